This design comes from an exercise in tuning for small area and a short achievable clock period on the open sky130 flow, not from production work.
At most, simulation tests tie the RTL to the original design; equivalence was not proved.
Runs are listed by start time; runs that overlapped did not see each other's results, and the first one shown may already differ from the original design.
Not every run is shown, and edits may drop behaviour that the tests do not exercise.
Function not checked in runs 2 to 7, 25, 37 and 38: the RTL went through the layout flow alone.

==> flow/design.v <==
`timescale 1ns / 1ps
module AHB_Mul(  
    input HCLK,
    input HRESETn,
    input [31:0]M_AHB_0_haddr,
    input [2:0]M_AHB_0_hburst,
    input M_AHB_0_hmastlock,
    input [3:0]M_AHB_0_hprot,
    output reg [31:0]M_AHB_0_hrdata,
    output M_AHB_0_hready,
    output M_AHB_0_hresp,
    input [2:0]M_AHB_0_hsize,
    input [1:0]M_AHB_0_htrans,
    input [31:0]M_AHB_0_hwdata,
    input M_AHB_0_hwrite,
    output[3:0] led 
    );
    assign M_AHB_0_hready = 1'b1;
    assign M_AHB_0_hresp = 1'b0;
    reg [31:0] mem_A;    
    reg [31:0] mem_B;    
    reg [31:0] mem_C;    
    reg [31:0] mem_D;    
    reg [31:0] mem_E;    
    reg [31:0] mem_F;    
    reg [31:0] mem_G;    
    reg [31:0] mem_H;    
    reg[31:0] mem_I;   
    reg [1:0]   w_ctrl;  
    reg [1:0]   r_ctrl;  
    reg [3:0]   w_addr;  
    reg [3:0]   r_addr;  
    assign led[3:0] = mem_A[3:0];  
    always@(posedge HCLK)
    begin 
        if(!HRESETn)
        begin
            w_ctrl <= 2'b00;
            w_addr <= 4'h0;
        end
        else if(M_AHB_0_hwrite == 1'b1) 
        begin
        case(M_AHB_0_htrans)
            2'b00 :  
            begin
                w_ctrl <= 2'b00;
            end
            2'b01 :  
            begin
                w_ctrl <= 2'b01;
            end
            2'b10 :  
            begin
                w_ctrl <= 2'b10;
                w_addr <= M_AHB_0_haddr[5:2];
            end
            2'b11 :  
            begin
                w_ctrl <= 2'b11;
                w_addr <= M_AHB_0_haddr[5:2];
            end
        endcase
        end
        else
        begin
            w_ctrl <= 2'b00;  
        end
   end
    always@(posedge HCLK)  
    begin
    if(!HRESETn)
    begin
        mem_A <= 32'h0;
        mem_B <= 32'h0;
        mem_C <= 32'h0;
        mem_D <= 32'h0;
        mem_E <= 32'h0;
        mem_F <= 32'h0;
        mem_G <= 32'h0;
        mem_H <= 32'h0;
    end
    else
    case(w_ctrl)
        2'b00:  
        begin        
        end
        2'b01:  
        begin
        end
        2'b10:  
        begin
        case(w_addr)
            4'h0 : mem_A <= M_AHB_0_hwdata;
            4'h1 : mem_B <= M_AHB_0_hwdata;
            4'h2 : mem_C <= M_AHB_0_hwdata;
            4'h3 : mem_D <= M_AHB_0_hwdata;
            4'h4 : mem_E <= M_AHB_0_hwdata;
            4'h5 : mem_F <= M_AHB_0_hwdata;
            4'h6 : mem_G <= M_AHB_0_hwdata;
            4'h7 : mem_H <= M_AHB_0_hwdata;
        endcase
        end
        2'b11:  
        begin
        case(w_addr)
            4'h0 : mem_A <= M_AHB_0_hwdata;
            4'h1 : mem_B <= M_AHB_0_hwdata;
            4'h2 : mem_C <= M_AHB_0_hwdata;
            4'h3 : mem_D <= M_AHB_0_hwdata;
            4'h4 : mem_E <= M_AHB_0_hwdata;
            4'h5 : mem_F <= M_AHB_0_hwdata;
            4'h6 : mem_G <= M_AHB_0_hwdata;
            4'h7 : mem_H <= M_AHB_0_hwdata;
        endcase
        end
    endcase
    end
    always@(posedge HCLK) begin
        if (!HRESETn) begin
            r_ctrl <= 2'b00;
            r_addr <= 4'h0;
        end
        else if (M_AHB_0_hwrite == 1'b0) begin  
            case(M_AHB_0_htrans)
                2'b00 : r_ctrl <= 2'b00; 
                2'b01 : r_ctrl <= 2'b01; 
                2'b10 : 
                    begin
                        r_ctrl <= 2'b10; 
                        r_addr <= M_AHB_0_haddr[5:2];
                    end
                2'b11 :
                    begin
                        r_ctrl <= 2'b11; 
                        r_addr <= M_AHB_0_haddr[5:2];
                    end
            endcase
        end
        else begin
            r_ctrl <= 2'b00;  
        end
    end
    always@(*) begin
        case(r_addr)
            4'h0 : M_AHB_0_hrdata = mem_A;
            4'h1 : M_AHB_0_hrdata = mem_B;
            4'h2 : M_AHB_0_hrdata = mem_C;
            4'h3 : M_AHB_0_hrdata = mem_D;
            4'h4 : M_AHB_0_hrdata = mem_E;
            4'h5 : M_AHB_0_hrdata = mem_F;
            4'h6 : M_AHB_0_hrdata = mem_G;
            4'h7 : M_AHB_0_hrdata = mem_H;
            4'h8 : M_AHB_0_hrdata = mem_I;
            default : M_AHB_0_hrdata = 32'h0;
        endcase
    end
    always@(posedge HCLK) begin
        if (!HRESETn) begin
            mem_I <= 32'h1;
        end
        else
        case(w_ctrl) 
        2'b00 : begin end  
        2'b01 : begin end  
        2'b10 , 2'b11 : begin  
            case(w_addr)
                4'h0 : mem_I <= mem_I * M_AHB_0_hwdata;
                4'h1 : mem_I <= mem_I * M_AHB_0_hwdata;
                4'h2 : mem_I <= mem_I * M_AHB_0_hwdata;
                4'h3 : mem_I <= mem_I * M_AHB_0_hwdata;
                4'h4 : mem_I <= mem_I * M_AHB_0_hwdata;
                4'h5 : mem_I <= mem_I * M_AHB_0_hwdata;
                4'h6 : mem_I <= mem_I * M_AHB_0_hwdata;
                4'h7 : mem_I <= mem_I * M_AHB_0_hwdata;
                4'h8 : mem_I <= M_AHB_0_hwdata;
            endcase
        end
        endcase
    end
endmodule
==> flow/run.sh <==
#!/bin/bash
# synth_recipe.tcl (not shown) runs the flow's synth.tcl, then flattens the netlist and writes it again
# the make line also repeats each setting of config.mk as NAME=value (left out here)
make -C /OpenROAD-flow-scripts/flow DESIGN_CONFIG=/design/flow/config.mk WORK_HOME=/design/flow/orfs CLKGATE_MAP_FILE= SYNTH_SCRIPT=/design/flow/synth_recipe.tcl finish
==> flow/config.mk <==
export PLATFORM = sky130hd
export DESIGN_NAME = AHB_Mul
export DESIGN_NICKNAME = AHB_Mul
export VERILOG_FILES = /design/flow/design.v
export SDC_FILE = /design/flow/constraint.sdc
export NUM_CORES = 4
export LEC_CHECK = 0
export CAP_MARGIN = 20
export CORE_MARGIN = 2
export CORE_UTILIZATION = 40
export PLACE_DENSITY = 0.6
export SLEW_MARGIN = 20
==> flow/constraint.sdc <==
create_clock -name core_clock -period 10.0 [get_ports {HCLK}]
set_input_delay 2.0000 -clock core_clock [delete_from_list [all_inputs] [get_ports {HCLK}]]
set_output_delay 2.0000 -clock core_clock [all_outputs]
set_load 0.01 [all_outputs]
==> results of run 1 <==
[path summary, 6_finish.rpt]
check / start / to / slack (ns) / cells past startpoint
setup / recovery: M_AHB_0_hwdata[6] / mem_I[31]$_SDFFE_PN0P_ / 0.79 / 24
hold / removal: mem_A[14]$_SDFFE_PN0P_ / mem_A[14]$_SDFFE_PN0P_ / 0.45 / 2
setup reg to reg: mem_I[10]$_SDFFE_PN0P_ / mem_I[31]$_SDFFE_PN0P_ / 2.15 / 24
hold reg to reg: mem_A[14]$_SDFFE_PN0P_ / mem_A[14]$_SDFFE_PN0P_ / 0.45 / 2
[layout by cell type (no fill, tap or decap), drive strengths merged, types with 21 or more instances in the layout]
cell type and n:
nor2 41, a221oi 36, a21oi 293, fa 408
o21ai 34, inv 383, ha 123, and3 21
nand2 810, dfxtp 297, buf 110, mux2i 22
xnor2 61, a22oi 64, nand3 32, and2 315
clkbuf 45, clkdlybuf4s50 73
[cell families after synthesis]
family	share of synthesized area, %
and+or+nand+nor	20.5
xor gates and xnor gates	2.56
buffers and inverters	8.84
muxes	0.782
other	0.0267
adders and majority gates	34.5
DFF	21.1
AOI/OAI and AO/OA	11.7
[critical path: cells and delay by family]
family                     cells  cell delay, ns
adders and majority gates      9            4.31
AOI/OAI and AO/OA              5            1.10
buffers and inverters          5            1.34
and+or+nand+nor                5            0.86
[final cells by class]
| class | instances | area, um^2 | share of cell area [%] |
|---|---|---|---|
| diodes | 1 | 2.50 | 0.00808 |
| repair buffers | 183 | 1610 | 5.21 |
| well taps | 940 | 1180 | 3.80 |
| flip-flops and latches | 297 | 5950 | 19.2 |
| clock buffers | 45 | 868 | 2.80 |
| inverters | 381 | 1440 | 4.64 |
| multi-input cells | 2440 | 19800 | 63.9 |
| clock inverters | 10 | 135 | 0.436 |
[state kept, by name, indices dropped and copies added (netlist names)]
register  cells
mem_D        32
mem_I        32
w_ctrl        1
r_addr        4
mem_G        32
mem_B        32
mem_A        32
w_addr        4
mem_E        32
mem_F        32
mem_H        32
mem_C        32
[per-stage QoR]
stage | utilization (%) | hold slack (ns)
after floorplan | - | 0.434
after global placement | 42.9 | 0.441
after detailed placement | 42.9 | 0.444
after CTS | 44.3 | 0.454
after global routing | 44.3 | 0.465
final | 44.3 | 0.453
[routing by layer]
metal | vias up | global-route usage, %
li1 | 10500 | -
met1 | 11600 | 35.5
met2 | 793 | 40.4
met3 | 136 | 2.73
met4 | 0 | 6.35
met5 | - | 0
==> out/qor.txt, run 1 <==
WL/cell - 21.0 um
post-synth net total - 4000
clock buffer count from CTS - 31
1st-pass router iterations - 5
max-cap violations - 0
most frequent cell after synthesis - nand2_1
vias in the first global route - 23600
Die Span X - 269 um
PostCTS Resize Cnt - 0
Avg Cell Area, Syn - 8.31 um^2
H-tree depth - 1
GP Congestion - 0.859
Async S/R FF share, synth - 0%
Yosys reg bits - 297
worst-skew pair later-pin latency - 0.59 ns
period utilisation layout - 92.1%
worst hold path type - flip-flop to flip-flop
vias per inst - 5.37
Routed Antenna Nets - 0
Worst path slowest cell - clkdlybuf4s50_1
area of the die - 0.0725 mm^2
Final Max Tran Viols - 0
post-layout min period - 9.21 ns
area grow syn2layout - 10.0%
Die Y - 269 um
fin area - 0.0310 mm^2
WS Path Type - primary input to flip-flop
Global Route Usage Sum - 24.9%
wire length on met3 - 5.81 mm
Area after DPL - 0.0300 mm^2
Final #Nets - 3945
Placed Cells - 4241
Slew Limit Headroom - 29.5%
Yosys top cell area share - 29.0%
filler cell count - 7016
vias post-DR - 23100
slowest stage delay, CP - 0.74 ns
postcts setup bufs - 0
Final Hold Vio Count - 0
Critical Path RT - 10.43 ns
post-DP HPWL - 63.3 mm
met2 WL post-DR - 41.4 mm
post-synth top area cell - fa_1
Fmax - 0.109 GHz
total global routing overflow - 0
# hold bufs at CTS - 0
Finish-stage setup viols - 0
final WL - 90.1 mm
pre-CTS setup slack - 0.242 ns
worst-margin pin slew - 1.06 ns
pin count of the biggest net entering global routing - 142
main flop type after synthesis - dfxtp_1
max layer used - met4
Mapped Area - 0.0282 mm^2
Syn Inst Count - 3389
Port Buf Inserts - 75
Post-synth top cells - 810 x nand2_1, 408 x fa_1, 381 x inv_1, 315 x and2_1, 297 x dfxtp_1
Final WS setup - 0.793 ns
CTS clock-pin slew for the worst setup and hold paths - 0.06 ns
Worst Setup Start Kind - primary input
Post-synth EDFFs - 0
row count - 97
CTS root buffer - clkbuf_16
CTS tree - yes
Cell variety after synth - 57
RSZ-0062 raised after global routing - no
initial antenna violation count - 5
I/O pin cnt - 118
share of cells above drive strength 1 - 5.39%
CP Cell Sequence - clkdlybuf4s50_1, buf_12, and2_1, fa_1, fa_1, fa_1, inv_1, fa_1, inv_1, fa_1, fa_1, fa_1, fa_1, ha_1, nand2_1, nor2_1, a211oi_1, o21ai_0, o311ai_0, buf_4, a21oi_1, or4_1, nand3_1, a311oi_1
CP Capture Type - flip-flop
sequential fraction of the synthesis area - 21.1%
Worst Skew - 0.0209 ns
Worst Path Arrival - 9.64 ns
DRC Markers - 0
final std cells w/o fill - 4297
Synth Warn # - 1
first-pass GRT wire length - 141 mm
CTS Buffer Depth - 3
1st-iter DRT viols - 1938
total negative slack - 0 ns
cell mode on critical path - fa_1
Clock Sinks - 297
Max Fanout on Critical Path - 12
Initial Utilization - 40.3%
Area contributors post-synth - fa_1 29%, dfxtp_1 21%, nand2_1 11%
Core ar. - 0.0699 mm^2
WL met1 - 40.5 mm
status - no timing/DRC/antenna violations
Power of run 1 is not shown: the default activity estimate is doubtful for this run.
==> inputs of run 2 (changes only) <==
==> flow/design.v (replaced) <==
`timescale 1ns / 1ps
module AHB_Mul(
    input HCLK,
    input HRESETn,
    input [31:0]M_AHB_0_haddr,
    input [2:0]M_AHB_0_hburst,
    input M_AHB_0_hmastlock,
    input [3:0]M_AHB_0_hprot,
    output reg [31:0]M_AHB_0_hrdata,
    output M_AHB_0_hready,
    output M_AHB_0_hresp,
    input [2:0]M_AHB_0_hsize,
    input [1:0]M_AHB_0_htrans,
    input [31:0]M_AHB_0_hwdata,
    input M_AHB_0_hwrite,
    output[3:0] led
    );
    assign M_AHB_0_hready = 1'b1;
    assign M_AHB_0_hresp = 1'b0;
    reg [31:0] mem_A, mem_B, mem_C, mem_D, mem_E, mem_F, mem_G, mem_H;
    reg [31:0] p_s, p_c;      
    reg        w_act;         
    reg [3:0]  addr_q;        
    assign led[3:0] = mem_A[3:0];
    always @(posedge HCLK) begin
        w_act  <= HRESETn & M_AHB_0_htrans[1] & M_AHB_0_hwrite;
        addr_q <= M_AHB_0_haddr[5:2];
    end
    wire [31:0] wd = M_AHB_0_hwdata;
    wire mul_we = w_act & ~addr_q[3];
    wire p_we   = w_act & (addr_q == 4'h8);
    wire [31:0] wdr = wd & {32{HRESETn}};
    wire [7:0] ld;
    genvar i;
    generate for (i = 0; i < 8; i = i + 1) begin : g_ld
        assign ld[i] = ~HRESETn | (w_act & (addr_q == i));
    end endgenerate
    always @(posedge HCLK) begin
        if (ld[0]) mem_A <= wdr;
        if (ld[1]) mem_B <= wdr;
        if (ld[2]) mem_C <= wdr;
        if (ld[3]) mem_D <= wdr;
        if (ld[4]) mem_E <= wdr;
        if (ld[5]) mem_F <= wdr;
        if (ld[6]) mem_G <= wdr;
        if (ld[7]) mem_H <= wdr;
    end
    wire [31:0] p = p_s + p_c;
    wire [31:0] ms, mc;
    AHB_Mul_booth u_mul (.p(p), .d(wd), .ms(ms), .mc(mc));
    always @(posedge HCLK) begin
        if (!HRESETn) begin
            p_s <= 32'h1;
            p_c <= 32'h0;
        end else if (p_we) begin
            p_s <= wd;
            p_c <= 32'h0;
        end else if (mul_we) begin
            p_s <= ms;
            p_c <= mc;
        end
    end
    always @(*) begin
        case (addr_q)
            4'h0 : M_AHB_0_hrdata = mem_A;
            4'h1 : M_AHB_0_hrdata = mem_B;
            4'h2 : M_AHB_0_hrdata = mem_C;
            4'h3 : M_AHB_0_hrdata = mem_D;
            4'h4 : M_AHB_0_hrdata = mem_E;
            4'h5 : M_AHB_0_hrdata = mem_F;
            4'h6 : M_AHB_0_hrdata = mem_G;
            4'h7 : M_AHB_0_hrdata = mem_H;
            4'h8 : M_AHB_0_hrdata = p;
            default : M_AHB_0_hrdata = 32'h0;
        endcase
    end
endmodule
module AHB_Mul_booth(
    input  [31:0] p,
    input  [31:0] d,
    output [31:0] ms,
    output [31:0] mc
    );
    wire [32:0] pe = {p, 1'b0};
    wire [15:0] b_one, b_two, b_neg;
    genvar g;
    generate for (g = 0; g < 16; g = g + 1) begin : enc
        assign b_one[g] = pe[2*g+1] ^ pe[2*g];
        assign b_two[g] = (pe[2*g+2] & ~pe[2*g+1] & ~pe[2*g]) | (~pe[2*g+2] & pe[2*g+1] & pe[2*g]);
        assign b_neg[g] = pe[2*g+2];
    end endgenerate
    wire pp0_0 = (b_one[0] & d[0]) ^ b_neg[0];
    wire pp0_1 = ((b_one[0] & d[1]) | (b_two[0] & d[0])) ^ b_neg[0];
    wire pp0_2 = ((b_one[0] & d[2]) | (b_two[0] & d[1])) ^ b_neg[0];
    wire pp0_3 = ((b_one[0] & d[3]) | (b_two[0] & d[2])) ^ b_neg[0];
    wire pp0_4 = ((b_one[0] & d[4]) | (b_two[0] & d[3])) ^ b_neg[0];
    wire pp0_5 = ((b_one[0] & d[5]) | (b_two[0] & d[4])) ^ b_neg[0];
    wire pp0_6 = ((b_one[0] & d[6]) | (b_two[0] & d[5])) ^ b_neg[0];
    wire pp0_7 = ((b_one[0] & d[7]) | (b_two[0] & d[6])) ^ b_neg[0];
    wire pp0_8 = ((b_one[0] & d[8]) | (b_two[0] & d[7])) ^ b_neg[0];
    wire pp0_9 = ((b_one[0] & d[9]) | (b_two[0] & d[8])) ^ b_neg[0];
    wire pp0_10 = ((b_one[0] & d[10]) | (b_two[0] & d[9])) ^ b_neg[0];
    wire pp0_11 = ((b_one[0] & d[11]) | (b_two[0] & d[10])) ^ b_neg[0];
    wire pp0_12 = ((b_one[0] & d[12]) | (b_two[0] & d[11])) ^ b_neg[0];
    wire pp0_13 = ((b_one[0] & d[13]) | (b_two[0] & d[12])) ^ b_neg[0];
    wire pp0_14 = ((b_one[0] & d[14]) | (b_two[0] & d[13])) ^ b_neg[0];
    wire pp0_15 = ((b_one[0] & d[15]) | (b_two[0] & d[14])) ^ b_neg[0];
    wire pp0_16 = ((b_one[0] & d[16]) | (b_two[0] & d[15])) ^ b_neg[0];
    wire pp0_17 = ((b_one[0] & d[17]) | (b_two[0] & d[16])) ^ b_neg[0];
    wire pp0_18 = ((b_one[0] & d[18]) | (b_two[0] & d[17])) ^ b_neg[0];
    wire pp0_19 = ((b_one[0] & d[19]) | (b_two[0] & d[18])) ^ b_neg[0];
    wire pp0_20 = ((b_one[0] & d[20]) | (b_two[0] & d[19])) ^ b_neg[0];
    wire pp0_21 = ((b_one[0] & d[21]) | (b_two[0] & d[20])) ^ b_neg[0];
    wire pp0_22 = ((b_one[0] & d[22]) | (b_two[0] & d[21])) ^ b_neg[0];
    wire pp0_23 = ((b_one[0] & d[23]) | (b_two[0] & d[22])) ^ b_neg[0];
    wire pp0_24 = ((b_one[0] & d[24]) | (b_two[0] & d[23])) ^ b_neg[0];
    wire pp0_25 = ((b_one[0] & d[25]) | (b_two[0] & d[24])) ^ b_neg[0];
    wire pp0_26 = ((b_one[0] & d[26]) | (b_two[0] & d[25])) ^ b_neg[0];
    wire pp0_27 = ((b_one[0] & d[27]) | (b_two[0] & d[26])) ^ b_neg[0];
    wire pp0_28 = ((b_one[0] & d[28]) | (b_two[0] & d[27])) ^ b_neg[0];
    wire pp0_29 = ((b_one[0] & d[29]) | (b_two[0] & d[28])) ^ b_neg[0];
    wire pp0_30 = ((b_one[0] & d[30]) | (b_two[0] & d[29])) ^ b_neg[0];
    wire pp0_31 = ((b_one[0] & d[31]) | (b_two[0] & d[30])) ^ b_neg[0];
    wire pp1_0 = (b_one[1] & d[0]) ^ b_neg[1];
    wire pp1_1 = ((b_one[1] & d[1]) | (b_two[1] & d[0])) ^ b_neg[1];
    wire pp1_2 = ((b_one[1] & d[2]) | (b_two[1] & d[1])) ^ b_neg[1];
    wire pp1_3 = ((b_one[1] & d[3]) | (b_two[1] & d[2])) ^ b_neg[1];
    wire pp1_4 = ((b_one[1] & d[4]) | (b_two[1] & d[3])) ^ b_neg[1];
    wire pp1_5 = ((b_one[1] & d[5]) | (b_two[1] & d[4])) ^ b_neg[1];
    wire pp1_6 = ((b_one[1] & d[6]) | (b_two[1] & d[5])) ^ b_neg[1];
    wire pp1_7 = ((b_one[1] & d[7]) | (b_two[1] & d[6])) ^ b_neg[1];
    wire pp1_8 = ((b_one[1] & d[8]) | (b_two[1] & d[7])) ^ b_neg[1];
    wire pp1_9 = ((b_one[1] & d[9]) | (b_two[1] & d[8])) ^ b_neg[1];
    wire pp1_10 = ((b_one[1] & d[10]) | (b_two[1] & d[9])) ^ b_neg[1];
    wire pp1_11 = ((b_one[1] & d[11]) | (b_two[1] & d[10])) ^ b_neg[1];
    wire pp1_12 = ((b_one[1] & d[12]) | (b_two[1] & d[11])) ^ b_neg[1];
    wire pp1_13 = ((b_one[1] & d[13]) | (b_two[1] & d[12])) ^ b_neg[1];
    wire pp1_14 = ((b_one[1] & d[14]) | (b_two[1] & d[13])) ^ b_neg[1];
    wire pp1_15 = ((b_one[1] & d[15]) | (b_two[1] & d[14])) ^ b_neg[1];
    wire pp1_16 = ((b_one[1] & d[16]) | (b_two[1] & d[15])) ^ b_neg[1];
    wire pp1_17 = ((b_one[1] & d[17]) | (b_two[1] & d[16])) ^ b_neg[1];
    wire pp1_18 = ((b_one[1] & d[18]) | (b_two[1] & d[17])) ^ b_neg[1];
    wire pp1_19 = ((b_one[1] & d[19]) | (b_two[1] & d[18])) ^ b_neg[1];
    wire pp1_20 = ((b_one[1] & d[20]) | (b_two[1] & d[19])) ^ b_neg[1];
    wire pp1_21 = ((b_one[1] & d[21]) | (b_two[1] & d[20])) ^ b_neg[1];
    wire pp1_22 = ((b_one[1] & d[22]) | (b_two[1] & d[21])) ^ b_neg[1];
    wire pp1_23 = ((b_one[1] & d[23]) | (b_two[1] & d[22])) ^ b_neg[1];
    wire pp1_24 = ((b_one[1] & d[24]) | (b_two[1] & d[23])) ^ b_neg[1];
    wire pp1_25 = ((b_one[1] & d[25]) | (b_two[1] & d[24])) ^ b_neg[1];
    wire pp1_26 = ((b_one[1] & d[26]) | (b_two[1] & d[25])) ^ b_neg[1];
    wire pp1_27 = ((b_one[1] & d[27]) | (b_two[1] & d[26])) ^ b_neg[1];
    wire pp1_28 = ((b_one[1] & d[28]) | (b_two[1] & d[27])) ^ b_neg[1];
    wire pp1_29 = ((b_one[1] & d[29]) | (b_two[1] & d[28])) ^ b_neg[1];
    wire pp2_0 = (b_one[2] & d[0]) ^ b_neg[2];
    wire pp2_1 = ((b_one[2] & d[1]) | (b_two[2] & d[0])) ^ b_neg[2];
    wire pp2_2 = ((b_one[2] & d[2]) | (b_two[2] & d[1])) ^ b_neg[2];
    wire pp2_3 = ((b_one[2] & d[3]) | (b_two[2] & d[2])) ^ b_neg[2];
    wire pp2_4 = ((b_one[2] & d[4]) | (b_two[2] & d[3])) ^ b_neg[2];
    wire pp2_5 = ((b_one[2] & d[5]) | (b_two[2] & d[4])) ^ b_neg[2];
    wire pp2_6 = ((b_one[2] & d[6]) | (b_two[2] & d[5])) ^ b_neg[2];
    wire pp2_7 = ((b_one[2] & d[7]) | (b_two[2] & d[6])) ^ b_neg[2];
    wire pp2_8 = ((b_one[2] & d[8]) | (b_two[2] & d[7])) ^ b_neg[2];
    wire pp2_9 = ((b_one[2] & d[9]) | (b_two[2] & d[8])) ^ b_neg[2];
    wire pp2_10 = ((b_one[2] & d[10]) | (b_two[2] & d[9])) ^ b_neg[2];
    wire pp2_11 = ((b_one[2] & d[11]) | (b_two[2] & d[10])) ^ b_neg[2];
    wire pp2_12 = ((b_one[2] & d[12]) | (b_two[2] & d[11])) ^ b_neg[2];
    wire pp2_13 = ((b_one[2] & d[13]) | (b_two[2] & d[12])) ^ b_neg[2];
    wire pp2_14 = ((b_one[2] & d[14]) | (b_two[2] & d[13])) ^ b_neg[2];
    wire pp2_15 = ((b_one[2] & d[15]) | (b_two[2] & d[14])) ^ b_neg[2];
    wire pp2_16 = ((b_one[2] & d[16]) | (b_two[2] & d[15])) ^ b_neg[2];
    wire pp2_17 = ((b_one[2] & d[17]) | (b_two[2] & d[16])) ^ b_neg[2];
    wire pp2_18 = ((b_one[2] & d[18]) | (b_two[2] & d[17])) ^ b_neg[2];
    wire pp2_19 = ((b_one[2] & d[19]) | (b_two[2] & d[18])) ^ b_neg[2];
    wire pp2_20 = ((b_one[2] & d[20]) | (b_two[2] & d[19])) ^ b_neg[2];
    wire pp2_21 = ((b_one[2] & d[21]) | (b_two[2] & d[20])) ^ b_neg[2];
    wire pp2_22 = ((b_one[2] & d[22]) | (b_two[2] & d[21])) ^ b_neg[2];
    wire pp2_23 = ((b_one[2] & d[23]) | (b_two[2] & d[22])) ^ b_neg[2];
    wire pp2_24 = ((b_one[2] & d[24]) | (b_two[2] & d[23])) ^ b_neg[2];
    wire pp2_25 = ((b_one[2] & d[25]) | (b_two[2] & d[24])) ^ b_neg[2];
    wire pp2_26 = ((b_one[2] & d[26]) | (b_two[2] & d[25])) ^ b_neg[2];
    wire pp2_27 = ((b_one[2] & d[27]) | (b_two[2] & d[26])) ^ b_neg[2];
    wire pp3_0 = (b_one[3] & d[0]) ^ b_neg[3];
    wire pp3_1 = ((b_one[3] & d[1]) | (b_two[3] & d[0])) ^ b_neg[3];
    wire pp3_2 = ((b_one[3] & d[2]) | (b_two[3] & d[1])) ^ b_neg[3];
    wire pp3_3 = ((b_one[3] & d[3]) | (b_two[3] & d[2])) ^ b_neg[3];
    wire pp3_4 = ((b_one[3] & d[4]) | (b_two[3] & d[3])) ^ b_neg[3];
    wire pp3_5 = ((b_one[3] & d[5]) | (b_two[3] & d[4])) ^ b_neg[3];
    wire pp3_6 = ((b_one[3] & d[6]) | (b_two[3] & d[5])) ^ b_neg[3];
    wire pp3_7 = ((b_one[3] & d[7]) | (b_two[3] & d[6])) ^ b_neg[3];
    wire pp3_8 = ((b_one[3] & d[8]) | (b_two[3] & d[7])) ^ b_neg[3];
    wire pp3_9 = ((b_one[3] & d[9]) | (b_two[3] & d[8])) ^ b_neg[3];
    wire pp3_10 = ((b_one[3] & d[10]) | (b_two[3] & d[9])) ^ b_neg[3];
    wire pp3_11 = ((b_one[3] & d[11]) | (b_two[3] & d[10])) ^ b_neg[3];
    wire pp3_12 = ((b_one[3] & d[12]) | (b_two[3] & d[11])) ^ b_neg[3];
    wire pp3_13 = ((b_one[3] & d[13]) | (b_two[3] & d[12])) ^ b_neg[3];
    wire pp3_14 = ((b_one[3] & d[14]) | (b_two[3] & d[13])) ^ b_neg[3];
    wire pp3_15 = ((b_one[3] & d[15]) | (b_two[3] & d[14])) ^ b_neg[3];
    wire pp3_16 = ((b_one[3] & d[16]) | (b_two[3] & d[15])) ^ b_neg[3];
    wire pp3_17 = ((b_one[3] & d[17]) | (b_two[3] & d[16])) ^ b_neg[3];
    wire pp3_18 = ((b_one[3] & d[18]) | (b_two[3] & d[17])) ^ b_neg[3];
    wire pp3_19 = ((b_one[3] & d[19]) | (b_two[3] & d[18])) ^ b_neg[3];
    wire pp3_20 = ((b_one[3] & d[20]) | (b_two[3] & d[19])) ^ b_neg[3];
    wire pp3_21 = ((b_one[3] & d[21]) | (b_two[3] & d[20])) ^ b_neg[3];
    wire pp3_22 = ((b_one[3] & d[22]) | (b_two[3] & d[21])) ^ b_neg[3];
    wire pp3_23 = ((b_one[3] & d[23]) | (b_two[3] & d[22])) ^ b_neg[3];
    wire pp3_24 = ((b_one[3] & d[24]) | (b_two[3] & d[23])) ^ b_neg[3];
    wire pp3_25 = ((b_one[3] & d[25]) | (b_two[3] & d[24])) ^ b_neg[3];
    wire pp4_0 = (b_one[4] & d[0]) ^ b_neg[4];
    wire pp4_1 = ((b_one[4] & d[1]) | (b_two[4] & d[0])) ^ b_neg[4];
    wire pp4_2 = ((b_one[4] & d[2]) | (b_two[4] & d[1])) ^ b_neg[4];
    wire pp4_3 = ((b_one[4] & d[3]) | (b_two[4] & d[2])) ^ b_neg[4];
    wire pp4_4 = ((b_one[4] & d[4]) | (b_two[4] & d[3])) ^ b_neg[4];
    wire pp4_5 = ((b_one[4] & d[5]) | (b_two[4] & d[4])) ^ b_neg[4];
    wire pp4_6 = ((b_one[4] & d[6]) | (b_two[4] & d[5])) ^ b_neg[4];
    wire pp4_7 = ((b_one[4] & d[7]) | (b_two[4] & d[6])) ^ b_neg[4];
    wire pp4_8 = ((b_one[4] & d[8]) | (b_two[4] & d[7])) ^ b_neg[4];
    wire pp4_9 = ((b_one[4] & d[9]) | (b_two[4] & d[8])) ^ b_neg[4];
    wire pp4_10 = ((b_one[4] & d[10]) | (b_two[4] & d[9])) ^ b_neg[4];
    wire pp4_11 = ((b_one[4] & d[11]) | (b_two[4] & d[10])) ^ b_neg[4];
    wire pp4_12 = ((b_one[4] & d[12]) | (b_two[4] & d[11])) ^ b_neg[4];
    wire pp4_13 = ((b_one[4] & d[13]) | (b_two[4] & d[12])) ^ b_neg[4];
    wire pp4_14 = ((b_one[4] & d[14]) | (b_two[4] & d[13])) ^ b_neg[4];
    wire pp4_15 = ((b_one[4] & d[15]) | (b_two[4] & d[14])) ^ b_neg[4];
    wire pp4_16 = ((b_one[4] & d[16]) | (b_two[4] & d[15])) ^ b_neg[4];
    wire pp4_17 = ((b_one[4] & d[17]) | (b_two[4] & d[16])) ^ b_neg[4];
    wire pp4_18 = ((b_one[4] & d[18]) | (b_two[4] & d[17])) ^ b_neg[4];
    wire pp4_19 = ((b_one[4] & d[19]) | (b_two[4] & d[18])) ^ b_neg[4];
    wire pp4_20 = ((b_one[4] & d[20]) | (b_two[4] & d[19])) ^ b_neg[4];
    wire pp4_21 = ((b_one[4] & d[21]) | (b_two[4] & d[20])) ^ b_neg[4];
    wire pp4_22 = ((b_one[4] & d[22]) | (b_two[4] & d[21])) ^ b_neg[4];
    wire pp4_23 = ((b_one[4] & d[23]) | (b_two[4] & d[22])) ^ b_neg[4];
    wire pp5_0 = (b_one[5] & d[0]) ^ b_neg[5];
    wire pp5_1 = ((b_one[5] & d[1]) | (b_two[5] & d[0])) ^ b_neg[5];
    wire pp5_2 = ((b_one[5] & d[2]) | (b_two[5] & d[1])) ^ b_neg[5];
    wire pp5_3 = ((b_one[5] & d[3]) | (b_two[5] & d[2])) ^ b_neg[5];
    wire pp5_4 = ((b_one[5] & d[4]) | (b_two[5] & d[3])) ^ b_neg[5];
    wire pp5_5 = ((b_one[5] & d[5]) | (b_two[5] & d[4])) ^ b_neg[5];
    wire pp5_6 = ((b_one[5] & d[6]) | (b_two[5] & d[5])) ^ b_neg[5];
    wire pp5_7 = ((b_one[5] & d[7]) | (b_two[5] & d[6])) ^ b_neg[5];
    wire pp5_8 = ((b_one[5] & d[8]) | (b_two[5] & d[7])) ^ b_neg[5];
    wire pp5_9 = ((b_one[5] & d[9]) | (b_two[5] & d[8])) ^ b_neg[5];
    wire pp5_10 = ((b_one[5] & d[10]) | (b_two[5] & d[9])) ^ b_neg[5];
    wire pp5_11 = ((b_one[5] & d[11]) | (b_two[5] & d[10])) ^ b_neg[5];
    wire pp5_12 = ((b_one[5] & d[12]) | (b_two[5] & d[11])) ^ b_neg[5];
    wire pp5_13 = ((b_one[5] & d[13]) | (b_two[5] & d[12])) ^ b_neg[5];
    wire pp5_14 = ((b_one[5] & d[14]) | (b_two[5] & d[13])) ^ b_neg[5];
    wire pp5_15 = ((b_one[5] & d[15]) | (b_two[5] & d[14])) ^ b_neg[5];
    wire pp5_16 = ((b_one[5] & d[16]) | (b_two[5] & d[15])) ^ b_neg[5];
    wire pp5_17 = ((b_one[5] & d[17]) | (b_two[5] & d[16])) ^ b_neg[5];
    wire pp5_18 = ((b_one[5] & d[18]) | (b_two[5] & d[17])) ^ b_neg[5];
    wire pp5_19 = ((b_one[5] & d[19]) | (b_two[5] & d[18])) ^ b_neg[5];
    wire pp5_20 = ((b_one[5] & d[20]) | (b_two[5] & d[19])) ^ b_neg[5];
    wire pp5_21 = ((b_one[5] & d[21]) | (b_two[5] & d[20])) ^ b_neg[5];
    wire pp6_0 = (b_one[6] & d[0]) ^ b_neg[6];
    wire pp6_1 = ((b_one[6] & d[1]) | (b_two[6] & d[0])) ^ b_neg[6];
    wire pp6_2 = ((b_one[6] & d[2]) | (b_two[6] & d[1])) ^ b_neg[6];
    wire pp6_3 = ((b_one[6] & d[3]) | (b_two[6] & d[2])) ^ b_neg[6];
    wire pp6_4 = ((b_one[6] & d[4]) | (b_two[6] & d[3])) ^ b_neg[6];
    wire pp6_5 = ((b_one[6] & d[5]) | (b_two[6] & d[4])) ^ b_neg[6];
    wire pp6_6 = ((b_one[6] & d[6]) | (b_two[6] & d[5])) ^ b_neg[6];
    wire pp6_7 = ((b_one[6] & d[7]) | (b_two[6] & d[6])) ^ b_neg[6];
    wire pp6_8 = ((b_one[6] & d[8]) | (b_two[6] & d[7])) ^ b_neg[6];
    wire pp6_9 = ((b_one[6] & d[9]) | (b_two[6] & d[8])) ^ b_neg[6];
    wire pp6_10 = ((b_one[6] & d[10]) | (b_two[6] & d[9])) ^ b_neg[6];
    wire pp6_11 = ((b_one[6] & d[11]) | (b_two[6] & d[10])) ^ b_neg[6];
    wire pp6_12 = ((b_one[6] & d[12]) | (b_two[6] & d[11])) ^ b_neg[6];
    wire pp6_13 = ((b_one[6] & d[13]) | (b_two[6] & d[12])) ^ b_neg[6];
    wire pp6_14 = ((b_one[6] & d[14]) | (b_two[6] & d[13])) ^ b_neg[6];
    wire pp6_15 = ((b_one[6] & d[15]) | (b_two[6] & d[14])) ^ b_neg[6];
    wire pp6_16 = ((b_one[6] & d[16]) | (b_two[6] & d[15])) ^ b_neg[6];
    wire pp6_17 = ((b_one[6] & d[17]) | (b_two[6] & d[16])) ^ b_neg[6];
    wire pp6_18 = ((b_one[6] & d[18]) | (b_two[6] & d[17])) ^ b_neg[6];
    wire pp6_19 = ((b_one[6] & d[19]) | (b_two[6] & d[18])) ^ b_neg[6];
    wire pp7_0 = (b_one[7] & d[0]) ^ b_neg[7];
    wire pp7_1 = ((b_one[7] & d[1]) | (b_two[7] & d[0])) ^ b_neg[7];
    wire pp7_2 = ((b_one[7] & d[2]) | (b_two[7] & d[1])) ^ b_neg[7];
    wire pp7_3 = ((b_one[7] & d[3]) | (b_two[7] & d[2])) ^ b_neg[7];
    wire pp7_4 = ((b_one[7] & d[4]) | (b_two[7] & d[3])) ^ b_neg[7];
    wire pp7_5 = ((b_one[7] & d[5]) | (b_two[7] & d[4])) ^ b_neg[7];
    wire pp7_6 = ((b_one[7] & d[6]) | (b_two[7] & d[5])) ^ b_neg[7];
    wire pp7_7 = ((b_one[7] & d[7]) | (b_two[7] & d[6])) ^ b_neg[7];
    wire pp7_8 = ((b_one[7] & d[8]) | (b_two[7] & d[7])) ^ b_neg[7];
    wire pp7_9 = ((b_one[7] & d[9]) | (b_two[7] & d[8])) ^ b_neg[7];
    wire pp7_10 = ((b_one[7] & d[10]) | (b_two[7] & d[9])) ^ b_neg[7];
    wire pp7_11 = ((b_one[7] & d[11]) | (b_two[7] & d[10])) ^ b_neg[7];
    wire pp7_12 = ((b_one[7] & d[12]) | (b_two[7] & d[11])) ^ b_neg[7];
    wire pp7_13 = ((b_one[7] & d[13]) | (b_two[7] & d[12])) ^ b_neg[7];
    wire pp7_14 = ((b_one[7] & d[14]) | (b_two[7] & d[13])) ^ b_neg[7];
    wire pp7_15 = ((b_one[7] & d[15]) | (b_two[7] & d[14])) ^ b_neg[7];
    wire pp7_16 = ((b_one[7] & d[16]) | (b_two[7] & d[15])) ^ b_neg[7];
    wire pp7_17 = ((b_one[7] & d[17]) | (b_two[7] & d[16])) ^ b_neg[7];
    wire pp8_0 = (b_one[8] & d[0]) ^ b_neg[8];
    wire pp8_1 = ((b_one[8] & d[1]) | (b_two[8] & d[0])) ^ b_neg[8];
    wire pp8_2 = ((b_one[8] & d[2]) | (b_two[8] & d[1])) ^ b_neg[8];
    wire pp8_3 = ((b_one[8] & d[3]) | (b_two[8] & d[2])) ^ b_neg[8];
    wire pp8_4 = ((b_one[8] & d[4]) | (b_two[8] & d[3])) ^ b_neg[8];
    wire pp8_5 = ((b_one[8] & d[5]) | (b_two[8] & d[4])) ^ b_neg[8];
    wire pp8_6 = ((b_one[8] & d[6]) | (b_two[8] & d[5])) ^ b_neg[8];
    wire pp8_7 = ((b_one[8] & d[7]) | (b_two[8] & d[6])) ^ b_neg[8];
    wire pp8_8 = ((b_one[8] & d[8]) | (b_two[8] & d[7])) ^ b_neg[8];
    wire pp8_9 = ((b_one[8] & d[9]) | (b_two[8] & d[8])) ^ b_neg[8];
    wire pp8_10 = ((b_one[8] & d[10]) | (b_two[8] & d[9])) ^ b_neg[8];
    wire pp8_11 = ((b_one[8] & d[11]) | (b_two[8] & d[10])) ^ b_neg[8];
    wire pp8_12 = ((b_one[8] & d[12]) | (b_two[8] & d[11])) ^ b_neg[8];
    wire pp8_13 = ((b_one[8] & d[13]) | (b_two[8] & d[12])) ^ b_neg[8];
    wire pp8_14 = ((b_one[8] & d[14]) | (b_two[8] & d[13])) ^ b_neg[8];
    wire pp8_15 = ((b_one[8] & d[15]) | (b_two[8] & d[14])) ^ b_neg[8];
    wire pp9_0 = (b_one[9] & d[0]) ^ b_neg[9];
    wire pp9_1 = ((b_one[9] & d[1]) | (b_two[9] & d[0])) ^ b_neg[9];
    wire pp9_2 = ((b_one[9] & d[2]) | (b_two[9] & d[1])) ^ b_neg[9];
    wire pp9_3 = ((b_one[9] & d[3]) | (b_two[9] & d[2])) ^ b_neg[9];
    wire pp9_4 = ((b_one[9] & d[4]) | (b_two[9] & d[3])) ^ b_neg[9];
    wire pp9_5 = ((b_one[9] & d[5]) | (b_two[9] & d[4])) ^ b_neg[9];
    wire pp9_6 = ((b_one[9] & d[6]) | (b_two[9] & d[5])) ^ b_neg[9];
    wire pp9_7 = ((b_one[9] & d[7]) | (b_two[9] & d[6])) ^ b_neg[9];
    wire pp9_8 = ((b_one[9] & d[8]) | (b_two[9] & d[7])) ^ b_neg[9];
    wire pp9_9 = ((b_one[9] & d[9]) | (b_two[9] & d[8])) ^ b_neg[9];
    wire pp9_10 = ((b_one[9] & d[10]) | (b_two[9] & d[9])) ^ b_neg[9];
    wire pp9_11 = ((b_one[9] & d[11]) | (b_two[9] & d[10])) ^ b_neg[9];
    wire pp9_12 = ((b_one[9] & d[12]) | (b_two[9] & d[11])) ^ b_neg[9];
    wire pp9_13 = ((b_one[9] & d[13]) | (b_two[9] & d[12])) ^ b_neg[9];
    wire pp10_0 = (b_one[10] & d[0]) ^ b_neg[10];
    wire pp10_1 = ((b_one[10] & d[1]) | (b_two[10] & d[0])) ^ b_neg[10];
    wire pp10_2 = ((b_one[10] & d[2]) | (b_two[10] & d[1])) ^ b_neg[10];
    wire pp10_3 = ((b_one[10] & d[3]) | (b_two[10] & d[2])) ^ b_neg[10];
    wire pp10_4 = ((b_one[10] & d[4]) | (b_two[10] & d[3])) ^ b_neg[10];
    wire pp10_5 = ((b_one[10] & d[5]) | (b_two[10] & d[4])) ^ b_neg[10];
    wire pp10_6 = ((b_one[10] & d[6]) | (b_two[10] & d[5])) ^ b_neg[10];
    wire pp10_7 = ((b_one[10] & d[7]) | (b_two[10] & d[6])) ^ b_neg[10];
    wire pp10_8 = ((b_one[10] & d[8]) | (b_two[10] & d[7])) ^ b_neg[10];
    wire pp10_9 = ((b_one[10] & d[9]) | (b_two[10] & d[8])) ^ b_neg[10];
    wire pp10_10 = ((b_one[10] & d[10]) | (b_two[10] & d[9])) ^ b_neg[10];
    wire pp10_11 = ((b_one[10] & d[11]) | (b_two[10] & d[10])) ^ b_neg[10];
    wire pp11_0 = (b_one[11] & d[0]) ^ b_neg[11];
    wire pp11_1 = ((b_one[11] & d[1]) | (b_two[11] & d[0])) ^ b_neg[11];
    wire pp11_2 = ((b_one[11] & d[2]) | (b_two[11] & d[1])) ^ b_neg[11];
    wire pp11_3 = ((b_one[11] & d[3]) | (b_two[11] & d[2])) ^ b_neg[11];
    wire pp11_4 = ((b_one[11] & d[4]) | (b_two[11] & d[3])) ^ b_neg[11];
    wire pp11_5 = ((b_one[11] & d[5]) | (b_two[11] & d[4])) ^ b_neg[11];
    wire pp11_6 = ((b_one[11] & d[6]) | (b_two[11] & d[5])) ^ b_neg[11];
    wire pp11_7 = ((b_one[11] & d[7]) | (b_two[11] & d[6])) ^ b_neg[11];
    wire pp11_8 = ((b_one[11] & d[8]) | (b_two[11] & d[7])) ^ b_neg[11];
    wire pp11_9 = ((b_one[11] & d[9]) | (b_two[11] & d[8])) ^ b_neg[11];
    wire pp12_0 = (b_one[12] & d[0]) ^ b_neg[12];
    wire pp12_1 = ((b_one[12] & d[1]) | (b_two[12] & d[0])) ^ b_neg[12];
    wire pp12_2 = ((b_one[12] & d[2]) | (b_two[12] & d[1])) ^ b_neg[12];
    wire pp12_3 = ((b_one[12] & d[3]) | (b_two[12] & d[2])) ^ b_neg[12];
    wire pp12_4 = ((b_one[12] & d[4]) | (b_two[12] & d[3])) ^ b_neg[12];
    wire pp12_5 = ((b_one[12] & d[5]) | (b_two[12] & d[4])) ^ b_neg[12];
    wire pp12_6 = ((b_one[12] & d[6]) | (b_two[12] & d[5])) ^ b_neg[12];
    wire pp12_7 = ((b_one[12] & d[7]) | (b_two[12] & d[6])) ^ b_neg[12];
    wire pp13_0 = (b_one[13] & d[0]) ^ b_neg[13];
    wire pp13_1 = ((b_one[13] & d[1]) | (b_two[13] & d[0])) ^ b_neg[13];
    wire pp13_2 = ((b_one[13] & d[2]) | (b_two[13] & d[1])) ^ b_neg[13];
    wire pp13_3 = ((b_one[13] & d[3]) | (b_two[13] & d[2])) ^ b_neg[13];
    wire pp13_4 = ((b_one[13] & d[4]) | (b_two[13] & d[3])) ^ b_neg[13];
    wire pp13_5 = ((b_one[13] & d[5]) | (b_two[13] & d[4])) ^ b_neg[13];
    wire pp14_0 = (b_one[14] & d[0]) ^ b_neg[14];
    wire pp14_1 = ((b_one[14] & d[1]) | (b_two[14] & d[0])) ^ b_neg[14];
    wire pp14_2 = ((b_one[14] & d[2]) | (b_two[14] & d[1])) ^ b_neg[14];
    wire pp14_3 = ((b_one[14] & d[3]) | (b_two[14] & d[2])) ^ b_neg[14];
    wire pp15_0 = (b_one[15] & d[0]) ^ b_neg[15];
    wire pp15_1 = ((b_one[15] & d[1]) | (b_two[15] & d[0])) ^ b_neg[15];
    wire hs0 = b_neg[1] ^ pp0_2;
    wire hc0 = b_neg[1] & pp0_2;
    wire hs1 = pp0_3 ^ pp1_1;
    wire hc1 = pp0_3 & pp1_1;
    wire fs0 = b_neg[2] ^ pp0_4 ^ pp1_2;
    wire fc0 = (b_neg[2] & pp0_4) | (b_neg[2] & pp1_2) | (pp0_4 & pp1_2);
    wire hs2 = pp2_0 ^ hc1;
    wire hc2 = pp2_0 & hc1;
    wire fs1 = pp0_5 ^ pp1_3 ^ pp2_1;
    wire fc1 = (pp0_5 & pp1_3) | (pp0_5 & pp2_1) | (pp1_3 & pp2_1);
    wire hs3 = fc0 ^ hc2;
    wire hc3 = fc0 & hc2;
    wire fs2 = b_neg[3] ^ pp0_6 ^ pp1_4;
    wire fc2 = (b_neg[3] & pp0_6) | (b_neg[3] & pp1_4) | (pp0_6 & pp1_4);
    wire fs3 = pp2_2 ^ pp3_0 ^ fc1;
    wire fc3 = (pp2_2 & pp3_0) | (pp2_2 & fc1) | (pp3_0 & fc1);
    wire hs4 = fs2 ^ hc3;
    wire hc4 = fs2 & hc3;
    wire fs4 = pp0_7 ^ pp1_5 ^ pp2_3;
    wire fc4 = (pp0_7 & pp1_5) | (pp0_7 & pp2_3) | (pp1_5 & pp2_3);
    wire fs5 = pp3_1 ^ fc2 ^ fs4;
    wire fc5 = (pp3_1 & fc2) | (pp3_1 & fs4) | (fc2 & fs4);
    wire hs5 = fc3 ^ hc4;
    wire hc5 = fc3 & hc4;
    wire fs6 = b_neg[4] ^ pp0_8 ^ pp1_6;
    wire fc6 = (b_neg[4] & pp0_8) | (b_neg[4] & pp1_6) | (pp0_8 & pp1_6);
    wire fs7 = pp2_4 ^ pp3_2 ^ pp4_0;
    wire fc7 = (pp2_4 & pp3_2) | (pp2_4 & pp4_0) | (pp3_2 & pp4_0);
    wire fs8 = fc4 ^ fs6 ^ fs7;
    wire fc8 = (fc4 & fs6) | (fc4 & fs7) | (fs6 & fs7);
    wire hs6 = fc5 ^ fs8;
    wire hc6 = fc5 & fs8;
    wire fs9 = pp0_9 ^ pp1_7 ^ pp2_5;
    wire fc9 = (pp0_9 & pp1_7) | (pp0_9 & pp2_5) | (pp1_7 & pp2_5);
    wire fs10 = pp3_3 ^ pp4_1 ^ fc6;
    wire fc10 = (pp3_3 & pp4_1) | (pp3_3 & fc6) | (pp4_1 & fc6);
    wire fs11 = fc7 ^ fs9 ^ fc8;
    wire fc11 = (fc7 & fs9) | (fc7 & fc8) | (fs9 & fc8);
    wire hs7 = fs10 ^ hc6;
    wire hc7 = fs10 & hc6;
    wire fs12 = b_neg[5] ^ pp0_10 ^ pp1_8;
    wire fc12 = (b_neg[5] & pp0_10) | (b_neg[5] & pp1_8) | (pp0_10 & pp1_8);
    wire fs13 = pp2_6 ^ pp3_4 ^ pp4_2;
    wire fc13 = (pp2_6 & pp3_4) | (pp2_6 & pp4_2) | (pp3_4 & pp4_2);
    wire fs14 = pp5_0 ^ fc9 ^ fs12;
    wire fc14 = (pp5_0 & fc9) | (pp5_0 & fs12) | (fc9 & fs12);
    wire fs15 = fs13 ^ fc10 ^ fs14;
    wire fc15 = (fs13 & fc10) | (fs13 & fs14) | (fc10 & fs14);
    wire hs8 = fc11 ^ hc7;
    wire hc8 = fc11 & hc7;
    wire fs16 = pp0_11 ^ pp1_9 ^ pp2_7;
    wire fc16 = (pp0_11 & pp1_9) | (pp0_11 & pp2_7) | (pp1_9 & pp2_7);
    wire fs17 = pp3_5 ^ pp4_3 ^ pp5_1;
    wire fc17 = (pp3_5 & pp4_3) | (pp3_5 & pp5_1) | (pp4_3 & pp5_1);
    wire fs18 = fc12 ^ fc13 ^ fs16;
    wire fc18 = (fc12 & fc13) | (fc12 & fs16) | (fc13 & fs16);
    wire fs19 = fs17 ^ fc14 ^ fs18;
    wire fc19 = (fs17 & fc14) | (fs17 & fs18) | (fc14 & fs18);
    wire hs9 = fc15 ^ fs19;
    wire hc9 = fc15 & fs19;
    wire fs20 = b_neg[6] ^ pp0_12 ^ pp1_10;
    wire fc20 = (b_neg[6] & pp0_12) | (b_neg[6] & pp1_10) | (pp0_12 & pp1_10);
    wire fs21 = pp2_8 ^ pp3_6 ^ pp4_4;
    wire fc21 = (pp2_8 & pp3_6) | (pp2_8 & pp4_4) | (pp3_6 & pp4_4);
    wire fs22 = pp5_2 ^ pp6_0 ^ fc16;
    wire fc22 = (pp5_2 & pp6_0) | (pp5_2 & fc16) | (pp6_0 & fc16);
    wire fs23 = fc17 ^ fs20 ^ fs21;
    wire fc23 = (fc17 & fs20) | (fc17 & fs21) | (fs20 & fs21);
    wire fs24 = fc18 ^ fs22 ^ fs23;
    wire fc24 = (fc18 & fs22) | (fc18 & fs23) | (fs22 & fs23);
    wire hs10 = fc19 ^ fs24;
    wire hc10 = fc19 & fs24;
    wire fs25 = pp0_13 ^ pp1_11 ^ pp2_9;
    wire fc25 = (pp0_13 & pp1_11) | (pp0_13 & pp2_9) | (pp1_11 & pp2_9);
    wire fs26 = pp3_7 ^ pp4_5 ^ pp5_3;
    wire fc26 = (pp3_7 & pp4_5) | (pp3_7 & pp5_3) | (pp4_5 & pp5_3);
    wire fs27 = pp6_1 ^ fc20 ^ fc21;
    wire fc27 = (pp6_1 & fc20) | (pp6_1 & fc21) | (fc20 & fc21);
    wire fs28 = fs25 ^ fs26 ^ fc22;
    wire fc28 = (fs25 & fs26) | (fs25 & fc22) | (fs26 & fc22);
    wire fs29 = fc23 ^ fs27 ^ fs28;
    wire fc29 = (fc23 & fs27) | (fc23 & fs28) | (fs27 & fs28);
    wire hs11 = fc24 ^ hc10;
    wire hc11 = fc24 & hc10;
    wire fs30 = b_neg[7] ^ pp0_14 ^ pp1_12;
    wire fc30 = (b_neg[7] & pp0_14) | (b_neg[7] & pp1_12) | (pp0_14 & pp1_12);
    wire fs31 = pp2_10 ^ pp3_8 ^ pp4_6;
    wire fc31 = (pp2_10 & pp3_8) | (pp2_10 & pp4_6) | (pp3_8 & pp4_6);
    wire fs32 = pp5_4 ^ pp6_2 ^ pp7_0;
    wire fc32 = (pp5_4 & pp6_2) | (pp5_4 & pp7_0) | (pp6_2 & pp7_0);
    wire fs33 = fc25 ^ fc26 ^ fs30;
    wire fc33 = (fc25 & fc26) | (fc25 & fs30) | (fc26 & fs30);
    wire fs34 = fs31 ^ fs32 ^ fc27;
    wire fc34 = (fs31 & fs32) | (fs31 & fc27) | (fs32 & fc27);
    wire fs35 = fs33 ^ fc28 ^ fs34;
    wire fc35 = (fs33 & fc28) | (fs33 & fs34) | (fc28 & fs34);
    wire hs12 = fc29 ^ fs35;
    wire hc12 = fc29 & fs35;
    wire fs36 = pp0_15 ^ pp1_13 ^ pp2_11;
    wire fc36 = (pp0_15 & pp1_13) | (pp0_15 & pp2_11) | (pp1_13 & pp2_11);
    wire fs37 = pp3_9 ^ pp4_7 ^ pp5_5;
    wire fc37 = (pp3_9 & pp4_7) | (pp3_9 & pp5_5) | (pp4_7 & pp5_5);
    wire fs38 = pp6_3 ^ pp7_1 ^ fc30;
    wire fc38 = (pp6_3 & pp7_1) | (pp6_3 & fc30) | (pp7_1 & fc30);
    wire fs39 = fc31 ^ fc32 ^ fs36;
    wire fc39 = (fc31 & fc32) | (fc31 & fs36) | (fc32 & fs36);
    wire fs40 = fs37 ^ fc33 ^ fs38;
    wire fc40 = (fs37 & fc33) | (fs37 & fs38) | (fc33 & fs38);
    wire fs41 = fs39 ^ fc34 ^ fs40;
    wire fc41 = (fs39 & fc34) | (fs39 & fs40) | (fc34 & fs40);
    wire hs13 = fc35 ^ fs41;
    wire hc13 = fc35 & fs41;
    wire fs42 = b_neg[8] ^ pp0_16 ^ pp1_14;
    wire fc42 = (b_neg[8] & pp0_16) | (b_neg[8] & pp1_14) | (pp0_16 & pp1_14);
    wire fs43 = pp2_12 ^ pp3_10 ^ pp4_8;
    wire fc43 = (pp2_12 & pp3_10) | (pp2_12 & pp4_8) | (pp3_10 & pp4_8);
    wire fs44 = pp5_6 ^ pp6_4 ^ pp7_2;
    wire fc44 = (pp5_6 & pp6_4) | (pp5_6 & pp7_2) | (pp6_4 & pp7_2);
    wire fs45 = pp8_0 ^ fc36 ^ fc37;
    wire fc45 = (pp8_0 & fc36) | (pp8_0 & fc37) | (fc36 & fc37);
    wire fs46 = fs42 ^ fs43 ^ fs44;
    wire fc46 = (fs42 & fs43) | (fs42 & fs44) | (fs43 & fs44);
    wire fs47 = fc38 ^ fc39 ^ fs45;
    wire fc47 = (fc38 & fc39) | (fc38 & fs45) | (fc39 & fs45);
    wire fs48 = fs46 ^ fc40 ^ fs47;
    wire fc48 = (fs46 & fc40) | (fs46 & fs47) | (fc40 & fs47);
    wire hs14 = fc41 ^ fs48;
    wire hc14 = fc41 & fs48;
    wire fs49 = pp0_17 ^ pp1_15 ^ pp2_13;
    wire fc49 = (pp0_17 & pp1_15) | (pp0_17 & pp2_13) | (pp1_15 & pp2_13);
    wire fs50 = pp3_11 ^ pp4_9 ^ pp5_7;
    wire fc50 = (pp3_11 & pp4_9) | (pp3_11 & pp5_7) | (pp4_9 & pp5_7);
    wire fs51 = pp6_5 ^ pp7_3 ^ pp8_1;
    wire fc51 = (pp6_5 & pp7_3) | (pp6_5 & pp8_1) | (pp7_3 & pp8_1);
    wire fs52 = fc42 ^ fc43 ^ fc44;
    wire fc52 = (fc42 & fc43) | (fc42 & fc44) | (fc43 & fc44);
    wire fs53 = fs49 ^ fs50 ^ fs51;
    wire fc53 = (fs49 & fs50) | (fs49 & fs51) | (fs50 & fs51);
    wire fs54 = fc45 ^ fc46 ^ fs52;
    wire fc54 = (fc45 & fc46) | (fc45 & fs52) | (fc46 & fs52);
    wire fs55 = fs53 ^ fc47 ^ fs54;
    wire fc55 = (fs53 & fc47) | (fs53 & fs54) | (fc47 & fs54);
    wire hs15 = fc48 ^ fs55;
    wire hc15 = fc48 & fs55;
    wire fs56 = b_neg[9] ^ pp0_18 ^ pp1_16;
    wire fc56 = (b_neg[9] & pp0_18) | (b_neg[9] & pp1_16) | (pp0_18 & pp1_16);
    wire fs57 = pp2_14 ^ pp3_12 ^ pp4_10;
    wire fc57 = (pp2_14 & pp3_12) | (pp2_14 & pp4_10) | (pp3_12 & pp4_10);
    wire fs58 = pp5_8 ^ pp6_6 ^ pp7_4;
    wire fc58 = (pp5_8 & pp6_6) | (pp5_8 & pp7_4) | (pp6_6 & pp7_4);
    wire fs59 = pp8_2 ^ pp9_0 ^ fc49;
    wire fc59 = (pp8_2 & pp9_0) | (pp8_2 & fc49) | (pp9_0 & fc49);
    wire fs60 = fc50 ^ fc51 ^ fs56;
    wire fc60 = (fc50 & fc51) | (fc50 & fs56) | (fc51 & fs56);
    wire fs61 = fs57 ^ fs58 ^ fc52;
    wire fc61 = (fs57 & fs58) | (fs57 & fc52) | (fs58 & fc52);
    wire fs62 = fc53 ^ fs59 ^ fs60;
    wire fc62 = (fc53 & fs59) | (fc53 & fs60) | (fs59 & fs60);
    wire fs63 = fc54 ^ fs61 ^ fs62;
    wire fc63 = (fc54 & fs61) | (fc54 & fs62) | (fs61 & fs62);
    wire hs16 = fc55 ^ fs63;
    wire hc16 = fc55 & fs63;
    wire fs64 = pp0_19 ^ pp1_17 ^ pp2_15;
    wire fc64 = (pp0_19 & pp1_17) | (pp0_19 & pp2_15) | (pp1_17 & pp2_15);
    wire fs65 = pp3_13 ^ pp4_11 ^ pp5_9;
    wire fc65 = (pp3_13 & pp4_11) | (pp3_13 & pp5_9) | (pp4_11 & pp5_9);
    wire fs66 = pp6_7 ^ pp7_5 ^ pp8_3;
    wire fc66 = (pp6_7 & pp7_5) | (pp6_7 & pp8_3) | (pp7_5 & pp8_3);
    wire fs67 = pp9_1 ^ fc56 ^ fc57;
    wire fc67 = (pp9_1 & fc56) | (pp9_1 & fc57) | (fc56 & fc57);
    wire fs68 = fc58 ^ fs64 ^ fs65;
    wire fc68 = (fc58 & fs64) | (fc58 & fs65) | (fs64 & fs65);
    wire fs69 = fs66 ^ fc59 ^ fc60;
    wire fc69 = (fs66 & fc59) | (fs66 & fc60) | (fc59 & fc60);
    wire fs70 = fs67 ^ fs68 ^ fc61;
    wire fc70 = (fs67 & fs68) | (fs67 & fc61) | (fs68 & fc61);
    wire fs71 = fc62 ^ fs69 ^ fs70;
    wire fc71 = (fc62 & fs69) | (fc62 & fs70) | (fs69 & fs70);
    wire hs17 = fc63 ^ fs71;
    wire hc17 = fc63 & fs71;
    wire fs72 = b_neg[10] ^ pp0_20 ^ pp10_0;
    wire fc72 = (b_neg[10] & pp0_20) | (b_neg[10] & pp10_0) | (pp0_20 & pp10_0);
    wire fs73 = pp1_18 ^ pp2_16 ^ pp3_14;
    wire fc73 = (pp1_18 & pp2_16) | (pp1_18 & pp3_14) | (pp2_16 & pp3_14);
    wire fs74 = pp4_12 ^ pp5_10 ^ pp6_8;
    wire fc74 = (pp4_12 & pp5_10) | (pp4_12 & pp6_8) | (pp5_10 & pp6_8);
    wire fs75 = pp7_6 ^ pp8_4 ^ pp9_2;
    wire fc75 = (pp7_6 & pp8_4) | (pp7_6 & pp9_2) | (pp8_4 & pp9_2);
    wire fs76 = fc64 ^ fc65 ^ fc66;
    wire fc76 = (fc64 & fc65) | (fc64 & fc66) | (fc65 & fc66);
    wire fs77 = fs72 ^ fs73 ^ fs74;
    wire fc77 = (fs72 & fs73) | (fs72 & fs74) | (fs73 & fs74);
    wire fs78 = fs75 ^ fc67 ^ fc68;
    wire fc78 = (fs75 & fc67) | (fs75 & fc68) | (fc67 & fc68);
    wire fs79 = fs76 ^ fs77 ^ fc69;
    wire fc79 = (fs76 & fs77) | (fs76 & fc69) | (fs77 & fc69);
    wire fs80 = fs78 ^ fc70 ^ fs79;
    wire fc80 = (fs78 & fc70) | (fs78 & fs79) | (fc70 & fs79);
    wire hs18 = fc71 ^ fs80;
    wire hc18 = fc71 & fs80;
    wire fs81 = pp0_21 ^ pp10_1 ^ pp1_19;
    wire fc81 = (pp0_21 & pp10_1) | (pp0_21 & pp1_19) | (pp10_1 & pp1_19);
    wire fs82 = pp2_17 ^ pp3_15 ^ pp4_13;
    wire fc82 = (pp2_17 & pp3_15) | (pp2_17 & pp4_13) | (pp3_15 & pp4_13);
    wire fs83 = pp5_11 ^ pp6_9 ^ pp7_7;
    wire fc83 = (pp5_11 & pp6_9) | (pp5_11 & pp7_7) | (pp6_9 & pp7_7);
    wire fs84 = pp8_5 ^ pp9_3 ^ fc72;
    wire fc84 = (pp8_5 & pp9_3) | (pp8_5 & fc72) | (pp9_3 & fc72);
    wire fs85 = fc73 ^ fc74 ^ fc75;
    wire fc85 = (fc73 & fc74) | (fc73 & fc75) | (fc74 & fc75);
    wire fs86 = fs81 ^ fs82 ^ fs83;
    wire fc86 = (fs81 & fs82) | (fs81 & fs83) | (fs82 & fs83);
    wire fs87 = fc76 ^ fc77 ^ fs84;
    wire fc87 = (fc76 & fc77) | (fc76 & fs84) | (fc77 & fs84);
    wire fs88 = fs85 ^ fs86 ^ fc78;
    wire fc88 = (fs85 & fs86) | (fs85 & fc78) | (fs86 & fc78);
    wire fs89 = fs87 ^ fc79 ^ fs88;
    wire fc89 = (fs87 & fc79) | (fs87 & fs88) | (fc79 & fs88);
    wire hs19 = fc80 ^ fs89;
    wire hc19 = fc80 & fs89;
    wire fs90 = b_neg[11] ^ pp0_22 ^ pp10_2;
    wire fc90 = (b_neg[11] & pp0_22) | (b_neg[11] & pp10_2) | (pp0_22 & pp10_2);
    wire fs91 = pp11_0 ^ pp1_20 ^ pp2_18;
    wire fc91 = (pp11_0 & pp1_20) | (pp11_0 & pp2_18) | (pp1_20 & pp2_18);
    wire fs92 = pp3_16 ^ pp4_14 ^ pp5_12;
    wire fc92 = (pp3_16 & pp4_14) | (pp3_16 & pp5_12) | (pp4_14 & pp5_12);
    wire fs93 = pp6_10 ^ pp7_8 ^ pp8_6;
    wire fc93 = (pp6_10 & pp7_8) | (pp6_10 & pp8_6) | (pp7_8 & pp8_6);
    wire fs94 = pp9_4 ^ fc81 ^ fc82;
    wire fc94 = (pp9_4 & fc81) | (pp9_4 & fc82) | (fc81 & fc82);
    wire fs95 = fc83 ^ fs90 ^ fs91;
    wire fc95 = (fc83 & fs90) | (fc83 & fs91) | (fs90 & fs91);
    wire fs96 = fs92 ^ fs93 ^ fc84;
    wire fc96 = (fs92 & fs93) | (fs92 & fc84) | (fs93 & fc84);
    wire fs97 = fc85 ^ fc86 ^ fs94;
    wire fc97 = (fc85 & fc86) | (fc85 & fs94) | (fc86 & fs94);
    wire fs98 = fs95 ^ fc87 ^ fs96;
    wire fc98 = (fs95 & fc87) | (fs95 & fs96) | (fc87 & fs96);
    wire fs99 = fs97 ^ fc88 ^ fs98;
    wire fc99 = (fs97 & fc88) | (fs97 & fs98) | (fc88 & fs98);
    wire hs20 = fc89 ^ fs99;
    wire hc20 = fc89 & fs99;
    wire fs100 = pp0_23 ^ pp10_3 ^ pp11_1;
    wire fc100 = (pp0_23 & pp10_3) | (pp0_23 & pp11_1) | (pp10_3 & pp11_1);
    wire fs101 = pp1_21 ^ pp2_19 ^ pp3_17;
    wire fc101 = (pp1_21 & pp2_19) | (pp1_21 & pp3_17) | (pp2_19 & pp3_17);
    wire fs102 = pp4_15 ^ pp5_13 ^ pp6_11;
    wire fc102 = (pp4_15 & pp5_13) | (pp4_15 & pp6_11) | (pp5_13 & pp6_11);
    wire fs103 = pp7_9 ^ pp8_7 ^ pp9_5;
    wire fc103 = (pp7_9 & pp8_7) | (pp7_9 & pp9_5) | (pp8_7 & pp9_5);
    wire fs104 = fc90 ^ fc91 ^ fc92;
    wire fc104 = (fc90 & fc91) | (fc90 & fc92) | (fc91 & fc92);
    wire fs105 = fc93 ^ fs100 ^ fs101;
    wire fc105 = (fc93 & fs100) | (fc93 & fs101) | (fs100 & fs101);
    wire fs106 = fs102 ^ fs103 ^ fc94;
    wire fc106 = (fs102 & fs103) | (fs102 & fc94) | (fs103 & fc94);
    wire fs107 = fc95 ^ fs104 ^ fs105;
    wire fc107 = (fc95 & fs104) | (fc95 & fs105) | (fs104 & fs105);
    wire fs108 = fc96 ^ fc97 ^ fs106;
    wire fc108 = (fc96 & fc97) | (fc96 & fs106) | (fc97 & fs106);
    wire fs109 = fs107 ^ fc98 ^ fs108;
    wire fc109 = (fs107 & fc98) | (fs107 & fs108) | (fc98 & fs108);
    wire hs21 = fc99 ^ fs109;
    wire hc21 = fc99 & fs109;
    wire fs110 = b_neg[12] ^ pp0_24 ^ pp10_4;
    wire fc110 = (b_neg[12] & pp0_24) | (b_neg[12] & pp10_4) | (pp0_24 & pp10_4);
    wire fs111 = pp11_2 ^ pp12_0 ^ pp1_22;
    wire fc111 = (pp11_2 & pp12_0) | (pp11_2 & pp1_22) | (pp12_0 & pp1_22);
    wire fs112 = pp2_20 ^ pp3_18 ^ pp4_16;
    wire fc112 = (pp2_20 & pp3_18) | (pp2_20 & pp4_16) | (pp3_18 & pp4_16);
    wire fs113 = pp5_14 ^ pp6_12 ^ pp7_10;
    wire fc113 = (pp5_14 & pp6_12) | (pp5_14 & pp7_10) | (pp6_12 & pp7_10);
    wire fs114 = pp8_8 ^ pp9_6 ^ fc100;
    wire fc114 = (pp8_8 & pp9_6) | (pp8_8 & fc100) | (pp9_6 & fc100);
    wire fs115 = fc101 ^ fc102 ^ fc103;
    wire fc115 = (fc101 & fc102) | (fc101 & fc103) | (fc102 & fc103);
    wire fs116 = fs110 ^ fs111 ^ fs112;
    wire fc116 = (fs110 & fs111) | (fs110 & fs112) | (fs111 & fs112);
    wire fs117 = fs113 ^ fc104 ^ fc105;
    wire fc117 = (fs113 & fc104) | (fs113 & fc105) | (fc104 & fc105);
    wire fs118 = fs114 ^ fs115 ^ fs116;
    wire fc118 = (fs114 & fs115) | (fs114 & fs116) | (fs115 & fs116);
    wire fs119 = fc106 ^ fc107 ^ fs117;
    wire fc119 = (fc106 & fc107) | (fc106 & fs117) | (fc107 & fs117);
    wire fs120 = fs118 ^ fc108 ^ fs119;
    wire fc120 = (fs118 & fc108) | (fs118 & fs119) | (fc108 & fs119);
    wire hs22 = fc109 ^ fs120;
    wire hc22 = fc109 & fs120;
    wire fs121 = pp0_25 ^ pp10_5 ^ pp11_3;
    wire fc121 = (pp0_25 & pp10_5) | (pp0_25 & pp11_3) | (pp10_5 & pp11_3);
    wire fs122 = pp12_1 ^ pp1_23 ^ pp2_21;
    wire fc122 = (pp12_1 & pp1_23) | (pp12_1 & pp2_21) | (pp1_23 & pp2_21);
    wire fs123 = pp3_19 ^ pp4_17 ^ pp5_15;
    wire fc123 = (pp3_19 & pp4_17) | (pp3_19 & pp5_15) | (pp4_17 & pp5_15);
    wire fs124 = pp6_13 ^ pp7_11 ^ pp8_9;
    wire fc124 = (pp6_13 & pp7_11) | (pp6_13 & pp8_9) | (pp7_11 & pp8_9);
    wire fs125 = pp9_7 ^ fc110 ^ fc111;
    wire fc125 = (pp9_7 & fc110) | (pp9_7 & fc111) | (fc110 & fc111);
    wire fs126 = fc112 ^ fc113 ^ fs121;
    wire fc126 = (fc112 & fc113) | (fc112 & fs121) | (fc113 & fs121);
    wire fs127 = fs122 ^ fs123 ^ fs124;
    wire fc127 = (fs122 & fs123) | (fs122 & fs124) | (fs123 & fs124);
    wire fs128 = fc114 ^ fc115 ^ fc116;
    wire fc128 = (fc114 & fc115) | (fc114 & fc116) | (fc115 & fc116);
    wire fs129 = fs125 ^ fs126 ^ fs127;
    wire fc129 = (fs125 & fs126) | (fs125 & fs127) | (fs126 & fs127);
    wire fs130 = fc117 ^ fc118 ^ fs128;
    wire fc130 = (fc117 & fc118) | (fc117 & fs128) | (fc118 & fs128);
    wire fs131 = fs129 ^ fc119 ^ fs130;
    wire fc131 = (fs129 & fc119) | (fs129 & fs130) | (fc119 & fs130);
    wire hs23 = fc120 ^ fs131;
    wire hc23 = fc120 & fs131;
    wire fs132 = b_neg[13] ^ pp0_26 ^ pp10_6;
    wire fc132 = (b_neg[13] & pp0_26) | (b_neg[13] & pp10_6) | (pp0_26 & pp10_6);
    wire fs133 = pp11_4 ^ pp12_2 ^ pp13_0;
    wire fc133 = (pp11_4 & pp12_2) | (pp11_4 & pp13_0) | (pp12_2 & pp13_0);
    wire fs134 = pp1_24 ^ pp2_22 ^ pp3_20;
    wire fc134 = (pp1_24 & pp2_22) | (pp1_24 & pp3_20) | (pp2_22 & pp3_20);
    wire fs135 = pp4_18 ^ pp5_16 ^ pp6_14;
    wire fc135 = (pp4_18 & pp5_16) | (pp4_18 & pp6_14) | (pp5_16 & pp6_14);
    wire fs136 = pp7_12 ^ pp8_10 ^ pp9_8;
    wire fc136 = (pp7_12 & pp8_10) | (pp7_12 & pp9_8) | (pp8_10 & pp9_8);
    wire fs137 = fc121 ^ fc122 ^ fc123;
    wire fc137 = (fc121 & fc122) | (fc121 & fc123) | (fc122 & fc123);
    wire fs138 = fc124 ^ fs132 ^ fs133;
    wire fc138 = (fc124 & fs132) | (fc124 & fs133) | (fs132 & fs133);
    wire fs139 = fs134 ^ fs135 ^ fs136;
    wire fc139 = (fs134 & fs135) | (fs134 & fs136) | (fs135 & fs136);
    wire fs140 = fc125 ^ fc126 ^ fc127;
    wire fc140 = (fc125 & fc126) | (fc125 & fc127) | (fc126 & fc127);
    wire fs141 = fs137 ^ fs138 ^ fs139;
    wire fc141 = (fs137 & fs138) | (fs137 & fs139) | (fs138 & fs139);
    wire fs142 = fc128 ^ fc129 ^ fs140;
    wire fc142 = (fc128 & fc129) | (fc128 & fs140) | (fc129 & fs140);
    wire fs143 = fs141 ^ fc130 ^ fs142;
    wire fc143 = (fs141 & fc130) | (fs141 & fs142) | (fc130 & fs142);
    wire hs24 = fc131 ^ fs143;
    wire hc24 = fc131 & fs143;
    wire fs144 = pp0_27 ^ pp10_7 ^ pp11_5;
    wire fc144 = (pp0_27 & pp10_7) | (pp0_27 & pp11_5) | (pp10_7 & pp11_5);
    wire fs145 = pp12_3 ^ pp13_1 ^ pp1_25;
    wire fc145 = (pp12_3 & pp13_1) | (pp12_3 & pp1_25) | (pp13_1 & pp1_25);
    wire fs146 = pp2_23 ^ pp3_21 ^ pp4_19;
    wire fc146 = (pp2_23 & pp3_21) | (pp2_23 & pp4_19) | (pp3_21 & pp4_19);
    wire fs147 = pp5_17 ^ pp6_15 ^ pp7_13;
    wire fc147 = (pp5_17 & pp6_15) | (pp5_17 & pp7_13) | (pp6_15 & pp7_13);
    wire fs148 = pp8_11 ^ pp9_9 ^ fc132;
    wire fc148 = (pp8_11 & pp9_9) | (pp8_11 & fc132) | (pp9_9 & fc132);
    wire fs149 = fc133 ^ fc134 ^ fc135;
    wire fc149 = (fc133 & fc134) | (fc133 & fc135) | (fc134 & fc135);
    wire fs150 = fc136 ^ fs144 ^ fs145;
    wire fc150 = (fc136 & fs144) | (fc136 & fs145) | (fs144 & fs145);
    wire fs151 = fs146 ^ fs147 ^ fc137;
    wire fc151 = (fs146 & fs147) | (fs146 & fc137) | (fs147 & fc137);
    wire fs152 = fc138 ^ fc139 ^ fs148;
    wire fc152 = (fc138 & fc139) | (fc138 & fs148) | (fc139 & fs148);
    wire fs153 = fs149 ^ fs150 ^ fc140;
    wire fc153 = (fs149 & fs150) | (fs149 & fc140) | (fs150 & fc140);
    wire fs154 = fs151 ^ fc141 ^ fs152;
    wire fc154 = (fs151 & fc141) | (fs151 & fs152) | (fc141 & fs152);
    wire fs155 = fc142 ^ fs153 ^ fs154;
    wire fc155 = (fc142 & fs153) | (fc142 & fs154) | (fs153 & fs154);
    wire hs25 = fc143 ^ fs155;
    wire hc25 = fc143 & fs155;
    wire fs156 = b_neg[14] ^ pp0_28 ^ pp10_8;
    wire fc156 = (b_neg[14] & pp0_28) | (b_neg[14] & pp10_8) | (pp0_28 & pp10_8);
    wire fs157 = pp11_6 ^ pp12_4 ^ pp13_2;
    wire fc157 = (pp11_6 & pp12_4) | (pp11_6 & pp13_2) | (pp12_4 & pp13_2);
    wire fs158 = pp14_0 ^ pp1_26 ^ pp2_24;
    wire fc158 = (pp14_0 & pp1_26) | (pp14_0 & pp2_24) | (pp1_26 & pp2_24);
    wire fs159 = pp3_22 ^ pp4_20 ^ pp5_18;
    wire fc159 = (pp3_22 & pp4_20) | (pp3_22 & pp5_18) | (pp4_20 & pp5_18);
    wire fs160 = pp6_16 ^ pp7_14 ^ pp8_12;
    wire fc160 = (pp6_16 & pp7_14) | (pp6_16 & pp8_12) | (pp7_14 & pp8_12);
    wire fs161 = pp9_10 ^ fc144 ^ fc145;
    wire fc161 = (pp9_10 & fc144) | (pp9_10 & fc145) | (fc144 & fc145);
    wire fs162 = fc146 ^ fc147 ^ fs156;
    wire fc162 = (fc146 & fc147) | (fc146 & fs156) | (fc147 & fs156);
    wire fs163 = fs157 ^ fs158 ^ fs159;
    wire fc163 = (fs157 & fs158) | (fs157 & fs159) | (fs158 & fs159);
    wire fs164 = fs160 ^ fc148 ^ fc149;
    wire fc164 = (fs160 & fc148) | (fs160 & fc149) | (fc148 & fc149);
    wire fs165 = fc150 ^ fs161 ^ fs162;
    wire fc165 = (fc150 & fs161) | (fc150 & fs162) | (fs161 & fs162);
    wire fs166 = fs163 ^ fc151 ^ fc152;
    wire fc166 = (fs163 & fc151) | (fs163 & fc152) | (fc151 & fc152);
    wire fs167 = fs164 ^ fs165 ^ fc153;
    wire fc167 = (fs164 & fs165) | (fs164 & fc153) | (fs165 & fc153);
    wire fs168 = fc154 ^ fs166 ^ fs167;
    wire fc168 = (fc154 & fs166) | (fc154 & fs167) | (fs166 & fs167);
    wire hs26 = fc155 ^ hc25;
    wire hc26 = fc155 & hc25;
    wire fs169 = pp0_29 ^ pp10_9 ^ pp11_7;
    wire fc169 = (pp0_29 & pp10_9) | (pp0_29 & pp11_7) | (pp10_9 & pp11_7);
    wire fs170 = pp12_5 ^ pp13_3 ^ pp14_1;
    wire fc170 = (pp12_5 & pp13_3) | (pp12_5 & pp14_1) | (pp13_3 & pp14_1);
    wire fs171 = pp1_27 ^ pp2_25 ^ pp3_23;
    wire fc171 = (pp1_27 & pp2_25) | (pp1_27 & pp3_23) | (pp2_25 & pp3_23);
    wire fs172 = pp4_21 ^ pp5_19 ^ pp6_17;
    wire fc172 = (pp4_21 & pp5_19) | (pp4_21 & pp6_17) | (pp5_19 & pp6_17);
    wire fs173 = pp7_15 ^ pp8_13 ^ pp9_11;
    wire fc173 = (pp7_15 & pp8_13) | (pp7_15 & pp9_11) | (pp8_13 & pp9_11);
    wire fs174 = fc156 ^ fc157 ^ fc158;
    wire fc174 = (fc156 & fc157) | (fc156 & fc158) | (fc157 & fc158);
    wire fs175 = fc159 ^ fc160 ^ fs169;
    wire fc175 = (fc159 & fc160) | (fc159 & fs169) | (fc160 & fs169);
    wire fs176 = fs170 ^ fs171 ^ fs172;
    wire fc176 = (fs170 & fs171) | (fs170 & fs172) | (fs171 & fs172);
    wire fs177 = fs173 ^ fc161 ^ fc162;
    wire fc177 = (fs173 & fc161) | (fs173 & fc162) | (fc161 & fc162);
    wire fs178 = fc163 ^ fs174 ^ fs175;
    wire fc178 = (fc163 & fs174) | (fc163 & fs175) | (fs174 & fs175);
    wire fs179 = fs176 ^ fc164 ^ fc165;
    wire fc179 = (fs176 & fc164) | (fs176 & fc165) | (fc164 & fc165);
    wire fs180 = fs177 ^ fs178 ^ fc166;
    wire fc180 = (fs177 & fs178) | (fs177 & fc166) | (fs178 & fc166);
    wire fs181 = fs179 ^ fc167 ^ fs180;
    wire fc181 = (fs179 & fc167) | (fs179 & fs180) | (fc167 & fs180);
    wire hs27 = fc168 ^ fs181;
    wire hc27 = fc168 & fs181;
    wire fs182 = b_neg[15] ^ pp0_30 ^ pp10_10;
    wire fc182 = (b_neg[15] & pp0_30) | (b_neg[15] & pp10_10) | (pp0_30 & pp10_10);
    wire fs183 = pp11_8 ^ pp12_6 ^ pp13_4;
    wire fc183 = (pp11_8 & pp12_6) | (pp11_8 & pp13_4) | (pp12_6 & pp13_4);
    wire fs184 = pp14_2 ^ pp15_0 ^ pp1_28;
    wire fc184 = (pp14_2 & pp15_0) | (pp14_2 & pp1_28) | (pp15_0 & pp1_28);
    wire fs185 = pp2_26 ^ pp3_24 ^ pp4_22;
    wire fc185 = (pp2_26 & pp3_24) | (pp2_26 & pp4_22) | (pp3_24 & pp4_22);
    wire fs186 = pp5_20 ^ pp6_18 ^ pp7_16;
    wire fc186 = (pp5_20 & pp6_18) | (pp5_20 & pp7_16) | (pp6_18 & pp7_16);
    wire fs187 = pp8_14 ^ pp9_12 ^ fc169;
    wire fc187 = (pp8_14 & pp9_12) | (pp8_14 & fc169) | (pp9_12 & fc169);
    wire fs188 = fc170 ^ fc171 ^ fc172;
    wire fc188 = (fc170 & fc171) | (fc170 & fc172) | (fc171 & fc172);
    wire fs189 = fc173 ^ fs182 ^ fs183;
    wire fc189 = (fc173 & fs182) | (fc173 & fs183) | (fs182 & fs183);
    wire fs190 = fs184 ^ fs185 ^ fs186;
    wire fc190 = (fs184 & fs185) | (fs184 & fs186) | (fs185 & fs186);
    wire fs191 = fc174 ^ fc175 ^ fc176;
    wire fc191 = (fc174 & fc175) | (fc174 & fc176) | (fc175 & fc176);
    wire fs192 = fs187 ^ fs188 ^ fs189;
    wire fc192 = (fs187 & fs188) | (fs187 & fs189) | (fs188 & fs189);
    wire fs193 = fs190 ^ fc177 ^ fc178;
    wire fc193 = (fs190 & fc177) | (fs190 & fc178) | (fc177 & fc178);
    wire fs194 = fs191 ^ fs192 ^ fc179;
    wire fc194 = (fs191 & fs192) | (fs191 & fc179) | (fs192 & fc179);
    wire fs195 = fs193 ^ fc180 ^ fs194;
    wire fc195 = (fs193 & fc180) | (fs193 & fs194) | (fc180 & fs194);
    wire hs28 = fc181 ^ fs195;
    wire hc28 = fc181 & fs195;
    wire fs196 = pp0_31 ^ pp10_11 ^ pp11_9;
    wire fs197 = pp12_7 ^ pp13_5 ^ pp14_3;
    wire fs198 = pp15_1 ^ pp1_29 ^ pp2_27;
    wire fs199 = pp3_25 ^ pp4_23 ^ pp5_21;
    wire fs200 = pp6_19 ^ pp7_17 ^ pp8_15;
    wire fs201 = pp9_13 ^ fc182 ^ fc183;
    wire fs202 = fc184 ^ fc185 ^ fc186;
    wire fs203 = fs196 ^ fs197 ^ fs198;
    wire fs204 = fs199 ^ fs200 ^ fc187;
    wire fs205 = fc188 ^ fc189 ^ fc190;
    wire fs206 = fs201 ^ fs202 ^ fs203;
    wire fs207 = fc191 ^ fs204 ^ fc192;
    wire fs208 = fs205 ^ fs206 ^ fc193;
    wire fs209 = fs207 ^ fc194 ^ fs208;
    wire hs29 = fc195 ^ fs209;
    assign ms = {hc28, hc27, hc26, fs168, hc24, hc23, hc22, hc21, hc20, hc19, hc18, hc17, hc16, hc15, hc14, hc13, hc12, hc11, fs29, hc9, hc8, fs15, fs11, hc5, fs5, fs3, fs1, fs0, hc0, pp1_0, pp0_1, b_neg[0]};
    assign mc = {hs29, hs28, hs27, hs26, hs25, hs24, hs23, hs22, hs21, hs20, hs19, hs18, hs17, hs16, hs15, hs14, hs13, hs12, hs11, hs10, hs9, hs8, hs7, hs6, hs5, hs4, hs3, hs2, hs1, hs0, 1'b0, pp0_0};
endmodule
--- a/flow/config.mk
+++ b/flow/config.mk
@@ -5,6 +5,7 @@
 export SDC_FILE = /design/flow/constraint.sdc
 export NUM_CORES = 4
 export LEC_CHECK = 0
+export ABC_AREA = 1
 export CAP_MARGIN = 20
 export CORE_MARGIN = 2
 export CORE_UTILIZATION = 40
==> run 2 against run 1 <==
Still clean; utilization increased by 1.0 points; synthesized cell count decreased by 17%; fmax increased by 22%; register-to-register slack improved by 0.31 ns; global-route usage increased by 4.4 points; via count decreased by 5.0%; flip-flop and latch count increased by 27; worst hold slack improved by 0.011 ns; clock-buffer cell count increased by 9; wire length increased by 5.6%.
==> out/qor.txt, run 2 <==
status - no timing/DRC/antenna violations
worst hold path type - flip-flop to flip-flop
vias per inst - 5.95
Die Y - 255 um
final WL - 95.2 mm
CP Capture Type - flip-flop
Synth Warn # - 1
GP Congestion - 1.00
R2R cell count - 36
Fmax - 0.133 GHz
WS Path Type - flip-flop to flip-flop
Final Max Tran Viols - 0
Initial Utilization - 40.6%
post-DP HPWL - 65.3 mm
hold path depth - 2
post-layout min period - 7.54 ns
max-cap violations - 0
slowest stage delay, CP - 0.64 ns
Yosys reg bits - 324
postcts setup bufs - 0
Global Route Usage Sum - 29.3%
first-pass GRT wire length - 140 mm
PostCTS Resize Cnt - 0
Post-synth EDFFs - 256
Final Hold Vio Count - 0
I/O pin cnt - 118
CTS clock-pin slew for the worst setup and hold paths - 0.06 ns
WL/cell - 25.9 um
r2r endpoint - p_c[31]$_SDFFE_PP0P_
period utilisation layout - 75.4%
Port Buf Inserts - 75
Async S/R FF share, synth - 0%
Mapped Area - 0.0252 mm^2
Finish-stage setup viols - 0
most frequent cells in the layout - 614 x nand2_1, 371 x inv_1, 261 x xor2_1
Area after DPL - 0.0269 mm^2
worst-skew pair later-pin latency - 0.56 ns
Critical Path RT - 10.47 ns
Core ar. - 0.0619 mm^2
# hold bufs at CTS - 0
total global routing overflow - 0
worst-margin pin slew - 1.20 ns
H-tree depth - 2
hold path endpoint - p_c[29]$_SDFFE_PP0P_
worst r2r src - p_s[9]$_SDFFE_PN0P_
met3 usage - 5.71%
most frequent cell after synthesis - nand2_1
Die Span X - 255 um
fin area - 0.0281 mm^2
Cell variety after synth - 48
CTS Buffer Depth - 3
Worst Path Arrival - 8.02 ns
CTS tree - yes
Final #Nets - 3146
filler cell count - 5954
Yosys top cell area share - 30.5%
row count - 91
area grow syn2layout - 11.6%
Worst path slowest cell - nand2_1
vias post-DR - 21900
RSZ-0062 raised after global routing - no
Clock Sinks - 324
met1 Track Usage GR - 38.4%
Area contributors post-synth - edfxtp_1 31%, fa_1 15%, nand2_1 9.2%
cell mode on critical path - nand2_1
initial antenna violation count - 4
pin count of the biggest net entering global routing - 54
Worst R2R Setup Slack - 2.46 ns
sequential fraction of the synthesis area - 35.9%
1st-iter DRT viols - 2569
clock buffer count from CTS - 36
total negative slack - 0 ns
post-synth net total - 3131
Syn Inst Count - 2797
CTS root buffer - clkbuf_16
Routed Antenna Nets - 0
share of cells above drive strength 1 - 5.74%
DRC Markers - 0
CP startpoint - p_s[9]$_SDFFE_PN0P_
main flop type after synthesis - edfxtp_1
Worst Skew - 0.0149 ns
hold_sp - p_c[29]$_SDFFE_PP0P_
met2 usage - 46.8%
vias in the first global route - 21800
most common cell after layout, fill and taps aside - nand2_1
post-synth top area cell - edfxtp_1
Post-synth top cells - 616 x nand2_1, 373 x inv_1, 261 x xor2_1, 256 x edfxtp_1, 240 x o22ai_1
1st-pass router iterations - 6
Max Fanout on Critical Path - 18
Avg Cell Area, Syn - 9.00 um^2
Slew Limit Headroom - 19.5%
area of the die - 0.0650 mm^2
GR peak layer - met2
Worst Setup Start Kind - flip-flop
[run 2: cell count changes after synthesis, moves of 50 or more]
cell and delta:
a21oi_1 -200, clkbuf_1 -114, ha_1 -63, xnor2_1 -50
edfxtp_1 +256, xor2_1 +243, a22oi_1 -64, nand3_1 +98
dfxtp_1 -229, nand2_1 -194, o22ai_1 +224, and2_1 -312
fa_1 -214
[run 2: cells by family after synthesis]
kind of cell	Yosys count	share of synthesized area [%]
AOI/OAI and AO/OA	515	13.1
other	2	0.0298
adders and majority gates	254	18.4
DFF	324	35.9
buffers and inverters	545	8.30
xor gates and xnor gates	276	9.84
and+or+nand+nor	881	14.4
[run 2: how the worst max path moves through the flow]
stage	cells past startpoint	end	slack, ns
after CTS	36	p_c[31]$_SDFFE_PP0P_	2.69
after global routing	43	p_c[31]$_SDFFE_PP0P_	2.09
final	36	p_c[31]$_SDFFE_PP0P_	2.46
after global placement	28	p_c[31]$_SDFFE_PP0P_	2.17
after detailed placement	27	p_c[31]$_SDFFE_PP0P_	2.44
after floorplan	29	p_c[31]$_SDFFE_PP0P_	3.83
[run 2: worst max-delay path: cells and delay by family, from the launching register on]
kind,cells,cell delay [ns]
buf+inv,4,0.23
flops,1,0.32
simple gates,24,3.84
compound gates,1,0.41
fa+ha+maj,6,2.47
xor+xnor,1,0.14
[run 2: through the flow]
step / setup WS, ns / hold slack [ns] / utilization, % / cells
6_report: 2.46 / 0.465 / 45.4 / 3679
5_1_grt: 2.09 / 0.484 / 45.4 / 3678
4_1_cts: 2.69 / 0.468 / 45.4 / 3677
3_5_place_dp: 2.44 / 0.461 / 43.5 / 3611
3_3_place_gp: 2.17 / 0.454 / 43.4 / 3610
2_1_floorplan: 3.83 / 0.445 / - / 2797
[run 2: routing by layer]
layer  routed length, um  vias to the layer above
met4                5130                        6
met5                  36                        -
li1                    -                     9393
met1               37200                    10800
met2               43300                     1376
met3                9590                      326
[run 2: cell type report]
type	instances	area [um^2]	share of cell area [%]
Tap cell	837	1050	3.73
Clock buffer	54	1020	3.64
Inverter	390	1470	5.23
Clock inverter	12	154	0.548
Sequential cell	324	9050	32.2
Multi-Input combinational cell	1928	14200	50.4
Timing Repair Buffer	132	1190	4.25
Antenna cell	2	5.00	0.0178
Power of run 2 is not shown: the default activity estimate is doubtful for this run.
==> run 3: too many edits to list; what changed since run 2 <==
flow/design.v: 831 -> 845 lines; modules unchanged: 1
  AHB_Mul_booth: edited, 754 -> 768 lines, shown in part
==> module AHB_Mul_booth as of run 3, first 33 of 768 lines <==
module AHB_Mul_booth(
    input  [31:0] p,
    input  [31:0] d,
    output [31:0] ms,
    output [31:0] mc
    );
    wire [32:0] pe = {p, 1'b0};
    wire [15:0] b_one, b_two, b_neg;
    genvar g;
    generate for (g = 0; g < 16; g = g + 1) begin : enc
        assign b_one[g] = pe[2*g+1] ^ pe[2*g];
        assign b_two[g] = (pe[2*g+2] & ~pe[2*g+1] & ~pe[2*g]) | (~pe[2*g+2] & pe[2*g+1] & pe[2*g]);
        assign b_neg[g] = pe[2*g+2];
    end endgenerate
    wire pp0_0 = (b_one[0] & d[0]) ^ b_neg[0];
    wire pp0_1 = ((b_one[0] & d[1]) | (b_two[0] & d[0])) ^ b_neg[0];
    wire pp0_2 = ((b_one[0] & d[2]) | (b_two[0] & d[1])) ^ b_neg[0];
    wire pp0_3 = ((b_one[0] & d[3]) | (b_two[0] & d[2])) ^ b_neg[0];
    wire pp0_4 = ((b_one[0] & d[4]) | (b_two[0] & d[3])) ^ b_neg[0];
    wire pp0_5 = ((b_one[0] & d[5]) | (b_two[0] & d[4])) ^ b_neg[0];
    wire pp0_6 = ((b_one[0] & d[6]) | (b_two[0] & d[5])) ^ b_neg[0];
    wire pp0_7 = ((b_one[0] & d[7]) | (b_two[0] & d[6])) ^ b_neg[0];
    wire pp0_8 = ((b_one[0] & d[8]) | (b_two[0] & d[7])) ^ b_neg[0];
    wire pp0_9 = ((b_one[0] & d[9]) | (b_two[0] & d[8])) ^ b_neg[0];
    wire pp0_10 = ((b_one[0] & d[10]) | (b_two[0] & d[9])) ^ b_neg[0];
    wire pp0_11 = ((b_one[0] & d[11]) | (b_two[0] & d[10])) ^ b_neg[0];
    wire pp0_12 = ((b_one[0] & d[12]) | (b_two[0] & d[11])) ^ b_neg[0];
    wire pp0_13 = ((b_one[0] & d[13]) | (b_two[0] & d[12])) ^ b_neg[0];
    wire pp0_14 = ((b_one[0] & d[14]) | (b_two[0] & d[13])) ^ b_neg[0];
    wire pp0_15 = ((b_one[0] & d[15]) | (b_two[0] & d[14])) ^ b_neg[0];
    wire pp0_16 = ((b_one[0] & d[16]) | (b_two[0] & d[15])) ^ b_neg[0];
    wire pp0_17 = ((b_one[0] & d[17]) | (b_two[0] & d[16])) ^ b_neg[0];
    wire pp0_18 = ((b_one[0] & d[18]) | (b_two[0] & d[17])) ^ b_neg[0];
==> run 3 against run 2 <==
Still clean; critical path depth decreased by 22; sequential share of layout area decreased by 0.70 points; worst setup slack improved by 0.48 ns; register-to-register slack improved by 0.63 ns; synthesized area increased by 2.7%; utilization decreased by 0.65 points; non-clock buffer count decreased by 5; die area increased by 2.6%.
==> out/qor.txt, run 3 <==
final WL - 95.2 mm
1st-pass router iterations - 6
WS Path Type - primary input to flip-flop
most common cell after layout, fill and taps aside - nand2_1
GP Congestion - 0.979
Post-synth EDFFs - 256
worst-skew pair later-pin latency - 0.56 ns
Die Span X - 258 um
worst hold path type - flip-flop to flip-flop
Final Max Tran Viols - 0
cell mode on critical path - fa_1
r2r endpoint - p_c[31]$_SDFFE_PP0P_
initial antenna violation count - 1
Port Buf Inserts - 75
final core utilization - 44.7%
total negative slack - 0 ns
1st-iter DRT viols - 2614
Post-synth top cells - 693 x nand2_1, 407 x inv_1, 261 x xor2_1, 256 x edfxtp_1, 241 x o22ai_1
Worst R2R Setup Slack - 3.09 ns
most frequent cell after synthesis - nand2_1
Finish-stage setup viols - 0
hold slack - 0.471 ns
CTS clock-pin slew for the worst setup and hold paths - 0.07 ns
clock buffer count from CTS - 35
Critical Path RT - 10.41 ns
Fmax - 0.142 GHz
Clock Sinks - 324
sequential fraction of the synthesis area - 35.0%
worst r2r src - p_c[8]$_SDFFE_PP0P_
postcts setup bufs - 0
Routed Antenna Nets - 0
hold path endpoint - p_s[7]$_SDFFE_PN0P_
post-layout min period - 7.06 ns
Syn Inst Count - 2928
H-tree depth - 2
Initial Utilization - 40.2%
Worst Skew - 0.0313 ns
area grow syn2layout - 11.1%
CP Cell Sequence - clkdlybuf4s50_1, clkinv_1, o22ai_1, xor2_1, fa_1, fa_1, fa_1, fa_1, fa_1, fa_1, xor2_1, xor2_1, xnor2_1, a211oi_1
post-synth net total - 3263
CTS root buffer - clkbuf_16
row count - 93
pin count of the biggest net entering global routing - 61
WL/cell - 25.0 um
total global routing overflow - 0
Yosys reg bits - 324
hold path depth - 2
CP Capture Type - flip-flop
Worst path slowest cell - clkinv_1
Final WS setup - 2.94 ns
post-DP HPWL - 64.7 mm
DRC Markers - 0
Synth Warn # - 1
slowest stage delay, CP - 0.91 ns
Worst Path Arrival - 7.47 ns
most frequent cells in the layout - 690 x nand2_1, 407 x inv_1, 261 x xor2_1
Global Route Usage Sum - 28.2%
Max Fanout on Critical Path - 26
PostCTS Resize Cnt - 0
hold_sp - p_s[7]$_SDFFE_PN0P_
GR peak layer - met2
vias post-DR - 22300
worst-margin pin slew - 1.24 ns
vias in the first global route - 22200
filler cell count - 6234
Final Hold Vio Count - 0
vias per inst - 5.84
Cell variety after synth - 44
main flop type after synthesis - edfxtp_1
Core ar. - 0.0642 mm^2
Area contributors post-synth - edfxtp_1 30%, fa_1 15%, nand2_1 10%
area of the die - 0.0667 mm^2
Final #Nets - 3265
Yosys top cell area share - 29.7%
CTS tree - yes
Async S/R FF share, synth - 0%
Die Y - 258 um
I/O pin cnt - 118
period utilisation layout - 70.6%
# hold bufs at CTS - 0
met1 Track Usage GR - 37.7%
Mapped Area - 0.0259 mm^2
pre-CTS setup slack - 2.48 ns
post-synth top area cell - edfxtp_1
met2 usage - 42.9%
CTS Buffer Depth - 3
Slew Limit Headroom - 17.4%
met3 usage - 6.00%
Worst Setup Start Kind - primary input
R2R cell count - 25
Avg Cell Area, Syn - 8.83 um^2
first-pass GRT wire length - 140 mm
RSZ-0062 raised after global routing - no
status - no timing/DRC/antenna violations
share of cells above drive strength 1 - 7.03%
max-cap violations - 0
==> run 3: changes by cell type after synthesis, moves of 7 or more <==
| cell | delta |
|---|---|
| inv_1 | +34 |
| a21oi_1 | -9 |
| nand2_1 | +77 |
| nand2_4 | +8 |
| nand2_2 | +28 |
| nor2_1 | -7 |
| inv_2 | +9 |
| nand3_2 | +10 |
| o21ai_0 | -25 |
| buf_1 | +10 |
| clkbuf_1 | -10 |
==> run 3: area by class of cell <==
cell class	count	area (um^2)	share of cell area (%)
Antenna cell	1	2.50	0.00871
Clock buffer	41	908	3.16
Clock inverter	23	308	1.07
Inverter	432	1620	5.65
Multi-Input combinational cell	2010	14600	50.8
Sequential cell	324	9050	31.5
Tap cell	855	1070	3.73
Timing Repair Buffer	127	1170	4.08
==> run 3: per-stage QoR <==
stage	std cells	area (um^2)
6_report	3813	28700
5_1_grt	3813	28700
4_1_cts	3810	28700
3_5_place_dp	3746	27500
3_3_place_gp	3745	27400
2_1_floorplan	2928	25900
==> run 3: worst max-delay path: cells and delay by family <==
family / cells / cell delay (ns)
buffers and inverters: 2 / 1.52
XOR/XNOR: 4 / 0.69
adder cells (fa/ha/maj): 6 / 2.66
AO/OA/AOI/OAI: 2 / 0.59
==> run 3: metal layers <==
layer | up-vias | wire length [um]
met3 | 322 | 9210
li1 | 9701 | -
met1 | 11000 | 38500
met5 | - | 0
met2 | 1269 | 41900
met4 | 0 | 5580
==> run 3: how the worst max path moves through the flow <==
stage	startpoint	to	slack, ns	cells after the start
global placement	M_AHB_0_hwdata[6]	p_c[31]$_SDFFE_PP0P_	2.52	14
CTS	M_AHB_0_hwdata[6]	p_c[31]$_SDFFE_PP0P_	3.06	14
floorplan	M_AHB_0_hwdata[3]	p_c[31]$_SDFFE_PP0P_	3.92	18
detailed placement	M_AHB_0_hwdata[6]	p_c[31]$_SDFFE_PP0P_	2.48	14
finish	M_AHB_0_hwdata[6]	p_c[31]$_SDFFE_PP0P_	2.94	14
global route	p_c[8]$_SDFFE_PP0P_	p_c[31]$_SDFFE_PP0P_	2.79	26
==> run 3: kinds of logic after synthesis <==
logic type / count (synthesis) / synth area share [%]
AND/OR/NAND/NOR: 992 / 16.4
buffers and inverters: 594 / 8.93
AO/OA/AOI/OAI: 486 / 12.3
flip-flops: 324 / 35.0
XOR/XNOR: 275 / 9.35
adder cells (fa/ha/maj): 255 / 18.0
other: 2 / 0.0291
Power of run 3 is not shown: the default activity estimate is doubtful for this run.
==> inputs of run 4 (changes only) <==
--- a/flow/design.v
+++ b/flow/design.v
@@ -45,17 +45,15 @@
         if (ld[6]) mem_G <= wdr;
         if (ld[7]) mem_H <= wdr;
     end
-    wire [31:0] p = p_s + p_c;
+    reg p_one;
+    wire p_en = w_act & (~addr_q[3] | p_we);
+    always @(posedge HCLK)
+        p_one <= ~HRESETn | (p_one & ~p_en);
+    wire [31:0] p = (p_one | p_we) ? 32'h1 : p_s + p_c;
     wire [31:0] ms, mc;
     AHB_Mul_booth u_mul (.p(p), .d(wd), .ms(ms), .mc(mc));
     always @(posedge HCLK) begin
-        if (!HRESETn) begin
-            p_s <= 32'h1;
-            p_c <= 32'h0;
-        end else if (p_we) begin
-            p_s <= wd;
-            p_c <= 32'h0;
-        end else if (mul_we) begin
+        if (p_en) begin
             p_s <= ms;
             p_c <= mc;
         end
--- a/flow/config.mk
+++ b/flow/config.mk
@@ -10,4 +10,5 @@
 export CORE_MARGIN = 2
 export CORE_UTILIZATION = 40
 export PLACE_DENSITY = 0.6
+export SETUP_SLACK_MARGIN = 3
 export SLEW_MARGIN = 20
==> run 4 against run 3 <==
Flip-flop and latch count rose by 1; utilization up 0.18 points; clock skew increased by 0.019 ns; design area fell by 1.9%; die area decreased by 2.2%; worst setup slack better by 0.26 ns; non-clock buffer count fell by 7; critical endpoint is now p_c[31]$_DFFE_PP_; still clean on timing, DRC and antenna.
==> out/qor.txt, run 4 <==
area of the die - 0.0652 mm^2
worst hold path type - flip-flop to flip-flop
first-pass GRT wire length - 126 mm
1st-pass router iterations - 6
Final #Nets - 2982
CTS Buffer Depth - 3
worst-margin pin slew - 1.07 ns
CTS root buffer - clkbuf_16
Global Route Usage Sum - 25.7%
most common cell after layout, fill and taps aside - nand2_1
Finish-stage setup viols - 0
Final Hold Vio Count - 0
Port Buf Inserts - 75
Worst Setup Start Kind - primary input
row count - 92
CP startpoint - M_AHB_0_hwdata[7]
Final Max Tran Viols - 0
I/O pin cnt - 118
Worst Skew - 0.0499 ns
max-cap violations - 0
vias post-DR - 19900
RSZ-0062 raised after global routing - no
Async S/R FF share, synth - 0%
post-synth net total - 2959
WS Path Type - primary input to flip-flop
hold_sp - p_one$_DFF_P_
Syn Inst Count - 2624
Critical Path RT - 10.34 ns
Mapped Area - 0.0253 mm^2
Clock Sinks - 325
post-DP HPWL - 59.0 mm
pin count of the biggest net entering global routing - 65
Multi-input gate area - 0.0134 mm^2
total global routing overflow - 0
vias per inst - 5.65
Cell variety after synth - 57
CTS clock-pin slew for the worst setup and hold paths - 0.06 ns
Routed Antenna Nets - 0
Die Span X - 255 um
worst-skew pair later-pin latency - 0.59 ns
total negative slack - 0 ns
DRC Markers - 0
ANT cells - 0
initial antenna violation count - 0
WL/cell - 24.1 um
status - no timing/DRC/antenna violations
clock buffer count from CTS - 36
Storage cell area - 0.00970 mm^2
Post-synth top cells - 527 x nand2_1, 419 x inv_1, 319 x edfxtp_1, 268 x xor2_1, 240 x o22ai_1
Core ar. - 0.0627 mm^2
Worst Path Arrival - 7.14 ns
Yosys reg bits - 325
Max Fanout on Critical Path - 12
final WL - 84.7 mm
1st-iter DRT viols - 2575
Synth Warn # - 1
Area contributors post-synth - edfxtp_1 38%, fa_1 15%, xor2_1 9.3%
filler cell count - 5917
Avg Cell Area, Syn - 9.63 um^2
area grow syn2layout - 11.5%
Initial Utilization - 40.3%
most frequent cells in the layout - 520 x nand2_1, 412 x inv_1, 319 x edfxtp_1
GP Congestion - 0.956
Die Y - 255 um
vias in the first global route - 20100
post-layout min period - 6.80 ns
most frequent cell after synthesis - nand2_1
CTS tree - yes
Yosys top cell area share - 37.9%
main flop type after synthesis - edfxtp_1
Slew Limit Headroom - 28.3%
post-synth top area cell - edfxtp_1
worst r2r src - addr_q[2]$_DFF_P_
H-tree depth - 2
CP Capture Type - flip-flop
Post-synth EDFFs - 319
period utilisation layout - 68.0%
sequential fraction of the synthesis area - 38.4%
Fmax - 0.147 GHz
share of cells above drive strength 1 - 7.29%
run 4: cell count changes after synthesis, moves of 12 or more:
cell      change
o211ai_1     -30
clkbuf_1     -28
a21oi_1      -63
edfxtp_1     +63
nand2_2      -28
nand2_1     -166
dfxtp_1      -62
nand3_1      -34
inv_1        +12
buf_1        -12
run 4: metal layers:
| layer | GRT usage (%) | wire length (um) | up-vias |
|---|---|---|---|
| li1 | - | - | 8759 |
| met1 | 34.5 | 33700 | 9701 |
| met2 | 39.7 | 37400 | 1174 |
| met3 | 5.00 | 8880 | 265 |
| met4 | 12.7 | 4630 | 0 |
| met5 | 0 | 0 | - |
run 4: layout make-up:
| type | instances | area share [%] |
|---|---|---|
| clock buffer | 39 | 3.24 |
| clock inverter | 26 | 1.08 |
| inverter | 443 | 6.07 |
| multi-input combinational | 1719 | 47.5 |
| sequential | 325 | 34.4 |
| tap | 846 | 3.76 |
| timing repair buffer | 120 | 3.86 |
| timing repair inverter | 2 | 0.0355 |
run 4: cells by family after synthesis:
group	after synthesis	share of synthesized area [%]
fa+ha+maj	255	18.4
buf+inv	580	9.19
simple gates	784	13.7
xor+xnor	283	9.81
other cells	2	0.0297
flops	325	38.4
compound gates	395	10.4
run 4: repair_timing:
| item | 4_1_cts | 5_1_grt |
|---|---|---|
| gates resized for setup | 7 | 24 |
| gates cloned | 0 | 2 |
| pin swaps | 0 | 2 |
| endpoints found under the setup margin | 1 | 1 |
| endpoints found under the hold margin | 0 | 0 |
| setup buffers | 0 | 8 |
| hold buffers | 0 | 0 |
run 4: final timing paths:
path / endpoint / slack (ns) / depth (start not counted)
hold / removal: p_one$_DFF_P_ / 0.55 / 2
setup reg to reg: p_c[31]$_DFFE_PP_ / 3.34 / 23
hold reg to reg: p_one$_DFF_P_ / 0.55 / 2
setup / recovery: p_c[31]$_DFFE_PP_ / 3.20 / 16
run 4: worst max-delay path, cell delays in order:
cell	delay, ns
clkdlybuf4s50_1	0.79
clkinvlp_4	0.49
o22ai_1	0.31
xor2_1	0.20
fa_1	0.43
inv_1	0.09
fa_1	0.43
fa_1	0.49
inv_1	0.05
fa_1	0.39
fa_1	0.42
fa_1	0.42
xor2_1	0.18
xor2_1	0.25
xnor2_1	0.15
inv_1	0.05
run 4: stage by stage:
step                util, %  std cells  worst slack [ns]  area [um^2]  hold slack, ns
global route           44.9       3520              3.01        28200           0.572
finish                 44.9       3520              3.20        28200           0.548
detailed placement     42.7       3445              2.38        26800           0.540
CTS                    44.6       3510              3.05        28000           0.548
floorplan                 -       2624              3.87        25300           0.508
global placement       42.7       3445              2.35        26800           0.520
Power of run 4 is not shown: the default activity estimate is doubtful for this run.
==> inputs of run 5 (changes only) <==
--- a/flow/design.v
+++ b/flow/design.v
@@ -51,7 +51,7 @@
         p_one <= ~HRESETn | (p_one & ~p_en);
     wire [31:0] p = (p_one | p_we) ? 32'h1 : p_s + p_c;
     wire [31:0] ms, mc;
-    AHB_Mul_booth u_mul (.p(p), .d(wd), .ms(ms), .mc(mc));
+    AHB_Mul_booth u_mul (.p(wd), .d(p), .ms(ms), .mc(mc));
     always @(posedge HCLK) begin
         if (p_en) begin
             p_s <= ms;
==> run 5 against run 4 <==
Non-clock buffer count grew 12; global-route usage is 1.1 points higher; design area shrank 0.48%; worst hold slack improved by 0.013 ns; critical path depth is 2 higher; wire length up 1.5%; synthesized area down 0.37%; highest routed layer is now met5.
==> out/qor.txt, run 5 <==
Final Max Tran Viols - 0
1st-pass router iterations - 6
WS Path Type - primary input to flip-flop
max-cap violations - 0
CP Capture Type - flip-flop
filler cell count - 5927
Syn Inst Count - 2639
DRC Markers - 0
Initial Utilization - 40.6%
CTS tree - yes
ANT cells - 0
r2r endpoint - p_c[31]$_DFFE_PP_
vias per inst - 5.63
Synth Warn # - 1
Cell variety after synth - 54
initial antenna violation count - 2
H-tree depth - 2
worst-skew pair later-pin latency - 0.58 ns
Area contributors post-synth - edfxtp_1 38%, fa_1 16%, xor2_1 9.2%
Critical Path RT - 10.32 ns
final WL - 85.9 mm
Yosys reg bits - 325
most frequent cell after synthesis - nand2_1
RSZ-0062 raised after global routing - no
Worst Setup Start Kind - primary input
Worst Skew - 0.0188 ns
hold path depth - 2
Core ar. - 0.0619 mm^2
worst-margin pin slew - 1.03 ns
GP Congestion - 1.01
CTS clock-pin slew for the worst setup and hold paths - 0.06 ns
worst hold path type - flip-flop to flip-flop
post-DP HPWL - 61.4 mm
Die Y - 255 um
total global routing overflow - 0
post-synth top area cell - edfxtp_1
Yosys top cell area share - 38.1%
Clock Sinks - 325
Avg Cell Area, Syn - 9.54 um^2
Max Fanout on Critical Path - 18
hold_sp - p_one$_DFF_P_
hold path endpoint - p_one$_DFF_P_
period utilisation layout - 67.4%
vias in the first global route - 19700
sequential fraction of the synthesis area - 38.5%
most frequent cells in the layout - 519 x nand2_1, 413 x inv_1, 319 x edfxtp_1
area of the die - 0.0649 mm^2
Async S/R FF share, synth - 0%
I/O pin cnt - 118
main flop type after synthesis - edfxtp_1
Final #Nets - 2998
Worst Path Arrival - 7.06 ns
area grow syn2layout - 11.3%
share of cells above drive strength 1 - 6.43%
Die Span X - 255 um
Final Hold Vio Count - 0
post-layout min period - 6.74 ns
CTS root buffer - clkbuf_16
Finish-stage setup viols - 0
first-pass GRT wire length - 127 mm
vias post-DR - 19900
clock buffer count from CTS - 37
final std cells w/o fill - 3527
Mapped Area - 0.0252 mm^2
total negative slack - 0 ns
# hold bufs at CTS - 0
Post-synth EDFFs - 319
post-synth net total - 2974
status - no timing/DRC/antenna violations
CTS Buffer Depth - 3
most common cell after layout, fill and taps aside - nand2_1
Placed Cells - 3460
pin count of the biggest net entering global routing - 65
final core utilization - 45.2%
R2R cell count - 20
1st-iter DRT viols - 2184
row count - 91
Global Route Usage Sum - 26.7%
worst r2r src - p_s[26]$_DFFE_PP_
Fmax - 0.148 GHz
Port Buf Inserts - 75
Routed Antenna Nets - 0
Post-synth top cells - 520 x nand2_1, 414 x inv_1, 319 x edfxtp_1, 263 x xor2_1, 236 x o22ai_1
Worst R2R Setup Slack - 3.35 ns
Slew Limit Headroom - 31.0%
WL/cell - 24.4 um
==> run 5: logic make-up (layout without fill, tap and decap cells) <==
group | count (synthesis) | in the layout | share of synthesized area, %
AND/OR/NAND/NOR | 797 | 797 | 13.6
buffers and inverters | 584 | 635 | 9.19
AO/OA/AOI/OAI | 400 | 400 | 10.5
flip-flops | 325 | 325 | 38.5
XOR/XNOR | 275 | 275 | 9.60
adder cells (fa/ha/maj) | 255 | 255 | 18.5
other | 2 | 2 | 0.0298
multiplexers | 1 | 1 | 0.0447
==> run 5: through the flow <==
stage,instance area [um^2],setup WS [ns],hold WS [ns]
3_3_place_gp,26800,2.21,0.519
4_1_cts,28000,3.03,0.557
3_5_place_dp,26800,2.18,0.549
6_report,28000,3.26,0.561
2_1_floorplan,25200,3.40,0.508
5_1_grt,28000,3.05,0.574
==> run 5: routing by layer <==
layer  share of wire, %  vias up  global-route usage [%]
met5              0.014        -                       0
met4                4.9        2                    12.6
met3                8.6      210                    4.29
met2                 46     1022                    43.5
met1                 40     9769                    35.0
li1                   -     8847                       -
==> run 5: critical path, cell delays in order <==
cell	delay, ns
clkdlybuf4s50_1	0.47
buf_6	0.26
nand2_1	0.12
o21ai_1	0.24
clkinv_2	0.22
o22ai_1	0.23
xor2_1	0.20
fa_1	0.44
inv_1	0.10
fa_1	0.44
fa_1	0.54
inv_1	0.07
fa_1	0.38
fa_1	0.40
fa_1	0.44
xor2_1	0.19
xor2_1	0.16
xor2_1	0.14
==> run 5: area by class of cell <==
cell class                 instances  area (um^2)  area share (%)
timing repair buffer             132         1180            4.21
multi-input combinational       1730        13200            47.2
tap                              837         1050            3.74
inverter                         437         1650            5.88
clock inverter                    24          267           0.951
sequential                       325         9700            34.6
clock buffer                      42          945            3.37
==> run 5: how the worst max path moves through the flow <==
stage                             from           endpoint  slack, ns  depth (start not counted)
finish              M_AHB_0_hwdata[19]  p_c[31]$_DFFE_PP_       3.26                         18
global route        M_AHB_0_hwdata[19]  p_c[31]$_DFFE_PP_       3.05                         18
CTS                  M_AHB_0_hwdata[5]  p_c[31]$_DFFE_PP_       3.03                         15
detailed placement   M_AHB_0_hwdata[3]  p_c[31]$_DFFE_PP_       2.18                         16
global placement     M_AHB_0_hwdata[3]  p_c[31]$_DFFE_PP_       2.21                         16
floorplan            M_AHB_0_hwdata[1]  p_c[31]$_DFFE_PP_       3.40                         19
==> run 5: repair_timing <==
| item | in CTS | in global routing |
|---|---|---|
| setup endpoints to repair | 1 | 1 |
| setup buffers | 0 | 1 |
| gates resized for setup | 4 | 12 |
| cloned | 0 | 0 |
Power of run 5 is not shown: the default activity estimate is doubtful for this run.
==> inputs of run 6 (changes only) <==
--- a/flow/design.v
+++ b/flow/design.v
@@ -51,7 +51,7 @@
         p_one <= ~HRESETn | (p_one & ~p_en);
     wire [31:0] p = (p_one | p_we) ? 32'h1 : p_s + p_c;
     wire [31:0] ms, mc;
-    AHB_Mul_booth u_mul (.p(wd), .d(p), .ms(ms), .mc(mc));
+    AHB_Mul_booth u_mul (.p(p), .d(wd), .ms(ms), .mc(mc));
     always @(posedge HCLK) begin
         if (p_en) begin
             p_s <= ms;
--- a/flow/config.mk
+++ b/flow/config.mk
@@ -10,5 +10,5 @@
 export CORE_MARGIN = 2
 export CORE_UTILIZATION = 40
 export PLACE_DENSITY = 0.6
-export SETUP_SLACK_MARGIN = 3
+export SETUP_SLACK_MARGIN = 5
 export SLEW_MARGIN = 20
==> run 6 against run 5 <==
Still clean; utilization rose by 7.3 points; first-iteration DRC count rose by 29%; worst hold slack improved by 0.060 ns; die area rose by 0.36%; wire length rose by 8.9%.
==> out/qor.txt, run 6 <==
Final Max Tran Viols - 0
Die Span X - 255 um
Worst Path Arrival - 6.32 ns
RSZ-0062 raised after global routing - yes
Global Route Usage Sum - 28.1%
H-tree depth - 2
slowest stage delay, CP - 0.52 ns
Worst Skew - 0.0328 ns
r2r endpoint - p_c[31]$_DFFE_PP_
most frequent cells in the layout - 400 x nand2_1, 361 x inv_1, 319 x edfxtp_1
Routed Antenna Nets - 0
Finish-stage setup viols - 0
WL met1 - 35.4 mm
clock buffer count from CTS - 37
vias in the first global route - 21800
area of the die - 0.0652 mm^2
DRC Markers - 0
hold_sp - p_one$_DFF_P_
Initial Utilization - 40.3%
worst hold path type - flip-flop to flip-flop
Core ar. - 0.0627 mm^2
Syn Inst Count - 2624
post-layout min period - 5.96 ns
most common cell after layout, fill and taps aside - nand2_1
initial antenna violation count - 0
R2R cell count - 29
Final Hold Vio Count - 0
post-synth top area cell - edfxtp_1
Avg Cell Area, Syn - 9.63 um^2
WS Path Type - flip-flop to flip-flop
share of cells above drive strength 1 - 30.2%
sequential fraction of the synthesis area - 38.4%
Slew Limit Headroom - 31.6%
first-pass GRT wire length - 138 mm
most frequent cell after synthesis - nand2_1
Post-synth EDFFs - 319
Yosys top cell area share - 37.9%
I/O pin cnt - 118
hold path endpoint - p_one$_DFF_P_
Port Buf Inserts - 75
CP startpoint - p_s[7]$_DFFE_PP_
post-synth net total - 2959
CTS root buffer - clkbuf_16
Yosys reg bits - 325
Critical Path RT - 10.35 ns
Synth Area in XOR/XNOR - 9.81%
CP Capture Type - flip-flop
worst-margin pin slew - 1.03 ns
CTS tree - yes
main flop type after synthesis - edfxtp_1
Die Y - 255 um
vias per inst - 5.81
GP Congestion - 0.932
1st-pass router iterations - 6
period utilisation layout - 59.6%
WL/cell - 25.0 um
Synth Warn # - 1
vias post-DR - 21700
mux cell area share after synthesis - 0%
worst-skew pair later-pin latency - 0.59 ns
Cell variety after synth - 57
Clock Sinks - 325
pin count of the biggest net entering global routing - 65
Mapped Area - 0.0253 mm^2
1st-iter DRT viols - 2826
Worst R2R Setup Slack - 4.04 ns
max-cap violations - 0
Worst Setup Start Kind - flip-flop
Post-synth top cells - 527 x nand2_1, 419 x inv_1, 319 x edfxtp_1, 268 x xor2_1, 240 x o22ai_1
met2 WL post-DR - 41.4 mm
Worst path slowest cell - fa_1
Fmax - 0.168 GHz
status - no timing/DRC/antenna violations
row count - 92
Final #Nets - 3196
area grow syn2layout - 30.6%
Synth Area in Compound Gates - 10.4%
largest family of logic cells by synthesized area - adder cells
Max Fanout on Critical Path - 5
wire length on met3 - 11.1 mm
total global routing overflow - 0
final WL - 93.5 mm
ANT cells - 0
total negative slack - 0 ns
Async S/R FF share, synth - 0%
Area contributors post-synth - edfxtp_1 38%, fa_1 15%, xor2_1 9.3%
CTS clock-pin slew for the worst setup and hold paths - 0.08 ns
cell mode on critical path - nand2_4
post-DP HPWL - 59.0 mm
Simple-Gate Fraction of Synth Area - 13.7%
CTS Buffer Depth - 3
max layer used - met4
Adder-Cell Fraction of Synth Area - 18.4%
hold path depth - 2
worst r2r src - p_s[7]$_DFFE_PP_
[run 6: final cells by class]
type / count / area [um^2]
fillers: 5389 / 29700
multi-input cells: 1720 / 15800
flip-flops and latches: 325 / 9700
repair buffers: 325 / 3230
inverters: 443 / 1960
well taps: 846 / 1060
clock buffers: 42 / 955
clock inverters: 26 / 260
repair inverters: 9 / 58.8
[run 6: worst max-delay path, delay by kind of cell (launching register included)]
family / cells / cell delay, ns
adder cells (fa/ha/maj): 7 / 2.60
AND/OR/NAND/NOR: 9 / 0.88
XOR/XNOR: 4 / 0.80
AO/OA/AOI/OAI: 3 / 0.60
flip-flops: 1 / 0.43
buffers and inverters: 6 / 0.43
[run 6: timing repair]
item | CTS | global route
resized for setup | 770 | 131
hold buffers | 0 | 0
pin swaps | 146 | 76
buffers inserted | 178 | 29
cloned | 15 | 0
endpoints found under the setup margin | 81 | 62
[run 6: worst max-delay path by stage]
stage	end	slack, ns	cells after the start
final	p_c[31]$_DFFE_PP_	4.04	29
after global placement	p_c[31]$_DFFE_PP_	2.62	17
after CTS	p_c[31]$_DFFE_PP_	4.11	14
after global routing	p_c[31]$_DFFE_PP_	3.79	29
after floorplan	p_c[31]$_DFFE_PP_	4.21	17
after detailed placement	p_c[31]$_DFFE_PP_	2.64	17
[run 6: metal layers]
layer / up-vias / global-route usage, %
li1: 9206 / -
met1: 10700 / 36.8
met2: 1414 / 43.5
met3: 379 / 6.86
met4: 0 / 14.2
met5: - / 0
[run 6: per-stage QoR]
step                instance area [um^2]  setup WS, ns  hold slack (ns)  utilization [%]  std cells
floorplan                          25700          4.21            0.508                -       2624
global placement                   27000          2.62            0.519             43.0       3445
detailed placement                 27000          2.64            0.539             43.1       3446
CTS                                32300          4.11            0.615             51.4       3707
global route                       33000          3.79            0.675             52.6       3736
finish                             33000          4.04            0.621             52.6       3736
[run 6: logic make-up (layout without fill, tap and decap cells)]
| group | Yosys count | in the layout |
|---|---|---|
| AO/OA/AOI/OAI | 395 | 395 |
| XOR/XNOR | 283 | 283 |
| adder cells (fa/ha/maj) | 255 | 255 |
| buffers and inverters | 580 | 845 |
| flip-flops | 325 | 325 |
| other | 2 | 2 |
| AND/OR/NAND/NOR | 784 | 785 |
Power of run 6 is not shown: the default activity estimate is doubtful for this run.
==> inputs of run 7 (changes only) <==
--- a/flow/design.v
+++ b/flow/design.v
@@ -51,7 +51,7 @@
         p_one <= ~HRESETn | (p_one & ~p_en);
     wire [31:0] p = (p_one | p_we) ? 32'h1 : p_s + p_c;
     wire [31:0] ms, mc;
-    AHB_Mul_booth u_mul (.p(p), .d(wd), .ms(ms), .mc(mc));
+    AHB_Mul_booth u_mul (.p(wd), .d(p), .ms(ms), .mc(mc));
     always @(posedge HCLK) begin
         if (p_en) begin
             p_s <= ms;
==> flow/flow/run.sh (new file) <==
#!/bin/bash
# Own layout flow: the standard synthesis and layout, with two changes:
#  - after synthesis, fixfa.py removes the inverters that Yosys's full-adder
#    extraction leaves between adder cells (each adder may be swapped for its
#    complemented form, fa(~a,~b,~c) = ~fa(a,b,c));
#  - the port buffers are buf_4 cells instead of the slow delay buffers that
#    buffer_ports picks by default.
# Each tool's full output goes to a log file of its own in this folder.
set -euo pipefail
R=orfs/results/sky130hd/AHB_Mul/base
bash standard.sh synth > synth.log 2>&1
cp $R/1_2_yosys.v yosys_orig.v
python3 flow/fixfa.py yosys_orig.v $R/1_2_yosys.v > fixfa.log 2>&1
rm -f $R/1_synth.odb $R/1_synth.sdc
bash standard.sh BUFFER_PORTS_ARGS="-buffer_cell sky130_fd_sc_hd__buf_4" finish > finish.log 2>&1
==> flow/flow/fixfa.py (new file) <==
#!/usr/bin/env python3
"""Remove the inverters that Yosys's extract_fa leaves around full adders.

A full adder with all three inputs inverted gives both outputs inverted:
fa(~a, ~b, ~c) = (~sum, ~cout).  So each fa cell may be swapped for its
complemented form (inputs and outputs inverted) without changing what it
computes.  This script picks, for every fa cell, the form that needs the
fewest inverters on the nets around the adders, rewires the netlist, and
drops the inverters left without loads.

usage: fixfa.py IN.v OUT.v
"""
import re
import sys
from collections import defaultdict

INV = re.compile(r"sky130_fd_sc_hd__(inv|clkinv)_\d+$")
FA = re.compile(r"sky130_fd_sc_hd__fa_\d+$")
OUTPINS = {"X", "Y", "Q", "Q_N", "SUM", "COUT", "HI", "LO"}

src = open(sys.argv[1]).read()
mod_start = src.index("module ")
body_end = src.rindex("endmodule")

cell_re = re.compile(r"\n(\s*)(sky130_fd_sc_hd__\w+)\s+(\S+)\s*\((.*?)\);", re.S)
pin_re = re.compile(r"\.(\w+)\(\s*((?:\\\S+\s)|[^()\s]+)\s*\)")

cells = []
for m in cell_re.finditer(src):
    pins = [(p, n.strip()) for p, n in pin_re.findall(m.group(4))]
    cells.append({"span": m.span(), "type": m.group(2), "name": m.group(3),
                  "pins": dict(pins), "order": [p for p, _ in pins], "indent": m.group(1)})

driver = {}
loads = defaultdict(list)
for i, c in enumerate(cells):
    for p, n in c["pins"].items():
        if p in OUTPINS:
            driver[n] = (i, p)
        else:
            loads[n].append((i, p))

others = "\n".join(l for l in src[mod_start:body_end].split("\n")
                   if l.strip().startswith(("assign", "input", "output", "inout")))
others += src[mod_start:src.index(");", mod_start)]
other_tokens = set(re.findall(r"\\\S+|[A-Za-z_][A-Za-z0-9_$]*(?:\[\d+\])?", others))
for t in list(other_tokens):
    other_tokens.add(re.sub(r"\[\d+\]$", "", t))


def is_inv(i):
    return INV.match(cells[i]["type"]) is not None


def resolve(n):
    p = 0
    while n in driver and is_inv(driver[n][0]):
        n = cells[driver[n][0]]["pins"]["A"]
        p ^= 1
    return n, p


fas = [i for i, c in enumerate(cells) if FA.match(c["type"])]
fa_out = {}  # net -> fa index
for i in fas:
    for p in ("SUM", "COUT"):
        if p in cells[i]["pins"]:
            fa_out[cells[i]["pins"][p]] = i

# load pins to rewire: every fa input, and every non-inverter load of a net
# that resolves to an fa output
uses = []  # (cell, pin, base, parity)
for i in fas:
    for p in ("A", "B", "CIN"):
        b, par = resolve(cells[i]["pins"][p])
        uses.append((i, p, b, par))
for i, c in enumerate(cells):
    if is_inv(i) or FA.match(c["type"]):
        continue
    for p, n in c["pins"].items():
        if p in OUTPINS:
            continue
        b, par = resolve(n)
        if b in fa_out:
            uses.append((i, p, b, par))
# nets that resolve to an fa output and are used outside instances: keep as is
for n in list(driver):
    if n in other_tokens:
        b, par = resolve(n)
        if b in fa_out:
            sys.exit(f"fixfa: net {n} used outside cells resolves to an adder output; not handled")

x = {i: 0 for i in fas}
SWAP = {"sky130_fd_sc_hd__xor2_1": "sky130_fd_sc_hd__xnor2_1",
        "sky130_fd_sc_hd__xnor2_1": "sky130_fd_sc_hd__xor2_1"}
all_loads = defaultdict(int)
for i, c in enumerate(cells):
    for p, n in c["pins"].items():
        if p not in OUTPINS:
            all_loads[n] += 1
# a swappable driver whose every load is rewired here may be complemented
use_count = defaultdict(int)
for (i, p, b, par) in uses:
    use_count[b] += 1
swappable = set()
for b, k in use_count.items():
    if b in driver and cells[driver[b][0]]["type"] in SWAP and b not in other_tokens:
        # all loads of b, and of inverters of b, must be among the uses
        ok = True
        stack = [b]
        while stack:
            n = stack.pop()
            for (i, p) in loads[n]:
                if is_inv(i):
                    stack.append(cells[i]["pins"]["Y"])
                    if cells[i]["pins"]["Y"] in other_tokens:
                        ok = False
        if ok:
            swappable.add(b)


def needs():
    pol = defaultdict(set)
    for (i, p, b, par) in uses:
        q = par ^ (x[i] if FA.match(cells[i]["type"]) and p in ("A", "B", "CIN") else 0)
        q ^= x[fa_out[b]] if b in fa_out else 0
        pol[b].add(q)
    return pol


def cost():
    n = 0
    for b, qs in needs().items():
        if 1 in qs and not (b in swappable and qs == {1}):
            n += 1
    return n


best = cost()
print(f"fixfa: {len(fas)} adders, {best} inverted nets before", file=sys.stderr)
improved = True
rounds = 0
while improved and rounds < 50:
    improved = False
    rounds += 1
    for i in fas:
        x[i] ^= 1
        c = cost()
        if c < best:
            best = c
            improved = True
        else:
            x[i] ^= 1
print(f"fixfa: {sum(x.values())} adders complemented, {best} inverted nets after", file=sys.stderr)

# physical nets: a complemented adder drives new nets holding the complement
phys = {}
newnets = []
for i in fas:
    if x[i]:
        for p in ("SUM", "COUT"):
            if p in cells[i]["pins"]:
                n = cells[i]["pins"][p]
                r = "fixfa_n" + str(len(newnets))
                newnets.append(r)
                phys[n] = r
                cells[i]["pins"][p] = r
inv_of = {}
newcells = []


def literal(b, q):
    """net carrying value(b) xor q"""
    pb = phys.get(b, b)
    if b in fa_out and x[fa_out[b]]:
        q ^= 1
    if not q:
        return pb
    if pb not in inv_of:
        o = "fixfa_i" + str(len(newnets))
        newnets.append(o)
        inv_of[pb] = o
        newcells.append(f"  sky130_fd_sc_hd__inv_1 fixfa_inv{len(newcells)} (\n    .A({pb}),\n    .Y({o})\n  );")
    return inv_of[pb]


swapped = set()
for b, qs in needs().items():
    if b in swappable and qs == {1}:
        d = driver[b][0]
        cells[d]["type"] = SWAP[cells[d]["type"]]
        o, n = ("X", "Y") if "X" in cells[d]["pins"] else ("Y", "X")
        cells[d]["pins"][n] = cells[d]["pins"].pop(o)
        cells[d]["order"] = [n if q == o else q for q in cells[d]["order"]]
        swapped.add(b)
print(f"fixfa: swapped {len(swapped)} xor/xnor drivers", file=sys.stderr)
for (i, p, b, par) in uses:
    q = par ^ (x[i] if FA.match(cells[i]["type"]) and p in ("A", "B", "CIN") else 0)
    cells[i]["pins"][p] = literal(b, q ^ (1 if b in swapped else 0))

# drop inverters without loads, repeatedly; a complemented adder's old output
# net that still has loads is driven from an inverter of the new net
dead = set()
restore = {}
while True:
    cnt = defaultdict(int)
    for i, c in enumerate(cells):
        if i in dead:
            continue
        for p, n in c["pins"].items():
            if p not in OUTPINS:
                cnt[n] += 1
    for t in newcells:
        cnt[re.search(r"\.A\(([^()]*)\)", t).group(1).strip()] += 1
    more = [i for i, c in enumerate(cells) if i not in dead and is_inv(i)
            and cnt[c["pins"]["Y"]] == 0 and c["pins"]["Y"] not in other_tokens]
    if not more:
        break
    dead.update(more)
for n, r in phys.items():
    if cnt.get(n, 0) or n in other_tokens:
        newcells.append(f"  sky130_fd_sc_hd__inv_1 fixfa_inv{len(newcells)} (\n    .A({r}),\n    .Y({n})\n  );")
print(f"fixfa: removed {len(dead)} inverters, added {len(newcells)}", file=sys.stderr)


def fmt(n):
    return n + " " if n.startswith("\\") else n


out = []
pos = 0
for i, c in enumerate(cells):
    s, e = c["span"]
    out.append(src[pos:s])
    if i not in dead:
        pins = ",\n".join(f"    .{p}({fmt(c['pins'][p])})" for p in c["order"])
        out.append(f"\n{c['indent']}{c['type']} {c['name']} (\n{pins}\n  );")
    pos = e
rest = src[pos:]
k = rest.rindex("endmodule")
decl = "".join(f"  wire {n};\n" for n in newnets)
out.append(rest[:k] + "\n".join(newcells) + "\n" + rest[k:])
text = "".join(out)
h = text.index(");", text.index("module ")) + 2
text = text[:h] + "\n" + decl + text[h:]
open(sys.argv[2], "w").write(text)
==> flow/standard.sh (new file) <==
#!/bin/bash
# synth_recipe.tcl (not shown) runs the flow's synth.tcl, then flattens the netlist and writes it again
# the make line also repeats each setting of config.mk as NAME=value (left out here)
make -C /OpenROAD-flow-scripts/flow DESIGN_CONFIG=/design/flow/config.mk WORK_HOME=/design/flow/orfs CLKGATE_MAP_FILE= SYNTH_SCRIPT=/design/flow/synth_recipe.tcl "${@:-finish}"
--- a/flow/config.mk
+++ b/flow/config.mk
@@ -10,5 +10,5 @@
 export CORE_MARGIN = 2
 export CORE_UTILIZATION = 40
 export PLACE_DENSITY = 0.6
-export SETUP_SLACK_MARGIN = 5
+export SETUP_SLACK_MARGIN = 3
 export SLEW_MARGIN = 20
removed: flow/run.sh
==> run 7 against run 6 <==
Clock skew down 0.012 ns; global-route usage down 2.0 points; design area down 18%; die area down 2.3%; sequential share of layout area up 6.4 points; critical path depth down 15.
==> out/qor.txt, run 7 <==
status - no timing/DRC/antenna violations
Mapped Area - 0.0247 mm^2
row count - 91
worst-margin pin slew - 1.07 ns
Slew Limit Headroom - 28.9%
WS Path Type - primary input to flip-flop
Critical path buffers and inverters - 2
area of the die - 0.0637 mm^2
area grow syn2layout - 9.65%
post-synth net total - 2841
final WL - 83.2 mm
# hold bufs at CTS - 0
DRC Markers - 0
Clock Sinks - 325
Routed Antenna Nets - 0
pre-CTS setup slack - 2.27 ns
Worst Path Arrival - 7.13 ns
Crit path max-delay family - adder cells
final std cells w/o fill - 3321
most frequent cells in the layout - 518 x nand2_1, 319 x edfxtp_1, 279 x inv_1
GP Congestion - 0.927
Avg Cell Area, Syn - 9.84 um^2
initial antenna violation count - 2
cell mode on critical path - fa_1
max-cap violations - 0
hold path endpoint - p_one$_DFF_P_
ANT cells - 0
Final Hold Vio Count - 0
worst r2r src - p_c[11]$_DFFE_PP_
Synth Warn # - 1
R2R cell count - 20
hold path depth - 2
Worst Setup Start Kind - primary input
Worst R2R Setup Slack - 3.37 ns
Final #Nets - 2841
r2r endpoint - p_c[31]$_DFFE_PP_
Worst path slowest cell - o21ai_0
total negative slack - 0 ns
Global Route Usage Sum - 26.1%
slowest stage delay, CP - 0.71 ns
CP Cell Sequence - buf_4, nand2_1, o21ai_0, inv_1, o22ai_1, xor2_1, fa_1, fa_1, fa_1, fa_1, fa_1, xor2_1, xor2_1, xor2_1
Core ar. - 0.0614 mm^2
vias in the first global route - 19100
Syn Inst Count - 2506
Placed Cells - 3258
vias post-DR - 19200
CTS tree - yes
filler cell count - 5833
I/O pin cnt - 118
Die Span X - 252 um
vias per inst - 5.79
Final WS setup - 3.26 ns
CP Capture Type - flip-flop
Fmax - 0.148 GHz
Port Buf Inserts - 75
hold slack - 0.536 ns
Initial Utilization - 40.2%
H-tree depth - 2
worst hold path type - flip-flop to flip-flop
1st-pass router iterations - 6
RSZ-0062 raised after global routing - no
share of cells above drive strength 1 - 8.65%
total global routing overflow - 0
post-DP HPWL - 58.2 mm
first-pass GRT wire length - 123 mm
post-layout min period - 6.74 ns
CTS root buffer - clkbuf_16
hold_sp - p_one$_DFF_P_
Die Y - 252 um
most common cell after layout, fill and taps aside - nand2_1
Final Max Tran Viols - 0
Critical Path RT - 10.39 ns
Finish-stage setup viols - 0
CTS Buffer Depth - 3
clock buffer count from CTS - 35
Worst Skew - 0.0210 ns
period utilisation layout - 67.4%
1st-iter DRT viols - 2157
pin count of the biggest net entering global routing - 65
Max Fanout on Critical Path - 18
WL/cell - 25.1 um
CTS clock-pin slew for the worst setup and hold paths - 0.06 ns
worst-skew pair later-pin latency - 0.58 ns
==> run 7: area by class of cell <==
type,count,area (um^2),share of cell area (%)
clock buffer,49,988,3.65
clock inverter,13,148,0.546
inverter,304,1150,4.26
tap,790,988,3.65
multi-input combinational,1730,13200,49.0
sequential,325,9700,35.9
timing repair buffer,110,830,3.07
==> run 7: per-stage QoR <==
stage / cell area [um^2] / util, %
floorplan: 24700 / -
global placement: 25900 / 42.2
detailed placement: 25900 / 42.2
CTS: 27000 / 44.1
global route: 27100 / 44.1
finish: 27100 / 44.1
==> run 7: worst max-delay path by stage <==
stage	from	cells after the start	slack, ns	to
global route	M_AHB_0_hwdata[11]	15	3.04	p_c[31]$_DFFE_PP_
global placement	M_AHB_0_hwdata[1]	17	2.38	p_c[31]$_DFFE_PP_
floorplan	M_AHB_0_hwdata[1]	17	3.43	p_c[31]$_DFFE_PP_
detailed placement	M_AHB_0_hwdata[1]	17	2.27	p_c[31]$_DFFE_PP_
finish	M_AHB_0_hwdata[17]	14	3.26	p_c[31]$_DFFE_PP_
CTS	M_AHB_0_hwdata[1]	17	3.26	p_c[31]$_DFFE_PP_
==> run 7: worst min-delay path, stage by stage, from the launching register on <==
cell     delay [ns]
dfxtp_1        0.30
inv_1          0.10
o21ai_0        0.09
==> run 7: per-layer routing <==
metal  routed length [um]  vias to the layer above  GRT usage, %
met5                   33                        -             0
met4                 3340                        4          10.3
met3                 7590                      220          4.60
met2                38400                     1006          41.7
met1                33800                     9483          35.4
li1                     -                     8526             -
==> run 7: repair_timing <==
action | CTS | global route
hold endpoints to repair | 0 | 0
buffers inserted | 1 | 0
resized for setup | 1 | 3
endpoints found under the setup margin | 1 | 1
Power of run 7 is not shown: the default activity estimate is doubtful for this run.
==> inputs of run 8 (changes only) <==
--- a/flow/design.v
+++ b/flow/design.v
@@ -19,6 +19,7 @@
     assign M_AHB_0_hresp = 1'b0;
     reg [31:0] mem_A, mem_B, mem_C, mem_D, mem_E, mem_F, mem_G, mem_H;
     reg [31:0] p_s, p_c;      
+    reg [2:0] p_t;        
     reg        w_act;         
     reg [3:0]  addr_q;        
     assign led[3:0] = mem_A[3:0];
@@ -49,13 +50,15 @@
     wire p_en = w_act & (~addr_q[3] | p_we);
     always @(posedge HCLK)
         p_one <= ~HRESETn | (p_one & ~p_en);
-    wire [31:0] p = (p_one | p_we) ? 32'h1 : p_s + p_c;
+    wire [31:0] p = (p_one | p_we) ? 32'h1 : p_s + p_c + {^p_t, 31'h0};
     wire [31:0] ms, mc;
-    AHB_Mul_booth u_mul (.p(wd), .d(p), .ms(ms), .mc(mc));
+    wire [2:0] mt;
+    AHB_Mul_booth u_mul (.p(wd), .d(p), .ms(ms), .mc(mc), .mt(mt));
     always @(posedge HCLK) begin
         if (p_en) begin
             p_s <= ms;
             p_c <= mc;
+            p_t <= mt;
         end
     end
     always @(*) begin
@@ -77,7 +80,8 @@
     input  [31:0] p,
     input  [31:0] d,
     output [31:0] ms,
-    output [31:0] mc
+    output [31:0] mc,
+    output [2:0] mt
     );
     wire [32:0] pe = {p, 1'b0};
     wire [15:0] b_one, b_two, b_neg;
@@ -817,27 +821,25 @@
     wire tx5 = pp4_23 ^ pp5_21;
     wire tx6 = pp6_19 ^ pp7_17;
     wire tx7 = pp8_15 ^ pp9_13;
-    wire tx8 = tx0 ^ tx1;
-    wire tx9 = tx2 ^ tx3;
-    wire tx10 = tx4 ^ tx5;
-    wire tx11 = tx6 ^ tx7;
-    wire tx12 = tx10 ^ tx11;
-    wire tx13 = tx8 ^ tx9;
-    wire tx14 = tx12 ^ tx13;
-    wire ty0 = hc6 ^ fc45;
-    wire ty1 = fc46 ^ fc6;
-    wire ty2 = fc7 ^ fc8;
-    wire ty3 = ty0 ^ ty1;
-    wire ty4 = ty2 ^ fc47;
-    wire ty5 = ty3 ^ fc48;
-    wire ty6 = fc97 ^ ty4;
-    wire ty7 = fc98 ^ ty5;
-    wire ty8 = ty6 ^ ty7;
-    wire ty9 = fc142 ^ fc99;
-    wire ty10 = ty8 ^ ty9;
-    wire ty11 = ty10 ^ fc143;
-    wire ty12 = ty11 ^ fc168;
-    wire ty13 = ty12 ^ fc195;
-    assign ms = {tx14, fc194, fc193, fc192, fc191, fc190, fc189, fc188, fc187, fc186, fc185, fc184, fc183, fc182, fc181, fc180, fc179, fc178, fc177, fc176, fc175, fc174, fc173, fc172, fc171, fc170, fc169, hc28, hc27, hs27, pp0_1, b_neg[0]};
-    assign mc = {ty13, fs195, fs194, fs193, fs192, fs191, fs190, fs189, fs188, fs187, fs186, fs185, fs184, fs183, fs182, fs181, fs180, fs179, fs178, fs177, fs176, fs175, fs174, fs173, fs172, fs171, fs170, fs169, hs28, pp1_0, 1'b0, pp0_0};
+    wire tx8 = hc6 ^ tx0;
+    wire tx9 = tx1 ^ tx2;
+    wire tx10 = tx3 ^ tx4;
+    wire tx11 = tx5 ^ tx6;
+    wire tx12 = tx7 ^ fc45;
+    wire tx13 = fc46 ^ fc6;
+    wire tx14 = fc7 ^ fc8;
+    wire tx15 = tx10 ^ tx11;
+    wire tx16 = tx8 ^ tx9;
+    wire tx17 = tx12 ^ tx13;
+    wire tx18 = tx14 ^ tx15;
+    wire tx19 = tx16 ^ fc47;
+    wire tx20 = tx17 ^ fc48;
+    wire tx21 = fc97 ^ tx18;
+    wire tx22 = tx19 ^ fc98;
+    wire tx23 = tx20 ^ tx21;
+    wire tx24 = tx22 ^ tx23;
+    wire tx25 = fc142 ^ tx24;
+    assign ms = {tx25, fc194, fc193, fc192, fc191, fc190, fc189, fc188, fc187, fc186, fc185, fc184, fc183, fc182, fc181, fc180, fc179, fc178, fc177, fc176, fc175, fc174, fc173, fc172, fc171, fc170, fc169, hc28, hc27, hs27, pp0_1, b_neg[0]};
+    assign mc = {fc195, fs195, fs194, fs193, fs192, fs191, fs190, fs189, fs188, fs187, fs186, fs185, fs184, fs183, fs182, fs181, fs180, fs179, fs178, fs177, fs176, fs175, fs174, fs173, fs172, fs171, fs170, fs169, hs28, pp1_0, 1'b0, pp0_0};
+    assign mt = {fc168, fc143, fc99};
 endmodule
==> run 8 against run 7 <==
Still clean; critical path depth down 2; final cell count up 1.0%; die area up 0.68%; clock skew up 0.0066 ns; critical endpoint is now p_c[30]$_DFFE_PP_; largest cell class unchanged.
==> out/qor.txt, run 8 <==
Final #Nets - 2851
post-synth net total - 2855
DRC Markers - 0
max-cap violations - 0
vias per inst - 5.80
total global routing overflow - 0
hold path endpoint - p_one$_DFF_P_
Die Y - 253 um
vias post-DR - 19500
Synth Warn # - 1
Max Fanout on Critical Path - 28
hold path depth - 2
CTS clock-pin slew for the worst setup and hold paths - 0.06 ns
post-DP HPWL - 59.5 mm
area of the die - 0.0641 mm^2
I/O pin cnt - 118
vias in the first global route - 19600
Final Hold Vio Count - 0
Die Span X - 253 um
pin count of the biggest net entering global routing - 68
1st-pass router iterations - 6
WL met1 - 34.3 mm
final WL - 84.9 mm
max layer used - met4
Worst R2R Setup Slack - 3.72 ns
r2r endpoint - p_c[30]$_DFFE_PP_
period utilisation layout - 67.8%
CTS Buffer Depth - 3
WL/cell - 25.3 um
total negative slack - 0 ns
row count - 91
Port Buf Inserts - 75
Worst Skew - 0.0277 ns
postcts setup bufs - 0
worst-skew pair later-pin latency - 0.58 ns
first-pass GRT wire length - 126 mm
share of cells above drive strength 1 - 7.87%
H-tree depth - 2
filler cell count - 5889
most frequent cells in the layout - 491 x nand2_1, 322 x edfxtp_1, 260 x inv_1
Core ar. - 0.0616 mm^2
Mapped Area - 0.0248 mm^2
area grow syn2layout - 10.3%
Global Route Usage Sum - 26.7%
met2 WL post-DR - 38.1 mm
Finish-stage setup viols - 0
clock buffer count from CTS - 38
CP Capture Type - flip-flop
final core utilization - 44.5%
worst hold path type - flip-flop to flip-flop
wire length on met3 - 8.47 mm
CTS tree - yes
Avg Cell Area, Syn - 9.97 um^2
GP Congestion - 0.949
R2R cell count - 16
Fmax - 0.148 GHz
Worst Setup Start Kind - primary input
Critical Path RT - 10.29 ns
CTS root buffer - clkbuf_16
status - no timing/DRC/antenna violations
worst r2r src - p_s[6]$_DFFE_PP_
Final Max Tran Viols - 0
Syn Inst Count - 2491
hold slack - 0.544 ns
worst-margin pin slew - 1.11 ns
Slew Limit Headroom - 25.6%
post-layout min period - 6.78 ns
hold_sp - p_one$_DFF_P_
WS Path Type - primary input to flip-flop
Initial Utilization - 40.3%
initial antenna violation count - 1
Worst Path Arrival - 7.07 ns
1st-iter DRT viols - 2122
RSZ-0062 raised after global routing - no
most common cell after layout, fill and taps aside - nand2_1
Routed Antenna Nets - 0
Clock Sinks - 328
-- run 8: worst max-delay path: stages --
cell	delay, ns
buf_4	0.44
inv_1	0.55
nor2_1	0.27
clkinv_2	0.46
o21ai_0	0.38
xnor2_1	0.13
fa_1	0.58
fa_1	0.46
fa_1	0.46
fa_1	0.41
fa_1	0.51
fa_1	0.41
-- run 8: worst max-delay path by stage --
stage,from,to,cells after the start
after global routing,M_AHB_0_hwdata[1],p_c[29]$_DFFE_PP_,12
after global placement,M_AHB_0_hwdata[1],p_c[30]$_DFFE_PP_,12
after CTS,M_AHB_0_hwdata[1],p_c[30]$_DFFE_PP_,12
final,M_AHB_0_hwdata[1],p_c[30]$_DFFE_PP_,12
after floorplan,M_AHB_0_hwdata[1],p_c[29]$_DFFE_PP_,13
after detailed placement,M_AHB_0_hwdata[1],p_c[30]$_DFFE_PP_,12
-- run 8: through the flow --
stage	area, um^2	worst slack, ns	instances
global route	27400	3.09	3354
CTS	27400	3.28	3353
finish	27400	3.22	3355
floorplan	24800	3.80	2491
detailed placement	26100	2.24	3284
global placement	26100	2.29	3284
-- run 8: repair_timing --
action                                  in CTS  in global routing
hold buffers                                 0                  0
endpoints found under the setup margin       5                  0
resized for setup                            1                  0
-- run 8: per-layer routing --
| layer | vias up | GRT usage [%] |
|---|---|---|
| li1 | 8530 | - |
| met1 | 9624 | 35.8 |
| met2 | 1087 | 41.8 |
| met3 | 228 | 5.56 |
| met4 | 0 | 12.2 |
| met5 | - | 0 |
-- run 8: cell type report --
type | count | area, um^2 | share of cell area [%]
tap | 837 | 1050 | 3.82
antenna | 2 | 5.00 | 0.0183
clock inverter | 23 | 267 | 0.972
multi-input combinational | 1731 | 13400 | 49.0
inverter | 283 | 1070 | 3.89
sequential | 328 | 9790 | 35.7
clock buffer | 46 | 1000 | 3.65
timing repair buffer | 105 | 788 | 2.88
Power of run 8 is not shown: the default activity estimate is doubtful for this run.
==> inputs of run 9 (changes only) <==
--- a/flow/config.mk
+++ b/flow/config.mk
@@ -10,5 +10,5 @@
 export CORE_MARGIN = 2
 export CORE_UTILIZATION = 40
 export PLACE_DENSITY = 0.6
-export SETUP_SLACK_MARGIN = 3
+export SETUP_SLACK_MARGIN = 4
 export SLEW_MARGIN = 20
==> run 9 against run 8 <==
Largest cell class unchanged; clock-buffer cell count decreased by 3; first-iteration DRC count up 0.33%; critical path type unchanged; fmax grew 14%; synthesized cell count unchanged; still clean on timing, DRC and antenna; global-route usage rose by 0.052 points; worst setup slack better by 0.84 ns; utilization increased by 0.86 points; final cell count rose by 0.63%; design area is 1.9% higher; via count is 0.85% higher.
==> out/qor.txt, run 9 <==
Worst Setup Start Kind - primary input
Crit path max-delay family - adder cells
1st-pass router iterations - 5
area of the die - 0.0641 mm^2
cell mode on critical path - fa_1
Finish-stage setup viols - 0
Multi-input gate area - 0.0137 mm^2
GP Congestion - 0.957
Core ar. - 0.0616 mm^2
share of cells above drive strength 1 - 11.3%
Storage cell area - 0.00979 mm^2
WS Path Type - primary input to flip-flop
first-pass GRT wire length - 126 mm
Final #Nets - 2875
filler cell count - 5827
Global Route Usage Sum - 26.8%
Port Buf Inserts - 75
Worst Skew - 0.0226 ns
Worst Path Arrival - 6.24 ns
vias per inst - 5.82
Slew Limit Headroom - 25.1%
worst hold path type - flip-flop to flip-flop
Die Y - 253 um
DRC Markers - 0
I/O pin cnt - 118
fin area - 0.0279 mm^2
vias in the first global route - 19700
1st-iter DRT viols - 2129
vias post-DR - 19600
post-synth net total - 2855
Synth Warn # - 1
total global routing overflow - 0
pre-CTS setup slack - 2.71 ns
CTS Buffer Depth - 3
CP Capture Type - flip-flop
post-layout min period - 5.93 ns
# hold bufs at CTS - 0
WL/cell - 25.4 um
area grow syn2layout - 12.5%
Syn Inst Count - 2491
period utilisation layout - 59.3%
Clock Sinks - 328
CP Cell Sequence - buf_4, nor2_1, nor2_4, clkinv_2, o22ai_1, xnor2_1, fa_1, fa_1, fa_1, fa_1, fa_1, fa_1
Critical Path RT - 10.31 ns
Final Hold Vio Count - 0
CTS root buffer - clkbuf_16
CTS clock-pin slew for the worst setup and hold paths - 0.06 ns
slowest stage delay, CP - 0.55 ns
final core utilization - 45.4%
Routed Antenna Nets - 0
Fmax - 0.169 GHz
final WL - 85.8 mm
clock buffer count from CTS - 37
initial antenna violation count - 0
ANT cells - 0
H-tree depth - 2
status - no timing/DRC/antenna violations
most frequent cells in the layout - 488 x nand2_1, 322 x edfxtp_1, 252 x inv_1
Final Max Tran Viols - 0
worst-margin pin slew - 1.12 ns
Initial Utilization - 40.3%
pin count of the biggest net entering global routing - 68
max-cap violations - 0
Worst path slowest cell - fa_1
Area after DPL - 0.0261 mm^2
CTS tree - yes
RSZ-0062 raised after global routing - yes
Mapped Area - 0.0248 mm^2
Final WS setup - 4.07 ns
Critical path buffers and inverters - 2
Max Fanout on Critical Path - 17
worst-skew pair later-pin latency - 0.57 ns
total negative slack - 0 ns
Die Span X - 253 um
post-DP HPWL - 59.6 mm
most common cell after layout, fill and taps aside - nand2_1
row count - 91
Avg Cell Area, Syn - 9.97 um^2
## run 9: metal layers
layer	vias to the layer above	GRT usage [%]	share of wire, %
met5	-	0	0
li1	8605	-	-
met4	0	10.9	4.5
met3	222	5.40	9.4
met2	1073	42.8	46
met1	9735	35.6	40
## run 9: timing repair
action                     in CTS  in global routing
pin swaps                       0                  0
buffers inserted                8                 12
gates cloned                    5                  0
setup endpoints to repair      36                 35
gates resized for setup        27                 63
## run 9: path summary, 6_finish.rpt
kind / start / to / slack, ns / cells past startpoint
setup / recovery: M_AHB_0_hwdata[19] / p_c[30]$_DFFE_PP_ / 4.07 / 12
hold / removal: p_one$_DFF_P_ / p_one$_DFF_P_ / 0.53 / 2
setup reg to reg: p_s[23]$_DFFE_PP_ / p_c[30]$_DFFE_PP_ / 4.07 / 22
hold reg to reg: p_one$_DFF_P_ / p_one$_DFF_P_ / 0.53 / 2
## run 9: per-stage QoR
| stage | cells | hold slack (ns) |
|---|---|---|
| floorplan | 2491 | 0.508 |
| global placement | 3284 | 0.523 |
| detailed placement | 3284 | 0.525 |
| CTS | 3364 | 0.535 |
| global route | 3376 | 0.558 |
| finish | 3376 | 0.533 |
## run 9: final cells by class
type | instances | share of cell area, %
clock inverter | 24 | 1.12
sequential | 328 | 35.0
clock buffer | 43 | 3.47
timing repair buffer | 125 | 3.40
inverter | 283 | 4.04
timing repair inverter | 5 | 0.116
tap | 837 | 3.75
multi-input combinational | 1731 | 49.1
## run 9: worst min-delay path: stages, from the launching register on
cell	delay [ns]
dfxtp_1	0.30
inv_1	0.09
o21ai_0	0.09
Power of run 9 is not shown: the default activity estimate is doubtful for this run.
==> inputs of run 10 (changes only) <==
--- a/flow/config.mk
+++ b/flow/config.mk
@@ -10,5 +10,5 @@
 export CORE_MARGIN = 2
 export CORE_UTILIZATION = 40
 export PLACE_DENSITY = 0.6
-export SETUP_SLACK_MARGIN = 4
+export SETUP_SLACK_MARGIN = 4.5
 export SLEW_MARGIN = 20
==> run 10 against run 9 <==
First-iteration DRC count up 7.7%; via count up 4.2%; design area up 9.8%; critical path type unchanged; critical endpoint is now p_c[29]$_DFFE_PP_.
==> out/qor.txt, run 10 <==
worst r2r src - p_s[26]$_DFFE_PP_
Worst Setup Start Kind - primary input
Worst Skew - 0.0266 ns
worst-margin pin slew - 1.09 ns
Final #Nets - 2990
1st-pass router iterations - 8
GP Congestion - 0.973
CTS root buffer - clkbuf_16
first-pass GRT wire length - 130 mm
most common cell after layout, fill and taps aside - nand2_1
ANT cells - 0
Critical Path RT - 10.32 ns
worst hold path type - flip-flop to flip-flop
post-synth net total - 2855
R2R cell count - 20
WS Path Type - primary input to flip-flop
area of the die - 0.0641 mm^2
Global Route Usage Sum - 27.6%
hold path depth - 2
status - no timing/DRC/antenna violations
worst-skew pair later-pin latency - 0.59 ns
Max Fanout on Critical Path - 19
1st-iter DRT viols - 2292
vias per inst - 5.87
CTS tree - yes
share of cells above drive strength 1 - 23.5%
max-cap violations - 0
Final WS setup - 4.52 ns
Synth Warn # - 1
Die Y - 253 um
DRC Markers - 0
Final Hold Vio Count - 0
area grow syn2layout - 23.5%
total global routing overflow - 0
Routed Antenna Nets - 0
CTS clock-pin slew for the worst setup and hold paths - 0.07 ns
post-layout min period - 5.48 ns
Final Max Tran Viols - 0
r2r endpoint - p_c[30]$_DFFE_PP_
pre-CTS setup slack - 3.30 ns
most frequent cells in the layout - 439 x nand2_1, 322 x edfxtp_1, 237 x inv_1
# hold bufs at CTS - 0
Core ar. - 0.0616 mm^2
Worst Path Arrival - 5.81 ns
initial antenna violation count - 3
Initial Utilization - 40.3%
Worst path slowest cell - fa_1
hold path endpoint - p_one$_DFF_P_
slowest stage delay, CP - 0.55 ns
Syn Inst Count - 2491
pin count of the biggest net entering global routing - 68
final WL - 90.7 mm
vias in the first global route - 20100
post-DP HPWL - 59.9 mm
clock buffer count from CTS - 38
vias post-DR - 20500
CP Capture Type - flip-flop
Clock Sinks - 328
I/O pin cnt - 118
CTS Buffer Depth - 3
fin area - 0.0307 mm^2
row count - 91
Slew Limit Headroom - 27.0%
CP Cell Sequence - buf_4, clkinvlp_4, buf_6, o22ai_4, xnor2_2, fa_2, fa_1, fa_2, fa_2, fa_1, fa_2
RSZ-0062 raised after global routing - yes
WL/cell - 26.0 um
period utilisation layout - 54.8%
cell mode on critical path - fa_2
Finish-stage setup viols - 0
H-tree depth - 2
hold_sp - p_one$_DFF_P_
Mapped Area - 0.0248 mm^2
total negative slack - 0 ns
Avg Cell Area, Syn - 9.97 um^2
Die Span X - 253 um
Port Buf Inserts - 75
Worst R2R Setup Slack - 4.55 ns
Area after DPL - 0.0263 mm^2
Fmax - 0.182 GHz
[run 10: cell types whose count changed in the layout (fill, tap and decap cells not counted), sizes merged]
| cell | before | now |
|---|---|---|
| clkinvlp | 19 | 16 |
| nand3 | 107 | 109 |
| bufinv | 6 | 4 |
| buf | 125 | 229 |
| clkinv | 26 | 29 |
| clkbuf | 43 | 53 |
| inv | 261 | 258 |
[run 10: repair_timing]
item | in CTS | in global routing
pin swaps | 13 | 89
cloned | 8 | 6
resized for setup | 202 | 234
endpoints found under the setup margin | 65 | 53
endpoints found under the hold margin | 0 | 0
setup buffers | 35 | 92
[run 10: how the worst max path moves through the flow]
stage / startpoint / end / depth (start not counted)
floorplan: M_AHB_0_hwdata[1] / p_c[29]$_DFFE_PP_ / 13
global placement: M_AHB_0_hwdata[5] / p_c[27]$_DFFE_PP_ / 12
detailed placement: M_AHB_0_hwdata[5] / p_c[25]$_DFFE_PP_ / 13
CTS: p_s[26]$_DFFE_PP_ / p_c[29]$_DFFE_PP_ / 18
global route: p_s[19]$_DFFE_PP_ / p_c[29]$_DFFE_PP_ / 19
finish: M_AHB_0_hwdata[0] / p_c[29]$_DFFE_PP_ / 11
[run 10: per-layer routing]
metal	routed length, um	GRT usage (%)
met4	4450	10.8
met2	42000	44.7
met5	13	0
met3	9190	5.92
met1	35100	36.3
[run 10: area by class of cell]
class | count | area, um^2
inverters | 283 | 1190
fillers | 5502 | 30900
clock buffers | 50 | 1020
well taps | 837 | 1050
flip-flops and latches | 328 | 9790
clock inverters | 14 | 183
repair inverters | 10 | 66.3
repair buffers | 232 | 2040
multi-input cells | 1733 | 15400
[run 10: worst max-delay path, delay by kind of cell]
kind,cells,cell delay [ns]
compound gates,1,0.14
xor+xnor,1,0.14
fa+ha+maj,6,2.78
buf+inv,3,0.73
[run 10: through the flow]
step	cells	hold WS [ns]	utilization [%]
final	3487	0.541	49.8
after CTS	3389	0.539	46.7
after detailed placement	3282	0.530	42.6
after global placement	3282	0.522	42.6
after floorplan	2491	0.508	-
after global routing	3487	0.614	49.8
Power of run 10 is not shown: the default activity estimate is doubtful for this run.
--- run 11: outline of the changes from run 10 ---
flow/design.v: 845 -> 841 lines; modules unchanged: 0
  AHB_Mul: edited, 77 -> 80 lines
  AHB_Mul_booth: edited, 767 -> 760 lines, not shown
==> module AHB_Mul, changes in run 11 <==
@@ -19,6 +19,7 @@
     reg [31:0] mem_A, mem_B, mem_C, mem_D, mem_E, mem_F, mem_G, mem_H;
     reg [31:0] p_s, p_c;      
     reg [2:0] p_t;        
+    reg [6:0] p_3;        
     reg        w_act;         
     reg [3:0]  addr_q;        
     assign led[3:0] = mem_A[3:0];
@@ -49,15 +50,17 @@
     wire p_en = w_act & (~addr_q[3] | p_we);
     always @(posedge HCLK)
         p_one <= ~HRESETn | (p_one & ~p_en);
-    wire [31:0] p = (p_one | p_we) ? 32'h1 : p_s + p_c + {^p_t, 31'h0};
+    wire [31:0] p = (p_one | p_we) ? 32'h1 : p_s + p_c + {^p_t, p_3, 24'h0};
     wire [31:0] ms, mc;
     wire [2:0] mt;
-    AHB_Mul_booth u_mul (.p(wd), .d(p), .ms(ms), .mc(mc), .mt(mt));
+    wire [6:0] m3;
+    AHB_Mul_booth u_mul (.p(wd), .d(p), .ms(ms), .mc(mc), .mt(mt), .m3(m3));
     always @(posedge HCLK) begin
         if (p_en) begin
             p_s <= ms;
             p_c <= mc;
             p_t <= mt;
+            p_3 <= m3;
         end
     end
     always @(*) begin
--- a/flow/config.mk
+++ b/flow/config.mk
@@ -10,5 +10,5 @@
 export CORE_MARGIN = 2
 export CORE_UTILIZATION = 40
 export PLACE_DENSITY = 0.6
-export SETUP_SLACK_MARGIN = 4.5
+export SETUP_SLACK_MARGIN = 4
 export SLEW_MARGIN = 20
==> run 11 against run 10 <==
Design area shrank 8.3%; utilization shrank 5.0 points; clock skew grew 0.012 ns; worst hold slack gained 0.0017 ns; worst setup slack lost 0.47 ns; register-to-register slack lost 0.29 ns; flip-flop and latch count grew 7; non-clock buffer count shrank 107.
==> out/qor.txt, run 11 <==
Initial Utilization - 40.3%
post-layout min period - 5.96 ns
fin area - 0.0281 mm^2
CTS tree - yes
ANT cells - 0
CP Cell Sequence - buf_4, nor2_1, nor2_1, inv_2, buf_4, o22ai_1, xor2_1, fa_1, fa_1, fa_1, fa_1, fa_1, inv_1
area of the die - 0.0652 mm^2
Synth Warn # - 1
final std cells w/o fill - 3451
Fmax - 0.168 GHz
WL/cell - 25.2 um
total negative slack - 0 ns
Worst Setup Start Kind - primary input
Global Route Usage Sum - 26.0%
clock buffer count from CTS - 39
most common cell after layout, fill and taps aside - nand2_1
Slew Limit Headroom - 27.5%
# hold bufs at CTS - 0
total global routing overflow - 0
worst hold path type - flip-flop to flip-flop
Avg Cell Area, Syn - 9.89 um^2
vias per inst - 5.76
post-synth net total - 2915
RSZ-0062 raised after global routing - yes
slowest stage delay, CP - 0.62 ns
Mapped Area - 0.0253 mm^2
Critical path buffers and inverters - 4
post-DP HPWL - 60.5 mm
area grow syn2layout - 11.4%
Area after DPL - 0.0267 mm^2
DRC Markers - 0
Port Buf Inserts - 75
CTS clock-pin slew for the worst setup and hold paths - 0.06 ns
period utilisation layout - 59.6%
worst-skew pair later-pin latency - 0.60 ns
Routed Antenna Nets - 0
status - no timing/DRC/antenna violations
initial antenna violation count - 2
worst-margin pin slew - 1.08 ns
I/O pin cnt - 118
WS Path Type - primary input to flip-flop
most frequent cells in the layout - 510 x nand2_1, 329 x edfxtp_1, 292 x inv_1
vias in the first global route - 19700
Die Y - 255 um
Worst path slowest cell - fa_1
Worst Path Arrival - 6.30 ns
Syn Inst Count - 2555
Die Span X - 255 um
H-tree depth - 2
Clock Sinks - 335
Core ar. - 0.0627 mm^2
Final #Nets - 2935
Finish-stage setup viols - 0
Max Fanout on Critical Path - 22
Final Hold Vio Count - 0
CTS Buffer Depth - 3
1st-pass router iterations - 5
Final Max Tran Viols - 0
Placed Cells - 3376
final WL - 87.0 mm
Critical Path RT - 10.34 ns
CTS root buffer - clkbuf_16
CP Capture Type - flip-flop
max-cap violations - 0
1st-iter DRT viols - 2094
Crit path max-delay family - adder cells
Worst Skew - 0.0390 ns
vias post-DR - 19900
GP Congestion - 0.977
share of cells above drive strength 1 - 9.94%
cell mode on critical path - fa_1
row count - 92
pin count of the biggest net entering global routing - 48
first-pass GRT wire length - 127 mm
-- run 11: changes by cell type in the layout (fill, tap and decap cells not counted), sizes merged, moves of 7 or more --
cell      previous run  this run
buf                229       125
clkinvlp            16         6
edfxtp             322       329
inv                258       311
nand2              494       516
nand3              109       119
nand3b              17         4
xnor2               84        71
xor2               188       206
-- run 11: worst paths after layout --
check                                        from                 to  slack, ns  depth (start not counted)
worst max-delay path            M_AHB_0_hwdata[5]  p_c[23]$_DFFE_PP_       4.04                         13
worst min-delay path                p_one$_DFF_P_      p_one$_DFF_P_       0.54                          2
worst max register to register   p_s[8]$_DFFE_PP_  p_c[21]$_DFFE_PP_       4.26                         20
worst min register to register      p_one$_DFF_P_      p_one$_DFF_P_       0.54                          2
-- run 11: layout make-up --
type	count	area (um^2)
clock inverters	24	255
flip-flops and latches	335	10000
fillers	5954	34600
multi-input cells	1752	13600
repair buffers	125	950
well taps	846	1060
clock buffers	47	1030
inverters	322	1220
-- run 11: what timing repair did --
| action | CTS | global route |
|---|---|---|
| setup buffers | 1 | 3 |
| pin swaps | 0 | 4 |
| endpoints found under the setup margin | 30 | 32 |
| resized for setup | 11 | 34 |
-- run 11: layer usage --
metal	wire, um	vias up	global-route usage [%]
li1	-	8731	-
met1	34300	9786	34.2
met2	39900	1118	41.8
met3	8510	233	5.26
met4	4190	0	11.3
met5	0	-	0
-- run 11: stage by stage --
| step | hold slack, ns | setup slack [ns] | utilization [%] |
|---|---|---|---|
| after floorplan | 0.508 | 4.15 | - |
| after global placement | 0.524 | 3.20 | 42.5 |
| after detailed placement | 0.527 | 3.16 | 42.5 |
| after CTS | 0.540 | 3.89 | 44.6 |
| after global routing | 0.565 | 3.93 | 44.8 |
| final | 0.542 | 4.04 | 44.8 |
-- run 11: worst reg2reg max path, stage by stage (launching register included) --
cell and delay, ns:
edfxtp_1 0.38, ha_1 0.31, ha_1 0.38, nand2_1 0.13
nor2_1 0.23, nand3_1 0.16, nand2_1 0.20, nand2_1 0.07
nand2_1 0.12, nor2_1 0.11, nor2_1 0.22, nand2_4 0.16
buf_4 0.22, o22ai_1 0.23, xor2_1 0.21, fa_1 0.47
fa_1 0.50, inv_1 0.06, fa_1 0.38, fa_1 0.51
fa_1 0.42
Power of run 11 is not shown: the default activity estimate is doubtful for this run.
==> inputs of run 12 (changes only) <==
==> flow/design.v: back to that of run 8 <==
--- a/flow/config.mk
+++ b/flow/config.mk
@@ -9,6 +9,7 @@
 export CAP_MARGIN = 20
 export CORE_MARGIN = 2
 export CORE_UTILIZATION = 40
+export CTS_BUF_LIST = sky130_fd_sc_hd__clkbuf_4 sky130_fd_sc_hd__clkbuf_8
 export PLACE_DENSITY = 0.6
 export SETUP_SLACK_MARGIN = 4
 export SLEW_MARGIN = 20
==> run 12 against run 11 <==
Sequential share of layout area fell by 0.34 points; design area fell by 1.2%; register-to-register slack got worse by 0.16 ns; synthesized area fell by 1.7%; synthesized cell count fell by 2.5%; global-route usage rose by 0.73 points; utilization rose by 0.30 points; critical path type unchanged; flip-flop and latch count fell by 7; non-clock buffer count fell by 1; worst setup slack got worse by 0.069 ns; clock skew rose by 0.016 ns; final cell count fell by 1.2%; still clean; highest routed layer unchanged.
==> out/qor.txt, run 12 <==
slowest stage delay, CP - 0.56 ns
r2r endpoint - p_c[30]$_DFFE_PP_
area grow syn2layout - 11.9%
vias post-DR - 19800
Multi-input gate area - 0.0137 mm^2
area of the die - 0.0641 mm^2
vias in the first global route - 19800
Storage cell area - 0.00979 mm^2
worst r2r src - p_s[24]$_DFFE_PP_
most frequent cells in the layout - 487 x nand2_1, 322 x edfxtp_1, 252 x inv_1
Synth Warn # - 1
Core ar. - 0.0616 mm^2
CTS tree - yes
post-layout min period - 6.03 ns
Avg Cell Area, Syn - 9.97 um^2
max-cap violations - 0
status - no timing/DRC/antenna violations
1st-iter DRT viols - 2067
Slew Limit Headroom - 23.4%
hold slack - 0.533 ns
row count - 91
CTS Buffer Depth - 3
GP Congestion - 0.957
CP startpoint - M_AHB_0_hwdata[19]
Fmax - 0.166 GHz
CTS root buffer - clkbuf_8
period utilisation layout - 60.3%
total negative slack - 0 ns
Final Max Tran Viols - 0
Die Y - 253 um
vias per inst - 5.80
Worst R2R Setup Slack - 4.10 ns
Port Buf Inserts - 75
CTS clock-pin slew for the worst setup and hold paths - 0.06 ns
Worst Path Arrival - 6.44 ns
most common cell after layout, fill and taps aside - nand2_1
Finish-stage setup viols - 0
Mapped Area - 0.0248 mm^2
total global routing overflow - 0
Max Fanout on Critical Path - 17
Worst setup endpoint - p_c[30]$_DFFE_PP_
DRC Markers - 0
Global Route Usage Sum - 26.8%
post-synth net total - 2855
Initial Utilization - 40.3%
R2R cell count - 15
Die Span X - 253 um
Final Hold Vio Count - 0
filler cell count - 5870
initial antenna violation count - 1
worst hold path type - flip-flop to flip-flop
worst-margin pin slew - 1.15 ns
final WL - 86.2 mm
first-pass GRT wire length - 126 mm
Worst path slowest cell - fa_1
WL/cell - 25.3 um
cell mode on critical path - fa_1
Critical Path RT - 10.41 ns
pin count of the biggest net entering global routing - 68
RSZ-0062 raised after global routing - yes
share of cells above drive strength 1 - 12.6%
# hold bufs at CTS - 0
I/O pin cnt - 118
1st-pass router iterations - 8
clock buffer count from CTS - 56
worst-skew pair later-pin latency - 0.69 ns
Syn Inst Count - 2491
Clock Sinks - 328
post-DP HPWL - 59.6 mm
Worst Setup Start Kind - primary input
Routed Antenna Nets - 0
CP Capture Type - flip-flop
H-tree depth - 2
Final #Nets - 2893
WS Path Type - primary input to flip-flop
CP Cell Sequence - buf_4, nor2_1, nor2_2, clkinv_2, o22ai_1, xnor2_1, fa_1, fa_1, fa_1, fa_1, fa_1, fa_1
Worst Skew - 0.0549 ns
run 12: layout make-up:
class | instances | share of cell area (%)
Tap cell | 837 | 3.77
Multi-Input combinational cell | 1731 | 49.3
Inverter | 283 | 4.02
Timing Repair Buffer | 124 | 3.37
Timing Repair inverter | 5 | 0.0990
Clock buffer | 86 | 3.69
Antenna cell | 1 | 0.00900
Clock inverter | 14 | 0.495
Sequential cell | 328 | 35.2
run 12: worst min path at each step:
stage | startpoint | endpoint | slack, ns | cells after the start
after floorplan | p_one$_DFF_P_ | p_one$_DFF_P_ | 0.51 | 2
after global placement | p_one$_DFF_P_ | p_one$_DFF_P_ | 0.52 | 2
after detailed placement | p_one$_DFF_P_ | p_one$_DFF_P_ | 0.53 | 2
after CTS | p_one$_DFF_P_ | p_one$_DFF_P_ | 0.53 | 2
after global routing | p_one$_DFF_P_ | p_one$_DFF_P_ | 0.56 | 2
final | p_one$_DFF_P_ | p_one$_DFF_P_ | 0.53 | 2
run 12: what timing repair did:
item,in CTS,in global routing
setup buffers,2,17
setup endpoints to repair,35,49
cloned,2,3
resized for setup,22,67
pin swaps,0,1
run 12: critical path: cells and delay by family:
| family | cells | cell delay [ns] |
|---|---|---|
| simple gates | 2 | 0.55 |
| xor+xnor | 1 | 0.20 |
| buf+inv | 2 | 0.63 |
| compound gates | 1 | 0.23 |
| fa+ha+maj | 6 | 2.80 |
run 12: metal layers:
metal / part of all wire, % / track usage, % / routed length (um)
met2: 46 / 43.1 / 39900
met3: 9.2 / 5.68 / 7910
met1: 41 / 35.4 / 34900
met4: 4.1 / 10.3 / 3490
met5: 0 / 0 / 0
run 12: stage by stage:
step	cells	area, um^2	utilization, %	setup slack, ns
after floorplan	2491	24800	-	4.00
after global placement	3284	26100	42.4	2.77
after detailed placement	3284	26100	42.4	2.71
after CTS	3388	27400	44.5	3.92
after global routing	3409	27800	45.1	3.94
final	3409	27800	45.1	3.97
Power of run 12 is not shown: the default activity estimate is doubtful for this run.
==> inputs of run 13 (changes only) <==
==> flow/design.v: back to that of run 11 <==
--- a/flow/config.mk
+++ b/flow/config.mk
@@ -8,8 +8,7 @@
 export ABC_AREA = 1
 export CAP_MARGIN = 20
 export CORE_MARGIN = 2
-export CORE_UTILIZATION = 40
-export CTS_BUF_LIST = sky130_fd_sc_hd__clkbuf_4 sky130_fd_sc_hd__clkbuf_8
-export PLACE_DENSITY = 0.6
+export CORE_UTILIZATION = 55
+export PLACE_DENSITY = 0.7
 export SETUP_SLACK_MARGIN = 4
 export SLEW_MARGIN = 20
==> run 13 against run 12 <==
Still clean; non-clock buffer count shrank 6; register-to-register slack gained 0.20 ns; design area is essentially flat; die area shrank 26%; synthesized area grew 1.7%; utilization grew 16 points; wire length shrank 3.9%; final cell count shrank 6.2%; clock skew shrank 0.030 ns; critical path depth grew 1; critical path type unchanged; critical endpoint is now p_c[23]$_DFFE_PP_.
==> out/qor.txt, run 13 <==
post-synth net total - 2915
Die Y - 218 um
I/O pin cnt - 118
vias post-DR - 20100
most common cell after layout, fill and taps aside - nand2_1
CTS root buffer - clkbuf_16
initial antenna violation count - 0
1st-iter DRT viols - 2742
total global routing overflow - 0
Critical Path RT - 10.32 ns
RSZ-0062 raised after global routing - yes
Final Hold Vio Count - 0
total negative slack - 0 ns
Core ar. - 0.0454 mm^2
post-DP HPWL - 57.1 mm
final WL - 82.9 mm
share of cells above drive strength 1 - 9.62%
vias in the first global route - 19900
status - no timing/DRC/antenna violations
Worst Path Arrival - 6.31 ns
cell mode on critical path - fa_1
Finish-stage setup viols - 0
Routed Antenna Nets - 0
Mapped Area - 0.0253 mm^2
WL/cell - 25.9 um
Initial Utilization - 55.7%
Worst R2R Setup Slack - 4.30 ns
vias per inst - 6.30
post-layout min period - 5.99 ns
met1 Track Usage GR - 43.9%
area grow syn2layout - 10.2%
Avg Cell Area, Syn - 9.89 um^2
Final Max Tran Viols - 0
Final #Nets - 2928
Slew Limit Headroom - 27.7%
period utilisation layout - 59.9%
worst-margin pin slew - 1.08 ns
Clock Sinks - 335
max-cap violations - 0
Fmax - 0.167 GHz
pin count of the biggest net entering global routing - 73
row count - 78
CTS Buffer Depth - 3
clock buffer count from CTS - 38
CTS tree - yes
CTS clock-pin slew for the worst setup and hold paths - 0.06 ns
Syn Inst Count - 2555
Port Buf Inserts - 75
1st-pass router iterations - 7
Max Fanout on Critical Path - 22
worst-skew pair later-pin latency - 0.59 ns
CP Capture Type - flip-flop
CP Cell Sequence - buf_4, nor2_1, nor2_1, inv_1, buf_4, o22ai_1, xor2_1, fa_1, fa_1, fa_1, fa_1, fa_1, inv_1
Global Route Usage Sum - 35.0%
Worst path slowest cell - fa_1
ANT cells - 0
worst hold path type - flip-flop to flip-flop
Worst Skew - 0.0249 ns
met2 usage - 55.2%
first-pass GRT wire length - 122 mm
met3 usage - 8.85%
GP Congestion - 0.976
GR peak layer - met2
H-tree depth - 2
Die Span X - 218 um
DRC Markers - 0
slowest stage delay, CP - 0.50 ns
Synth Warn # - 1
most frequent cells in the layout - 509 x nand2_1, 329 x edfxtp_1, 292 x inv_1
Worst Setup Start Kind - primary input
area of the die - 0.0477 mm^2
WS Path Type - primary input to flip-flop
[run 13: critical path: cells and delay by family]
family                     cells  cell delay [ns]
AOI/OAI and AO/OA              1             0.22
xor gates and xnor gates       1             0.23
and+or+nand+nor                2             0.54
adders and majority gates      5             2.31
buffers and inverters          4             0.98
[run 13: timing repair]
item | in CTS | in global routing
pin swaps | 0 | 2
gates resized for setup | 10 | 28
hold buffers | 0 | 0
endpoints found under the hold margin | 0 | 0
setup buffers | 1 | 6
gates cloned | 0 | 1
endpoints found under the setup margin | 13 | 29
[run 13: worst paths after layout]
check,from,end,depth (start not counted)
setup reg to reg,p_s[6]$_DFFE_PP_,p_c[23]$_DFFE_PP_,17
hold reg to reg,p_one$_DFF_P_,p_one$_DFF_P_,2
hold / removal,p_one$_DFF_P_,p_one$_DFF_P_,2
setup / recovery,M_AHB_0_hwdata[5],p_c[23]$_DFFE_PP_,13
[run 13: metal layers]
| layer | share of wire, % | up-vias | wire [um] |
|---|---|---|---|
| li1 | - | 8719 | - |
| met4 | 6.9 | 0 | 5680 |
| met3 | 11 | 326 | 8840 |
| met1 | 37 | 9751 | 30400 |
| met2 | 46 | 1353 | 37900 |
| met5 | 0 | - | 0 |
[run 13: area by class of cell]
cell class / count / area [um^2]
fillers: 3746 / 17600
multi-input cells: 1752 / 13600
flip-flops and latches: 335 / 10000
repair inverters: 1 / 7.51
well taps: 600 / 751
clock inverters: 27 / 359
clock buffers: 43 / 970
repair buffers: 118 / 893
inverters: 322 / 1230
[run 13: through the flow]
stage	setup slack [ns]	cell area [um^2]	std cells	hold slack, ns	utilization [%]
after floorplan	4.15	25300	2555	0.508	-
after global placement	3.37	26300	3120	0.517	57.9
after detailed placement	3.28	26300	3120	0.533	57.9
after CTS	3.95	27700	3191	0.543	60.9
after global routing	3.88	27800	3198	0.567	61.3
final	4.01	27800	3198	0.551	61.3
Power of run 13 is not shown: the default activity estimate is doubtful for this run.
==> inputs of run 14 (changes only) <==
--- a/flow/config.mk
+++ b/flow/config.mk
@@ -8,7 +8,7 @@
 export ABC_AREA = 1
 export CAP_MARGIN = 20
 export CORE_MARGIN = 2
-export CORE_UTILIZATION = 55
-export PLACE_DENSITY = 0.7
-export SETUP_SLACK_MARGIN = 4
+export CORE_UTILIZATION = 40
+export PLACE_DENSITY = 0.6
+export SETUP_SLACK_MARGIN = 4.75
 export SLEW_MARGIN = 20
==> run 14 against run 13 <==
Sequential share of layout area down 4.4 points; die area grew 37%; non-clock buffer count rose by 128; worst hold slack worse by 0.019 ns; design area grew 14%; still clean on timing, DRC and antenna.
==> out/qor.txt, run 14 <==
status - no timing/DRC/antenna violations
CTS Buffer Depth - 3
Slew Limit Headroom - 27.9%
post-layout min period - 5.40 ns
1st-pass router iterations - 8
slowest stage delay, CP - 0.62 ns
max-cap violations - 0
total global routing overflow - 0
worst hold path type - flip-flop to flip-flop
Worst Skew - 0.0185 ns
hold_sp - p_one$_DFF_P_
Finish-stage setup viols - 0
area grow syn2layout - 25.7%
Worst path slowest cell - fa_2
vias per inst - 5.83
CP Capture Type - primary output
worst-margin pin slew - 1.08 ns
CTS clock-pin slew for the worst setup and hold paths - 0.05 ns
Mapped Area - 0.0253 mm^2
WL/cell - 26.0 um
Port Buf Inserts - 75
H-tree depth - 2
Die Y - 255 um
Final Hold Vio Count - 0
Worst Setup Start Kind - flip-flop
Routed Antenna Nets - 0
Final Max Tran Viols - 0
worst-skew pair later-pin latency - 0.59 ns
Area after DPL - 0.0269 mm^2
WS Path Type - flip-flop to primary output
Syn Inst Count - 2555
ANT cells - 0
Critical Path RT - 8.00 ns
Core ar. - 0.0627 mm^2
share of cells above drive strength 1 - 26.7%
post-synth net total - 2915
Synth Warn # - 1
area of the die - 0.0652 mm^2
Clock Sinks - 335
GP Congestion - 0.989
Avg Cell Area, Syn - 9.89 um^2
clock buffer count from CTS - 38
fin area - 0.0318 mm^2
vias post-DR - 20800
CTS tree - yes
RSZ-0062 raised after global routing - yes
Crit path max-delay family - adder cells
initial antenna violation count - 1
Fmax - 0.185 GHz
vias in the first global route - 21200
period utilisation layout - 54.0%
CP startpoint - p_s[24]$_DFFE_PP_
Worst Path Arrival - 3.40 ns
DRC Markers - 0
CP Cell Sequence - fa_2, ha_4, buf_6, nand2_8, inv_6, nand2_4, inv_2, a21oi_2, nand4_1, nand3_4, o21ai_2, a221oi_2, nand3_2, buf_6
most common cell after layout, fill and taps aside - nand2_1
I/O pin cnt - 118
first-pass GRT wire length - 135 mm
1st-iter DRT viols - 2403
worst r2r src - p_s[24]$_DFFE_PP_
row count - 92
most frequent cells in the layout - 408 x nand2_1, 329 x edfxtp_1, 270 x inv_1
total negative slack - 0 ns
Global Route Usage Sum - 27.9%
CTS root buffer - clkbuf_16
pin count of the biggest net entering global routing - 75
Max Fanout on Critical Path - 5
Critical path buffers and inverters - 4
final WL - 93.0 mm
cell mode on critical path - buf_6
Initial Utilization - 40.3%
Die Span X - 255 um
Final #Nets - 3059
post-DP HPWL - 59.9 mm
==> run 14: changes by cell type in the layout (fill, tap and decap cells not counted), moves of 28 or more <==
cell and change:
buf_4 +72, buf_6 +28, ha_1 -48, ha_4 +48, nand2_1 -101, nand2_2 +68, nand2_4 +30, nand3_1 -30
nor2_1 -40
==> run 14: cell type report <==
| class | instances | area, um^2 |
|---|---|---|
| clock buffers | 47 | 985 |
| clock inverters | 22 | 250 |
| fillers | 5559 | 31000 |
| inverters | 322 | 1300 |
| multi-input cells | 1753 | 15800 |
| flip-flops and latches | 335 | 10000 |
| well taps | 846 | 1060 |
| repair buffers | 246 | 2370 |
| repair inverters | 3 | 17.5 |
==> run 14: worst min-delay path, stage by stage, from the launching register on <==
cell and delay [ns]:
dfxtp_1 0.29, inv_1 0.09, o21ai_0 0.09
==> run 14: what timing repair did <==
item | in CTS | in global routing
resized for setup | 349 | 187
buffers inserted | 93 | 31
hold buffers | 0 | 0
pin swaps | 109 | 109
endpoints found under the setup margin | 78 | 58
cloned | 9 | 1
==> run 14: metal layers <==
| layer | vias to the layer above | GRT usage (%) | share of wire (%) |
|---|---|---|---|
| met1 | 10300 | 35.8 | 38 |
| li1 | 8997 | - | - |
| met4 | 2 | 13.4 | 6.0 |
| met3 | 291 | 6.61 | 11 |
| met2 | 1257 | 44.4 | 45 |
| met5 | - | 0 | 0.0086 |
==> run 14: final timing paths <==
path              cells past startpoint            endpoint  slack [ns]
setup / recovery                     14  M_AHB_0_hrdata[26]        4.60
hold / removal                        2       p_one$_DFF_P_        0.53
setup reg to reg                     38   p_s[31]$_DFFE_PP_        4.63
hold reg to reg                       2       p_one$_DFF_P_        0.53
==> run 14: metrics by stage <==
step | instances | utilization [%] | hold slack (ns) | setup slack [ns]
3_3_place_gp | 3371 | 42.8 | 0.520 | 3.28
2_1_floorplan | 2555 | - | 0.508 | 4.52
6_report | 3574 | 50.6 | 0.532 | 4.60
5_1_grt | 3574 | 50.6 | 0.596 | 4.42
4_1_cts | 3542 | 48.9 | 0.534 | 4.67
3_5_place_dp | 3371 | 42.8 | 0.525 | 3.24
Power of run 14 is not shown: the default activity estimate is doubtful for this run.
==> inputs of run 15 (changes only) <==
--- a/flow/config.mk
+++ b/flow/config.mk
@@ -10,5 +10,5 @@
 export CORE_MARGIN = 2
 export CORE_UTILIZATION = 40
 export PLACE_DENSITY = 0.6
-export SETUP_SLACK_MARGIN = 4.75
+export SETUP_SLACK_MARGIN = 5
 export SLEW_MARGIN = 20
==> run 15 against run 14 <==
Clock-buffer cell count up 2; register-to-register slack better by 0.09 ns; global-route usage up 0.44 points; sequential share of layout area down 2.2 points; critical endpoint is now M_AHB_0_hrdata[30]; fmax up 0.76%; synthesized area unchanged; final cell count up 2.8%.
==> out/qor.txt, run 15 <==
vias in the first global route - 21400
area of the die - 0.0652 mm^2
Max Fanout on Critical Path - 4
Worst Path Arrival - 3.36 ns
DRC Markers - 0
Critical Path RT - 8.00 ns
Core ar. - 0.0627 mm^2
CTS tree - yes
hold_sp - p_one$_DFF_P_
Routed Antenna Nets - 0
vias per inst - 5.90
Final #Nets - 3157
share of cells above drive strength 1 - 38.3%
I/O pin cnt - 118
clock buffer count from CTS - 39
area grow syn2layout - 35.2%
CTS Buffer Depth - 3
Final Max Tran Viols - 0
initial antenna violation count - 2
final WL - 96.2 mm
CP Cell Sequence - fa_1, ha_4, nand2_4, inv_4, nand2_4, nor3_4, and2_4, nand2_4, nand2_2, nand2_2, nand2_2, nor2_4, a221oi_2, nand3_1, buf_4
WS Path Type - flip-flop to primary output
status - no timing/DRC/antenna violations
worst-skew pair later-pin latency - 0.59 ns
post-DP HPWL - 61.5 mm
WL/cell - 26.2 um
Finish-stage setup viols - 0
most common cell after layout, fill and taps aside - nand2_1
CTS root buffer - clkbuf_16
Die Y - 255 um
worst-margin pin slew - 1.09 ns
Fmax - 0.187 GHz
Syn Inst Count - 2555
Port Buf Inserts - 75
pin count of the biggest net entering global routing - 75
period utilisation layout - 53.6%
Global Route Usage Sum - 28.3%
1st-iter DRT viols - 2546
worst r2r src - p_s[5]$_DFFE_PP_
GP Congestion - 0.976
Die Span X - 255 um
Worst Skew - 0.0302 ns
Worst Setup Start Kind - flip-flop
CP startpoint - p_s[25]$_DFFE_PP_
Initial Utilization - 40.3%
max-cap violations - 0
Avg Cell Area, Syn - 9.89 um^2
Worst path slowest cell - fa_1
RSZ-0062 raised after global routing - yes
CTS clock-pin slew for the worst setup and hold paths - 0.06 ns
vias post-DR - 21700
Slew Limit Headroom - 27.3%
Clock Sinks - 335
CP Capture Type - primary output
slowest stage delay, CP - 0.54 ns
1st-pass router iterations - 7
worst hold path type - flip-flop to flip-flop
first-pass GRT wire length - 138 mm
post-layout min period - 5.36 ns
# hold bufs at CTS - 0
row count - 92
total global routing overflow - 0
most frequent cells in the layout - 351 x nand2_1, 329 x edfxtp_1, 245 x buf_4
Mapped Area - 0.0253 mm^2
H-tree depth - 2
total negative slack - 0 ns
post-synth net total - 2915
Synth Warn # - 1
Final Hold Vio Count - 0
-- run 15: final timing paths --
check / slack, ns / end / cells past startpoint
worst max-delay path: 4.64 / M_AHB_0_hrdata[30] / 15
worst min-delay path: 0.63 / p_one$_DFF_P_ / 2
worst max register to register: 4.72 / p_c[23]$_DFFE_PP_ / 21
worst min register to register: 0.63 / p_one$_DFF_P_ / 2
-- run 15: metrics by stage --
| stage | hold slack [ns] | utilization, % | std cells | area [um^2] | worst slack [ns] |
|---|---|---|---|---|---|
| after detailed placement | 0.553 | 43.1 | 3369 | 27000 | 3.42 |
| after floorplan | 0.508 | - | 2555 | 25900 | 4.52 |
| after global routing | 0.645 | 54.4 | 3674 | 34200 | 4.51 |
| after global placement | 0.529 | 43.0 | 3368 | 27000 | 3.46 |
| after CTS | 0.630 | 50.4 | 3576 | 31600 | 4.61 |
| final | 0.628 | 54.4 | 3675 | 34200 | 4.64 |
-- run 15: worst max-delay path: cells and delay by family (launching register included) --
kind                       cells  cell delay (ns)
and+or+nand+nor               10             0.98
adders and majority gates      2             0.93
DFF                            1             0.39
buffers and inverters          2             0.23
AOI/OAI and AO/OA              1             0.23
-- run 15: metal layers --
metal / wire [um] / global-route usage (%) / up-vias
met1: 36000 / 36.8 / 10700
met4: 5790 / 12.8 / 2
met5: 16 / 0 / -
met2: 44600 / 46.1 / 1348
met3: 9830 / 5.19 / 376
li1: - / - / 9203
-- run 15: repair_timing --
item | 4_1_cts | 5_1_grt
setup endpoints to repair | 85 | 72
resized for setup | 470 | 423
cloned | 9 | 0
pin swaps | 134 | 243
setup buffers | 126 | 98
-- run 15: cell type report --
| class | count | area, um^2 |
|---|---|---|
| fill | 5265 | 28600 |
| tap | 846 | 1060 |
| clock inverter | 23 | 191 |
| sequential | 335 | 10000 |
| timing repair inverter | 4 | 27.5 |
| inverter | 322 | 1340 |
| timing repair buffer | 343 | 3370 |
| antenna | 1 | 2.50 |
| multi-input combinational | 1752 | 17100 |
| clock buffer | 49 | 1050 |
Power of run 15 is not shown: the default activity estimate is doubtful for this run.
==> inputs of run 16 (changes only) <==
--- a/flow/config.mk
+++ b/flow/config.mk
@@ -10,5 +10,6 @@
 export CORE_MARGIN = 2
 export CORE_UTILIZATION = 40
 export PLACE_DENSITY = 0.6
-export SETUP_SLACK_MARGIN = 5
+export SETUP_SLACK_MARGIN = 4.5
 export SLEW_MARGIN = 20
+export TNS_END_PERCENT = 20
==> run 16 against run 15 <==
Non-clock buffer count fell by 187; clock-buffer cell count is 5 lower; die area unchanged; critical path type is now primary input to flip-flop; largest cell class unchanged; final cell count decreased by 5.3%; synthesized cell count stayed put; flip-flop and latch count is the same; synthesized area unchanged; first-iteration DRC count is 6.7% lower; still clean.
==> out/qor.txt, run 16 <==
status - no timing/DRC/antenna violations
Final #Nets - 2965
Worst Skew - 0.0232 ns
Synth Warn # - 1
Routed Antenna Nets - 0
clock buffer count from CTS - 38
# hold bufs at CTS - 0
initial antenna violation count - 6
total global routing overflow - 0
period utilisation layout - 55.2%
H-tree depth - 2
Max Fanout on Critical Path - 28
worst-skew pair later-pin latency - 0.60 ns
Syn Inst Count - 2555
WS Path Type - primary input to flip-flop
Critical path buffers and inverters - 4
post-layout min period - 5.52 ns
vias post-DR - 20200
Fmax - 0.181 GHz
Die Span X - 255 um
Final Hold Vio Count - 0
1st-pass router iterations - 5
Crit path max-delay family - adder cells
CTS root buffer - clkbuf_16
hold path depth - 2
1st-iter DRT viols - 2376
Worst path slowest cell - fa_1
Worst Path Arrival - 5.84 ns
pre-CTS setup slack - 3.56 ns
WL/cell - 25.7 um
r2r endpoint - p_c[29]$_DFFE_PP_
CP Capture Type - flip-flop
hold_sp - p_one$_DFF_P_
first-pass GRT wire length - 130 mm
vias in the first global route - 20400
CP startpoint - M_AHB_0_hwdata[1]
row count - 92
final std cells w/o fill - 3480
Mapped Area - 0.0253 mm^2
fin area - 0.0296 mm^2
area grow syn2layout - 17.1%
DRC Markers - 0
Core ar. - 0.0627 mm^2
cell mode on critical path - fa_1
CTS tree - yes
most common cell after layout, fill and taps aside - nand2_1
max-cap violations - 0
final WL - 89.3 mm
RSZ-0062 raised after global routing - yes
Slew Limit Headroom - 26.5%
worst hold path type - flip-flop to flip-flop
CTS clock-pin slew for the worst setup and hold paths - 0.05 ns
pin count of the biggest net entering global routing - 75
Clock Sinks - 335
GP Congestion - 0.992
CP Cell Sequence - buf_8, nand2_1, inv_1, nor2_2, inv_2, buf_4, o22ai_1, xor2_1, fa_1, fa_1, fa_1, fa_1, fa_1
Finish-stage setup viols - 0
worst r2r src - p_c[26]$_DFFE_PP_
Worst Setup Start Kind - primary input
worst-margin pin slew - 1.10 ns
Worst R2R Setup Slack - 4.63 ns
Port Buf Inserts - 75
vias per inst - 5.81
area of the die - 0.0652 mm^2
I/O pin cnt - 118
post-synth net total - 2915
Critical Path RT - 10.32 ns
total negative slack - 0 ns
Final Max Tran Viols - 0
CTS Buffer Depth - 3
hold path endpoint - p_one$_DFF_P_
most frequent cells in the layout - 478 x nand2_1, 329 x edfxtp_1, 285 x inv_1
Avg Cell Area, Syn - 9.89 um^2
post-DP HPWL - 59.4 mm
Global Route Usage Sum - 26.9%
Final WS setup - 4.48 ns
Initial Utilization - 40.3%
R2R cell count - 16
Placed Cells - 3377
share of cells above drive strength 1 - 16.7%
Die Y - 255 um
Area after DPL - 0.0268 mm^2
slowest stage delay, CP - 0.52 ns
## run 16: layout make-up
class                      count  area, um^2
clock buffer                  44         973
tap                          846        1060
timing repair buffer         156        1360
inverter                     322        1280
fill                        5876       33200
antenna                        1        2.50
multi-input combinational   1752       14600
clock inverter                24         287
sequential                   335       10000
## run 16: worst max-delay path by stage
stage	to	slack, ns	cells past startpoint
6_report	p_c[19]$_DFFE_PP_	4.48	13
4_1_cts	M_AHB_0_hrdata[9]	4.39	13
3_5_place_dp	p_c[22]$_DFFE_PP_	3.56	12
3_3_place_gp	p_c[23]$_DFFE_PP_	3.65	12
2_1_floorplan	p_c[23]$_DFFE_PP_	4.49	15
5_1_grt	M_AHB_0_hrdata[29]	4.42	14
## run 16: layer usage
metal	global-route usage, %	share of wire, %	vias up
li1	-	-	8802
met5	0	0.026	-
met1	35.2	39	9993
met4	10.9	4.8	4
met2	42.9	46	1139
met3	6.32	10	281
## run 16: worst register-to-register path, stage by stage, from the launching register on
cell      delay (ns)
edfxtp_1        0.43
fa_1            0.55
ha_4            0.35
nand2_4         0.10
nor4_4          0.33
nand3_2         0.17
buf_4           0.17
nand3_2         0.11
nand3_4         0.14
buf_6           0.20
o22ai_1         0.13
xnor2_1         0.19
fa_2            0.48
fa_1            0.53
fa_1            0.44
fa_2            0.36
fa_1            0.45
## run 16: what timing repair did
item	4_1_cts	5_1_grt
gates cloned	1	1
pin swaps	19	35
setup buffers	14	17
gates resized for setup	103	156
endpoints found under the setup margin	51	49
## run 16: metrics by stage
stage               util (%)  hold WS, ns
finish                  47.1        0.536
detailed placement      42.7        0.527
global placement        42.7        0.521
global route            47.1        0.557
CTS                     45.7        0.539
floorplan                  -        0.508
Power of run 16 is not shown: the default activity estimate is doubtful for this run.
==> inputs of run 17 (changes only) <==
--- a/flow/config.mk
+++ b/flow/config.mk
@@ -12,4 +12,4 @@
 export PLACE_DENSITY = 0.6
 export SETUP_SLACK_MARGIN = 4.5
 export SLEW_MARGIN = 20
-export TNS_END_PERCENT = 20
+export TNS_END_PERCENT = 0
==> run 17 against run 16 <==
First-iteration DRC count fell by 4.1%; worst setup slack got worse by 0.0018 ns; die area stayed put; clock skew rose by 0.0041 ns; clock-buffer cell count decreased by 1; synthesized cell count did not move; sequential share of layout area is 0.10 points higher; highest routed layer unchanged.
==> out/qor.txt, run 17 <==
Max Fanout on Critical Path - 12
first-pass GRT wire length - 130 mm
hold_sp - p_one$_DFF_P_
area grow syn2layout - 16.7%
GP Congestion - 0.972
Final Max Tran Viols - 0
Critical path buffers and inverters - 3
Die Y - 255 um
Worst R2R Setup Slack - 4.60 ns
total negative slack - 0 ns
post-synth net total - 2915
post-layout min period - 5.52 ns
Slew Limit Headroom - 22.6%
Port Buf Inserts - 75
slowest stage delay, CP - 0.54 ns
CTS Buffer Depth - 3
period utilisation layout - 55.2%
Syn Inst Count - 2555
Critical Path RT - 10.34 ns
Finish-stage setup viols - 0
CP Cell Sequence - buf_4, nor2_1, nand2_1, o21ai_1, clkinv_2, o22ai_1, xnor2_2, fa_1, fa_1, fa_2, fa_1, fa_1, inv_1
H-tree depth - 2
1st-pass router iterations - 13
Initial Utilization - 40.3%
CP Capture Type - flip-flop
max-cap violations - 0
CTS root buffer - clkbuf_16
Routed Antenna Nets - 0
pin count of the biggest net entering global routing - 73
Final Hold Vio Count - 0
R2R cell count - 19
post-DP HPWL - 59.5 mm
Crit path max-delay family - adder cells
Clock Sinks - 335
Die Span X - 255 um
worst hold path type - flip-flop to flip-flop
Mapped Area - 0.0253 mm^2
Final #Nets - 2969
share of cells above drive strength 1 - 16.2%
1st-iter DRT viols - 2278
final WL - 90.0 mm
clock buffer count from CTS - 38
Worst Path Arrival - 5.86 ns
most frequent cells in the layout - 487 x nand2_1, 329 x edfxtp_1, 290 x inv_1
worst-skew pair later-pin latency - 0.59 ns
ANT cells - 0
worst r2r src - p_s[25]$_DFFE_PP_
most common cell after layout, fill and taps aside - nand2_1
row count - 92
cell mode on critical path - fa_1
Worst Skew - 0.0273 ns
Fmax - 0.181 GHz
I/O pin cnt - 118
vias in the first global route - 20200
hold path depth - 2
Synth Warn # - 1
hold path endpoint - p_one$_DFF_P_
Core ar. - 0.0627 mm^2
initial antenna violation count - 3
CTS tree - yes
CTS clock-pin slew for the worst setup and hold paths - 0.06 ns
total global routing overflow - 0
Global Route Usage Sum - 26.8%
worst-margin pin slew - 1.16 ns
DRC Markers - 0
Avg Cell Area, Syn - 9.89 um^2
Worst Setup Start Kind - primary input
WL/cell - 25.8 um
filler cell count - 5765
vias per inst - 5.88
area of the die - 0.0652 mm^2
status - no timing/DRC/antenna violations
r2r endpoint - p_c[30]$_DFFE_PP_
RSZ-0062 raised after global routing - yes
vias post-DR - 20500
Worst path slowest cell - fa_1
WS Path Type - primary input to flip-flop
-- run 17: timing repair --
item,CTS,global route
pin swaps,15,39
gates cloned,1,2
hold buffers,0,0
setup endpoints to repair,69,54
resized for setup,81,154
buffers inserted,13,29
-- run 17: through the flow --
step / hold slack [ns] / cell area, um^2 / std cells / utilization [%] / worst slack, ns
2_1_floorplan: 0.508 / 25400 / 2555 / - / 4.48
3_3_place_gp: 0.518 / 26700 / 3370 / 42.6 / 3.02
3_5_place_dp: 0.533 / 26700 / 3370 / 42.6 / 2.98
4_1_cts: 0.543 / 28500 / 3452 / 45.4 / 4.40
5_1_grt: 0.583 / 29500 / 3483 / 47.0 / 4.34
6_report: 0.537 / 29500 / 3483 / 47.0 / 4.48
-- run 17: how the worst max path moves through the flow --
| stage | startpoint | end | slack (ns) | cells past startpoint |
|---|---|---|---|---|
| final | M_AHB_0_hwdata[19] | p_c[23]$_DFFE_PP_ | 4.48 | 13 |
| after floorplan | M_AHB_0_hwdata[3] | p_c[21]$_DFFE_PP_ | 4.48 | 14 |
| after detailed placement | M_AHB_0_hwdata[1] | p_c[20]$_DFFE_PP_ | 2.98 | 13 |
| after global placement | M_AHB_0_hwdata[1] | p_c[20]$_DFFE_PP_ | 3.02 | 13 |
| after global routing | M_AHB_0_hwdata[13] | p_c[23]$_DFFE_PP_ | 4.34 | 13 |
| after CTS | p_s[14]$_DFFE_PP_ | M_AHB_0_hrdata[15] | 4.40 | 14 |
-- run 17: layout make-up --
type                    instances  area, um^2  share of cell area (%)
inverters                     322        1270                    4.32
repair buffers                159        1330                    4.49
flip-flops and latches        335       10000                    33.9
clock buffers                  43         970                    3.29
well taps                     846        1060                    3.59
multi-input cells            1753       14600                    49.4
clock inverters                25         297                    1.01
-- run 17: layer usage --
layer | GRT usage (%) | vias up | part of all wire [%]
li1 | - | 8790 | -
met1 | 34.7 | 10100 | 39
met2 | 43.4 | 1289 | 46
met3 | 5.24 | 280 | 10
met4 | 12.5 | 4 | 5.4
met5 | 0 | - | 0.019
-- run 17: worst min-delay path, delay by kind of cell (launching register included) --
| family | cells | cell delay (ns) |
|---|---|---|
| AOI/OAI and AO/OA | 1 | 0.09 |
| DFF | 1 | 0.30 |
| buffers and inverters | 1 | 0.10 |
Power of run 17 is not shown: the default activity estimate is doubtful for this run.
==> inputs of run 18 (changes only) <==
--- a/flow/config.mk
+++ b/flow/config.mk
@@ -12,4 +12,3 @@
 export PLACE_DENSITY = 0.6
 export SETUP_SLACK_MARGIN = 4.5
 export SLEW_MARGIN = 20
-export TNS_END_PERCENT = 0
==> run 18 against run 17 <==
Register-to-register slack improved by 0.02 ns; wire length decreased by 0.58%; critical path depth unchanged; utilization increased by 0.44 points; die area unchanged; flip-flop and latch count unchanged; sequential share of layout area decreased by 0.32 points; clock skew decreased by 0.0044 ns; highest routed layer unchanged; critical endpoint is now p_c[22]$_DFFE_PP_.
==> out/qor.txt, run 18 <==
# hold bufs at CTS - 0
1st-pass router iterations - 5
vias post-DR - 20400
post-layout min period - 5.48 ns
R2R cell count - 16
vias in the first global route - 20300
Worst setup endpoint - p_c[22]$_DFFE_PP_
Final Hold Vio Count - 0
share of cells above drive strength 1 - 17.5%
post-DP HPWL - 59.4 mm
Worst Setup Start Kind - primary input
worst-skew pair later-pin latency - 0.59 ns
final WL - 89.5 mm
Synth Warn # - 1
Avg Cell Area, Syn - 9.89 um^2
Critical Path RT - 10.32 ns
max-cap violations - 0
Final Max Tran Viols - 0
Finish-stage setup viols - 0
clock buffer count from CTS - 38
pre-CTS setup slack - 3.56 ns
CP startpoint - M_AHB_0_hwdata[19]
hold slack - 0.535 ns
Global Route Usage Sum - 26.9%
Final WS setup - 4.52 ns
Core ar. - 0.0627 mm^2
period utilisation layout - 54.8%
worst r2r src - p_c[26]$_DFFE_PP_
Die Span X - 255 um
worst hold path type - flip-flop to flip-flop
RSZ-0062 raised after global routing - yes
Final #Nets - 2970
first-pass GRT wire length - 131 mm
row count - 92
Routed Antenna Nets - 0
Max Fanout on Critical Path - 12
area grow syn2layout - 17.8%
WL/cell - 25.7 um
status - no timing/DRC/antenna violations
Worst Path Arrival - 5.80 ns
post-synth net total - 2915
CTS clock-pin slew for the worst setup and hold paths - 0.06 ns
most frequent cells in the layout - 474 x nand2_1, 329 x edfxtp_1, 285 x inv_1
pin count of the biggest net entering global routing - 75
Mapped Area - 0.0253 mm^2
vias per inst - 5.84
I/O pin cnt - 118
1st-iter DRT viols - 2356
WS Path Type - primary input to flip-flop
area of the die - 0.0652 mm^2
CP Capture Type - flip-flop
Initial Utilization - 40.3%
Port Buf Inserts - 75
Clock Sinks - 335
Syn Inst Count - 2555
Slew Limit Headroom - 26.5%
CTS Buffer Depth - 3
DRC Markers - 0
total negative slack - 0 ns
GP Congestion - 0.992
initial antenna violation count - 4
CTS root buffer - clkbuf_16
total global routing overflow - 0
ANT cells - 0
Fmax - 0.182 GHz
r2r endpoint - p_c[29]$_DFFE_PP_
Die Y - 255 um
Worst R2R Setup Slack - 4.62 ns
CTS tree - yes
worst-margin pin slew - 1.10 ns
H-tree depth - 2
most common cell after layout, fill and taps aside - nand2_1
Worst Skew - 0.0230 ns
[run 18: per-layer routing]
metal / GRT usage (%) / up-vias / part of all wire, %
met1: 35.3 / 10000 / 39
met4: 11.3 / 2 / 4.9
met2: 42.8 / 1232 / 45
met3: 6.13 / 294 / 11
li1: - / 8808 / -
met5: 0 / - / 0.015
[run 18: final cells by class]
type	instances	area, um^2
clock inverter	24	287
tap	846	1060
timing repair buffer	161	1430
sequential	335	10000
fill	5856	33000
multi-input combinational	1752	14700
inverter	322	1290
clock buffer	44	973
[run 18: stage by stage]
| stage | area (um^2) | instances | util, % |
|---|---|---|---|
| 2_1_floorplan | 25500 | 2555 | - |
| 3_5_place_dp | 26800 | 3377 | 42.7 |
| 3_3_place_gp | 26800 | 3377 | 42.7 |
| 4_1_cts | 28800 | 3461 | 45.8 |
| 6_report | 29800 | 3484 | 47.4 |
| 5_1_grt | 29800 | 3484 | 47.4 |
[run 18: worst min path at each step]
| stage | from | slack (ns) | cells after the start | to |
|---|---|---|---|---|
| 4_1_cts | p_one$_DFF_P_ | 0.54 | 2 | p_one$_DFF_P_ |
| 6_report | p_one$_DFF_P_ | 0.53 | 2 | p_one$_DFF_P_ |
| 2_1_floorplan | p_one$_DFF_P_ | 0.51 | 2 | p_one$_DFF_P_ |
| 3_3_place_gp | p_one$_DFF_P_ | 0.52 | 2 | p_one$_DFF_P_ |
| 3_5_place_dp | p_one$_DFF_P_ | 0.53 | 2 | p_one$_DFF_P_ |
| 5_1_grt | p_one$_DFF_P_ | 0.56 | 2 | p_one$_DFF_P_ |
[run 18: repair_timing]
item,4_1_cts,5_1_grt
cloned,1,1
pin swaps,20,54
hold endpoints to repair,0,0
setup buffers,15,21
setup endpoints to repair,51,48
resized for setup,121,169
[run 18: worst max-delay path: stages]
cell	delay, ns
buf_4	0.22
nor2_1	0.24
nand2_1	0.08
o21ai_1	0.17
bufinv_8	0.26
o22ai_1	0.16
xnor2_1	0.25
fa_2	0.55
fa_2	0.48
fa_1	0.39
fa_1	0.49
inv_1	0.05
fa_1	0.43
Power of run 18 is not shown: the default activity estimate is doubtful for this run.
==> inputs of run 19 (changes only) <==
--- a/flow/config.mk
+++ b/flow/config.mk
@@ -5,7 +5,6 @@
 export SDC_FILE = /design/flow/constraint.sdc
 export NUM_CORES = 4
 export LEC_CHECK = 0
-export ABC_AREA = 1
 export CAP_MARGIN = 20
 export CORE_MARGIN = 2
 export CORE_UTILIZATION = 40
==> run 19 against run 18 <==
Fmax down 24%; highest routed layer unchanged; synthesized area up 11%; synthesized cell count up 17%; still clean; final cell count up 14%; critical path type is now flip-flop to flip-flop; non-clock buffer count up 155; critical path depth up 18; worst setup slack worse by 1.7 ns; critical endpoint is now p_s[31]$_DFFE_PP_.
==> out/qor.txt, run 19 <==
post-DP HPWL - 68.8 mm
pre-CTS setup slack - 2.00 ns
final std cells w/o fill - 3979
share of cells above drive strength 1 - 22.9%
CTS root buffer - clkbuf_16
total global routing overflow - 0
Die Span X - 269 um
Synth Warn # - 1
most common cell after layout, fill and taps aside - edfxtp_1
Routed Antenna Nets - 0
Worst Path Arrival - 7.55 ns
GP Congestion - 0.928
area grow syn2layout - 21.7%
CTS Buffer Depth - 3
Initial Utilization - 40.3%
RSZ-0062 raised after global routing - yes
cell mode on critical path - xnor2_1
Clock Sinks - 335
initial antenna violation count - 13
CTS clock-pin slew for the worst setup and hold paths - 0.06 ns
vias per inst - 6.77
Worst Skew - 0.0216 ns
Slew Limit Headroom - 27.1%
Final Max Tran Viols - 0
Die Y - 269 um
row count - 97
WS Path Type - flip-flop to flip-flop
Avg Cell Area, Syn - 9.43 um^2
filler cell count - 6287
CTS tree - yes
Port Buf Inserts - 75
status - no timing/DRC/antenna violations
Final #Nets - 3365
vias post-DR - 26900
Global Route Usage Sum - 30.4%
final WL - 116 mm
Fmax - 0.139 GHz
I/O pin cnt - 118
Finish-stage setup viols - 0
period utilisation layout - 72.1%
Area after DPL - 0.0293 mm^2
Critical path buffers and inverters - 3
vias in the first global route - 25600
Mapped Area - 0.0282 mm^2
post-synth net total - 3348
max-cap violations - 0
fin area - 0.0343 mm^2
WL/cell - 29.1 um
clock buffer count from CTS - 39
DRC Markers - 0
Placed Cells - 3727
Final Hold Vio Count - 0
Syn Inst Count - 2988
area of the die - 0.0726 mm^2
Crit path max-delay family - XOR/XNOR gates
Critical Path RT - 10.34 ns
Final WS setup - 2.79 ns
worst-margin pin slew - 1.09 ns
slowest stage delay, CP - 0.41 ns
most frequent cells in the layout - 329 x edfxtp_1, 253 x a21oi_1, 232 x nor2_1
post-layout min period - 7.21 ns
Max Fanout on Critical Path - 2
Worst path slowest cell - edfxtp_1
1st-iter DRT viols - 4587
Core ar. - 0.0699 mm^2
first-pass GRT wire length - 166 mm
pin count of the biggest net entering global routing - 75
# hold bufs at CTS - 0
worst-skew pair later-pin latency - 0.58 ns
CP Capture Type - flip-flop
total negative slack - 0 ns
1st-pass router iterations - 9
H-tree depth - 2
worst hold path type - flip-flop to flip-flop
Worst Setup Start Kind - flip-flop
[run 19: cell types whose count changed in the layout (fill, tap and decap cells not counted), moves of 36 or more]
cell and delta:
nand2_1 -264, xor2_1 -174, and2_1 +47, inv_1 -181
a21oi_1 +242, buf_6 +46, nor2_1 +165, o22ai_1 -36
fa_1 -42, buf_4 +85, fa_2 +42, a22oi_1 +152
o21ai_0 +130
[run 19: worst paths after layout]
check,from,end,slack (ns),cells after the start
setup / recovery,p_s[3]$_DFFE_PP_,p_s[31]$_DFFE_PP_,2.79,31
hold / removal,p_one$_DFF_P_,p_one$_DFF_P_,0.53,2
hold reg to reg,p_one$_DFF_P_,p_one$_DFF_P_,0.53,2
setup reg to reg,p_s[3]$_DFFE_PP_,p_s[31]$_DFFE_PP_,2.79,31
[run 19: worst reg2reg max path, delay by kind of cell (launching register included)]
kind                     cells  cell delay [ns]
XOR/XNOR                    14             2.64
adder cells (fa/ha/maj)      6             1.93
flip-flops                   1             0.41
AO/OA/AOI/OAI                5             1.19
buffers and inverters        3             0.42
AND/OR/NAND/NOR              3             0.39
[run 19: cell type report]
class                   instances  area [um^2]  share of cell area [%]
multi-input cells            2195        18200                    53.1
flip-flops and latches        335        10000                    29.2
repair buffers                316         3160                    9.21
well taps                     940         1180                    3.43
clock buffers                  49         1050                    3.07
inverters                     118          454                    1.33
clock inverters                21          213                   0.621
diodes                          5         12.5                  0.0365
[run 19: per-stage QoR]
stage	util, %	hold slack, ns
2_1_floorplan	-	0.473
6_report	49.0	0.530
4_1_cts	47.0	0.532
3_3_place_gp	41.9	0.505
5_1_grt	49.0	0.610
3_5_place_dp	41.9	0.520
[run 19: what timing repair did]
action / in CTS / in global routing
buffers inserted: 84 / 74
pin swaps: 94 / 111
gates resized for setup: 279 / 189
setup endpoints to repair: 79 / 77
cloned: 16 / 3
endpoints found under the hold margin: 0 / 0
[run 19: routing by layer]
metal | vias up | GRT usage, % | part of all wire, %
li1 | 11100 | - | -
met4 | 12 | 17.9 | 7.0
met5 | - | 0 | 0.071
met3 | 569 | 10.1 | 14
met2 | 2164 | 45.2 | 43
met1 | 13100 | 38.7 | 36
Power of run 19 is not shown: the default activity estimate is doubtful for this run.
==> inputs of run 20 (changes only) <==
--- a/flow/flow/fixfa.py
+++ b/flow/flow/fixfa.py
@@ -151,6 +151,26 @@
             improved = True
         else:
             x[i] ^= 1
+# then simulated annealing from the greedy result (fixed seed: reproducible)
+import math
+import random
+rng = random.Random(1)
+cur = best
+bestx = dict(x)
+steps = 6000
+for s_ in range(steps):
+    temp = 2.0 * (1 - s_ / steps) + 0.05
+    i = rng.choice(fas)
+    x[i] ^= 1
+    c = cost()
+    if c <= cur or rng.random() < math.exp((cur - c) / temp):
+        cur = c
+        if c < best:
+            best = c
+            bestx = dict(x)
+    else:
+        x[i] ^= 1
+x = bestx
 print(f"fixfa: {sum(x.values())} adders complemented, {best} inverted nets after", file=sys.stderr)
 
 # physical nets: a complemented adder drives new nets holding the complement
--- a/flow/config.mk
+++ b/flow/config.mk
@@ -5,6 +5,7 @@
 export SDC_FILE = /design/flow/constraint.sdc
 export NUM_CORES = 4
 export LEC_CHECK = 0
+export ABC_AREA = 1
 export CAP_MARGIN = 20
 export CORE_MARGIN = 2
 export CORE_UTILIZATION = 40
==> run 20 against run 19 <==
Still clean; synthesized area decreased by 11%; wire length down 24%; first-iteration DRC count fell by 51%; sequential share of layout area increased by 4.9 points; clock-buffer cell count increased by 3; non-clock buffer count shrank 151; largest cell class unchanged.
==> out/qor.txt, run 20 <==
period utilisation layout - 55.0%
Critical path buffers and inverters - 1
Mapped Area - 0.0251 mm^2
Worst Path Arrival - 3.50 ns
row count - 91
area of the die - 0.0647 mm^2
Syn Inst Count - 2503
GP Congestion - 0.980
Fmax - 0.182 GHz
total negative slack - 0 ns
I/O pin cnt - 118
vias in the first global route - 19900
H-tree depth - 2
Synth Warn # - 1
ANT cells - 0
Final Max Tran Viols - 0
Crit path max-delay family - simple AND/OR/NAND/NOR gates
Worst Skew - 0.0350 ns
max-cap violations - 0
Clock Sinks - 335
1st-iter DRT viols - 2232
post-synth net total - 2863
CTS root buffer - clkbuf_16
CTS tree - yes
worst-margin pin slew - 1.12 ns
Slew Limit Headroom - 25.2%
cell mode on critical path - nand2_1
post-layout min period - 5.50 ns
area grow syn2layout - 17.1%
1st-pass router iterations - 7
Die Y - 254 um
CTS clock-pin slew for the worst setup and hold paths - 0.06 ns
Placed Cells - 3308
clock buffer count from CTS - 37
Worst Setup Start Kind - flip-flop
Finish-stage setup viols - 0
CTS Buffer Depth - 3
DRC Markers - 0
CP Capture Type - primary output
WL/cell - 25.7 um
Final Hold Vio Count - 0
filler cell count - 5723
most common cell after layout, fill and taps aside - nand2_1
worst hold path type - flip-flop to flip-flop
Global Route Usage Sum - 26.7%
Die Span X - 254 um
first-pass GRT wire length - 126 mm
worst-skew pair later-pin latency - 0.58 ns
status - no timing/DRC/antenna violations
Initial Utilization - 40.6%
most frequent cells in the layout - 477 x nand2_1, 329 x edfxtp_1, 232 x inv_1
slowest stage delay, CP - 0.41 ns
Port Buf Inserts - 75
Critical Path RT - 8.00 ns
vias per inst - 5.86
Final #Nets - 2925
final std cells w/o fill - 3431
pin count of the biggest net entering global routing - 75
vias post-DR - 20100
CP Cell Sequence - ha_1, ha_4, nand2_2, nor2_2, nand3_1, nand2_2, nand2_1, nand2_1, nand2_1, nand3_4, nor2_1, a211oi_1, nand3_1, buf_4
Core ar. - 0.0618 mm^2
Avg Cell Area, Syn - 10.0 um^2
final WL - 88.3 mm
post-DP HPWL - 59.3 mm
WS Path Type - flip-flop to primary output
# hold bufs at CTS - 0
RSZ-0062 raised after global routing - yes
total global routing overflow - 0
Max Fanout on Critical Path - 5
Worst path slowest cell - edfxtp_1
Routed Antenna Nets - 0
initial antenna violation count - 2
share of cells above drive strength 1 - 17.2%
[run 20: cell count changes in the layout (fill, tap and decap cells not counted), sizes merged, moves of 75 or more]
cell   previous run  this run
inv             117       252
xnor2            48       123
xor2             38       154
nor2            246       105
nand2           233       516
a22oi           155         0
buf             304       164
a21oi           281        21
o21ai           192        52
[run 20: timing repair]
| action | 4_1_cts | 5_1_grt |
|---|---|---|
| cloned | 2 | 3 |
| buffers inserted | 14 | 36 |
| pin swaps | 17 | 42 |
| setup endpoints to repair | 57 | 51 |
| resized for setup | 95 | 174 |
[run 20: final cells by class]
| cell class | instances | area (um^2) | share of cell area (%) |
|---|---|---|---|
| Inverter | 270 | 1110 | 3.77 |
| Multi-Input combinational cell | 1754 | 14600 | 49.7 |
| Clock buffer | 52 | 1030 | 3.52 |
| Sequential cell | 335 | 10000 | 34.1 |
| Clock inverter | 16 | 159 | 0.541 |
| Timing Repair Buffer | 165 | 1400 | 4.76 |
| Timing Repair inverter | 2 | 15.0 | 0.0511 |
| Tap cell | 837 | 1050 | 3.57 |
[run 20: worst paths after layout]
path	start	end	slack, ns	depth (start not counted)
worst max-delay path	p_c[8]$_DFFE_PP_	M_AHB_0_hrdata[17]	4.50	14
worst min-delay path	p_one$_DFF_P_	p_one$_DFF_P_	0.54	2
worst max register to register	p_s[26]$_DFFE_PP_	p_c[30]$_DFFE_PP_	4.55	16
worst min register to register	p_one$_DFF_P_	p_one$_DFF_P_	0.54	2
[run 20: worst register-to-register path, stage by stage, from the launching register on]
cell,delay (ns)
edfxtp_1,0.45
fa_1,0.52
ha_4,0.35
nand2_4,0.10
nor4_4,0.30
nand3_2,0.16
buf_4,0.17
nand3_2,0.12
nand3_4,0.14
buf_4,0.22
o21ai_0,0.19
xnor2_1,0.13
fa_1,0.58
fa_1,0.43
fa_1,0.49
fa_1,0.39
fa_1,0.43
[run 20: metal layers]
layer | global-route usage [%] | routed length, um | vias up
met5 | 0 | 26 | -
met2 | 42.7 | 40000 | 1234
met4 | 11.3 | 4430 | 4
met1 | 34.9 | 34300 | 9838
met3 | 6.12 | 9570 | 319
li1 | - | - | 8715
[run 20: stage by stage]
stage | hold slack, ns | worst slack (ns) | cell area (um^2) | utilization, %
after detailed placement | 0.526 | 3.42 | 26400 | 42.8
after floorplan | 0.508 | 4.49 | 25200 | -
after global routing | 0.556 | 4.28 | 29400 | 47.5
final | 0.538 | 4.50 | 29400 | 47.5
after CTS | 0.539 | 4.32 | 28200 | 45.6
after global placement | 0.520 | 3.50 | 26400 | 42.8
Power of run 20 is not shown: the default activity estimate is doubtful for this run.
==> inputs of run 21 (changes only) <==
--- a/flow/flow/run.sh
+++ b/flow/flow/run.sh
@@ -12,4 +12,4 @@
 cp $R/1_2_yosys.v yosys_orig.v
 python3 flow/fixfa.py yosys_orig.v $R/1_2_yosys.v > fixfa.log 2>&1
 rm -f $R/1_synth.odb $R/1_synth.sdc
-bash standard.sh BUFFER_PORTS_ARGS="-buffer_cell sky130_fd_sc_hd__buf_4" finish > finish.log 2>&1
+bash standard.sh BUFFER_PORTS_ARGS="-buffer_cell sky130_fd_sc_hd__buf_4" RECOVER_POWER=50 finish > finish.log 2>&1
==> run 21 against run 20 <==
Now fails the layout checks on max-capacitance violations, max-slew violations; die area unchanged; non-clock buffer count stayed put; via count increased by 0.11%; sequential share of layout area rose by 0.087 points; worst setup slack got worse by 1.5 ns; critical path type is now primary input to flip-flop; highest routed layer unchanged.
==> out/qor.txt, run 21 <==
vias in the first global route - 19900
CTS tree - yes
first-pass GRT wire length - 126 mm
RSZ-0062 raised after global routing - yes
1st-iter DRT viols - 2316
r2r endpoint - p_c[30]$_DFFE_PP_
Mapped Area - 0.0251 mm^2
Critical Path RT - 10.31 ns
worst r2r src - p_s[26]$_DFFE_PP_
worst-margin pin slew - 4.34 ns
CP Capture Type - flip-flop
slowest stage delay, CP - 1.65 ns
Global Route Usage Sum - 26.7%
worst hold path type - flip-flop to flip-flop
status - failed layout checks
WL/cell - 25.7 um
Synth Warn # - 1
worst-skew pair later-pin latency - 0.59 ns
Worst path slowest cell - clkbuf_1
CTS root buffer - clkbuf_16
DRC Markers - 0
Routed Antenna Nets - 0
Die Span X - 254 um
share of cells above drive strength 1 - 16.8%
Die Y - 254 um
final WL - 88.3 mm
CTS clock-pin slew for the worst setup and hold paths - 0.06 ns
WS Path Type - primary input to flip-flop
H-tree depth - 2
# hold bufs at CTS - 0
Finish-stage setup viols - 0
Worst R2R Setup Slack - 4.49 ns
clock buffer count from CTS - 37
GP Congestion - 0.980
Core ar. - 0.0618 mm^2
ANT cells - 0
Avg Cell Area, Syn - 10.0 um^2
row count - 91
total global routing overflow - 0
Worst Skew - 0.0368 ns
Max Fanout on Critical Path - 28
max-cap violations - 7
Initial Utilization - 40.6%
area of the die - 0.0647 mm^2
I/O pin cnt - 118
total negative slack - 0 ns
most frequent cells in the layout - 477 x nand2_1, 329 x edfxtp_1, 232 x inv_1
initial antenna violation count - 2
filler cell count - 5736
Fmax - 0.144 GHz
Syn Inst Count - 2503
R2R cell count - 16
Final Hold Vio Count - 0
vias per inst - 5.87
pin count of the biggest net entering global routing - 75
area grow syn2layout - 16.8%
vias post-DR - 20100
Worst setup endpoint - p_c[21]$_DFFE_PP_
post-DP HPWL - 59.3 mm
final std cells w/o fill - 3431
most common cell after layout, fill and taps aside - nand2_1
CP startpoint - M_AHB_0_hwdata[1]
hold slack - 0.538 ns
Worst Setup Start Kind - primary input
post-synth net total - 2863
Clock Sinks - 335
post-layout min period - 6.96 ns
Worst Path Arrival - 7.27 ns
Placed Cells - 3308
Slew Limit Headroom - -190%
period utilisation layout - 69.6%
CP Cell Sequence - clkbuf_1, nand2_1, inv_1, nor2_1, inv_4, o22ai_1, xnor2_1, fa_1, fa_1, fa_1, fa_1, fa_1
Port Buf Inserts - 75
Final #Nets - 2925
cell mode on critical path - fa_1
1st-pass router iterations - 6
CTS Buffer Depth - 3
Final Max Tran Viols - 199
Fail Reasons - max-capacitance violations, max-slew violations
[run 21: critical path: cells and delay by family]
kind | cells | cell delay [ns]
buf+inv | 3 | 2.11
compound gates | 1 | 0.18
simple gates | 2 | 0.37
xor+xnor | 1 | 0.18
fa+ha+maj | 5 | 2.38
[run 21: final cells by class]
cell class | instances | area (um^2) | area share, %
inverter | 270 | 1110 | 3.78
clock buffer | 52 | 1030 | 3.53
tap | 837 | 1050 | 3.58
sequential | 335 | 10000 | 34.2
timing repair buffer | 165 | 1370 | 4.67
timing repair inverter | 2 | 15.0 | 0.0513
multi-input combinational | 1754 | 14600 | 49.7
clock inverter | 16 | 159 | 0.543
[run 21: routing by layer]
metal / vias to the layer above / track usage (%) / share of wire [%]
met2: 1176 / 42.7 / 45
li1: 8721 / - / -
met5: - / 0 / 0.034
met1: 9904 / 34.9 / 40
met3: 327 / 6.12 / 10
met4: 4 / 11.3 / 5.2
[run 21: through the flow]
stage / worst slack [ns] / area [um^2] / util [%]
2_1_floorplan: 4.49 / 25200 / -
3_3_place_gp: 3.50 / 26400 / 42.8
3_5_place_dp: 3.42 / 26400 / 42.8
4_1_cts: 4.32 / 28200 / 45.6
5_1_grt: 2.88 / 29300 / 47.4
6_report: 3.04 / 29300 / 47.4
[run 21: how the worst min path moves through the flow]
stage	start	endpoint	slack, ns	depth (start not counted)
floorplan	p_one$_DFF_P_	p_one$_DFF_P_	0.51	2
detailed placement	p_one$_DFF_P_	p_one$_DFF_P_	0.53	2
global route	p_one$_DFF_P_	p_one$_DFF_P_	0.56	2
CTS	p_one$_DFF_P_	p_one$_DFF_P_	0.54	2
finish	p_one$_DFF_P_	p_one$_DFF_P_	0.54	2
global placement	p_one$_DFF_P_	p_one$_DFF_P_	0.52	2
[run 21: timing repair]
| item | CTS | global route |
|---|---|---|
| endpoints found under the setup margin | 57 | 51 |
| gates resized for setup | 95 | 174 |
| setup buffers | 14 | 36 |
| gates cloned | 2 | 3 |
| pin swaps | 17 | 42 |
Power of run 21 is not shown: the default activity estimate is doubtful for this run.
==> inputs of run 22 (changes only) <==
--- a/flow/design.v
+++ b/flow/design.v
@@ -64,20 +64,21 @@
             p_3 <= m3;
         end
     end
+    reg [31:0] rd_ah;
     always @(*) begin
-        case (addr_q)
-            4'h0 : M_AHB_0_hrdata = mem_A;
-            4'h1 : M_AHB_0_hrdata = mem_B;
-            4'h2 : M_AHB_0_hrdata = mem_C;
-            4'h3 : M_AHB_0_hrdata = mem_D;
-            4'h4 : M_AHB_0_hrdata = mem_E;
-            4'h5 : M_AHB_0_hrdata = mem_F;
-            4'h6 : M_AHB_0_hrdata = mem_G;
-            4'h7 : M_AHB_0_hrdata = mem_H;
-            4'h8 : M_AHB_0_hrdata = p;
-            default : M_AHB_0_hrdata = 32'h0;
+        case (addr_q[2:0])
+            3'h0 : rd_ah = mem_A;
+            3'h1 : rd_ah = mem_B;
+            3'h2 : rd_ah = mem_C;
+            3'h3 : rd_ah = mem_D;
+            3'h4 : rd_ah = mem_E;
+            3'h5 : rd_ah = mem_F;
+            3'h6 : rd_ah = mem_G;
+            default : rd_ah = mem_H;
         endcase
     end
+    always @(*)
+        M_AHB_0_hrdata = addr_q[3] ? (addr_q[2:0] == 3'h0 ? p : 32'h0) : rd_ah;
 endmodule
 module AHB_Mul_booth(
     input  [31:0] p,
--- a/flow/flow/run.sh
+++ b/flow/flow/run.sh
@@ -12,4 +12,4 @@
 cp $R/1_2_yosys.v yosys_orig.v
 python3 flow/fixfa.py yosys_orig.v $R/1_2_yosys.v > fixfa.log 2>&1
 rm -f $R/1_synth.odb $R/1_synth.sdc
-bash standard.sh BUFFER_PORTS_ARGS="-buffer_cell sky130_fd_sc_hd__buf_4" RECOVER_POWER=50 finish > finish.log 2>&1
+bash standard.sh BUFFER_PORTS_ARGS="-buffer_cell sky130_fd_sc_hd__buf_4" finish > finish.log 2>&1
==> run 22 against run 21 <==
The run now finishes clean; clock skew is 0.0074 ns lower; fmax grew 28%; worst setup slack improved by 1.5 ns; synthesized cell count down 0.52%; via count increased by 0.62%; clock-buffer cell count down 9; global-route usage rose by 1.3 points; sequential share of layout area up 0.68 points; synthesized area grew 0.33%; wire length increased by 4.1%; critical path type unchanged.
==> out/qor.txt, run 22 <==
status - no timing/DRC/antenna violations
total global routing overflow - 0
1st-iter DRT viols - 2442
Slew Limit Headroom - 29.4%
Die Y - 255 um
met1 Track Usage GR - 37.4%
Final Max Tran Viols - 0
Global Route Usage Sum - 28.0%
worst-skew pair later-pin latency - 0.59 ns
Critical Path RT - 10.32 ns
met3 usage - 5.46%
CTS root buffer - clkbuf_16
Max Fanout on Critical Path - 12
pin count of the biggest net entering global routing - 75
clock buffer count from CTS - 39
Final #Nets - 2890
# hold bufs at CTS - 0
Finish-stage setup viols - 0
Core ar. - 0.0619 mm^2
Syn Inst Count - 2490
Fmax - 0.183 GHz
H-tree depth - 2
vias in the first global route - 20300
worst r2r src - p_s[6]$_DFFE_PP_
WL/cell - 27.1 um
GP Congestion - 0.988
Routed Antenna Nets - 0
Final WS setup - 4.55 ns
row count - 91
post-synth net total - 2850
post-DP HPWL - 61.2 mm
max-cap violations - 0
Worst Setup Start Kind - primary input
most common cell after layout, fill and taps aside - nand2_1
pre-CTS setup slack - 3.41 ns
post-layout min period - 5.45 ns
hold path depth - 2
CTS Buffer Depth - 3
CP Capture Type - flip-flop
CTS tree - yes
Synth Warn # - 1
Die Span X - 255 um
Final Hold Vio Count - 0
CP startpoint - M_AHB_0_hwdata[19]
I/O pin cnt - 118
final WL - 91.9 mm
RSZ-0062 raised after global routing - yes
vias per inst - 5.96
Worst Path Arrival - 5.77 ns
Avg Cell Area, Syn - 10.1 um^2
Mapped Area - 0.0252 mm^2
WS Path Type - primary input to flip-flop
met2 usage - 44.8%
first-pass GRT wire length - 132 mm
vias post-DR - 20300
R2R cell count - 16
worst hold path type - flip-flop to flip-flop
area of the die - 0.0649 mm^2
worst-margin pin slew - 1.06 ns
Worst Skew - 0.0294 ns
Port Buf Inserts - 75
share of cells above drive strength 1 - 14.6%
Initial Utilization - 40.6%
1st-pass router iterations - 6
CTS clock-pin slew for the worst setup and hold paths - 0.06 ns
filler cell count - 5836
area grow syn2layout - 14.1%
GR peak layer - met2
most frequent cells in the layout - 468 x nand2_1, 329 x edfxtp_1, 249 x o22ai_1
hold_sp - p_one$_DFF_P_
total negative slack - 0 ns
Clock Sinks - 335
initial antenna violation count - 1
period utilisation layout - 54.5%
DRC Markers - 0
## run 22: what timing repair did
| action | CTS | global route |
|---|---|---|
| endpoints found under the setup margin | 54 | 51 |
| gates resized for setup | 49 | 98 |
| cloned | 0 | 4 |
| pin swaps | 0 | 12 |
| buffers inserted | 0 | 33 |
## run 22: per-layer routing
layer	share of wire (%)	routed length, um	vias up
met5	0	0	-
met4	4.5	4090	0
met3	11	10000	259
met2	45	41700	1316
met1	39	36100	10000
li1	-	-	8676
## run 22: per-stage QoR
stage / hold WS [ns] / instances / cell area (um^2) / utilization (%)
after floorplan: 0.469 / 2490 / 25200 / -
after global placement: 0.488 / 3289 / 26500 / 42.8
after detailed placement: 0.492 / 3289 / 26500 / 42.8
after CTS: 0.505 / 3360 / 27900 / 45.1
after global routing: 0.553 / 3397 / 28700 / 46.3
final: 0.501 / 3398 / 28700 / 46.4
## run 22: path summary, 6_finish.rpt
path | slack, ns | to
worst max-delay path | 4.55 | p_c[23]$_DFFE_PP_
worst min-delay path | 0.50 | p_one$_DFF_P_
worst max register to register | 4.58 | p_c[23]$_DFFE_PP_
worst min register to register | 0.50 | p_one$_DFF_P_
## run 22: layout make-up
cell class	instances	area, um^2	share of cell area, %
antenna	1	2.50	0.00872
sequential	335	10000	34.8
timing repair buffer	149	1210	4.22
clock buffer	43	1000	3.49
inverter	258	1030	3.57
clock inverter	28	274	0.954
tap	837	1050	3.65
multi-input combinational	1747	14100	49.3
## run 22: critical path, cell delays in order
cell      delay, ns
buf_4          0.25
nor2_1         0.13
nor2_4         0.24
clkinv_2       0.21
o22ai_1        0.31
xor2_2         0.27
fa_1           0.49
fa_1           0.47
fa_1           0.45
fa_1           0.50
fa_1           0.42
Power of run 22 is not shown: the default activity estimate is doubtful for this run.
==> inputs of run 23 (changes only) <==
--- a/flow/config.mk
+++ b/flow/config.mk
@@ -10,5 +10,5 @@
 export CORE_MARGIN = 2
 export CORE_UTILIZATION = 40
 export PLACE_DENSITY = 0.6
-export SETUP_SLACK_MARGIN = 4.5
+export SETUP_SLACK_MARGIN = 4.7
 export SLEW_MARGIN = 20
==> run 23 against run 22 <==
Still clean on timing, DRC and antenna; highest routed layer unchanged; first-iteration DRC count down 5.8%; synthesized area stayed put; flip-flop and latch count unchanged; largest cell class unchanged.
==> out/qor.txt, run 23 <==
final WL - 93.4 mm
most frequent cells in the layout - 449 x nand2_1, 329 x edfxtp_1, 229 x o22ai_1
Storage cell area - 0.0100 mm^2
Crit path max-delay family - adder cells
Die Y - 255 um
Die Span X - 255 um
Global Route Usage Sum - 27.8%
Clock Sinks - 335
Max Fanout on Critical Path - 20
period utilisation layout - 53.0%
row count - 91
WL/cell - 27.1 um
Multi-input gate area - 0.0148 mm^2
cell mode on critical path - fa_1
Worst R2R Setup Slack - 4.77 ns
total negative slack - 0 ns
Slew Limit Headroom - 34.6%
# hold bufs at CTS - 0
Syn Inst Count - 2490
CTS clock-pin slew for the worst setup and hold paths - 0.06 ns
Worst Skew - 0.0224 ns
pin count of the biggest net entering global routing - 75
CTS root buffer - clkbuf_16
Finish-stage setup viols - 0
slowest stage delay, CP - 0.53 ns
CTS Buffer Depth - 3
Final Max Tran Viols - 0
H-tree depth - 2
DRC Markers - 0
vias per inst - 5.98
Final Hold Vio Count - 0
1st-pass router iterations - 8
Routed Antenna Nets - 0
WS Path Type - primary input to flip-flop
clock buffer count from CTS - 39
Avg Cell Area, Syn - 10.1 um^2
Mapped Area - 0.0252 mm^2
vias post-DR - 20600
total global routing overflow - 0
Initial Utilization - 40.6%
Critical path buffers and inverters - 3
initial antenna violation count - 1
I/O pin cnt - 118
post-DP HPWL - 60.2 mm
Final #Nets - 2939
first-pass GRT wire length - 131 mm
worst-margin pin slew - 0.979 ns
Area after DPL - 0.0266 mm^2
CP Capture Type - flip-flop
CP Cell Sequence - buf_4, o21ai_1, inv_1, buf_4, o22ai_2, xnor2_1, fa_1, fa_1, fa_2, fa_1, fa_1
share of cells above drive strength 1 - 20.5%
Critical Path RT - 10.31 ns
GP Congestion - 0.968
most common cell after layout, fill and taps aside - nand2_1
max-cap violations - 0
Worst path slowest cell - fa_1
Port Buf Inserts - 75
Worst Setup Start Kind - primary input
area of the die - 0.0649 mm^2
Core ar. - 0.0619 mm^2
worst hold path type - flip-flop to flip-flop
hold slack - 0.502 ns
area grow syn2layout - 19.0%
status - no timing/DRC/antenna violations
1st-iter DRT viols - 2301
post-synth net total - 2850
final std cells w/o fill - 3445
RSZ-0062 raised after global routing - yes
Fmax - 0.189 GHz
post-layout min period - 5.30 ns
Worst Path Arrival - 5.61 ns
Synth Warn # - 1
fin area - 0.0299 mm^2
worst-skew pair later-pin latency - 0.58 ns
CTS tree - yes
filler cell count - 5755
vias in the first global route - 20300
Placed Cells - 3284
[run 23: final timing paths]
kind,startpoint,end,cells past startpoint
worst max-delay path,M_AHB_0_hwdata[11],p_c[23]$_DFFE_PP_,11
worst min-delay path,p_one$_DFF_P_,p_one$_DFF_P_,2
worst max register to register,p_3[1]$_DFFE_PP_,p_c[27]$_DFFE_PP_,16
worst min register to register,p_one$_DFF_P_,p_one$_DFF_P_,2
[run 23: stage by stage]
stage / worst slack, ns / utilization [%]
floorplan: 4.57 / -
global placement: 3.58 / 43.0
detailed placement: 3.50 / 43.0
CTS: 4.59 / 46.1
global route: 4.64 / 48.3
finish: 4.70 / 48.3
[run 23: timing repair]
item / 4_1_cts / 5_1_grt
cloned: 3 / 8
buffers inserted: 22 / 57
endpoints found under the hold margin: 0 / 0
setup endpoints to repair: 67 / 60
pin swaps: 9 / 35
resized for setup: 112 / 160
[run 23: layout make-up]
type | count | area share, %
antenna | 1 | 0.00836
timing repair inverter | 2 | 0.0334
clock buffer | 49 | 3.49
timing repair buffer | 192 | 5.69
sequential | 335 | 33.4
tap | 837 | 3.50
multi-input combinational | 1751 | 49.6
clock inverter | 20 | 0.740
inverter | 258 | 3.50
[run 23: layer usage]
layer / up-vias / global-route usage, % / routed length, um
li1: 8790 / - / -
met1: 10200 / 36.1 / 35800
met2: 1310 / 44.7 / 42300
met3: 326 / 6.34 / 10400
met4: 0 / 11.7 / 4910
met5: - / 0 / 0
[run 23: tightest hold or removal path: cells and delay by family, from the launching register on]
| kind | cells | cell delay (ns) |
|---|---|---|
| flip-flops | 1 | 0.29 |
| buffers and inverters | 1 | 0.07 |
| AO/OA/AOI/OAI | 1 | 0.08 |
Power of run 23 is not shown: the default activity estimate is doubtful for this run.
==> inputs of run 24 (changes only) <==
--- a/flow/config.mk
+++ b/flow/config.mk
@@ -9,6 +9,8 @@
 export CAP_MARGIN = 20
 export CORE_MARGIN = 2
 export CORE_UTILIZATION = 40
+export CTS_CLUSTER_DIAMETER = 100
+export CTS_CLUSTER_SIZE = 30
 export PLACE_DENSITY = 0.6
-export SETUP_SLACK_MARGIN = 4.7
+export SETUP_SLACK_MARGIN = 4.5
 export SLEW_MARGIN = 20
==> run 24 against run 23 <==
Fmax shrank 3.4%; final cell count shrank 2.6%; global-route usage shrank 0.057 points; worst hold slack gained 0.0038 ns; first-iteration DRC count shrank 0.61%; highest routed layer unchanged.
==> out/qor.txt, run 24 <==
share of cells above drive strength 1 - 13.0%
Syn Inst Count - 2490
period utilisation layout - 54.8%
most common cell after layout, fill and taps aside - nand2_1
area of the die - 0.0649 mm^2
WL/cell - 26.9 um
GP Congestion - 0.988
final WL - 90.2 mm
WS Path Type - flip-flop to primary output
Die Y - 255 um
Worst path slowest cell - nand3_4
CTS Buffer Depth - 3
worst-margin pin slew - 1.06 ns
1st-iter DRT viols - 2287
Port Buf Inserts - 75
worst r2r src - p_c[7]$_DFFE_PP_
Worst Setup Start Kind - flip-flop
Critical Path RT - 8.00 ns
critical path depth - 12
CTS tree - yes
CP Cell Sequence - ha_1, ha_1, nand2_1, nor2_1, nand2_1, nand2_2, nand2_2, nand2_2, or2_4, nand3_4, o22ai_2, buf_4
Die Span X - 255 um
max-cap violations - 0
vias in the first global route - 20100
total negative slack - 0 ns
post-DP HPWL - 61.2 mm
H-tree depth - 1
Worst Skew - 0.0298 ns
Finish-stage setup viols - 0
worst hold path type - flip-flop to flip-flop
Area after DPL - 0.0265 mm^2
CTS clock-pin slew for the worst setup and hold paths - 0.10 ns
fin area - 0.0280 mm^2
Fmax - 0.182 GHz
Synth Warn # - 1
Slew Limit Headroom - 29.5%
vias post-DR - 20000
Final Max Tran Viols - 0
Global Route Usage Sum - 27.7%
DRC Markers - 0
clock buffer count from CTS - 19
Final #Nets - 2864
vias per inst - 5.95
slowest stage delay, CP - 0.43 ns
final core utilization - 45.1%
pin count of the biggest net entering global routing - 75
post-synth net total - 2850
cell mode on critical path - nand2_2
Placed Cells - 3289
Worst Path Arrival - 3.48 ns
most frequent cells in the layout - 462 x nand2_1, 329 x edfxtp_1, 255 x o22ai_1
RSZ-0062 raised after global routing - yes
R2R cell count - 18
Final Hold Vio Count - 0
total global routing overflow - 0
area grow syn2layout - 11.1%
Max Fanout on Critical Path - 22
CTS root buffer - clkbuf_16
Routed Antenna Nets - 0
r2r endpoint - p_c[27]$_DFFE_PP_
I/O pin cnt - 118
Initial Utilization - 40.6%
1st-pass router iterations - 6
row count - 91
Critical path buffers and inverters - 1
Clock Sinks - 335
status - no timing/DRC/antenna violations
worst-skew pair later-pin latency - 0.58 ns
ANT cells - 0
Mapped Area - 0.0252 mm^2
Avg Cell Area, Syn - 10.1 um^2
CP startpoint - p_s[4]$_DFFE_PP_
Worst R2R Setup Slack - 4.66 ns
final std cells w/o fill - 3354
Crit path max-delay family - simple AND/OR/NAND/NOR gates
Core ar. - 0.0619 mm^2
initial antenna violation count - 1
first-pass GRT wire length - 131 mm
CP Capture Type - primary output
post-layout min period - 5.48 ns
Worst setup endpoint - M_AHB_0_hrdata[10]
[run 24: area by class of cell]
type | count | area (um^2)
fillers | 5919 | 34000
inverters | 258 | 1030
flip-flops and latches | 335 | 10000
clock inverters | 9 | 149
well taps | 837 | 1050
repair buffers | 146 | 1190
multi-input cells | 1744 | 14000
clock buffers | 25 | 498
[run 24: how the worst min path moves through the flow]
stage / start / slack, ns / to / depth (start not counted)
after floorplan: p_one$_DFF_P_ / 0.47 / p_one$_DFF_P_ / 2
after global placement: p_one$_DFF_P_ / 0.49 / p_one$_DFF_P_ / 2
after detailed placement: p_one$_DFF_P_ / 0.49 / p_one$_DFF_P_ / 2
after CTS: p_one$_DFF_P_ / 0.51 / p_one$_DFF_P_ / 2
after global routing: p_one$_DFF_P_ / 0.56 / p_one$_DFF_P_ / 2
final: p_one$_DFF_P_ / 0.51 / p_one$_DFF_P_ / 2
[run 24: what timing repair did]
| item | in CTS | in global routing |
|---|---|---|
| setup endpoints to repair | 54 | 49 |
| hold buffers | 0 | 0 |
| gates resized for setup | 49 | 94 |
| buffers inserted | 1 | 29 |
| pin swaps | 1 | 9 |
| cloned | 0 | 1 |
[run 24: tightest hold or removal path: cells and delay by family, from the launching register on]
family	cells	cell delay, ns
AO/OA/AOI/OAI	1	0.08
flip-flops	1	0.31
buffers and inverters	1	0.07
[run 24: per-layer routing]
metal | global-route usage [%] | wire (um) | vias to the layer above
li1 | - | - | 8597
met1 | 37.3 | 35400 | 9896
met2 | 44.8 | 41400 | 1215
met3 | 4.91 | 9380 | 243
met4 | 10.3 | 4010 | 0
met5 | 0 | 0 | -
[run 24: metrics by stage]
step / worst slack [ns] / hold slack [ns]
6_report: 4.52 / 0.506
5_1_grt: 4.44 / 0.559
4_1_cts: 4.32 / 0.510
3_5_place_dp: 3.41 / 0.492
3_3_place_gp: 3.51 / 0.488
2_1_floorplan: 4.50 / 0.469
Power of run 24 is not shown: the default activity estimate is doubtful for this run.
==> run 25: too many edits to list; what changed since run 24 <==
flow/design.v: 842 -> 838 lines; modules unchanged: 0
  AHB_Mul: edited, 81 -> 81 lines
  AHB_Mul_booth: edited, 760 -> 756 lines, not shown
==> module AHB_Mul, changes in run 25 <==
@@ -19,7 +19,7 @@
     reg [31:0] mem_A, mem_B, mem_C, mem_D, mem_E, mem_F, mem_G, mem_H;
     reg [31:0] p_s, p_c;      
     reg [2:0] p_t;        
-    reg [6:0] p_3;        
+    reg [8:0] p_3;        
     reg        w_act;         
     reg [3:0]  addr_q;        
     assign led[3:0] = mem_A[3:0];
@@ -50,10 +50,10 @@
     wire p_en = w_act & (~addr_q[3] | p_we);
     always @(posedge HCLK)
         p_one <= ~HRESETn | (p_one & ~p_en);
-    wire [31:0] p = (p_one | p_we) ? 32'h1 : p_s + p_c + {^p_t, p_3, 24'h0};
+    wire [31:0] p = (p_one | p_we) ? 32'h1 : p_s + p_c + {^p_t, p_3, 22'h0};
     wire [31:0] ms, mc;
     wire [2:0] mt;
-    wire [6:0] m3;
+    wire [8:0] m3;
     AHB_Mul_booth u_mul (.p(wd), .d(p), .ms(ms), .mc(mc), .mt(mt), .m3(m3));
     always @(posedge HCLK) begin
         if (p_en) begin
--- a/flow/config.mk
+++ b/flow/config.mk
@@ -9,8 +9,6 @@
 export CAP_MARGIN = 20
 export CORE_MARGIN = 2
 export CORE_UTILIZATION = 40
-export CTS_CLUSTER_DIAMETER = 100
-export CTS_CLUSTER_SIZE = 30
 export PLACE_DENSITY = 0.6
 export SETUP_SLACK_MARGIN = 4.5
 export SLEW_MARGIN = 20
==> run 25 against run 24 <==
Still clean; synthesized cell count shrank 1.9%; clock-buffer cell count up 23; final cell count about the same; register-to-register slack worse by 0.06 ns; critical path type is now primary input to flip-flop; critical endpoint is now p_c[20]$_DFFE_PP_.
==> out/qor.txt, run 25 <==
ANT cells - 0
post-DP HPWL - 59.7 mm
period utilisation layout - 54.7%
Port Buf Inserts - 75
Worst Setup Start Kind - primary input
Finish-stage setup viols - 0
Final #Nets - 2847
final WL - 88.7 mm
I/O pin cnt - 118
initial antenna violation count - 0
Mapped Area - 0.0250 mm^2
Initial Utilization - 40.5%
post-layout min period - 5.47 ns
Die Span X - 254 um
# hold bufs at CTS - 0
Worst Path Arrival - 5.80 ns
1st-pass router iterations - 6
Worst path slowest cell - fa_1
most frequent cells in the layout - 446 x nand2_1, 331 x edfxtp_1, 249 x o22ai_1
max-cap violations - 0
RSZ-0062 raised after global routing - yes
CP Capture Type - flip-flop
slowest stage delay, CP - 0.51 ns
vias per inst - 5.89
clock buffer count from CTS - 39
Synth Warn # - 1
Critical Path RT - 10.33 ns
worst-skew pair later-pin latency - 0.59 ns
Avg Cell Area, Syn - 10.2 um^2
Worst Skew - 0.0261 ns
most common cell after layout, fill and taps aside - nand2_1
H-tree depth - 2
CTS Buffer Depth - 3
CTS clock-pin slew for the worst setup and hold paths - 0.07 ns
pin count of the biggest net entering global routing - 77
total negative slack - 0 ns
status - no timing/DRC/antenna violations
Global Route Usage Sum - 27.7%
Syn Inst Count - 2443
first-pass GRT wire length - 130 mm
Final Hold Vio Count - 0
worst hold path type - flip-flop to flip-flop
share of cells above drive strength 1 - 14.8%
CP Cell Sequence - buf_16, inv_1, buf_4, nor2_2, clkinvlp_4, buf_12, o22ai_2, xor2_1, fa_1, fa_1, fa_1, fa_1, fa_1
area grow syn2layout - 14.8%
CTS tree - yes
DRC Markers - 0
Storage cell area - 0.0101 mm^2
row count - 91
Core ar. - 0.0617 mm^2
CTS root buffer - clkbuf_16
Clock Sinks - 337
post-synth net total - 2801
Die Y - 254 um
Multi-input gate area - 0.0140 mm^2
total global routing overflow - 0
WS Path Type - primary input to flip-flop
filler cell count - 5850
vias post-DR - 19800
GP Congestion - 0.950
Fmax - 0.183 GHz
worst-margin pin slew - 1.06 ns
Slew Limit Headroom - 29.3%
area of the die - 0.0645 mm^2
Max Fanout on Critical Path - 28
Routed Antenna Nets - 0
cell mode on critical path - fa_1
vias in the first global route - 20100
1st-iter DRT viols - 2086
Final Max Tran Viols - 0
WL/cell - 26.5 um
-- run 25: cell type report --
cell class	count	area share, %
Tap cell	837	3.65
Clock inverter	22	0.999
Timing Repair Buffer	155	4.34
Sequential cell	337	35.1
Timing Repair inverter	3	0.0785
Clock buffer	48	3.63
Multi-Input combinational cell	1715	48.9
Inverter	238	3.30
-- run 25: final timing paths --
| check | startpoint | endpoint | slack (ns) | cells past startpoint |
|---|---|---|---|---|
| worst max register to register | p_s[25]$_DFFE_PP_ | p_c[29]$_DFFE_PP_ | 4.60 | 14 |
| worst min-delay path | p_one$_DFF_P_ | p_one$_DFF_P_ | 0.54 | 2 |
| worst max-delay path | M_AHB_0_hwdata[1] | p_c[20]$_DFFE_PP_ | 4.53 | 13 |
| worst min register to register | p_one$_DFF_P_ | p_one$_DFF_P_ | 0.54 | 2 |
-- run 25: layer usage --
metal  GRT usage [%]  part of all wire [%]  vias to the layer above
li1                -                     -                     8578
met1            35.7                    39                     9715
met2            44.7                    46                     1149
met3            6.22                    10                      316
met4            12.1                   5.1                        0
met5               0                     0                        -
-- run 25: critical path, delay by kind of cell --
| kind | cells | cell delay, ns |
|---|---|---|
| compound gates | 1 | 0.16 |
| xor+xnor | 1 | 0.20 |
| fa+ha+maj | 5 | 2.29 |
| buf+inv | 5 | 0.90 |
| simple gates | 1 | 0.19 |
-- run 25: stage by stage --
stage                     utilization [%]  std cells  hold WS, ns  cell area (um^2)  worst slack (ns)
after CTS                            45.5       3340        0.540             28100              4.32
after global placement               42.8       3248        0.519             26400              3.38
after detailed placement             42.8       3248        0.532             26400              3.41
after global routing                 46.5       3355        0.573             28700              4.45
final                                46.5       3355        0.541             28700              4.53
after floorplan                         -       2443        0.508             25100              4.50
-- run 25: timing repair --
| item | CTS | global route |
|---|---|---|
| pin swaps | 0 | 4 |
| endpoints found under the setup margin | 57 | 56 |
| gates resized for setup | 43 | 98 |
| setup buffers | 19 | 14 |
| cloned | 3 | 0 |
Power of run 25 is not shown: the default activity estimate is doubtful for this run.
## Run 26: large edit since run 25, in outline
flow/design.v: 838 -> 841 lines; modules unchanged: 0
  AHB_Mul: edited, 81 -> 80 lines, not shown
  AHB_Mul_booth: edited, 756 -> 760 lines, not shown
--- a/flow/config.mk
+++ b/flow/config.mk
@@ -9,6 +9,8 @@
 export CAP_MARGIN = 20
 export CORE_MARGIN = 2
 export CORE_UTILIZATION = 40
+export CTS_CLUSTER_DIAMETER = 100
+export CTS_CLUSTER_SIZE = 30
 export PLACE_DENSITY = 0.6
-export SETUP_SLACK_MARGIN = 4.5
+export SETUP_SLACK_MARGIN = 4.7
 export SLEW_MARGIN = 20
==> run 26 against run 25 <==
Clock-buffer cell count shrank 20; register-to-register slack gained 0.17 ns; sequential share of layout area shrank 2.5 points; non-clock buffer count increased by 67; first-iteration DRC count up 7.9%; global-route usage is 0.53 points higher; flip-flop and latch count fell by 2; highest routed layer is now met5; synthesized cell count grew 2.0%; fmax increased by 1.7%; die area decreased by 2.5%; critical endpoint is now p_c[20]$_DFF_P_.
==> out/qor.txt, run 26 <==
final core utilization - 47.2%
CTS tree - yes
hold_sp - p_one$_DFF_P_
1st-pass router iterations - 7
Port Buf Inserts - 75
Avg Cell Area, Syn - 9.77 um^2
area grow syn2layout - 16.9%
max-cap violations - 0
Worst Setup Start Kind - primary input
1st-iter DRT viols - 2250
DRC Markers - 0
Initial Utilization - 40.4%
Final #Nets - 2947
area of the die - 0.0628 mm^2
row count - 90
cell mode on critical path - fa_1
final std cells w/o fill - 3383
first-pass GRT wire length - 131 mm
RSZ-0062 raised after global routing - yes
Max Fanout on Critical Path - 28
Final Hold Vio Count - 0
Die Span X - 251 um
Synth Warn # - 1
met1 Track Usage GR - 36.6%
CTS root buffer - clkbuf_16
Global Route Usage Sum - 28.2%
Syn Inst Count - 2491
pin count of the biggest net entering global routing - 44
hold path depth - 2
share of cells above drive strength 1 - 17.2%
fin area - 0.0284 mm^2
Final Max Tran Viols - 0
worst-skew pair later-pin latency - 0.60 ns
WS Path Type - primary input to flip-flop
period utilisation layout - 53.8%
initial antenna violation count - 1
ANT cells - 0
clock buffer count from CTS - 20
Routed Antenna Nets - 0
post-DP HPWL - 59.1 mm
most frequent cells in the layout - 419 x nand2_1, 256 x edfxtp_1, 237 x o22ai_1
Critical Path RT - 10.41 ns
worst r2r src - addr_q[3]$_DFF_P_
Fmax - 0.186 GHz
WL/cell - 26.5 um
# hold bufs at CTS - 0
vias in the first global route - 20500
met2 usage - 45.3%
total global routing overflow - 0
Worst path slowest cell - fa_1
Critical path buffers and inverters - 1
Clock Sinks - 335
Worst Path Arrival - 5.79 ns
H-tree depth - 1
Crit path max-delay family - adder cells
worst hold path type - flip-flop to flip-flop
final WL - 89.6 mm
Slew Limit Headroom - 39.4%
Mapped Area - 0.0243 mm^2
total negative slack - 0 ns
I/O pin cnt - 118
CP Capture Type - flip-flop
GP Congestion - 0.951
Worst R2R Setup Slack - 4.77 ns
Finish-stage setup viols - 0
Core ar. - 0.0602 mm^2
Die Y - 251 um
worst-margin pin slew - 0.908 ns
r2r endpoint - p_c[23]$_DFF_P_
GR peak layer - met2
vias post-DR - 20400
Placed Cells - 3249
filler cell count - 5570
status - no timing/DRC/antenna violations
CTS Buffer Depth - 3
CTS clock-pin slew for the worst setup and hold paths - 0.08 ns
vias per inst - 6.02
R2R cell count - 14
post-synth net total - 2851
met3 usage - 6.05%
slowest stage delay, CP - 0.55 ns
Worst Skew - 0.0712 ns
hold path endpoint - p_one$_DFF_P_
most common cell after layout, fill and taps aside - nand2_1
Area after DPL - 0.0259 mm^2
CP Cell Sequence - buf_4, nor2_1, nor2_1, nand2_8, o22ai_2, xnor2_1, fa_1, fa_1, fa_2, fa_1, fa_1
post-layout min period - 5.38 ns
## run 26: cell types whose count changed in the layout (fill, tap and decap cells not counted), sizes merged, moves of 15 or more
cell	delta
dfxtp	+73
buf	+65
xnor2	+15
nand3	+22
clkbuf	-18
xor2	-16
edfxtp	-75
## run 26: worst min-delay path, stage by stage (launching register included)
cell	delay, ns
dfxtp_1	0.30
inv_1	0.09
o21ai_0	0.10
## run 26: stage by stage
step	setup slack, ns	hold slack (ns)
after global routing	4.58	0.603
final	4.62	0.549
after global placement	2.64	0.471
after floorplan	4.53	0.447
after detailed placement	2.71	0.479
after CTS	4.52	0.509
## run 26: worst max-delay path by stage
stage	depth (start not counted)	from	slack [ns]	end
5_1_grt	11	M_AHB_0_hwdata[3]	4.58	p_c[20]$_DFF_P_
3_3_place_gp	13	M_AHB_0_hwdata[9]	2.64	p_c[23]$_DFF_P_
4_1_cts	12	p_s[10]$_DFF_P_	4.52	M_AHB_0_hrdata[16]
2_1_floorplan	13	M_AHB_0_hwdata[5]	4.53	p_c[20]$_DFF_P_
6_report	11	M_AHB_0_hwdata[3]	4.62	p_c[20]$_DFF_P_
3_5_place_dp	13	M_AHB_0_hwdata[9]	2.71	p_c[23]$_DFF_P_
## run 26: layout make-up
type	count	area, um^2	share of cell area (%)
Timing Repair Buffer	222	1890	6.65
Sequential cell	335	9270	32.6
Inverter	247	1020	3.58
Clock buffer	28	531	1.87
Tap cell	782	978	3.44
Clock inverter	8	146	0.515
Multi-Input combinational cell	1759	14600	51.3
Timing Repair inverter	2	13.8	0.0484
## run 26: what timing repair did
item / 4_1_cts / 5_1_grt
endpoints found under the setup margin: 92 / 58
gates cloned: 2 / 1
buffers inserted: 36 / 59
pin swaps: 10 / 26
gates resized for setup: 118 / 119
## run 26: metal layers
metal	routed length, um	part of all wire (%)
met1	34500	39
met4	4500	5.0
met5	13	0.015
met3	9470	11
met2	41100	46
Power of run 26 is not shown: the default activity estimate is doubtful for this run.
==> inputs of run 27 (changes only) <==
--- a/flow/config.mk
+++ b/flow/config.mk
@@ -8,9 +8,9 @@
 export ABC_AREA = 1
 export CAP_MARGIN = 20
 export CORE_MARGIN = 2
-export CORE_UTILIZATION = 40
+export CORE_UTILIZATION = 50
 export CTS_CLUSTER_DIAMETER = 100
 export CTS_CLUSTER_SIZE = 30
-export PLACE_DENSITY = 0.6
-export SETUP_SLACK_MARGIN = 4.7
+export PLACE_DENSITY = 0.7
+export SETUP_SLACK_MARGIN = 4.5
 export SLEW_MARGIN = 20
==> run 27 against run 26 <==
Highest routed layer unchanged; final cell count down 6.4%; register-to-register slack got worse by 0.09 ns; worst setup slack got worse by 0.14 ns; largest cell class unchanged; synthesized area unchanged; sequential share of layout area rose by 1.5 points; global-route usage grew 6.4 points; utilization increased by 9.6 points.
==> out/qor.txt, run 27 <==
worst hold path type - flip-flop to flip-flop
CTS root buffer - clkbuf_16
vias per inst - 6.55
WL/cell - 27.9 um
Initial Utilization - 50.9%
Worst Skew - 0.0313 ns
RSZ-0062 raised after global routing - no
Global Route Usage Sum - 34.6%
Die Y - 225 um
status - no timing/DRC/antenna violations
1st-iter DRT viols - 2974
WS Path Type - primary input to flip-flop
I/O pin cnt - 118
Fmax - 0.181 GHz
Die Span X - 225 um
CP Capture Type - flip-flop
most common cell after layout, fill and taps aside - nand2_1
Critical Path RT - 10.42 ns
post-synth net total - 2851
period utilisation layout - 55.2%
clock buffer count from CTS - 19
R2R cell count - 20
Max Fanout on Critical Path - 13
worst-margin pin slew - 0.959 ns
row count - 80
cell mode on critical path - fa_1
first-pass GRT wire length - 128 mm
max-cap violations - 0
hold_sp - p_one$_DFF_P_
area grow syn2layout - 11.8%
CTS Buffer Depth - 3
H-tree depth - 1
area of the die - 0.0505 mm^2
Slew Limit Headroom - 36.0%
Worst Path Arrival - 5.94 ns
Mapped Area - 0.0243 mm^2
hold path depth - 2
vias post-DR - 20700
Final #Nets - 2899
total negative slack - 0 ns
post-DP HPWL - 58.6 mm
DRC Markers - 0
GP Congestion - 0.987
CP Cell Sequence - buf_4, inv_1, nor2_4, clkinv_4, buf_4, o21ai_4, inv_4, buf_6, o22ai_1, xnor2_1, fa_1, fa_1, fa_2, fa_1, fa_1
CTS clock-pin slew for the worst setup and hold paths - 0.12 ns
total global routing overflow - 0
Clock Sinks - 335
worst r2r src - p_s[7]$_DFF_P_
pin count of the biggest net entering global routing - 43
most frequent cells in the layout - 422 x nand2_1, 256 x edfxtp_1, 251 x o22ai_1
final WL - 88.3 mm
CP startpoint - M_AHB_0_hwdata[9]
Syn Inst Count - 2491
worst-skew pair later-pin latency - 0.57 ns
Avg Cell Area, Syn - 9.77 um^2
pre-CTS setup slack - 2.67 ns
initial antenna violation count - 4
Worst Setup Start Kind - primary input
Final WS setup - 4.48 ns
vias in the first global route - 20600
post-layout min period - 5.52 ns
Critical path buffers and inverters - 6
share of cells above drive strength 1 - 13.1%
Final Hold Vio Count - 0
Synth Warn # - 1
Port Buf Inserts - 75
Crit path max-delay family - adder cells
Routed Antenna Nets - 0
Finish-stage setup viols - 0
critical path depth - 15
CTS tree - yes
1st-pass router iterations - 8
slowest stage delay, CP - 0.52 ns
Worst path slowest cell - fa_1
Core ar. - 0.0478 mm^2
# hold bufs at CTS - 0
Final Max Tran Viols - 0
run 27: area by class of cell:
cell class                      count  area (um^2)
Fill cell                        4090        20600
Multi-Input combinational cell   1761        14200
Sequential cell                   335         9270
Timing Repair Buffer              173         1390
Inverter                          247         1020
Tap cell                          615          769
Clock buffer                       28          519
Clock inverter                      5         50.0
Timing Repair inverter              2         15.0
Antenna cell                        1         2.50
run 27: stage by stage:
stage	cells	util, %	area (um^2)	hold slack (ns)
after floorplan	2491	-	24400	0.447
after global placement	3081	53.4	25600	0.463
after detailed placement	3081	53.4	25600	0.471
after CTS	3133	55.5	26500	0.491
after global routing	3166	56.9	27200	0.555
final	3167	56.9	27200	0.516
run 27: worst paths after layout:
path | slack [ns] | to
max | 4.48 | p_c[23]$_DFF_P_
max reg2reg | 4.68 | p_c[23]$_DFF_P_
min | 0.52 | p_one$_DFF_P_
min reg2reg | 0.52 | p_one$_DFF_P_
run 27: repair_timing:
| item | 4_1_cts | 5_1_grt |
|---|---|---|
| cloned | 1 | 3 |
| pin swaps | 4 | 11 |
| resized for setup | 72 | 91 |
| setup buffers | 18 | 30 |
| setup endpoints to repair | 88 | 60 |
| endpoints found under the hold margin | 0 | 0 |
run 27: tightest hold or removal path, delay by kind of cell, from the launching register on:
kind | cells | cell delay, ns
AO/OA/AOI/OAI | 1 | 0.08
flip-flops | 1 | 0.32
buffers and inverters | 1 | 0.07
run 27: routing by layer:
metal | vias up | global-route usage (%) | part of all wire [%]
met5 | - | 0 | 0.040
met4 | 6 | 16.6 | 5.7
met1 | 9985 | 45.3 | 37
met3 | 385 | 11.5 | 14
met2 | 1664 | 52.0 | 43
li1 | 8692 | - | -
Power of run 27 is not shown: the default activity estimate is doubtful for this run.
==> inputs of run 28 (changes only) <==
--- a/flow/config.mk
+++ b/flow/config.mk
@@ -8,9 +8,9 @@
 export ABC_AREA = 1
 export CAP_MARGIN = 20
 export CORE_MARGIN = 2
-export CORE_UTILIZATION = 50
+export CORE_UTILIZATION = 40
 export CTS_CLUSTER_DIAMETER = 100
 export CTS_CLUSTER_SIZE = 30
-export PLACE_DENSITY = 0.7
+export PLACE_DENSITY = 0.6
 export SETUP_SLACK_MARGIN = 4.5
 export SLEW_MARGIN = 20
==> run 28 against run 27 <==
Synthesized area unchanged; first-iteration DRC count down 20%; die area up 25%; critical path type is now flip-flop to primary output; final cell count up 5.1%; worst hold slack worse by 0.0031 ns; flip-flop and latch count unchanged; non-clock buffer count down 4; worst setup slack worse by 0.022 ns; critical path depth down 3; sequential share of layout area down 0.22 points; utilization down 11 points; register-to-register slack worse by 0.06 ns.
==> out/qor.txt, run 28 <==
status - no timing/DRC/antenna violations
most frequent cells in the layout - 430 x nand2_1, 258 x o22ai_1, 256 x edfxtp_1
WS Path Type - flip-flop to primary output
CP Cell Sequence - ha_1, ha_1, nand2_1, inv_1, a21oi_1, nand2_1, nand2_1, nand2_1, nand2_1, nand3_2, o22ai_2, buf_4
CTS Buffer Depth - 3
final core utilization - 45.4%
total global routing overflow - 0
period utilisation layout - 55.4%
1st-pass router iterations - 6
area grow syn2layout - 12.5%
CP Capture Type - primary output
Finish-stage setup viols - 0
Worst Skew - 0.0472 ns
worst-margin pin slew - 1.12 ns
Worst path slowest cell - o22ai_2
Die Y - 251 um
Core ar. - 0.0602 mm^2
Initial Utilization - 40.4%
final WL - 89.3 mm
Mapped Area - 0.0243 mm^2
Critical Path RT - 8.00 ns
Worst Setup Start Kind - flip-flop
pin count of the biggest net entering global routing - 43
Critical path buffers and inverters - 2
H-tree depth - 1
ANT cells - 0
first-pass GRT wire length - 131 mm
post-layout min period - 5.54 ns
vias post-DR - 20200
Syn Inst Count - 2491
CTS clock-pin slew for the worst setup and hold paths - 0.07 ns
post-DP HPWL - 60.0 mm
row count - 90
most common cell after layout, fill and taps aside - nand2_1
WL/cell - 26.8 um
Global Route Usage Sum - 28.2%
vias per inst - 6.06
Clock Sinks - 335
Routed Antenna Nets - 0
Slew Limit Headroom - 25.1%
1st-iter DRT viols - 2381
Final #Nets - 2893
slowest stage delay, CP - 0.48 ns
share of cells above drive strength 1 - 12.4%
Worst Path Arrival - 3.54 ns
GP Congestion - 0.929
clock buffer count from CTS - 20
cell mode on critical path - nand2_1
CTS tree - yes
initial antenna violation count - 1
CTS root buffer - clkbuf_16
Fmax - 0.181 GHz
Final Hold Vio Count - 0
Synth Warn # - 1
worst-skew pair later-pin latency - 0.58 ns
area of the die - 0.0628 mm^2
vias in the first global route - 20200
total negative slack - 0 ns
Final Max Tran Viols - 0
max-cap violations - 0
worst hold path type - flip-flop to flip-flop
post-synth net total - 2851
Port Buf Inserts - 75
I/O pin cnt - 118
Crit path max-delay family - simple AND/OR/NAND/NOR gates
DRC Markers - 0
Die Span X - 251 um
Max Fanout on Critical Path - 15
Avg Cell Area, Syn - 9.77 um^2
RSZ-0062 raised after global routing - yes
## run 28: tightest hold or removal path, delay by kind of cell (launching register included)
family / cells / cell delay [ns]
compound gates: 1 / 0.09
buf+inv: 1 / 0.07
flops: 1 / 0.30
## run 28: path summary, 6_finish.rpt
kind	startpoint	slack, ns	end	cells past startpoint
worst max register to register	addr_q[1]$_DFF_P_	4.62	p_c[23]$_DFF_P_	15
worst min-delay path	p_one$_DFF_P_	0.51	p_one$_DFF_P_	2
worst min register to register	p_one$_DFF_P_	0.51	p_one$_DFF_P_	2
worst max-delay path	p_s[8]$_DFF_P_	4.46	M_AHB_0_hrdata[17]	12
## run 28: metrics by stage
stage          cells  hold slack, ns  cell area (um^2)  setup WS, ns
2_1_floorplan   2491           0.447             24400          4.47
3_3_place_gp    3256           0.465             25800          2.81
3_5_place_dp    3256           0.489             25800          2.77
4_1_cts         3306           0.518             27000          4.42
5_1_grt         3328           0.565             27400          4.37
6_report        3328           0.513             27400          4.46
## run 28: layout make-up
class,count,area [um^2]
clock buffers,27,527
clock inverters,8,123
fillers,5668,32900
inverters,247,1010
multi-input cells,1759,14000
flip-flops and latches,335,9270
well taps,782,978
repair buffers,169,1430
repair inverters,1,5.00
## run 28: timing repair
item / CTS / global route
hold buffers: 0 / 0
setup endpoints to repair: 84 / 55
endpoints found under the hold margin: 0 / 0
gates cloned: 1 / 1
pin swaps: 3 / 8
setup buffers: 14 / 21
resized for setup: 86 / 53
## run 28: routing by layer
metal  up-vias  part of all wire [%]  global-route usage (%)
met5         -                 0.016                       0
met4         2                   4.8                    11.9
met3       274                    11                    6.53
met2      1316                    45                    44.3
met1      9914                    39                    37.5
li1       8660                     -                       -
Power of run 28 is not shown: the default activity estimate is doubtful for this run.
==> inputs of run 29 (changes only) <==
==> flow/flow/run.sh (replaced) <==
#!/bin/bash
# Own layout flow: the standard synthesis and layout, with two changes:
#  - after synthesis, fixfa.py removes the inverters that Yosys's full-adder
#    extraction leaves between adder cells (each adder may be swapped for its
#    complemented form, fa(~a,~b,~c) = ~fa(a,b,c));
#  - the port buffers are buf_2 cells instead of the slow delay buffers that
#    buffer_ports picks by default.
# Each tool's full output goes to a log file of its own in this folder.
set -euo pipefail
R=orfs/results/sky130hd/AHB_Mul/base
bash standard.sh synth > synth.log 2>&1
cp $R/1_2_yosys.v yosys_orig.v
python3 flow/fixfa.py yosys_orig.v $R/1_2_yosys.v > fixfa.log 2>&1
rm -f $R/1_synth.odb $R/1_synth.sdc
bash standard.sh BUFFER_PORTS_ARGS="-buffer_cell sky130_fd_sc_hd__buf_2" finish > finish.log 2>&1
==> run 29 against run 28 <==
Highest routed layer unchanged; register-to-register slack better by 0.02 ns; worst hold slack worse by 0.0028 ns; global-route usage is 0.70 points lower; still clean on timing, DRC and antenna.
==> out/qor.txt, run 29 <==
1st-pass router iterations - 6
vias in the first global route - 20100
CTS clock-pin slew for the worst setup and hold paths - 0.11 ns
Routed Antenna Nets - 0
worst hold path type - flip-flop to flip-flop
max-cap violations - 0
hold path depth - 2
Clock Sinks - 335
Synth Warn # - 1
CTS tree - yes
Avg Cell Area, Syn - 9.77 um^2
Fmax - 0.182 GHz
status - no timing/DRC/antenna violations
CTS Buffer Depth - 3
Port Buf Inserts - 75
Die Y - 251 um
Worst Setup Start Kind - flip-flop
CP Capture Type - primary output
first-pass GRT wire length - 128 mm
Initial Utilization - 40.4%
CP Cell Sequence - inv_2, nand4_1, nand2_2, clkinv_1, clkbuf_8, nand2_1, nor2_2, inv_6, o22ai_1, buf_2
most common cell after layout, fill and taps aside - nand2_1
Final Hold Vio Count - 0
area of the die - 0.0628 mm^2
row count - 90
post-synth net total - 2851
Critical Path RT - 8.00 ns
Worst path slowest cell - dfxtp_2
total global routing overflow - 0
Worst Skew - 0.0394 ns
I/O pin cnt - 118
slowest stage delay, CP - 0.50 ns
final WL - 87.8 mm
RSZ-0062 raised after global routing - yes
H-tree depth - 1
Mapped Area - 0.0243 mm^2
Slew Limit Headroom - 38.7%
WL/cell - 26.4 um
pin count of the biggest net entering global routing - 43
share of cells above drive strength 1 - 12.7%
Syn Inst Count - 2491
Global Route Usage Sum - 27.5%
1st-iter DRT viols - 2371
Core ar. - 0.0602 mm^2
post-DP HPWL - 59.2 mm
period utilisation layout - 54.9%
area grow syn2layout - 11.9%
Worst Path Arrival - 3.49 ns
Max Fanout on Critical Path - 38
worst-skew pair later-pin latency - 0.59 ns
most frequent cells in the layout - 425 x nand2_1, 260 x o22ai_1, 256 x edfxtp_1
vias per inst - 6.06
total negative slack - 0 ns
Final Max Tran Viols - 0
worst-margin pin slew - 0.917 ns
initial antenna violation count - 4
Finish-stage setup viols - 0
CTS root buffer - clkbuf_16
Final #Nets - 2894
R2R cell count - 17
Die Span X - 251 um
DRC Markers - 0
GP Congestion - 0.959
WS Path Type - flip-flop to primary output
ANT cells - 0
clock buffer count from CTS - 21
vias post-DR - 20200
post-layout min period - 5.49 ns
run 29: worst paths after layout:
path | endpoint | startpoint | slack [ns]
worst max register to register | p_c[23]$_DFF_P_ | addr_q[2]$_DFF_P_ | 4.64
worst min-delay path | p_one$_DFF_P_ | p_one$_DFF_P_ | 0.51
worst max-delay path | M_AHB_0_hrdata[7] | addr_q[2]$_DFF_P_ | 4.51
worst min register to register | p_one$_DFF_P_ | p_one$_DFF_P_ | 0.51
run 29: layer usage:
metal / GRT usage (%) / wire length, um / share of wire (%) / vias up
li1: - / - / - / 8681
met1: 36.6 / 34700 / 39 / 9900
met2: 43.6 / 39000 / 44 / 1279
met3: 6.17 / 9890 / 11 / 320
met4: 11.0 / 4180 / 4.8 / 8
met5: 0 / 57 / 0.065 / -
run 29: timing repair:
action                                  in CTS  in global routing
endpoints found under the setup margin      78                 45
buffers inserted                            15                 18
gates cloned                                 1                  2
resized for setup                           72                 74
pin swaps                                    5                  6
hold buffers                                 0                  0
run 29: stage by stage:
| stage | area, um^2 | utilization (%) | setup slack (ns) | std cells | hold WS, ns |
|---|---|---|---|---|---|
| CTS | 26700 | 44.4 | 4.38 | 3311 | 0.521 |
| floorplan | 24400 | - | 4.47 | 2491 | 0.447 |
| finish | 27200 | 45.2 | 4.51 | 3331 | 0.511 |
| detailed placement | 25700 | 42.6 | 2.67 | 3257 | 0.485 |
| global route | 27200 | 45.2 | 4.40 | 3331 | 0.557 |
| global placement | 25700 | 42.6 | 2.72 | 3257 | 0.474 |
run 29: worst max-delay path, delay by kind of cell (launching register included):
kind | cells | cell delay, ns
AOI/OAI and AO/OA | 1 | 0.35
buffers and inverters | 5 | 1.16
DFF | 1 | 0.50
and+or+nand+nor | 4 | 0.83
run 29: final cells by class:
| cell class | count | area, um^2 |
|---|---|---|
| Fill cell | 5667 | 33000 |
| Multi-Input combinational cell | 1759 | 14100 |
| Sequential cell | 335 | 9270 |
| Timing Repair Buffer | 168 | 1190 |
| Inverter | 247 | 1010 |
| Tap cell | 782 | 978 |
| Clock buffer | 29 | 566 |
| Clock inverter | 9 | 135 |
| Timing Repair inverter | 2 | 10.0 |
Power of run 29 is not shown: the default activity estimate is doubtful for this run.
==> inputs of run 30 (changes only) <==
--- a/flow/config.mk
+++ b/flow/config.mk
@@ -8,9 +8,9 @@
 export ABC_AREA = 1
 export CAP_MARGIN = 20
 export CORE_MARGIN = 2
-export CORE_UTILIZATION = 40
+export CORE_UTILIZATION = 50
 export CTS_CLUSTER_DIAMETER = 100
 export CTS_CLUSTER_SIZE = 30
-export PLACE_DENSITY = 0.6
+export PLACE_DENSITY = 0.7
 export SETUP_SLACK_MARGIN = 4.5
 export SLEW_MARGIN = 20
==> run 30 against run 29 <==
Global-route usage rose by 7.2 points; non-clock buffer count fell by 4; flip-flop and latch count did not move; wire length rose by 0.66%; sequential share of layout area rose by 0.38 points; worst hold slack improved by 0.010 ns; synthesized cell count did not move; largest cell class unchanged.
==> out/qor.txt, run 30 <==
status - no timing/DRC/antenna violations
worst-skew pair later-pin latency - 0.57 ns
worst-margin pin slew - 0.905 ns
Core ar. - 0.0478 mm^2
CTS clock-pin slew for the worst setup and hold paths - 0.08 ns
Final #Nets - 2890
Synth Warn # - 1
vias in the first global route - 20400
Die Span X - 225 um
H-tree depth - 1
area grow syn2layout - 10.6%
total global routing overflow - 0
Finish-stage setup viols - 0
post-synth net total - 2851
Worst Skew - 0.0445 ns
1st-pass router iterations - 8
Final Max Tran Viols - 0
final WL - 88.4 mm
share of cells above drive strength 1 - 12.7%
Global Route Usage Sum - 34.7%
vias per inst - 6.59
post-layout min period - 5.51 ns
GP Congestion - 0.973
Clock Sinks - 335
1st-iter DRT viols - 2941
Critical Path RT - 8.00 ns
Port Buf Inserts - 75
Worst Path Arrival - 3.51 ns
DRC Markers - 0
post-DP HPWL - 58.0 mm
Worst Setup Start Kind - flip-flop
Max Fanout on Critical Path - 14
Mapped Area - 0.0243 mm^2
Fmax - 0.181 GHz
clock buffer count from CTS - 18
max-cap violations - 0
period utilisation layout - 55.1%
CTS root buffer - clkbuf_16
initial antenna violation count - 5
Final Hold Vio Count - 0
Die Y - 225 um
CTS Buffer Depth - 3
worst hold path type - flip-flop to flip-flop
RSZ-0062 raised after global routing - yes
Routed Antenna Nets - 0
hold slack - 0.521 ns
Initial Utilization - 50.9%
vias post-DR - 20800
row count - 80
most common cell after layout, fill and taps aside - nand2_1
CP Capture Type - primary output
Slew Limit Headroom - 39.6%
WS Path Type - flip-flop to primary output
Avg Cell Area, Syn - 9.77 um^2
filler cell count - 4108
CTS tree - yes
Syn Inst Count - 2491
area of the die - 0.0505 mm^2
pin count of the biggest net entering global routing - 42
Worst R2R Setup Slack - 4.54 ns
I/O pin cnt - 118
WL/cell - 28.0 um
total negative slack - 0 ns
most frequent cells in the layout - 423 x nand2_1, 256 x edfxtp_1, 255 x o22ai_1
first-pass GRT wire length - 128 mm
[run 30: critical path: stages, from the launching register on]
cell and delay, ns:
dfxtp_1 0.31, ha_1 0.29, ha_1 0.38, nand2_1 0.19, inv_1 0.08, a21oi_1 0.28, nand3_2 0.19, nand2_1 0.11
nand3_2 0.29, buf_4 0.36, o22ai_1 0.27, buf_2 0.19
[run 30: cell type report]
type                            instances  area [um^2]  area share [%]
Timing Repair inverter                  2         15.0          0.0558
Clock buffer                           25          477            1.77
Sequential cell                       335         9270            34.4
Clock inverter                          7         82.6           0.307
Antenna cell                            3         7.51          0.0279
Timing Repair Buffer                  164         1100            4.07
Inverter                              247         1040            3.87
Tap cell                              615          769            2.86
Multi-Input combinational cell       1762        14200            52.6
[run 30: worst paths after layout]
| check | start | to | depth (start not counted) |
|---|---|---|---|
| max | p_s[9]$_DFF_P_ | M_AHB_0_hrdata[10] | 11 |
| min | p_one$_DFF_P_ | p_one$_DFF_P_ | 2 |
| max reg2reg | p_s[13]$_DFF_P_ | p_c[29]$_DFF_P_ | 15 |
| min reg2reg | p_one$_DFF_P_ | p_one$_DFF_P_ | 2 |
[run 30: layer usage]
layer  track usage [%]  share of wire (%)  wire (um)  up-vias
met2              50.3                 42      36900     1736
met3              12.3                 16      13900      363
met4              16.2                5.6       4960        6
li1                  -                  -          -     8679
met5             0.880              0.091         80        -
met1              46.5                 37      32500    10000
[run 30: what timing repair did]
| item | CTS | global route |
|---|---|---|
| pin swaps | 4 | 5 |
| setup buffers | 20 | 19 |
| endpoints found under the setup margin | 80 | 62 |
| hold buffers | 0 | 0 |
| resized for setup | 73 | 91 |
| gates cloned | 1 | 4 |
[run 30: through the flow]
stage | cell area (um^2) | instances | utilization (%) | setup WS, ns
floorplan | 24400 | 2491 | - | 4.47
finish | 26900 | 3160 | 56.3 | 4.49
global route | 26900 | 3158 | 56.3 | 4.44
global placement | 25400 | 3081 | 53.1 | 2.77
detailed placement | 25400 | 3081 | 53.1 | 2.71
CTS | 26300 | 3134 | 55.1 | 4.35
Power of run 30 is not shown: the default activity estimate is doubtful for this run.
==> inputs of run 31 (changes only) <==
--- a/flow/design.v
+++ b/flow/design.v
@@ -29,7 +29,6 @@
         addr_q <= M_AHB_0_haddr[5:2];
     end
     wire [31:0] wd = M_AHB_0_hwdata;
-    wire mul_we = w_act & ~addr_q[3];
     wire p_we   = w_act & (addr_q == 4'h8);
     wire [31:0] wdr = wd & {32{HRESETn}};
     wire [7:0] ld;
@@ -51,7 +50,12 @@
     wire p_en = w_act & (~addr_q[3] | p_we);
     always @(posedge HCLK)
         p_one <= ~HRESETn | (p_one & ~p_en);
-    wire [31:0] p = (p_one | p_we) ? 32'h1 : p_s + p_c + {^p_t, p_3, 24'h0};
+    wire [31:24] t3 = {^p_t, p_3};
+    wire [31:24] x3 = p_s[31:24] ^ p_c[31:24] ^ t3;
+    wire [31:24] y3 = (p_s[31:24] & p_c[31:24]) | (p_s[31:24] & t3) | (p_c[31:24] & t3);
+    wire [31:0] pa = {x3, p_s[24-1:0]};
+    wire [31:0] pb = {y3[30:24], 1'b0, p_c[24-1:0]};
+    wire [31:0] p = (p_one | p_we) ? 32'h1 : pa + pb;
     wire [31:0] dm = p_en ? wd : 32'h1;
     wire [31:0] ms, mc;
     wire [2:0] mt;
--- a/flow/config.mk
+++ b/flow/config.mk
@@ -8,9 +8,9 @@
 export ABC_AREA = 1
 export CAP_MARGIN = 20
 export CORE_MARGIN = 2
-export CORE_UTILIZATION = 50
+export CORE_UTILIZATION = 40
 export CTS_CLUSTER_DIAMETER = 100
 export CTS_CLUSTER_SIZE = 30
-export PLACE_DENSITY = 0.7
+export PLACE_DENSITY = 0.6
 export SETUP_SLACK_MARGIN = 4.5
 export SLEW_MARGIN = 20
==> run 31 against run 30 <==
Flip-flop and latch count did not move; clock-buffer cell count fell by 1; first-iteration DRC count fell by 25%; worst hold slack improved by 0.030 ns; highest routed layer unchanged; fmax fell by 1.3%; still clean on timing, DRC and antenna; synthesized cell count fell by 1.4%; clock skew fell by 0.0091 ns; die area rose by 23%; design area fell by 1.0%; synthesized area fell by 1.5%; register-to-register slack improved by 0.11 ns; critical endpoint is now M_AHB_0_hrdata[30]; final cell count rose by 3.4%.
==> out/qor.txt, run 31 <==
status - no timing/DRC/antenna violations
CTS clock-pin slew for the worst setup and hold paths - 0.11 ns
Finish-stage setup viols - 0
area grow syn2layout - 11.1%
Final Hold Vio Count - 0
DRC Markers - 0
final core utilization - 45.1%
Worst Setup Start Kind - flip-flop
post-synth net total - 2794
GP Congestion - 0.967
first-pass GRT wire length - 124 mm
final WL - 84.6 mm
Critical Path RT - 8.00 ns
H-tree depth - 1
vias in the first global route - 19300
vias per inst - 5.91
Worst Path Arrival - 3.58 ns
1st-iter DRT viols - 2200
Port Buf Inserts - 75
CP Capture Type - primary output
1st-pass router iterations - 6
worst hold path type - flip-flop to flip-flop
Routed Antenna Nets - 0
Die Y - 249 um
most common cell after layout, fill and taps aside - nand2_1
WL/cell - 25.9 um
total global routing overflow - 0
Global Route Usage Sum - 26.7%
Synth Warn # - 1
filler cell count - 5568
R2R cell count - 16
hold path depth - 2
Max Fanout on Critical Path - 6
Avg Cell Area, Syn - 9.76 um^2
Storage cell area - 0.00927 mm^2
RSZ-0062 raised after global routing - yes
total negative slack - 0 ns
Worst Skew - 0.0355 ns
vias post-DR - 19300
clock buffer count from CTS - 19
CTS Buffer Depth - 3
Syn Inst Count - 2457
Final Max Tran Viols - 0
post-layout min period - 5.58 ns
period utilisation layout - 55.8%
CTS tree - yes
Die Span X - 249 um
CTS root buffer - clkbuf_16
Mapped Area - 0.0240 mm^2
Fmax - 0.179 GHz
Slew Limit Headroom - 33.6%
initial antenna violation count - 6
pin count of the biggest net entering global routing - 43
WS Path Type - flip-flop to primary output
Final #Nets - 2816
# hold bufs at CTS - 0
post-DP HPWL - 59.2 mm
max-cap violations - 0
share of cells above drive strength 1 - 11.9%
Clock Sinks - 335
I/O pin cnt - 118
row count - 89
worst-skew pair later-pin latency - 0.58 ns
Core ar. - 0.0591 mm^2
most frequent cells in the layout - 454 x nand2_1, 256 x o22ai_1, 256 x edfxtp_1
Multi-input gate area - 0.0137 mm^2
worst-margin pin slew - 0.996 ns
area of the die - 0.0619 mm^2
Initial Utilization - 40.6%
-- run 31: repair_timing --
| item | CTS | global route |
|---|---|---|
| resized for setup | 79 | 56 |
| setup endpoints to repair | 91 | 42 |
| cloned | 0 | 1 |
| setup buffers | 11 | 10 |
| pin swaps | 6 | 2 |
-- run 31: per-stage QoR --
step / cell area (um^2) / hold slack, ns / setup WS (ns) / std cells
floorplan: 24000 / 0.501 / 4.45 / 2457
global placement: 25200 / 0.520 / 2.90 / 3209
detailed placement: 25200 / 0.534 / 2.98 / 3209
CTS: 26300 / 0.554 / 4.42 / 3254
global route: 26600 / 0.616 / 4.34 / 3266
finish: 26600 / 0.550 / 4.42 / 3267
-- run 31: final timing paths --
check             slack (ns)         startpoint                 end
setup / recovery        4.42    p_s[27]$_DFF_P_  M_AHB_0_hrdata[30]
hold / removal          0.55      p_one$_DFF_P_       p_one$_DFF_P_
setup reg to reg        4.65  addr_q[1]$_DFF_P_     p_c[31]$_DFF_P_
hold reg to reg         0.55      p_one$_DFF_P_       p_one$_DFF_P_
-- run 31: cell type report --
cell class | instances | area share, %
diodes | 2 | 0.0188
clock buffers | 24 | 1.89
clock inverters | 10 | 0.836
inverters | 234 | 3.65
multi-input cells | 1741 | 51.3
flip-flops and latches | 335 | 34.8
well taps | 773 | 3.63
repair buffers | 148 | 3.86
-- run 31: critical path: stages, from the launching register on --
cell	delay, ns
dfxtp_1	0.33
fa_1	0.47
ha_1	0.40
a21oi_1	0.26
o21bai_1	0.10
a21oi_1	0.21
o21ai_0	0.12
nor2_1	0.21
nand2_1	0.07
nand2_1	0.08
nand3_1	0.25
o22ai_2	0.30
buf_2	0.19
-- run 31: routing by layer --
layer  routed length (um)  part of all wire, %  vias to the layer above  GRT usage (%)
met1                32800                   39                     9520           34.7
met5                   20                0.024                        -              0
met3                 8490                   10                      184           5.52
met4                 3270                  3.9                        4           10.4
met2                40000                   47                     1116           43.8
li1                     -                    -                     8470              -
Power of run 31 is not shown: the default activity estimate is doubtful for this run.
==> inputs of run 32 (changes only) <==
==> flow/flow/run.sh (replaced) <==
#!/bin/bash
# Own layout flow: the standard synthesis and layout, with two changes:
#  - after synthesis, fixfa.py removes the inverters that Yosys's full-adder
#    extraction leaves between adder cells (each adder may be swapped for its
#    complemented form, fa(~a,~b,~c) = ~fa(a,b,c));
#  - the port buffers are buf_1 cells instead of the slow delay buffers that
#    buffer_ports picks by default.
# Each tool's full output goes to a log file of its own in this folder.
set -euo pipefail
R=orfs/results/sky130hd/AHB_Mul/base
bash standard.sh synth > synth.log 2>&1
cp $R/1_2_yosys.v yosys_orig.v
python3 flow/fixfa.py yosys_orig.v $R/1_2_yosys.v > fixfa.log 2>&1
rm -f $R/1_synth.odb $R/1_synth.sdc
bash standard.sh BUFFER_PORTS_ARGS="-buffer_cell sky130_fd_sc_hd__buf_1" finish > finish.log 2>&1
==> run 32 against run 31 <==
Die area unchanged; flip-flop and latch count stayed put; via count is 1.2% higher; worst hold slack improved by 0.0024 ns; first-iteration DRC count increased by 0.55%; critical endpoint is now M_AHB_0_hrdata[6]; highest routed layer unchanged.
==> out/qor.txt, run 32 <==
Final Hold Vio Count - 0
H-tree depth - 1
CTS Buffer Depth - 3
Placed Cells - 3211
WL/cell - 26.0 um
CTS clock-pin slew for the worst setup and hold paths - 0.11 ns
max-cap violations - 0
Max Fanout on Critical Path - 17
Worst Skew - 0.0284 ns
I/O pin cnt - 118
initial antenna violation count - 2
Final WS setup - 4.53 ns
Syn Inst Count - 2457
most common cell after layout, fill and taps aside - nand2_1
area of the die - 0.0619 mm^2
total negative slack - 0 ns
Critical Path RT - 8.00 ns
share of cells above drive strength 1 - 10.3%
status - no timing/DRC/antenna violations
final WL - 85.7 mm
Global Route Usage Sum - 27.0%
Die Span X - 249 um
DRC Markers - 0
first-pass GRT wire length - 125 mm
worst hold path type - flip-flop to flip-flop
RSZ-0062 raised after global routing - yes
Final #Nets - 2842
Mapped Area - 0.0240 mm^2
worst-skew pair later-pin latency - 0.58 ns
Clock Sinks - 335
post-synth net total - 2794
CP startpoint - addr_q[2]$_DFF_P_
1st-pass router iterations - 5
Initial Utilization - 40.6%
Die Y - 249 um
Finish-stage setup viols - 0
Final Max Tran Viols - 0
1st-iter DRT viols - 2212
Core ar. - 0.0591 mm^2
CTS root buffer - clkbuf_16
# hold bufs at CTS - 0
Port Buf Inserts - 75
hold_sp - p_one$_DFF_P_
fin area - 0.0267 mm^2
clock buffer count from CTS - 19
final std cells w/o fill - 3292
Slew Limit Headroom - 38.0%
Avg Cell Area, Syn - 9.76 um^2
most frequent cells in the layout - 453 x nand2_1, 256 x edfxtp_1, 255 x o22ai_1
Routed Antenna Nets - 0
vias post-DR - 19500
worst-margin pin slew - 0.928 ns
post-DP HPWL - 58.6 mm
pre-CTS setup slack - 2.66 ns
Worst Path Arrival - 3.47 ns
period utilisation layout - 54.7%
row count - 89
WS Path Type - flip-flop to primary output
post-layout min period - 5.47 ns
Synth Warn # - 1
filler cell count - 5582
vias in the first global route - 19500
GP Congestion - 0.967
Worst Setup Start Kind - flip-flop
Area after DPL - 0.0251 mm^2
CTS tree - yes
Fmax - 0.183 GHz
worst r2r src - addr_q[2]$_DFF_P_
vias per inst - 5.93
area grow syn2layout - 11.5%
total global routing overflow - 0
pin count of the biggest net entering global routing - 43
CP Capture Type - primary output
## run 32: layer usage
| layer | vias to the layer above | share of wire (%) | track usage, % |
|---|---|---|---|
| li1 | 8519 | - | - |
| met1 | 9600 | 39 | 35.1 |
| met2 | 1165 | 46 | 44.4 |
| met3 | 236 | 10 | 5.35 |
| met4 | 2 | 4.5 | 10.2 |
| met5 | - | 0.015 | 0 |
## run 32: area by class of cell
cell class | instances | area, um^2 | share of cell area (%)
timing repair inverter | 4 | 32.5 | 0.122
tap | 773 | 967 | 3.62
sequential | 335 | 9270 | 34.7
multi-input combinational | 1741 | 13700 | 51.2
inverter | 234 | 960 | 3.59
clock buffer | 25 | 498 | 1.86
clock inverter | 9 | 178 | 0.665
timing repair buffer | 170 | 1120 | 4.20
antenna | 1 | 2.50 | 0.00936
## run 32: path summary, 6_finish.rpt
kind,end,slack [ns],cells after the start
worst max-delay path,M_AHB_0_hrdata[6],4.53,10
worst min-delay path,p_one$_DFF_P_,0.55,2
worst max register to register,p_c[22]$_DFF_P_,4.65,19
worst min register to register,p_one$_DFF_P_,0.55,2
## run 32: repair_timing
item                                    4_1_cts  5_1_grt
setup buffers                                23       18
gates cloned                                  2        3
endpoints found under the setup margin       86       51
pin swaps                                     9       10
gates resized for setup                      91       63
## run 32: critical path, cell delays in order, from the launching register on
cell and delay, ns:
dfxtp_4 0.48, inv_4 0.10, nand2_2 0.20, inv_2 0.13
nand2_8 0.21, o21ai_4 0.13, buf_12 0.16, nor3_2 0.48
inv_4 0.25, o21ai_0 0.51, buf_1 0.22
## run 32: through the flow
| stage | utilization [%] | hold slack (ns) |
|---|---|---|
| floorplan | - | 0.501 |
| global placement | 42.5 | 0.518 |
| detailed placement | 42.5 | 0.533 |
| CTS | 44.5 | 0.553 |
| global route | 45.2 | 0.612 |
| finish | 45.2 | 0.553 |
Power of run 32 is not shown: the default activity estimate is doubtful for this run.
==> inputs of run 33 (changes only) <==
--- a/flow/config.mk
+++ b/flow/config.mk
@@ -12,5 +12,5 @@
 export CTS_CLUSTER_DIAMETER = 100
 export CTS_CLUSTER_SIZE = 30
 export PLACE_DENSITY = 0.6
-export SETUP_SLACK_MARGIN = 4.5
+export SETUP_SLACK_MARGIN = 4.6
 export SLEW_MARGIN = 20
==> run 33 against run 32 <==
Final cell count is 1.2% higher; via count is 2.4% higher; synthesized area is the same; fmax up 1.5%; utilization is 1.3 points higher; design area up 2.9%; synthesized cell count did not move; worst setup slack gained 0.083 ns; flip-flop and latch count unchanged; critical endpoint is now M_AHB_0_hrdata[28].
==> out/qor.txt, run 33 <==
pre-CTS setup slack - 2.75 ns
post-layout min period - 5.38 ns
Die Span X - 249 um
1st-pass router iterations - 6
most frequent cells in the layout - 448 x nand2_1, 256 x edfxtp_1, 246 x o22ai_1
Critical Path RT - 8.00 ns
Slew Limit Headroom - 40.6%
filler cell count - 5533
period utilisation layout - 53.8%
vias post-DR - 20000
WS Path Type - flip-flop to primary output
max-cap violations - 0
worst hold path type - flip-flop to flip-flop
area of the die - 0.0619 mm^2
row count - 89
Mapped Area - 0.0240 mm^2
Max Fanout on Critical Path - 6
most common cell after layout, fill and taps aside - nand2_1
total negative slack - 0 ns
total global routing overflow - 0
Final Max Tran Viols - 0
post-synth net total - 2794
# hold bufs at CTS - 0
worst-margin pin slew - 0.890 ns
Worst Setup Start Kind - flip-flop
share of cells above drive strength 1 - 13.6%
I/O pin cnt - 118
Global Route Usage Sum - 27.4%
vias in the first global route - 19600
Die Y - 249 um
1st-iter DRT viols - 2454
DRC Markers - 0
GP Congestion - 0.947
pin count of the biggest net entering global routing - 43
Routed Antenna Nets - 0
CTS clock-pin slew for the worst setup and hold paths - 0.11 ns
CTS tree - yes
clock buffer count from CTS - 19
worst-skew pair later-pin latency - 0.58 ns
vias per inst - 6.00
Finish-stage setup viols - 0
WL/cell - 26.1 um
first-pass GRT wire length - 127 mm
Multi-input gate area - 0.0140 mm^2
CTS Buffer Depth - 3
post-DP HPWL - 59.0 mm
Syn Inst Count - 2457
status - no timing/DRC/antenna violations
Clock Sinks - 335
RSZ-0062 raised after global routing - yes
Final WS setup - 4.62 ns
Synth Warn # - 1
Final Hold Vio Count - 0
Storage cell area - 0.00927 mm^2
Worst Skew - 0.0432 ns
CTS root buffer - clkbuf_16
H-tree depth - 1
Fmax - 0.186 GHz
fin area - 0.0275 mm^2
Port Buf Inserts - 75
Worst Path Arrival - 3.38 ns
Avg Cell Area, Syn - 9.76 um^2
Final #Nets - 2883
Core ar. - 0.0591 mm^2
CP Capture Type - primary output
area grow syn2layout - 14.7%
initial antenna violation count - 2
Initial Utilization - 40.6%
final WL - 87.1 mm
Area after DPL - 0.0252 mm^2
[run 33: cell count changes in the layout (fill, tap and decap cells not counted), moves of 5 or more]
cell | previous run | this run
buf_12 | 7 | 12
nand3_4 | 2 | 13
fa_1 | 195 | 185
buf_4 | 82 | 110
nand2_4 | 6 | 11
o22ai_1 | 255 | 246
fa_2 | 1 | 11
o22ai_2 | 6 | 12
buf_1 | 66 | 61
nand2_1 | 453 | 448
nand3_2 | 15 | 7
[run 33: worst paths after layout]
| path | start | to | slack [ns] | depth (start not counted) |
|---|---|---|---|---|
| worst min register to register | p_one$_DFF_P_ | p_one$_DFF_P_ | 0.55 | 2 |
| worst max register to register | addr_q[1]$_DFF_P_ | p_c[31]$_DFF_P_ | 4.71 | 16 |
| worst min-delay path | p_one$_DFF_P_ | p_one$_DFF_P_ | 0.55 | 2 |
| worst max-delay path | p_s[26]$_DFF_P_ | M_AHB_0_hrdata[28] | 4.62 | 9 |
[run 33: area by class of cell]
type | count | share of cell area [%]
clock inverter | 8 | 0.382
timing repair inverter | 6 | 0.182
inverter | 234 | 3.83
antenna | 1 | 0.00910
clock buffer | 26 | 1.86
multi-input combinational | 1742 | 51.0
tap | 773 | 3.52
timing repair buffer | 208 | 5.50
sequential | 335 | 33.7
[run 33: timing repair]
item	4_1_cts	5_1_grt
resized for setup	139	103
endpoints found under the setup margin	86	50
buffers inserted	34	48
pin swaps	7	36
gates cloned	5	3
[run 33: stage by stage]
stage | util, % | instances | hold slack [ns]
after CTS | 45.1 | 3281 | 0.548
final | 46.5 | 3333 | 0.545
after global routing | 46.5 | 3333 | 0.584
after global placement | 42.6 | 3208 | 0.517
after detailed placement | 42.6 | 3208 | 0.530
after floorplan | - | 2457 | 0.501
[run 33: critical path, cell delays in order, from the launching register on]
cell and delay, ns:
dfxtp_1 0.32, fa_1 0.49, ha_2 0.41, nand2_1 0.17, nor4_2 0.35, nand3_1 0.17, nand3_1 0.18, nand3_2 0.27
o22ai_2 0.28, buf_1 0.19
[run 33: per-layer routing]
layer	wire (um)	global-route usage (%)
met5	13	0
met2	40100	44.1
met3	8480	4.38
met1	33600	36.0
met4	4920	13.6
Power of run 33 is not shown: the default activity estimate is doubtful for this run.
==> inputs of run 34 (changes only) <==
--- a/flow/config.mk
+++ b/flow/config.mk
@@ -11,6 +11,7 @@
 export CORE_UTILIZATION = 40
 export CTS_CLUSTER_DIAMETER = 100
 export CTS_CLUSTER_SIZE = 30
+export GPL_ROUTABILITY_DRIVEN = 0
 export PLACE_DENSITY = 0.6
-export SETUP_SLACK_MARGIN = 4.6
+export SETUP_SLACK_MARGIN = 4.5
 export SLEW_MARGIN = 20
==> run 34 against run 33 <==
Still clean; synthesized cell count did not move; via count fell by 0.21%; register-to-register slack got worse by 0.12 ns; non-clock buffer count fell by 17; synthesized area did not move; sequential share of layout area rose by 1.0 points; global-route usage fell by 0.72 points; utilization fell by 1.3 points; clock skew rose by 0.0090 ns; fmax fell by 2.9%; worst setup slack got worse by 0.16 ns; wire length fell by 3.3%; largest cell class unchanged; highest routed layer unchanged.
==> out/qor.txt, run 34 <==
Avg Cell Area, Syn - 9.76 um^2
CTS root buffer - clkbuf_16
Worst Setup Start Kind - flip-flop
Critical Path RT - 8.00 ns
Final Max Tran Viols - 0
Syn Inst Count - 2457
DRC Markers - 0
worst hold path type - flip-flop to flip-flop
Core ar. - 0.0591 mm^2
CP Capture Type - primary output
area of the die - 0.0619 mm^2
final std cells w/o fill - 3306
Max Fanout on Critical Path - 6
Port Buf Inserts - 75
first-pass GRT wire length - 125 mm
worst-skew pair later-pin latency - 0.58 ns
row count - 89
vias in the first global route - 19800
ANT cells - 0
CTS clock-pin slew for the worst setup and hold paths - 0.11 ns
Multi-input gate area - 0.0136 mm^2
Routed Antenna Nets - 0
CTS Buffer Depth - 3
Fmax - 0.180 GHz
post-synth net total - 2794
I/O pin cnt - 118
CTS tree - yes
final WL - 84.2 mm
Die Span X - 249 um
1st-pass router iterations - 6
1st-iter DRT viols - 2500
vias per inst - 6.03
most common cell after layout, fill and taps aside - nand2_1
pre-CTS setup slack - 2.64 ns
WL/cell - 25.5 um
area grow syn2layout - 11.4%
Slew Limit Headroom - 20.7%
Worst Skew - 0.0523 ns
worst-margin pin slew - 1.19 ns
post-DP HPWL - 56.4 mm
Initial Utilization - 40.6%
WS Path Type - flip-flop to primary output
Storage cell area - 0.00927 mm^2
Global Route Usage Sum - 26.7%
Die Y - 249 um
H-tree depth - 1
Synth Warn # - 1
Finish-stage setup viols - 0
Placed Cells - 3209
Clock Sinks - 335
vias post-DR - 20000
clock buffer count from CTS - 18
Final Hold Vio Count - 0
hold slack - 0.538 ns
share of cells above drive strength 1 - 10.5%
cell mode on critical path - nand3_1
Final #Nets - 2858
post-layout min period - 5.55 ns
period utilisation layout - 55.5%
status - no timing/DRC/antenna violations
max-cap violations - 0
most frequent cells in the layout - 455 x nand2_1, 256 x edfxtp_1, 252 x o22ai_1
Final WS setup - 4.45 ns
RSZ-0062 raised after global routing - yes
Mapped Area - 0.0240 mm^2
Worst Path Arrival - 3.55 ns
pin count of the biggest net entering global routing - 43
# hold bufs at CTS - 0
total global routing overflow - 0
initial antenna violation count - 2
total negative slack - 0 ns
Worst path slowest cell - fa_1
slowest stage delay, CP - 0.48 ns
CP Cell Sequence - fa_1, ha_1, nand2_1, nor4_1, nand3_1, nand3_1, nand3_1, o22ai_1, buf_1
filler cell count - 5482
run 34: changes by cell type in the layout (fill, tap and decap cells not counted), sizes merged:
cell | before | now
clkinvlp | 8 | 4
clkinv | 8 | 12
bufinv | 2 | 1
nand2 | 468 | 467
nor2 | 106 | 105
diode | 1 | 0
buf | 200 | 181
inv | 230 | 226
run 34: area by class of cell:
class | instances | share of cell area, %
repair inverters | 1 | 0.0281
inverters | 234 | 3.62
clock buffers | 24 | 1.77
multi-input cells | 1740 | 51.1
flip-flops and latches | 335 | 34.7
well taps | 773 | 3.62
clock inverters | 8 | 0.314
repair buffers | 191 | 4.86
run 34: stage by stage:
stage | area (um^2) | util (%)
after CTS | 26200 | 44.2
final | 26700 | 45.2
after global placement | 25100 | 42.5
after floorplan | 24000 | -
after global routing | 26700 | 45.2
after detailed placement | 25100 | 42.5
run 34: layer usage:
metal / vias to the layer above / routed length (um) / global-route usage, %
met3: 269 / 9580 / 5.04
met1: 9766 / 32600 / 35.7
met4: 2 / 4280 / 11.4
li1: 8570 / - / -
met2: 1343 / 37800 / 42.4
met5: - / 13 / 0
run 34: worst paths after layout:
| path | startpoint | to | slack [ns] | cells after the start |
|---|---|---|---|---|
| min reg2reg | p_one$_DFF_P_ | p_one$_DFF_P_ | 0.54 | 2 |
| max | p_s[27]$_DFF_P_ | M_AHB_0_hrdata[28] | 4.45 | 9 |
| max reg2reg | p_s[27]$_DFF_P_ | p_s[30]$_DFF_P_ | 4.59 | 14 |
| min | p_one$_DFF_P_ | p_one$_DFF_P_ | 0.54 | 2 |
run 34: worst max-delay path: cells and delay by family, from the launching register on:
family,cells,cell delay (ns)
AND/OR/NAND/NOR,5,1.23
adder cells (fa/ha/maj),2,0.89
flip-flops,1,0.33
buffers and inverters,1,0.21
AO/OA/AOI/OAI,1,0.35
run 34: what timing repair did:
item / 4_1_cts / 5_1_grt
gates cloned: 1 / 1
pin swaps: 10 / 19
resized for setup: 79 / 73
setup endpoints to repair: 88 / 52
setup buffers: 29 / 34
Power of run 34 is not shown: the default activity estimate is doubtful for this run.
==> inputs of run 35 (changes only) <==
--- a/flow/config.mk
+++ b/flow/config.mk
@@ -9,9 +9,8 @@
 export CAP_MARGIN = 20
 export CORE_MARGIN = 2
 export CORE_UTILIZATION = 40
-export CTS_CLUSTER_DIAMETER = 100
-export CTS_CLUSTER_SIZE = 30
-export GPL_ROUTABILITY_DRIVEN = 0
+export CTS_CLUSTER_DIAMETER = 80
+export CTS_CLUSTER_SIZE = 25
 export PLACE_DENSITY = 0.6
 export SETUP_SLACK_MARGIN = 4.5
 export SLEW_MARGIN = 20
==> run 35 against run 34 <==
Clock-buffer cell count grew 8; final cell count is 0.12% lower; flip-flop and latch count did not move; critical path depth up 2; clock skew up 0.0056 ns; worst setup slack lost 0.063 ns; non-clock buffer count decreased by 21; worst hold slack better by 0.010 ns; synthesized area is the same; still clean; global-route usage up 0.41 points; synthesized cell count unchanged; highest routed layer is now met4; register-to-register slack is essentially flat.
==> out/qor.txt, run 35 <==
Final Max Tran Viols - 0
Worst Skew - 0.0579 ns
pre-CTS setup slack - 2.66 ns
final std cells w/o fill - 3302
first-pass GRT wire length - 126 mm
Worst Setup Start Kind - flip-flop
# hold bufs at CTS - 0
vias in the first global route - 19600
most frequent cells in the layout - 454 x nand2_1, 256 x o22ai_1, 256 x edfxtp_1
Mapped Area - 0.0240 mm^2
post-synth net total - 2794
WL/cell - 26.0 um
I/O pin cnt - 118
final WL - 85.7 mm
Clock Sinks - 335
Fmax - 0.178 GHz
worst-margin pin slew - 0.908 ns
R2R cell count - 19
pin count of the biggest net entering global routing - 43
CTS tree - yes
Final Hold Vio Count - 0
RSZ-0062 raised after global routing - yes
area grow syn2layout - 11.5%
Worst path slowest cell - fa_1
worst-skew pair later-pin latency - 0.61 ns
CP Capture Type - primary output
CTS Buffer Depth - 3
max-cap violations - 0
clock buffer count from CTS - 23
CP startpoint - p_s[26]$_DFF_P_
critical path depth - 11
vias post-DR - 19600
Global Route Usage Sum - 27.1%
Die Span X - 249 um
CTS clock-pin slew for the worst setup and hold paths - 0.10 ns
most common cell after layout, fill and taps aside - nand2_1
Critical path buffers and inverters - 1
row count - 89
period utilisation layout - 56.1%
Worst R2R Setup Slack - 4.58 ns
Initial Utilization - 40.6%
WS Path Type - flip-flop to primary output
Die Y - 249 um
CP Cell Sequence - fa_1, ha_1, a21oi_1, o21ai_0, nand2_1, o311ai_0, nor2_1, a21o_1, nand3_1, o21ai_0, buf_1
post-layout min period - 5.61 ns
1st-pass router iterations - 8
Slew Limit Headroom - 39.4%
Placed Cells - 3211
Finish-stage setup viols - 0
Port Buf Inserts - 75
share of cells above drive strength 1 - 9.98%
Critical Path RT - 8.00 ns
Final WS setup - 4.39 ns
slowest stage delay, CP - 0.47 ns
Core ar. - 0.0591 mm^2
CTS root buffer - clkbuf_16
r2r endpoint - p_c[22]$_DFF_P_
Avg Cell Area, Syn - 9.76 um^2
Worst setup endpoint - M_AHB_0_hrdata[31]
Worst Path Arrival - 3.61 ns
Crit path max-delay family - compound AO/OA/AOI/OAI gates
initial antenna violation count - 2
area of the die - 0.0619 mm^2
fin area - 0.0267 mm^2
Max Fanout on Critical Path - 6
worst hold path type - flip-flop to flip-flop
Synth Warn # - 1
Area after DPL - 0.0251 mm^2
vias per inst - 5.95
DRC Markers - 0
total negative slack - 0 ns
status - no timing/DRC/antenna violations
cell mode on critical path - o21ai_0
Final #Nets - 2846
Routed Antenna Nets - 0
total global routing overflow - 0
post-DP HPWL - 58.6 mm
worst r2r src - addr_q[2]$_DFF_P_
filler cell count - 5578
H-tree depth - 1
Syn Inst Count - 2457
1st-iter DRT viols - 2226
GP Congestion - 0.967
[run 35: cell type report]
type                       count  area [um^2]  area share, %
sequential                   335         9270           34.7
timing repair buffer         170         1110           4.16
antenna                        3         7.51         0.0281
multi-input combinational   1741        13600           51.0
tap                          773          967           3.62
inverter                     234          952           3.56
timing repair inverter         4         30.0          0.112
clock buffer                  32          609           2.28
clock inverter                10          138          0.515
[run 35: metal layers]
layer  routed length [um]  track usage (%)  share of wire, %  up-vias
met2                39300             44.3                46     1221
met1                33400             35.1                39     9624
li1                     -                -                 -     8541
met4                 4240             11.4               5.0        0
met5                    0                0                 0        -
met3                 8750             5.36                10      253
[run 35: repair_timing]
action	in CTS	in global routing
pin swaps	10	4
resized for setup	93	43
endpoints found under the setup margin	86	41
setup buffers	25	16
cloned	3	2
[run 35: worst reg2reg max path: cells and delay by family (launching register included)]
kind / cells / cell delay (ns)
DFF: 1 / 0.47
xor gates and xnor gates: 1 / 0.25
adders and majority gates: 5 / 2.31
AOI/OAI and AO/OA: 2 / 0.24
buffers and inverters: 7 / 1.25
and+or+nand+nor: 4 / 0.72
[run 35: worst min-delay path by stage]
stage | from | endpoint | slack, ns | depth (start not counted)
CTS | p_one$_DFF_P_ | p_one$_DFF_P_ | 0.55 | 2
floorplan | p_one$_DFF_P_ | p_one$_DFF_P_ | 0.50 | 2
finish | p_one$_DFF_P_ | p_one$_DFF_P_ | 0.55 | 2
detailed placement | p_one$_DFF_P_ | p_one$_DFF_P_ | 0.53 | 2
global placement | p_one$_DFF_P_ | p_one$_DFF_P_ | 0.52 | 2
global route | p_one$_DFF_P_ | p_one$_DFF_P_ | 0.61 | 2
[run 35: per-stage QoR]
step / hold WS [ns] / utilization, %
final: 0.548 / 45.2
after global routing: 0.610 / 45.2
after CTS: 0.551 / 44.6
after detailed placement: 0.533 / 42.5
after global placement: 0.518 / 42.5
after floorplan: 0.501 / -
Power of run 35 is not shown: the default activity estimate is doubtful for this run.
==> inputs of run 36 (changes only) <==
==> flow/config.mk (replaced) <==
export PLATFORM = sky130hd
export DESIGN_NAME = AHB_Mul
export DESIGN_NICKNAME = AHB_Mul
export VERILOG_FILES = /design/flow/design.v
export SDC_FILE = /design/flow/constraint.sdc
export NUM_CORES = 4
export LEC_CHECK = 0
export ABC_AREA = 1
export CAP_MARGIN = 5
export CORE_MARGIN = 2
export CORE_UTILIZATION = 40
export CTS_CLUSTER_DIAMETER = 100
export CTS_CLUSTER_SIZE = 30
export PLACE_DENSITY = 0.6
export SETUP_SLACK_MARGIN = 4.5
export SLEW_MARGIN = 5
==> run 36 against run 35 <==
Worst setup slack better by 0.066 ns; final cell count is 0.12% lower; worst hold slack better by 0.0020 ns; via count is 0.70% lower; critical path type unchanged; largest cell class unchanged; die area stayed put; utilization is 0.057 points higher; critical path depth stayed put; clock skew is 0.030 ns lower; synthesized area stayed put; flip-flop and latch count stayed put.
==> out/qor.txt, run 36 <==
Critical Path RT - 8.00 ns
Max Fanout on Critical Path - 6
Port Buf Inserts - 75
Mapped Area - 0.0240 mm^2
1st-iter DRT viols - 2285
initial antenna violation count - 2
WL/cell - 26.0 um
pre-CTS setup slack - 2.66 ns
Final #Nets - 2848
Fmax - 0.180 GHz
Finish-stage setup viols - 0
period utilisation layout - 55.4%
Slew Limit Headroom - 37.9%
worst hold path type - flip-flop to flip-flop
Final Hold Vio Count - 0
share of cells above drive strength 1 - 10.4%
Global Route Usage Sum - 27.0%
CTS tree - yes
max-cap violations - 0
Final WS setup - 4.46 ns
post-layout min period - 5.54 ns
total negative slack - 0 ns
most common cell after layout, fill and taps aside - nand2_1
Avg Cell Area, Syn - 9.76 um^2
Worst Path Arrival - 3.54 ns
Core ar. - 0.0591 mm^2
DRC Markers - 0
Synth Warn # - 1
clock buffer count from CTS - 19
status - no timing/DRC/antenna violations
Die Span X - 249 um
post-DP HPWL - 58.6 mm
H-tree depth - 1
Syn Inst Count - 2457
first-pass GRT wire length - 125 mm
area grow syn2layout - 11.6%
CP Capture Type - primary output
RSZ-0062 raised after global routing - yes
Area after DPL - 0.0251 mm^2
# hold bufs at CTS - 0
worst-skew pair later-pin latency - 0.58 ns
Worst Skew - 0.0283 ns
vias post-DR - 19500
post-synth net total - 2794
row count - 89
fin area - 0.0268 mm^2
vias per inst - 5.91
CTS root buffer - clkbuf_16
total global routing overflow - 0
Final Max Tran Viols - 0
GP Congestion - 0.967
CTS Buffer Depth - 3
final core utilization - 45.3%
Die Y - 249 um
pin count of the biggest net entering global routing - 43
1st-pass router iterations - 6
Worst Setup Start Kind - flip-flop
I/O pin cnt - 118
worst-margin pin slew - 0.930 ns
WS Path Type - flip-flop to primary output
Initial Utilization - 40.6%
CTS clock-pin slew for the worst setup and hold paths - 0.11 ns
area of the die - 0.0619 mm^2
Clock Sinks - 335
vias in the first global route - 19600
final WL - 85.8 mm
most frequent cells in the layout - 453 x nand2_1, 256 x edfxtp_1, 255 x o22ai_1
Routed Antenna Nets - 0
## run 36: critical path, stage by stage, from the launching register on
cell and delay [ns]:
dfxtp_1 0.33, fa_1 0.47, ha_1 0.39, a21oi_1 0.22, o21ai_0 0.14, nand2_1 0.08
o311ai_0 0.12, nor2_1 0.24, a21o_1 0.17, nand3_1 0.28, o21ai_1 0.32, buf_1 0.22
## run 36: stage by stage
step	instances	hold WS (ns)
final	3298	0.550
after floorplan	2457	0.501
after CTS	3274	0.553
after global routing	3298	0.612
after detailed placement	3211	0.533
after global placement	3211	0.518
## run 36: cell type report
| class | instances | area, um^2 |
|---|---|---|
| antenna | 1 | 2.50 |
| clock buffer | 25 | 498 |
| clock inverter | 9 | 178 |
| fill | 5582 | 32400 |
| inverter | 234 | 958 |
| multi-input combinational | 1741 | 13700 |
| sequential | 335 | 9270 |
| tap | 773 | 967 |
| timing repair buffer | 175 | 1170 |
| timing repair inverter | 5 | 40.0 |
## run 36: routing by layer
metal  global-route usage [%]  share of wire, %  wire (um)
met5                        0             0.015         13
met4                     10.9               4.9       4200
met3                     5.25               9.6       8250
met2                     44.4                46      39500
met1                     35.0                39      33900
## run 36: path summary, 6_finish.rpt
path	start	end	slack (ns)	cells after the start
worst max-delay path	p_s[26]$_DFF_P_	M_AHB_0_hrdata[31]	4.46	11
worst min-delay path	p_one$_DFF_P_	p_one$_DFF_P_	0.55	2
worst max register to register	addr_q[2]$_DFF_P_	p_c[22]$_DFF_P_	4.65	19
worst min register to register	p_one$_DFF_P_	p_one$_DFF_P_	0.55	2
## run 36: repair_timing
action / CTS / global route
cloned: 3 / 3
buffers inserted: 26 / 20
setup endpoints to repair: 86 / 49
pin swaps: 9 / 9
endpoints found under the hold margin: 0 / 0
resized for setup: 94 / 62
Power of run 36 is not shown: the default activity estimate is doubtful for this run.
==> inputs of run 37 (changes only) <==
==> flow/design.v (replaced) <==
`timescale 1ns / 1ps
module AHB_Mul(
    input HCLK,
    input HRESETn,
    input [31:0]M_AHB_0_haddr,
    input [2:0]M_AHB_0_hburst,
    input M_AHB_0_hmastlock,
    input [3:0]M_AHB_0_hprot,
    output reg [31:0]M_AHB_0_hrdata,
    output M_AHB_0_hready,
    output M_AHB_0_hresp,
    input [2:0]M_AHB_0_hsize,
    input [1:0]M_AHB_0_htrans,
    input [31:0]M_AHB_0_hwdata,
    input M_AHB_0_hwrite,
    output[3:0] led
    );
    assign M_AHB_0_hready = 1'b1;
    assign M_AHB_0_hresp = 1'b0;
    reg [31:0] mem_A, mem_B, mem_C, mem_D, mem_E, mem_F, mem_G, mem_H;
    reg [31:0] p_s, p_c;      
    reg [2:0] p_t;        
    reg [14:0] p_3;        
    reg [6:0] p_4;        
    reg        w_act;         
    reg [3:0]  addr_q;        
    assign led[3:0] = mem_A[3:0];
    always @(posedge HCLK) begin
        w_act  <= HRESETn & M_AHB_0_htrans[1] & M_AHB_0_hwrite;
        addr_q <= M_AHB_0_haddr[5:2];
    end
    wire [31:0] wd = M_AHB_0_hwdata;
    wire p_we   = w_act & (addr_q == 4'h8);
    wire [31:0] wdr = wd & {32{HRESETn}};
    wire [7:0] ld;
    genvar i;
    generate for (i = 0; i < 8; i = i + 1) begin : g_ld
        assign ld[i] = ~HRESETn | (w_act & (addr_q == i));
    end endgenerate
    always @(posedge HCLK) begin
        if (ld[0]) mem_A <= wdr;
        if (ld[1]) mem_B <= wdr;
        if (ld[2]) mem_C <= wdr;
        if (ld[3]) mem_D <= wdr;
        if (ld[4]) mem_E <= wdr;
        if (ld[5]) mem_F <= wdr;
        if (ld[6]) mem_G <= wdr;
        if (ld[7]) mem_H <= wdr;
    end
    reg p_one;
    wire p_en = w_act & (~addr_q[3] | p_we);
    always @(posedge HCLK)
        p_one <= ~HRESETn | (p_one & ~p_en);
    wire [31:16] t3 = {^p_t, p_3};
    wire [31:16] x1 = p_s[31:16] ^ p_c[31:16] ^ t3;
    wire [31:16] y1 = (p_s[31:16] & p_c[31:16]) | (p_s[31:16] & t3) | (p_c[31:16] & t3);
    wire [31:24] t4 = {1'b0, p_4};
    wire [31:24] y1s = y1[30:24-1];
    wire [31:24] x2 = x1[31:24] ^ y1s ^ t4;
    wire [31:24] y2 = (x1[31:24] & y1s) | (x1[31:24] & t4) | (y1s & t4);
    wire [31:0] pa = {x2, x1[24-1:16], p_s[16-1:0]};
    wire [31:0] pb = {y2[30:24], 1'b0, y1[24-2:16], 1'b0, p_c[16-1:0]};
    wire [31:0] p = (p_one | p_we) ? 32'h1 : pa + pb;
    wire [31:0] dm = p_en ? wd : 32'h1;
    wire [31:0] ms, mc;
    wire [2:0] mt;
    wire [14:0] m3;
    wire [6:0] m4;
    AHB_Mul_booth u_mul (.p(dm), .d(p), .ms(ms), .mc(mc), .mt(mt), .m3(m3), .m4(m4));
    always @(posedge HCLK) begin
        p_s <= ms;
        p_c <= mc;
        p_t <= mt;
        p_3 <= m3;
        p_4 <= m4;
    end
    reg [31:0] rd_ah;
    always @(*) begin
        case (addr_q[2:0])
            3'h0 : rd_ah = mem_A;
            3'h1 : rd_ah = mem_B;
            3'h2 : rd_ah = mem_C;
            3'h3 : rd_ah = mem_D;
            3'h4 : rd_ah = mem_E;
            3'h5 : rd_ah = mem_F;
            3'h6 : rd_ah = mem_G;
            default : rd_ah = mem_H;
        endcase
    end
    always @(*)
        M_AHB_0_hrdata = addr_q[3] ? (addr_q[2:0] == 3'h0 ? p : 32'h0) : rd_ah;
endmodule
module AHB_Mul_booth(
    input  [31:0] p,
    input  [31:0] d,
    output [31:0] ms,
    output [31:0] mc,
    output [2:0] mt,
    output [14:0] m3,
    output [6:0] m4
    );
    wire [32:0] pe = {p, 1'b0};
    wire [15:0] b_one, b_two, b_neg;
    genvar g;
    generate for (g = 0; g < 16; g = g + 1) begin : enc
        assign b_one[g] = pe[2*g+1] ^ pe[2*g];
        assign b_two[g] = (pe[2*g+2] & ~pe[2*g+1] & ~pe[2*g]) | (~pe[2*g+2] & pe[2*g+1] & pe[2*g]);
        assign b_neg[g] = pe[2*g+2];
    end endgenerate
    wire pp0_0 = (b_one[0] & d[0]) ^ b_neg[0];
    wire pp0_1 = ((b_one[0] & d[1]) | (b_two[0] & d[0])) ^ b_neg[0];
    wire pp0_2 = ((b_one[0] & d[2]) | (b_two[0] & d[1])) ^ b_neg[0];
    wire pp0_3 = ((b_one[0] & d[3]) | (b_two[0] & d[2])) ^ b_neg[0];
    wire pp0_4 = ((b_one[0] & d[4]) | (b_two[0] & d[3])) ^ b_neg[0];
    wire pp0_5 = ((b_one[0] & d[5]) | (b_two[0] & d[4])) ^ b_neg[0];
    wire pp0_6 = ((b_one[0] & d[6]) | (b_two[0] & d[5])) ^ b_neg[0];
    wire pp0_7 = ((b_one[0] & d[7]) | (b_two[0] & d[6])) ^ b_neg[0];
    wire pp0_8 = ((b_one[0] & d[8]) | (b_two[0] & d[7])) ^ b_neg[0];
    wire pp0_9 = ((b_one[0] & d[9]) | (b_two[0] & d[8])) ^ b_neg[0];
    wire pp0_10 = ((b_one[0] & d[10]) | (b_two[0] & d[9])) ^ b_neg[0];
    wire pp0_11 = ((b_one[0] & d[11]) | (b_two[0] & d[10])) ^ b_neg[0];
    wire pp0_12 = ((b_one[0] & d[12]) | (b_two[0] & d[11])) ^ b_neg[0];
    wire pp0_13 = ((b_one[0] & d[13]) | (b_two[0] & d[12])) ^ b_neg[0];
    wire pp0_14 = ((b_one[0] & d[14]) | (b_two[0] & d[13])) ^ b_neg[0];
    wire pp0_15 = ((b_one[0] & d[15]) | (b_two[0] & d[14])) ^ b_neg[0];
    wire pp0_16 = ((b_one[0] & d[16]) | (b_two[0] & d[15])) ^ b_neg[0];
    wire pp0_17 = ((b_one[0] & d[17]) | (b_two[0] & d[16])) ^ b_neg[0];
    wire pp0_18 = ((b_one[0] & d[18]) | (b_two[0] & d[17])) ^ b_neg[0];
    wire pp0_19 = ((b_one[0] & d[19]) | (b_two[0] & d[18])) ^ b_neg[0];
    wire pp0_20 = ((b_one[0] & d[20]) | (b_two[0] & d[19])) ^ b_neg[0];
    wire pp0_21 = ((b_one[0] & d[21]) | (b_two[0] & d[20])) ^ b_neg[0];
    wire pp0_22 = ((b_one[0] & d[22]) | (b_two[0] & d[21])) ^ b_neg[0];
    wire pp0_23 = ((b_one[0] & d[23]) | (b_two[0] & d[22])) ^ b_neg[0];
    wire pp0_24 = ((b_one[0] & d[24]) | (b_two[0] & d[23])) ^ b_neg[0];
    wire pp0_25 = ((b_one[0] & d[25]) | (b_two[0] & d[24])) ^ b_neg[0];
    wire pp0_26 = ((b_one[0] & d[26]) | (b_two[0] & d[25])) ^ b_neg[0];
    wire pp0_27 = ((b_one[0] & d[27]) | (b_two[0] & d[26])) ^ b_neg[0];
    wire pp0_28 = ((b_one[0] & d[28]) | (b_two[0] & d[27])) ^ b_neg[0];
    wire pp0_29 = ((b_one[0] & d[29]) | (b_two[0] & d[28])) ^ b_neg[0];
    wire pp0_30 = ((b_one[0] & d[30]) | (b_two[0] & d[29])) ^ b_neg[0];
    wire pp0_31 = ((b_one[0] & d[31]) | (b_two[0] & d[30])) ^ b_neg[0];
    wire pp1_0 = (b_one[1] & d[0]) ^ b_neg[1];
    wire pp1_1 = ((b_one[1] & d[1]) | (b_two[1] & d[0])) ^ b_neg[1];
    wire pp1_2 = ((b_one[1] & d[2]) | (b_two[1] & d[1])) ^ b_neg[1];
    wire pp1_3 = ((b_one[1] & d[3]) | (b_two[1] & d[2])) ^ b_neg[1];
    wire pp1_4 = ((b_one[1] & d[4]) | (b_two[1] & d[3])) ^ b_neg[1];
    wire pp1_5 = ((b_one[1] & d[5]) | (b_two[1] & d[4])) ^ b_neg[1];
    wire pp1_6 = ((b_one[1] & d[6]) | (b_two[1] & d[5])) ^ b_neg[1];
    wire pp1_7 = ((b_one[1] & d[7]) | (b_two[1] & d[6])) ^ b_neg[1];
    wire pp1_8 = ((b_one[1] & d[8]) | (b_two[1] & d[7])) ^ b_neg[1];
    wire pp1_9 = ((b_one[1] & d[9]) | (b_two[1] & d[8])) ^ b_neg[1];
    wire pp1_10 = ((b_one[1] & d[10]) | (b_two[1] & d[9])) ^ b_neg[1];
    wire pp1_11 = ((b_one[1] & d[11]) | (b_two[1] & d[10])) ^ b_neg[1];
    wire pp1_12 = ((b_one[1] & d[12]) | (b_two[1] & d[11])) ^ b_neg[1];
    wire pp1_13 = ((b_one[1] & d[13]) | (b_two[1] & d[12])) ^ b_neg[1];
    wire pp1_14 = ((b_one[1] & d[14]) | (b_two[1] & d[13])) ^ b_neg[1];
    wire pp1_15 = ((b_one[1] & d[15]) | (b_two[1] & d[14])) ^ b_neg[1];
    wire pp1_16 = ((b_one[1] & d[16]) | (b_two[1] & d[15])) ^ b_neg[1];
    wire pp1_17 = ((b_one[1] & d[17]) | (b_two[1] & d[16])) ^ b_neg[1];
    wire pp1_18 = ((b_one[1] & d[18]) | (b_two[1] & d[17])) ^ b_neg[1];
    wire pp1_19 = ((b_one[1] & d[19]) | (b_two[1] & d[18])) ^ b_neg[1];
    wire pp1_20 = ((b_one[1] & d[20]) | (b_two[1] & d[19])) ^ b_neg[1];
    wire pp1_21 = ((b_one[1] & d[21]) | (b_two[1] & d[20])) ^ b_neg[1];
    wire pp1_22 = ((b_one[1] & d[22]) | (b_two[1] & d[21])) ^ b_neg[1];
    wire pp1_23 = ((b_one[1] & d[23]) | (b_two[1] & d[22])) ^ b_neg[1];
    wire pp1_24 = ((b_one[1] & d[24]) | (b_two[1] & d[23])) ^ b_neg[1];
    wire pp1_25 = ((b_one[1] & d[25]) | (b_two[1] & d[24])) ^ b_neg[1];
    wire pp1_26 = ((b_one[1] & d[26]) | (b_two[1] & d[25])) ^ b_neg[1];
    wire pp1_27 = ((b_one[1] & d[27]) | (b_two[1] & d[26])) ^ b_neg[1];
    wire pp1_28 = ((b_one[1] & d[28]) | (b_two[1] & d[27])) ^ b_neg[1];
    wire pp1_29 = ((b_one[1] & d[29]) | (b_two[1] & d[28])) ^ b_neg[1];
    wire pp2_0 = (b_one[2] & d[0]) ^ b_neg[2];
    wire pp2_1 = ((b_one[2] & d[1]) | (b_two[2] & d[0])) ^ b_neg[2];
    wire pp2_2 = ((b_one[2] & d[2]) | (b_two[2] & d[1])) ^ b_neg[2];
    wire pp2_3 = ((b_one[2] & d[3]) | (b_two[2] & d[2])) ^ b_neg[2];
    wire pp2_4 = ((b_one[2] & d[4]) | (b_two[2] & d[3])) ^ b_neg[2];
    wire pp2_5 = ((b_one[2] & d[5]) | (b_two[2] & d[4])) ^ b_neg[2];
    wire pp2_6 = ((b_one[2] & d[6]) | (b_two[2] & d[5])) ^ b_neg[2];
    wire pp2_7 = ((b_one[2] & d[7]) | (b_two[2] & d[6])) ^ b_neg[2];
    wire pp2_8 = ((b_one[2] & d[8]) | (b_two[2] & d[7])) ^ b_neg[2];
    wire pp2_9 = ((b_one[2] & d[9]) | (b_two[2] & d[8])) ^ b_neg[2];
    wire pp2_10 = ((b_one[2] & d[10]) | (b_two[2] & d[9])) ^ b_neg[2];
    wire pp2_11 = ((b_one[2] & d[11]) | (b_two[2] & d[10])) ^ b_neg[2];
    wire pp2_12 = ((b_one[2] & d[12]) | (b_two[2] & d[11])) ^ b_neg[2];
    wire pp2_13 = ((b_one[2] & d[13]) | (b_two[2] & d[12])) ^ b_neg[2];
    wire pp2_14 = ((b_one[2] & d[14]) | (b_two[2] & d[13])) ^ b_neg[2];
    wire pp2_15 = ((b_one[2] & d[15]) | (b_two[2] & d[14])) ^ b_neg[2];
    wire pp2_16 = ((b_one[2] & d[16]) | (b_two[2] & d[15])) ^ b_neg[2];
    wire pp2_17 = ((b_one[2] & d[17]) | (b_two[2] & d[16])) ^ b_neg[2];
    wire pp2_18 = ((b_one[2] & d[18]) | (b_two[2] & d[17])) ^ b_neg[2];
    wire pp2_19 = ((b_one[2] & d[19]) | (b_two[2] & d[18])) ^ b_neg[2];
    wire pp2_20 = ((b_one[2] & d[20]) | (b_two[2] & d[19])) ^ b_neg[2];
    wire pp2_21 = ((b_one[2] & d[21]) | (b_two[2] & d[20])) ^ b_neg[2];
    wire pp2_22 = ((b_one[2] & d[22]) | (b_two[2] & d[21])) ^ b_neg[2];
    wire pp2_23 = ((b_one[2] & d[23]) | (b_two[2] & d[22])) ^ b_neg[2];
    wire pp2_24 = ((b_one[2] & d[24]) | (b_two[2] & d[23])) ^ b_neg[2];
    wire pp2_25 = ((b_one[2] & d[25]) | (b_two[2] & d[24])) ^ b_neg[2];
    wire pp2_26 = ((b_one[2] & d[26]) | (b_two[2] & d[25])) ^ b_neg[2];
    wire pp2_27 = ((b_one[2] & d[27]) | (b_two[2] & d[26])) ^ b_neg[2];
    wire pp3_0 = (b_one[3] & d[0]) ^ b_neg[3];
    wire pp3_1 = ((b_one[3] & d[1]) | (b_two[3] & d[0])) ^ b_neg[3];
    wire pp3_2 = ((b_one[3] & d[2]) | (b_two[3] & d[1])) ^ b_neg[3];
    wire pp3_3 = ((b_one[3] & d[3]) | (b_two[3] & d[2])) ^ b_neg[3];
    wire pp3_4 = ((b_one[3] & d[4]) | (b_two[3] & d[3])) ^ b_neg[3];
    wire pp3_5 = ((b_one[3] & d[5]) | (b_two[3] & d[4])) ^ b_neg[3];
    wire pp3_6 = ((b_one[3] & d[6]) | (b_two[3] & d[5])) ^ b_neg[3];
    wire pp3_7 = ((b_one[3] & d[7]) | (b_two[3] & d[6])) ^ b_neg[3];
    wire pp3_8 = ((b_one[3] & d[8]) | (b_two[3] & d[7])) ^ b_neg[3];
    wire pp3_9 = ((b_one[3] & d[9]) | (b_two[3] & d[8])) ^ b_neg[3];
    wire pp3_10 = ((b_one[3] & d[10]) | (b_two[3] & d[9])) ^ b_neg[3];
    wire pp3_11 = ((b_one[3] & d[11]) | (b_two[3] & d[10])) ^ b_neg[3];
    wire pp3_12 = ((b_one[3] & d[12]) | (b_two[3] & d[11])) ^ b_neg[3];
    wire pp3_13 = ((b_one[3] & d[13]) | (b_two[3] & d[12])) ^ b_neg[3];
    wire pp3_14 = ((b_one[3] & d[14]) | (b_two[3] & d[13])) ^ b_neg[3];
    wire pp3_15 = ((b_one[3] & d[15]) | (b_two[3] & d[14])) ^ b_neg[3];
    wire pp3_16 = ((b_one[3] & d[16]) | (b_two[3] & d[15])) ^ b_neg[3];
    wire pp3_17 = ((b_one[3] & d[17]) | (b_two[3] & d[16])) ^ b_neg[3];
    wire pp3_18 = ((b_one[3] & d[18]) | (b_two[3] & d[17])) ^ b_neg[3];
    wire pp3_19 = ((b_one[3] & d[19]) | (b_two[3] & d[18])) ^ b_neg[3];
    wire pp3_20 = ((b_one[3] & d[20]) | (b_two[3] & d[19])) ^ b_neg[3];
    wire pp3_21 = ((b_one[3] & d[21]) | (b_two[3] & d[20])) ^ b_neg[3];
    wire pp3_22 = ((b_one[3] & d[22]) | (b_two[3] & d[21])) ^ b_neg[3];
    wire pp3_23 = ((b_one[3] & d[23]) | (b_two[3] & d[22])) ^ b_neg[3];
    wire pp3_24 = ((b_one[3] & d[24]) | (b_two[3] & d[23])) ^ b_neg[3];
    wire pp3_25 = ((b_one[3] & d[25]) | (b_two[3] & d[24])) ^ b_neg[3];
    wire pp4_0 = (b_one[4] & d[0]) ^ b_neg[4];
    wire pp4_1 = ((b_one[4] & d[1]) | (b_two[4] & d[0])) ^ b_neg[4];
    wire pp4_2 = ((b_one[4] & d[2]) | (b_two[4] & d[1])) ^ b_neg[4];
    wire pp4_3 = ((b_one[4] & d[3]) | (b_two[4] & d[2])) ^ b_neg[4];
    wire pp4_4 = ((b_one[4] & d[4]) | (b_two[4] & d[3])) ^ b_neg[4];
    wire pp4_5 = ((b_one[4] & d[5]) | (b_two[4] & d[4])) ^ b_neg[4];
    wire pp4_6 = ((b_one[4] & d[6]) | (b_two[4] & d[5])) ^ b_neg[4];
    wire pp4_7 = ((b_one[4] & d[7]) | (b_two[4] & d[6])) ^ b_neg[4];
    wire pp4_8 = ((b_one[4] & d[8]) | (b_two[4] & d[7])) ^ b_neg[4];
    wire pp4_9 = ((b_one[4] & d[9]) | (b_two[4] & d[8])) ^ b_neg[4];
    wire pp4_10 = ((b_one[4] & d[10]) | (b_two[4] & d[9])) ^ b_neg[4];
    wire pp4_11 = ((b_one[4] & d[11]) | (b_two[4] & d[10])) ^ b_neg[4];
    wire pp4_12 = ((b_one[4] & d[12]) | (b_two[4] & d[11])) ^ b_neg[4];
    wire pp4_13 = ((b_one[4] & d[13]) | (b_two[4] & d[12])) ^ b_neg[4];
    wire pp4_14 = ((b_one[4] & d[14]) | (b_two[4] & d[13])) ^ b_neg[4];
    wire pp4_15 = ((b_one[4] & d[15]) | (b_two[4] & d[14])) ^ b_neg[4];
    wire pp4_16 = ((b_one[4] & d[16]) | (b_two[4] & d[15])) ^ b_neg[4];
    wire pp4_17 = ((b_one[4] & d[17]) | (b_two[4] & d[16])) ^ b_neg[4];
    wire pp4_18 = ((b_one[4] & d[18]) | (b_two[4] & d[17])) ^ b_neg[4];
    wire pp4_19 = ((b_one[4] & d[19]) | (b_two[4] & d[18])) ^ b_neg[4];
    wire pp4_20 = ((b_one[4] & d[20]) | (b_two[4] & d[19])) ^ b_neg[4];
    wire pp4_21 = ((b_one[4] & d[21]) | (b_two[4] & d[20])) ^ b_neg[4];
    wire pp4_22 = ((b_one[4] & d[22]) | (b_two[4] & d[21])) ^ b_neg[4];
    wire pp4_23 = ((b_one[4] & d[23]) | (b_two[4] & d[22])) ^ b_neg[4];
    wire pp5_0 = (b_one[5] & d[0]) ^ b_neg[5];
    wire pp5_1 = ((b_one[5] & d[1]) | (b_two[5] & d[0])) ^ b_neg[5];
    wire pp5_2 = ((b_one[5] & d[2]) | (b_two[5] & d[1])) ^ b_neg[5];
    wire pp5_3 = ((b_one[5] & d[3]) | (b_two[5] & d[2])) ^ b_neg[5];
    wire pp5_4 = ((b_one[5] & d[4]) | (b_two[5] & d[3])) ^ b_neg[5];
    wire pp5_5 = ((b_one[5] & d[5]) | (b_two[5] & d[4])) ^ b_neg[5];
    wire pp5_6 = ((b_one[5] & d[6]) | (b_two[5] & d[5])) ^ b_neg[5];
    wire pp5_7 = ((b_one[5] & d[7]) | (b_two[5] & d[6])) ^ b_neg[5];
    wire pp5_8 = ((b_one[5] & d[8]) | (b_two[5] & d[7])) ^ b_neg[5];
    wire pp5_9 = ((b_one[5] & d[9]) | (b_two[5] & d[8])) ^ b_neg[5];
    wire pp5_10 = ((b_one[5] & d[10]) | (b_two[5] & d[9])) ^ b_neg[5];
    wire pp5_11 = ((b_one[5] & d[11]) | (b_two[5] & d[10])) ^ b_neg[5];
    wire pp5_12 = ((b_one[5] & d[12]) | (b_two[5] & d[11])) ^ b_neg[5];
    wire pp5_13 = ((b_one[5] & d[13]) | (b_two[5] & d[12])) ^ b_neg[5];
    wire pp5_14 = ((b_one[5] & d[14]) | (b_two[5] & d[13])) ^ b_neg[5];
    wire pp5_15 = ((b_one[5] & d[15]) | (b_two[5] & d[14])) ^ b_neg[5];
    wire pp5_16 = ((b_one[5] & d[16]) | (b_two[5] & d[15])) ^ b_neg[5];
    wire pp5_17 = ((b_one[5] & d[17]) | (b_two[5] & d[16])) ^ b_neg[5];
    wire pp5_18 = ((b_one[5] & d[18]) | (b_two[5] & d[17])) ^ b_neg[5];
    wire pp5_19 = ((b_one[5] & d[19]) | (b_two[5] & d[18])) ^ b_neg[5];
    wire pp5_20 = ((b_one[5] & d[20]) | (b_two[5] & d[19])) ^ b_neg[5];
    wire pp5_21 = ((b_one[5] & d[21]) | (b_two[5] & d[20])) ^ b_neg[5];
    wire pp6_0 = (b_one[6] & d[0]) ^ b_neg[6];
    wire pp6_1 = ((b_one[6] & d[1]) | (b_two[6] & d[0])) ^ b_neg[6];
    wire pp6_2 = ((b_one[6] & d[2]) | (b_two[6] & d[1])) ^ b_neg[6];
    wire pp6_3 = ((b_one[6] & d[3]) | (b_two[6] & d[2])) ^ b_neg[6];
    wire pp6_4 = ((b_one[6] & d[4]) | (b_two[6] & d[3])) ^ b_neg[6];
    wire pp6_5 = ((b_one[6] & d[5]) | (b_two[6] & d[4])) ^ b_neg[6];
    wire pp6_6 = ((b_one[6] & d[6]) | (b_two[6] & d[5])) ^ b_neg[6];
    wire pp6_7 = ((b_one[6] & d[7]) | (b_two[6] & d[6])) ^ b_neg[6];
    wire pp6_8 = ((b_one[6] & d[8]) | (b_two[6] & d[7])) ^ b_neg[6];
    wire pp6_9 = ((b_one[6] & d[9]) | (b_two[6] & d[8])) ^ b_neg[6];
    wire pp6_10 = ((b_one[6] & d[10]) | (b_two[6] & d[9])) ^ b_neg[6];
    wire pp6_11 = ((b_one[6] & d[11]) | (b_two[6] & d[10])) ^ b_neg[6];
    wire pp6_12 = ((b_one[6] & d[12]) | (b_two[6] & d[11])) ^ b_neg[6];
    wire pp6_13 = ((b_one[6] & d[13]) | (b_two[6] & d[12])) ^ b_neg[6];
    wire pp6_14 = ((b_one[6] & d[14]) | (b_two[6] & d[13])) ^ b_neg[6];
    wire pp6_15 = ((b_one[6] & d[15]) | (b_two[6] & d[14])) ^ b_neg[6];
    wire pp6_16 = ((b_one[6] & d[16]) | (b_two[6] & d[15])) ^ b_neg[6];
    wire pp6_17 = ((b_one[6] & d[17]) | (b_two[6] & d[16])) ^ b_neg[6];
    wire pp6_18 = ((b_one[6] & d[18]) | (b_two[6] & d[17])) ^ b_neg[6];
    wire pp6_19 = ((b_one[6] & d[19]) | (b_two[6] & d[18])) ^ b_neg[6];
    wire pp7_0 = (b_one[7] & d[0]) ^ b_neg[7];
    wire pp7_1 = ((b_one[7] & d[1]) | (b_two[7] & d[0])) ^ b_neg[7];
    wire pp7_2 = ((b_one[7] & d[2]) | (b_two[7] & d[1])) ^ b_neg[7];
    wire pp7_3 = ((b_one[7] & d[3]) | (b_two[7] & d[2])) ^ b_neg[7];
    wire pp7_4 = ((b_one[7] & d[4]) | (b_two[7] & d[3])) ^ b_neg[7];
    wire pp7_5 = ((b_one[7] & d[5]) | (b_two[7] & d[4])) ^ b_neg[7];
    wire pp7_6 = ((b_one[7] & d[6]) | (b_two[7] & d[5])) ^ b_neg[7];
    wire pp7_7 = ((b_one[7] & d[7]) | (b_two[7] & d[6])) ^ b_neg[7];
    wire pp7_8 = ((b_one[7] & d[8]) | (b_two[7] & d[7])) ^ b_neg[7];
    wire pp7_9 = ((b_one[7] & d[9]) | (b_two[7] & d[8])) ^ b_neg[7];
    wire pp7_10 = ((b_one[7] & d[10]) | (b_two[7] & d[9])) ^ b_neg[7];
    wire pp7_11 = ((b_one[7] & d[11]) | (b_two[7] & d[10])) ^ b_neg[7];
    wire pp7_12 = ((b_one[7] & d[12]) | (b_two[7] & d[11])) ^ b_neg[7];
    wire pp7_13 = ((b_one[7] & d[13]) | (b_two[7] & d[12])) ^ b_neg[7];
    wire pp7_14 = ((b_one[7] & d[14]) | (b_two[7] & d[13])) ^ b_neg[7];
    wire pp7_15 = ((b_one[7] & d[15]) | (b_two[7] & d[14])) ^ b_neg[7];
    wire pp7_16 = ((b_one[7] & d[16]) | (b_two[7] & d[15])) ^ b_neg[7];
    wire pp7_17 = ((b_one[7] & d[17]) | (b_two[7] & d[16])) ^ b_neg[7];
    wire pp8_0 = (b_one[8] & d[0]) ^ b_neg[8];
    wire pp8_1 = ((b_one[8] & d[1]) | (b_two[8] & d[0])) ^ b_neg[8];
    wire pp8_2 = ((b_one[8] & d[2]) | (b_two[8] & d[1])) ^ b_neg[8];
    wire pp8_3 = ((b_one[8] & d[3]) | (b_two[8] & d[2])) ^ b_neg[8];
    wire pp8_4 = ((b_one[8] & d[4]) | (b_two[8] & d[3])) ^ b_neg[8];
    wire pp8_5 = ((b_one[8] & d[5]) | (b_two[8] & d[4])) ^ b_neg[8];
    wire pp8_6 = ((b_one[8] & d[6]) | (b_two[8] & d[5])) ^ b_neg[8];
    wire pp8_7 = ((b_one[8] & d[7]) | (b_two[8] & d[6])) ^ b_neg[8];
    wire pp8_8 = ((b_one[8] & d[8]) | (b_two[8] & d[7])) ^ b_neg[8];
    wire pp8_9 = ((b_one[8] & d[9]) | (b_two[8] & d[8])) ^ b_neg[8];
    wire pp8_10 = ((b_one[8] & d[10]) | (b_two[8] & d[9])) ^ b_neg[8];
    wire pp8_11 = ((b_one[8] & d[11]) | (b_two[8] & d[10])) ^ b_neg[8];
    wire pp8_12 = ((b_one[8] & d[12]) | (b_two[8] & d[11])) ^ b_neg[8];
    wire pp8_13 = ((b_one[8] & d[13]) | (b_two[8] & d[12])) ^ b_neg[8];
    wire pp8_14 = ((b_one[8] & d[14]) | (b_two[8] & d[13])) ^ b_neg[8];
    wire pp8_15 = ((b_one[8] & d[15]) | (b_two[8] & d[14])) ^ b_neg[8];
    wire pp9_0 = (b_one[9] & d[0]) ^ b_neg[9];
    wire pp9_1 = ((b_one[9] & d[1]) | (b_two[9] & d[0])) ^ b_neg[9];
    wire pp9_2 = ((b_one[9] & d[2]) | (b_two[9] & d[1])) ^ b_neg[9];
    wire pp9_3 = ((b_one[9] & d[3]) | (b_two[9] & d[2])) ^ b_neg[9];
    wire pp9_4 = ((b_one[9] & d[4]) | (b_two[9] & d[3])) ^ b_neg[9];
    wire pp9_5 = ((b_one[9] & d[5]) | (b_two[9] & d[4])) ^ b_neg[9];
    wire pp9_6 = ((b_one[9] & d[6]) | (b_two[9] & d[5])) ^ b_neg[9];
    wire pp9_7 = ((b_one[9] & d[7]) | (b_two[9] & d[6])) ^ b_neg[9];
    wire pp9_8 = ((b_one[9] & d[8]) | (b_two[9] & d[7])) ^ b_neg[9];
    wire pp9_9 = ((b_one[9] & d[9]) | (b_two[9] & d[8])) ^ b_neg[9];
    wire pp9_10 = ((b_one[9] & d[10]) | (b_two[9] & d[9])) ^ b_neg[9];
    wire pp9_11 = ((b_one[9] & d[11]) | (b_two[9] & d[10])) ^ b_neg[9];
    wire pp9_12 = ((b_one[9] & d[12]) | (b_two[9] & d[11])) ^ b_neg[9];
    wire pp9_13 = ((b_one[9] & d[13]) | (b_two[9] & d[12])) ^ b_neg[9];
    wire pp10_0 = (b_one[10] & d[0]) ^ b_neg[10];
    wire pp10_1 = ((b_one[10] & d[1]) | (b_two[10] & d[0])) ^ b_neg[10];
    wire pp10_2 = ((b_one[10] & d[2]) | (b_two[10] & d[1])) ^ b_neg[10];
    wire pp10_3 = ((b_one[10] & d[3]) | (b_two[10] & d[2])) ^ b_neg[10];
    wire pp10_4 = ((b_one[10] & d[4]) | (b_two[10] & d[3])) ^ b_neg[10];
    wire pp10_5 = ((b_one[10] & d[5]) | (b_two[10] & d[4])) ^ b_neg[10];
    wire pp10_6 = ((b_one[10] & d[6]) | (b_two[10] & d[5])) ^ b_neg[10];
    wire pp10_7 = ((b_one[10] & d[7]) | (b_two[10] & d[6])) ^ b_neg[10];
    wire pp10_8 = ((b_one[10] & d[8]) | (b_two[10] & d[7])) ^ b_neg[10];
    wire pp10_9 = ((b_one[10] & d[9]) | (b_two[10] & d[8])) ^ b_neg[10];
    wire pp10_10 = ((b_one[10] & d[10]) | (b_two[10] & d[9])) ^ b_neg[10];
    wire pp10_11 = ((b_one[10] & d[11]) | (b_two[10] & d[10])) ^ b_neg[10];
    wire pp11_0 = (b_one[11] & d[0]) ^ b_neg[11];
    wire pp11_1 = ((b_one[11] & d[1]) | (b_two[11] & d[0])) ^ b_neg[11];
    wire pp11_2 = ((b_one[11] & d[2]) | (b_two[11] & d[1])) ^ b_neg[11];
    wire pp11_3 = ((b_one[11] & d[3]) | (b_two[11] & d[2])) ^ b_neg[11];
    wire pp11_4 = ((b_one[11] & d[4]) | (b_two[11] & d[3])) ^ b_neg[11];
    wire pp11_5 = ((b_one[11] & d[5]) | (b_two[11] & d[4])) ^ b_neg[11];
    wire pp11_6 = ((b_one[11] & d[6]) | (b_two[11] & d[5])) ^ b_neg[11];
    wire pp11_7 = ((b_one[11] & d[7]) | (b_two[11] & d[6])) ^ b_neg[11];
    wire pp11_8 = ((b_one[11] & d[8]) | (b_two[11] & d[7])) ^ b_neg[11];
    wire pp11_9 = ((b_one[11] & d[9]) | (b_two[11] & d[8])) ^ b_neg[11];
    wire pp12_0 = (b_one[12] & d[0]) ^ b_neg[12];
    wire pp12_1 = ((b_one[12] & d[1]) | (b_two[12] & d[0])) ^ b_neg[12];
    wire pp12_2 = ((b_one[12] & d[2]) | (b_two[12] & d[1])) ^ b_neg[12];
    wire pp12_3 = ((b_one[12] & d[3]) | (b_two[12] & d[2])) ^ b_neg[12];
    wire pp12_4 = ((b_one[12] & d[4]) | (b_two[12] & d[3])) ^ b_neg[12];
    wire pp12_5 = ((b_one[12] & d[5]) | (b_two[12] & d[4])) ^ b_neg[12];
    wire pp12_6 = ((b_one[12] & d[6]) | (b_two[12] & d[5])) ^ b_neg[12];
    wire pp12_7 = ((b_one[12] & d[7]) | (b_two[12] & d[6])) ^ b_neg[12];
    wire pp13_0 = (b_one[13] & d[0]) ^ b_neg[13];
    wire pp13_1 = ((b_one[13] & d[1]) | (b_two[13] & d[0])) ^ b_neg[13];
    wire pp13_2 = ((b_one[13] & d[2]) | (b_two[13] & d[1])) ^ b_neg[13];
    wire pp13_3 = ((b_one[13] & d[3]) | (b_two[13] & d[2])) ^ b_neg[13];
    wire pp13_4 = ((b_one[13] & d[4]) | (b_two[13] & d[3])) ^ b_neg[13];
    wire pp13_5 = ((b_one[13] & d[5]) | (b_two[13] & d[4])) ^ b_neg[13];
    wire pp14_0 = (b_one[14] & d[0]) ^ b_neg[14];
    wire pp14_1 = ((b_one[14] & d[1]) | (b_two[14] & d[0])) ^ b_neg[14];
    wire pp14_2 = ((b_one[14] & d[2]) | (b_two[14] & d[1])) ^ b_neg[14];
    wire pp14_3 = ((b_one[14] & d[3]) | (b_two[14] & d[2])) ^ b_neg[14];
    wire pp15_0 = (b_one[15] & d[0]) ^ b_neg[15];
    wire pp15_1 = ((b_one[15] & d[1]) | (b_two[15] & d[0])) ^ b_neg[15];
    wire hs0 = b_neg[5] ^ pp0_10;
    wire hc0 = b_neg[5] & pp0_10;
    wire hs1 = pp0_11 ^ pp1_9;
    wire hc1 = pp0_11 & pp1_9;
    wire fs0 = b_neg[6] ^ pp0_12 ^ pp1_10;
    wire fc0 = (b_neg[6] & pp0_12) | (b_neg[6] & pp1_10) | (pp0_12 & pp1_10);
    wire hs2 = pp2_8 ^ pp3_6;
    wire hc2 = pp2_8 & pp3_6;
    wire fs1 = pp0_13 ^ pp1_11 ^ pp2_9;
    wire fc1 = (pp0_13 & pp1_11) | (pp0_13 & pp2_9) | (pp1_11 & pp2_9);
    wire hs3 = pp3_7 ^ pp4_5;
    wire hc3 = pp3_7 & pp4_5;
    wire fs2 = b_neg[7] ^ pp0_14 ^ pp1_12;
    wire fc2 = (b_neg[7] & pp0_14) | (b_neg[7] & pp1_12) | (pp0_14 & pp1_12);
    wire fs3 = pp2_10 ^ pp3_8 ^ pp4_6;
    wire fc3 = (pp2_10 & pp3_8) | (pp2_10 & pp4_6) | (pp3_8 & pp4_6);
    wire hs4 = pp5_4 ^ pp6_2;
    wire hc4 = pp5_4 & pp6_2;
    wire fs4 = pp0_15 ^ pp1_13 ^ pp2_11;
    wire fc4 = (pp0_15 & pp1_13) | (pp0_15 & pp2_11) | (pp1_13 & pp2_11);
    wire fs5 = pp3_9 ^ pp4_7 ^ pp5_5;
    wire fc5 = (pp3_9 & pp4_7) | (pp3_9 & pp5_5) | (pp4_7 & pp5_5);
    wire hs5 = pp6_3 ^ pp7_1;
    wire hc5 = pp6_3 & pp7_1;
    wire fs6 = b_neg[8] ^ pp0_16 ^ pp1_14;
    wire fc6 = (b_neg[8] & pp0_16) | (b_neg[8] & pp1_14) | (pp0_16 & pp1_14);
    wire fs7 = pp2_12 ^ pp3_10 ^ pp4_8;
    wire fc7 = (pp2_12 & pp3_10) | (pp2_12 & pp4_8) | (pp3_10 & pp4_8);
    wire fs8 = pp0_17 ^ pp1_15 ^ pp2_13;
    wire fc8 = (pp0_17 & pp1_15) | (pp0_17 & pp2_13) | (pp1_15 & pp2_13);
    wire fs9 = b_neg[9] ^ pp0_18 ^ pp1_16;
    wire fc9 = (b_neg[9] & pp0_18) | (b_neg[9] & pp1_16) | (pp0_18 & pp1_16);
    wire hs6 = pp2_14 ^ pp3_12;
    wire hc6 = pp2_14 & pp3_12;
    wire fs10 = pp0_19 ^ pp1_17 ^ pp2_15;
    wire fc10 = (pp0_19 & pp1_17) | (pp0_19 & pp2_15) | (pp1_17 & pp2_15);
    wire hs7 = pp3_13 ^ pp4_11;
    wire hc7 = pp3_13 & pp4_11;
    wire fs11 = b_neg[10] ^ pp0_20 ^ pp10_0;
    wire fc11 = (b_neg[10] & pp0_20) | (b_neg[10] & pp10_0) | (pp0_20 & pp10_0);
    wire fs12 = pp1_18 ^ pp2_16 ^ pp3_14;
    wire fc12 = (pp1_18 & pp2_16) | (pp1_18 & pp3_14) | (pp2_16 & pp3_14);
    wire hs8 = pp4_12 ^ pp5_10;
    wire hc8 = pp4_12 & pp5_10;
    wire fs13 = pp0_21 ^ pp10_1 ^ pp1_19;
    wire fc13 = (pp0_21 & pp10_1) | (pp0_21 & pp1_19) | (pp10_1 & pp1_19);
    wire fs14 = pp2_17 ^ pp3_15 ^ pp4_13;
    wire fc14 = (pp2_17 & pp3_15) | (pp2_17 & pp4_13) | (pp3_15 & pp4_13);
    wire hs9 = pp5_11 ^ pp6_9;
    wire hc9 = pp5_11 & pp6_9;
    wire fs15 = b_neg[11] ^ pp0_22 ^ pp10_2;
    wire fc15 = (b_neg[11] & pp0_22) | (b_neg[11] & pp10_2) | (pp0_22 & pp10_2);
    wire fs16 = pp11_0 ^ pp1_20 ^ pp2_18;
    wire fc16 = (pp11_0 & pp1_20) | (pp11_0 & pp2_18) | (pp1_20 & pp2_18);
    wire fs17 = pp3_16 ^ pp4_14 ^ pp5_12;
    wire fc17 = (pp3_16 & pp4_14) | (pp3_16 & pp5_12) | (pp4_14 & pp5_12);
    wire hs10 = pp6_10 ^ pp7_8;
    wire hc10 = pp6_10 & pp7_8;
    wire fs18 = pp0_23 ^ pp10_3 ^ pp11_1;
    wire fc18 = (pp0_23 & pp10_3) | (pp0_23 & pp11_1) | (pp10_3 & pp11_1);
    wire fs19 = pp1_21 ^ pp2_19 ^ pp3_17;
    wire fc19 = (pp1_21 & pp2_19) | (pp1_21 & pp3_17) | (pp2_19 & pp3_17);
    wire fs20 = pp4_15 ^ pp5_13 ^ pp6_11;
    wire fc20 = (pp4_15 & pp5_13) | (pp4_15 & pp6_11) | (pp5_13 & pp6_11);
    wire hs11 = pp7_9 ^ pp8_7;
    wire hc11 = pp7_9 & pp8_7;
    wire fs21 = b_neg[12] ^ pp0_24 ^ pp10_4;
    wire fc21 = (b_neg[12] & pp0_24) | (b_neg[12] & pp10_4) | (pp0_24 & pp10_4);
    wire fs22 = pp11_2 ^ pp12_0 ^ pp1_22;
    wire fc22 = (pp11_2 & pp12_0) | (pp11_2 & pp1_22) | (pp12_0 & pp1_22);
    wire hs12 = pp2_20 ^ pp3_18;
    wire hc12 = pp2_20 & pp3_18;
    wire fs23 = pp0_25 ^ pp10_5 ^ pp11_3;
    wire fc23 = (pp0_25 & pp10_5) | (pp0_25 & pp11_3) | (pp10_5 & pp11_3);
    wire hs13 = pp12_1 ^ pp1_23;
    wire hc13 = pp12_1 & pp1_23;
    wire fs24 = b_neg[13] ^ pp0_26 ^ pp10_6;
    wire fc24 = (b_neg[13] & pp0_26) | (b_neg[13] & pp10_6) | (pp0_26 & pp10_6);
    wire fs25 = pp11_4 ^ pp12_2 ^ pp13_0;
    wire fc25 = (pp11_4 & pp12_2) | (pp11_4 & pp13_0) | (pp12_2 & pp13_0);
    wire fs26 = pp0_27 ^ pp10_7 ^ pp11_5;
    wire fc26 = (pp0_27 & pp10_7) | (pp0_27 & pp11_5) | (pp10_7 & pp11_5);
    wire hs14 = pp12_3 ^ pp13_1;
    wire hc14 = pp12_3 & pp13_1;
    wire fs27 = b_neg[14] ^ pp0_28 ^ pp10_8;
    wire fc27 = (b_neg[14] & pp0_28) | (b_neg[14] & pp10_8) | (pp0_28 & pp10_8);
    wire fs28 = pp11_6 ^ pp12_4 ^ pp13_2;
    wire fc28 = (pp11_6 & pp12_4) | (pp11_6 & pp13_2) | (pp12_4 & pp13_2);
    wire hs15 = pp14_0 ^ pp1_26;
    wire hc15 = pp14_0 & pp1_26;
    wire fs29 = pp0_29 ^ pp10_9 ^ pp11_7;
    wire fc29 = (pp0_29 & pp10_9) | (pp0_29 & pp11_7) | (pp10_9 & pp11_7);
    wire fs30 = pp12_5 ^ pp13_3 ^ pp14_1;
    wire fc30 = (pp12_5 & pp13_3) | (pp12_5 & pp14_1) | (pp13_3 & pp14_1);
    wire hs16 = pp1_27 ^ pp2_25;
    wire hc16 = pp1_27 & pp2_25;
    wire fs31 = b_neg[15] ^ pp0_30 ^ pp10_10;
    wire fc31 = (b_neg[15] & pp0_30) | (b_neg[15] & pp10_10) | (pp0_30 & pp10_10);
    wire fs32 = pp11_8 ^ pp12_6 ^ pp13_4;
    wire fc32 = (pp11_8 & pp12_6) | (pp11_8 & pp13_4) | (pp12_6 & pp13_4);
    wire fs33 = pp14_2 ^ pp15_0 ^ pp1_28;
    wire fc33 = (pp14_2 & pp15_0) | (pp14_2 & pp1_28) | (pp15_0 & pp1_28);
    wire hs17 = pp2_26 ^ pp3_24;
    wire hc17 = pp2_26 & pp3_24;
    wire hs18 = b_neg[3] ^ pp0_6;
    wire hc18 = b_neg[3] & pp0_6;
    wire hs19 = pp0_7 ^ pp1_5;
    wire hc19 = pp0_7 & pp1_5;
    wire fs34 = b_neg[4] ^ pp0_8 ^ pp1_6;
    wire fc34 = (b_neg[4] & pp0_8) | (b_neg[4] & pp1_6) | (pp0_8 & pp1_6);
    wire hs20 = pp2_4 ^ pp3_2;
    wire hc20 = pp2_4 & pp3_2;
    wire fs35 = pp0_9 ^ pp1_7 ^ pp2_5;
    wire fc35 = (pp0_9 & pp1_7) | (pp0_9 & pp2_5) | (pp1_7 & pp2_5);
    wire hs21 = pp3_3 ^ pp4_1;
    wire hc21 = pp3_3 & pp4_1;
    wire fs36 = pp1_8 ^ pp2_6 ^ pp3_4;
    wire fc36 = (pp1_8 & pp2_6) | (pp1_8 & pp3_4) | (pp2_6 & pp3_4);
    wire fs37 = pp4_2 ^ pp5_0 ^ hs0;
    wire fc37 = (pp4_2 & pp5_0) | (pp4_2 & hs0) | (pp5_0 & hs0);
    wire fs38 = pp2_7 ^ pp3_5 ^ pp4_3;
    wire fc38 = (pp2_7 & pp3_5) | (pp2_7 & pp4_3) | (pp3_5 & pp4_3);
    wire fs39 = pp5_1 ^ hc0 ^ hs1;
    wire fc39 = (pp5_1 & hc0) | (pp5_1 & hs1) | (hc0 & hs1);
    wire fs40 = pp4_4 ^ pp5_2 ^ pp6_0;
    wire fc40 = (pp4_4 & pp5_2) | (pp4_4 & pp6_0) | (pp5_2 & pp6_0);
    wire fs41 = hc1 ^ hs2 ^ fs0;
    wire fc41 = (hc1 & hs2) | (hc1 & fs0) | (hs2 & fs0);
    wire fs42 = pp5_3 ^ pp6_1 ^ hc2;
    wire fc42 = (pp5_3 & pp6_1) | (pp5_3 & hc2) | (pp6_1 & hc2);
    wire fs43 = hs3 ^ fc0 ^ fs1;
    wire fc43 = (hs3 & fc0) | (hs3 & fs1) | (fc0 & fs1);
    wire fs44 = pp7_0 ^ hc3 ^ hs4;
    wire fc44 = (pp7_0 & hc3) | (pp7_0 & hs4) | (hc3 & hs4);
    wire fs45 = fc1 ^ fs2 ^ fs3;
    wire fc45 = (fc1 & fs2) | (fc1 & fs3) | (fs2 & fs3);
    wire fs46 = hc4 ^ hs5 ^ fc2;
    wire fc46 = (hc4 & hs5) | (hc4 & fc2) | (hs5 & fc2);
    wire fs47 = fc3 ^ fs4 ^ fs5;
    wire fc47 = (fc3 & fs4) | (fc3 & fs5) | (fs4 & fs5);
    wire fs48 = pp5_6 ^ pp6_4 ^ pp7_2;
    wire fc48 = (pp5_6 & pp6_4) | (pp5_6 & pp7_2) | (pp6_4 & pp7_2);
    wire fs49 = pp8_0 ^ hc5 ^ fc4;
    wire fc49 = (pp8_0 & hc5) | (pp8_0 & fc4) | (hc5 & fc4);
    wire hs22 = fc5 ^ fs6;
    wire hc22 = fc5 & fs6;
    wire fs50 = pp3_11 ^ pp4_9 ^ pp5_7;
    wire fc50 = (pp3_11 & pp4_9) | (pp3_11 & pp5_7) | (pp4_9 & pp5_7);
    wire fs51 = pp6_5 ^ pp7_3 ^ pp8_1;
    wire fc51 = (pp6_5 & pp7_3) | (pp6_5 & pp8_1) | (pp7_3 & pp8_1);
    wire fs52 = fc6 ^ fc7 ^ fs8;
    wire fc52 = (fc6 & fc7) | (fc6 & fs8) | (fc7 & fs8);
    wire fs53 = pp4_10 ^ pp5_8 ^ pp6_6;
    wire fc53 = (pp4_10 & pp5_8) | (pp4_10 & pp6_6) | (pp5_8 & pp6_6);
    wire fs54 = pp7_4 ^ pp8_2 ^ pp9_0;
    wire fc54 = (pp7_4 & pp8_2) | (pp7_4 & pp9_0) | (pp8_2 & pp9_0);
    wire fs55 = hs6 ^ fc8 ^ fs9;
    wire fc55 = (hs6 & fc8) | (hs6 & fs9) | (fc8 & fs9);
    wire fs56 = pp5_9 ^ pp6_7 ^ pp7_5;
    wire fc56 = (pp5_9 & pp6_7) | (pp5_9 & pp7_5) | (pp6_7 & pp7_5);
    wire fs57 = pp8_3 ^ pp9_1 ^ hc6;
    wire fc57 = (pp8_3 & pp9_1) | (pp8_3 & hc6) | (pp9_1 & hc6);
    wire fs58 = hs7 ^ fc9 ^ fs10;
    wire fc58 = (hs7 & fc9) | (hs7 & fs10) | (fc9 & fs10);
    wire fs59 = pp6_8 ^ pp7_6 ^ pp8_4;
    wire fc59 = (pp6_8 & pp7_6) | (pp6_8 & pp8_4) | (pp7_6 & pp8_4);
    wire fs60 = pp9_2 ^ hc7 ^ hs8;
    wire fc60 = (pp9_2 & hc7) | (pp9_2 & hs8) | (hc7 & hs8);
    wire fs61 = fc10 ^ fs11 ^ fs12;
    wire fc61 = (fc10 & fs11) | (fc10 & fs12) | (fs11 & fs12);
    wire fs62 = pp7_7 ^ pp8_5 ^ pp9_3;
    wire fc62 = (pp7_7 & pp8_5) | (pp7_7 & pp9_3) | (pp8_5 & pp9_3);
    wire fs63 = hc8 ^ hs9 ^ fc11;
    wire fc63 = (hc8 & hs9) | (hc8 & fc11) | (hs9 & fc11);
    wire fs64 = fc12 ^ fs13 ^ fs14;
    wire fc64 = (fc12 & fs13) | (fc12 & fs14) | (fs13 & fs14);
    wire fs65 = pp8_6 ^ pp9_4 ^ hc9;
    wire fc65 = (pp8_6 & pp9_4) | (pp8_6 & hc9) | (pp9_4 & hc9);
    wire fs66 = hs10 ^ fc13 ^ fc14;
    wire fc66 = (hs10 & fc13) | (hs10 & fc14) | (fc13 & fc14);
    wire fs67 = fs15 ^ fs16 ^ fs17;
    wire fc67 = (fs15 & fs16) | (fs15 & fs17) | (fs16 & fs17);
    wire fs68 = pp9_5 ^ hc10 ^ hs11;
    wire fc68 = (pp9_5 & hc10) | (pp9_5 & hs11) | (hc10 & hs11);
    wire fs69 = fc15 ^ fc16 ^ fc17;
    wire fc69 = (fc15 & fc16) | (fc15 & fc17) | (fc16 & fc17);
    wire fs70 = fs18 ^ fs19 ^ fs20;
    wire fc70 = (fs18 & fs19) | (fs18 & fs20) | (fs19 & fs20);
    wire fs71 = pp4_16 ^ pp5_14 ^ pp6_12;
    wire fc71 = (pp4_16 & pp5_14) | (pp4_16 & pp6_12) | (pp5_14 & pp6_12);
    wire fs72 = pp7_10 ^ pp8_8 ^ pp9_6;
    wire fc72 = (pp7_10 & pp8_8) | (pp7_10 & pp9_6) | (pp8_8 & pp9_6);
    wire fs73 = hc11 ^ hs12 ^ fc18;
    wire fc73 = (hc11 & hs12) | (hc11 & fc18) | (hs12 & fc18);
    wire hs23 = fc19 ^ fc20;
    wire hc23 = fc19 & fc20;
    wire fs74 = pp2_21 ^ pp3_19 ^ pp4_17;
    wire fc74 = (pp2_21 & pp3_19) | (pp2_21 & pp4_17) | (pp3_19 & pp4_17);
    wire fs75 = pp5_15 ^ pp6_13 ^ pp7_11;
    wire fc75 = (pp5_15 & pp6_13) | (pp5_15 & pp7_11) | (pp6_13 & pp7_11);
    wire fs76 = pp8_9 ^ pp9_7 ^ hc12;
    wire fc76 = (pp8_9 & pp9_7) | (pp8_9 & hc12) | (pp9_7 & hc12);
    wire fs77 = hs13 ^ fc21 ^ fc22;
    wire fc77 = (hs13 & fc21) | (hs13 & fc22) | (fc21 & fc22);
    wire fs78 = pp1_24 ^ pp2_22 ^ pp3_20;
    wire fc78 = (pp1_24 & pp2_22) | (pp1_24 & pp3_20) | (pp2_22 & pp3_20);
    wire fs79 = pp4_18 ^ pp5_16 ^ pp6_14;
    wire fc79 = (pp4_18 & pp5_16) | (pp4_18 & pp6_14) | (pp5_16 & pp6_14);
    wire fs80 = pp7_12 ^ pp8_10 ^ pp9_8;
    wire fc80 = (pp7_12 & pp8_10) | (pp7_12 & pp9_8) | (pp8_10 & pp9_8);
    wire fs81 = hc13 ^ fc23 ^ fs24;
    wire fc81 = (hc13 & fc23) | (hc13 & fs24) | (fc23 & fs24);
    wire fs82 = pp1_25 ^ pp2_23 ^ pp3_21;
    wire fc82 = (pp1_25 & pp2_23) | (pp1_25 & pp3_21) | (pp2_23 & pp3_21);
    wire fs83 = pp4_19 ^ pp5_17 ^ pp6_15;
    wire fc83 = (pp4_19 & pp5_17) | (pp4_19 & pp6_15) | (pp5_17 & pp6_15);
    wire fs84 = pp7_13 ^ pp8_11 ^ pp9_9;
    wire fc84 = (pp7_13 & pp8_11) | (pp7_13 & pp9_9) | (pp8_11 & pp9_9);
    wire fs85 = hs14 ^ fc24 ^ fc25;
    wire fc85 = (hs14 & fc24) | (hs14 & fc25) | (fc24 & fc25);
    wire fs86 = pp2_24 ^ pp3_22 ^ pp4_20;
    wire fc86 = (pp2_24 & pp3_22) | (pp2_24 & pp4_20) | (pp3_22 & pp4_20);
    wire fs87 = pp5_18 ^ pp6_16 ^ pp7_14;
    wire fc87 = (pp5_18 & pp6_16) | (pp5_18 & pp7_14) | (pp6_16 & pp7_14);
    wire fs88 = pp8_12 ^ pp9_10 ^ hc14;
    wire fc88 = (pp8_12 & pp9_10) | (pp8_12 & hc14) | (pp9_10 & hc14);
    wire fs89 = hs15 ^ fc26 ^ fs27;
    wire fc89 = (hs15 & fc26) | (hs15 & fs27) | (fc26 & fs27);
    wire fs90 = pp3_23 ^ pp4_21 ^ pp5_19;
    wire fc90 = (pp3_23 & pp4_21) | (pp3_23 & pp5_19) | (pp4_21 & pp5_19);
    wire fs91 = pp6_17 ^ pp7_15 ^ pp8_13;
    wire fc91 = (pp6_17 & pp7_15) | (pp6_17 & pp8_13) | (pp7_15 & pp8_13);
    wire fs92 = pp9_11 ^ hc15 ^ hs16;
    wire fc92 = (pp9_11 & hc15) | (pp9_11 & hs16) | (hc15 & hs16);
    wire fs93 = fc27 ^ fc28 ^ fs29;
    wire fc93 = (fc27 & fc28) | (fc27 & fs29) | (fc28 & fs29);
    wire fs94 = pp4_22 ^ pp5_20 ^ pp6_18;
    wire fc94 = (pp4_22 & pp5_20) | (pp4_22 & pp6_18) | (pp5_20 & pp6_18);
    wire fs95 = pp7_16 ^ pp8_14 ^ pp9_12;
    wire fc95 = (pp7_16 & pp8_14) | (pp7_16 & pp9_12) | (pp8_14 & pp9_12);
    wire fs96 = hc16 ^ hs17 ^ fc29;
    wire fc96 = (hc16 & hs17) | (hc16 & fc29) | (hs17 & fc29);
    wire fs97 = fc30 ^ fs31 ^ fs32;
    wire fc97 = (fc30 & fs31) | (fc30 & fs32) | (fs31 & fs32);
    wire hs24 = b_neg[2] ^ pp0_4;
    wire hc24 = b_neg[2] & pp0_4;
    wire hs25 = pp0_5 ^ pp1_3;
    wire hc25 = pp0_5 & pp1_3;
    wire fs98 = pp1_4 ^ pp2_2 ^ pp3_0;
    wire fc98 = (pp1_4 & pp2_2) | (pp1_4 & pp3_0) | (pp2_2 & pp3_0);
    wire fs99 = pp2_3 ^ pp3_1 ^ hc18;
    wire fc99 = (pp2_3 & pp3_1) | (pp2_3 & hc18) | (pp3_1 & hc18);
    wire fs100 = pp4_0 ^ hc19 ^ hs20;
    wire fc100 = (pp4_0 & hc19) | (pp4_0 & hs20) | (hc19 & hs20);
    wire fs101 = hc20 ^ hs21 ^ fc34;
    wire fc101 = (hc20 & hs21) | (hc20 & fc34) | (hs21 & fc34);
    wire fs102 = hc21 ^ fc35 ^ fs36;
    wire fc102 = (hc21 & fc35) | (hc21 & fs36) | (fc35 & fs36);
    wire fs103 = fc36 ^ fs38 ^ fc37;
    wire fc103 = (fc36 & fs38) | (fc36 & fc37) | (fs38 & fc37);
    wire fs104 = fc38 ^ fs40 ^ fc39;
    wire fc104 = (fc38 & fs40) | (fc38 & fc39) | (fs40 & fc39);
    wire fs105 = fc40 ^ fs42 ^ fc41;
    wire fc105 = (fc40 & fs42) | (fc40 & fc41) | (fs42 & fc41);
    wire fs106 = fc42 ^ fs44 ^ fc43;
    wire fc106 = (fc42 & fs44) | (fc42 & fc43) | (fs44 & fc43);
    wire fs107 = fc44 ^ fc45 ^ fs46;
    wire fc107 = (fc44 & fc45) | (fc44 & fs46) | (fc45 & fs46);
    wire fs108 = fs48 ^ fs7 ^ fc46;
    wire fc108 = (fs48 & fs7) | (fs48 & fc46) | (fs7 & fc46);
    wire hs26 = hs22 ^ fc47;
    wire hc26 = hs22 & fc47;
    wire fs109 = fc48 ^ fs50 ^ fs51;
    wire fc109 = (fc48 & fs50) | (fc48 & fs51) | (fs50 & fs51);
    wire fs110 = hc22 ^ fc49 ^ fs52;
    wire fc110 = (hc22 & fc49) | (hc22 & fs52) | (fc49 & fs52);
    wire fs111 = fc50 ^ fc51 ^ fs53;
    wire fc111 = (fc50 & fc51) | (fc50 & fs53) | (fc51 & fs53);
    wire fs112 = fs54 ^ fc52 ^ fs55;
    wire fc112 = (fs54 & fc52) | (fs54 & fs55) | (fc52 & fs55);
    wire fs113 = fc53 ^ fc54 ^ fs56;
    wire fc113 = (fc53 & fc54) | (fc53 & fs56) | (fc54 & fs56);
    wire fs114 = fs57 ^ fc55 ^ fs58;
    wire fc114 = (fs57 & fc55) | (fs57 & fs58) | (fc55 & fs58);
    wire fs115 = fc56 ^ fs59 ^ fc57;
    wire fc115 = (fc56 & fs59) | (fc56 & fc57) | (fs59 & fc57);
    wire fs116 = fs60 ^ fc58 ^ fs61;
    wire fc116 = (fs60 & fc58) | (fs60 & fs61) | (fc58 & fs61);
    wire fs117 = fc59 ^ fs62 ^ fc60;
    wire fc117 = (fc59 & fs62) | (fc59 & fc60) | (fs62 & fc60);
    wire fs118 = fc61 ^ fs63 ^ fs64;
    wire fc118 = (fc61 & fs63) | (fc61 & fs64) | (fs63 & fs64);
    wire fs119 = fc62 ^ fs65 ^ fc63;
    wire fc119 = (fc62 & fs65) | (fc62 & fc63) | (fs65 & fc63);
    wire fs120 = fc64 ^ fs66 ^ fs67;
    wire fc120 = (fc64 & fs66) | (fc64 & fs67) | (fs66 & fs67);
    wire fs121 = fc65 ^ fc66 ^ fs68;
    wire fc121 = (fc65 & fc66) | (fc65 & fs68) | (fc66 & fs68);
    wire fs122 = fc67 ^ fs69 ^ fs70;
    wire fc122 = (fc67 & fs69) | (fc67 & fs70) | (fs69 & fs70);
    wire fs123 = fs21 ^ fs22 ^ fs71;
    wire fc123 = (fs21 & fs22) | (fs21 & fs71) | (fs22 & fs71);
    wire fs124 = fs72 ^ fc68 ^ hs23;
    wire fc124 = (fs72 & fc68) | (fs72 & hs23) | (fc68 & hs23);
    wire hs27 = fc69 ^ fc70;
    wire hc27 = fc69 & fc70;
    wire fs125 = fc71 ^ fc72 ^ fs23;
    wire fc125 = (fc71 & fc72) | (fc71 & fs23) | (fc72 & fs23);
    wire fs126 = fs74 ^ fs75 ^ hc23;
    wire fc126 = (fs74 & fs75) | (fs74 & hc23) | (fs75 & hc23);
    wire fs127 = fs76 ^ fc73 ^ fs77;
    wire fc127 = (fs76 & fc73) | (fs76 & fs77) | (fc73 & fs77);
    wire fs128 = fc74 ^ fc75 ^ fs25;
    wire fc128 = (fc74 & fc75) | (fc74 & fs25) | (fc75 & fs25);
    wire fs129 = fs78 ^ fs79 ^ fs80;
    wire fc129 = (fs78 & fs79) | (fs78 & fs80) | (fs79 & fs80);
    wire fs130 = fc76 ^ fc77 ^ fs81;
    wire fc130 = (fc76 & fc77) | (fc76 & fs81) | (fc77 & fs81);
    wire fs131 = fc78 ^ fc79 ^ fc80;
    wire fc131 = (fc78 & fc79) | (fc78 & fc80) | (fc79 & fc80);
    wire fs132 = fs26 ^ fs82 ^ fs83;
    wire fc132 = (fs26 & fs82) | (fs26 & fs83) | (fs82 & fs83);
    wire fs133 = fs84 ^ fc81 ^ fs85;
    wire fc133 = (fs84 & fc81) | (fs84 & fs85) | (fc81 & fs85);
    wire fs134 = fc82 ^ fc83 ^ fc84;
    wire fc134 = (fc82 & fc83) | (fc82 & fc84) | (fc83 & fc84);
    wire fs135 = fs28 ^ fs86 ^ fs87;
    wire fc135 = (fs28 & fs86) | (fs28 & fs87) | (fs86 & fs87);
    wire fs136 = fs88 ^ fc85 ^ fs89;
    wire fc136 = (fs88 & fc85) | (fs88 & fs89) | (fc85 & fs89);
    wire fs137 = fc86 ^ fc87 ^ fs30;
    wire fc137 = (fc86 & fc87) | (fc86 & fs30) | (fc87 & fs30);
    wire fs138 = fs90 ^ fs91 ^ fc88;
    wire fc138 = (fs90 & fs91) | (fs90 & fc88) | (fs91 & fc88);
    wire fs139 = fs92 ^ fc89 ^ fs93;
    wire fc139 = (fs92 & fc89) | (fs92 & fs93) | (fc89 & fs93);
    wire fs140 = fc90 ^ fc91 ^ fs33;
    wire fc140 = (fc90 & fc91) | (fc90 & fs33) | (fc91 & fs33);
    wire fs141 = fs94 ^ fs95 ^ fc92;
    wire fc141 = (fs94 & fs95) | (fs94 & fc92) | (fs95 & fc92);
    wire fs142 = fc93 ^ fs96 ^ fs97;
    wire fc142 = (fc93 & fs96) | (fc93 & fs97) | (fs96 & fs97);
    wire hs28 = b_neg[1] ^ pp0_2;
    wire hc28 = b_neg[1] & pp0_2;
    wire hs29 = pp0_3 ^ pp1_1;
    wire hc29 = pp0_3 & pp1_1;
    wire fs143 = pp1_2 ^ pp2_0 ^ hs24;
    wire fc143 = (pp1_2 & pp2_0) | (pp1_2 & hs24) | (pp2_0 & hs24);
    wire fs144 = pp2_1 ^ hc24 ^ hs25;
    wire fc144 = (pp2_1 & hc24) | (pp2_1 & hs25) | (hc24 & hs25);
    wire fs145 = hc25 ^ hs18 ^ fs98;
    wire fc145 = (hc25 & hs18) | (hc25 & fs98) | (hs18 & fs98);
    wire fs146 = hs19 ^ fc98 ^ fs99;
    wire fc146 = (hs19 & fc98) | (hs19 & fs99) | (fc98 & fs99);
    wire fs147 = fs34 ^ fc99 ^ fs100;
    wire fc147 = (fs34 & fc99) | (fs34 & fs100) | (fc99 & fs100);
    wire fs148 = fs35 ^ fc100 ^ fs101;
    wire fc148 = (fs35 & fc100) | (fs35 & fs101) | (fc100 & fs101);
    wire fs149 = fc101 ^ fs37 ^ fs102;
    wire fc149 = (fc101 & fs37) | (fc101 & fs102) | (fs37 & fs102);
    wire fs150 = fs39 ^ fc102 ^ fs103;
    wire fc150 = (fs39 & fc102) | (fs39 & fs103) | (fc102 & fs103);
    wire fs151 = fs41 ^ fc103 ^ fs104;
    wire fc151 = (fs41 & fc103) | (fs41 & fs104) | (fc103 & fs104);
    wire fs152 = fs43 ^ fc104 ^ fs105;
    wire fc152 = (fs43 & fc104) | (fs43 & fs105) | (fc104 & fs105);
    wire fs153 = fs45 ^ fc105 ^ fs106;
    wire fc153 = (fs45 & fc105) | (fs45 & fs106) | (fc105 & fs106);
    wire fs154 = fs47 ^ fc106 ^ fs107;
    wire fc154 = (fs47 & fc106) | (fs47 & fs107) | (fc106 & fs107);
    wire fs155 = fs49 ^ hs26 ^ fc107;
    wire fc155 = (fs49 & hs26) | (fs49 & fc107) | (hs26 & fc107);
    wire fs156 = fs109 ^ hc26 ^ fc108;
    wire fc156 = (fs109 & hc26) | (fs109 & fc108) | (hc26 & fc108);
    wire fs157 = fc109 ^ fs111 ^ fc110;
    wire fc157 = (fc109 & fs111) | (fc109 & fc110) | (fs111 & fc110);
    wire fs158 = fc111 ^ fs113 ^ fc112;
    wire fc158 = (fc111 & fs113) | (fc111 & fc112) | (fs113 & fc112);
    wire fs159 = fc113 ^ fs115 ^ fc114;
    wire fc159 = (fc113 & fs115) | (fc113 & fc114) | (fs115 & fc114);
    wire fs160 = fc115 ^ fs117 ^ fc116;
    wire fc160 = (fc115 & fs117) | (fc115 & fc116) | (fs117 & fc116);
    wire fs161 = fc117 ^ fs119 ^ fc118;
    wire fc161 = (fc117 & fs119) | (fc117 & fc118) | (fs119 & fc118);
    wire fs162 = fc119 ^ fs121 ^ fc120;
    wire fc162 = (fc119 & fs121) | (fc119 & fc120) | (fs121 & fc120);
    wire fs163 = fs73 ^ fs123 ^ fc121;
    wire fc163 = (fs73 & fs123) | (fs73 & fc121) | (fs123 & fc121);
    wire hs30 = fs124 ^ hs27;
    wire hc30 = fs124 & hs27;
    wire fs164 = fc123 ^ fs125 ^ fc124;
    wire fc164 = (fc123 & fs125) | (fc123 & fc124) | (fs125 & fc124);
    wire fs165 = fs126 ^ hc27 ^ fs127;
    wire fc165 = (fs126 & hc27) | (fs126 & fs127) | (hc27 & fs127);
    wire fs166 = fc125 ^ fc126 ^ fs128;
    wire fc166 = (fc125 & fc126) | (fc125 & fs128) | (fc126 & fs128);
    wire fs167 = fs129 ^ fc127 ^ fs130;
    wire fc167 = (fs129 & fc127) | (fs129 & fs130) | (fc127 & fs130);
    wire fs168 = fc128 ^ fc129 ^ fs131;
    wire fc168 = (fc128 & fc129) | (fc128 & fs131) | (fc129 & fs131);
    wire fs169 = fs132 ^ fc130 ^ fs133;
    wire fc169 = (fs132 & fc130) | (fs132 & fs133) | (fc130 & fs133);
    wire fs170 = fc131 ^ fc132 ^ fs134;
    wire fc170 = (fc131 & fc132) | (fc131 & fs134) | (fc132 & fs134);
    wire fs171 = fs135 ^ fc133 ^ fs136;
    wire fc171 = (fs135 & fc133) | (fs135 & fs136) | (fc133 & fs136);
    wire fs172 = fc134 ^ fc135 ^ fs137;
    wire fc172 = (fc134 & fc135) | (fc134 & fs137) | (fc135 & fs137);
    wire fs173 = fs138 ^ fc136 ^ fs139;
    wire fc173 = (fs138 & fc136) | (fs138 & fs139) | (fc136 & fs139);
    wire fs174 = fc137 ^ fc138 ^ fs140;
    wire fc174 = (fc137 & fc138) | (fc137 & fs140) | (fc138 & fs140);
    wire fs175 = fs141 ^ fc139 ^ fs142;
    wire fc175 = (fs141 & fc139) | (fs141 & fs142) | (fc139 & fs142);
    wire tx0 = pp0_31 ^ pp10_11;
    wire tx1 = pp11_9 ^ pp12_7;
    wire tx2 = pp13_5 ^ pp14_3;
    wire tx3 = pp15_1 ^ pp1_29;
    wire tx4 = pp2_27 ^ pp3_25;
    wire tx5 = pp4_23 ^ pp5_21;
    wire tx6 = pp6_19 ^ pp7_17;
    wire tx7 = pp8_15 ^ pp9_13;
    wire tx8 = hc17 ^ tx0;
    wire tx9 = tx1 ^ tx2;
    wire tx10 = tx3 ^ tx4;
    wire tx11 = tx5 ^ tx6;
    wire tx12 = tx7 ^ fc31;
    wire tx13 = fc32 ^ fc33;
    wire tx14 = fc94 ^ fc95;
    wire tx15 = tx10 ^ tx11;
    wire tx16 = tx8 ^ tx9;
    wire tx17 = tx12 ^ tx13;
    wire tx18 = tx14 ^ tx15;
    wire tx19 = tx16 ^ fc96;
    wire tx20 = tx17 ^ fc140;
    wire tx21 = fc97 ^ tx18;
    wire tx22 = tx19 ^ tx20;
    wire tx23 = tx21 ^ tx22;
    assign ms = {tx23, fc172, fc170, fc168, fc166, fc164, fc163, fc162, fc161, fc160, fc159, fc158, fc157, fc156, fc155, fc154, fc153, fc152, fc151, fc150, fc149, fc148, fc147, fc146, fc145, fc144, fc143, hc29, hc28, hs28, pp0_1, b_neg[0]};
    assign mc = {fc175, fc173, fc171, fc169, fc167, fc165, hc30, fs163, fs162, fs161, fs160, fs159, fs158, fs157, fs156, fs155, fs154, fs153, fs152, fs151, fs150, fs149, fs148, fs147, fs146, fs145, fs144, fs143, hs29, pp1_0, 1'b0, pp0_0};
    assign m3 = {fs174, fs172, fs170, fs168, fs166, fs164, hs30, fs122, fs120, fs118, fs116, fs114, fs112, fs110, fs108};
    assign m4 = {fs175, fs173, fs171, fs169, fs167, fs165, fc122};
    assign mt = {fc174, fc142, fc141};
endmodule
--- a/flow/config.mk
+++ b/flow/config.mk
@@ -6,11 +6,11 @@
 export NUM_CORES = 4
 export LEC_CHECK = 0
 export ABC_AREA = 1
-export CAP_MARGIN = 5
+export CAP_MARGIN = 20
 export CORE_MARGIN = 2
 export CORE_UTILIZATION = 40
 export CTS_CLUSTER_DIAMETER = 100
 export CTS_CLUSTER_SIZE = 30
 export PLACE_DENSITY = 0.6
 export SETUP_SLACK_MARGIN = 4.5
-export SLEW_MARGIN = 5
+export SLEW_MARGIN = 20
==> run 37 against run 36 <==
Worst setup slack worse by 0.033 ns; design area is 2.2% higher; final cell count hardly changed; non-clock buffer count is 3 lower; critical path type unchanged; clock skew is 0.0062 ns lower.
==> out/qor.txt, run 37 <==
status - no timing/DRC/antenna violations
period utilisation layout - 55.8%
CTS root buffer - clkbuf_16
area of the die - 0.0630 mm^2
CP Capture Type - primary output
r2r endpoint - p_4[6]$_DFF_P_
Initial Utilization - 40.4%
Worst Path Arrival - 3.58 ns
vias in the first global route - 19900
WS Path Type - flip-flop to primary output
CP startpoint - p_3[12]$_DFF_P_
WL met1 - 33.9 mm
share of cells above drive strength 1 - 12.0%
met2 WL post-DR - 40.1 mm
CTS clock-pin slew for the worst setup and hold paths - 0.10 ns
Port Buf Inserts - 75
total negative slack - 0 ns
worst hold path type - flip-flop to flip-flop
worst-skew pair later-pin latency - 0.57 ns
RSZ-0062 raised after global routing - yes
Routed Antenna Nets - 0
hold path depth - 2
CTS Buffer Depth - 3
I/O pin cnt - 118
vias per inst - 6.11
post-layout min period - 5.58 ns
worst r2r src - p_3[12]$_DFF_P_
Die Span X - 251 um
pin count of the biggest net entering global routing - 46
H-tree depth - 1
Die Y - 251 um
Syn Inst Count - 2463
Mapped Area - 0.0244 mm^2
Final Max Tran Viols - 0
Fmax - 0.179 GHz
Worst R2R Setup Slack - 4.62 ns
GP Congestion - 0.945
Core ar. - 0.0604 mm^2
final WL - 89.2 mm
Final #Nets - 2842
most frequent cells in the layout - 429 x nand2_1, 261 x o22ai_1, 256 x edfxtp_1
clock buffer count from CTS - 19
post-synth net total - 2800
Finish-stage setup viols - 0
Area after DPL - 0.0256 mm^2
fin area - 0.0274 mm^2
R2R cell count - 18
vias post-DR - 20200
WL/cell - 27.0 um
Critical Path RT - 8.00 ns
Worst Skew - 0.0222 ns
Synth Warn # - 1
worst-margin pin slew - 1.16 ns
CTS tree - yes
Avg Cell Area, Syn - 9.91 um^2
DRC Markers - 0
most common cell after layout, fill and taps aside - nand2_1
Clock Sinks - 350
max layer used - met5
Max Fanout on Critical Path - 4
1st-pass router iterations - 6
Slew Limit Headroom - 22.6%
first-pass GRT wire length - 130 mm
Global Route Usage Sum - 27.8%
initial antenna violation count - 3
filler cell count - 5676
wire length on met3 - 10.2 mm
total global routing overflow - 0
Worst Setup Start Kind - flip-flop
row count - 90
Final Hold Vio Count - 0
post-DP HPWL - 60.6 mm
Worst setup endpoint - M_AHB_0_hrdata[29]
area grow syn2layout - 12.1%
max-cap violations - 0
1st-iter DRT viols - 2297
[run 37: area by class of cell]
class | count | area [um^2] | share of cell area (%)
repair inverters | 1 | 7.51 | 0.0274
multi-input cells | 1745 | 14200 | 52.0
repair buffers | 172 | 1040 | 3.82
clock buffers | 24 | 494 | 1.81
clock inverters | 10 | 199 | 0.727
inverters | 216 | 850 | 3.10
well taps | 782 | 978 | 3.57
flip-flops and latches | 350 | 9580 | 35.0
diodes | 1 | 2.50 | 0.00914
[run 37: how the worst min path moves through the flow]
stage                       start       endpoint  slack, ns
floorplan           p_one$_DFF_P_  p_one$_DFF_P_       0.47
global placement    p_one$_DFF_P_  p_one$_DFF_P_       0.48
detailed placement  p_one$_DFF_P_  p_one$_DFF_P_       0.49
CTS                 p_one$_DFF_P_  p_one$_DFF_P_       0.51
global route        p_one$_DFF_P_  p_one$_DFF_P_       0.56
finish              p_one$_DFF_P_  p_one$_DFF_P_       0.51
[run 37: what timing repair did]
action / 4_1_cts / 5_1_grt
endpoints found under the setup margin: 82 / 47
hold buffers: 0 / 0
gates resized for setup: 98 / 76
gates cloned: 2 / 0
pin swaps: 22 / 41
setup buffers: 14 / 26
[run 37: through the flow]
step | util, % | setup WS (ns) | cells | hold slack, ns
floorplan | - | 4.81 | 2463 | 0.468
global placement | 42.4 | 2.75 | 3224 | 0.483
detailed placement | 42.4 | 2.78 | 3224 | 0.489
CTS | 44.5 | 4.39 | 3274 | 0.508
global route | 45.4 | 4.33 | 3300 | 0.558
finish | 45.4 | 4.42 | 3301 | 0.506
[run 37: worst max-delay path: stages (launching register included)]
cell and delay (ns):
dfxtp_2 0.34, fa_1 0.55, fa_1 0.46, ha_4 0.27, inv_2 0.10, o21bai_1 0.11
o21bai_1 0.19, nor3_2 0.23, nand2_1 0.11, nand2_1 0.13, nand3_4 0.15, o22ai_4 0.21
buf_2 0.17
[run 37: routing by layer]
metal	vias up	GRT usage [%]
met5	-	0
met4	4	13.8
met3	308	7.14
met2	1272	43.6
met1	9972	35.6
li1	8605	-
Power of run 37 is not shown: the default activity estimate is doubtful for this run.
==> run 38: too many edits to list; what changed since run 37 <==
flow/design.v: 825 -> 846 lines; modules unchanged: 0
  AHB_Mul: edited, 91 -> 85 lines, not shown
  AHB_Mul_booth: edited, 733 -> 760 lines, shown in part
==> module AHB_Mul_booth as of run 38, first 34 of 760 lines <==
module AHB_Mul_booth(
    input  [31:0] p,
    input  [31:0] d,
    output [31:0] ms,
    output [31:0] mc,
    output [2:0] mt,
    output [6:0] m3
    );
    wire [32:0] pe = {p, 1'b0};
    wire [15:0] b_one, b_two, b_neg;
    genvar g;
    generate for (g = 0; g < 16; g = g + 1) begin : enc
        assign b_one[g] = pe[2*g+1] ^ pe[2*g];
        assign b_two[g] = (pe[2*g+2] & ~pe[2*g+1] & ~pe[2*g]) | (~pe[2*g+2] & pe[2*g+1] & pe[2*g]);
        assign b_neg[g] = pe[2*g+2];
    end endgenerate
    wire pp0_0 = (b_one[0] & d[0]) ^ b_neg[0];
    wire pp0_1 = ((b_one[0] & d[1]) | (b_two[0] & d[0])) ^ b_neg[0];
    wire pp0_2 = ((b_one[0] & d[2]) | (b_two[0] & d[1])) ^ b_neg[0];
    wire pp0_3 = ((b_one[0] & d[3]) | (b_two[0] & d[2])) ^ b_neg[0];
    wire pp0_4 = ((b_one[0] & d[4]) | (b_two[0] & d[3])) ^ b_neg[0];
    wire pp0_5 = ((b_one[0] & d[5]) | (b_two[0] & d[4])) ^ b_neg[0];
    wire pp0_6 = ((b_one[0] & d[6]) | (b_two[0] & d[5])) ^ b_neg[0];
    wire pp0_7 = ((b_one[0] & d[7]) | (b_two[0] & d[6])) ^ b_neg[0];
    wire pp0_8 = ((b_one[0] & d[8]) | (b_two[0] & d[7])) ^ b_neg[0];
    wire pp0_9 = ((b_one[0] & d[9]) | (b_two[0] & d[8])) ^ b_neg[0];
    wire pp0_10 = ((b_one[0] & d[10]) | (b_two[0] & d[9])) ^ b_neg[0];
    wire pp0_11 = ((b_one[0] & d[11]) | (b_two[0] & d[10])) ^ b_neg[0];
    wire pp0_12 = ((b_one[0] & d[12]) | (b_two[0] & d[11])) ^ b_neg[0];
    wire pp0_13 = ((b_one[0] & d[13]) | (b_two[0] & d[12])) ^ b_neg[0];
    wire pp0_14 = ((b_one[0] & d[14]) | (b_two[0] & d[13])) ^ b_neg[0];
    wire pp0_15 = ((b_one[0] & d[15]) | (b_two[0] & d[14])) ^ b_neg[0];
    wire pp0_16 = ((b_one[0] & d[16]) | (b_two[0] & d[15])) ^ b_neg[0];
    wire pp0_17 = ((b_one[0] & d[17]) | (b_two[0] & d[16])) ^ b_neg[0];
==> run 38 against run 37 <==
Clock-buffer cell count grew 1; clock skew is 0.012 ns higher; die area rose by 1.8%; utilization shrank 0.66 points; non-clock buffer count decreased by 26; final cell count increased by 1.4%; flip-flop and latch count decreased by 15; critical path depth is the same; sequential share of layout area up 1.3 points; critical endpoint unchanged; largest cell class unchanged.
==> out/qor.txt, run 38 <==
initial antenna violation count - 0
Die Span X - 253 um
slowest stage delay, CP - 0.57 ns
Final Hold Vio Count - 0
H-tree depth - 1
worst-skew pair later-pin latency - 0.60 ns
Die Y - 253 um
Core ar. - 0.0616 mm^2
Worst R2R Setup Slack - 4.60 ns
total negative slack - 0 ns
GP Congestion - 0.976
Slew Limit Headroom - 30.5%
most frequent cells in the layout - 481 x nand2_1, 329 x edfxtp_1, 255 x o22ai_1
vias in the first global route - 19600
vias per inst - 5.94
CP Capture Type - primary output
Worst Skew - 0.0340 ns
hold path endpoint - p_one$_DFF_P_
Routed Antenna Nets - 0
Fmax - 0.181 GHz
Finish-stage setup viols - 0
CTS root buffer - clkbuf_16
1st-iter DRT viols - 2547
filler cell count - 5874
period utilisation layout - 55.1%
Final #Nets - 2834
Crit path max-delay family - adder cells
hold_sp - p_one$_DFF_P_
total global routing overflow - 0
pin count of the biggest net entering global routing - 75
WS Path Type - flip-flop to primary output
area grow syn2layout - 10.8%
Port Buf Inserts - 75
post-synth net total - 2815
hold path depth - 2
I/O pin cnt - 118
ANT cells - 0
clock buffer count from CTS - 19
post-layout min period - 5.51 ns
Worst Setup Start Kind - flip-flop
1st-pass router iterations - 6
status - no timing/DRC/antenna violations
Critical path buffers and inverters - 2
Synth Warn # - 1
r2r endpoint - p_c[23]$_DFFE_PP_
post-DP HPWL - 59.6 mm
worst hold path type - flip-flop to flip-flop
R2R cell count - 15
area of the die - 0.0641 mm^2
Worst path slowest cell - fa_1
Syn Inst Count - 2478
CP Cell Sequence - fa_1, ha_2, inv_1, o21ai_0, nor2_1, nand2_1, a21oi_1, nand2_1, nand2_1, nand3_2, o22ai_2, buf_1
Avg Cell Area, Syn - 10.0 um^2
WL/cell - 26.0 um
CTS tree - yes
max-cap violations - 0
most common cell after layout, fill and taps aside - nand2_1
Final Max Tran Viols - 0
CTS Buffer Depth - 3
share of cells above drive strength 1 - 10.2%
Clock Sinks - 335
worst r2r src - p_c[10]$_DFFE_PP_
Critical Path RT - 8.00 ns
Global Route Usage Sum - 27.0%
row count - 91
vias post-DR - 19900
CTS clock-pin slew for the worst setup and hold paths - 0.11 ns
cell mode on critical path - nand2_1
first-pass GRT wire length - 127 mm
worst-margin pin slew - 1.04 ns
final WL - 87.1 mm
DRC Markers - 0
Mapped Area - 0.0249 mm^2
RSZ-0062 raised after global routing - yes
Initial Utilization - 40.4%
Worst Path Arrival - 3.51 ns
Max Fanout on Critical Path - 4
## run 38: how the worst max path moves through the flow
| stage | startpoint | to | slack, ns | depth (start not counted) |
|---|---|---|---|---|
| after floorplan | M_AHB_0_hwdata[3] | p_c[23]$_DFFE_PP_ | 4.50 | 13 |
| after global placement | M_AHB_0_hwdata[5] | p_c[23]$_DFFE_PP_ | 3.12 | 12 |
| after detailed placement | M_AHB_0_hwdata[5] | p_c[21]$_DFFE_PP_ | 3.08 | 12 |
| after CTS | p_s[25]$_DFFE_PP_ | p_c[27]$_DFFE_PP_ | 4.26 | 19 |
| after global routing | p_s[27]$_DFFE_PP_ | M_AHB_0_hrdata[28] | 4.38 | 12 |
| final | p_s[28]$_DFFE_PP_ | M_AHB_0_hrdata[29] | 4.49 | 12 |
## run 38: final cells by class
type                       instances  area, um^2  area share, %
clock buffer                      25         498           1.81
clock inverter                     9         183          0.664
tap                              837        1050           3.80
sequential                       335       10000           36.3
inverter                         254        1040           3.77
multi-input combinational       1739       13800           50.2
timing repair inverter             2        15.0         0.0545
timing repair buffer             146         918           3.34
## run 38: worst min-delay path: stages, from the launching register on
cell and delay, ns:
dfxtp_1 0.32, inv_1 0.07, o21ai_0 0.08
## run 38: stage by stage
step	cells	hold slack (ns)	worst slack (ns)	area, um^2	util (%)
3_3_place_gp	3284	0.482	3.12	26000	42.3
4_1_cts	3326	0.508	4.26	26900	43.7
5_1_grt	3347	0.541	4.38	27500	44.7
2_1_floorplan	2478	0.469	4.50	25000	-
6_report	3347	0.510	4.49	27500	44.7
3_5_place_dp	3284	0.487	3.08	26000	42.3
## run 38: timing repair
item	4_1_cts	5_1_grt
cloned	2	2
resized for setup	44	96
hold buffers	0	0
buffers inserted	6	18
pin swaps	0	12
setup endpoints to repair	62	63
## run 38: per-layer routing
metal | vias up | wire length, um | GRT usage (%) | share of wire [%]
met5 | - | 0 | 0 | 0
met4 | 0 | 4720 | 11.7 | 5.4
met3 | 261 | 8880 | 5.68 | 10
met2 | 1206 | 39400 | 43.2 | 45
met1 | 9861 | 34100 | 35.3 | 39
li1 | 8561 | - | - | -
Power of run 38 is not shown: the default activity estimate is doubtful for this run.

what the ideal ports hide:
Ports are ideal in the flow. The routed layouts listed here were re-timed in OpenROAD.
Step 1, drivers: a clkbuf_16 drives HCLK and a buf_2 each remaining input, both assumed.
Step 2 adds t to the input delays and takes it off the output delays; t is the mean of the earliest and latest rising clock arrival at the registers after step 1. Input paths then give back, and output paths get back, about the clock's delay inside the block.
a / b / c = ideal ports / drivers / drivers and shift; a / b = the first two.
run | t, ns | setup slack, ns | worst register clock-pin slew, ns
run 1 | 0.637 | 0.793 / 0.826 / 0.189 | 0.07 / 0.07
run 2 | 0.616 | 2.457 / 2.457 / 2.251 | 0.06 / 0.06
run 3 | 0.613 | 2.938 / 2.971 / 2.359 | 0.07 / 0.07
run 4 | 0.629 | 3.198 / 3.233 / 2.604 | 0.07 / 0.07
run 5 | 0.631 | 3.260 / 3.293 / 2.662 | 0.06 / 0.06
run 6 | 0.635 | 4.035 / 4.035 / 3.453 | 0.08 / 0.08
run 7 | 0.621 | 3.256 / 3.261 / 2.640 | 0.06 / 0.06
run 8 | 0.621 | 3.221 / 3.246 / 2.625 | 0.06 / 0.06
run 9 | 0.619 | 4.066 / 4.071 / 3.477 | 0.07 / 0.07
run 10 | 0.627 | 4.515 / 4.485 / 3.857 | 0.07 / 0.07
run 11 | 0.639 | 4.042 / 4.017 / 3.428 | 0.07 / 0.07
run 12 | 0.712 | 3.973 / 4.002 / 3.291 | 0.07 / 0.07
run 13 | 0.634 | 4.012 / 3.998 / 3.367 | 0.07 / 0.07
run 14 | 0.641 | 4.600 / 4.535 / 3.983 | 0.06 / 0.06
run 15 | 0.637 | 4.641 / 4.581 / 4.079 | 0.06 / 0.06
run 16 | 0.643 | 4.482 / 4.421 / 3.844 | 0.07 / 0.07
run 17 | 0.633 | 4.480 / 4.457 / 3.878 | 0.07 / 0.07
run 18 | 0.645 | 4.520 / 4.486 / 3.916 | 0.07 / 0.07
run 19 | 0.643 | 2.790 / 2.780 / 2.410 | 0.06 / 0.06
run 20 | 0.627 | 4.499 / 4.435 / 3.963 | 0.07 / 0.07
run 21 | 0.631 | 3.042 / 3.048 / 2.417 | 0.07 / 0.07
run 22 | 0.629 | 4.547 / 4.487 / 3.953 | 0.07 / 0.07
run 23 | 0.623 | 4.705 / 4.703 / 4.093 | 0.06 / 0.06
run 24 | 0.629 | 4.518 / 4.459 / 3.941 | 0.11 / 0.11
run 25 | 0.639 | 4.530 / 4.498 / 3.860 | 0.07 / 0.07
run 26 | 0.630 | 4.621 / 4.659 / 4.029 | 0.12 / 0.12
run 27 | 0.613 | 4.484 / 4.454 / 3.859 | 0.12 / 0.12
run 28 | 0.623 | 4.462 / 4.401 / 3.884 | 0.11 / 0.11
run 29 | 0.637 | 4.513 / 4.452 / 3.957 | 0.11 / 0.11
run 30 | 0.611 | 4.488 / 4.429 / 3.930 | 0.12 / 0.12
run 31 | 0.627 | 4.418 / 4.355 / 3.835 | 0.11 / 0.11
run 32 | 0.629 | 4.533 / 4.471 / 3.935 | 0.11 / 0.11
run 33 | 0.615 | 4.615 / 4.555 / 4.058 | 0.11 / 0.11
run 34 | 0.612 | 4.452 / 4.394 / 3.840 | 0.11 / 0.11
run 35 | 0.646 | 4.389 / 4.325 / 3.835 | 0.10 / 0.10
run 36 | 0.629 | 4.455 / 4.394 / 3.962 | 0.12 / 0.12
run 37 | 0.619 | 4.422 / 4.363 / 3.889 | 0.12 / 0.12
run 38 | 0.639 | 4.489 / 4.428 / 3.913 | 0.11 / 0.11
For run 12, which loses most, drivers alone change the setup slack by +0.029 ns; drivers and shift together by -0.682 ns.
